From an optimization exercise on the open Yosys and OpenROAD flow, aimed at small area and a short achievable clock period; shortcuts taken in it are not production practice.
Where RTL was checked, it was by simulation tests only, not by an equivalence proof against the original.
Order is by start time. A run may have started before the one above it ended, and the first run may already hold edits.
The series may have gaps, and a smaller design here may also do less where the tests do not look.
Only the layout flow was run in runs 15, 18 to 21, 26 and 29; the RTL was not checked for function there.
Power and IR drop assume default switching activity.

**flow/run.sh**
```bash
#!/bin/bash
# synth_recipe.tcl (not shown) runs the flow's synth.tcl, then flattens the netlist and writes it again
# the make line also repeats each setting of config.mk as NAME=value (left out here)
make -C /OpenROAD-flow-scripts/flow DESIGN_CONFIG=/design/flow/config.mk WORK_HOME=/design/flow/orfs CLKGATE_MAP_FILE= SYNTH_SCRIPT=/design/flow/synth_recipe.tcl finish
```
**flow/config.mk**
```make
export PLATFORM = sky130hd
export DESIGN_NAME = saw2sin
export DESIGN_NICKNAME = saw2sin
export VERILOG_FILES = /design/flow/design.v
export SDC_FILE = /design/flow/constraint.sdc
export NUM_CORES = 4
export LEC_CHECK = 0
export CAP_MARGIN = 20
export CORE_MARGIN = 2
export CORE_UTILIZATION = 40
export SLEW_MARGIN = 20
```
**flow/constraint.sdc**
```tcl
create_clock -name core_clock -period 70.0 [get_ports {i_clk}]
set_input_delay 14.0000 -clock core_clock [delete_from_list [all_inputs] [get_ports {i_clk}]]
set_output_delay 14.0000 -clock core_clock [all_outputs]
set_load 0.01 [all_outputs]
```
**flow/design.v**
```verilog
`default_nettype none
module cordic
( input  var [15:0] i_qph  
, output var [15:0] o_sin  
);
logic [15:0] i_x;
logic [15:0] i_y;
always_comb i_x = i_qph[15] ? 16'h0000 : 16'hDBD9;
always_comb i_y = i_qph[15] ? 16'hDBD9 : 16'h0000;
logic [22:0] cordic_angle [0:18];
always_comb cordic_angle[ 0] = 23'h25C80A;  
always_comb cordic_angle[ 1] = 23'h13F670;  
always_comb cordic_angle[ 2] = 23'h0A2223;  
always_comb cordic_angle[ 3] = 23'h05161A;  
always_comb cordic_angle[ 4] = 23'h028BAF;  
always_comb cordic_angle[ 5] = 23'h0145EC;  
always_comb cordic_angle[ 6] = 23'h00A2F8;  
always_comb cordic_angle[ 7] = 23'h00517C;  
always_comb cordic_angle[ 8] = 23'h0028BE;  
always_comb cordic_angle[ 9] = 23'h00145F;  
always_comb cordic_angle[10] = 23'h000A2F;  
always_comb cordic_angle[11] = 23'h000517;  
always_comb cordic_angle[12] = 23'h00028B;  
always_comb cordic_angle[13] = 23'h000145;  
always_comb cordic_angle[14] = 23'h0000A2;  
always_comb cordic_angle[15] = 23'h000051;  
always_comb cordic_angle[16] = 23'h000028;  
always_comb cordic_angle[17] = 23'h000014;  
always_comb cordic_angle[18] = 23'h00000A;  
/*verilator lint_off UNOPTFLAT*/
logic [18:0] x [0:19];
logic [18:0] y [0:19];
logic [22:0] p [0:19];
/*verilator lint_on UNOPTFLAT*/
always_comb x[0] = {1'b0, i_x, {2{1'b0}}};
always_comb y[0] = {1'b0, i_y, {2{1'b0}}};
always_comb p[0] = {i_qph, {7{1'b0}}};
/*verilator lint_off ALWCOMBORDER*/
for (genvar i = 0; i < 19; i = i + 1) begin: l_cordic_steps
  always_comb
    if (p[i][22]) begin
      x[i+1] = x[i] + (y[i] >>> (i+1));
      y[i+1] = y[i] - (x[i] >>> (i+1));
      p[i+1] = p[i] + cordic_angle[i];
    end else begin
      x[i+1] = x[i] - (y[i] >>> (i+1));
      y[i+1] = y[i] + (x[i] >>> (i+1));
      p[i+1] = p[i] - cordic_angle[i];
    end
end
/*verilator lint_on ALWCOMBORDER*/
always_comb
  if (i_qph > 16'd65508)   o_sin = 16'hFFFE;
  else if (i_qph < 16'd32) o_sin = i_qph + (i_qph >> 1);
  else                     o_sin = y[19][17:2];
endmodule
`default_nettype none
module saw2sin
( input  var        i_clk
, input  var [15:0] i_saw
, output var [15:0] o_sin
);
logic invert;
always_comb invert = i_saw[15];
logic reverse;
always_comb reverse = i_saw[14];
logic [15:0] qsaw;
always_comb qsaw = reverse
  ? {~i_saw[13:0], 2'b11}  
  : {i_saw[13:0], 2'b01};  
logic [15:0] qsin;
cordic cordic
( .i_qph (qsaw)
, .o_sin (qsin)
);
logic [16:0] sin;
always_ff @(posedge i_clk) sin <= reverse
  ? (invert ? ~{1'b1, qsin[15:0]}           
            : {1'b1, qsin[15:0]} + 17'd1)   
  : (invert ? ~{1'b1, qsin[15:0]} + 17'd2   
            : {1'b1, qsin[15:0]} + 17'd0);  
always_comb o_sin = sin[16:1];
endmodule
```
==> run summary, run 1 <==
post-synth top area share=between 20% and 30%; Max-Slew Margin vs Limit=between 30% and 40%; Slew Limit Fails=0; met3 Usage GRT=less than 1%; final-report setup violation count=0; initial DRC count=2139; met1 GRT Util=28.20%; fin util=roughly 45%; Seq cells post-synth=16; Hold WC Path Type=in -> reg; number of buffers created by CTS=3; most frequent cells in the layout=ha_1, xnor2_1, inv_1; syn_nets=slightly above 7000; slowest stage cell on the critical path=or4_1; post-detail-place hpwl=~110 mm; Final Cycle Share=a little over nine tenths; fmax=15.02 MHz; Post-Syn Area=~44000 um^2; Filler cells=between 10000 and 15000; most common cell after layout, fill and taps aside=ha_1; Clock Sinks=16; max_cap viols=0; grt ovf=0; ys async rst share=0%; DRC Markers=0; Top reg by flops=sin; max reg flops=16; sequential area share after synthesis=less than 1%; first-pass GRT wire length=199.8 mm; initial antenna violation count=0; Max H-tree Level=1; EDFF count, synth=0; antenna cell count=0; CTS Buffer Depth=2; Final min period=around 67 ns; largest net degree at the start of global routing=44; number of global-route vias before repair=a little under 40000; clock slew at reported path FFs=roughly 0.04 ns; met2 global-route usage=a little under two fifths; worst-path maximum fanout=23; row count=roughly 120; WHS=approximately 14 ns; Worst Max-Slew Pin Slew=~0.9 ns; Top-Level Pins=33; Initial Util=around two fifths; chip width=about 340 um; Core Box Area=roughly 110000 um^2; Final Wtd Congestion=between 0.9 and 1; nets=approximately 7200; largest registers=sin (16); Yosys warning total=6; top cells by area, synth=ha_1, xnor2_1, a21oi_1; Total Wirelength=125.1 mm; Hold Crit Depth=3; status=finished clean; Buffers on Ports=32; Distinct cells, synth=126; GR peak layer=met2; DR vias=42390; Die Area=about 110000 um^2; Routed WL per cell=about 16 um; clock root buffer master=clkbuf_16; Synth Area per Inst=about 7.3 um^2; cells after synthesis=roughly 6000; CTS tree=done; hold_buf cts=0; Area Overhead vs Synth=11.81%; Non-Filler Instances=7676; Pre-Repair DR Iteration Count=5; Synth Flop Type=dfxtp_1; share of cells above drive strength 1=between 10% and 20%; Die Y-Extent=about 340 um; All-Layer GR Usage=around a fifth; CP Launch Type=input pin; final setup margin=about 3.4 ns; CP arrival=66.77 ns; Synth area leader=ha_1; Critical Path RT=between 70 and 80 ns; routed vias/inst=between 5 and 6; Max stage delay on crit path=roughly 0.54 ns; Inst Count DP=around 7600; post-route ant nets=0; Final Hold Fails=0; WS Path Type=in -> reg; CP endpoint kind=register; pre-CTS setup slack=-2.119 ns
## final cells by class
| type | count | area [um^2] | area share [%] |
|---|---|---|---|
| multi-input cells | 5352 | 42830 | 86.79 |
| inverters | 589 | 2243 | 4.546 |
| repair buffers | 238 | 2024 | 4.102 |
| well taps | 1476 | 1847 | 3.742 |
| flip-flops and latches | 16 | 320.3 | 0.6491 |
| clock buffers | 3 | 75.07 | 0.1521 |
| repair inverters | 2 | 10.01 | 0.02028 |
## timing repair
item	in CTS	in global routing
cloned	0	3
pin swaps	5	72
endpoints found under the setup margin	16	16
resized for setup	38	442
setup buffers	6	82
endpoints found under the hold margin	0	0
## cell usage after synthesis, types with 8 or more instances
| master | instances |
|---|---|
| a211oi_1 | 29 |
| or2_2 | 20 |
| mux2i_1 | 25 |
| xor2_1 | 287 |
| buf_4 | 17 |
| o211a_1 | 11 |
| o211ai_1 | 24 |
| and3_1 | 22 |
| inv_1 | 577 |
| nor3_1 | 112 |
| ha_1 | 933 |
| a2111oi_0 | 11 |
| a21oi_1 | 639 |
| nor4_1 | 24 |
| nor3b_1 | 17 |
| o21ai_0 | 346 |
| nand3b_1 | 9 |
| o31a_1 | 8 |
| o22ai_1 | 11 |
| a211o_1 | 12 |
| a21boi_0 | 53 |
| o21a_1 | 61 |
| nand2b_1 | 110 |
| o21bai_1 | 281 |
| nor2b_1 | 90 |
| nand2_1 | 291 |
| or4_1 | 17 |
| and2_1 | 38 |
| fa_1 | 35 |
| nor2_1 | 473 |
| buf_6 | 8 |
| and4_1 | 8 |
| clkbuf_1 | 59 |
| a31o_2 | 18 |
| nand4_1 | 33 |
| a21o_1 | 262 |
| a31oi_1 | 69 |
| buf_1 | 11 |
| a41oi_1 | 8 |
| o41ai_1 | 8 |
| o31ai_1 | 38 |
| nand3_1 | 76 |
| dfxtp_1 | 16 |
| xnor2_1 | 624 |
| or3_1 | 36 |
## worst max-delay path: cells and delay by family
kind                       cells  cell delay, ns
xor gates and xnor gates      18            3.43
buffers and inverters         17            2.50
AOI/OAI and AO/OA            174           29.55
muxes                          1            0.16
and+or+nand+nor               57            9.32
adders and majority gates     26            7.78
## metrics by stage
stage / area, um^2 / TNS [ns]
floorplan: 44180 / 0
global placement: 46710 / -15.28
detailed placement: 46710 / -27.10
CTS: 47000 / 0
global route: 49350 / -3.777
finish: 49350 / 0
## layer usage
| metal | vias up | share of wire, % |
|---|---|---|
| li1 | 21880 | - |
| met5 | - | 0 |
| met3 | 124 | 2.2 |
| met4 | 0 | 2.0 |
| met2 | 614 | 48 |
| met1 | 19780 | 48 |
## kinds of logic (layout without fill, tap and decap cells)
logic type,count (synthesis),count (layout),share of synthesized area (%)
buffers and inverters,693,832,6.220
adder cells (fa/ha/maj),973,973,28.15
flip-flops,16,16,0.7257
AND/OR/NAND/NOR,1418,1418,15.79
multiplexers,32,32,0.7597
AO/OA/AOI/OAI,1995,1995,29.12
XOR/XNOR,934,934,19.23
## final timing paths
check,startpoint,to
worst max-delay path,i_saw[6],sin[15]$_DFF_P_
worst min-delay path,i_saw[14],sin[1]$_DFF_P_
Power of run 1 is not shown: default switching activity piles up to over one toggle a cycle in this logic, so the estimate is an artifact.
==> run 2: changes to the inputs <==
==> flow/design.v (replaced) <==
`default_nettype none
module sin_rom
( input  wire [5:0] m
, output logic [16:0] c0
, output logic [7:0] c1
);
always_comb
  case (m)
    6'd0: begin c0 = 17'd129946; c1 = 8'd201; end
    6'd1: begin c0 = 17'd2088; c1 = 8'd201; end
    6'd2: begin c0 = 17'd5301; c1 = 8'd201; end
    6'd3: begin c0 = 17'd8509; c1 = 8'd200; end
    6'd4: begin c0 = 17'd11710; c1 = 8'd200; end
    6'd5: begin c0 = 17'd14903; c1 = 8'd199; end
    6'd6: begin c0 = 17'd18086; c1 = 8'd199; end
    6'd7: begin c0 = 17'd21255; c1 = 8'd198; end
    6'd8: begin c0 = 17'd24410; c1 = 8'd197; end
    6'd9: begin c0 = 17'd27549; c1 = 8'd196; end
    6'd10: begin c0 = 17'd30670; c1 = 8'd194; end
    6'd11: begin c0 = 17'd33770; c1 = 8'd193; end
    6'd12: begin c0 = 17'd36848; c1 = 8'd192; end
    6'd13: begin c0 = 17'd39902; c1 = 8'd190; end
    6'd14: begin c0 = 17'd42931; c1 = 8'd188; end
    6'd15: begin c0 = 17'd45933; c1 = 8'd187; end
    6'd16: begin c0 = 17'd48905; c1 = 8'd185; end
    6'd17: begin c0 = 17'd51846; c1 = 8'd183; end
    6'd18: begin c0 = 17'd54754; c1 = 8'd181; end
    6'd19: begin c0 = 17'd57627; c1 = 8'd178; end
    6'd20: begin c0 = 17'd60464; c1 = 8'd176; end
    6'd21: begin c0 = 17'd63263; c1 = 8'd174; end
    6'd22: begin c0 = 17'd66022; c1 = 8'd171; end
    6'd23: begin c0 = 17'd68740; c1 = 8'd169; end
    6'd24: begin c0 = 17'd71415; c1 = 8'd166; end
    6'd25: begin c0 = 17'd74045; c1 = 8'd163; end
    6'd26: begin c0 = 17'd76629; c1 = 8'd160; end
    6'd27: begin c0 = 17'd79165; c1 = 8'd157; end
    6'd28: begin c0 = 17'd81652; c1 = 8'd154; end
    6'd29: begin c0 = 17'd84088; c1 = 8'd151; end
    6'd30: begin c0 = 17'd86471; c1 = 8'd147; end
    6'd31: begin c0 = 17'd88801; c1 = 8'd144; end
    6'd32: begin c0 = 17'd91076; c1 = 8'd140; end
    6'd33: begin c0 = 17'd93294; c1 = 8'd137; end
    6'd34: begin c0 = 17'd95454; c1 = 8'd133; end
    6'd35: begin c0 = 17'd97556; c1 = 8'd129; end
    6'd36: begin c0 = 17'd99596; c1 = 8'd126; end
    6'd37: begin c0 = 17'd101575; c1 = 8'd122; end
    6'd38: begin c0 = 17'd103492; c1 = 8'd118; end
    6'd39: begin c0 = 17'd105344; c1 = 8'd114; end
    6'd40: begin c0 = 17'd107131; c1 = 8'd110; end
    6'd41: begin c0 = 17'd108852; c1 = 8'd105; end
    6'd42: begin c0 = 17'd110506; c1 = 8'd101; end
    6'd43: begin c0 = 17'd112092; c1 = 8'd97; end
    6'd44: begin c0 = 17'd113608; c1 = 8'd93; end
    6'd45: begin c0 = 17'd115055; c1 = 8'd88; end
    6'd46: begin c0 = 17'd116430; c1 = 8'd84; end
    6'd47: begin c0 = 17'd117734; c1 = 8'd79; end
    6'd48: begin c0 = 17'd118964; c1 = 8'd75; end
    6'd49: begin c0 = 17'd120122; c1 = 8'd70; end
    6'd50: begin c0 = 17'd121206; c1 = 8'd65; end
    6'd51: begin c0 = 17'd122215; c1 = 8'd61; end
    6'd52: begin c0 = 17'd123149; c1 = 8'd56; end
    6'd53: begin c0 = 17'd124007; c1 = 8'd51; end
    6'd54: begin c0 = 17'd124788; c1 = 8'd46; end
    6'd55: begin c0 = 17'd125493; c1 = 8'd42; end
    6'd56: begin c0 = 17'd126121; c1 = 8'd37; end
    6'd57: begin c0 = 17'd126671; c1 = 8'd32; end
    6'd58: begin c0 = 17'd127143; c1 = 8'd27; end
    6'd59: begin c0 = 17'd127537; c1 = 8'd22; end
    6'd60: begin c0 = 17'd127852; c1 = 8'd17; end
    6'd61: begin c0 = 17'd128089; c1 = 8'd12; end
    6'd62: begin c0 = 17'd128246; c1 = 8'd7; end
    6'd63: begin c0 = 17'd128325; c1 = 8'd2; end
    default: begin c0 = 'x; c1 = 'x; end
  endcase
endmodule
module sin_qrom
( input  wire [2:0] mq
, input  wire [2:0] aq
, output logic [3:0] qn
);
always_comb
  case ({mq, aq})
    6'd0: qn = 4'd15;
    6'd1: qn = 4'd15;
    6'd2: qn = 4'd15;
    6'd3: qn = 4'd15;
    6'd4: qn = 4'd15;
    6'd5: qn = 4'd15;
    6'd6: qn = 4'd14;
    6'd7: qn = 4'd14;
    6'd8: qn = 4'd15;
    6'd9: qn = 4'd15;
    6'd10: qn = 4'd15;
    6'd11: qn = 4'd14;
    6'd12: qn = 4'd14;
    6'd13: qn = 4'd14;
    6'd14: qn = 4'd13;
    6'd15: qn = 4'd12;
    6'd16: qn = 4'd15;
    6'd17: qn = 4'd15;
    6'd18: qn = 4'd15;
    6'd19: qn = 4'd14;
    6'd20: qn = 4'd14;
    6'd21: qn = 4'd13;
    6'd22: qn = 4'd12;
    6'd23: qn = 4'd11;
    6'd24: qn = 4'd15;
    6'd25: qn = 4'd15;
    6'd26: qn = 4'd14;
    6'd27: qn = 4'd14;
    6'd28: qn = 4'd13;
    6'd29: qn = 4'd12;
    6'd30: qn = 4'd11;
    6'd31: qn = 4'd9;
    6'd32: qn = 4'd15;
    6'd33: qn = 4'd15;
    6'd34: qn = 4'd14;
    6'd35: qn = 4'd14;
    6'd36: qn = 4'd13;
    6'd37: qn = 4'd11;
    6'd38: qn = 4'd10;
    6'd39: qn = 4'd8;
    6'd40: qn = 4'd15;
    6'd41: qn = 4'd15;
    6'd42: qn = 4'd14;
    6'd43: qn = 4'd13;
    6'd44: qn = 4'd12;
    6'd45: qn = 4'd11;
    6'd46: qn = 4'd9;
    6'd47: qn = 4'd7;
    6'd48: qn = 4'd15;
    6'd49: qn = 4'd15;
    6'd50: qn = 4'd14;
    6'd51: qn = 4'd13;
    6'd52: qn = 4'd12;
    6'd53: qn = 4'd11;
    6'd54: qn = 4'd9;
    6'd55: qn = 4'd7;
    6'd56: qn = 4'd15;
    6'd57: qn = 4'd15;
    6'd58: qn = 4'd14;
    6'd59: qn = 4'd13;
    6'd60: qn = 4'd12;
    6'd61: qn = 4'd10;
    6'd62: qn = 4'd9;
    6'd63: qn = 4'd6;
    default: qn = 'x;
  endcase
endmodule
`default_nettype none
module saw2sin
( input  wire        i_clk
, input  wire [15:0] i_saw
, output logic [15:0] o_sin
);
wire inv = i_saw[15];
wire rev = i_saw[14];
wire [13:0] v = i_saw[13:0] ^ {14{rev}};
wire [5:0] m = v[13:8];
wire [7:0] tb = {~v[7], v[6:0]};
wire [6:0] a = tb[7] ? ~tb[6:0] : tb[6:0];
wire [16:0] c0;
wire [7:0] c1;
sin_rom rom (.m(m), .c0(c0), .c1(c1));
wire [3:0] qn;
sin_qrom qrom (.mq(m[5:3]), .aq(a[6:4]), .qn(qn));
wire [3:0] bneg, bone, btwo;
assign bneg[0] = tb[1];
assign bone[0] = tb[0] ^ rev;
assign btwo[0] = (tb[1] & ~tb[0] & ~rev) | (~tb[1] & tb[0] & rev);
assign bneg[1] = tb[3];
assign bone[1] = tb[2] ^ tb[1];
assign btwo[1] = (tb[3] & ~tb[2] & ~tb[1]) | (~tb[3] & tb[2] & tb[1]);
assign bneg[2] = tb[5];
assign bone[2] = tb[4] ^ tb[3];
assign btwo[2] = (tb[5] & ~tb[4] & ~tb[3]) | (~tb[5] & tb[4] & tb[3]);
assign bneg[3] = tb[7];
assign bone[3] = tb[6] ^ tb[5];
assign btwo[3] = (tb[7] & ~tb[6] & ~tb[5]) | (~tb[7] & tb[6] & tb[5]);
wire b_pp0_4 = (((bone[0] & c1[4]) | (btwo[0] & c1[3])) ^ bneg[0]);
wire b_pp0_5 = (((bone[0] & c1[5]) | (btwo[0] & c1[4])) ^ bneg[0]);
wire b_pp0_6 = (((bone[0] & c1[6]) | (btwo[0] & c1[5])) ^ bneg[0]);
wire b_pp0_7 = (((bone[0] & c1[7]) | (btwo[0] & c1[6])) ^ bneg[0]);
wire b_pp0_8 = ((btwo[0] & c1[7]) ^ bneg[0]);
wire b_nneg0 = ~bneg[0];
wire b_pp1_2 = (((bone[1] & c1[2]) | (btwo[1] & c1[1])) ^ bneg[1]);
wire b_pp1_3 = (((bone[1] & c1[3]) | (btwo[1] & c1[2])) ^ bneg[1]);
wire b_pp1_4 = (((bone[1] & c1[4]) | (btwo[1] & c1[3])) ^ bneg[1]);
wire b_pp1_5 = (((bone[1] & c1[5]) | (btwo[1] & c1[4])) ^ bneg[1]);
wire b_pp1_6 = (((bone[1] & c1[6]) | (btwo[1] & c1[5])) ^ bneg[1]);
wire b_pp1_7 = (((bone[1] & c1[7]) | (btwo[1] & c1[6])) ^ bneg[1]);
wire b_pp1_8 = ((btwo[1] & c1[7]) ^ bneg[1]);
wire b_nneg1 = ~bneg[1];
wire b_pp2_0 = ((bone[2] & c1[0]) ^ bneg[2]);
wire b_pp2_1 = (((bone[2] & c1[1]) | (btwo[2] & c1[0])) ^ bneg[2]);
wire b_pp2_2 = (((bone[2] & c1[2]) | (btwo[2] & c1[1])) ^ bneg[2]);
wire b_pp2_3 = (((bone[2] & c1[3]) | (btwo[2] & c1[2])) ^ bneg[2]);
wire b_pp2_4 = (((bone[2] & c1[4]) | (btwo[2] & c1[3])) ^ bneg[2]);
wire b_pp2_5 = (((bone[2] & c1[5]) | (btwo[2] & c1[4])) ^ bneg[2]);
wire b_pp2_6 = (((bone[2] & c1[6]) | (btwo[2] & c1[5])) ^ bneg[2]);
wire b_pp2_7 = (((bone[2] & c1[7]) | (btwo[2] & c1[6])) ^ bneg[2]);
wire b_pp2_8 = ((btwo[2] & c1[7]) ^ bneg[2]);
wire b_nneg2 = ~bneg[2];
wire b_neg2 = bneg[2];
wire b_pp3_0 = ((bone[3] & c1[0]) ^ bneg[3]);
wire b_pp3_1 = (((bone[3] & c1[1]) | (btwo[3] & c1[0])) ^ bneg[3]);
wire b_pp3_2 = (((bone[3] & c1[2]) | (btwo[3] & c1[1])) ^ bneg[3]);
wire b_pp3_3 = (((bone[3] & c1[3]) | (btwo[3] & c1[2])) ^ bneg[3]);
wire b_pp3_4 = (((bone[3] & c1[4]) | (btwo[3] & c1[3])) ^ bneg[3]);
wire b_pp3_5 = (((bone[3] & c1[5]) | (btwo[3] & c1[4])) ^ bneg[3]);
wire b_pp3_6 = (((bone[3] & c1[6]) | (btwo[3] & c1[5])) ^ bneg[3]);
wire b_pp3_7 = (((bone[3] & c1[7]) | (btwo[3] & c1[6])) ^ bneg[3]);
wire b_pp3_8 = ((btwo[3] & c1[7]) ^ bneg[3]);
wire b_nneg3 = ~bneg[3];
wire b_neg3 = bneg[3];
wire b_q0 = qn[0];
wire b_q1 = qn[1];
wire b_q2 = qn[2];
wire b_q3 = qn[3];
wire b_ninv = ~inv;
wire fs1 = b_pp0_6 ^ b_pp1_4 ^ b_pp2_2;
wire fc2 = (b_pp0_6 & b_pp1_4) | (b_pp0_6 & b_pp2_2) | (b_pp1_4 & b_pp2_2);
wire hs3 = b_pp0_7 ^ b_pp1_5;
wire hc4 = b_pp0_7 & b_pp1_5;
wire fs5 = b_pp0_4 ^ b_pp1_2 ^ b_pp2_0;
wire fc6 = (b_pp0_4 & b_pp1_2) | (b_pp0_4 & b_pp2_0) | (b_pp1_2 & b_pp2_0);
wire fs7 = b_pp0_5 ^ b_pp1_3 ^ b_pp2_1;
wire fc8 = (b_pp0_5 & b_pp1_3) | (b_pp0_5 & b_pp2_1) | (b_pp1_3 & b_pp2_1);
wire fs9 = fs1 ^ b_pp3_0 ^ b_neg3;
wire fc10 = (fs1 & b_pp3_0) | (fs1 & b_neg3) | (b_pp3_0 & b_neg3);
wire hs11 = b_q2 ^ b_ninv;
wire hc12 = b_q2 & b_ninv;
wire fs13 = hs3 ^ b_pp2_3 ^ b_pp3_1;
wire fc14 = (hs3 & b_pp2_3) | (hs3 & b_pp3_1) | (b_pp2_3 & b_pp3_1);
wire fs15 = b_q3 ^ c0[3] ^ fc2;
wire fc16 = (b_q3 & c0[3]) | (b_q3 & fc2) | (c0[3] & fc2);
wire fs17 = b_pp0_8 ^ b_pp1_6 ^ b_pp2_4;
wire fc18 = (b_pp0_8 & b_pp1_6) | (b_pp0_8 & b_pp2_4) | (b_pp1_6 & b_pp2_4);
wire fs19 = b_pp3_2 ^ c0[4] ^ hc4;
wire fc20 = (b_pp3_2 & c0[4]) | (b_pp3_2 & hc4) | (c0[4] & hc4);
wire fs21 = b_nneg0 ^ b_pp1_7 ^ b_pp2_5;
wire fc22 = (b_nneg0 & b_pp1_7) | (b_nneg0 & b_pp2_5) | (b_pp1_7 & b_pp2_5);
wire hs23 = b_pp3_3 ^ c0[5];
wire hc24 = b_pp3_3 & c0[5];
wire fs25 = b_pp1_8 ^ b_pp2_6 ^ b_pp3_4;
wire fc26 = (b_pp1_8 & b_pp2_6) | (b_pp1_8 & b_pp3_4) | (b_pp2_6 & b_pp3_4);
wire hs27 = b_nneg1 ^ b_pp2_7;
wire hc28 = b_nneg1 & b_pp2_7;
wire hs29 = fs5 ^ b_neg2;
wire hc30 = fs5 & b_neg2;
wire fs31 = fs7 ^ b_q1 ^ c0[1];
wire fc32 = (fs7 & b_q1) | (fs7 & c0[1]) | (b_q1 & c0[1]);
wire fs33 = fs9 ^ hs11 ^ c0[2];
wire fc34 = (fs9 & hs11) | (fs9 & c0[2]) | (hs11 & c0[2]);
wire fs35 = fs13 ^ fs15 ^ fc10;
wire fc36 = (fs13 & fs15) | (fs13 & fc10) | (fs15 & fc10);
wire fs37 = fs17 ^ fs19 ^ fc14;
wire fc38 = (fs17 & fs19) | (fs17 & fc14) | (fs19 & fc14);
wire fs39 = fs21 ^ hs23 ^ fc18;
wire fc40 = (fs21 & hs23) | (fs21 & fc18) | (hs23 & fc18);
wire fs41 = fs25 ^ c0[6] ^ fc22;
wire fc42 = (fs25 & c0[6]) | (fs25 & fc22) | (c0[6] & fc22);
wire fs43 = hs27 ^ b_pp3_5 ^ c0[7];
wire fc44 = (hs27 & b_pp3_5) | (hs27 & c0[7]) | (b_pp3_5 & c0[7]);
wire fs45 = b_pp2_8 ^ b_pp3_6 ^ c0[8];
wire fc46 = (b_pp2_8 & b_pp3_6) | (b_pp2_8 & c0[8]) | (b_pp3_6 & c0[8]);
wire hs47 = b_nneg2 ^ b_pp3_7;
wire hc48 = b_nneg2 & b_pp3_7;
wire hs49 = hs29 ^ b_q0;
wire hc50 = hs29 & b_q0;
wire fs51 = fs31 ^ fc6 ^ hc30;
wire fc52 = (fs31 & fc6) | (fs31 & hc30) | (fc6 & hc30);
wire fs53 = fs33 ^ fc8 ^ fc32;
wire fc54 = (fs33 & fc8) | (fs33 & fc32) | (fc8 & fc32);
wire fs55 = fs35 ^ hc12 ^ fc34;
wire fc56 = (fs35 & hc12) | (fs35 & fc34) | (hc12 & fc34);
wire fs57 = fs37 ^ fc16 ^ fc36;
wire fc58 = (fs37 & fc16) | (fs37 & fc36) | (fc16 & fc36);
wire fs59 = fs39 ^ fc20 ^ fc38;
wire fc60 = (fs39 & fc20) | (fs39 & fc38) | (fc20 & fc38);
wire fs61 = fs41 ^ hc24 ^ fc40;
wire fc62 = (fs41 & hc24) | (fs41 & fc40) | (hc24 & fc40);
wire fs63 = fs43 ^ fc26 ^ fc42;
wire fc64 = (fs43 & fc26) | (fs43 & fc42) | (fc26 & fc42);
wire fs65 = fs45 ^ hc28 ^ fc44;
wire fc66 = (fs45 & hc28) | (fs45 & fc44) | (hc28 & fc44);
wire fs67 = hs47 ^ c0[9] ^ fc46;
wire fc68 = (hs47 & c0[9]) | (hs47 & fc46) | (c0[9] & fc46);
wire fs69 = b_pp3_8 ^ c0[10] ^ hc48;
wire fc70 = (b_pp3_8 & c0[10]) | (b_pp3_8 & hc48) | (c0[10] & hc48);
wire hs71 = b_nneg3 ^ c0[11];
wire hc72 = b_nneg3 & c0[11];
wire [16:0] ra = {c0[16], c0[15], c0[14], c0[13], c0[12], hs71, fs69, fs67, fs65, fs63, fs61, fs59, fs57, fs55, fs53, fs51, hs49};
wire [16:0] rb = {1'b0, 1'b0, 1'b0, 1'b0, hc72, fc70, fc68, fc66, fc64, fc62, fc60, fc58, fc56, fc54, fc52, hc50, c0[0]};
wire [16:0] z = ra + rb;
wire [14:0] zi = z[16:2];
logic [15:0] sin_q;
always_ff @(posedge i_clk) sin_q <= {~inv, zi ^ {15{inv}}};
always_comb o_sin = sin_q;
endmodule
==> run 2 against run 1 <==
Net effect: final cell count decreased by 87%; sequential share of layout area up 4.6 points; first-iteration DRC count is 57% lower; maximum frequency rose to 3.0 times the previous value; wire length is 85% lower; critical path type unchanged.
==> run summary, run 2 <==
TNS Setup=0 ns; CP endpoint kind=register; post-synthesis mux area share=1.436%; Post-Syn Area=approximately 5700 um^2; setup bufs post-CTS=0; most frequent cells in the layout=nand2_1, a21oi_1, nor2_1; max_cap viols=0; Synth Area in XOR/XNOR=14.25%; Seq cells post-synth=16; ys async rst share=0%; share of cells above drive strength 1=5.769%; antenna cell count=0; grt ovf=0; Initial Util=about two fifths; Clock Sinks=16; PostCTS Resize Cnt=0; syn_nets=between 800 and 900; sequential area share after synthesis=about 5.6%; fmax=45.76 MHz; CP arrival=22.03 ns; DR vias=between 5000 and 6000; most common cell in the netlist=nand2_1; Top-Level Pins=33; number of global-route vias before repair=between 5000 and 6000; Routed WL per cell=around 20 um; top cells by area, synth=fa_1, xnor2_1, ha_1; post-route ant nets=0; Pre-Repair DR Iteration Count=7; EDFF count, synth=0; Total Wirelength=18.83 mm; Core Box Area=13930 um^2; Hold WC Path Type=in -> reg; initial antenna violation count=0; post-detail-place hpwl=approximately 14 mm; Area Overhead vs Synth=5.484%; clock slew at reported path FFs=about 0.05 ns; Synth Area in Simple Gates=19.89%; DRC Markers=0; CTS tree=done; RSZ-0062 raised after global routing=no; Final Cycle Share=31.22%; Die Area=15350 um^2; Post-synth top cells=nand2_1, a21oi_1, nor2_1, xnor2_1, o21ai_0; clock root buffer master=clkbuf_16; hold_buf cts=0; post-synthesis compound-gate area fraction=31.27%; Distinct cells, synth=85; Final Hold Fails=0; final-report setup violation count=0; Buffers on Ports=32; routed vias/inst=6.209; Final Wtd Congestion=~0.94; worst-path maximum fanout=51; Setup crit start=i_saw[11]; CP Launch Type=input pin; Filler cells=1428; WS Path Type=in -> reg; Worst Max-Slew Pin Slew=roughly 0.94 ns; cells after synthesis=~810; first-pass GRT wire length=29.76 mm; Top reg by flops=sin_q; main combinational cell family by area after synthesis=compound AO/OA/AOI/OAI gates; status=finished clean; Die Y-Extent=approximately 120 um; Final min period=~22 ns; initial DRC count=~920; row count=43; nets=around 860; post-synth top area share=a little under a tenth; Slew Limit Fails=0; CTS Buffer Depth=2; chip width=around 120 um; All-Layer GR Usage=24.68%; largest net degree at the start of global routing=60; Max-Slew Margin vs Limit=37.25%; Post-Synth Adder-Cell Area=between 10% and 20%; hold_sp=i_saw[15]; number of buffers created by CTS=3; Synth Area per Inst=about 7.1 um^2; Synth Flop Type=dfxtp_1; Critical Path RT=around 70 ns; most common cell after layout, fill and taps aside=nand2_1; largest registers=sin_q (16); Yosys warning total=3; Max H-tree Level=1; Synth area leader=fa_1; max reg flops=16
run 2: critical path, cell delays in order:
cell	delay [ns]
clkdlybuf4s50_1	1.02
xor2_4	0.17
buf_4	0.49
inv_2	0.48
nand2_1	0.24
and3_1	0.19
o31ai_2	0.08
a221oi_4	0.62
and3_1	0.25
a211oi_1	0.06
o22ai_1	0.24
xor2_1	0.14
fa_1	0.49
fa_1	0.52
fa_1	0.51
inv_1	0.05
fa_1	0.42
ha_1	0.36
a21o_1	0.22
a21oi_1	0.17
nor2b_1	0.08
or3_1	0.34
a21o_1	0.18
a21oi_1	0.22
o21bai_1	0.13
a21oi_1	0.18
xnor2_1	0.12
run 2: logic make-up after synthesis:
kind of cell	Yosys count
xor gates and xnor gates	82
buffers and inverters	122
muxes	8
and+or+nand+nor	247
adders and majority gates	67
AOI/OAI and AO/OA	270
DFF	16
run 2: layout make-up:
cell class | instances | area (um^2) | area share (%)
Sequential cell | 16 | 320.3 | 5.282
Timing Repair Buffer | 38 | 360.3 | 5.942
Tap cell | 180 | 225.2 | 3.714
Multi-Input combinational cell | 674 | 4890 | 80.63
Clock buffer | 4 | 88.84 | 1.465
Inverter | 48 | 180.2 | 2.971
run 2: metal layers:
metal	routed length (um)	share of wire [%]	vias to the layer above	global-route usage [%]
met4	827	4.4	0	11.24
met2	8011	43	338	36.68
met3	1586	8.4	47	1.923
li1	-	-	2817	-
met1	8400	45	2759	36.13
met5	0	0	-	0
run 2: final timing paths:
kind                to  depth (start not counted)
max   sin_q[8]$_DFF_P_                         27
min   sin_q[0]$_DFF_P_                          3
run 2: through the flow:
stage / setup slack, ns / cells / util (%) / hold WS, ns / area [um^2]
finish: 48.15 / 960 / 43.52 / 14.95 / 6065
global route: 47.67 / 960 / 43.52 / 15.01 / 6065
CTS: 48.19 / 960 / 43.52 / 14.95 / 6065
detailed placement: 47.96 / 956 / 42.88 / 14.73 / 5976
global placement: 48.13 / 956 / 42.88 / 14.74 / 5976
floorplan: 49.59 / 812 / - / 14.30 / 5749
Power of run 2 is not shown: the default activity estimate is doubtful for this run.
==> run 3: changes to the inputs <==
--- a/flow/config.mk
+++ b/flow/config.mk
@@ -6,4 +6,5 @@
 export NUM_CORES = 4
 export LEC_CHECK = 0
+export ABC_AREA = 1
 export CAP_MARGIN = 20
 export CORE_MARGIN = 2
==> run 3 against run 2 <==
Net effect: utilization grew 1.5 points; global-route usage grew 3.0 points; maximum frequency grew 8.7%; via count shrank 8.7%; area after synthesis shrank 13%; final cell count shrank 1.0%; wire length shrank 2.4%; die area shrank 12%.
==> run summary, run 3 <==
Max-Slew Margin vs Limit=between 40% and 50%; Initial Util=approximately 41%; Final min period=around 20 ns; antenna cell count=0; WS Path Type=in -> reg; Max H-tree Level=1; Routed WL per cell=roughly 19 um; Top reg by flops=sin_q; Filler cells=1353; Synth Flop Type=dfxtp_1; row count=40; PostCTS Resize Cnt=0; Final Cycle Share=28.71%; Final Hold Fails=0; Post-Syn Area=5011 um^2; ys async rst share=0%; Synth Area per Inst=~6.5 um^2; nets=~860; syn_nets=between 800 and 900; Top-Level Pins=33; top cells by area, synth=nand2_1, fa_1, ha_1; All-Layer GR Usage=between 20% and 30%; sequential area share after synthesis=between 6 and 7%; most frequent cells in the layout=nand2_1, inv_1, xor2_1, nand3_1, nor2_1; CP endpoint kind=register; Buffers on Ports=32; initial DRC count=544; fmax=~50 MHz; largest net degree at the start of global routing=52; Distinct cells, synth=56; DRC Markers=0; CTS Buffer Depth=2; status=finished clean; CP arrival=just over 20 ns; post-synth top area share=13.41%; number of buffers created by CTS=3; share of cells above drive strength 1=under 10%; post-detail-place hpwl=between 10 and 15 mm; initial antenna violation count=1; largest registers=sin_q (16); Pre-Repair DR Iteration Count=6; first-pass GRT wire length=about 29 mm; setup bufs post-CTS=0; EDFF count, synth=0; chip width=~120 um; Total Wirelength=between 15 and 20 mm; worst-path maximum fanout=20; final-report setup violation count=0; Worst Setup EP=sin_q[13]$_DFF_P_; clock slew at reported path FFs=roughly 0.040 ns; max_cap viols=0; CTS tree=done; Critical Path RT=~70 ns; Core Box Area=around 12000 um^2; Die Area=13440 um^2; hold_buf cts=0; number of global-route vias before repair=~5100; Final Cell Area=approximately 5400 um^2; Post-synth top cells=nand2_1, inv_1, nand3_1, xor2_1, nor2_1; Setup crit start=i_saw[10]; max reg flops=16; clock root buffer master=clkbuf_16; Final Wtd Congestion=just over 1; Synth area leader=nand2_1; CP Launch Type=input pin; TNS Setup=0 ns; grt ovf=0; Clock Sinks=16; Area Overhead vs Synth=8.714%; Seq cells post-synth=16; Yosys warning total=3; post-route ant nets=0; Worst Max-Slew Pin Slew=around 0.83 ns; Die Y-Extent=115.9 um; most common cell after layout, fill and taps aside=nand2_1; routed vias/inst=5.726; Hold WC Path Type=in -> reg; Area after DPL=between 5000 and 6000 um^2; cells after synthesis=between 700 and 800; DR vias=5440; most common cell in the netlist=nand2_1; Slew Limit Fails=0; RSZ-0062 raised after global routing=no
-- run 3: changes by cell type after synthesis, moves of 11 or more --
cell      previous run  this run
a21oi_1             74        34
a22oi_1             15         1
buf_2               21         7
clkbuf_1            31         7
inv_1               43       110
nand2_1             93       179
nand2_2              0        17
nand2b_1            11         0
nand3_1             15        51
nor2_1              70        48
o21ai_0             52        30
xnor2_1             53         7
xor2_1              23        51
-- run 3: cell type report --
| type | instances | area [um^2] | share of cell area, % |
|---|---|---|---|
| inverter | 124 | 470.5 | 8.636 |
| multi-input combinational | 605 | 4041 | 74.18 |
| tap | 168 | 210.2 | 3.859 |
| timing repair buffer | 34 | 330.3 | 6.063 |
| sequential | 16 | 320.3 | 5.880 |
| clock buffer | 3 | 75.07 | 1.378 |
-- run 3: critical path: stages --
cell             delay [ns]
clkdlybuf4s50_1        0.47
inv_1                  0.10
nand2_1                0.05
nand2_1                0.63
nand2_1                0.46
nand2_1                0.43
a21oi_1                0.15
a31oi_1                0.19
nand3_2                0.20
o21ai_1                0.20
xor2_1                 0.13
fa_1                   0.49
fa_1                   0.52
fa_1                   0.51
inv_1                  0.05
fa_1                   0.48
ha_1                   0.36
a21oi_1                0.22
o21a_1                 0.15
nand2_2                0.07
nand2_1                0.08
nand2_2                0.09
nand2_1                0.07
nand2_1                0.04
nand2_1                0.05
inv_1                  0.03
-- run 3: kinds of logic (layout without fill, tap and decap cells) --
kind of cell	after synthesis	count (layout)	synth area share, %
xor+xnor	61	61	11.56
simple gates	328	328	29.11
compound gates	153	153	20.20
flops	16	16	6.392
buf+inv	150	161	12.96
fa+ha+maj	63	63	19.78
-- run 3: how the worst min path moves through the flow --
| stage | from | end | slack, ns | cells past startpoint |
|---|---|---|---|---|
| detailed placement | sin_q[11]$_DFF_P_ | o_sin[11] | 14.74 | 1 |
| global route | sin_q[11]$_DFF_P_ | o_sin[11] | 15.00 | 1 |
| global placement | sin_q[11]$_DFF_P_ | o_sin[11] | 14.74 | 1 |
| CTS | i_saw[15] | sin_q[0]$_DFF_P_ | 14.97 | 3 |
| floorplan | sin_q[0]$_DFF_P_ | o_sin[0] | 14.30 | 0 |
| finish | i_saw[15] | sin_q[0]$_DFF_P_ | 14.96 | 3 |
-- run 3: metal layers --
layer | track usage [%] | vias up | part of all wire [%]
met5 | 0 | - | 0
met4 | 8.571 | 0 | 3.2
met3 | 5.492 | 43 | 11
met2 | 41.17 | 308 | 41
met1 | 40.24 | 2527 | 45
li1 | - | 2562 | -
-- run 3: metrics by stage --
step	setup slack, ns	hold WS (ns)	util [%]	instances
6_report	49.90	14.96	44.98	950
3_5_place_dp	49.01	14.74	44.40	947
4_1_cts	49.26	14.97	45.02	950
3_3_place_gp	48.97	14.74	44.40	947
2_1_floorplan	51.02	14.30	-	771
5_1_grt	49.57	15.00	44.98	950
Power of run 3 is not shown: the default activity estimate is doubtful for this run.
==> run 4: changes to the inputs <==
--- a/flow/config.mk
+++ b/flow/config.mk
@@ -9,4 +9,4 @@
 export CAP_MARGIN = 20
 export CORE_MARGIN = 2
-export CORE_UTILIZATION = 40
+export CORE_UTILIZATION = 65
 export SLEW_MARGIN = 20
==> run 4 against run 3 <==
Net effect: highest routed layer unchanged; wire length fell by 8.1%; worst hold slack got worse by 0.0098 ns; maximum frequency rose by 0.29%; sequential share of layout area increased by 0.13 points; area after synthesis is the same; cell area down 2.2%; worst setup slack gained 0.059 ns; critical path depth unchanged; non-clock buffer count is 2 lower; still clean; count of clock-buffer cells in the layout is 1 higher; synthesized cell count unchanged; global-route usage grew 11 points.
==> run summary, run 4 <==
most common cell after layout, fill and taps aside=nand2_1; most frequent cells in the layout=nand2_1, inv_1, xor2_1, nand3_1, nor2_1; routed vias/inst=around 6.6; Top-Level Pins=33; All-Layer GR Usage=~40%; top cells by area, synth=nand2_1, fa_1, ha_1; Final Cycle Share=between 20 and 30%; antenna cell count=0; cells after synthesis=just under 800; DRC Markers=0; post-synth top area share=a little over an eighth; Synth Flop Type=dfxtp_1; Hold Path Sink=sin_q[0]$_DFF_P_; fmax=49.91 MHz; CTS tree=done; chip width=roughly 92 um; initial antenna violation count=0; post-detail-place hpwl=between 10 and 15 mm; final-report setup violation count=0; Pre-Repair DR Iteration Count=19; Final Wtd Congestion=approximately 1.1; ys async rst share=0%; setup bufs post-CTS=0; Top reg by flops=sin_q; max reg flops=16; RSZ-0062 raised after global routing=no; Final Cell Area=~5300 um^2; EDFF count, synth=0; Post-synth top cells=nand2_1, inv_1, nand3_1, xor2_1, nor2_1; Setup crit start=i_saw[10]; Buffers on Ports=32; hold_buf cts=0; Max H-tree Level=1; clock root buffer master=clkbuf_8; WS Path Type=in -> reg; Core Box Area=7607 um^2; share of cells above drive strength 1=8.835%; max_cap viols=0; Area Overhead vs Synth=6.367%; largest registers=sin_q (16); Total Wirelength=16.89 mm; Die Area=8427 um^2; first-pass GRT wire length=about 26 mm; Die Y-Extent=91.80 um; status=finished clean; TNS Setup=0 ns; DR vias=between 5000 and 6000; Clock Sinks=16; post-route ant nets=0; Final min period=approximately 20 ns; nets=862; Final Hold Fails=0; CP endpoint kind=register; Routed WL per cell=19.12 um; number of global-route vias before repair=~5200; clock slew at reported path FFs=0.06 ns; sequential area share after synthesis=6.392%; grt ovf=0; CP Launch Type=input pin; Initial Util=about two thirds; Seq cells post-synth=16; Worst Max-Slew Pin Slew=approximately 0.95 ns; CP arrival=20.18 ns; Hold Crit Depth=3; initial DRC count=approximately 1100; syn_nets=between 800 and 900; Slew Limit Fails=0; Synth area leader=nand2_1; most common cell in the netlist=nand2_1; worst-path maximum fanout=20; Area after DPL=roughly 5300 um^2; Synth Area per Inst=6.499 um^2; number of buffers created by CTS=3; Post-Syn Area=5011 um^2; hold_sp=i_saw[15]; Hold WC Path Type=in -> reg; Distinct cells, synth=56; largest net degree at the start of global routing=52; PostCTS Resize Cnt=0; CTS Buffer Depth=2; row count=32; Max-Slew Margin vs Limit=between 30% and 40%; Yosys warning total=3; Critical Path RT=70.15 ns
run 4: cells by family after synthesis:
kind of cell	after synthesis	synth area share, %
flip-flops	16	6.392
XOR/XNOR	61	11.56
buffers and inverters	150	12.96
AO/OA/AOI/OAI	153	20.20
adder cells (fa/ha/maj)	63	19.78
AND/OR/NAND/NOR	328	29.11
run 4: final cells by class:
cell class | count | area [um^2]
fillers | 631 | 2277
repair buffers | 32 | 315.3
inverters | 124 | 470.5
multi-input cells | 605 | 4041
flip-flops and latches | 16 | 320.3
clock buffers | 4 | 55.05
well taps | 102 | 127.6
run 4: worst max-delay path by stage:
stage	endpoint	slack, ns
2_1_floorplan	sin_q[13]$_DFF_P_	51.02
3_3_place_gp	sin_q[13]$_DFF_P_	49.28
3_5_place_dp	sin_q[7]$_DFF_P_	49.12
4_1_cts	sin_q[7]$_DFF_P_	49.36
5_1_grt	sin_q[7]$_DFF_P_	49.69
6_report	sin_q[7]$_DFF_P_	49.96
run 4: routing by layer:
layer  global-route usage (%)  vias up  wire (um)
met3                    9.203      130       2506
li1                         -     2547          -
met1                    51.67     2535       6161
met2                    61.09      586       7129
met5                        0        -          0
met4                    17.41        0       1088
run 4: through the flow:
stage	setup slack (ns)	std cells	utilization, %	hold WS (ns)
after floorplan	51.02	771	-	14.30
after global placement	49.28	879	69.41	14.74
after detailed placement	49.12	879	69.41	14.73
after CTS	49.36	883	70.13	14.94
after global routing	49.69	883	70.07	15.02
final	49.96	883	70.07	14.95
run 4: worst max-delay path: stages:
cell and delay (ns):
clkdlybuf4s50_1 0.48, inv_1 0.10, nand2_1 0.05, nand2_1 0.59
nand2_1 0.41, nand2_1 0.29, a21oi_1 0.11, a31oi_1 0.20
nand3_2 0.24, o21ai_1 0.23, xor2_1 0.13, fa_1 0.48
fa_1 0.52, fa_1 0.51, inv_1 0.05, fa_1 0.46
ha_1 0.41, nand2_1 0.11, nor2_1 0.16, nand4_1 0.12
nand2_1 0.13, nand2_1 0.09, nand2_1 0.07, nand2_1 0.06
nand2_1 0.09, inv_1 0.05
Power of run 4 is not shown: the default activity estimate is doubtful for this run.
==> run 5: changes to the inputs <==
==> flow/design.v (replaced) <==
`default_nettype none
module sin_rom(m, c0, c1);
  input [5:0] m;
  wire [5:0] m;
  output [15:0] c0;
  wire [15:0] c0;
  output [7:0] c1;
  wire [7:0] c1;
  wire _000_;
  wire _001_;
  wire _002_;
  wire _003_;
  wire _004_;
  wire _005_;
  wire _006_;
  wire _007_;
  wire _008_;
  wire _009_;
  wire _010_;
  wire _011_;
  wire _012_;
  wire _013_;
  wire _014_;
  wire _015_;
  wire _016_;
  wire _017_;
  wire _018_;
  wire _019_;
  wire _020_;
  wire _021_;
  wire _022_;
  wire _023_;
  wire _024_;
  wire _025_;
  wire _026_;
  wire _027_;
  wire _028_;
  wire _029_;
  wire _030_;
  wire _031_;
  wire _032_;
  wire _033_;
  wire _034_;
  wire _035_;
  wire _036_;
  wire _037_;
  wire _038_;
  wire _039_;
  wire _040_;
  wire _041_;
  wire _042_;
  wire _043_;
  wire _044_;
  wire _045_;
  wire _046_;
  wire _047_;
  wire _048_;
  wire _049_;
  wire _050_;
  wire _051_;
  wire _052_;
  wire _053_;
  wire _054_;
  wire _055_;
  wire _056_;
  wire _057_;
  wire _058_;
  wire _059_;
  wire _060_;
  wire _061_;
  wire _062_;
  wire _063_;
  wire _064_;
  wire _065_;
  wire _066_;
  wire _067_;
  wire _068_;
  wire _069_;
  wire _070_;
  wire _071_;
  wire _072_;
  wire _073_;
  wire _074_;
  wire _075_;
  wire _076_;
  wire _077_;
  wire _078_;
  wire _079_;
  wire _080_;
  wire _081_;
  wire _082_;
  wire _083_;
  wire _084_;
  wire _085_;
  wire _086_;
  wire _087_;
  wire _088_;
  wire _089_;
  wire _090_;
  wire _091_;
  wire _092_;
  wire _093_;
  wire _094_;
  wire _095_;
  wire _096_;
  wire _097_;
  wire _098_;
  wire _099_;
  wire _100_;
  wire _101_;
  wire _102_;
  wire _103_;
  wire _104_;
  wire _105_;
  wire _106_;
  wire _107_;
  wire _108_;
  wire _109_;
  wire _110_;
  wire _111_;
  wire _112_;
  wire _113_;
  wire _114_;
  wire _115_;
  wire _116_;
  wire _117_;
  wire _118_;
  wire _119_;
  wire _120_;
  wire _121_;
  wire _122_;
  wire _123_;
  wire _124_;
  wire _125_;
  wire _126_;
  wire _127_;
  wire _128_;
  wire _129_;
  wire _130_;
  wire _131_;
  wire _132_;
  wire _133_;
  wire _134_;
  wire _135_;
  wire _136_;
  wire _137_;
  wire _138_;
  wire _139_;
  wire _140_;
  wire _141_;
  wire _142_;
  wire _143_;
  wire _144_;
  wire _145_;
  wire _146_;
  wire _147_;
  wire _148_;
  wire _149_;
  wire _150_;
  wire _151_;
  wire _152_;
  wire _153_;
  wire _154_;
  wire _155_;
  wire _156_;
  wire _157_;
  wire _158_;
  wire _159_;
  wire _160_;
  wire _161_;
  wire _162_;
  wire _163_;
  wire _164_;
  wire _165_;
  wire _166_;
  wire _167_;
  wire _168_;
  wire _169_;
  wire _170_;
  wire _171_;
  wire _172_;
  wire _173_;
  wire _174_;
  wire _175_;
  wire _176_;
  wire _177_;
  wire _178_;
  wire _179_;
  wire _180_;
  wire _181_;
  wire _182_;
  wire _183_;
  wire _184_;
  wire _185_;
  wire _186_;
  wire _187_;
  wire _188_;
  wire _189_;
  wire _190_;
  wire _191_;
  wire _192_;
  wire _193_;
  wire _194_;
  wire _195_;
  wire _196_;
  wire _197_;
  wire _198_;
  wire _199_;
  wire _200_;
  wire _201_;
  wire _202_;
  wire _203_;
  wire _204_;
  wire _205_;
  wire _206_;
  wire _207_;
  wire _208_;
  wire _209_;
  wire _210_;
  wire _211_;
  wire _212_;
  wire _213_;
  wire _214_;
  wire _215_;
  wire _216_;
  wire _217_;
  wire _218_;
  wire _219_;
  wire _220_;
  wire _221_;
  wire _222_;
  wire _223_;
  wire _224_;
  wire _225_;
  wire _226_;
  wire _227_;
  wire _228_;
  wire _229_;
  wire _230_;
  wire _231_;
  wire _232_;
  wire _233_;
  wire _234_;
  wire _235_;
  wire _236_;
  wire _237_;
  wire _238_;
  wire _239_;
  wire _240_;
  wire _241_;
  wire _242_;
  wire _243_;
  wire _244_;
  wire _245_;
  wire _246_;
  wire _247_;
  wire _248_;
  wire _249_;
  wire _250_;
  wire _251_;
  wire _252_;
  wire _253_;
  wire _254_;
  wire _255_;
  wire _256_;
  wire _257_;
  wire _258_;
  wire _259_;
  wire _260_;
  wire _261_;
  wire _262_;
  wire _263_;
  wire _264_;
  wire _265_;
  wire _266_;
  wire _267_;
  wire _268_;
  wire _269_;
  wire _270_;
  wire _271_;
  wire _272_;
  wire _273_;
  wire _274_;
  wire _275_;
  wire _276_;
  wire _277_;
  wire _278_;
  wire _279_;
  wire _280_;
  wire _281_;
  wire _282_;
  wire _283_;
  wire _284_;
  wire _285_;
  wire _286_;
  wire _287_;
  wire _288_;
  wire _289_;
  wire _290_;
  wire _291_;
  wire _292_;
  wire _293_;
  wire _294_;
  wire _295_;
  wire _296_;
  wire _297_;
  wire _298_;
  wire _299_;
  wire _300_;
  wire _301_;
  wire _302_;
  wire _303_;
  wire _304_;
  wire _305_;
  wire _306_;
  wire _307_;
  wire _308_;
  wire _309_;
  wire _310_;
  wire _311_;
  wire _312_;
  wire _313_;
  wire _314_;
  wire _315_;
  wire _316_;
  wire _317_;
  wire _318_;
  wire _319_;
  wire _320_;
  wire _321_;
  wire _322_;
  wire _323_;
  assign _195_ = ~m[5];
  assign _205_ = ~(m[4] | m[3]);
  assign _215_ = ~m[4];
  assign _225_ = ~(m[2] | m[3]);
  assign _236_ = _215_ & ~(_225_);
  assign _246_ = ~_236_;
  assign _256_ = ~(m[0] | m[1]);
  assign _265_ = m[2] & ~(_256_);
  assign _266_ = m[3] & ~(_265_);
  assign _267_ = ~m[3];
  assign _268_ = ~(m[1] & m[2]);
  assign _269_ = _267_ & ~(_268_);
  assign _270_ = ~m[0];
  assign _271_ = m[1] | m[2];
  assign _272_ = _270_ & ~(_271_);
  assign _273_ = _272_ | _269_;
  assign _274_ = _273_ | _266_;
  assign _275_ = m[2] & ~(m[0]);
  assign _276_ = _267_ & ~(_275_);
  assign _277_ = _276_ | _274_;
  assign _278_ = _277_ & ~(_246_);
  assign _279_ = _278_ | _205_;
  assign _280_ = _195_ & ~(_279_);
  assign _281_ = m[0] & m[1];
  assign _282_ = m[4] & ~(m[3]);
  assign _283_ = _282_ & ~(m[2]);
  assign _284_ = _283_ & ~(_281_);
  assign _285_ = _236_ | _195_;
  assign _286_ = _285_ | _284_;
  assign c1[6] = _286_ & ~(_280_);
  assign _287_ = m[3] | ~(m[2]);
  assign _288_ = m[3] & ~(m[2]);
  assign _289_ = _288_ | ~(_287_);
  assign _290_ = _215_ & ~(_289_);
  assign _291_ = m[5] & ~(_290_);
  assign _292_ = ~m[2];
  assign _293_ = _292_ & ~(_281_);
  assign _294_ = _267_ & ~(_293_);
  assign _295_ = m[3] & ~(_271_);
  assign _296_ = _295_ | _215_;
  assign _297_ = ~(_296_ | _294_);
  assign _298_ = _291_ & ~(_297_);
  assign _299_ = ~(m[0] | m[2]);
  assign _300_ = m[3] & ~(_299_);
  assign _301_ = _300_ & _271_;
  assign _302_ = _301_ & ~(_215_);
  assign _303_ = _280_ & ~(_302_);
  assign c1[5] = _303_ | _298_;
  assign _304_ = ~m[1];
  assign _305_ = m[0] | m[1];
  assign _306_ = _292_ ? _304_ : _305_;
  assign _307_ = _306_ & ~(_267_);
  assign _308_ = m[4] & ~(_269_);
  assign _309_ = _308_ & ~(_284_);
  assign _310_ = _309_ & ~(_307_);
  assign _311_ = ~(m[1] & m[3]);
  assign _312_ = ~(_311_ | _275_);
  assign _313_ = _312_ | m[4];
  assign _314_ = m[2] & ~(_313_);
  assign _315_ = _314_ | _310_;
  assign _316_ = m[0] & ~(m[1]);
  assign _317_ = m[0] | ~(m[1]);
  assign _318_ = _317_ & ~(_316_);
  assign _319_ = _288_ & ~(_318_);
  assign _320_ = ~(_319_ | _296_);
  assign _321_ = _265_ ? m[3] : _320_;
  assign c1[4] = m[5] ? _315_ : _321_;
  assign _322_ = m[0] & ~(m[2]);
  assign _323_ = ~_322_;
  assign _000_ = ~(_306_ & _267_);
  assign _001_ = _323_ & ~(_000_);
  assign _002_ = _300_ & ~(_306_);
  assign _003_ = _002_ | _215_;
  assign _004_ = _003_ | _001_;
  assign _005_ = _004_ & ~(_278_);
  assign _006_ = _005_ | m[5];
  assign _007_ = _292_ & ~(_318_);
  assign _008_ = _007_ | _316_;
  assign _009_ = _267_ & ~(_008_);
  assign _010_ = _322_ | _267_;
  assign _011_ = _268_ & ~(_010_);
  assign _012_ = _011_ & ~(_256_);
  assign _013_ = ~(_012_ | _009_);
  assign _014_ = _013_ | _215_;
  assign _015_ = m[1] & ~(m[3]);
  assign _016_ = m[0] & m[2];
  assign _017_ = ~(_311_ | _016_);
  assign _018_ = _017_ | m[4];
  assign _019_ = ~(_018_ | _015_);
  assign _020_ = _019_ | _195_;
  assign _021_ = _014_ & ~(_020_);
  assign c1[3] = _006_ & ~(_021_);
  assign _022_ = _292_ ? _267_ : _256_;
  assign _023_ = ~(_022_ | _312_);
  assign _024_ = _023_ & ~(m[4]);
  assign _025_ = _319_ | _215_;
  assign _026_ = _008_ | _288_;
  assign _027_ = _026_ & ~(_025_);
  assign _028_ = _027_ | _024_;
  assign _029_ = ~(_299_ | _016_);
  assign _030_ = _029_ | m[3];
  assign _031_ = m[3] & ~(_306_);
  assign _032_ = _031_ | _312_;
  assign _033_ = ~(_032_ & m[2]);
  assign _034_ = ~(_033_ & _030_);
  assign _035_ = _256_ & ~(_287_);
  assign _036_ = m[4] & ~(_035_);
  assign _037_ = _319_ | ~(_036_);
  assign _038_ = ~(_037_ | _034_);
  assign _039_ = m[0] & ~(m[3]);
  assign _040_ = _215_ & ~(_039_);
  assign _041_ = _268_ & ~(_270_);
  assign _042_ = _040_ & ~(_041_);
  assign _043_ = _042_ | _038_;
  assign c1[2] = _195_ ? _028_ : _043_;
  assign _044_ = _271_ & ~(_281_);
  assign _045_ = _307_ & ~(_044_);
  assign _046_ = _294_ | m[4];
  assign _047_ = _046_ | _045_;
  assign _048_ = ~(_311_ & m[4]);
  assign _049_ = _000_ & ~(_048_);
  assign _050_ = _047_ & ~(_049_);
  assign _051_ = m[3] & ~(_312_);
  assign _052_ = _270_ & ~(_268_);
  assign _053_ = ~(_052_ | _041_);
  assign _054_ = _267_ & ~(_053_);
  assign _055_ = _054_ | _215_;
  assign _056_ = _055_ | _051_;
  assign _057_ = _289_ & ~(_317_);
  assign _058_ = _215_ & ~(_057_);
  assign _059_ = _058_ & ~(_016_);
  assign _060_ = _056_ & ~(_059_);
  assign c1[1] = m[5] ? _050_ : _060_;
  assign _061_ = _267_ & ~(_318_);
  assign _062_ = _215_ & ~(_061_);
  assign _063_ = _062_ | m[5];
  assign _064_ = m[0] & ~(_311_);
  assign _065_ = _215_ & ~(_064_);
  assign _066_ = ~(_271_ & _268_);
  assign _067_ = m[0] | ~(m[3]);
  assign _068_ = _066_ & ~(_067_);
  assign _069_ = _068_ | _272_;
  assign _070_ = _065_ & ~(_069_);
  assign _071_ = _195_ & ~(_070_);
  assign _072_ = _071_ | ~(_063_);
  assign _073_ = _053_ | _267_;
  assign _074_ = _225_ | ~(_308_);
  assign _075_ = _073_ & ~(_074_);
  assign _076_ = _072_ & ~(_075_);
  assign _077_ = _246_ & ~(_062_);
  assign _078_ = _077_ | _032_;
  assign _079_ = ~(_268_ & _267_);
  assign _080_ = m[2] ? _256_ : _316_;
  assign _081_ = _080_ | _079_;
  assign _082_ = ~(_067_ & m[4]);
  assign _083_ = _081_ & ~(_082_);
  assign _084_ = _083_ | _195_;
  assign _085_ = _078_ & ~(_084_);
  assign c1[0] = _085_ | _076_;
  assign _086_ = _079_ & ~(_215_);
  assign _087_ = _195_ & ~(_086_);
  assign _088_ = _272_ & _205_;
  assign _089_ = ~_088_;
  assign c0[15] = ~(_089_ & _087_);
  assign _090_ = m[5] & ~(_225_);
  assign c1[7] = ~(_090_ | _291_);
  assign _091_ = _301_ | m[4];
  assign _092_ = _089_ & ~(_091_);
  assign _093_ = _092_ | ~(_087_);
  assign c0[14] = ~(_093_ & c1[7]);
  assign _094_ = ~(_090_ & _279_);
  assign _095_ = _091_ | ~(_274_);
  assign _096_ = m[4] & ~(_274_);
  assign _097_ = _096_ | m[5];
  assign _098_ = _095_ & ~(_097_);
  assign c0[13] = _094_ & ~(_098_);
  assign _099_ = ~(_031_ | _025_);
  assign _100_ = ~_318_;
  assign _101_ = m[2] ? m[1] : _100_;
  assign _102_ = _101_ & ~(_267_);
  assign _103_ = _215_ & ~(_102_);
  assign _104_ = _103_ | _099_;
  assign _105_ = _267_ & ~(_101_);
  assign _106_ = _104_ & ~(_105_);
  assign _107_ = _195_ & ~(_106_);
  assign _108_ = _266_ | _246_;
  assign _109_ = _283_ | _195_;
  assign _110_ = _108_ & ~(_109_);
  assign c0[12] = _110_ | _107_;
  assign _111_ = _015_ | m[4];
  assign _112_ = _111_ | _002_;
  assign _113_ = _289_ & ~(_048_);
  assign _114_ = _112_ & ~(_113_);
  assign _115_ = _114_ | _195_;
  assign _116_ = ~(m[4] & m[3]);
  assign _117_ = _116_ | _008_;
  assign _118_ = ~_029_;
  assign _119_ = _118_ & ~(_086_);
  assign _120_ = _119_ | m[5];
  assign _121_ = _117_ & ~(_120_);
  assign c0[11] = _115_ & ~(_121_);
  assign _122_ = ~(m[4] | m[1]);
  assign _123_ = ~_080_;
  assign _124_ = _323_ & ~(_044_);
  assign _125_ = _124_ | m[3];
  assign _126_ = _123_ & ~(_125_);
  assign _127_ = _322_ & ~(_311_);
  assign _128_ = _127_ | _052_;
  assign _129_ = ~(_128_ | _296_);
  assign _130_ = _129_ & ~(_126_);
  assign _131_ = _130_ | _122_;
  assign _132_ = _040_ & ~(_319_);
  assign _133_ = ~(_132_ & _033_);
  assign _134_ = _275_ | ~(_015_);
  assign _135_ = _134_ & ~(_296_);
  assign _136_ = _133_ & ~(_135_);
  assign c0[10] = _195_ ? _131_ : _136_;
  assign _137_ = _127_ | _256_;
  assign _138_ = _030_ & ~(_137_);
  assign _139_ = m[4] & ~(_138_);
  assign _140_ = ~(m[4] | m[0]);
  assign _141_ = _140_ & ~(_088_);
  assign _142_ = _141_ | _139_;
  assign _143_ = _055_ | _307_;
  assign _144_ = _125_ & ~(_018_);
  assign _145_ = _143_ & ~(_144_);
  assign c0[9] = _195_ ? _142_ : _145_;
  assign _146_ = _067_ & ~(m[4]);
  assign _147_ = _124_ | ~(_146_);
  assign _148_ = _300_ & ~(_265_);
  assign _149_ = _308_ & ~(_148_);
  assign _150_ = _149_ | _195_;
  assign _151_ = _147_ & ~(_150_);
  assign _152_ = _035_ | _015_;
  assign _153_ = _073_ & ~(_152_);
  assign _154_ = _153_ | _215_;
  assign _155_ = _016_ | m[3];
  assign _156_ = ~(_155_ | _272_);
  assign _157_ = _156_ & _058_;
  assign _158_ = _157_ | m[5];
  assign _159_ = _154_ & ~(_158_);
  assign c0[8] = _159_ | _151_;
  assign _160_ = _317_ & ~(_010_);
  assign _161_ = m[4] & ~(_160_);
  assign _162_ = _039_ & ~(_066_);
  assign _163_ = _267_ & ~(_162_);
  assign _164_ = ~(_155_ | _080_);
  assign _165_ = _163_ & ~(_164_);
  assign _166_ = _161_ & ~(_165_);
  assign _167_ = _166_ | _063_;
  assign _168_ = _033_ & ~(_156_);
  assign _169_ = _168_ | _215_;
  assign _170_ = _062_ & ~(_068_);
  assign _171_ = _170_ | _195_;
  assign _172_ = _169_ & ~(_171_);
  assign c0[7] = _167_ & ~(_172_);
  assign _173_ = _067_ & ~(_101_);
  assign _174_ = _173_ | _037_;
  assign _175_ = ~(_044_ | _010_);
  assign _176_ = _040_ & ~(_175_);
  assign _177_ = _174_ & ~(_176_);
  assign _178_ = _195_ & ~(_177_);
  assign _179_ = _034_ | _018_;
  assign _180_ = _320_ & ~(_069_);
  assign _181_ = _180_ | _195_;
  assign _182_ = _179_ & ~(_181_);
  assign c0[6] = _182_ | _178_;
  assign _183_ = ~(_032_ | _010_);
  assign _184_ = ~(_294_ | _275_);
  assign _185_ = _184_ & ~(_183_);
  assign _186_ = _185_ | _306_;
  assign _187_ = _011_ | ~(_186_);
  assign _188_ = _187_ | _313_;
  assign _189_ = _317_ & _282_;
  assign _190_ = _189_ | m[5];
  assign _191_ = _188_ & ~(_190_);
  assign _192_ = _292_ & ~(_316_);
  assign _193_ = m[3] & ~(_192_);
  assign _194_ = _193_ | _215_;
  assign _196_ = _194_ | _126_;
  assign _197_ = _271_ ? _300_ : _270_;
  assign _198_ = _062_ & ~(_197_);
  assign _199_ = _198_ | _195_;
  assign _200_ = _196_ & ~(_199_);
  assign c0[5] = _200_ | _191_;
  assign _201_ = ~(_044_ & _267_);
  assign _202_ = ~(_201_ & _161_);
  assign _203_ = _062_ & ~(_300_);
  assign _204_ = _202_ & ~(_203_);
  assign _206_ = ~(_082_ | _192_);
  assign _207_ = ~(_206_ & _000_);
  assign _208_ = _029_ | _267_;
  assign _209_ = _007_ | m[4];
  assign _210_ = _208_ & ~(_209_);
  assign _211_ = _207_ & ~(_210_);
  assign c0[4] = _195_ ? _204_ : _211_;
  assign _212_ = _163_ | ~(_073_);
  assign _213_ = _035_ | _322_;
  assign _214_ = _213_ | _183_;
  assign _216_ = m[4] ? _212_ : _214_;
  assign _217_ = _187_ | _215_;
  assign _218_ = ~(_079_ | _029_);
  assign _219_ = _146_ & ~(_218_);
  assign _220_ = _217_ & ~(_219_);
  assign c0[3] = m[5] ? _216_ : _220_;
  assign _221_ = _195_ & ~(_225_);
  assign _222_ = ~(_221_ & _317_);
  assign _223_ = _222_ | _183_;
  assign _224_ = _087_ & ~(_189_);
  assign _226_ = _223_ & ~(_224_);
  assign _227_ = m[3] & ~(_318_);
  assign _228_ = _227_ | m[4];
  assign _229_ = _186_ & ~(_228_);
  assign _230_ = _229_ | _226_;
  assign _231_ = _300_ & ~(_318_);
  assign _232_ = _231_ | _246_;
  assign _233_ = _232_ | _009_;
  assign _234_ = _300_ & ~(_044_);
  assign _235_ = _036_ & ~(_234_);
  assign _237_ = _235_ | _195_;
  assign _238_ = _233_ & ~(_237_);
  assign c0[2] = _230_ & ~(_238_);
  assign _239_ = _276_ & ~(_316_);
  assign _240_ = _239_ | _215_;
  assign _241_ = _033_ & ~(_240_);
  assign _242_ = _071_ & ~(_241_);
  assign _243_ = _215_ & ~(_164_);
  assign _244_ = _100_ & ~(_023_);
  assign _245_ = _277_ & ~(_244_);
  assign _247_ = _245_ | m[4];
  assign _248_ = _247_ & ~(_243_);
  assign _249_ = _248_ | _288_;
  assign _250_ = _316_ & _225_;
  assign _251_ = _250_ | _002_;
  assign _252_ = _161_ & ~(_251_);
  assign _253_ = _252_ | _195_;
  assign _254_ = _249_ & ~(_253_);
  assign c0[1] = _254_ | _242_;
  assign _255_ = _162_ | _025_;
  assign _257_ = _033_ & ~(_255_);
  assign _258_ = _247_ & ~(_257_);
  assign _259_ = _258_ | _195_;
  assign _260_ = _185_ | _215_;
  assign _261_ = _012_ | _288_;
  assign _262_ = _243_ & ~(_261_);
  assign _263_ = _262_ | m[5];
  assign _264_ = _260_ & ~(_263_);
  assign c0[0] = _259_ & ~(_264_);
endmodule
module sin_qrom(mq, aq, qn);
  input [1:0] mq;
  wire [1:0] mq;
  input [2:0] aq;
  wire [2:0] aq;
  output [2:0] qn;
  wire [2:0] qn;
  wire _00_;
  wire _01_;
  wire _02_;
  wire _03_;
  wire _04_;
  wire _05_;
  wire _06_;
  wire _07_;
  wire _08_;
  wire _09_;
  wire _10_;
  wire _11_;
  wire _12_;
  wire _13_;
  wire _14_;
  wire _15_;
  wire _16_;
  assign _16_ = ~aq[2];
  assign _00_ = ~(mq[0] | mq[1]);
  assign _01_ = _00_ & ~(aq[1]);
  assign _02_ = _01_ | _16_;
  assign _03_ = ~(aq[0] | mq[0]);
  assign _04_ = mq[1] & ~(_03_);
  assign _05_ = aq[1] & ~(_00_);
  assign _06_ = _05_ | _04_;
  assign _07_ = ~aq[0];
  assign _08_ = ~(aq[1] & mq[1]);
  assign _09_ = _08_ | _16_;
  assign qn[2] = _09_ | _07_;
  assign _10_ = ~(qn[2] & _06_);
  assign qn[1] = _10_ | _02_;
  assign _11_ = _06_ | _02_;
  assign _12_ = aq[2] | ~(aq[0]);
  assign _13_ = _05_ & ~(_12_);
  assign _14_ = _07_ & ~(_09_);
  assign _15_ = _14_ | _13_;
  assign qn[0] = _11_ & ~(_15_);
endmodule
`default_nettype none
module saw2sin
( input  wire        i_clk
, input  wire [15:0] i_saw
, output logic [15:0] o_sin
);
wire inv = i_saw[15];
wire rev = i_saw[14];
wire [13:0] v = i_saw[13:0] ^ {14{rev}};
wire [5:0] m = v[13:8];
wire [7:0] tb = {~v[7], v[6:0]};
wire [6:0] a = tb[7] ? ~tb[6:0] : tb[6:0];
wire [15:0] c0;
wire [7:0] c1;
sin_rom rom (.m(m), .c0(c0), .c1(c1));
wire [2:0] qn;
sin_qrom qrom (.mq(m[5:4]), .aq(a[6:4]), .qn(qn));
wire [3:0] bneg, bone, btwo;
assign bneg[0] = tb[1];
assign bone[0] = tb[0] ^ rev;
assign btwo[0] = (tb[1] & ~tb[0] & ~rev) | (~tb[1] & tb[0] & rev);
assign bneg[1] = tb[3];
assign bone[1] = tb[2] ^ tb[1];
assign btwo[1] = (tb[3] & ~tb[2] & ~tb[1]) | (~tb[3] & tb[2] & tb[1]);
assign bneg[2] = tb[5];
assign bone[2] = tb[4] ^ tb[3];
assign btwo[2] = (tb[5] & ~tb[4] & ~tb[3]) | (~tb[5] & tb[4] & tb[3]);
assign bneg[3] = tb[7];
assign bone[3] = tb[6] ^ tb[5];
assign btwo[3] = (tb[7] & ~tb[6] & ~tb[5]) | (~tb[7] & tb[6] & tb[5]);
wire b_pp0_5 = (((bone[0] & c1[5]) | (btwo[0] & c1[4])) ^ bneg[0]);
wire b_pp0_6 = (((bone[0] & c1[6]) | (btwo[0] & c1[5])) ^ bneg[0]);
wire b_pp0_7 = (((bone[0] & c1[7]) | (btwo[0] & c1[6])) ^ bneg[0]);
wire b_pp0_8 = ((btwo[0] & c1[7]) ^ bneg[0]);
wire b_nneg0 = ~bneg[0];
wire b_pp1_3 = (((bone[1] & c1[3]) | (btwo[1] & c1[2])) ^ bneg[1]);
wire b_pp1_4 = (((bone[1] & c1[4]) | (btwo[1] & c1[3])) ^ bneg[1]);
wire b_pp1_5 = (((bone[1] & c1[5]) | (btwo[1] & c1[4])) ^ bneg[1]);
wire b_pp1_6 = (((bone[1] & c1[6]) | (btwo[1] & c1[5])) ^ bneg[1]);
wire b_pp1_7 = (((bone[1] & c1[7]) | (btwo[1] & c1[6])) ^ bneg[1]);
wire b_pp1_8 = ((btwo[1] & c1[7]) ^ bneg[1]);
wire b_nneg1 = ~bneg[1];
wire b_pp2_1 = (((bone[2] & c1[1]) | (btwo[2] & c1[0])) ^ bneg[2]);
wire b_pp2_2 = (((bone[2] & c1[2]) | (btwo[2] & c1[1])) ^ bneg[2]);
wire b_pp2_3 = (((bone[2] & c1[3]) | (btwo[2] & c1[2])) ^ bneg[2]);
wire b_pp2_4 = (((bone[2] & c1[4]) | (btwo[2] & c1[3])) ^ bneg[2]);
wire b_pp2_5 = (((bone[2] & c1[5]) | (btwo[2] & c1[4])) ^ bneg[2]);
wire b_pp2_6 = (((bone[2] & c1[6]) | (btwo[2] & c1[5])) ^ bneg[2]);
wire b_pp2_7 = (((bone[2] & c1[7]) | (btwo[2] & c1[6])) ^ bneg[2]);
wire b_pp2_8 = ((btwo[2] & c1[7]) ^ bneg[2]);
wire b_nneg2 = ~bneg[2];
wire b_pp3_0 = ((bone[3] & c1[0]) ^ bneg[3]);
wire b_pp3_1 = (((bone[3] & c1[1]) | (btwo[3] & c1[0])) ^ bneg[3]);
wire b_pp3_2 = (((bone[3] & c1[2]) | (btwo[3] & c1[1])) ^ bneg[3]);
wire b_pp3_3 = (((bone[3] & c1[3]) | (btwo[3] & c1[2])) ^ bneg[3]);
wire b_pp3_4 = (((bone[3] & c1[4]) | (btwo[3] & c1[3])) ^ bneg[3]);
wire b_pp3_5 = (((bone[3] & c1[5]) | (btwo[3] & c1[4])) ^ bneg[3]);
wire b_pp3_6 = (((bone[3] & c1[6]) | (btwo[3] & c1[5])) ^ bneg[3]);
wire b_pp3_7 = (((bone[3] & c1[7]) | (btwo[3] & c1[6])) ^ bneg[3]);
wire b_pp3_8 = ((btwo[3] & c1[7]) ^ bneg[3]);
wire b_nneg3 = ~bneg[3];
wire b_neg3 = bneg[3];
wire b_q0 = qn[0];
wire b_q1 = qn[1];
wire b_q2 = qn[2];
wire b_ninv = ~inv;
wire fs1 = b_pp0_6 ^ b_pp1_4 ^ b_pp2_2;
wire fc2 = (b_pp0_6 & b_pp1_4) | (b_pp0_6 & b_pp2_2) | (b_pp1_4 & b_pp2_2);
wire hs3 = b_pp0_7 ^ b_pp1_5;
wire hc4 = b_pp0_7 & b_pp1_5;
wire hs5 = b_pp0_5 ^ b_pp1_3;
wire hc6 = b_pp0_5 & b_pp1_3;
wire fs7 = fs1 ^ b_pp3_0 ^ b_neg3;
wire fc8 = (fs1 & b_pp3_0) | (fs1 & b_neg3) | (b_pp3_0 & b_neg3);
wire hs9 = b_q1 ^ b_ninv;
wire hc10 = b_q1 & b_ninv;
wire fs11 = hs3 ^ b_pp2_3 ^ b_pp3_1;
wire fc12 = (hs3 & b_pp2_3) | (hs3 & b_pp3_1) | (b_pp2_3 & b_pp3_1);
wire fs13 = b_q2 ^ c0[2] ^ fc2;
wire fc14 = (b_q2 & c0[2]) | (b_q2 & fc2) | (c0[2] & fc2);
wire fs15 = b_pp0_8 ^ b_pp1_6 ^ b_pp2_4;
wire fc16 = (b_pp0_8 & b_pp1_6) | (b_pp0_8 & b_pp2_4) | (b_pp1_6 & b_pp2_4);
wire fs17 = b_pp3_2 ^ c0[3] ^ hc4;
wire fc18 = (b_pp3_2 & c0[3]) | (b_pp3_2 & hc4) | (c0[3] & hc4);
wire fs19 = b_nneg0 ^ b_pp1_7 ^ b_pp2_5;
wire fc20 = (b_nneg0 & b_pp1_7) | (b_nneg0 & b_pp2_5) | (b_pp1_7 & b_pp2_5);
wire hs21 = b_pp3_3 ^ c0[4];
wire hc22 = b_pp3_3 & c0[4];
wire fs23 = b_pp1_8 ^ b_pp2_6 ^ b_pp3_4;
wire fc24 = (b_pp1_8 & b_pp2_6) | (b_pp1_8 & b_pp3_4) | (b_pp2_6 & b_pp3_4);
wire hs25 = b_nneg1 ^ b_pp2_7;
wire hc26 = b_nneg1 & b_pp2_7;
wire hs27 = hs5 ^ b_pp2_1;
wire hc28 = hs5 & b_pp2_1;
wire fs29 = fs7 ^ hs9 ^ c0[1];
wire fc30 = (fs7 & hs9) | (fs7 & c0[1]) | (hs9 & c0[1]);
wire fs31 = fs11 ^ fs13 ^ fc8;
wire fc32 = (fs11 & fs13) | (fs11 & fc8) | (fs13 & fc8);
wire fs33 = fs15 ^ fs17 ^ fc12;
wire fc34 = (fs15 & fs17) | (fs15 & fc12) | (fs17 & fc12);
wire fs35 = fs19 ^ hs21 ^ fc16;
wire fc36 = (fs19 & hs21) | (fs19 & fc16) | (hs21 & fc16);
wire fs37 = fs23 ^ c0[5] ^ fc20;
wire fc38 = (fs23 & c0[5]) | (fs23 & fc20) | (c0[5] & fc20);
wire fs39 = hs25 ^ b_pp3_5 ^ c0[6];
wire fc40 = (hs25 & b_pp3_5) | (hs25 & c0[6]) | (b_pp3_5 & c0[6]);
wire fs41 = b_pp2_8 ^ b_pp3_6 ^ c0[7];
wire fc42 = (b_pp2_8 & b_pp3_6) | (b_pp2_8 & c0[7]) | (b_pp3_6 & c0[7]);
wire hs43 = b_nneg2 ^ b_pp3_7;
wire hc44 = b_nneg2 & b_pp3_7;
wire hs45 = hs27 ^ b_q0;
wire hc46 = hs27 & b_q0;
wire fs47 = fs29 ^ hc6 ^ hc28;
wire fc48 = (fs29 & hc6) | (fs29 & hc28) | (hc6 & hc28);
wire fs49 = fs31 ^ hc10 ^ fc30;
wire fc50 = (fs31 & hc10) | (fs31 & fc30) | (hc10 & fc30);
wire fs51 = fs33 ^ fc14 ^ fc32;
wire fc52 = (fs33 & fc14) | (fs33 & fc32) | (fc14 & fc32);
wire fs53 = fs35 ^ fc18 ^ fc34;
wire fc54 = (fs35 & fc18) | (fs35 & fc34) | (fc18 & fc34);
wire fs55 = fs37 ^ hc22 ^ fc36;
wire fc56 = (fs37 & hc22) | (fs37 & fc36) | (hc22 & fc36);
wire fs57 = fs39 ^ fc24 ^ fc38;
wire fc58 = (fs39 & fc24) | (fs39 & fc38) | (fc24 & fc38);
wire fs59 = fs41 ^ hc26 ^ fc40;
wire fc60 = (fs41 & hc26) | (fs41 & fc40) | (hc26 & fc40);
wire fs61 = hs43 ^ c0[8] ^ fc42;
wire fc62 = (hs43 & c0[8]) | (hs43 & fc42) | (c0[8] & fc42);
wire fs63 = b_pp3_8 ^ c0[9] ^ hc44;
wire fc64 = (b_pp3_8 & c0[9]) | (b_pp3_8 & hc44) | (c0[9] & hc44);
wire hs65 = b_nneg3 ^ c0[10];
wire hc66 = b_nneg3 & c0[10];
wire [15:0] ra = {c0[15], c0[14], c0[13], c0[12], c0[11], hs65, fs63, fs61, fs59, fs57, fs55, fs53, fs51, fs49, fs47, hs45};
wire [15:0] rb = {1'b0, 1'b0, 1'b0, 1'b0, hc66, fc64, fc62, fc60, fc58, fc56, fc54, fc52, fc50, fc48, hc46, c0[0]};
wire [15:0] z;
wire [15:0] pg_g0 = ra & rb;
wire [15:0] pg_p0 = ra ^ rb;
wire pfx_g1 = pg_g0[1] | (pg_p0[1] & pg_g0[0]);
wire pfx_p1 = pg_p0[1] & pg_p0[0];
wire pfx_g2 = pg_g0[3] | (pg_p0[3] & pg_g0[2]);
wire pfx_p2 = pg_p0[3] & pg_p0[2];
wire pfx_g3 = pg_g0[5] | (pg_p0[5] & pg_g0[4]);
wire pfx_p3 = pg_p0[5] & pg_p0[4];
wire pfx_g4 = pg_g0[7] | (pg_p0[7] & pg_g0[6]);
wire pfx_p4 = pg_p0[7] & pg_p0[6];
wire pfx_g5 = pg_g0[9] | (pg_p0[9] & pg_g0[8]);
wire pfx_p5 = pg_p0[9] & pg_p0[8];
wire pfx_g6 = pg_g0[11] | (pg_p0[11] & pg_g0[10]);
wire pfx_p6 = pg_p0[11] & pg_p0[10];
wire pfx_g7 = pg_g0[13] | (pg_p0[13] & pg_g0[12]);
wire pfx_p7 = pg_p0[13] & pg_p0[12];
wire pfx_g8 = pg_g0[15] | (pg_p0[15] & pg_g0[14]);
wire pfx_p8 = pg_p0[15] & pg_p0[14];
wire pfx_g9 = pfx_g2 | (pfx_p2 & pfx_g1);
wire pfx_p9 = pfx_p2 & pfx_p1;
wire pfx_g10 = pfx_g4 | (pfx_p4 & pfx_g3);
wire pfx_p10 = pfx_p4 & pfx_p3;
wire pfx_g11 = pfx_g6 | (pfx_p6 & pfx_g5);
wire pfx_p11 = pfx_p6 & pfx_p5;
wire pfx_g12 = pfx_g8 | (pfx_p8 & pfx_g7);
wire pfx_p12 = pfx_p8 & pfx_p7;
wire pfx_g13 = pfx_g10 | (pfx_p10 & pfx_g9);
wire pfx_p13 = pfx_p10 & pfx_p9;
wire pfx_g14 = pfx_g12 | (pfx_p12 & pfx_g11);
wire pfx_p14 = pfx_p12 & pfx_p11;
wire pfx_g15 = pfx_g14 | (pfx_p14 & pfx_g13);
wire pfx_p15 = pfx_p14 & pfx_p13;
wire pfx_g16 = pfx_g11 | (pfx_p11 & pfx_g13);
wire pfx_p16 = pfx_p11 & pfx_p13;
wire pfx_g17 = pfx_g3 | (pfx_p3 & pfx_g9);
wire pfx_p17 = pfx_p3 & pfx_p9;
wire pfx_g18 = pfx_g5 | (pfx_p5 & pfx_g13);
wire pfx_p18 = pfx_p5 & pfx_p13;
wire pfx_g19 = pfx_g7 | (pfx_p7 & pfx_g16);
wire pfx_p19 = pfx_p7 & pfx_p16;
wire pfx_g20 = pg_g0[2] | (pg_p0[2] & pfx_g1);
wire pfx_p20 = pg_p0[2] & pfx_p1;
wire pfx_g21 = pg_g0[4] | (pg_p0[4] & pfx_g9);
wire pfx_p21 = pg_p0[4] & pfx_p9;
wire pfx_g22 = pg_g0[6] | (pg_p0[6] & pfx_g17);
wire pfx_p22 = pg_p0[6] & pfx_p17;
wire pfx_g23 = pg_g0[8] | (pg_p0[8] & pfx_g13);
wire pfx_p23 = pg_p0[8] & pfx_p13;
wire pfx_g24 = pg_g0[10] | (pg_p0[10] & pfx_g18);
wire pfx_p24 = pg_p0[10] & pfx_p18;
wire pfx_g25 = pg_g0[12] | (pg_p0[12] & pfx_g16);
wire pfx_p25 = pg_p0[12] & pfx_p16;
wire pfx_g26 = pg_g0[14] | (pg_p0[14] & pfx_g19);
wire pfx_p26 = pg_p0[14] & pfx_p19;
assign z[0] = pg_p0[0];
assign z[1] = pg_p0[1] ^ pg_g0[0];
assign z[2] = pg_p0[2] ^ pfx_g1;
assign z[3] = pg_p0[3] ^ pfx_g20;
assign z[4] = pg_p0[4] ^ pfx_g9;
assign z[5] = pg_p0[5] ^ pfx_g21;
assign z[6] = pg_p0[6] ^ pfx_g17;
assign z[7] = pg_p0[7] ^ pfx_g22;
assign z[8] = pg_p0[8] ^ pfx_g13;
assign z[9] = pg_p0[9] ^ pfx_g23;
assign z[10] = pg_p0[10] ^ pfx_g18;
assign z[11] = pg_p0[11] ^ pfx_g24;
assign z[12] = pg_p0[12] ^ pfx_g16;
assign z[13] = pg_p0[13] ^ pfx_g25;
assign z[14] = pg_p0[14] ^ pfx_g19;
assign z[15] = pg_p0[15] ^ pfx_g26;
wire [14:0] zi = z[15:1];
logic [15:0] sin_q;
always_ff @(posedge i_clk) sin_q <= {~inv, zi ^ {15{inv}}};
always_comb o_sin = sin_q;
endmodule
--- a/flow/config.mk
+++ b/flow/config.mk
@@ -9,4 +9,4 @@
 export CAP_MARGIN = 20
 export CORE_MARGIN = 2
-export CORE_UTILIZATION = 65
+export CORE_UTILIZATION = 40
 export SLEW_MARGIN = 20
==> run 5 against run 4 <==
Net effect: flip-flop and latch count unchanged; worst hold slack worse by 0.11 ns; via count fell by 21%; utilization is 25 points lower; critical path type unchanged.
==> run summary, run 5 <==
Final min period=~21 ns; post-detail-place hpwl=between 10 and 15 mm; Final Cell Area=4823 um^2; CP arrival=roughly 21 ns; largest registers=sin_q (16); syn_nets=approximately 760; Non-Filler Instances=~840; Initial Util=roughly two fifths; most common cell after layout, fill and taps aside=nand2_1; Synth area leader=nand2_1; top cells by area, synth=nand2_1, fa_1, ha_1; Hold WC Path Type=in -> reg; Filler cells=about 1200; grt ovf=0; final-report setup violation count=0; status=finished clean; Seq cells post-synth=16; Die Area=around 12000 um^2; Final Cycle Share=roughly 30%; Area Overhead vs Synth=9.145%; number of global-route vias before repair=between 4000 and 5000; DRC Markers=0; Post-Synth Adder-Cell Area=between 20% and 30%; Max H-tree Level=1; worst-path maximum fanout=24; nets=780; CTS Buffer Depth=2; Worst Max-Slew Pin Slew=approximately 0.78 ns; All-Layer GR Usage=between 20% and 30%; pwr dens=44.13 nW/um^2; Synth Flop Type=dfxtp_1; Core Box Area=~11000 um^2; Top reg by flops=sin_q; Leak Pwr=about 2.5 nW; Area after DPL=around 4800 um^2; Max VDD drop=48.76 uV; Top-Level Pins=33; DR vias=4583; chip width=around 110 um; Max-Slew Margin vs Limit=between 40% and 50%; number of buffers created by CTS=3; Synth Area per Inst=roughly 6.5 um^2; total power=0.2128 mW; Routed WL per cell=17.60 um; Distinct cells, synth=49; Slew Limit Fails=0; WHS=between 10 and 15 ns; Post-Syn Area=between 4000 and 5000 um^2; Die Y-Extent=roughly 110 um; hold_sp=i_saw[15]; Clock Sinks=16; max_cap viols=0; clock slew at reported path FFs=around 0.060 ns; Setup crit start=i_saw[14]; main combinational cell family by area after synthesis=simple AND/OR/NAND/NOR gates; Total Wirelength=around 15 mm; most common cell in the netlist=nand2_1; ys async rst share=0%; Final Wtd Congestion=between 1 and 1.5; TNS Setup=0 ns; max reg flops=16; row count=38; WS Path Type=in -> reg; largest net degree at the start of global routing=31; hold_buf cts=0; post-synth top area share=between 15 and 20%; first-pass GRT wire length=between 20 and 25 mm; Synth Area in XOR/XNOR=under 10%; antenna cell count=0; Buffers on Ports=32; RSZ-0062 raised after global routing=no; CTS tree=done; most frequent cells in the layout=nand2_1, nand3_1, inv_1; CP Launch Type=input pin; initial antenna violation count=0; routed vias/inst=~5.5; CP endpoint kind=register; Pre-Repair DR Iteration Count=6; clock root buffer master=clkbuf_8; Critical Path RT=approximately 70 ns; post-synthesis mux area share=0.2265%; Synth Area in Simple Gates=just under 40%; cells after synthesis=just under 700; EDFF count, synth=0; post-synthesis compound-gate area fraction=slightly above 10%; share of cells above drive strength 1=under 10%; Yosys warning total=1; Post-synth top cells=nand2_1, nand3_1, inv_1, ha_1, nor2_1; Final Hold Fails=0; fmax=roughly 48 MHz; Inst Count DP=approximately 840; setup bufs post-CTS=0; sequential area share after synthesis=around 7.2%; initial DRC count=~540; post-route ant nets=0; PostCTS Resize Cnt=0
==> run 5: path summary, 6_finish.rpt <==
check | end | slack [ns] | depth (start not counted)
setup / recovery | sin_q[10]$_DFF_P_ | 49.18 | 26
hold / removal | sin_q[0]$_DFF_P_ | 14.84 | 2
==> run 5: where the power goes <==
group	switching (mW)	internal, mW	total (mW)
clock network	0.00297	0.00499	0.00796
logic	0.103	0.0840	0.187
registers	0.00103	0.0168	0.0179
==> run 5: worst max-delay path: stages <==
cell             delay, ns
clkdlybuf4s50_1       0.39
buf_4                 0.26
or2_2                 0.34
nand2_2               0.41
inv_1                 0.52
o21ai_0               0.20
inv_1                 0.08
nor2_2                0.43
nand2_1               0.14
nand3_1               0.12
nand2_1               0.06
ha_1                  0.32
fa_1                  0.54
inv_1                 0.05
fa_1                  0.52
inv_1                 0.05
fa_1                  0.50
ha_1                  0.30
nand2_1               0.04
nor2_1                0.09
a211oi_1              0.08
o31ai_1               0.48
a31oi_1               0.21
fa_1                  0.47
xnor2_1               0.15
xor2_1                0.17
==> run 5: metal layers <==
layer  GRT usage [%]  vias up  part of all wire, %  wire (um)
li1                -     2215                    -          -
met1           36.75     2113                   45       6692
met2           38.73      220                   44       6478
met3           2.331       35                  7.4       1093
met4           9.158        0                  3.4        505
met5               0        -                    0          0
==> run 5: through the flow <==
step,setup slack (ns),util (%)
finish,49.18,44.69
global route,48.68,44.69
CTS,49.18,44.69
detailed placement,48.92,44.18
global placement,49.04,44.18
floorplan,50.39,-
==> run 5: kinds of logic (layout without fill, tap and decap cells) <==
kind of cell,count (synthesis),after routing
muxes,1,1
and+or+nand+nor,376,376
adders and majority gates,63,63
AOI/OAI and AO/OA,77,77
DFF,16,16
xor gates and xnor gates,36,36
buffers and inverters,112,130
==> run 5: cell type report <==
type	instances	area [um^2]	share of cell area, %
multi-input combinational	553	3583	74.29
inverter	91	346.6	7.185
timing repair buffer	35	342.8	7.108
sequential	16	320.3	6.641
tap	140	175.2	3.632
clock buffer	4	55.05	1.141
==> run 6: changes to the inputs <==
==> flow/flow/run.sh (new file) <==
#!/bin/bash
# Own flow: the standard layout, with one change to synthesis: ABC maps the
# combinational logic with flow/abc_area.script (area-first mapping, then
# sizing) instead of ORFS's abc_area.script.  Everything else, including
# synth_recipe.tcl (-nofsm -noshare, flatten, rename), is the standard flow.
set -euo pipefail
rm -rf scripts_abc
cp -r "$FLOW_HOME/scripts" scripts_abc
cp flow/abc_area.script scripts_abc/abc_area.script
bash standard.sh SCRIPTS_DIR="$PWD/scripts_abc" synth > synth.log 2>&1
bash standard.sh finish > layout.log 2>&1
==> flow/flow/abc_area.script (new file) <==
strash
dch
map -a
topo
dnsize -c
==> flow/standard.sh (new file) <==
#!/bin/bash
# synth_recipe.tcl (not shown) runs the flow's synth.tcl, then flattens the netlist and writes it again
# the make line also repeats each setting of config.mk as NAME=value (left out here)
make -C /OpenROAD-flow-scripts/flow DESIGN_CONFIG=/design/flow/config.mk WORK_HOME=/design/flow/orfs CLKGATE_MAP_FILE= SYNTH_SCRIPT=/design/flow/synth_recipe.tcl "${@:-finish}"
removed: flow/run.sh
==> run 6 against run 5 <==
Net effect: synthesized cell count decreased by 23%; first-iteration DRC count decreased by 18%; final cell count decreased by 19%; count of clock-buffer cells in the layout unchanged; flip-flop and latch count unchanged; worst setup slack got worse by 2.2 ns; critical path depth increased by 10; still clean on timing, DRC and antenna; sequential share of layout area increased by 0.92 points; die area decreased by 17%; maximum frequency decreased by 9.5%; worst hold slack improved by 0.044 ns; via count decreased by 15%; critical endpoint is now sin_q[14]$_DFF_P_.
==> run summary, run 6 <==
EDFF count, synth=0; Area after DPL=4183 um^2; Post-Syn Area=3645 um^2; Final Hold Fails=0; syn_nets=between 600 and 700; RSZ-0062 raised after global routing=no; fmax=around 43 MHz; Distinct cells, synth=33; Pre-Repair DR Iteration Count=5; antenna cell count=0; share of cells above drive strength 1=about 3.2%; chip width=99.46 um; clock slew at reported path FFs=about 0.06 ns; Inst Count DP=about 670; number of global-route vias before repair=around 3600; largest registers=sin_q (16); top cells by area, synth=fa_1, ha_1, clkinv_1; CP Launch Type=input pin; Synth Area per Inst=around 7.0 um^2; slowest stage cell on the critical path=xnor2_1; Initial Util=between 40% and 50%; TNS Setup=0 ns; largest net degree at the start of global routing=28; row count=34; PostCTS Resize Cnt=0; Seq cells post-synth=16; CTS tree=done; WS Path Type=in -> reg; most frequent cells in the layout=clkinv_1, nor2_1, nand2_1; Clock Sinks=16; Non-Filler Instances=between 600 and 700; Final min period=23.02 ns; sequential area share after synthesis=under 10%; setup bufs post-CTS=0; Filler cells=roughly 890; Slew Limit Fails=0; final-report setup violation count=0; Core Box Area=slightly below 9000 um^2; Die Y-Extent=99.46 um; CTS Buffer Depth=2; Hold WC Path Type=in -> reg; Total Wirelength=about 12 mm; post-route ant nets=0; max_cap viols=0; initial antenna violation count=0; Buffers on Ports=32; Max stage delay on crit path=between 0.8 and 0.9 ns; Max-Slew Margin vs Limit=between 30% and 40%; number of buffers created by CTS=3; Final Wtd Congestion=1.024; nets=~650; Max H-tree Level=1; Yosys warning total=1; Die Area=9891 um^2; Hold Path Sink=sin_q[7]$_DFF_P_; status=finished clean; Synth Flop Type=dfxtp_1; ys async rst share=0%; Post-synth top cells=clkinv_1, nor2_1, nand2_1, a21oi_1; max reg flops=16; most common cell in the netlist=clkinv_1; WP buf/inv=8; grt ovf=0; worst-path maximum fanout=13; Hold Crit Depth=2; WHS=~15 ns; most common cell after layout, fill and taps aside=clkinv_1; Final Cell Area=between 4000 and 5000 um^2; Critical Path RT=70.13 ns; All-Layer GR Usage=23.64%; Worst Max-Slew Pin Slew=a little under 1 ns; DRC Markers=0; Top delay family on crit path=adder cells; Top-Level Pins=33; post-synth top area share=15.93%; routed vias/inst=between 5 and 6; Top reg by flops=sin_q; clock root buffer master=clkbuf_8; Synth area leader=fa_1; hold_buf cts=0; cells after synthesis=about 520; Routed WL per cell=around 17 um; initial DRC count=442; post-detail-place hpwl=slightly below 10 mm; CP endpoint kind=register; first-pass GRT wire length=~18 mm; DR vias=3898; Area Overhead vs Synth=16.27%; hold_sp=i_saw[15]; Worst path most repeated cell=clkinv_1; Final Cycle Share=roughly 33%; CP arrival=~23 ns
[run 6: cell types whose count changed after synthesis, sizes merged, moves of 11 or more]
cell	delta
nor3	+11
nand2	-187
o22ai	+19
xor2	+15
clkinv	+103
inv	-90
nand3	-82
nor2	+41
buf	-19
a21oi	+12
[run 6: worst max-delay path by stage]
stage | slack, ns | endpoint | startpoint | cells after the start
finish | 46.98 | sin_q[14]$_DFF_P_ | i_saw[14] | 36
global route | 46.22 | sin_q[14]$_DFF_P_ | i_saw[14] | 36
CTS | 47.06 | sin_q[14]$_DFF_P_ | i_saw[14] | 36
detailed placement | 46.83 | sin_q[14]$_DFF_P_ | i_saw[14] | 36
global placement | 47.12 | sin_q[14]$_DFF_P_ | i_saw[14] | 36
floorplan | 48.43 | sin_q[14]$_DFF_P_ | i_saw[14] | 33
[run 6: layer usage]
metal	vias to the layer above	part of all wire, %	global-route usage (%)
met5	-	0	0
met4	0	3.5	9.062
met3	32	10	3.092
met2	237	42	35.71
met1	1788	44	34.31
li1	1841	-	-
[run 6: kinds of logic (layout without fill, tap and decap cells)]
group	Yosys count	after routing	share of synthesized area, %
AND/OR/NAND/NOR	152	152	16.79
AO/OA/AOI/OAI	129	129	21.70
buffers and inverters	104	150	10.71
adder cells (fa/ha/maj)	63	63	27.60
XOR/XNOR	60	60	14.42
flip-flops	16	16	8.788
[run 6: cell type report]
cell class                 instances  area (um^2)  area share, %
multi-input combinational        404         2942          69.41
timing repair buffer              42        395.4          9.330
inverter                         104        390.4          9.212
sequential                        16        320.3          7.558
tap                              108        135.1          3.189
clock buffer                       4        55.05          1.299
[run 6: through the flow]
step	util, %	worst slack [ns]
after floorplan	-	48.43
after global placement	47.73	47.12
after detailed placement	47.73	46.83
after CTS	48.36	47.06
after global routing	48.36	46.22
final	48.36	46.98
Power of run 6 is not shown: the default activity estimate is doubtful for this run.
==> run 7: changes to the inputs <==
==> flow/flow/abc_area.script (replaced) <==
strash
dch
map -a
topo
stime -c
buffer -c
upsize -c
dnsize -c
==> run 7 against run 6 <==
Net effect: still clean on timing, DRC and antenna; maximum frequency up 6.6%; sequential share of layout area decreased by 0.35 points; global-route usage up 0.71 points; worst setup slack better by 1.4 ns; first-iteration DRC count decreased by 14%; critical path depth shrank 4; cell area grew 4.8%; via count fell by 1.7%; worst hold slack worse by 0.033 ns; critical path type unchanged; critical endpoint unchanged.
==> run summary, run 7 <==
Post-Syn Area=between 3000 and 4000 um^2; fmax=46.33 MHz; most common cell in the netlist=inv_1; first-pass GRT wire length=between 15 and 20 mm; Yosys warning total=1; Die Y-Extent=103.5 um; row count=36; CP arrival=about 22 ns; CTS tree=done; ys async rst share=0%; DR vias=approximately 3800; EDFF count, synth=0; Max stage delay on crit path=around 0.55 ns; chip width=slightly above 100 um; final-report setup violation count=0; Final Hold Fails=0; most frequent cells in the layout=inv_1, nor2_1, nand2_1; TNS Setup=0 ns; sequential area share after synthesis=approximately 8.1%; WS Path Type=in -> reg; top cells by area, synth=fa_1, ha_1, inv_1; slowest stage cell on the critical path=fa_1; max reg flops=16; Hold WC Path Type=in -> reg; PostCTS Resize Cnt=0; Routed WL per cell=~18 um; Synth Flop Type=dfxtp_1; Worst Max-Slew Pin Slew=0.7498 ns; Max H-tree Level=1; initial antenna violation count=0; Final Wtd Congestion=about 1.0; most common cell after layout, fill and taps aside=inv_1; post-synth top area share=between 10% and 20%; antenna cell count=0; number of global-route vias before repair=3770; largest registers=sin_q (16); WP buf/inv=7; Seq cells post-synth=16; hold_buf cts=0; worst-path maximum fanout=13; cells after synthesis=between 500 and 600; initial DRC count=between 300 and 400; CP endpoint kind=register; nets=between 600 and 700; All-Layer GR Usage=24.35%; Total Wirelength=approximately 12 mm; clock slew at reported path FFs=about 0.060 ns; Area after DPL=4385 um^2; Buffers on Ports=32; Distinct cells, synth=55; largest net degree at the start of global routing=28; Final Cycle Share=roughly 31%; Post-synth top cells=inv_1, nor2_1, nand2_1, a21oi_1; Pre-Repair DR Iteration Count=7; CTS Buffer Depth=2; Top-Level Pins=33; Synth Area per Inst=7.340 um^2; post-detail-place hpwl=~10 mm; DRC Markers=0; Top delay family on crit path=adder cells; post-route ant nets=0; Final Cell Area=around 4400 um^2; RSZ-0062 raised after global routing=no; setup bufs post-CTS=0; number of buffers created by CTS=3; clock root buffer master=clkbuf_8; Area Overhead vs Synth=12.24%; share of cells above drive strength 1=under 10%; Max-Slew Margin vs Limit=approximately half; CP Launch Type=input pin; Initial Util=just over 40%; Slew Limit Fails=0; Core Box Area=approximately 9700 um^2; Clock Sinks=16; WHS=approximately 15 ns; Final min period=~22 ns; Critical Path RT=~70 ns; Top reg by flops=sin_q; routed vias/inst=about 5.5; Die Area=between 10000 and 15000 um^2; max_cap viols=0; Synth area leader=fa_1; status=finished clean; syn_nets=619; grt ovf=0
## run 7: final timing paths
check,slack [ns],from,cells past startpoint,end
worst max-delay path,48.42,i_saw[14],32,sin_q[14]$_DFF_P_
worst min-delay path,14.85,i_saw[15],2,sin_q[7]$_DFF_P_
## run 7: kinds of logic (layout without fill, tap and decap cells)
| kind of cell | Yosys count | in the layout | synth area share [%] |
|---|---|---|---|
| buffers and inverters | 119 | 144 | 12.40 |
| XOR/XNOR | 60 | 60 | 15.65 |
| adder cells (fa/ha/maj) | 63 | 63 | 25.43 |
| AO/OA/AOI/OAI | 129 | 129 | 20.56 |
| flip-flops | 16 | 16 | 8.096 |
| AND/OR/NAND/NOR | 152 | 152 | 17.87 |
## run 7: stage by stage
step / worst slack, ns / utilization (%) / cells
floorplan: 49.51 / - / 539
CTS: 48.43 / 45.85 / 697
global route: 47.83 / 45.85 / 697
finish: 48.42 / 45.85 / 697
detailed placement: 48.16 / 45.28 / 693
global placement: 48.27 / 45.28 / 693
## run 7: cell type report
type | count | area, um^2
Inverter | 104 | 402.9
Multi-Input combinational cell | 404 | 3146
Timing Repair Buffer | 36 | 350.3
Fill cell | 1004 | 5244
Tap cell | 133 | 166.4
Clock buffer | 4 | 55.05
Sequential cell | 16 | 320.3
## run 7: per-layer routing
metal,vias up,global-route usage (%),part of all wire [%]
met2,192,38.11,44
met4,0,8.198,3.0
li1,1820,-,-
met1,1790,33.99,44
met3,28,4.099,8.2
met5,-,0,0
Power of run 7 is not shown: the default activity estimate is doubtful for this run.
==> run 8: changes to the inputs <==
--- a/flow/flow/run.sh
+++ b/flow/flow/run.sh
@@ -9,3 +9,3 @@
 cp flow/abc_area.script scripts_abc/abc_area.script
 bash standard.sh SCRIPTS_DIR="$PWD/scripts_abc" synth > synth.log 2>&1
-bash standard.sh finish > layout.log 2>&1
+bash standard.sh "BUFFER_PORTS_ARGS=-buffer_cell sky130_fd_sc_hd__buf_2" finish > layout.log 2>&1
==> run 8 against run 7 <==
Net effect: highest routed layer unchanged; via count is essentially flat; wire length grew 1.6%; worst setup slack gained 0.22 ns; still clean; critical path type unchanged.
==> run summary, run 8 <==
Buffers on Ports=32; All-Layer GR Usage=24.19%; Final Hold Fails=0; CP endpoint kind=register; Distinct cells, synth=55; post-detail-place hpwl=10.37 mm; max reg flops=16; nets=approximately 640; Hold WC Path Type=in -> reg; initial DRC count=~270; CTS Buffer Depth=2; CTS tree=done; TNS Setup=0 ns; Worst path most repeated cell=inv_1; fmax=between 40 and 50 MHz; antenna cell count=0; first-pass GRT wire length=between 15 and 20 mm; Clock Sinks=16; hold_buf cts=0; ys async rst share=0%; post-synth top area share=between 10% and 20%; Die Area=about 11000 um^2; CP Launch Type=input pin; most common cell in the netlist=inv_1; WS Path Type=in -> reg; WL met3=roughly 1.0 mm; chip width=a little over 100 um; Synth Flop Type=dfxtp_1; Final Wtd Congestion=approximately 0.98; largest net degree at the start of global routing=28; clock root buffer master=clkbuf_8; Worst Setup EP=sin_q[14]$_DFF_P_; Area Overhead vs Synth=7.812%; Non-Filler Instances=about 700; worst-path maximum fanout=25; final-report setup violation count=0; clock slew at reported path FFs=0.06 ns; PostCTS Resize Cnt=0; Max H-tree Level=1; setup bufs post-CTS=0; Top-Level Pins=33; sequential area share after synthesis=8.096%; cells after synthesis=539; Synth area leader=fa_1; DR vias=between 3000 and 4000; Routed WL per cell=18.12 um; Met1 Wirelength=approximately 5.7 mm; number of buffers created by CTS=3; Post-synth top cells=inv_1, nor2_1, nand2_1, a21oi_1; CP arrival=21.50 ns; Slew Limit Fails=0; slowest stage cell on the critical path=fa_1; Die Y-Extent=103.5 um; post-route ant nets=0; DRC Markers=0; Critical Path RT=between 70 and 80 ns; Initial Util=roughly two fifths; status=finished clean; share of cells above drive strength 1=between 10 and 15%; number of global-route vias before repair=between 3000 and 4000; max_cap viols=0; row count=36; Hold Crit Depth=2; grt ovf=0; Final Cycle Share=a little under a third; RSZ-0062 raised after global routing=no; Max-Slew Margin vs Limit=42.76%; Pre-Repair DR Iteration Count=5; initial antenna violation count=0; Yosys warning total=1; top cells by area, synth=fa_1, ha_1, inv_1; largest registers=sin_q (16); most common cell after layout, fill and taps aside=inv_1; Worst Max-Slew Pin Slew=0.8586 ns; pre-CTS setup slack=between 40 and 50 ns; Core Box Area=just under 10000 um^2; Inst Count DP=between 600 and 700; Setup crit start=i_saw[14]; Seq cells post-synth=16; Top reg by flops=sin_q; Final min period=21.37 ns; Total Wirelength=~13 mm; Max stage delay on crit path=between 0.5 and 0.6 ns; Post-Syn Area=just under 4000 um^2; met2 WL=approximately 5.4 mm; EDFF count, synth=0; syn_nets=just over 600; routed vias/inst=roughly 5.5; Synth Area per Inst=7.340 um^2; final setup margin=about 50 ns; max layer used=met4; most frequent cells in the layout=inv_1, nor2_1, nand2_1
run 8: worst min-delay path by stage:
stage | from | to | slack (ns)
floorplan | sin_q[0]$_DFF_P_ | o_sin[0] | 14.30
global placement | sin_q[3]$_DFF_P_ | o_sin[3] | 14.40
detailed placement | sin_q[13]$_DFF_P_ | o_sin[13] | 14.39
CTS | i_saw[15] | sin_q[1]$_DFF_P_ | 14.20
global route | i_saw[15] | sin_q[9]$_DFF_P_ | 14.21
finish | i_saw[15] | sin_q[0]$_DFF_P_ | 14.20
run 8: kinds of logic (layout without fill, tap and decap cells):
family / count (synthesis) / count (layout) / share of synthesized area [%]
and+or+nand+nor: 152 / 152 / 17.87
buffers and inverters: 119 / 142 / 12.40
xor gates and xnor gates: 60 / 60 / 15.65
DFF: 16 / 16 / 8.096
adders and majority gates: 63 / 63 / 25.43
AOI/OAI and AO/OA: 129 / 129 / 20.56
run 8: per-layer routing:
metal | global-route usage (%) | up-vias
met2 | 36.43 | 203
met5 | 0 | -
met4 | 8.603 | 0
li1 | - | 1819
met1 | 35.59 | 1784
met3 | 2.688 | 26
run 8: layout make-up:
cell class	count	area [um^2]
clock buffers	4	55.05
fillers	1037	5419
inverters	104	402.9
multi-input cells	404	3146
flip-flops and latches	16	320.3
well taps	133	166.4
repair buffers	34	175.2
run 8: through the flow:
step / hold slack (ns) / instance area [um^2] / util [%]
floorplan: 14.30 / 3956 / -
detailed placement: 14.39 / 4210 / 43.48
global placement: 14.40 / 4210 / 43.48
global route: 14.21 / 4265 / 44.04
finish: 14.20 / 4265 / 44.04
CTS: 14.20 / 4265 / 44.04
run 8: critical path: cells and delay by family:
kind / cells / cell delay (ns)
fa+ha+maj: 6 / 2.21
compound gates: 8 / 1.69
simple gates: 9 / 1.56
buf+inv: 9 / 1.40
xor+xnor: 3 / 0.57
Power of run 8 is not shown: the default activity estimate is doubtful for this run.
==> run 9: changes to the inputs <==
--- a/flow/flow/run.sh
+++ b/flow/flow/run.sh
@@ -9,3 +9,3 @@
 cp flow/abc_area.script scripts_abc/abc_area.script
 bash standard.sh SCRIPTS_DIR="$PWD/scripts_abc" synth > synth.log 2>&1
-bash standard.sh "BUFFER_PORTS_ARGS=-buffer_cell sky130_fd_sc_hd__buf_2" finish > layout.log 2>&1
+bash standard.sh finish > layout.log 2>&1
--- a/flow/config.mk
+++ b/flow/config.mk
@@ -10,3 +10,4 @@
 export CORE_MARGIN = 2
 export CORE_UTILIZATION = 40
+export GPL_TIMING_DRIVEN = 1
 export SLEW_MARGIN = 20
==> run 9 against run 8 <==
Net effect: flip-flop and latch count is the same; global-route usage up 0.16 points; first-iteration DRC count grew 42%; via count hardly changed; cell area is 4.1% higher; wire length is 1.6% lower.
==> run summary, run 9 <==
Final min period=roughly 22 ns; final-report setup violation count=0; Max-Slew Margin vs Limit=about half; initial DRC count=approximately 380; post-detail-place hpwl=10.32 mm; Die Area=about 11000 um^2; CP arrival=between 20 and 25 ns; Synth area leader=fa_1; Distinct cells, synth=55; fmax=approximately 46 MHz; post-synth top area share=between 10% and 20%; routed vias/inst=5.495; Synth Area per Inst=approximately 7.3 um^2; CTS Buffer Depth=2; Non-Filler Instances=around 700; max layer used=met4; most common cell after layout, fill and taps aside=inv_1; Total Wirelength=roughly 12 mm; most frequent cells in the layout=inv_1, nor2_1, nand2_1; clock root buffer master=clkbuf_8; max reg flops=16; hold_buf cts=0; cells after synthesis=about 540; Area after DPL=~4400 um^2; status=finished clean; register area=320.3 um^2; largest registers=sin_q (16); number of global-route vias before repair=~3800; first-pass GRT wire length=19.78 mm; max_cap viols=0; hold_sp=i_saw[15]; Routed WL per cell=17.78 um; CTS tree=done; Multi-input gate area=3146 um^2; WS Path Type=in -> reg; TNS Setup=0 ns; initial antenna violation count=0; EDFF count, synth=0; Hold Path Sink=sin_q[7]$_DFF_P_; clock slew at reported path FFs=approximately 0.060 ns; met2 WL=~5.5 mm; Inst Count DP=693; Hold WC Path Type=in -> reg; worst-path maximum fanout=13; Clock Sinks=16; Final Cell Area=4441 um^2; sequential area share after synthesis=8.096%; Final Hold Fails=0; Yosys warning total=1; Max stage delay on crit path=0.55 ns; RSZ-0062 raised after global routing=no; setup bufs post-CTS=0; Worst Max-Slew Pin Slew=~0.75 ns; DRC Markers=0; Buffers on Ports=32; most common cell in the netlist=inv_1; chip width=slightly above 100 um; Max H-tree Level=1; Top reg by flops=sin_q; pre-CTS setup slack=just under 50 ns; post-synthesis compound-gate area fraction=20.56%; share of cells above drive strength 1=9.397%; Post-synth top cells=inv_1, nor2_1, nand2_1, a21oi_1; Met1 Wirelength=about 5.5 mm; Core Box Area=9684 um^2; Final Wtd Congestion=around 1.0; DR vias=around 3800; row count=36; PostCTS Resize Cnt=0; main combinational cell family by area after synthesis=adder cells; Top-Level Pins=33; Synth Flop Type=dfxtp_1; final setup margin=~48 ns; post-route ant nets=0; Slew Limit Fails=0; CP endpoint kind=register; post-synthesis mux area share=0%; nets=around 650; Filler cells=1004; antenna cell count=0; Post-Syn Area=approximately 4000 um^2; Seq cells post-synth=16; Hold Crit Depth=2; syn_nets=619; Post-Synth Adder-Cell Area=between 20 and 30%; Critical Path RT=70.13 ns; largest net degree at the start of global routing=28; top cells by area, synth=fa_1, ha_1, inv_1; All-Layer GR Usage=approximately a quarter; CP Launch Type=input pin; Final Cycle Share=a little under a third; grt ovf=0; number of buffers created by CTS=3; WL met3=~1.0 mm; Pre-Repair DR Iteration Count=7; Synth Area in XOR/XNOR=15.65%; Synth Area in Simple Gates=~18%; Area Overhead vs Synth=12.24%; slowest stage cell on the critical path=fa_1; Die Y-Extent=~100 um; Initial Util=about two fifths; ys async rst share=0%
==> run 9: cell count changes in the layout (fill, tap and decap cells not counted), sizes merged <==
| cell | delta |
|---|---|
| clkdlybuf4s50 | +32 |
| buf | -30 |
==> run 9: cells by family (layout without fill, tap and decap cells) <==
logic type                 after synthesis  after routing
AOI/OAI and AO/OA                      129            129
xor gates and xnor gates                60             60
adders and majority gates               63             63
buffers and inverters                  119            144
DFF                                     16             16
and+or+nand+nor                        152            152
==> run 9: routing by layer <==
metal | up-vias | track usage (%)
met3 | 28 | 4.099
met5 | - | 0
met4 | 0 | 8.198
met1 | 1790 | 33.99
li1 | 1820 | -
met2 | 192 | 38.11
==> run 9: critical path, delay by kind of cell <==
family / cells / cell delay (ns)
AO/OA/AOI/OAI: 7 / 1.54
AND/OR/NAND/NOR: 7 / 1.12
buffers and inverters: 7 / 1.31
XOR/XNOR: 4 / 0.98
adder cells (fa/ha/maj): 7 / 2.75
==> run 9: worst max-delay path by stage <==
stage                          from                 to  cells past startpoint
after floorplan           i_saw[14]  sin_q[14]$_DFF_P_                     36
after global placement    i_saw[14]  sin_q[14]$_DFF_P_                     36
after detailed placement  i_saw[14]  sin_q[14]$_DFF_P_                     35
after CTS                 i_saw[14]  sin_q[14]$_DFF_P_                     36
after global routing      i_saw[14]  sin_q[14]$_DFF_P_                     34
final                     i_saw[14]  sin_q[14]$_DFF_P_                     32
==> run 9: cell type report <==
cell class,count,share of cell area [%]
Timing Repair Buffer,36,7.890
Multi-Input combinational cell,404,70.84
Clock buffer,4,1.240
Inverter,104,9.073
Sequential cell,16,7.213
Tap cell,133,3.748
==> run 9: metrics by stage <==
step	hold slack [ns]	util [%]
after floorplan	14.30	-
final	14.85	45.85
after global placement	14.74	45.28
after detailed placement	14.73	45.28
after global routing	14.92	45.85
after CTS	14.87	45.85
Power of run 9 is not shown: the default activity estimate is doubtful for this run.
==> run 10: changes to the inputs <==
--- a/flow/flow/run.sh
+++ b/flow/flow/run.sh
@@ -9,3 +9,3 @@
 cp flow/abc_area.script scripts_abc/abc_area.script
 bash standard.sh SCRIPTS_DIR="$PWD/scripts_abc" synth > synth.log 2>&1
-bash standard.sh finish > layout.log 2>&1
+bash standard.sh "BUFFER_PORTS_ARGS=-buffer_cell sky130_fd_sc_hd__buf_1" finish > layout.log 2>&1
--- a/flow/config.mk
+++ b/flow/config.mk
@@ -10,4 +10,3 @@
 export CORE_MARGIN = 2
 export CORE_UTILIZATION = 40
-export GPL_TIMING_DRIVEN = 1
 export SLEW_MARGIN = 20
==> run 10 against run 9 <==
Net effect: final cell count fell by 0.29%; count of clock-buffer cells in the layout fell by 1; worst hold slack lost 0.43 ns; area after synthesis unchanged; die area unchanged; sequential share of layout area grew 0.38 points; maximum frequency increased by 0.92%; first-iteration DRC count is 11% lower; via count increased by 0.63%; synthesized cell count unchanged.
==> run summary, run 10 <==
status=finished clean; DRC Markers=0; CTS Buffer Depth=2; Top reg by flops=sin_q; Distinct cells, synth=55; hold_buf cts=0; nets=644; share of cells above drive strength 1=a little under a tenth; most common cell after layout, fill and taps aside=inv_1; top cells by area, synth=fa_1, ha_1, inv_1; number of buffers created by CTS=3; Slew Limit Fails=0; WHS=between 10 and 15 ns; Final Cycle Share=between 30% and 40%; post-route ant nets=0; PostCTS Resize Cnt=0; Critical Path RT=around 70 ns; slowest stage cell on the critical path=fa_1; grt ovf=0; CTS tree=done; Final Hold Fails=0; number of global-route vias before repair=approximately 3600; antenna cell count=0; WP buf/inv=8; initial antenna violation count=0; Post-synth top cells=inv_1, nor2_1, nand2_1, a21oi_1; clock root buffer master=clkbuf_8; EDFF count, synth=0; Die Area=between 10000 and 15000 um^2; Clock Sinks=16; Die Y-Extent=around 100 um; CP arrival=~22 ns; hold_sp=i_saw[15]; cells after synthesis=about 540; largest registers=sin_q (16); sequential area share after synthesis=about 8.1%; Yosys warning total=1; CP endpoint kind=register; initial DRC count=338; DR vias=slightly below 4000; Top delay family on crit path=adder cells; post-synth top area share=roughly 15%; CP Launch Type=input pin; max_cap viols=0; Final Wtd Congestion=~1.1; Top-Level Pins=33; Synth Area per Inst=around 7.3 um^2; row count=36; Hold WC Path Type=in -> reg; syn_nets=approximately 620; Hold Path Sink=sin_q[7]$_DFF_P_; chip width=approximately 100 um; ys async rst share=0%; RSZ-0062 raised after global routing=no; Core Box Area=just under 10000 um^2; Seq cells post-synth=16; Pre-Repair DR Iteration Count=5; Worst Max-Slew Pin Slew=~0.94 ns; clock slew at reported path FFs=around 0.050 ns; Synth Flop Type=dfxtp_1; most common cell in the netlist=inv_1; Hold Crit Depth=2; Routed WL per cell=around 17 um; Post-Syn Area=~4000 um^2; Max H-tree Level=1; setup bufs post-CTS=0; final-report setup violation count=0; All-Layer GR Usage=22.67%; WS Path Type=in -> reg; Total Wirelength=11.88 mm; Max-Slew Margin vs Limit=37.01%; max reg flops=16; fmax=46.75 MHz; TNS Setup=0 ns; most frequent cells in the layout=inv_1, nor2_1, nand2_1; Area Overhead vs Synth=6.641%; Final min period=about 21 ns; Initial Util=between 40% and 50%; Buffers on Ports=32; fin util=between 40% and 50%; worst-path maximum fanout=13; post-detail-place hpwl=9.919 mm; Max stage delay on crit path=0.53 ns; routed vias/inst=roughly 5.5; largest net degree at the start of global routing=28; Synth area leader=fa_1; first-pass GRT wire length=approximately 19 mm
## run 10: worst max-delay path by stage
stage          cells after the start                end      start  slack (ns)
2_1_floorplan                     36  sin_q[14]$_DFF_P_  i_saw[14]       49.51
3_3_place_gp                      38  sin_q[14]$_DFF_P_  i_saw[14]       48.44
3_5_place_dp                      38  sin_q[14]$_DFF_P_  i_saw[14]       48.38
4_1_cts                           35  sin_q[14]$_DFF_P_  i_saw[14]       48.63
5_1_grt                           35  sin_q[14]$_DFF_P_  i_saw[14]       48.09
6_report                          36  sin_q[14]$_DFF_P_  i_saw[14]       48.61
## run 10: per-stage QoR
stage / instances / instance area, um^2 / worst slack (ns)
finish: 695 / 4219 / 48.61
global route: 695 / 4219 / 48.09
CTS: 695 / 4219 / 48.63
detailed placement: 692 / 4178 / 48.38
global placement: 692 / 4178 / 48.44
floorplan: 539 / 3956 / 49.51
## run 10: cell type report
cell class,instances,area (um^2)
fillers,1033,5465
flip-flops and latches,16,320.3
well taps,133,166.4
repair buffers,35,142.6
inverters,104,402.9
clock buffers,3,41.29
multi-input cells,404,3146
## run 10: logic make-up (layout without fill, tap and decap cells)
group	Yosys count	after routing	synth area share, %
fa+ha+maj	63	63	25.43
xor+xnor	60	60	15.65
simple gates	152	152	17.87
compound gates	129	129	20.56
buf+inv	119	142	12.40
flops	16	16	8.096
## run 10: metal layers
layer  vias to the layer above  part of all wire [%]  global-route usage, %
li1                       1820                     -                      -
met2                       201                    42                  34.89
met3                        34                   7.6                  1.008
met5                         -                     0                      0
met4                         0                   4.7                  10.02
met1                      1799                    45                  32.87
Power of run 10 is not shown: the default activity estimate is doubtful for this run.
==> run 11: changes to the inputs <==
--- a/flow/design.v
+++ b/flow/design.v
@@ -725,4 +725,23 @@
   assign qn[0] = _11_ & ~(_15_);
 endmodule
+module sin_fa
+( input  wire a
+, input  wire b
+, input  wire c
+, output wire s
+, output wire co
+);
+assign s = a ^ b ^ c;
+assign co = (a & b) | (a & c) | (b & c);
+endmodule
+module sin_ha
+( input  wire a
+, input  wire b
+, output wire s
+, output wire co
+);
+assign s = a ^ b;
+assign co = a & b;
+endmodule
 `default_nettype none
 module saw2sin
@@ -791,70 +810,70 @@
 wire b_q2 = qn[2];
 wire b_ninv = ~inv;
-wire fs1 = b_pp0_6 ^ b_pp1_4 ^ b_pp2_2;
-wire fc2 = (b_pp0_6 & b_pp1_4) | (b_pp0_6 & b_pp2_2) | (b_pp1_4 & b_pp2_2);
-wire hs3 = b_pp0_7 ^ b_pp1_5;
-wire hc4 = b_pp0_7 & b_pp1_5;
-wire hs5 = b_pp0_5 ^ b_pp1_3;
-wire hc6 = b_pp0_5 & b_pp1_3;
-wire fs7 = fs1 ^ b_pp3_0 ^ b_neg3;
-wire fc8 = (fs1 & b_pp3_0) | (fs1 & b_neg3) | (b_pp3_0 & b_neg3);
-wire hs9 = b_q1 ^ b_ninv;
-wire hc10 = b_q1 & b_ninv;
-wire fs11 = hs3 ^ b_pp2_3 ^ b_pp3_1;
-wire fc12 = (hs3 & b_pp2_3) | (hs3 & b_pp3_1) | (b_pp2_3 & b_pp3_1);
-wire fs13 = b_q2 ^ c0[2] ^ fc2;
-wire fc14 = (b_q2 & c0[2]) | (b_q2 & fc2) | (c0[2] & fc2);
-wire fs15 = b_pp0_8 ^ b_pp1_6 ^ b_pp2_4;
-wire fc16 = (b_pp0_8 & b_pp1_6) | (b_pp0_8 & b_pp2_4) | (b_pp1_6 & b_pp2_4);
-wire fs17 = b_pp3_2 ^ c0[3] ^ hc4;
-wire fc18 = (b_pp3_2 & c0[3]) | (b_pp3_2 & hc4) | (c0[3] & hc4);
-wire fs19 = b_nneg0 ^ b_pp1_7 ^ b_pp2_5;
-wire fc20 = (b_nneg0 & b_pp1_7) | (b_nneg0 & b_pp2_5) | (b_pp1_7 & b_pp2_5);
-wire hs21 = b_pp3_3 ^ c0[4];
-wire hc22 = b_pp3_3 & c0[4];
-wire fs23 = b_pp1_8 ^ b_pp2_6 ^ b_pp3_4;
-wire fc24 = (b_pp1_8 & b_pp2_6) | (b_pp1_8 & b_pp3_4) | (b_pp2_6 & b_pp3_4);
-wire hs25 = b_nneg1 ^ b_pp2_7;
-wire hc26 = b_nneg1 & b_pp2_7;
-wire hs27 = hs5 ^ b_pp2_1;
-wire hc28 = hs5 & b_pp2_1;
-wire fs29 = fs7 ^ hs9 ^ c0[1];
-wire fc30 = (fs7 & hs9) | (fs7 & c0[1]) | (hs9 & c0[1]);
-wire fs31 = fs11 ^ fs13 ^ fc8;
-wire fc32 = (fs11 & fs13) | (fs11 & fc8) | (fs13 & fc8);
-wire fs33 = fs15 ^ fs17 ^ fc12;
-wire fc34 = (fs15 & fs17) | (fs15 & fc12) | (fs17 & fc12);
-wire fs35 = fs19 ^ hs21 ^ fc16;
-wire fc36 = (fs19 & hs21) | (fs19 & fc16) | (hs21 & fc16);
-wire fs37 = fs23 ^ c0[5] ^ fc20;
-wire fc38 = (fs23 & c0[5]) | (fs23 & fc20) | (c0[5] & fc20);
-wire fs39 = hs25 ^ b_pp3_5 ^ c0[6];
-wire fc40 = (hs25 & b_pp3_5) | (hs25 & c0[6]) | (b_pp3_5 & c0[6]);
-wire fs41 = b_pp2_8 ^ b_pp3_6 ^ c0[7];
-wire fc42 = (b_pp2_8 & b_pp3_6) | (b_pp2_8 & c0[7]) | (b_pp3_6 & c0[7]);
-wire hs43 = b_nneg2 ^ b_pp3_7;
-wire hc44 = b_nneg2 & b_pp3_7;
-wire hs45 = hs27 ^ b_q0;
-wire hc46 = hs27 & b_q0;
-wire fs47 = fs29 ^ hc6 ^ hc28;
-wire fc48 = (fs29 & hc6) | (fs29 & hc28) | (hc6 & hc28);
-wire fs49 = fs31 ^ hc10 ^ fc30;
-wire fc50 = (fs31 & hc10) | (fs31 & fc30) | (hc10 & fc30);
-wire fs51 = fs33 ^ fc14 ^ fc32;
-wire fc52 = (fs33 & fc14) | (fs33 & fc32) | (fc14 & fc32);
-wire fs53 = fs35 ^ fc18 ^ fc34;
-wire fc54 = (fs35 & fc18) | (fs35 & fc34) | (fc18 & fc34);
-wire fs55 = fs37 ^ hc22 ^ fc36;
-wire fc56 = (fs37 & hc22) | (fs37 & fc36) | (hc22 & fc36);
-wire fs57 = fs39 ^ fc24 ^ fc38;
-wire fc58 = (fs39 & fc24) | (fs39 & fc38) | (fc24 & fc38);
-wire fs59 = fs41 ^ hc26 ^ fc40;
-wire fc60 = (fs41 & hc26) | (fs41 & fc40) | (hc26 & fc40);
-wire fs61 = hs43 ^ c0[8] ^ fc42;
-wire fc62 = (hs43 & c0[8]) | (hs43 & fc42) | (c0[8] & fc42);
-wire fs63 = b_pp3_8 ^ c0[9] ^ hc44;
-wire fc64 = (b_pp3_8 & c0[9]) | (b_pp3_8 & hc44) | (c0[9] & hc44);
-wire hs65 = b_nneg3 ^ c0[10];
-wire hc66 = b_nneg3 & c0[10];
+wire fs1, fc2;
+sin_fa u_fs1 (.a(b_pp0_6), .b(b_pp1_4), .c(b_pp2_2), .s(fs1), .co(fc2));
+wire hs3, hc4;
+sin_ha u_hs3 (.a(b_pp0_7), .b(b_pp1_5), .s(hs3), .co(hc4));
+wire hs5, hc6;
+sin_ha u_hs5 (.a(b_pp0_5), .b(b_pp1_3), .s(hs5), .co(hc6));
+wire fs7, fc8;
+sin_fa u_fs7 (.a(fs1), .b(b_pp3_0), .c(b_neg3), .s(fs7), .co(fc8));
+wire hs9, hc10;
+sin_ha u_hs9 (.a(b_q1), .b(b_ninv), .s(hs9), .co(hc10));
+wire fs11, fc12;
+sin_fa u_fs11 (.a(hs3), .b(b_pp2_3), .c(b_pp3_1), .s(fs11), .co(fc12));
+wire fs13, fc14;
+sin_fa u_fs13 (.a(b_q2), .b(c0[2]), .c(fc2), .s(fs13), .co(fc14));
+wire fs15, fc16;
+sin_fa u_fs15 (.a(b_pp0_8), .b(b_pp1_6), .c(b_pp2_4), .s(fs15), .co(fc16));
+wire fs17, fc18;
+sin_fa u_fs17 (.a(b_pp3_2), .b(c0[3]), .c(hc4), .s(fs17), .co(fc18));
+wire fs19, fc20;
+sin_fa u_fs19 (.a(b_nneg0), .b(b_pp1_7), .c(b_pp2_5), .s(fs19), .co(fc20));
+wire hs21, hc22;
+sin_ha u_hs21 (.a(b_pp3_3), .b(c0[4]), .s(hs21), .co(hc22));
+wire fs23, fc24;
+sin_fa u_fs23 (.a(b_pp1_8), .b(b_pp2_6), .c(b_pp3_4), .s(fs23), .co(fc24));
+wire hs25, hc26;
+sin_ha u_hs25 (.a(b_nneg1), .b(b_pp2_7), .s(hs25), .co(hc26));
+wire hs27, hc28;
+sin_ha u_hs27 (.a(hs5), .b(b_pp2_1), .s(hs27), .co(hc28));
+wire fs29, fc30;
+sin_fa u_fs29 (.a(fs7), .b(hs9), .c(c0[1]), .s(fs29), .co(fc30));
+wire fs31, fc32;
+sin_fa u_fs31 (.a(fs11), .b(fs13), .c(fc8), .s(fs31), .co(fc32));
+wire fs33, fc34;
+sin_fa u_fs33 (.a(fs15), .b(fs17), .c(fc12), .s(fs33), .co(fc34));
+wire fs35, fc36;
+sin_fa u_fs35 (.a(fs19), .b(hs21), .c(fc16), .s(fs35), .co(fc36));
+wire fs37, fc38;
+sin_fa u_fs37 (.a(fs23), .b(c0[5]), .c(fc20), .s(fs37), .co(fc38));
+wire fs39, fc40;
+sin_fa u_fs39 (.a(hs25), .b(b_pp3_5), .c(c0[6]), .s(fs39), .co(fc40));
+wire fs41, fc42;
+sin_fa u_fs41 (.a(b_pp2_8), .b(b_pp3_6), .c(c0[7]), .s(fs41), .co(fc42));
+wire hs43, hc44;
+sin_ha u_hs43 (.a(b_nneg2), .b(b_pp3_7), .s(hs43), .co(hc44));
+wire hs45, hc46;
+sin_ha u_hs45 (.a(hs27), .b(b_q0), .s(hs45), .co(hc46));
+wire fs47, fc48;
+sin_fa u_fs47 (.a(fs29), .b(hc6), .c(hc28), .s(fs47), .co(fc48));
+wire fs49, fc50;
+sin_fa u_fs49 (.a(fs31), .b(hc10), .c(fc30), .s(fs49), .co(fc50));
+wire fs51, fc52;
+sin_fa u_fs51 (.a(fs33), .b(fc14), .c(fc32), .s(fs51), .co(fc52));
+wire fs53, fc54;
+sin_fa u_fs53 (.a(fs35), .b(fc18), .c(fc34), .s(fs53), .co(fc54));
+wire fs55, fc56;
+sin_fa u_fs55 (.a(fs37), .b(hc22), .c(fc36), .s(fs55), .co(fc56));
+wire fs57, fc58;
+sin_fa u_fs57 (.a(fs39), .b(fc24), .c(fc38), .s(fs57), .co(fc58));
+wire fs59, fc60;
+sin_fa u_fs59 (.a(fs41), .b(hc26), .c(fc40), .s(fs59), .co(fc60));
+wire fs61, fc62;
+sin_fa u_fs61 (.a(hs43), .b(c0[8]), .c(fc42), .s(fs61), .co(fc62));
+wire fs63, fc64;
+sin_fa u_fs63 (.a(b_pp3_8), .b(c0[9]), .c(hc44), .s(fs63), .co(fc64));
+wire hs65, hc66;
+sin_ha u_hs65 (.a(b_nneg3), .b(c0[10]), .s(hs65), .co(hc66));
 wire [15:0] ra = {c0[15], c0[14], c0[13], c0[12], c0[11], hs65, fs63, fs61, fs59, fs57, fs55, fs53, fs51, fs49, fs47, hs45};
 wire [15:0] rb = {1'b0, 1'b0, 1'b0, 1'b0, hc66, fc64, fc62, fc60, fc58, fc56, fc54, fc52, fc50, fc48, hc46, c0[0]};
--- a/flow/flow/run.sh
+++ b/flow/flow/run.sh
@@ -9,3 +9,3 @@
 cp flow/abc_area.script scripts_abc/abc_area.script
 bash standard.sh SCRIPTS_DIR="$PWD/scripts_abc" synth > synth.log 2>&1
-bash standard.sh "BUFFER_PORTS_ARGS=-buffer_cell sky130_fd_sc_hd__buf_1" finish > layout.log 2>&1
+bash standard.sh "BUFFER_PORTS_ARGS=-buffer_cell sky130_fd_sc_hd__buf_2" finish > layout.log 2>&1
--- a/flow/config.mk
+++ b/flow/config.mk
@@ -11,2 +11,3 @@
 export CORE_UTILIZATION = 40
 export SLEW_MARGIN = 20
+export SYNTH_HIERARCHICAL = 1
==> run 11 against run 10 <==
Net effect: still clean on timing, DRC and antenna; area after synthesis fell by 2.8%; critical path depth shrank 5; flip-flop and latch count stayed put; via count decreased by 2.6%; cell area fell by 0.92%; wire length decreased by 3.7%; final cell count fell by 4.2%; highest routed layer unchanged; maximum frequency increased by 0.73%; worst hold slack worse by 0.24 ns; utilization increased by 1.5 points; global-route usage down 0.091 points; count of clock-buffer cells in the layout is 1 higher.
==> run summary, run 11 <==
status=finished clean; CTS tree=done; Clock Sinks=16; fmax=47.10 MHz; Routed WL per cell=about 17 um; share of cells above drive strength 1=around 15%; met3 Usage GRT=~2.5%; Final Cell Area=approximately 4200 um^2; hold_sp=i_saw[15]; Inst Count DP=662; Non-Filler Instances=between 600 and 700; most common cell in the netlist=inv_1; grt ovf=0; DR vias=3752; number of global-route vias before repair=3544; Post-synth top cells=inv_1, nor2_1, nand2_1, xor2_1, ha_1; Final min period=around 21 ns; number of buffers created by CTS=3; final-report setup violation count=0; Die Y-Extent=~100 um; Pre-Repair DR Iteration Count=7; TNS Setup=0 ns; initial antenna violation count=0; ys async rst share=0%; Setup crit start=i_saw[14]; sequential area share after synthesis=8.328%; DRC Markers=0; CP endpoint kind=register; PostCTS Resize Cnt=0; Hold Crit Depth=2; All-Layer GR Usage=between 20% and 30%; Core Box Area=9284 um^2; Hold WC Path Type=in -> reg; top cells by area, synth=fa_1, ha_1, xor2_1; antenna cell count=0; Synth Area per Inst=approximately 7.5 um^2; Worst Max-Slew Pin Slew=roughly 0.75 ns; Die Area=approximately 10000 um^2; Seq cells post-synth=16; routed vias/inst=5.634; CP arrival=~21 ns; most common cell after layout, fill and taps aside=inv_1; Slew Limit Fails=0; Total Wirelength=roughly 11 mm; initial DRC count=~460; Synth Flop Type=dfxtp_1; Max H-tree Level=1; Final Hold Fails=0; Buffers on Ports=32; Max stage delay on crit path=0.58 ns; met1 GRT Util=between 30% and 40%; Distinct cells, synth=52; Top reg by flops=sin_q; slowest stage cell on the critical path=xor2_1; Max-Slew Margin vs Limit=~50%; most frequent cells in the layout=inv_1, nor2_1, nand2_1; Area after DPL=4125 um^2; Initial Util=41.43%; CTS Buffer Depth=2; clock root buffer master=clkbuf_8; clock slew at reported path FFs=0.06 ns; chip width=between 100 and 150 um; RSZ-0062 raised after global routing=no; worst-path maximum fanout=14; post-detail-place hpwl=~9.3 mm; Critical Path RT=about 70 ns; Yosys warning total=7; Final Wtd Congestion=1.066; cells after synthesis=between 500 and 600; largest net degree at the start of global routing=32; EDFF count, synth=0; Final Cycle Share=~30%; Post-Syn Area=3846 um^2; max_cap viols=0; first-pass GRT wire length=about 18 mm; Synth area leader=fa_1; row count=35; GR peak layer=met2; syn_nets=599; setup bufs post-CTS=0; met2 global-route usage=33.81%; Area Overhead vs Synth=8.686%; Top-Level Pins=33; post-synth top area share=15.61%; hold_buf cts=0; largest registers=sin_q (16); post-route ant nets=0; max reg flops=16; CP Launch Type=input pin; Hold Path Sink=sin_q[7]$_DFF_P_; WS Path Type=in -> reg; nets=a little over 600
## run 11: cell types whose count changed after synthesis, sizes merged, moves of 3 or more
cell,delta
ha,+4
nor2,-15
o22ai,+9
xor2,+10
clkbuf,+3
inv,-27
a21oi,-5
xnor2,-10
## run 11: worst max-delay path: cells and delay by family
kind / cells / cell delay (ns)
simple gates: 8 / 0.94
buf+inv: 6 / 0.99
fa+ha+maj: 7 / 3.07
compound gates: 7 / 1.36
xor+xnor: 3 / 0.98
## run 11: layout make-up
class / instances / area, um^2
Fill cell: 980 / 5104
Timing Repair Buffer: 38 / 205.2
Tap cell: 129 / 161.4
Inverter: 76 / 285.3
Clock buffer: 4 / 55.05
Sequential cell: 16 / 320.3
Multi-Input combinational cell: 403 / 3153
## run 11: per-stage QoR
step                      worst slack (ns)  utilization, %  hold slack [ns]
after global routing                 48.07           45.03            14.20
after detailed placement             48.54           44.43            14.39
after global placement               48.73           44.43            14.39
after CTS                            48.78           45.03            14.19
final                                48.77           45.03            14.19
after floorplan                      49.61               -            14.30
## run 11: how the worst max path moves through the flow
| stage | to | slack (ns) | cells after the start |
|---|---|---|---|
| after floorplan | sin_q[13]$_DFF_P_ | 49.61 | 31 |
| after global placement | sin_q[14]$_DFF_P_ | 48.73 | 32 |
| after detailed placement | sin_q[13]$_DFF_P_ | 48.54 | 31 |
| after CTS | sin_q[14]$_DFF_P_ | 48.78 | 32 |
| after global routing | sin_q[14]$_DFF_P_ | 48.07 | 32 |
| final | sin_q[13]$_DFF_P_ | 48.77 | 31 |
## run 11: logic make-up (layout without fill, tap and decap cells)
logic type | count (synthesis) | in the layout | share of synthesized area (%)
AND/OR/NAND/NOR | 141 | 141 | 16.79
AO/OA/AOI/OAI | 133 | 133 | 22.19
buffers and inverters | 95 | 118 | 10.08
adder cells (fa/ha/maj) | 68 | 68 | 27.98
XOR/XNOR | 60 | 60 | 14.05
flip-flops | 16 | 16 | 8.328
multiplexers | 1 | 1 | 0.5855
## run 11: per-module statistics from Yosys (local to each module, per instance)
module / flip-flops and latches / area, um^2 / times used / cells
sin_qrom: 0 / 62.56 / 1 / 12
saw2sin: 16 / 1774 / 1 / 212
sin_ha: 0 / 12.51 / 9 / 1
sin_fa: 0 / 20.02 / 24 / 1
sin_rom: 0 / 1416 / 1 / 257
## run 11: per-layer routing
layer  wire [um]  up-vias
met4         449        0
li1            -     1782
met3        1026       38
met5           0        -
met1        5147     1708
met2        4821      224
Power of run 11 is not shown: the default activity estimate is doubtful for this run.
==> run 12: changes to the inputs <==
--- a/flow/flow/run.sh
+++ b/flow/flow/run.sh
@@ -9,3 +9,3 @@
 cp flow/abc_area.script scripts_abc/abc_area.script
 bash standard.sh SCRIPTS_DIR="$PWD/scripts_abc" synth > synth.log 2>&1
-bash standard.sh "BUFFER_PORTS_ARGS=-buffer_cell sky130_fd_sc_hd__buf_2" finish > layout.log 2>&1
+bash standard.sh "BUFFER_PORTS_ARGS=-buffer_cell sky130_fd_sc_hd__buf_1" finish > layout.log 2>&1
==> run 12 against run 11 <==
Net effect: worst setup slack got worse by 0.46 ns; flip-flop and latch count unchanged; still clean on timing, DRC and antenna; maximum frequency decreased by 2.1%; worst hold slack improved by 0.21 ns; area after synthesis unchanged; sequential share of layout area increased by 0.11 points; wire length increased by 4.4%; utilization decreased by 0.66 points; count of clock-buffer cells in the layout decreased by 1.
==> run summary, run 12 <==
clock root buffer master=clkbuf_8; routed vias/inst=5.709; EDFF count, synth=0; Final Cell Area=~4000 um^2; Yosys warning total=7; Max-Slew Margin vs Limit=a little over a third; WS Path Type=in -> reg; Synth area leader=fa_1; chip width=just over 100 um; worst-path maximum fanout=14; Top reg by flops=sin_q; Final Cycle Share=between 30% and 40%; CTS Buffer Depth=2; Die Y-Extent=around 100 um; number of buffers created by CTS=3; syn_nets=approximately 600; largest registers=sin_q (16); post-synth top area share=approximately 16%; post-route ant nets=0; final-report setup violation count=0; Area Overhead vs Synth=7.092%; clock slew at reported path FFs=~0.05 ns; WP buf/inv=6; Critical Path RT=approximately 70 ns; Die Area=roughly 10000 um^2; Top delay family on crit path=adder cells; largest net degree at the start of global routing=32; initial DRC count=roughly 360; DR vias=about 3800; CP arrival=roughly 22 ns; DRC Markers=0; Distinct cells, synth=52; Pre-Repair DR Iteration Count=5; Total Wirelength=roughly 12 mm; slowest stage cell on the critical path=buf_1; max reg flops=16; status=finished clean; All-Layer GR Usage=approximately a quarter; Clock Sinks=16; hold_buf cts=0; post-synthesis compound-gate area fraction=~22%; Max stage delay on crit path=between 0.6 and 0.7 ns; Filler cells=1004; Worst Max-Slew Pin Slew=around 0.97 ns; Non-Filler Instances=approximately 660; Slew Limit Fails=0; setup bufs post-CTS=0; antenna cell count=0; fmax=approximately 46 MHz; Top-Level Pins=33; Initial Util=roughly 41%; cells after synthesis=around 510; Synth Flop Type=dfxtp_1; Core Box Area=between 9000 and 10000 um^2; top cells by area, synth=fa_1, ha_1, xor2_1; post-synthesis mux area share=less than 1%; fin util=between 40% and 50%; Final min period=approximately 22 ns; CP endpoint kind=register; Area after DPL=about 4100 um^2; Synth Area per Inst=about 7.5 um^2; CTS tree=done; Max H-tree Level=1; Inst Count DP=661; row count=35; Synth Area in Simple Gates=between 10% and 20%; ys async rst share=0%; first-pass GRT wire length=18.72 mm; post-detail-place hpwl=just under 10 mm; main combinational cell family by area after synthesis=adder cells; sequential area share after synthesis=8.328%; most common cell after layout, fill and taps aside=inv_1; TNS Setup=0 ns; number of global-route vias before repair=roughly 3500; most common cell in the netlist=inv_1; Synth Area in XOR/XNOR=between 10% and 20%; Post-synth top cells=inv_1, nor2_1, nand2_1, xor2_1, ha_1; initial antenna violation count=0; max_cap viols=0; nets=around 620; RSZ-0062 raised after global routing=no; Post-Synth Adder-Cell Area=approximately 28%; grt ovf=0; Final Hold Fails=0; Hold WC Path Type=in -> reg; Routed WL per cell=approximately 18 um; PostCTS Resize Cnt=0; CP Launch Type=input pin; Seq cells post-synth=16; share of cells above drive strength 1=between 8 and 9%; Post-Syn Area=slightly below 4000 um^2; most frequent cells in the layout=inv_1, nor2_1, nand2_1; Final Wtd Congestion=roughly 1.0; Buffers on Ports=32
## run 12: changes by cell type in the layout (fill, tap and decap cells not counted)
cell | before | now
buf_2 | 32 | 0
buf_1 | 0 | 32
clkbuf_8 | 4 | 3
buf_4 | 6 | 5
## run 12: cell families (layout without fill, tap and decap cells)
| kind of cell | after synthesis | after routing |
|---|---|---|
| DFF | 16 | 16 |
| muxes | 1 | 1 |
| AOI/OAI and AO/OA | 133 | 133 |
| and+or+nand+nor | 141 | 141 |
| adders and majority gates | 68 | 68 |
| xor gates and xnor gates | 60 | 60 |
| buffers and inverters | 95 | 116 |
## run 12: cell type report
cell class                      instances  area [um^2]  area share, %
Clock buffer                            3        41.29          1.002
Timing Repair Buffer                   37        157.7          3.827
Tap cell                              129        161.4          3.919
Sequential cell                        16        320.3          7.776
Multi-Input combinational cell        403         3153          76.55
Inverter                               76        285.3          6.926
## run 12: modules after synthesis (local to each module, per instance)
module / copies in the design / area, um^2 / cells / flops+latches
saw2sin: 1 / 1774 / 212 / 16
sin_fa: 24 / 20.02 / 1 / 0
sin_ha: 9 / 12.51 / 1 / 0
sin_qrom: 1 / 62.56 / 12 / 0
sin_rom: 1 / 1416 / 257 / 0
## run 12: path summary, 6_finish.rpt
path	startpoint	to	slack, ns	cells past startpoint
max	i_saw[14]	sin_q[13]$_DFF_P_	48.31	31
min	i_saw[15]	sin_q[9]$_DFF_P_	14.40	2
## run 12: per-layer routing
layer  part of all wire (%)  track usage [%]
met5                      0                0
met2                     45            36.29
met1                     46            35.06
met4                    2.3            5.744
met3                    7.0            1.573
## run 12: through the flow
| step | worst slack, ns | hold WS (ns) |
|---|---|---|
| floorplan | 49.61 | 14.30 |
| global placement | 48.34 | 14.39 |
| detailed placement | 48.06 | 14.39 |
| CTS | 48.30 | 14.41 |
| global route | 47.69 | 14.46 |
| finish | 48.31 | 14.40 |
Power of run 12 is not shown: the default activity estimate is doubtful for this run.
==> run 13: changes to the inputs <==
--- a/flow/flow/run.sh
+++ b/flow/flow/run.sh
@@ -9,3 +9,3 @@
 cp flow/abc_area.script scripts_abc/abc_area.script
 bash standard.sh SCRIPTS_DIR="$PWD/scripts_abc" synth > synth.log 2>&1
-bash standard.sh "BUFFER_PORTS_ARGS=-buffer_cell sky130_fd_sc_hd__buf_1" finish > layout.log 2>&1
+bash standard.sh SETUP_SLACK_MARGIN=53 "BUFFER_PORTS_ARGS=-buffer_cell sky130_fd_sc_hd__buf_1" finish > layout.log 2>&1
==> run 13 against run 12 <==
Net effect: non-clock buffer count grew 80; sequential share of layout area shrank 1.7 points; area after synthesis is the same; utilization grew 12 points; first-iteration DRC count grew 55%; final cell count grew 12%; wire length grew 16%; cell area grew 28%; highest routed layer unchanged; count of clock-buffer cells in the layout is the same; critical path depth grew 15.
==> run summary, run 13 <==
sequential area share after synthesis=under 10%; largest net degree at the start of global routing=32; clock slew at reported path FFs=0.05 ns; DRC Markers=0; Inst Count DP=roughly 660; Hold WC Path Type=in -> reg; syn_nets=599; status=finished clean; Max stage delay on crit path=0.24 ns; largest registers=sin_q (16); share of cells above drive strength 1=between 30% and 40%; Die Area=10420 um^2; Final Hold Fails=0; post-synth top area share=about 16%; Worst Max-Slew Pin Slew=around 0.9 ns; ys async rst share=0%; initial DRC count=554; Critical Path RT=approximately 70 ns; Seq cells post-synth=16; Yosys warning total=7; grt ovf=0; Area Overhead vs Synth=36.99%; Die Y-Extent=102.1 um; row count=35; Top reg by flops=sin_q; WS Path Type=in -> reg; DR vias=about 4200; Max H-tree Level=1; Final Wtd Congestion=approximately 1.0; max_cap viols=0; antenna cell count=0; Post-Syn Area=just under 4000 um^2; pre-CTS setup slack=roughly 49 ns; Core Box Area=roughly 9300 um^2; Synth area leader=fa_1; Distinct cells, synth=52; RSZ-0062 raised after global routing=yes; top cells by area, synth=fa_1, ha_1, xor2_1; CTS tree=done; Final Cycle Share=between 20% and 30%; post-detail-place hpwl=around 9.8 mm; Clock Sinks=16; Routed WL per cell=~19 um; nets=702; slowest stage cell on the critical path=a211oi_2; most common cell in the netlist=inv_1; Total Wirelength=between 10 and 15 mm; Non-Filler Instances=approximately 740; Synth Area per Inst=approximately 7.5 um^2; routed vias/inst=between 5 and 6; first-pass GRT wire length=about 22 mm; CP Launch Type=input pin; Initial Util=41.43%; post-route ant nets=0; All-Layer GR Usage=roughly 27%; max reg flops=16; final setup margin=around 50 ns; CTS Buffer Depth=2; Synth Flop Type=dfxtp_1; number of global-route vias before repair=approximately 4100; worst-path maximum fanout=7; cells after synthesis=just over 500; Worst path most repeated cell=buf_4; CP endpoint kind=register; Pre-Repair DR Iteration Count=6; TNS Setup=0 ns; most common cell after layout, fill and taps aside=buf_4; CP arrival=approximately 20 ns; Max-Slew Margin vs Limit=around two fifths; clock root buffer master=clkbuf_8; EDFF count, synth=0; Top-Level Pins=33; Slew Limit Fails=0; initial antenna violation count=0; chip width=102.1 um; Final min period=around 20 ns; Post-synth top cells=inv_1, nor2_1, nand2_1, xor2_1, ha_1; number of buffers created by CTS=3; Buffers on Ports=32; fmax=just over 50 MHz; most frequent cells in the layout=buf_4, inv_1, nand2_1; final-report setup violation count=0
==> run 13: cell counts after synthesis <==
No cell type changed its count.
==> run 13: timing repair <==
item                       in CTS  in global routing
setup buffers                  68                 10
hold buffers                    0                  0
gates resized for setup        59                 32
gates cloned                    1                  0
pin swaps                      25                 24
setup endpoints to repair      15                 15
==> run 13: path summary, 6_finish.rpt <==
path              startpoint                 to  slack, ns  cells after the start
hold / removal     i_saw[15]   sin_q[7]$_DFF_P_      14.41                      2
setup / recovery   i_saw[14]  sin_q[13]$_DFF_P_      50.11                     46
==> run 13: worst max-delay path, delay by kind of cell <==
family                   cells  cell delay (ns)
adder cells (fa/ha/maj)      1             0.21
XOR/XNOR                     2             0.37
buffers and inverters       35             4.22
AND/OR/NAND/NOR              5             0.68
AO/OA/AOI/OAI                3             0.49
==> run 13: per-module statistics from Yosys (local to each module, per instance) <==
| module | times used | flip-flops and latches |
|---|---|---|
| saw2sin | 1 | 16 |
| sin_rom | 1 | 0 |
| sin_qrom | 1 | 0 |
| sin_fa | 24 | 0 |
| sin_ha | 9 | 0 |
==> run 13: cells by family after synthesis <==
logic type | after synthesis | share of synthesized area [%]
AND/OR/NAND/NOR | 141 | 16.79
AO/OA/AOI/OAI | 133 | 22.19
buffers and inverters | 95 | 10.08
adder cells (fa/ha/maj) | 68 | 27.98
XOR/XNOR | 60 | 14.05
flip-flops | 16 | 8.328
multiplexers | 1 | 0.5855
==> run 13: routing by layer <==
metal  global-route usage [%]  part of all wire [%]  wire [um]
met1                    37.62                    41       5686
met2                    41.60                    43       5988
met3                    3.830                   9.4       1306
met4                    13.54                   6.4        881
met5                        0                     0          0
==> run 13: area by class of cell <==
type                       instances  area (um^2)
fill                             880         4015
tap                              129        161.4
inverter                          76        319.1
sequential                        16        320.3
multi-input combinational        403         3553
clock buffer                       3        41.29
timing repair buffer             117        873.3
==> run 13: stage by stage <==
step	instance area, um^2	hold slack [ns]	util (%)
2_1_floorplan	3976	14.30	-
3_3_place_gp	4199	14.39	45.23
3_5_place_dp	4199	14.39	45.23
4_1_cts	5036	14.39	54.25
5_1_grt	5269	14.45	56.75
6_report	5269	14.41	56.75
Power of run 13 is not shown: the default activity estimate is doubtful for this run.
==> run 14: changes to the inputs <==
--- a/flow/flow/run.sh
+++ b/flow/flow/run.sh
@@ -9,3 +9,3 @@
 cp flow/abc_area.script scripts_abc/abc_area.script
 bash standard.sh SCRIPTS_DIR="$PWD/scripts_abc" synth > synth.log 2>&1
-bash standard.sh SETUP_SLACK_MARGIN=53 "BUFFER_PORTS_ARGS=-buffer_cell sky130_fd_sc_hd__buf_1" finish > layout.log 2>&1
+bash standard.sh SETUP_SLACK_MARGIN=50 "BUFFER_PORTS_ARGS=-buffer_cell sky130_fd_sc_hd__buf_1" finish > layout.log 2>&1
==> run 14 against run 13 <==
Net effect: die area is the same; final cell count fell by 5.8%; still clean; via count is 4.5% lower; first-iteration DRC count is 10% lower; synthesized cell count stayed put; worst hold slack got worse by 0.21 ns.
==> run summary, run 14 <==
status=finished clean; initial antenna violation count=0; syn_nets=around 600; largest net degree at the start of global routing=32; most common cell after layout, fill and taps aside=inv_1; Post-Syn Area=3846 um^2; row count=35; Pre-Repair DR Iteration Count=5; Max stage delay on crit path=between 0.5 and 0.6 ns; most common cell in the netlist=inv_1; Max H-tree Level=1; final-report setup violation count=0; Slew Limit Fails=0; Synth Flop Type=dfxtp_1; Synth Area per Inst=~7.5 um^2; All-Layer GR Usage=about a quarter; number of global-route vias before repair=3699; Buffers on Ports=32; clock root buffer master=clkbuf_8; grt ovf=0; nets=between 600 and 700; WP buf/inv=8; routed vias/inst=between 5 and 6; Max-Slew Margin vs Limit=just under 60%; antenna cell count=0; Initial Util=between 40% and 50%; Top-Level Pins=33; slowest stage cell on the critical path=fa_1; TNS Setup=0 ns; cells after synthesis=approximately 510; most frequent cells in the layout=inv_1, nand2_1, nor2_1; max reg flops=16; Setup crit start=i_saw[14]; CP arrival=between 15 and 20 ns; EDFF count, synth=0; Area Overhead vs Synth=23.78%; worst-path maximum fanout=7; Hold WC Path Type=in -> reg; fin util=between 50 and 60%; Worst Setup EP=sin_q[10]$_DFF_P_; Final Hold Fails=0; Final Cell Area=about 4800 um^2; Distinct cells, synth=52; Final Wtd Congestion=1.023; top cells by area, synth=fa_1, ha_1, xor2_1; CP Launch Type=input pin; fmax=approximately 50 MHz; DR vias=just over 4000; ys async rst share=0%; Total Wirelength=approximately 13 mm; number of buffers created by CTS=3; share of cells above drive strength 1=a little under a quarter; Routed WL per cell=roughly 18 um; Die Area=10420 um^2; post-detail-place hpwl=approximately 9.7 mm; Final Cycle Share=between 20 and 30%; Worst path most repeated cell=fa_1; initial DRC count=approximately 500; hold_buf cts=0; Top reg by flops=sin_q; DRC Markers=0; Critical Path RT=about 70 ns; sequential area share after synthesis=8.328%; Top delay family on crit path=adder cells; Synth area leader=fa_1; RSZ-0062 raised after global routing=no; largest registers=sin_q (16); Die Y-Extent=roughly 100 um; post-synth top area share=between 10% and 20%; CTS tree=done; first-pass GRT wire length=approximately 19 mm; clock slew at reported path FFs=around 0.060 ns; Area after DPL=4161 um^2; Worst Max-Slew Pin Slew=roughly 0.61 ns; Clock Sinks=16; Core Box Area=9284 um^2; WS Path Type=in -> reg; Levels on crit path=28; Yosys warning total=7; post-route ant nets=0; max_cap viols=0; CP endpoint kind=register; chip width=approximately 100 um; Post-synth top cells=inv_1, nor2_1, nand2_1, xor2_1, ha_1; CTS Buffer Depth=2; Seq cells post-synth=16; Final min period=19.77 ns
-- run 14: per-layer routing --
| metal | global-route usage, % | wire (um) |
|---|---|---|
| met4 | 10.67 | 782 |
| met3 | 3.283 | 1140 |
| met2 | 36.18 | 5399 |
| met5 | 0 | 0 |
| met1 | 33.56 | 5313 |
-- run 14: worst min-delay path by stage --
stage	endpoint	start	depth (start not counted)	slack, ns
final	sin_q[10]$_DFF_P_	i_saw[15]	3	14.19
after global routing	sin_q[10]$_DFF_P_	i_saw[15]	3	14.21
after CTS	sin_q[10]$_DFF_P_	i_saw[15]	3	14.19
after global placement	o_sin[11]	sin_q[11]$_DFF_P_	1	14.39
after detailed placement	o_sin[11]	sin_q[11]$_DFF_P_	1	14.39
after floorplan	o_sin[0]	sin_q[0]$_DFF_P_	0	14.30
-- run 14: per-module statistics from Yosys (local to each module, per instance) --
module / area, um^2 / copies in the design / flops+latches
saw2sin: 1774 / 1 / 16
sin_rom: 1416 / 1 / 0
sin_qrom: 62.56 / 1 / 0
sin_fa: 20.02 / 24 / 0
sin_ha: 12.51 / 9 / 0
-- run 14: cell type report --
class,count,area (um^2)
multi-input cells,403,3416
flip-flops and latches,16,320.3
well taps,129,161.4
repair buffers,73,489.2
clock buffers,4,55.05
fillers,911,4523
inverters,76,319.1
-- run 14: worst min-delay path, delay by kind of cell --
kind                      cells  cell delay (ns)
buffers and inverters         2             0.30
xor gates and xnor gates      1             0.09
-- run 14: through the flow --
step	setup WS [ns]	std cells	hold slack, ns
after CTS	50.00	676	14.19
final	50.23	701	14.19
after global placement	48.86	663	14.39
after detailed placement	48.92	663	14.39
after floorplan	50.01	514	14.30
after global routing	49.97	701	14.21
-- run 14: timing repair --
action | in CTS | in global routing
cloned | 0 | 1
resized for setup | 41 | 39
setup buffers | 9 | 24
pin swaps | 6 | 22
setup endpoints to repair | 12 | 9
-- run 14: kinds of logic (layout without fill, tap and decap cells) --
| family | after synthesis | count (layout) | share of synthesized area, % |
|---|---|---|---|
| compound gates | 133 | 133 | 22.19 |
| xor+xnor | 60 | 60 | 14.05 |
| fa+ha+maj | 68 | 68 | 27.98 |
| buf+inv | 95 | 153 | 10.08 |
| flops | 16 | 16 | 8.328 |
| mux | 1 | 1 | 0.5855 |
| simple gates | 141 | 141 | 16.79 |
Power of run 14 is not shown: the default activity estimate is doubtful for this run.
==> run 15: changes to the inputs <==
==> flow/design.v (replaced) <==
`default_nettype none
module sin_rom(m, c0, c1);
  input [5:0] m;
  wire [5:0] m;
  output [15:0] c0;
  wire [15:0] c0;
  output [7:0] c1;
  wire [7:0] c1;
  wire _000_;
  wire _001_;
  wire _002_;
  wire _003_;
  wire _004_;
  wire _005_;
  wire _006_;
  wire _007_;
  wire _008_;
  wire _009_;
  wire _010_;
  wire _011_;
  wire _012_;
  wire _013_;
  wire _014_;
  wire _015_;
  wire _016_;
  wire _017_;
  wire _018_;
  wire _019_;
  wire _020_;
  wire _021_;
  wire _022_;
  wire _023_;
  wire _024_;
  wire _025_;
  wire _026_;
  wire _027_;
  wire _028_;
  wire _029_;
  wire _030_;
  wire _031_;
  wire _032_;
  wire _033_;
  wire _034_;
  wire _035_;
  wire _036_;
  wire _037_;
  wire _038_;
  wire _039_;
  wire _040_;
  wire _041_;
  wire _042_;
  wire _043_;
  wire _044_;
  wire _045_;
  wire _046_;
  wire _047_;
  wire _048_;
  wire _049_;
  wire _050_;
  wire _051_;
  wire _052_;
  wire _053_;
  wire _054_;
  wire _055_;
  wire _056_;
  wire _057_;
  wire _058_;
  wire _059_;
  wire _060_;
  wire _061_;
  wire _062_;
  wire _063_;
  wire _064_;
  wire _065_;
  wire _066_;
  wire _067_;
  wire _068_;
  wire _069_;
  wire _070_;
  wire _071_;
  wire _072_;
  wire _073_;
  wire _074_;
  wire _075_;
  wire _076_;
  wire _077_;
  wire _078_;
  wire _079_;
  wire _080_;
  wire _081_;
  wire _082_;
  wire _083_;
  wire _084_;
  wire _085_;
  wire _086_;
  wire _087_;
  wire _088_;
  wire _089_;
  wire _090_;
  wire _091_;
  wire _092_;
  wire _093_;
  wire _094_;
  wire _095_;
  wire _096_;
  wire _097_;
  wire _098_;
  wire _099_;
  wire _100_;
  wire _101_;
  wire _102_;
  wire _103_;
  wire _104_;
  wire _105_;
  wire _106_;
  wire _107_;
  wire _108_;
  wire _109_;
  wire _110_;
  wire _111_;
  wire _112_;
  wire _113_;
  wire _114_;
  wire _115_;
  wire _116_;
  wire _117_;
  wire _118_;
  wire _119_;
  wire _120_;
  wire _121_;
  wire _122_;
  wire _123_;
  wire _124_;
  wire _125_;
  wire _126_;
  wire _127_;
  wire _128_;
  wire _129_;
  wire _130_;
  wire _131_;
  wire _132_;
  wire _133_;
  wire _134_;
  wire _135_;
  wire _136_;
  wire _137_;
  wire _138_;
  wire _139_;
  wire _140_;
  wire _141_;
  wire _142_;
  wire _143_;
  wire _144_;
  wire _145_;
  wire _146_;
  wire _147_;
  wire _148_;
  wire _149_;
  wire _150_;
  wire _151_;
  wire _152_;
  wire _153_;
  wire _154_;
  wire _155_;
  wire _156_;
  wire _157_;
  wire _158_;
  wire _159_;
  wire _160_;
  wire _161_;
  wire _162_;
  wire _163_;
  wire _164_;
  wire _165_;
  wire _166_;
  wire _167_;
  wire _168_;
  wire _169_;
  wire _170_;
  wire _171_;
  wire _172_;
  wire _173_;
  wire _174_;
  wire _175_;
  wire _176_;
  wire _177_;
  wire _178_;
  wire _179_;
  wire _180_;
  wire _181_;
  wire _182_;
  wire _183_;
  wire _184_;
  wire _185_;
  wire _186_;
  wire _187_;
  wire _188_;
  wire _189_;
  wire _190_;
  wire _191_;
  wire _192_;
  wire _193_;
  wire _194_;
  wire _195_;
  wire _196_;
  wire _197_;
  wire _198_;
  wire _199_;
  wire _200_;
  wire _201_;
  wire _202_;
  wire _203_;
  wire _204_;
  wire _205_;
  wire _206_;
  wire _207_;
  wire _208_;
  wire _209_;
  wire _210_;
  wire _211_;
  wire _212_;
  wire _213_;
  wire _214_;
  wire _215_;
  wire _216_;
  wire _217_;
  wire _218_;
  wire _219_;
  wire _220_;
  wire _221_;
  wire _222_;
  wire _223_;
  wire _224_;
  wire _225_;
  wire _226_;
  wire _227_;
  wire _228_;
  wire _229_;
  wire _230_;
  wire _231_;
  wire _232_;
  wire _233_;
  wire _234_;
  wire _235_;
  wire _236_;
  wire _237_;
  wire _238_;
  wire _239_;
  wire _240_;
  wire _241_;
  wire _242_;
  wire _243_;
  wire _244_;
  wire _245_;
  wire _246_;
  wire _247_;
  wire _248_;
  wire _249_;
  wire _250_;
  wire _251_;
  wire _252_;
  wire _253_;
  wire _254_;
  wire _255_;
  wire _256_;
  wire _257_;
  wire _258_;
  wire _259_;
  wire _260_;
  wire _261_;
  wire _262_;
  wire _263_;
  wire _264_;
  wire _265_;
  wire _266_;
  wire _267_;
  wire _268_;
  wire _269_;
  wire _270_;
  wire _271_;
  wire _272_;
  wire _273_;
  wire _274_;
  wire _275_;
  wire _276_;
  wire _277_;
  wire _278_;
  wire _279_;
  wire _280_;
  wire _281_;
  wire _282_;
  wire _283_;
  wire _284_;
  wire _285_;
  wire _286_;
  wire _287_;
  wire _288_;
  wire _289_;
  wire _290_;
  wire _291_;
  wire _292_;
  wire _293_;
  wire _294_;
  wire _295_;
  wire _296_;
  wire _297_;
  wire _298_;
  wire _299_;
  wire _300_;
  wire _301_;
  assign _194_ = ~m[5];
  assign _204_ = ~m[4];
  assign _215_ = ~(m[0] | m[1]);
  assign _225_ = ~(m[2] & m[3]);
  assign _235_ = ~(_225_ | _215_);
  assign _241_ = _204_ & ~(_235_);
  assign _242_ = _194_ & ~(_241_);
  assign _243_ = ~(m[2] | m[3]);
  assign _244_ = ~(_243_ & m[4]);
  assign _245_ = m[1] ? m[0] : m[2];
  assign _246_ = _245_ | _244_;
  assign _247_ = _243_ | m[4];
  assign _248_ = ~(_247_ & m[5]);
  assign _249_ = _248_ | ~(_246_);
  assign c1[6] = _249_ & ~(_242_);
  assign _250_ = m[2] & ~(m[3]);
  assign _251_ = m[3] & ~(m[2]);
  assign _252_ = _204_ & ~(_251_);
  assign _253_ = _252_ & ~(_250_);
  assign _254_ = m[5] & ~(_253_);
  assign _255_ = ~(m[0] & m[1]);
  assign _256_ = _255_ | m[3];
  assign _257_ = ~_250_;
  assign _258_ = ~m[2];
  assign _259_ = m[3] & ~(m[1]);
  assign _260_ = ~(_259_ & _258_);
  assign _261_ = ~(_260_ & m[4]);
  assign _262_ = _257_ & ~(_261_);
  assign _263_ = _262_ & _256_;
  assign _264_ = _254_ & ~(_263_);
  assign _265_ = ~(m[1] | m[2]);
  assign _266_ = ~_265_;
  assign _267_ = m[0] & m[3];
  assign _268_ = _267_ | ~(_225_);
  assign _269_ = ~(_268_ & _266_);
  assign _270_ = _269_ | _204_;
  assign _271_ = _270_ & _242_;
  assign c1[5] = _271_ | _264_;
  assign _272_ = ~m[3];
  assign _273_ = m[2] & ~(_215_);
  assign _274_ = _272_ & ~(_273_);
  assign _275_ = _269_ & ~(_274_);
  assign _276_ = _242_ & ~(_275_);
  assign _277_ = _255_ | _272_;
  assign _278_ = m[2] & ~(m[4]);
  assign _279_ = ~(_278_ & _277_);
  assign _280_ = ~(m[0] ^ m[1]);
  assign _281_ = ~(m[0] ^ m[2]);
  assign _282_ = ~(_281_ & m[3]);
  assign _283_ = ~(_282_ | _280_);
  assign _284_ = ~(_283_ | _245_);
  assign _285_ = m[4] & ~(_284_);
  assign _286_ = m[1] & m[2];
  assign _287_ = _286_ | _235_;
  assign _288_ = _285_ & ~(_287_);
  assign _289_ = _279_ & ~(_288_);
  assign _290_ = m[5] & ~(_289_);
  assign c1[4] = _290_ | _276_;
  assign _291_ = _273_ | ~(_268_);
  assign _292_ = _266_ & ~(_291_);
  assign _293_ = _292_ | _204_;
  assign _294_ = _245_ & ~(_281_);
  assign _295_ = _258_ & ~(_280_);
  assign _296_ = ~(_295_ | _294_);
  assign _297_ = _296_ & ~(m[3]);
  assign _298_ = _297_ | _293_;
  assign _299_ = _241_ & ~(_274_);
  assign _300_ = _299_ | m[5];
  assign _301_ = _298_ & ~(_300_);
  assign _000_ = m[2] & ~(m[0]);
  assign _001_ = ~(_000_ | _280_);
  assign _002_ = _272_ & ~(_001_);
  assign _003_ = _283_ | _204_;
  assign _004_ = _003_ | _002_;
  assign _005_ = _280_ & ~(_282_);
  assign _006_ = m[1] & ~(m[4]);
  assign _007_ = _006_ & ~(_005_);
  assign _008_ = _007_ | _194_;
  assign _009_ = _004_ & ~(_008_);
  assign c1[3] = _009_ | _301_;
  assign _010_ = _280_ & ~(_258_);
  assign _011_ = _010_ | _295_;
  assign _012_ = _011_ | _272_;
  assign _013_ = ~_215_;
  assign _014_ = _281_ | m[3];
  assign _015_ = _013_ & ~(_014_);
  assign _016_ = _015_ | _204_;
  assign _017_ = _016_ | ~(_012_);
  assign _018_ = m[0] & ~(_286_);
  assign _019_ = _018_ | _250_;
  assign _020_ = m[4] | ~(m[0]);
  assign _021_ = _019_ & ~(_020_);
  assign _022_ = _017_ & ~(_021_);
  assign _023_ = _022_ | _194_;
  assign _024_ = _286_ | _204_;
  assign _025_ = _272_ ? _280_ : _011_;
  assign _026_ = _025_ | _024_;
  assign _027_ = _274_ | m[4];
  assign _028_ = _265_ | _272_;
  assign _029_ = ~(_028_ | _273_);
  assign _030_ = _277_ & ~(_029_);
  assign _031_ = _030_ & ~(_027_);
  assign _032_ = _031_ | m[5];
  assign _033_ = _026_ & ~(_032_);
  assign c1[2] = _023_ & ~(_033_);
  assign _034_ = m[2] & ~(m[1]);
  assign _035_ = m[3] | ~(m[0]);
  assign _036_ = _034_ & ~(_035_);
  assign _037_ = ~(_036_ | _015_);
  assign _038_ = _259_ | _204_;
  assign _039_ = _268_ & ~(_280_);
  assign _040_ = ~(_039_ | _038_);
  assign _041_ = ~(_040_ & _037_);
  assign _042_ = _286_ & ~(m[3]);
  assign _043_ = m[0] & m[2];
  assign _044_ = _204_ & ~(_043_);
  assign _045_ = _044_ & ~(_042_);
  assign _046_ = _045_ & ~(_283_);
  assign _047_ = _041_ & ~(_046_);
  assign _048_ = _243_ & _215_;
  assign _049_ = _048_ | m[4];
  assign _050_ = _280_ & ~(_294_);
  assign _051_ = _050_ | _028_;
  assign _052_ = _243_ & ~(_280_);
  assign _053_ = _051_ & ~(_052_);
  assign _054_ = _053_ & ~(_049_);
  assign _055_ = ~(_274_ & _266_);
  assign _056_ = _055_ & ~(_038_);
  assign _057_ = _056_ | _054_;
  assign c1[1] = _194_ ? _047_ : _057_;
  assign _058_ = _010_ | ~(_268_);
  assign _059_ = _034_ | m[3];
  assign _060_ = ~(_059_ & _058_);
  assign _061_ = m[3] & ~(_280_);
  assign _062_ = ~m[0];
  assign _063_ = ~(_034_ & _062_);
  assign _064_ = _061_ | ~(_063_);
  assign _065_ = _256_ & ~(_064_);
  assign _066_ = m[4] ? _060_ : _065_;
  assign _067_ = _030_ & ~(_052_);
  assign _068_ = _204_ & ~(_067_);
  assign _069_ = _014_ | m[1];
  assign _070_ = _042_ | _204_;
  assign _071_ = _070_ | _267_;
  assign _072_ = _069_ & ~(_071_);
  assign _073_ = _072_ | _068_;
  assign c1[0] = _194_ ? _066_ : _073_;
  assign _074_ = _272_ & ~(_286_);
  assign _075_ = m[4] & ~(_074_);
  assign _076_ = _194_ & ~(_075_);
  assign _077_ = ~(_048_ & _204_);
  assign c0[15] = ~(_077_ & _076_);
  assign _078_ = m[5] & ~(_243_);
  assign _079_ = _078_ | _254_;
  assign _080_ = _049_ | ~(_269_);
  assign _081_ = _080_ & _076_;
  assign c0[14] = _081_ | _079_;
  assign _082_ = ~(_078_ & _241_);
  assign _083_ = _272_ & ~(_215_);
  assign _084_ = _083_ | _245_;
  assign _085_ = _084_ | m[2];
  assign _086_ = _085_ & ~(_042_);
  assign _087_ = _086_ ^ _293_;
  assign _088_ = _194_ & ~(_087_);
  assign c0[13] = _082_ & ~(_088_);
  assign _089_ = _278_ & ~(_029_);
  assign _090_ = _244_ & ~(_089_);
  assign _091_ = _090_ | _194_;
  assign _092_ = m[1] & ~(m[2]);
  assign _093_ = _268_ & ~(_092_);
  assign _094_ = _093_ | _061_;
  assign _095_ = _270_ & ~(_094_);
  assign _096_ = _278_ | _273_;
  assign _097_ = _096_ & ~(_006_);
  assign _098_ = _097_ | _095_;
  assign _099_ = _074_ & ~(_295_);
  assign _100_ = _099_ | m[5];
  assign _101_ = _098_ & ~(_100_);
  assign c0[12] = _091_ & ~(_101_);
  assign _102_ = _281_ & ~(_075_);
  assign _103_ = m[4] & m[3];
  assign _104_ = _103_ & ~(_001_);
  assign _105_ = _104_ | _102_;
  assign _106_ = m[1] & ~(m[3]);
  assign _107_ = ~(_292_ | _106_);
  assign _108_ = _204_ & ~(_107_);
  assign _109_ = _108_ | _262_;
  assign c0[11] = _194_ ? _105_ : _109_;
  assign _110_ = _106_ & ~(_000_);
  assign _111_ = _110_ | _261_;
  assign _112_ = ~(_010_ | _295_);
  assign _113_ = _112_ | _272_;
  assign _114_ = ~(_035_ & _204_);
  assign _115_ = _113_ & ~(_114_);
  assign _116_ = _111_ & ~(_115_);
  assign _117_ = ~(m[4] | m[1]);
  assign _118_ = _281_ ? m[3] : _245_;
  assign _119_ = _272_ & ~(_112_);
  assign _120_ = _119_ | _118_;
  assign _121_ = _120_ & ~(_092_);
  assign _122_ = _083_ & ~(_121_);
  assign _123_ = ~(_012_ | _034_);
  assign _124_ = ~(_123_ | _261_);
  assign _125_ = _124_ & ~(_122_);
  assign _126_ = _125_ | _117_;
  assign c0[10] = m[5] ? _116_ : _126_;
  assign _127_ = _050_ | _259_;
  assign _128_ = ~(_127_ & _204_);
  assign _129_ = _261_ | _235_;
  assign _130_ = _037_ & ~(_129_);
  assign _131_ = _128_ & ~(_130_);
  assign _132_ = _131_ | _194_;
  assign _133_ = _061_ | _235_;
  assign _134_ = _133_ | _016_;
  assign _135_ = _247_ & ~(_006_);
  assign _136_ = _062_ & ~(_135_);
  assign _137_ = _136_ | m[5];
  assign _138_ = _134_ & ~(_137_);
  assign c0[9] = _132_ & ~(_138_);
  assign _139_ = m[3] & ~(m[0]);
  assign _140_ = _139_ | m[4];
  assign _141_ = _140_ | _050_;
  assign _142_ = _291_ & ~(_070_);
  assign _143_ = _141_ & ~(_142_);
  assign _144_ = _250_ & _215_;
  assign _145_ = _144_ | _106_;
  assign _146_ = _058_ & ~(_145_);
  assign _147_ = _146_ | _204_;
  assign _148_ = _274_ & ~(_049_);
  assign _149_ = _147_ & ~(_148_);
  assign c0[8] = m[5] ? _143_ : _149_;
  assign _150_ = _272_ & ~(_280_);
  assign _151_ = _204_ & ~(_150_);
  assign _152_ = ~(_139_ & _112_);
  assign _153_ = m[5] & ~(_152_);
  assign _154_ = _151_ & ~(_153_);
  assign _155_ = m[1] & ~(m[0]);
  assign _156_ = _272_ ? _155_ : _280_;
  assign _157_ = _296_ & ~(_156_);
  assign _158_ = _157_ | _251_;
  assign _159_ = _194_ ? _121_ : _158_;
  assign _160_ = m[4] & ~(_159_);
  assign c0[7] = _160_ | _154_;
  assign _161_ = _005_ | ~(_035_);
  assign _162_ = ~(_161_ & _204_);
  assign _163_ = _215_ & ~(_272_);
  assign _164_ = _163_ | _024_;
  assign _165_ = ~(_164_ | _052_);
  assign _166_ = _162_ & ~(_165_);
  assign _167_ = ~_084_;
  assign _168_ = _259_ & ~(_000_);
  assign _169_ = _014_ & ~(_168_);
  assign _170_ = m[4] ? _167_ : _169_;
  assign c0[6] = _194_ ? _166_ : _170_;
  assign _171_ = _118_ | m[4];
  assign _172_ = ~(_038_ | _155_);
  assign _173_ = _172_ & ~(_093_);
  assign _174_ = _171_ & ~(_173_);
  assign _175_ = _093_ | _204_;
  assign _176_ = _175_ | _122_;
  assign _177_ = _025_ & ~(_080_);
  assign _178_ = _176_ & ~(_177_);
  assign c0[5] = _194_ ? _174_ : _178_;
  assign _179_ = _268_ | ~(_151_);
  assign _180_ = m[4] & ~(_034_);
  assign _181_ = _180_ & ~(_156_);
  assign _182_ = _179_ & ~(_181_);
  assign _183_ = ~(_144_ | _267_);
  assign _184_ = _183_ | _293_;
  assign _185_ = _282_ & ~(m[4]);
  assign _186_ = _185_ & ~(_295_);
  assign _187_ = _184_ & ~(_186_);
  assign c0[4] = _194_ ? _182_ : _187_;
  assign _188_ = _019_ & ~(_036_);
  assign _189_ = _204_ & ~(_188_);
  assign _190_ = _118_ & ~(_024_);
  assign _191_ = _190_ | m[5];
  assign _192_ = _191_ | _189_;
  assign _193_ = _036_ | m[3];
  assign _195_ = _193_ | ~(_255_);
  assign _196_ = _195_ & ~(_070_);
  assign _197_ = _027_ & ~(_189_);
  assign _198_ = _260_ & ~(_197_);
  assign _199_ = _198_ | _196_;
  assign _200_ = ~(_058_ & m[5]);
  assign _201_ = _199_ & ~(_200_);
  assign c0[3] = _192_ & ~(_201_);
  assign _202_ = _048_ | _017_;
  assign _203_ = _014_ & ~(_094_);
  assign _205_ = _151_ & ~(_203_);
  assign _206_ = _202_ & ~(_205_);
  assign _207_ = _206_ | m[5];
  assign _208_ = _053_ & ~(_161_);
  assign _209_ = ~(_277_ & m[4]);
  assign _210_ = _209_ | _208_;
  assign _211_ = _039_ | m[4];
  assign _212_ = _193_ & ~(_211_);
  assign _213_ = _212_ | _194_;
  assign _214_ = _210_ & ~(_213_);
  assign c0[2] = _207_ & ~(_214_);
  assign _216_ = _158_ & ~(_215_);
  assign _217_ = _055_ & ~(_216_);
  assign _218_ = _217_ | _204_;
  assign _219_ = _112_ & ~(_059_);
  assign _220_ = _252_ & ~(_219_);
  assign _221_ = _220_ | _194_;
  assign _222_ = _218_ & ~(_221_);
  assign _223_ = _135_ | _123_;
  assign _224_ = _048_ | _204_;
  assign _226_ = _224_ | _110_;
  assign _227_ = ~(_226_ | _029_);
  assign _228_ = _227_ | m[5];
  assign _229_ = _223_ & ~(_228_);
  assign c0[1] = _229_ | _222_;
  assign _230_ = _011_ & ~(_127_);
  assign _231_ = _241_ & ~(_230_);
  assign _232_ = _119_ | _204_;
  assign _233_ = _152_ & ~(_232_);
  assign _234_ = _233_ | _231_;
  assign _236_ = m[2] | ~(m[0]);
  assign _237_ = _156_ | ~(_252_);
  assign _238_ = _237_ & ~(_117_);
  assign _239_ = _236_ & ~(_238_);
  assign _240_ = _239_ | _285_;
  assign c0[0] = m[5] ? _234_ : _240_;
  assign c1[7] = ~_079_;
endmodule
module sin_qrom(mq, aq, qn);
  input [0:0] mq;
  wire [0:0] mq;
  input [2:0] aq;
  wire [2:0] aq;
  output [2:0] qn;
  wire [2:0] qn;
  wire _00_;
  wire _01_;
  wire _02_;
  wire _03_;
  wire _04_;
  wire _05_;
  assign _04_ = ~(aq[1] | mq);
  assign _05_ = aq[0] & ~(_04_);
  assign _00_ = ~(aq[1] & mq);
  assign _01_ = _00_ | ~(aq[0]);
  assign qn[0] = aq[2] ? _05_ : _01_;
  assign qn[2] = _01_ | ~(aq[2]);
  assign _02_ = _00_ & ~(_05_);
  assign _03_ = ~(_01_ & aq[2]);
  assign qn[1] = _03_ | _02_;
endmodule
module sin_fa
( input  wire a
, input  wire b
, input  wire c
, output wire s
, output wire co
);
assign s = a ^ b ^ c;
assign co = (a & b) | (a & c) | (b & c);
endmodule
module sin_ha
( input  wire a
, input  wire b
, output wire s
, output wire co
);
assign s = a ^ b;
assign co = a & b;
endmodule
`default_nettype none
module saw2sin
( input  wire        i_clk
, input  wire [15:0] i_saw
, output logic [15:0] o_sin
);
wire inv = i_saw[15];
wire rev = i_saw[14];
wire [13:0] v = i_saw[13:0] ^ {14{rev}};
wire [5:0] m = v[13:8];
wire [7:0] x = {~i_saw[7], i_saw[6:0]};
wire [6:0] a = x[7] ? ~x[6:0] : x[6:0];
wire [15:0] c0;
wire [7:0] c1;
sin_rom rom (.m(m), .c0(c0), .c1(c1));
wire [2:0] qn;
sin_qrom qrom (.mq(m[5:5]), .aq(a[6:4]), .qn(qn));
wire [3:0] bneg, bone, btwo;
assign bneg[0] = x[1] ^ rev;
assign bone[0] = x[0] ^ 1'b0;
assign btwo[0] = (x[1] & ~x[0] & ~1'b0) | (~x[1] & x[0] & 1'b0);
assign bneg[1] = x[3] ^ rev;
assign bone[1] = x[2] ^ x[1];
assign btwo[1] = (x[3] & ~x[2] & ~x[1]) | (~x[3] & x[2] & x[1]);
assign bneg[2] = x[5] ^ rev;
assign bone[2] = x[4] ^ x[3];
assign btwo[2] = (x[5] & ~x[4] & ~x[3]) | (~x[5] & x[4] & x[3]);
assign bneg[3] = x[7] ^ rev;
assign bone[3] = x[6] ^ x[5];
assign btwo[3] = (x[7] & ~x[6] & ~x[5]) | (~x[7] & x[6] & x[5]);
wire b_pp0_5 = (((bone[0] & c1[5]) | (btwo[0] & c1[4])) ^ bneg[0]);
wire b_pp0_6 = (((bone[0] & c1[6]) | (btwo[0] & c1[5])) ^ bneg[0]);
wire b_pp0_7 = (((bone[0] & c1[7]) | (btwo[0] & c1[6])) ^ bneg[0]);
wire b_pp0_8 = ((btwo[0] & c1[7]) ^ bneg[0]);
wire b_nneg0 = ~bneg[0];
wire b_pp1_3 = (((bone[1] & c1[3]) | (btwo[1] & c1[2])) ^ bneg[1]);
wire b_pp1_4 = (((bone[1] & c1[4]) | (btwo[1] & c1[3])) ^ bneg[1]);
wire b_pp1_5 = (((bone[1] & c1[5]) | (btwo[1] & c1[4])) ^ bneg[1]);
wire b_pp1_6 = (((bone[1] & c1[6]) | (btwo[1] & c1[5])) ^ bneg[1]);
wire b_pp1_7 = (((bone[1] & c1[7]) | (btwo[1] & c1[6])) ^ bneg[1]);
wire b_pp1_8 = ((btwo[1] & c1[7]) ^ bneg[1]);
wire b_nneg1 = ~bneg[1];
wire b_pp2_1 = (((bone[2] & c1[1]) | (btwo[2] & c1[0])) ^ bneg[2]);
wire b_pp2_2 = (((bone[2] & c1[2]) | (btwo[2] & c1[1])) ^ bneg[2]);
wire b_pp2_3 = (((bone[2] & c1[3]) | (btwo[2] & c1[2])) ^ bneg[2]);
wire b_pp2_4 = (((bone[2] & c1[4]) | (btwo[2] & c1[3])) ^ bneg[2]);
wire b_pp2_5 = (((bone[2] & c1[5]) | (btwo[2] & c1[4])) ^ bneg[2]);
wire b_pp2_6 = (((bone[2] & c1[6]) | (btwo[2] & c1[5])) ^ bneg[2]);
wire b_pp2_7 = (((bone[2] & c1[7]) | (btwo[2] & c1[6])) ^ bneg[2]);
wire b_pp2_8 = ((btwo[2] & c1[7]) ^ bneg[2]);
wire b_nneg2 = ~bneg[2];
wire b_pp3_0 = ((bone[3] & c1[0]) ^ bneg[3]);
wire b_pp3_1 = (((bone[3] & c1[1]) | (btwo[3] & c1[0])) ^ bneg[3]);
wire b_pp3_2 = (((bone[3] & c1[2]) | (btwo[3] & c1[1])) ^ bneg[3]);
wire b_pp3_3 = (((bone[3] & c1[3]) | (btwo[3] & c1[2])) ^ bneg[3]);
wire b_pp3_4 = (((bone[3] & c1[4]) | (btwo[3] & c1[3])) ^ bneg[3]);
wire b_pp3_5 = (((bone[3] & c1[5]) | (btwo[3] & c1[4])) ^ bneg[3]);
wire b_pp3_6 = (((bone[3] & c1[6]) | (btwo[3] & c1[5])) ^ bneg[3]);
wire b_pp3_7 = (((bone[3] & c1[7]) | (btwo[3] & c1[6])) ^ bneg[3]);
wire b_pp3_8 = ((btwo[3] & c1[7]) ^ bneg[3]);
wire b_nneg3 = ~bneg[3];
wire b_neg3 = bneg[3];
wire b_q0 = qn[0];
wire b_q1 = qn[1];
wire b_q2 = qn[2];
wire b_ninv = ~inv;
wire fs1, fc2;
sin_fa u_fs1 (.a(b_pp0_6), .b(b_pp1_4), .c(b_pp2_2), .s(fs1), .co(fc2));
wire hs3, hc4;
sin_ha u_hs3 (.a(b_pp0_7), .b(b_pp1_5), .s(hs3), .co(hc4));
wire hs5, hc6;
sin_ha u_hs5 (.a(b_pp0_5), .b(b_pp1_3), .s(hs5), .co(hc6));
wire fs7, fc8;
sin_fa u_fs7 (.a(fs1), .b(b_pp3_0), .c(b_neg3), .s(fs7), .co(fc8));
wire hs9, hc10;
sin_ha u_hs9 (.a(b_q1), .b(b_ninv), .s(hs9), .co(hc10));
wire fs11, fc12;
sin_fa u_fs11 (.a(hs3), .b(b_pp2_3), .c(b_pp3_1), .s(fs11), .co(fc12));
wire fs13, fc14;
sin_fa u_fs13 (.a(b_q2), .b(c0[2]), .c(fc2), .s(fs13), .co(fc14));
wire fs15, fc16;
sin_fa u_fs15 (.a(b_pp0_8), .b(b_pp1_6), .c(b_pp2_4), .s(fs15), .co(fc16));
wire fs17, fc18;
sin_fa u_fs17 (.a(b_pp3_2), .b(c0[3]), .c(hc4), .s(fs17), .co(fc18));
wire fs19, fc20;
sin_fa u_fs19 (.a(b_nneg0), .b(b_pp1_7), .c(b_pp2_5), .s(fs19), .co(fc20));
wire hs21, hc22;
sin_ha u_hs21 (.a(b_pp3_3), .b(c0[4]), .s(hs21), .co(hc22));
wire fs23, fc24;
sin_fa u_fs23 (.a(b_pp1_8), .b(b_pp2_6), .c(b_pp3_4), .s(fs23), .co(fc24));
wire hs25, hc26;
sin_ha u_hs25 (.a(b_nneg1), .b(b_pp2_7), .s(hs25), .co(hc26));
wire hs27, hc28;
sin_ha u_hs27 (.a(hs5), .b(b_pp2_1), .s(hs27), .co(hc28));
wire fs29, fc30;
sin_fa u_fs29 (.a(fs7), .b(hs9), .c(c0[1]), .s(fs29), .co(fc30));
wire fs31, fc32;
sin_fa u_fs31 (.a(fs11), .b(fs13), .c(fc8), .s(fs31), .co(fc32));
wire fs33, fc34;
sin_fa u_fs33 (.a(fs15), .b(fs17), .c(fc12), .s(fs33), .co(fc34));
wire fs35, fc36;
sin_fa u_fs35 (.a(fs19), .b(hs21), .c(fc16), .s(fs35), .co(fc36));
wire fs37, fc38;
sin_fa u_fs37 (.a(fs23), .b(c0[5]), .c(fc20), .s(fs37), .co(fc38));
wire fs39, fc40;
sin_fa u_fs39 (.a(hs25), .b(b_pp3_5), .c(c0[6]), .s(fs39), .co(fc40));
wire fs41, fc42;
sin_fa u_fs41 (.a(b_pp2_8), .b(b_pp3_6), .c(c0[7]), .s(fs41), .co(fc42));
wire hs43, hc44;
sin_ha u_hs43 (.a(b_nneg2), .b(b_pp3_7), .s(hs43), .co(hc44));
wire hs45, hc46;
sin_ha u_hs45 (.a(hs27), .b(b_q0), .s(hs45), .co(hc46));
wire fs47, fc48;
sin_fa u_fs47 (.a(fs29), .b(hc6), .c(hc28), .s(fs47), .co(fc48));
wire fs49, fc50;
sin_fa u_fs49 (.a(fs31), .b(hc10), .c(fc30), .s(fs49), .co(fc50));
wire fs51, fc52;
sin_fa u_fs51 (.a(fs33), .b(fc14), .c(fc32), .s(fs51), .co(fc52));
wire fs53, fc54;
sin_fa u_fs53 (.a(fs35), .b(fc18), .c(fc34), .s(fs53), .co(fc54));
wire fs55, fc56;
sin_fa u_fs55 (.a(fs37), .b(hc22), .c(fc36), .s(fs55), .co(fc56));
wire fs57, fc58;
sin_fa u_fs57 (.a(fs39), .b(fc24), .c(fc38), .s(fs57), .co(fc58));
wire fs59, fc60;
sin_fa u_fs59 (.a(fs41), .b(hc26), .c(fc40), .s(fs59), .co(fc60));
wire fs61, fc62;
sin_fa u_fs61 (.a(hs43), .b(c0[8]), .c(fc42), .s(fs61), .co(fc62));
wire fs63, fc64;
sin_fa u_fs63 (.a(b_pp3_8), .b(c0[9]), .c(hc44), .s(fs63), .co(fc64));
wire hs65, hc66;
sin_ha u_hs65 (.a(b_nneg3), .b(c0[10]), .s(hs65), .co(hc66));
wire [15:0] ra = {c0[15], c0[14], c0[13], c0[12], c0[11], hs65, fs63, fs61, fs59, fs57, fs55, fs53, fs51, fs49, fs47, hs45};
wire [15:0] rb = {1'b0, 1'b0, 1'b0, 1'b0, hc66, fc64, fc62, fc60, fc58, fc56, fc54, fc52, fc50, fc48, hc46, c0[0]};
wire [15:0] z;
wire [15:0] pg_g0 = ra & rb;
wire [15:0] pg_p0 = ra ^ rb;
wire pfx_g1 = pg_g0[1] | (pg_p0[1] & pg_g0[0]);
wire pfx_p1 = pg_p0[1] & pg_p0[0];
wire pfx_g2 = pg_g0[3] | (pg_p0[3] & pg_g0[2]);
wire pfx_p2 = pg_p0[3] & pg_p0[2];
wire pfx_g3 = pg_g0[5] | (pg_p0[5] & pg_g0[4]);
wire pfx_p3 = pg_p0[5] & pg_p0[4];
wire pfx_g4 = pg_g0[7] | (pg_p0[7] & pg_g0[6]);
wire pfx_p4 = pg_p0[7] & pg_p0[6];
wire pfx_g5 = pg_g0[9] | (pg_p0[9] & pg_g0[8]);
wire pfx_p5 = pg_p0[9] & pg_p0[8];
wire pfx_g6 = pg_g0[11] | (pg_p0[11] & pg_g0[10]);
wire pfx_p6 = pg_p0[11] & pg_p0[10];
wire pfx_g7 = pg_g0[13] | (pg_p0[13] & pg_g0[12]);
wire pfx_p7 = pg_p0[13] & pg_p0[12];
wire pfx_g8 = pg_g0[15] | (pg_p0[15] & pg_g0[14]);
wire pfx_p8 = pg_p0[15] & pg_p0[14];
wire pfx_g9 = pfx_g2 | (pfx_p2 & pfx_g1);
wire pfx_p9 = pfx_p2 & pfx_p1;
wire pfx_g10 = pfx_g4 | (pfx_p4 & pfx_g3);
wire pfx_p10 = pfx_p4 & pfx_p3;
wire pfx_g11 = pfx_g6 | (pfx_p6 & pfx_g5);
wire pfx_p11 = pfx_p6 & pfx_p5;
wire pfx_g12 = pfx_g8 | (pfx_p8 & pfx_g7);
wire pfx_p12 = pfx_p8 & pfx_p7;
wire pfx_g13 = pfx_g10 | (pfx_p10 & pfx_g9);
wire pfx_p13 = pfx_p10 & pfx_p9;
wire pfx_g14 = pfx_g12 | (pfx_p12 & pfx_g11);
wire pfx_p14 = pfx_p12 & pfx_p11;
wire pfx_g15 = pfx_g14 | (pfx_p14 & pfx_g13);
wire pfx_p15 = pfx_p14 & pfx_p13;
wire pfx_g16 = pfx_g11 | (pfx_p11 & pfx_g13);
wire pfx_p16 = pfx_p11 & pfx_p13;
wire pfx_g17 = pfx_g3 | (pfx_p3 & pfx_g9);
wire pfx_p17 = pfx_p3 & pfx_p9;
wire pfx_g18 = pfx_g5 | (pfx_p5 & pfx_g13);
wire pfx_p18 = pfx_p5 & pfx_p13;
wire pfx_g19 = pfx_g7 | (pfx_p7 & pfx_g16);
wire pfx_p19 = pfx_p7 & pfx_p16;
wire pfx_g20 = pg_g0[2] | (pg_p0[2] & pfx_g1);
wire pfx_p20 = pg_p0[2] & pfx_p1;
wire pfx_g21 = pg_g0[4] | (pg_p0[4] & pfx_g9);
wire pfx_p21 = pg_p0[4] & pfx_p9;
wire pfx_g22 = pg_g0[6] | (pg_p0[6] & pfx_g17);
wire pfx_p22 = pg_p0[6] & pfx_p17;
wire pfx_g23 = pg_g0[8] | (pg_p0[8] & pfx_g13);
wire pfx_p23 = pg_p0[8] & pfx_p13;
wire pfx_g24 = pg_g0[10] | (pg_p0[10] & pfx_g18);
wire pfx_p24 = pg_p0[10] & pfx_p18;
wire pfx_g25 = pg_g0[12] | (pg_p0[12] & pfx_g16);
wire pfx_p25 = pg_p0[12] & pfx_p16;
wire pfx_g26 = pg_g0[14] | (pg_p0[14] & pfx_g19);
wire pfx_p26 = pg_p0[14] & pfx_p19;
wire [15:0] pg_pi = pg_p0 ^ {16{inv}};
assign z[0] = pg_pi[0];
assign z[1] = pg_pi[1] ^ pg_g0[0];
assign z[2] = pg_pi[2] ^ pfx_g1;
assign z[3] = pg_pi[3] ^ pfx_g20;
assign z[4] = pg_pi[4] ^ pfx_g9;
assign z[5] = pg_pi[5] ^ pfx_g21;
assign z[6] = pg_pi[6] ^ pfx_g17;
assign z[7] = pg_pi[7] ^ pfx_g22;
assign z[8] = pg_pi[8] ^ pfx_g13;
assign z[9] = pg_pi[9] ^ pfx_g23;
assign z[10] = pg_pi[10] ^ pfx_g18;
assign z[11] = pg_pi[11] ^ pfx_g24;
assign z[12] = pg_pi[12] ^ pfx_g16;
assign z[13] = pg_pi[13] ^ pfx_g25;
assign z[14] = pg_pi[14] ^ pfx_g19;
assign z[15] = pg_pi[15] ^ pfx_g26;
wire [14:0] zi = z[15:1];
logic [15:0] sin_q;
always_ff @(posedge i_clk) sin_q <= {~inv, zi};
always_comb o_sin = sin_q;
endmodule
--- a/flow/flow/run.sh
+++ b/flow/flow/run.sh
@@ -9,3 +9,3 @@
 cp flow/abc_area.script scripts_abc/abc_area.script
 bash standard.sh SCRIPTS_DIR="$PWD/scripts_abc" synth > synth.log 2>&1
-bash standard.sh SETUP_SLACK_MARGIN=50 "BUFFER_PORTS_ARGS=-buffer_cell sky130_fd_sc_hd__buf_1" finish > layout.log 2>&1
+bash standard.sh "BUFFER_PORTS_ARGS=-buffer_cell sky130_fd_sc_hd__buf_1" finish > layout.log 2>&1
==> run 15 against run 14 <==
Net effect: die area down 6.0%; maximum frequency down 6.5%; via count down 7.2%; sequential share of layout area up 1.5 points; utilization down 6.9 points; global-route usage down 2.7 points; area after synthesis down 6.2%; first-iteration DRC count up 23%; count of clock-buffer cells in the layout unchanged; critical path depth up 3.
==> run summary, run 15 <==
Synth area leader=fa_1; Yosys warning total=7; Final Wtd Congestion=roughly 1.1; largest net degree at the start of global routing=35; setup bufs post-CTS=0; Max H-tree Level=1; Post-Synth Adder-Cell Area=between 20% and 30%; syn_nets=574; Die Y-Extent=a little under 100 um; EDFF count, synth=0; Routed WL per cell=between 15 and 20 um; largest registers=sin_q (16); Setup crit start=i_saw[14]; Seq cells post-synth=16; Synth Area per Inst=~7.2 um^2; max_cap viols=0; most common cell after layout, fill and taps aside=nor2_1; Post-Syn Area=3606 um^2; Slew Limit Fails=0; Worst path most repeated cell=fa_1; Die Area=~9800 um^2; number of buffers created by CTS=3; fmax=47.28 MHz; antenna cell count=0; clock root buffer master=clkbuf_8; Clock Sinks=16; RSZ-0062 raised after global routing=no; Filler cells=between 800 and 900; ys async rst share=0%; Distinct cells, synth=39; initial antenna violation count=0; Pre-Repair DR Iteration Count=6; max reg flops=16; Core Box Area=8721 um^2; sequential area share after synthesis=about 9%; Area Overhead vs Synth=7.356%; final-report setup violation count=0; Total Wirelength=~10 mm; share of cells above drive strength 1=under 10%; DRC Markers=0; cells after synthesis=around 500; Final min period=about 21 ns; Synth Area in Simple Gates=18.22%; clock slew at reported path FFs=roughly 0.06 ns; post-synth top area share=13.32%; hold_buf cts=0; Final Cycle Share=between 30% and 40%; initial DRC count=611; Post-synth top cells=nor2_1, inv_1, nand2_1, xor2_1; Top reg by flops=sin_q; Synth Flop Type=dfxtp_1; routed vias/inst=between 5 and 6; CP endpoint kind=register; row count=34; number of global-route vias before repair=roughly 3400; Worst Max-Slew Pin Slew=about 1.0 ns; Buffers on Ports=32; post-synthesis compound-gate area fraction=a little under a quarter; PostCTS Resize Cnt=0; CTS tree=done; TNS Setup=0 ns; nets=~600; status=finished clean; Final Hold Fails=0; Top-Level Pins=33; CP arrival=~21 ns; chip width=98.95 um; grt ovf=0; post-detail-place hpwl=around 8.6 mm; top cells by area, synth=fa_1, xor2_1, ha_1; Synth Area in XOR/XNOR=between 10% and 20%; first-pass GRT wire length=~17 mm; most frequent cells in the layout=nor2_1, inv_1, nand2_1; Critical Path RT=between 70 and 80 ns; post-synthesis mux area share=0%; Worst Setup EP=sin_q[14]$_DFF_P_; Hold WC Path Type=in -> reg; main combinational cell family by area after synthesis=adder cells; Max stage delay on crit path=0.76 ns; DR vias=3752; worst-path maximum fanout=10; WS Path Type=in -> reg; CP Launch Type=input pin; post-route ant nets=0; slowest stage cell on the critical path=xor2_1; All-Layer GR Usage=a little over a fifth; CTS Buffer Depth=2; Initial Util=around two fifths; Max-Slew Margin vs Limit=31.04%; most common cell in the netlist=nor2_1
-- run 15: changes by cell type in the layout (fill, tap and decap cells not counted), sizes merged, moves of 6 or more --
cell   previous run  this run
buf              71        35
nor2             61        70
xnor2            16        25
ha               38        30
inv              71        64
fa               30        24
-- run 15: metrics by stage --
| stage | instances | util [%] | area (um^2) | worst slack (ns) | hold WS [ns] |
|---|---|---|---|---|---|
| floorplan | 503 | - | 3606 | 49.86 | 14.30 |
| global placement | 629 | 43.76 | 3816 | 48.76 | 14.39 |
| detailed placement | 629 | 43.76 | 3816 | 48.67 | 14.38 |
| global route | 633 | 44.39 | 3871 | 48.42 | 14.55 |
| CTS | 633 | 44.39 | 3871 | 48.92 | 14.49 |
| finish | 633 | 44.39 | 3871 | 48.85 | 14.48 |
-- run 15: kinds of logic (layout without fill, tap and decap cells) --
kind of cell	count (synthesis)	count (layout)
buffers and inverters	83	105
AO/OA/AOI/OAI	129	129
adder cells (fa/ha/maj)	54	54
flip-flops	16	16
XOR/XNOR	71	71
AND/OR/NAND/NOR	150	150
-- run 15: Yosys stat by module (local to each module, per instance) --
| module | times used | cells | cell area (um^2) |
|---|---|---|---|
| saw2sin | 1 | 205 | 1647 |
| sin_fa | 24 | 1 | 20.02 |
| sin_ha | 9 | 1 | 12.51 |
| sin_qrom | 1 | 10 | 51.30 |
| sin_rom | 1 | 255 | 1315 |
-- run 15: final cells by class --
type	count	area (um^2)	share of cell area, %
Sequential cell	16	320.3	8.274
Multi-Input combinational cell	404	2970	76.73
Inverter	66	247.7	6.399
Clock buffer	4	55.05	1.422
Timing Repair Buffer	35	142.6	3.685
Tap cell	108	135.1	3.491
-- run 15: worst min path at each step --
stage,startpoint,endpoint,slack (ns),cells past startpoint
after global placement,sin_q[5]$_DFF_P_,o_sin[5],14.39,1
after CTS,i_saw[15],sin_q[15]$_DFF_P_,14.49,2
after global routing,i_saw[15],sin_q[15]$_DFF_P_,14.55,2
final,i_saw[15],sin_q[15]$_DFF_P_,14.48,2
after floorplan,sin_q[0]$_DFF_P_,o_sin[0],14.30,0
after detailed placement,sin_q[10]$_DFF_P_,o_sin[10],14.38,1
-- run 15: critical path, delay by kind of cell --
| family | cells | cell delay, ns |
|---|---|---|
| xor+xnor | 3 | 1.14 |
| simple gates | 9 | 1.02 |
| buf+inv | 6 | 1.16 |
| compound gates | 6 | 0.70 |
| fa+ha+maj | 7 | 3.23 |
-- run 15: routing by layer --
metal	share of wire [%]	global-route usage (%)
met1	41	29.01
met2	43	32.38
met3	10	3.688
met4	5.0	9.589
met5	0	0
Power of run 15 is not shown: the default activity estimate is doubtful for this run.
==> run 16: changes to the inputs <==
--- a/flow/design.v
+++ b/flow/design.v
@@ -636,11 +636,13 @@
   assign c1[7] = ~_079_;
 endmodule
-module sin_qrom(mq, aq, qn);
+module sin_qrom(mq, aq, ex, qn);
   input [0:0] mq;
   wire [0:0] mq;
   input [2:0] aq;
   wire [2:0] aq;
-  output [2:0] qn;
-  wire [2:0] qn;
+  input [1:0] ex;
+  wire [1:0] ex;
+  output [3:0] qn;
+  wire [3:0] qn;
   wire _00_;
   wire _01_;
@@ -649,13 +651,28 @@
   wire _04_;
   wire _05_;
-  assign _04_ = ~(aq[1] | mq);
-  assign _05_ = aq[0] & ~(_04_);
-  assign _00_ = ~(aq[1] & mq);
-  assign _01_ = _00_ | ~(aq[0]);
-  assign qn[0] = aq[2] ? _05_ : _01_;
-  assign qn[2] = _01_ | ~(aq[2]);
-  assign _02_ = _00_ & ~(_05_);
-  assign _03_ = ~(_01_ & aq[2]);
-  assign qn[1] = _03_ | _02_;
+  wire _06_;
+  wire _07_;
+  wire _08_;
+  wire _09_;
+  wire _10_;
+  wire _11_;
+  wire _12_;
+  assign _00_ = ex[1] & ~(ex[0]);
+  assign _01_ = ~(mq | aq[1]);
+  assign _02_ = ~(aq[0] & aq[2]);
+  assign _03_ = ~(_02_ | _01_);
+  assign _04_ = ~(mq & aq[1]);
+  assign _05_ = aq[2] & ~(_04_);
+  assign _06_ = _05_ | _03_;
+  assign _07_ = aq[0] & ~(_04_);
+  assign _08_ = _07_ | ~(_06_);
+  assign _09_ = ~(ex[0] ^ ex[1]);
+  assign _10_ = ~(_09_ | _08_);
+  assign _11_ = _06_ & ~(_10_);
+  assign qn[2] = _11_ ^ _00_;
+  assign qn[1] = _09_ ^ _08_;
+  assign _12_ = _07_ | aq[2];
+  assign qn[0] = _03_ | ~(_12_);
+  assign qn[3] = ~(_11_ | _00_);
 endmodule
 module sin_fa
@@ -693,6 +710,6 @@
 wire [7:0] c1;
 sin_rom rom (.m(m), .c0(c0), .c1(c1));
-wire [2:0] qn;
-sin_qrom qrom (.mq(m[5:5]), .aq(a[6:4]), .qn(qn));
+wire [3:0] qn;
+sin_qrom qrom (.mq(m[5:5]), .aq(a[6:4]), .ex({inv, bneg[3]}), .qn(qn));
 wire [3:0] bneg, bone, btwo;
 assign bneg[0] = x[1] ^ rev;
@@ -739,77 +756,72 @@
 wire b_pp3_8 = ((btwo[3] & c1[7]) ^ bneg[3]);
 wire b_nneg3 = ~bneg[3];
-wire b_neg3 = bneg[3];
 wire b_q0 = qn[0];
 wire b_q1 = qn[1];
 wire b_q2 = qn[2];
-wire b_ninv = ~inv;
-wire fs1, fc2;
-sin_fa u_fs1 (.a(b_pp0_6), .b(b_pp1_4), .c(b_pp2_2), .s(fs1), .co(fc2));
-wire hs3, hc4;
-sin_ha u_hs3 (.a(b_pp0_7), .b(b_pp1_5), .s(hs3), .co(hc4));
+wire b_q3 = qn[3];
+wire hs1, hc2;
+sin_ha u_hs1 (.a(b_pp0_5), .b(b_pp1_3), .s(hs1), .co(hc2));
+wire fs3, fc4;
+sin_fa u_fs3 (.a(b_pp0_6), .b(b_pp1_4), .c(b_pp2_2), .s(fs3), .co(fc4));
 wire hs5, hc6;
-sin_ha u_hs5 (.a(b_pp0_5), .b(b_pp1_3), .s(hs5), .co(hc6));
+sin_ha u_hs5 (.a(b_pp3_0), .b(b_q1), .s(hs5), .co(hc6));
 wire fs7, fc8;
-sin_fa u_fs7 (.a(fs1), .b(b_pp3_0), .c(b_neg3), .s(fs7), .co(fc8));
-wire hs9, hc10;
-sin_ha u_hs9 (.a(b_q1), .b(b_ninv), .s(hs9), .co(hc10));
+sin_fa u_fs7 (.a(b_pp0_7), .b(b_pp1_5), .c(b_pp2_3), .s(fs7), .co(fc8));
+wire fs9, fc10;
+sin_fa u_fs9 (.a(b_pp3_1), .b(b_q2), .c(c0[2]), .s(fs9), .co(fc10));
 wire fs11, fc12;
-sin_fa u_fs11 (.a(hs3), .b(b_pp2_3), .c(b_pp3_1), .s(fs11), .co(fc12));
+sin_fa u_fs11 (.a(b_pp0_8), .b(b_pp1_6), .c(b_pp2_4), .s(fs11), .co(fc12));
 wire fs13, fc14;
-sin_fa u_fs13 (.a(b_q2), .b(c0[2]), .c(fc2), .s(fs13), .co(fc14));
+sin_fa u_fs13 (.a(b_pp3_2), .b(b_q3), .c(c0[3]), .s(fs13), .co(fc14));
 wire fs15, fc16;
-sin_fa u_fs15 (.a(b_pp0_8), .b(b_pp1_6), .c(b_pp2_4), .s(fs15), .co(fc16));
-wire fs17, fc18;
-sin_fa u_fs17 (.a(b_pp3_2), .b(c0[3]), .c(hc4), .s(fs17), .co(fc18));
+sin_fa u_fs15 (.a(b_nneg0), .b(b_pp1_7), .c(b_pp2_5), .s(fs15), .co(fc16));
+wire hs17, hc18;
+sin_ha u_hs17 (.a(b_pp3_3), .b(c0[4]), .s(hs17), .co(hc18));
 wire fs19, fc20;
-sin_fa u_fs19 (.a(b_nneg0), .b(b_pp1_7), .c(b_pp2_5), .s(fs19), .co(fc20));
+sin_fa u_fs19 (.a(b_pp1_8), .b(b_pp2_6), .c(b_pp3_4), .s(fs19), .co(fc20));
 wire hs21, hc22;
-sin_ha u_hs21 (.a(b_pp3_3), .b(c0[4]), .s(hs21), .co(hc22));
-wire fs23, fc24;
-sin_fa u_fs23 (.a(b_pp1_8), .b(b_pp2_6), .c(b_pp3_4), .s(fs23), .co(fc24));
-wire hs25, hc26;
-sin_ha u_hs25 (.a(b_nneg1), .b(b_pp2_7), .s(hs25), .co(hc26));
-wire hs27, hc28;
-sin_ha u_hs27 (.a(hs5), .b(b_pp2_1), .s(hs27), .co(hc28));
+sin_ha u_hs21 (.a(b_nneg1), .b(b_pp2_7), .s(hs21), .co(hc22));
+wire hs23, hc24;
+sin_ha u_hs23 (.a(hs1), .b(b_pp2_1), .s(hs23), .co(hc24));
+wire fs25, fc26;
+sin_fa u_fs25 (.a(fs3), .b(hs5), .c(c0[1]), .s(fs25), .co(fc26));
+wire fs27, fc28;
+sin_fa u_fs27 (.a(fs7), .b(fs9), .c(fc4), .s(fs27), .co(fc28));
 wire fs29, fc30;
-sin_fa u_fs29 (.a(fs7), .b(hs9), .c(c0[1]), .s(fs29), .co(fc30));
+sin_fa u_fs29 (.a(fs11), .b(fs13), .c(fc8), .s(fs29), .co(fc30));
 wire fs31, fc32;
-sin_fa u_fs31 (.a(fs11), .b(fs13), .c(fc8), .s(fs31), .co(fc32));
+sin_fa u_fs31 (.a(fs15), .b(hs17), .c(fc12), .s(fs31), .co(fc32));
 wire fs33, fc34;
-sin_fa u_fs33 (.a(fs15), .b(fs17), .c(fc12), .s(fs33), .co(fc34));
+sin_fa u_fs33 (.a(fs19), .b(c0[5]), .c(fc16), .s(fs33), .co(fc34));
 wire fs35, fc36;
-sin_fa u_fs35 (.a(fs19), .b(hs21), .c(fc16), .s(fs35), .co(fc36));
+sin_fa u_fs35 (.a(hs21), .b(b_pp3_5), .c(c0[6]), .s(fs35), .co(fc36));
 wire fs37, fc38;
-sin_fa u_fs37 (.a(fs23), .b(c0[5]), .c(fc20), .s(fs37), .co(fc38));
-wire fs39, fc40;
-sin_fa u_fs39 (.a(hs25), .b(b_pp3_5), .c(c0[6]), .s(fs39), .co(fc40));
-wire fs41, fc42;
-sin_fa u_fs41 (.a(b_pp2_8), .b(b_pp3_6), .c(c0[7]), .s(fs41), .co(fc42));
-wire hs43, hc44;
-sin_ha u_hs43 (.a(b_nneg2), .b(b_pp3_7), .s(hs43), .co(hc44));
-wire hs45, hc46;
-sin_ha u_hs45 (.a(hs27), .b(b_q0), .s(hs45), .co(hc46));
+sin_fa u_fs37 (.a(b_pp2_8), .b(b_pp3_6), .c(c0[7]), .s(fs37), .co(fc38));
+wire hs39, hc40;
+sin_ha u_hs39 (.a(b_nneg2), .b(b_pp3_7), .s(hs39), .co(hc40));
+wire hs41, hc42;
+sin_ha u_hs41 (.a(hs23), .b(b_q0), .s(hs41), .co(hc42));
+wire fs43, fc44;
+sin_fa u_fs43 (.a(fs25), .b(hc2), .c(hc24), .s(fs43), .co(fc44));
+wire fs45, fc46;
+sin_fa u_fs45 (.a(fs27), .b(hc6), .c(fc26), .s(fs45), .co(fc46));
 wire fs47, fc48;
-sin_fa u_fs47 (.a(fs29), .b(hc6), .c(hc28), .s(fs47), .co(fc48));
+sin_fa u_fs47 (.a(fs29), .b(fc10), .c(fc28), .s(fs47), .co(fc48));
 wire fs49, fc50;
-sin_fa u_fs49 (.a(fs31), .b(hc10), .c(fc30), .s(fs49), .co(fc50));
+sin_fa u_fs49 (.a(fs31), .b(fc14), .c(fc30), .s(fs49), .co(fc50));
 wire fs51, fc52;
-sin_fa u_fs51 (.a(fs33), .b(fc14), .c(fc32), .s(fs51), .co(fc52));
+sin_fa u_fs51 (.a(fs33), .b(hc18), .c(fc32), .s(fs51), .co(fc52));
 wire fs53, fc54;
-sin_fa u_fs53 (.a(fs35), .b(fc18), .c(fc34), .s(fs53), .co(fc54));
+sin_fa u_fs53 (.a(fs35), .b(fc20), .c(fc34), .s(fs53), .co(fc54));
 wire fs55, fc56;
 sin_fa u_fs55 (.a(fs37), .b(hc22), .c(fc36), .s(fs55), .co(fc56));
 wire fs57, fc58;
-sin_fa u_fs57 (.a(fs39), .b(fc24), .c(fc38), .s(fs57), .co(fc58));
+sin_fa u_fs57 (.a(hs39), .b(c0[8]), .c(fc38), .s(fs57), .co(fc58));
 wire fs59, fc60;
-sin_fa u_fs59 (.a(fs41), .b(hc26), .c(fc40), .s(fs59), .co(fc60));
-wire fs61, fc62;
-sin_fa u_fs61 (.a(hs43), .b(c0[8]), .c(fc42), .s(fs61), .co(fc62));
-wire fs63, fc64;
-sin_fa u_fs63 (.a(b_pp3_8), .b(c0[9]), .c(hc44), .s(fs63), .co(fc64));
-wire hs65, hc66;
-sin_ha u_hs65 (.a(b_nneg3), .b(c0[10]), .s(hs65), .co(hc66));
-wire [15:0] ra = {c0[15], c0[14], c0[13], c0[12], c0[11], hs65, fs63, fs61, fs59, fs57, fs55, fs53, fs51, fs49, fs47, hs45};
-wire [15:0] rb = {1'b0, 1'b0, 1'b0, 1'b0, hc66, fc64, fc62, fc60, fc58, fc56, fc54, fc52, fc50, fc48, hc46, c0[0]};
+sin_fa u_fs59 (.a(b_pp3_8), .b(c0[9]), .c(hc40), .s(fs59), .co(fc60));
+wire hs61, hc62;
+sin_ha u_hs61 (.a(b_nneg3), .b(c0[10]), .s(hs61), .co(hc62));
+wire [15:0] ra = {c0[15], c0[14], c0[13], c0[12], c0[11], hs61, fs59, fs57, fs55, fs53, fs51, fs49, fs47, fs45, fs43, hs41};
+wire [15:0] rb = {1'b0, 1'b0, 1'b0, 1'b0, hc62, fc60, fc58, fc56, fc54, fc52, fc50, fc48, fc46, fc44, hc42, c0[0]};
 wire [15:0] z;
 wire [15:0] pg_g0 = ra & rb;
==> run 16 against run 15 <==
Net effect: still clean on timing, DRC and antenna; worst setup slack better by 0.55 ns; first-iteration DRC count is 7.0% higher; sequential share of layout area is 0.082 points lower; via count is 0.29% higher; die area is 0.44% higher; worst hold slack worse by 0.35 ns; wire length is 3.1% higher; utilization is 0.23 points higher; critical path depth is 1 lower; largest cell class unchanged; highest routed layer unchanged.
==> run summary, run 16 <==
Die Y-Extent=just under 100 um; PostCTS Resize Cnt=0; Area Overhead vs Synth=7.945%; number of buffers created by CTS=3; Synth Flop Type=dfxtp_1; final setup margin=about 49 ns; pre-CTS setup slack=between 40 and 50 ns; initial antenna violation count=0; most common cell after layout, fill and taps aside=nor2_1; Die Area=slightly below 10000 um^2; clock root buffer master=clkbuf_8; Pre-Repair DR Iteration Count=8; ys async rst share=0%; post-detail-place hpwl=between 8 and 9 mm; syn_nets=approximately 580; EDFF count, synth=0; Initial Util=just over 40%; Post-Syn Area=about 3600 um^2; RSZ-0062 raised after global routing=no; Post-synth top cells=nor2_1, inv_1, nand2_1, xor2_1, ha_1; Max stage delay on crit path=0.66 ns; TNS Setup=0 ns; routed vias/inst=approximately 6; first-pass GRT wire length=17.26 mm; Seq cells post-synth=16; Filler cells=~890; Non-Filler Instances=approximately 640; initial DRC count=roughly 650; Clock Sinks=16; DR vias=between 3000 and 4000; Final min period=between 20 and 25 ns; Yosys warning total=7; worst-path maximum fanout=10; top cells by area, synth=fa_1, ha_1, xor2_1; max_cap viols=0; CTS Buffer Depth=2; Routed WL per cell=about 17 um; share of cells above drive strength 1=a little under 9%; slowest stage cell on the critical path=xor2_1; final-report setup violation count=0; Inst Count DP=roughly 630; hold_sp=i_saw[15]; Total Wirelength=about 11 mm; most common cell in the netlist=nor2_1; Top reg by flops=sin_q; chip width=roughly 100 um; All-Layer GR Usage=between 20% and 30%; WHS=roughly 14 ns; clock slew at reported path FFs=~0.06 ns; Core Box Area=just under 9000 um^2; CP endpoint kind=register; most frequent cells in the layout=nor2_1, inv_1, nand2_1; Buffers on Ports=32; fmax=approximately 49 MHz; sequential area share after synthesis=under 10%; CTS tree=done; CP arrival=a little over 20 ns; Synth Area per Inst=between 7 and 8 um^2; Max-Slew Margin vs Limit=38.81%; nets=603; hold_buf cts=0; largest registers=sin_q (16); Critical Path RT=around 70 ns; Max H-tree Level=1; Synth area leader=fa_1; max reg flops=16; Distinct cells, synth=41; post-synth top area share=roughly an eighth; Slew Limit Fails=0; DRC Markers=0; cells after synthesis=506; Final Cycle Share=between 20 and 30%; Final Wtd Congestion=approximately 1.1; Hold WC Path Type=in -> reg; grt ovf=0; Worst Max-Slew Pin Slew=just over 0.9 ns; setup bufs post-CTS=0; status=finished clean; antenna cell count=0; largest net degree at the start of global routing=36; row count=34; WS Path Type=in -> reg; Setup crit start=i_saw[14]; number of global-route vias before repair=about 3400; CP Launch Type=input pin; post-route ant nets=0; Final Hold Fails=0; Top-Level Pins=33
==> run 16: cell count changes after synthesis, sizes merged <==
cell,previous run,this run
inv,64,67
nor2,70,69
a31oi,11,12
ha,30,32
fa,24,23
or2,0,1
o21ai,35,33
and3,0,1
nand3,12,10
o21bai,3,4
==> run 16: logic make-up after synthesis <==
kind of cell	Yosys count	synth area share (%)
buf+inv	86	9.430
flops	16	8.843
fa+ha+maj	55	23.76
compound gates	129	22.66
simple gates	149	17.93
xor+xnor	71	17.37
==> run 16: metal layers <==
metal	up-vias	share of wire, %	GRT usage [%]
met5	-	0	0
met2	287	41	32.69
met3	60	11	4.146
met4	0	5.6	11.49
li1	1744	-	-
met1	1672	42	30.15
==> run 16: Yosys stat by module (local to each module, per instance) <==
module | copies in the design | cell area (um^2)
saw2sin | 1 | 1647
sin_qrom | 1 | 100.1
sin_ha | 8 | 12.51
sin_fa | 23 | 20.02
sin_rom | 1 | 1315
==> run 16: area by class of cell <==
type	count	area [um^2]	area share, %
Clock buffer	4	55.05	1.408
Inverter	69	259.0	6.624
Multi-Input combinational cell	404	2983	76.29
Sequential cell	16	320.3	8.192
Tap cell	108	135.1	3.456
Timing Repair Buffer	37	157.7	4.032
==> run 16: worst paths after layout <==
kind | to | slack, ns | depth (start not counted)
worst min-delay path | sin_q[15]$_DFF_P_ | 14.14 | 3
worst max-delay path | sin_q[14]$_DFF_P_ | 49.40 | 30
==> run 16: metrics by stage <==
| step | area [um^2] | utilization [%] |
|---|---|---|
| 2_1_floorplan | 3622 | - |
| 3_3_place_gp | 3855 | 43.99 |
| 3_5_place_dp | 3855 | 43.99 |
| 4_1_cts | 3910 | 44.62 |
| 5_1_grt | 3910 | 44.62 |
| 6_report | 3910 | 44.62 |
==> run 16: worst max-delay path, delay by kind of cell <==
family                   cells  cell delay, ns
adder cells (fa/ha/maj)      6            2.80
AO/OA/AOI/OAI                6            0.69
buffers and inverters        6            1.23
AND/OR/NAND/NOR              9            0.99
XOR/XNOR                     3            1.02
Power of run 16 is not shown: the default activity estimate is doubtful for this run.
==> run 17: changes to the inputs <==
==> flow/flow/run.sh (replaced) <==
#!/bin/bash
# Own flow: the standard layout (standard.sh) with two changes.
#  1. Synthesis: ABC maps the combinational logic with flow/abc_area.script
#     (area-first mapping, then buffering and sizing) instead of ORFS's
#     abc_area.script.  It runs from a private copy of the ORFS scripts in
#     which only that file differs; synth_recipe.tcl (-nofsm -noshare,
#     flatten, rename) and everything else is the standard synthesis.
#  2. Layout: the port buffers that global placement inserts on every input
#     and output are sky130_fd_sc_hd__buf_1 cells.
# Each tool's full output goes to synth.log / layout.log here (and ORFS's own
# per-step logs under orfs/logs/).
set -euo pipefail
rm -rf scripts_abc
cp -r "$FLOW_HOME/scripts" scripts_abc
cp flow/abc_area.script scripts_abc/abc_area.script
bash standard.sh SCRIPTS_DIR="$PWD/scripts_abc" synth > synth.log 2>&1
bash standard.sh "BUFFER_PORTS_ARGS=-buffer_cell sky130_fd_sc_hd__buf_1" finish > layout.log 2>&1
==> run 17 against run 16 <==
Net effect: still clean; global-route usage unchanged; flip-flop and latch count unchanged; first-iteration DRC count unchanged; worst setup slack unchanged; sequential share of layout area unchanged; area after synthesis unchanged; die area unchanged; non-clock buffer count unchanged.
==> run summary, run 17 <==
status=finished clean; Final Hold Fails=0; met3 Usage GRT=4.146%; Final Cycle Share=about 30%; DR vias=between 3000 and 4000; Post-synth top cells=nor2_1, inv_1, nand2_1, xor2_1, ha_1; post-synth top area share=around an eighth; Die Area=around 9800 um^2; CP arrival=around 21 ns; Filler cells=893; most common cell in the netlist=nor2_1; Area Overhead vs Synth=7.945%; Multi-input gate area=2983 um^2; Top reg by flops=sin_q; post-detail-place hpwl=around 9 mm; Core Box Area=~9000 um^2; met1 GRT Util=~30%; final-report setup violation count=0; register area=approximately 320 um^2; TNS Setup=0 ns; pre-CTS setup slack=~50 ns; Routed WL per cell=16.94 um; final setup margin=approximately 49 ns; Max stage delay on crit path=~0.66 ns; met2 global-route usage=roughly 33%; Yosys warning total=7; Post-Syn Area=approximately 3600 um^2; DRC Markers=0; Slew Limit Fails=0; clock slew at reported path FFs=around 0.06 ns; Hold Crit Depth=3; WS Path Type=in -> reg; max_cap viols=0; nets=603; CP Launch Type=input pin; slowest stage cell on the critical path=xor2_1; Max-Slew Margin vs Limit=38.81%; most common cell after layout, fill and taps aside=nor2_1; largest registers=sin_q (16); Area after DPL=between 3000 and 4000 um^2; clock root buffer master=clkbuf_8; top cells by area, synth=fa_1, ha_1, xor2_1; cells after synthesis=approximately 510; Hold WC Path Type=in -> reg; Critical Path RT=70.12 ns; number of global-route vias before repair=3441; fmax=approximately 49 MHz; PostCTS Resize Cnt=0; share of cells above drive strength 1=under 10%; Final min period=20.60 ns; Initial Util=between 40% and 50%; hold_buf cts=0; Hold Path Sink=sin_q[15]$_DFF_P_; CTS tree=done; ys async rst share=0%; grt ovf=0; Die Y-Extent=between 90 and 100 um; Worst Max-Slew Pin Slew=just over 0.9 ns; Synth Area per Inst=just over 7 um^2; Distinct cells, synth=41; Total Wirelength=10.81 mm; CP endpoint kind=register; Synth area leader=fa_1; Synth Flop Type=dfxtp_1; most frequent cells in the layout=nor2_1, inv_1, nand2_1; antenna cell count=0; hold_sp=i_saw[15]; sequential area share after synthesis=under 10%; GR peak layer=met2; syn_nets=between 500 and 600; row count=34; All-Layer GR Usage=between 20% and 30%; Pre-Repair DR Iteration Count=8; worst-path maximum fanout=10; chip width=~100 um; max reg flops=16; Buffers on Ports=32; Max H-tree Level=1; routed vias/inst=between 5 and 6; first-pass GRT wire length=approximately 17 mm; EDFF count, synth=0; Final Cell Area=roughly 3900 um^2; initial antenna violation count=0; initial DRC count=about 650; Final Wtd Congestion=roughly 1.1; RSZ-0062 raised after global routing=no; setup bufs post-CTS=0; largest net degree at the start of global routing=36; CTS Buffer Depth=2; Seq cells post-synth=16; post-route ant nets=0; number of buffers created by CTS=3; fin util=about 45%; Clock Sinks=16; Top-Level Pins=33
## run 17: cell counts after synthesis
Identical to the previous run, type by type.
## run 17: area by class of cell
cell class,count,share of cell area [%]
tap,108,3.456
inverter,69,6.624
timing repair buffer,37,4.032
multi-input combinational,404,76.29
clock buffer,4,1.408
sequential,16,8.192
## run 17: worst max-delay path by stage
stage	start	endpoint	slack, ns	cells past startpoint
final	i_saw[14]	sin_q[14]$_DFF_P_	49.40	30
after global routing	i_saw[14]	sin_q[14]$_DFF_P_	48.96	30
after CTS	i_saw[14]	sin_q[14]$_DFF_P_	49.45	30
after detailed placement	i_saw[14]	sin_q[14]$_DFF_P_	49.20	30
after global placement	i_saw[14]	sin_q[14]$_DFF_P_	49.25	30
after floorplan	i_saw[14]	sin_q[14]$_DFF_P_	50.38	30
## run 17: logic make-up (layout without fill, tap and decap cells)
logic type / after synthesis / count (layout) / synth area share [%]
AND/OR/NAND/NOR: 149 / 149 / 17.93
AO/OA/AOI/OAI: 129 / 129 / 22.66
buffers and inverters: 86 / 110 / 9.430
XOR/XNOR: 71 / 71 / 17.37
adder cells (fa/ha/maj): 55 / 55 / 23.76
flip-flops: 16 / 16 / 8.843
## run 17: per-module statistics from Yosys (local to each module, per instance)
module / cell area, um^2 / flip-flops and latches
sin_fa: 20.02 / 0
sin_rom: 1315 / 0
sin_ha: 12.51 / 0
sin_qrom: 100.1 / 0
saw2sin: 1647 / 16
## run 17: critical path: cells and delay by family
family                   cells  cell delay (ns)
AND/OR/NAND/NOR              9             0.99
XOR/XNOR                     3             1.02
buffers and inverters        6             1.23
AO/OA/AOI/OAI                6             0.69
adder cells (fa/ha/maj)      6             2.80
## run 17: layer usage
layer	routed length, um	vias up
li1	-	1744
met1	4502	1672
met2	4468	287
met3	1227	60
met4	610	0
met5	0	-
## run 17: stage by stage
| stage | hold WS (ns) | std cells |
|---|---|---|
| 4_1_cts | 14.13 | 638 |
| 3_5_place_dp | 14.38 | 634 |
| 2_1_floorplan | 14.30 | 506 |
| 3_3_place_gp | 14.39 | 634 |
| 6_report | 14.14 | 638 |
| 5_1_grt | 14.16 | 638 |
Power of run 17 is not shown: the default activity estimate is doubtful for this run.
==> run 18: changes to the inputs <==
--- a/flow/design.v
+++ b/flow/design.v
@@ -760,68 +760,64 @@
 wire b_q2 = qn[2];
 wire b_q3 = qn[3];
-wire hs1, hc2;
-sin_ha u_hs1 (.a(b_pp0_5), .b(b_pp1_3), .s(hs1), .co(hc2));
-wire fs3, fc4;
-sin_fa u_fs3 (.a(b_pp0_6), .b(b_pp1_4), .c(b_pp2_2), .s(fs3), .co(fc4));
-wire hs5, hc6;
-sin_ha u_hs5 (.a(b_pp3_0), .b(b_q1), .s(hs5), .co(hc6));
-wire fs7, fc8;
-sin_fa u_fs7 (.a(b_pp0_7), .b(b_pp1_5), .c(b_pp2_3), .s(fs7), .co(fc8));
-wire fs9, fc10;
-sin_fa u_fs9 (.a(b_pp3_1), .b(b_q2), .c(c0[2]), .s(fs9), .co(fc10));
-wire fs11, fc12;
-sin_fa u_fs11 (.a(b_pp0_8), .b(b_pp1_6), .c(b_pp2_4), .s(fs11), .co(fc12));
-wire fs13, fc14;
-sin_fa u_fs13 (.a(b_pp3_2), .b(b_q3), .c(c0[3]), .s(fs13), .co(fc14));
-wire fs15, fc16;
-sin_fa u_fs15 (.a(b_nneg0), .b(b_pp1_7), .c(b_pp2_5), .s(fs15), .co(fc16));
-wire hs17, hc18;
-sin_ha u_hs17 (.a(b_pp3_3), .b(c0[4]), .s(hs17), .co(hc18));
-wire fs19, fc20;
-sin_fa u_fs19 (.a(b_pp1_8), .b(b_pp2_6), .c(b_pp3_4), .s(fs19), .co(fc20));
-wire hs21, hc22;
-sin_ha u_hs21 (.a(b_nneg1), .b(b_pp2_7), .s(hs21), .co(hc22));
-wire hs23, hc24;
-sin_ha u_hs23 (.a(hs1), .b(b_pp2_1), .s(hs23), .co(hc24));
-wire fs25, fc26;
-sin_fa u_fs25 (.a(fs3), .b(hs5), .c(c0[1]), .s(fs25), .co(fc26));
-wire fs27, fc28;
-sin_fa u_fs27 (.a(fs7), .b(fs9), .c(fc4), .s(fs27), .co(fc28));
-wire fs29, fc30;
-sin_fa u_fs29 (.a(fs11), .b(fs13), .c(fc8), .s(fs29), .co(fc30));
-wire fs31, fc32;
-sin_fa u_fs31 (.a(fs15), .b(hs17), .c(fc12), .s(fs31), .co(fc32));
-wire fs33, fc34;
-sin_fa u_fs33 (.a(fs19), .b(c0[5]), .c(fc16), .s(fs33), .co(fc34));
-wire fs35, fc36;
-sin_fa u_fs35 (.a(hs21), .b(b_pp3_5), .c(c0[6]), .s(fs35), .co(fc36));
-wire fs37, fc38;
-sin_fa u_fs37 (.a(b_pp2_8), .b(b_pp3_6), .c(c0[7]), .s(fs37), .co(fc38));
-wire hs39, hc40;
-sin_ha u_hs39 (.a(b_nneg2), .b(b_pp3_7), .s(hs39), .co(hc40));
-wire hs41, hc42;
-sin_ha u_hs41 (.a(hs23), .b(b_q0), .s(hs41), .co(hc42));
-wire fs43, fc44;
-sin_fa u_fs43 (.a(fs25), .b(hc2), .c(hc24), .s(fs43), .co(fc44));
-wire fs45, fc46;
-sin_fa u_fs45 (.a(fs27), .b(hc6), .c(fc26), .s(fs45), .co(fc46));
-wire fs47, fc48;
-sin_fa u_fs47 (.a(fs29), .b(fc10), .c(fc28), .s(fs47), .co(fc48));
-wire fs49, fc50;
-sin_fa u_fs49 (.a(fs31), .b(fc14), .c(fc30), .s(fs49), .co(fc50));
-wire fs51, fc52;
-sin_fa u_fs51 (.a(fs33), .b(hc18), .c(fc32), .s(fs51), .co(fc52));
-wire fs53, fc54;
-sin_fa u_fs53 (.a(fs35), .b(fc20), .c(fc34), .s(fs53), .co(fc54));
-wire fs55, fc56;
-sin_fa u_fs55 (.a(fs37), .b(hc22), .c(fc36), .s(fs55), .co(fc56));
-wire fs57, fc58;
-sin_fa u_fs57 (.a(hs39), .b(c0[8]), .c(fc38), .s(fs57), .co(fc58));
-wire fs59, fc60;
-sin_fa u_fs59 (.a(b_pp3_8), .b(c0[9]), .c(hc40), .s(fs59), .co(fc60));
-wire hs61, hc62;
-sin_ha u_hs61 (.a(b_nneg3), .b(c0[10]), .s(hs61), .co(hc62));
-wire [15:0] ra = {c0[15], c0[14], c0[13], c0[12], c0[11], hs61, fs59, fs57, fs55, fs53, fs51, fs49, fs47, fs45, fs43, hs41};
-wire [15:0] rb = {1'b0, 1'b0, 1'b0, 1'b0, hc62, fc60, fc58, fc56, fc54, fc52, fc50, fc48, fc46, fc44, hc42, c0[0]};
+wire ws1, wc1;
+sin_fa u_ws1 (.a(b_pp0_5), .b(b_pp1_3), .c(b_pp2_1), .s(ws1), .co(wc1));
+wire ws2, wc2;
+sin_ha u_ws2 (.a(b_q0), .b(c0[0]), .s(ws2), .co(wc2));
+wire ws3, wc3;
+sin_fa u_ws3 (.a(b_pp0_6), .b(b_pp1_4), .c(b_pp2_2), .s(ws3), .co(wc3));
+wire ws4, wc4;
+sin_fa u_ws4 (.a(b_pp3_0), .b(b_q1), .c(c0[1]), .s(ws4), .co(wc4));
+wire ws5, wc5;
+sin_fa u_ws5 (.a(b_pp0_7), .b(b_pp1_5), .c(b_pp2_3), .s(ws5), .co(wc5));
+wire ws6, wc6;
+sin_fa u_ws6 (.a(b_pp3_1), .b(b_q2), .c(c0[2]), .s(ws6), .co(wc6));
+wire ws7, wc7;
+sin_fa u_ws7 (.a(b_pp0_8), .b(b_pp1_6), .c(b_pp2_4), .s(ws7), .co(wc7));
+wire ws8, wc8;
+sin_fa u_ws8 (.a(b_pp3_2), .b(b_q3), .c(c0[3]), .s(ws8), .co(wc8));
+wire ws9, wc9;
+sin_fa u_ws9 (.a(b_nneg0), .b(b_pp1_7), .c(b_pp2_5), .s(ws9), .co(wc9));
+wire ws10, wc10;
+sin_ha u_ws10 (.a(b_pp3_3), .b(c0[4]), .s(ws10), .co(wc10));
+wire ws11, wc11;
+sin_fa u_ws11 (.a(b_pp1_8), .b(b_pp2_6), .c(b_pp3_4), .s(ws11), .co(wc11));
+wire ws12, wc12;
+sin_fa u_ws12 (.a(b_nneg1), .b(b_pp2_7), .c(b_pp3_5), .s(ws12), .co(wc12));
+wire ws13, wc13;
+sin_fa u_ws13 (.a(b_pp2_8), .b(b_pp3_6), .c(c0[7]), .s(ws13), .co(wc13));
+wire ws14, wc14;
+sin_fa u_ws14 (.a(b_nneg2), .b(b_pp3_7), .c(c0[8]), .s(ws14), .co(wc14));
+wire ws15, wc15;
+sin_fa u_ws15 (.a(wc1), .b(wc2), .c(ws3), .s(ws15), .co(wc15));
+wire ws16, wc16;
+sin_fa u_ws16 (.a(wc3), .b(wc4), .c(ws5), .s(ws16), .co(wc16));
+wire ws17, wc17;
+sin_fa u_ws17 (.a(wc5), .b(wc6), .c(ws7), .s(ws17), .co(wc17));
+wire ws18, wc18;
+sin_fa u_ws18 (.a(wc7), .b(wc8), .c(ws9), .s(ws18), .co(wc18));
+wire ws19, wc19;
+sin_fa u_ws19 (.a(wc9), .b(wc10), .c(ws11), .s(ws19), .co(wc19));
+wire ws20, wc20;
+sin_fa u_ws20 (.a(wc11), .b(ws12), .c(c0[6]), .s(ws20), .co(wc20));
+wire ws21, wc21;
+sin_fa u_ws21 (.a(wc14), .b(b_pp3_8), .c(c0[9]), .s(ws21), .co(wc21));
+wire ws22, wc22;
+sin_fa u_ws22 (.a(wc15), .b(ws16), .c(ws6), .s(ws22), .co(wc22));
+wire ws23, wc23;
+sin_fa u_ws23 (.a(wc16), .b(ws17), .c(ws8), .s(ws23), .co(wc23));
+wire ws24, wc24;
+sin_fa u_ws24 (.a(wc17), .b(ws18), .c(ws10), .s(ws24), .co(wc24));
+wire ws25, wc25;
+sin_fa u_ws25 (.a(wc18), .b(ws19), .c(c0[5]), .s(ws25), .co(wc25));
+wire ws26, wc26;
+sin_fa u_ws26 (.a(wc20), .b(wc12), .c(ws13), .s(ws26), .co(wc26));
+wire ws27, wc27;
+sin_fa u_ws27 (.a(wc21), .b(b_nneg3), .c(c0[10]), .s(ws27), .co(wc27));
+wire ws28, wc28;
+sin_fa u_ws28 (.a(wc25), .b(wc19), .c(ws20), .s(ws28), .co(wc28));
+wire ws29, wc29;
+sin_fa u_ws29 (.a(wc26), .b(wc13), .c(ws14), .s(ws29), .co(wc29));
+wire [15:0] ra = {c0[15], c0[14], c0[13], c0[12], wc27, ws27, wc29, ws29, wc28, ws28, wc24, wc23, wc22, ws22, ws15, ws1};
+wire [15:0] rb = {1'b0, 1'b0, 1'b0, 1'b0, c0[11], 1'b0, ws21, 1'b0, ws26, 1'b0, ws25, ws24, ws23, 1'b0, ws4, ws2};
 wire [15:0] z;
 wire [15:0] pg_g0 = ra & rb;
==> run 18 against run 17 <==
Net effect: still clean; count of clock-buffer cells in the layout is 1 lower; non-clock buffer count fell by 1; wire length increased by 3.0%; worst hold slack gained 0.093 ns; maximum frequency decreased by 0.48%; global-route usage increased by 1.2 points; worst setup slack worse by 0.099 ns; die area down 2.3%; critical path depth down 3; sequential share of layout area increased by 0.23 points; via count down 4.9%; critical endpoint unchanged; cell area decreased by 2.8%.
==> run summary, run 18 <==
CTS Buffer Depth=2; row count=34; Max H-tree Level=1; antenna cell count=0; Max-Slew Margin vs Limit=between 30% and 40%; Final Cell Area=around 3800 um^2; EDFF count, synth=0; hold_buf cts=0; slowest stage cell on the critical path=xor2_1; Distinct cells, synth=41; max_cap viols=0; TNS Setup=0 ns; Worst Max-Slew Pin Slew=slightly above 0.9 ns; PostCTS Resize Cnt=0; fmax=approximately 48 MHz; register area=about 320 um^2; Post-synth top cells=nor2_1, nand2_1, inv_1, xor2_1; RSZ-0062 raised after global routing=no; hold_sp=i_saw[15]; Top delay family on crit path=adder cells; Core Box Area=between 8000 and 9000 um^2; Seq cells post-synth=16; Final min period=just over 20 ns; post-synth top area share=about 15%; final-report setup violation count=0; DR vias=approximately 3600; Initial Util=about two fifths; grt ovf=0; share of cells above drive strength 1=about 8.8%; Filler cells=between 800 and 900; Buffers on Ports=32; largest registers=sin_q (16); Yosys warning total=7; WP buf/inv=5; CTS tree=done; Final Cycle Share=between 20% and 30%; cells after synthesis=488; Routed WL per cell=between 15 and 20 um; Multi-input gate area=between 2000 and 3000 um^2; chip width=98.01 um; initial DRC count=between 400 and 500; Area Overhead vs Synth=7.575%; post-route ant nets=0; worst-path maximum fanout=10; initial antenna violation count=0; Die Y-Extent=between 90 and 100 um; Total Wirelength=between 10 and 15 mm; most common cell after layout, fill and taps aside=nor2_1; largest net degree at the start of global routing=36; Slew Limit Fails=0; Hold Path Sink=sin_q[15]$_DFF_P_; syn_nets=around 550; first-pass GRT wire length=about 18 mm; sequential area share after synthesis=a little under a tenth; Pre-Repair DR Iteration Count=5; top cells by area, synth=fa_1, xor2_1, dfxtp_1; Top reg by flops=sin_q; most frequent cells in the layout=nor2_1, nand2_1, inv_1; CP arrival=about 21 ns; Critical Path RT=around 70 ns; setup bufs post-CTS=0; routed vias/inst=between 5 and 6; number of buffers created by CTS=3; Final Wtd Congestion=slightly above 1; nets=roughly 580; Max stage delay on crit path=0.65 ns; CP Launch Type=input pin; number of global-route vias before repair=~3400; clock slew at reported path FFs=roughly 0.05 ns; CP endpoint kind=register; Clock Sinks=16; Die Area=9605 um^2; Hold WC Path Type=in -> reg; post-detail-place hpwl=around 9.3 mm; Area after DPL=between 3000 and 4000 um^2; Top-Level Pins=33; All-Layer GR Usage=23.13%; DRC Markers=0; most common cell in the netlist=nor2_1; Synth Flop Type=dfxtp_1; Synth area leader=fa_1; status=finished clean; max reg flops=16; Synth Area per Inst=7.243 um^2; Post-Syn Area=3535 um^2; WS Path Type=in -> reg; Final Hold Fails=0; ys async rst share=0%; Hold Crit Depth=2; clock root buffer master=clkbuf_8
[run 18: changes by cell type after synthesis, sizes merged]
| cell | change |
|---|---|
| ha | -10 |
| inv | -6 |
| nor2 | -5 |
| fa | +4 |
| nand2 | +2 |
| o21bai | -2 |
| a211oi | -1 |
| a21o | +1 |
| a221oi | -1 |
| a311oi | +1 |
| nor3 | -1 |
| o21ai | -1 |
| xor2 | +1 |
[run 18: area by class of cell]
class	instances	share of cell area [%]
Multi-Input combinational cell	392	76.74
Sequential cell	16	8.424
Clock buffer	3	1.086
Tap cell	108	3.554
Inverter	63	6.219
Timing Repair Buffer	36	3.982
[run 18: worst max-delay path by stage]
stage	startpoint	end	slack (ns)	depth (start not counted)
final	i_saw[14]	sin_q[14]$_DFF_P_	49.30	27
after global routing	i_saw[14]	sin_q[14]$_DFF_P_	48.79	28
after CTS	i_saw[14]	sin_q[14]$_DFF_P_	49.27	27
after detailed placement	i_saw[14]	sin_q[14]$_DFF_P_	49.04	27
after global placement	i_saw[14]	sin_q[14]$_DFF_P_	49.11	27
after floorplan	i_saw[14]	sin_q[14]$_DFF_P_	50.32	27
[run 18: cell families after synthesis]
kind of cell	share of synthesized area, %
AO/OA/AOI/OAI	22.90
AND/OR/NAND/NOR	17.88
XOR/XNOR	18.05
flip-flops	9.062
adder cells (fa/ha/maj)	23.08
buffers and inverters	9.027
[run 18: metrics by stage]
| step | cells | setup slack (ns) | hold slack [ns] | util [%] |
|---|---|---|---|---|
| finish | 618 | 49.30 | 14.23 | 44.03 |
| global route | 618 | 48.79 | 14.28 | 44.03 |
| CTS | 618 | 49.27 | 14.39 | 44.02 |
| detailed placement | 615 | 49.04 | 14.38 | 43.54 |
| global placement | 615 | 49.11 | 14.39 | 43.54 |
| floorplan | 488 | 50.32 | 14.30 | - |
[run 18: routing by layer]
metal / global-route usage (%) / vias to the layer above / share of wire (%)
met4: 9.081 / 0 / 4.2
met2: 35.77 / 228 / 44
li1: - / 1678 / -
met5: 0 / - / 0
met3: 1.790 / 35 / 9.2
met1: 33.56 / 1637 / 43
[run 18: modules after synthesis (local to each module, per instance)]
module    cell area (um^2)  times used  flip-flops and latches  cells
saw2sin               1554           1                      16    189
sin_fa               20.02          27                       0      1
sin_ha               12.51           2                       0      1
sin_qrom             100.1           1                       0     15
sin_rom               1315           1                       0    255
Power of run 18 is not shown: the default activity estimate is doubtful for this run.
==> run 19: changes to the inputs <==
--- a/flow/design.v
+++ b/flow/design.v
@@ -760,64 +760,68 @@
 wire b_q2 = qn[2];
 wire b_q3 = qn[3];
-wire ws1, wc1;
-sin_fa u_ws1 (.a(b_pp0_5), .b(b_pp1_3), .c(b_pp2_1), .s(ws1), .co(wc1));
-wire ws2, wc2;
-sin_ha u_ws2 (.a(b_q0), .b(c0[0]), .s(ws2), .co(wc2));
-wire ws3, wc3;
-sin_fa u_ws3 (.a(b_pp0_6), .b(b_pp1_4), .c(b_pp2_2), .s(ws3), .co(wc3));
-wire ws4, wc4;
-sin_fa u_ws4 (.a(b_pp3_0), .b(b_q1), .c(c0[1]), .s(ws4), .co(wc4));
-wire ws5, wc5;
-sin_fa u_ws5 (.a(b_pp0_7), .b(b_pp1_5), .c(b_pp2_3), .s(ws5), .co(wc5));
-wire ws6, wc6;
-sin_fa u_ws6 (.a(b_pp3_1), .b(b_q2), .c(c0[2]), .s(ws6), .co(wc6));
-wire ws7, wc7;
-sin_fa u_ws7 (.a(b_pp0_8), .b(b_pp1_6), .c(b_pp2_4), .s(ws7), .co(wc7));
-wire ws8, wc8;
-sin_fa u_ws8 (.a(b_pp3_2), .b(b_q3), .c(c0[3]), .s(ws8), .co(wc8));
-wire ws9, wc9;
-sin_fa u_ws9 (.a(b_nneg0), .b(b_pp1_7), .c(b_pp2_5), .s(ws9), .co(wc9));
-wire ws10, wc10;
-sin_ha u_ws10 (.a(b_pp3_3), .b(c0[4]), .s(ws10), .co(wc10));
-wire ws11, wc11;
-sin_fa u_ws11 (.a(b_pp1_8), .b(b_pp2_6), .c(b_pp3_4), .s(ws11), .co(wc11));
-wire ws12, wc12;
-sin_fa u_ws12 (.a(b_nneg1), .b(b_pp2_7), .c(b_pp3_5), .s(ws12), .co(wc12));
-wire ws13, wc13;
-sin_fa u_ws13 (.a(b_pp2_8), .b(b_pp3_6), .c(c0[7]), .s(ws13), .co(wc13));
-wire ws14, wc14;
-sin_fa u_ws14 (.a(b_nneg2), .b(b_pp3_7), .c(c0[8]), .s(ws14), .co(wc14));
-wire ws15, wc15;
-sin_fa u_ws15 (.a(wc1), .b(wc2), .c(ws3), .s(ws15), .co(wc15));
-wire ws16, wc16;
-sin_fa u_ws16 (.a(wc3), .b(wc4), .c(ws5), .s(ws16), .co(wc16));
-wire ws17, wc17;
-sin_fa u_ws17 (.a(wc5), .b(wc6), .c(ws7), .s(ws17), .co(wc17));
-wire ws18, wc18;
-sin_fa u_ws18 (.a(wc7), .b(wc8), .c(ws9), .s(ws18), .co(wc18));
-wire ws19, wc19;
-sin_fa u_ws19 (.a(wc9), .b(wc10), .c(ws11), .s(ws19), .co(wc19));
-wire ws20, wc20;
-sin_fa u_ws20 (.a(wc11), .b(ws12), .c(c0[6]), .s(ws20), .co(wc20));
-wire ws21, wc21;
-sin_fa u_ws21 (.a(wc14), .b(b_pp3_8), .c(c0[9]), .s(ws21), .co(wc21));
-wire ws22, wc22;
-sin_fa u_ws22 (.a(wc15), .b(ws16), .c(ws6), .s(ws22), .co(wc22));
-wire ws23, wc23;
-sin_fa u_ws23 (.a(wc16), .b(ws17), .c(ws8), .s(ws23), .co(wc23));
-wire ws24, wc24;
-sin_fa u_ws24 (.a(wc17), .b(ws18), .c(ws10), .s(ws24), .co(wc24));
-wire ws25, wc25;
-sin_fa u_ws25 (.a(wc18), .b(ws19), .c(c0[5]), .s(ws25), .co(wc25));
-wire ws26, wc26;
-sin_fa u_ws26 (.a(wc20), .b(wc12), .c(ws13), .s(ws26), .co(wc26));
-wire ws27, wc27;
-sin_fa u_ws27 (.a(wc21), .b(b_nneg3), .c(c0[10]), .s(ws27), .co(wc27));
-wire ws28, wc28;
-sin_fa u_ws28 (.a(wc25), .b(wc19), .c(ws20), .s(ws28), .co(wc28));
-wire ws29, wc29;
-sin_fa u_ws29 (.a(wc26), .b(wc13), .c(ws14), .s(ws29), .co(wc29));
-wire [15:0] ra = {c0[15], c0[14], c0[13], c0[12], wc27, ws27, wc29, ws29, wc28, ws28, wc24, wc23, wc22, ws22, ws15, ws1};
-wire [15:0] rb = {1'b0, 1'b0, 1'b0, 1'b0, c0[11], 1'b0, ws21, 1'b0, ws26, 1'b0, ws25, ws24, ws23, 1'b0, ws4, ws2};
+wire hs1, hc2;
+sin_ha u_hs1 (.a(b_pp0_5), .b(b_pp1_3), .s(hs1), .co(hc2));
+wire fs3, fc4;
+sin_fa u_fs3 (.a(b_pp0_6), .b(b_pp1_4), .c(b_pp2_2), .s(fs3), .co(fc4));
+wire hs5, hc6;
+sin_ha u_hs5 (.a(b_pp3_0), .b(b_q1), .s(hs5), .co(hc6));
+wire fs7, fc8;
+sin_fa u_fs7 (.a(b_pp0_7), .b(b_pp1_5), .c(b_pp2_3), .s(fs7), .co(fc8));
+wire fs9, fc10;
+sin_fa u_fs9 (.a(b_pp3_1), .b(b_q2), .c(c0[2]), .s(fs9), .co(fc10));
+wire fs11, fc12;
+sin_fa u_fs11 (.a(b_pp0_8), .b(b_pp1_6), .c(b_pp2_4), .s(fs11), .co(fc12));
+wire fs13, fc14;
+sin_fa u_fs13 (.a(b_pp3_2), .b(b_q3), .c(c0[3]), .s(fs13), .co(fc14));
+wire fs15, fc16;
+sin_fa u_fs15 (.a(b_nneg0), .b(b_pp1_7), .c(b_pp2_5), .s(fs15), .co(fc16));
+wire hs17, hc18;
+sin_ha u_hs17 (.a(b_pp3_3), .b(c0[4]), .s(hs17), .co(hc18));
+wire fs19, fc20;
+sin_fa u_fs19 (.a(b_pp1_8), .b(b_pp2_6), .c(b_pp3_4), .s(fs19), .co(fc20));
+wire hs21, hc22;
+sin_ha u_hs21 (.a(b_nneg1), .b(b_pp2_7), .s(hs21), .co(hc22));
+wire hs23, hc24;
+sin_ha u_hs23 (.a(hs1), .b(b_pp2_1), .s(hs23), .co(hc24));
+wire fs25, fc26;
+sin_fa u_fs25 (.a(fs3), .b(hs5), .c(c0[1]), .s(fs25), .co(fc26));
+wire fs27, fc28;
+sin_fa u_fs27 (.a(fs7), .b(fs9), .c(fc4), .s(fs27), .co(fc28));
+wire fs29, fc30;
+sin_fa u_fs29 (.a(fs11), .b(fs13), .c(fc8), .s(fs29), .co(fc30));
+wire fs31, fc32;
+sin_fa u_fs31 (.a(fs15), .b(hs17), .c(fc12), .s(fs31), .co(fc32));
+wire fs33, fc34;
+sin_fa u_fs33 (.a(fs19), .b(c0[5]), .c(fc16), .s(fs33), .co(fc34));
+wire fs35, fc36;
+sin_fa u_fs35 (.a(hs21), .b(b_pp3_5), .c(c0[6]), .s(fs35), .co(fc36));
+wire fs37, fc38;
+sin_fa u_fs37 (.a(b_pp2_8), .b(b_pp3_6), .c(c0[7]), .s(fs37), .co(fc38));
+wire hs39, hc40;
+sin_ha u_hs39 (.a(b_nneg2), .b(b_pp3_7), .s(hs39), .co(hc40));
+wire hs41, hc42;
+sin_ha u_hs41 (.a(hs23), .b(b_q0), .s(hs41), .co(hc42));
+wire fs43, fc44;
+sin_fa u_fs43 (.a(fs25), .b(hc2), .c(hc24), .s(fs43), .co(fc44));
+wire fs45, fc46;
+sin_fa u_fs45 (.a(fs27), .b(hc6), .c(fc26), .s(fs45), .co(fc46));
+wire fs47, fc48;
+sin_fa u_fs47 (.a(fs29), .b(fc10), .c(fc28), .s(fs47), .co(fc48));
+wire fs49, fc50;
+sin_fa u_fs49 (.a(fs31), .b(fc14), .c(fc30), .s(fs49), .co(fc50));
+wire fs51, fc52;
+sin_fa u_fs51 (.a(fs33), .b(hc18), .c(fc32), .s(fs51), .co(fc52));
+wire fs53, fc54;
+sin_fa u_fs53 (.a(fs35), .b(fc20), .c(fc34), .s(fs53), .co(fc54));
+wire fs55, fc56;
+sin_fa u_fs55 (.a(fs37), .b(hc22), .c(fc36), .s(fs55), .co(fc56));
+wire fs57, fc58;
+sin_fa u_fs57 (.a(hs39), .b(c0[8]), .c(fc38), .s(fs57), .co(fc58));
+wire fs59, fc60;
+sin_fa u_fs59 (.a(b_pp3_8), .b(c0[9]), .c(hc40), .s(fs59), .co(fc60));
+wire hs61, hc62;
+sin_ha u_hs61 (.a(b_nneg3), .b(c0[10]), .s(hs61), .co(hc62));
+wire [15:0] ra = {c0[15], c0[14], c0[13], c0[12], c0[11], hs61, fs59, fs57, fs55, fs53, fs51, fs49, fs47, fs45, fs43, hs41};
+wire [15:0] rb = {1'b0, 1'b0, 1'b0, 1'b0, hc62, fc60, fc58, fc56, fc54, fc52, fc50, fc48, fc46, fc44, hc42, c0[0]};
 wire [15:0] z;
 wire [15:0] pg_g0 = ra & rb;
@@ -839,57 +843,69 @@
 wire pfx_g8 = pg_g0[15] | (pg_p0[15] & pg_g0[14]);
 wire pfx_p8 = pg_p0[15] & pg_p0[14];
-wire pfx_g9 = pfx_g2 | (pfx_p2 & pfx_g1);
-wire pfx_p9 = pfx_p2 & pfx_p1;
-wire pfx_g10 = pfx_g4 | (pfx_p4 & pfx_g3);
-wire pfx_p10 = pfx_p4 & pfx_p3;
-wire pfx_g11 = pfx_g6 | (pfx_p6 & pfx_g5);
-wire pfx_p11 = pfx_p6 & pfx_p5;
-wire pfx_g12 = pfx_g8 | (pfx_p8 & pfx_g7);
-wire pfx_p12 = pfx_p8 & pfx_p7;
-wire pfx_g13 = pfx_g10 | (pfx_p10 & pfx_g9);
-wire pfx_p13 = pfx_p10 & pfx_p9;
-wire pfx_g14 = pfx_g12 | (pfx_p12 & pfx_g11);
-wire pfx_p14 = pfx_p12 & pfx_p11;
-wire pfx_g15 = pfx_g14 | (pfx_p14 & pfx_g13);
-wire pfx_p15 = pfx_p14 & pfx_p13;
-wire pfx_g16 = pfx_g11 | (pfx_p11 & pfx_g13);
-wire pfx_p16 = pfx_p11 & pfx_p13;
-wire pfx_g17 = pfx_g3 | (pfx_p3 & pfx_g9);
-wire pfx_p17 = pfx_p3 & pfx_p9;
-wire pfx_g18 = pfx_g5 | (pfx_p5 & pfx_g13);
-wire pfx_p18 = pfx_p5 & pfx_p13;
-wire pfx_g19 = pfx_g7 | (pfx_p7 & pfx_g16);
-wire pfx_p19 = pfx_p7 & pfx_p16;
-wire pfx_g20 = pg_g0[2] | (pg_p0[2] & pfx_g1);
-wire pfx_p20 = pg_p0[2] & pfx_p1;
-wire pfx_g21 = pg_g0[4] | (pg_p0[4] & pfx_g9);
-wire pfx_p21 = pg_p0[4] & pfx_p9;
-wire pfx_g22 = pg_g0[6] | (pg_p0[6] & pfx_g17);
-wire pfx_p22 = pg_p0[6] & pfx_p17;
-wire pfx_g23 = pg_g0[8] | (pg_p0[8] & pfx_g13);
-wire pfx_p23 = pg_p0[8] & pfx_p13;
-wire pfx_g24 = pg_g0[10] | (pg_p0[10] & pfx_g18);
-wire pfx_p24 = pg_p0[10] & pfx_p18;
-wire pfx_g25 = pg_g0[12] | (pg_p0[12] & pfx_g16);
-wire pfx_p25 = pg_p0[12] & pfx_p16;
-wire pfx_g26 = pg_g0[14] | (pg_p0[14] & pfx_g19);
-wire pfx_p26 = pg_p0[14] & pfx_p19;
+wire pfx_g9 = pg_g0[2] | (pg_p0[2] & pfx_g1);
+wire pfx_p9 = pg_p0[2] & pfx_p1;
+wire pfx_g10 = pfx_g2 | (pfx_p2 & pfx_g1);
+wire pfx_p10 = pfx_p2 & pfx_p1;
+wire pfx_g11 = pg_g0[6] | (pg_p0[6] & pfx_g3);
+wire pfx_p11 = pg_p0[6] & pfx_p3;
+wire pfx_g12 = pfx_g4 | (pfx_p4 & pfx_g3);
+wire pfx_p12 = pfx_p4 & pfx_p3;
+wire pfx_g13 = pg_g0[10] | (pg_p0[10] & pfx_g5);
+wire pfx_p13 = pg_p0[10] & pfx_p5;
+wire pfx_g14 = pfx_g6 | (pfx_p6 & pfx_g5);
+wire pfx_p14 = pfx_p6 & pfx_p5;
+wire pfx_g15 = pg_g0[14] | (pg_p0[14] & pfx_g7);
+wire pfx_p15 = pg_p0[14] & pfx_p7;
+wire pfx_g16 = pfx_g8 | (pfx_p8 & pfx_g7);
+wire pfx_p16 = pfx_p8 & pfx_p7;
+wire pfx_g17 = pg_g0[4] | (pg_p0[4] & pfx_g10);
+wire pfx_p17 = pg_p0[4] & pfx_p10;
+wire pfx_g18 = pfx_g3 | (pfx_p3 & pfx_g10);
+wire pfx_p18 = pfx_p3 & pfx_p10;
+wire pfx_g19 = pfx_g11 | (pfx_p11 & pfx_g10);
+wire pfx_p19 = pfx_p11 & pfx_p10;
+wire pfx_g20 = pfx_g12 | (pfx_p12 & pfx_g10);
+wire pfx_p20 = pfx_p12 & pfx_p10;
+wire pfx_g21 = pg_g0[12] | (pg_p0[12] & pfx_g14);
+wire pfx_p21 = pg_p0[12] & pfx_p14;
+wire pfx_g22 = pfx_g7 | (pfx_p7 & pfx_g14);
+wire pfx_p22 = pfx_p7 & pfx_p14;
+wire pfx_g23 = pfx_g15 | (pfx_p15 & pfx_g14);
+wire pfx_p23 = pfx_p15 & pfx_p14;
+wire pfx_g24 = pfx_g16 | (pfx_p16 & pfx_g14);
+wire pfx_p24 = pfx_p16 & pfx_p14;
+wire pfx_g25 = pg_g0[8] | (pg_p0[8] & pfx_g20);
+wire pfx_p25 = pg_p0[8] & pfx_p20;
+wire pfx_g26 = pfx_g5 | (pfx_p5 & pfx_g20);
+wire pfx_p26 = pfx_p5 & pfx_p20;
+wire pfx_g27 = pfx_g13 | (pfx_p13 & pfx_g20);
+wire pfx_p27 = pfx_p13 & pfx_p20;
+wire pfx_g28 = pfx_g14 | (pfx_p14 & pfx_g20);
+wire pfx_p28 = pfx_p14 & pfx_p20;
+wire pfx_g29 = pfx_g21 | (pfx_p21 & pfx_g20);
+wire pfx_p29 = pfx_p21 & pfx_p20;
+wire pfx_g30 = pfx_g22 | (pfx_p22 & pfx_g20);
+wire pfx_p30 = pfx_p22 & pfx_p20;
+wire pfx_g31 = pfx_g23 | (pfx_p23 & pfx_g20);
+wire pfx_p31 = pfx_p23 & pfx_p20;
+wire pfx_g32 = pfx_g24 | (pfx_p24 & pfx_g20);
+wire pfx_p32 = pfx_p24 & pfx_p20;
 wire [15:0] pg_pi = pg_p0 ^ {16{inv}};
 assign z[0] = pg_pi[0];
 assign z[1] = pg_pi[1] ^ pg_g0[0];
 assign z[2] = pg_pi[2] ^ pfx_g1;
-assign z[3] = pg_pi[3] ^ pfx_g20;
-assign z[4] = pg_pi[4] ^ pfx_g9;
-assign z[5] = pg_pi[5] ^ pfx_g21;
-assign z[6] = pg_pi[6] ^ pfx_g17;
-assign z[7] = pg_pi[7] ^ pfx_g22;
-assign z[8] = pg_pi[8] ^ pfx_g13;
-assign z[9] = pg_pi[9] ^ pfx_g23;
-assign z[10] = pg_pi[10] ^ pfx_g18;
-assign z[11] = pg_pi[11] ^ pfx_g24;
-assign z[12] = pg_pi[12] ^ pfx_g16;
-assign z[13] = pg_pi[13] ^ pfx_g25;
-assign z[14] = pg_pi[14] ^ pfx_g19;
-assign z[15] = pg_pi[15] ^ pfx_g26;
+assign z[3] = pg_pi[3] ^ pfx_g9;
+assign z[4] = pg_pi[4] ^ pfx_g10;
+assign z[5] = pg_pi[5] ^ pfx_g17;
+assign z[6] = pg_pi[6] ^ pfx_g18;
+assign z[7] = pg_pi[7] ^ pfx_g19;
+assign z[8] = pg_pi[8] ^ pfx_g20;
+assign z[9] = pg_pi[9] ^ pfx_g25;
+assign z[10] = pg_pi[10] ^ pfx_g26;
+assign z[11] = pg_pi[11] ^ pfx_g27;
+assign z[12] = pg_pi[12] ^ pfx_g28;
+assign z[13] = pg_pi[13] ^ pfx_g29;
+assign z[14] = pg_pi[14] ^ pfx_g30;
+assign z[15] = pg_pi[15] ^ pfx_g31;
 wire [14:0] zi = z[15:1];
 logic [15:0] sin_q;
==> run 19 against run 18 <==
Net effect: still clean on timing, DRC and antenna; critical path depth down 3; cell area increased by 3.0%; flip-flop and latch count unchanged; non-clock buffer count rose by 1; critical path type unchanged; critical endpoint is now sin_q[6]$_DFF_P_.
==> run summary, run 19 <==
status=finished clean; slowest stage cell on the critical path=xor2_1; Final min period=about 20 ns; clock root buffer master=clkbuf_8; Core Box Area=approximately 9000 um^2; CP arrival=between 20 and 25 ns; Clock Sinks=16; setup bufs post-CTS=0; RSZ-0062 raised after global routing=no; post-detail-place hpwl=9.168 mm; WS Path Type=in -> reg; worst-path maximum fanout=10; CP Launch Type=input pin; number of buffers created by CTS=3; post-synth top area share=approximately 13%; Worst Max-Slew Pin Slew=0.9161 ns; Top-Level Pins=33; first-pass GRT wire length=roughly 18 mm; clock slew at reported path FFs=roughly 0.050 ns; WP buf/inv=4; Final Cycle Share=about 29%; hold_sp=i_saw[15]; All-Layer GR Usage=between 20% and 30%; most common cell after layout, fill and taps aside=nor2_1; Post-synth top cells=nor2_1, nand2_1, inv_1, xor2_1; CP endpoint kind=register; Max-Slew Margin vs Limit=around two fifths; Hold Crit Depth=2; chip width=99.54 um; most common cell in the netlist=nor2_1; CTS Buffer Depth=2; routed vias/inst=roughly 5.8; Seq cells post-synth=16; Area Overhead vs Synth=7.231%; cells after synthesis=slightly above 500; Distinct cells, synth=42; Max H-tree Level=1; CP cell instances=buf_1 > xor2_1 > inv_2 > ha_1 > ha_1 > inv_1 > nand2_1 > o21ai_0 > nor3_1 > a31oi_1 > o22ai_1 > inv_1 > o22ai_1 > xor2_1 > fa_1 > fa_1 > fa_1 > ha_1 > a31oi_4 > nor3_2 > nor2_2 > o21ai_0 > a21oi_1 > xor2_1; ys async rst share=0%; Buffers on Ports=32; Die Area=around 10000 um^2; Routed WL per cell=~17 um; largest net degree at the start of global routing=36; max_cap viols=0; Initial Util=around two fifths; initial antenna violation count=0; Top delay family on crit path=adder cells; Synth Flop Type=dfxtp_1; final-report setup violation count=0; CTS tree=done; max reg flops=16; fmax=49.06 MHz; Max stage delay on crit path=roughly 0.79 ns; Yosys warning total=7; hold_buf cts=0; number of global-route vias before repair=approximately 3500; TNS Setup=0 ns; post-route ant nets=0; Critical Path RT=approximately 70 ns; share of cells above drive strength 1=9.398%; Synth area leader=fa_1; largest registers=sin_q (16); antenna cell count=0; syn_nets=around 580; Final Wtd Congestion=1.001; DR vias=3707; Slew Limit Fails=0; Post-Syn Area=roughly 3700 um^2; most frequent cells in the layout=nor2_1, nand2_1, inv_1; Die Y-Extent=99.54 um; PostCTS Resize Cnt=0; DRC Markers=0; Synth Area per Inst=~7.2 um^2; EDFF count, synth=0; top cells by area, synth=fa_1, xor2_1, ha_1; grt ovf=0; Final Hold Fails=0; nets=606; Hold WC Path Type=in -> reg; sequential area share after synthesis=a little under 9%; row count=34; Pre-Repair DR Iteration Count=6; initial DRC count=about 400; Top reg by flops=sin_q; Total Wirelength=around 11 mm; Hold Path Sink=sin_q[15]$_DFF_P_
run 19: cell count changes after synthesis, moves of 3 or more:
cell / change
inv_2: +3
fa_1: -4
xor2_1: +4
ha_1: +10
xnor2_1: -3
a21oi_1: +4
nand3_1: +4
run 19: how the worst max path moves through the flow:
stage | depth (start not counted) | slack, ns | startpoint | to
floorplan | 27 | 50.77 | i_saw[14] | sin_q[12]$_DFF_P_
global placement | 27 | 49.52 | i_saw[14] | sin_q[12]$_DFF_P_
detailed placement | 24 | 49.43 | i_saw[14] | sin_q[6]$_DFF_P_
CTS | 24 | 49.68 | i_saw[14] | sin_q[6]$_DFF_P_
global route | 25 | 49.18 | i_saw[14] | sin_q[6]$_DFF_P_
finish | 24 | 49.62 | i_saw[14] | sin_q[6]$_DFF_P_
run 19: Yosys stat by module, one instance, submodules excluded:
module,flops+latches,times used,cell area [um^2]
saw2sin,16,1,1675
sin_fa,0,23,20.02
sin_ha,0,8,12.51
sin_qrom,0,1,100.1
sin_rom,0,1,1315
run 19: cell type report:
class / instances / area [um^2]
fillers: 921 / 4891
multi-input cells: 410 / 3012
flip-flops and latches: 16 / 320.3
inverters: 66 / 247.7
repair buffers: 37 / 158.9
well taps: 108 / 135.1
clock buffers: 3 / 41.29
run 19: logic make-up (layout without fill, tap and decap cells):
logic type                 count (synthesis)  in the layout  synth area share [%]
adders and majority gates                 55             55                 23.58
DFF                                       16             16                 8.773
buffers and inverters                     83            106                 9.356
xor gates and xnor gates                  72             72                 17.27
and+or+nand+nor                          149            149                 17.79
AOI/OAI and AO/OA                        134            134                 23.23
run 19: stage by stage:
step	util [%]	setup slack [ns]	instances	hold WS [ns]	cell area, um^2
global placement	43.98	49.52	637	14.39	3872
CTS	44.44	49.68	640	14.40	3914
finish	44.46	49.62	640	14.25	3915
detailed placement	43.98	49.43	637	14.39	3872
floorplan	-	50.77	509	14.30	3651
global route	44.46	49.18	640	14.31	3915
run 19: per-layer routing:
layer | global-route usage (%) | share of wire, % | wire length [um] | up-vias
met1 | 31.09 | 43 | 4794 | 1660
met2 | 34.62 | 43 | 4722 | 245
met4 | 11.49 | 5.2 | 574 | 0
met5 | 0 | 0 | 0 | -
met3 | 2.741 | 8.7 | 963 | 44
li1 | - | - | - | 1758
Power of run 19 is not shown: the default activity estimate is doubtful for this run.
==> run 20: changes to the inputs <==
==> flow/design.v: back to that of run 18 <==
--- a/flow/flow/run.sh
+++ b/flow/flow/run.sh
@@ -15,3 +15,3 @@
 cp flow/abc_area.script scripts_abc/abc_area.script
 bash standard.sh SCRIPTS_DIR="$PWD/scripts_abc" synth > synth.log 2>&1
-bash standard.sh "BUFFER_PORTS_ARGS=-buffer_cell sky130_fd_sc_hd__buf_1" finish > layout.log 2>&1
+bash standard.sh SETUP_SLACK_MARGIN=50.2 "BUFFER_PORTS_ARGS=-buffer_cell sky130_fd_sc_hd__buf_1" finish > layout.log 2>&1
==> run 20 against run 19 <==
Net effect: global-route usage is 0.70 points higher; synthesized cell count down 4.1%; die area down 3.1%; flip-flop and latch count unchanged; worst hold slack lost 0.018 ns; cell area grew 2.5%; still clean; maximum frequency rose by 4.5%; count of clock-buffer cells in the layout stayed put; non-clock buffer count up 15; utilization grew 2.0 points; final cell count down 0.94%; critical path depth is 3 higher.
==> run summary, run 20 <==
Die Area=9605 um^2; worst-path maximum fanout=10; number of buffers created by CTS=3; Post-Syn Area=around 3500 um^2; sequential area share after synthesis=9.062%; post-detail-place hpwl=around 9.3 mm; Slew Limit Fails=0; slowest stage cell on the critical path=fa_1; top cells by area, synth=fa_1, xor2_1, dfxtp_1; Synth Area per Inst=between 7 and 8 um^2; initial antenna violation count=0; Top reg by flops=sin_q; max_cap viols=0; Final min period=around 19 ns; Post-synth top cells=nor2_1, nand2_1, inv_1, xor2_1; Final Cycle Share=roughly 28%; Synth Flop Type=dfxtp_1; largest registers=sin_q (16); Max stage delay on crit path=0.46 ns; status=finished clean; CTS tree=done; Inst Count DP=615; Non-Filler Instances=roughly 630; Yosys warning total=7; Final Cell Area=4014 um^2; Worst Max-Slew Pin Slew=0.8070 ns; DRC Markers=0; TNS Setup=0 ns; Area after DPL=roughly 3800 um^2; nets=around 590; row count=34; Die Y-Extent=98.01 um; routed vias/inst=between 5 and 6; hold_buf cts=0; Hold WC Path Type=in -> reg; CP endpoint kind=register; grt ovf=0; Top-Level Pins=33; CTS Buffer Depth=2; largest net degree at the start of global routing=36; clock root buffer master=clkbuf_8; most common cell after layout, fill and taps aside=nor2_1; share of cells above drive strength 1=a little over an eighth; Critical Path RT=roughly 70 ns; Final Hold Fails=0; met2 global-route usage=between 30% and 40%; GR peak layer=met2; DR vias=approximately 3700; post-synth top area share=roughly 15%; Routed WL per cell=approximately 18 um; CP Launch Type=input pin; met1 GRT Util=approximately a third; met3 Usage GRT=around 2.6%; most common cell in the netlist=nor2_1; Core Box Area=8636 um^2; Setup crit start=i_saw[14]; Final Wtd Congestion=approximately 1; post-route ant nets=0; number of global-route vias before repair=between 3000 and 4000; cells after synthesis=around 490; initial DRC count=about 470; chip width=slightly below 100 um; final-report setup violation count=0; All-Layer GR Usage=a little under a quarter; CP arrival=19.61 ns; RSZ-0062 raised after global routing=no; fmax=around 50 MHz; max reg flops=16; Max H-tree Level=1; pre-CTS setup slack=49.04 ns; Synth area leader=fa_1; Buffers on Ports=32; first-pass GRT wire length=about 18 mm; syn_nets=554; Max-Slew Margin vs Limit=a little under half; Worst path most repeated cell=fa_1; Area Overhead vs Synth=13.56%; Worst Setup EP=sin_q[14]$_DFF_P_; Clock Sinks=16; Distinct cells, synth=41; clock slew at reported path FFs=around 0.05 ns; Pre-Repair DR Iteration Count=5; antenna cell count=0; WS Path Type=in -> reg; Total Wirelength=11.32 mm; final setup margin=50.51 ns; ys async rst share=0%; Seq cells post-synth=16; Initial Util=between 40% and 50%; EDFF count, synth=0; most frequent cells in the layout=nor2_1, nand2_1, inv_1
run 20: changes by cell type after synthesis, sizes merged, moves of 4 or more:
cell and change:
o21ai -5, nand3 -4, fa +4, a21oi -4
ha -10
run 20: how the worst min path moves through the flow:
stage | from | endpoint | depth (start not counted) | slack (ns)
after floorplan | sin_q[0]$_DFF_P_ | o_sin[0] | 0 | 14.30
after global placement | sin_q[3]$_DFF_P_ | o_sin[3] | 1 | 14.39
after detailed placement | sin_q[15]$_DFF_P_ | o_sin[15] | 1 | 14.38
after CTS | i_saw[15] | sin_q[15]$_DFF_P_ | 2 | 14.39
after global routing | i_saw[15] | sin_q[15]$_DFF_P_ | 2 | 14.28
final | i_saw[15] | sin_q[15]$_DFF_P_ | 2 | 14.23
run 20: final cells by class:
cell class              instances  area [um^2]
multi-input cells             392         2982
well taps                     108        135.1
inverters                      63        244.0
clock buffers                   3        41.29
flip-flops and latches         16        320.3
fillers                       883         4622
repair buffers                 52        291.5
run 20: logic make-up after synthesis:
| kind of cell | after synthesis | synth area share [%] |
|---|---|---|
| compound gates | 126 | 22.90 |
| xor+xnor | 72 | 18.05 |
| fa+ha+maj | 49 | 23.08 |
| buf+inv | 80 | 9.027 |
| flops | 16 | 9.062 |
| simple gates | 145 | 17.88 |
run 20: metrics by stage:
step	hold WS [ns]	utilization, %
3_3_place_gp	14.39	43.54
3_5_place_dp	14.38	43.54
4_1_cts	14.39	44.52
2_1_floorplan	14.30	-
6_report	14.23	46.48
5_1_grt	14.28	46.48
run 20: timing repair:
| action | 4_1_cts | 5_1_grt |
|---|---|---|
| setup buffers | 0 | 16 |
| pin swaps | 1 | 3 |
| resized for setup | 10 | 9 |
| setup endpoints to repair | 11 | 8 |
run 20: worst max-delay path, delay by kind of cell:
family | cells | cell delay, ns
AO/OA/AOI/OAI | 6 | 0.85
AND/OR/NAND/NOR | 6 | 0.83
XOR/XNOR | 3 | 0.55
buffers and inverters | 5 | 0.62
adder cells (fa/ha/maj) | 7 | 2.76
run 20: per-layer routing:
layer,share of wire [%],vias to the layer above,wire length (um)
met1,43,1682,4823
met2,44,226,4990
met3,9.4,38,1062
met4,3.9,0,443
met5,0,-,0
li1,-,1705,-
run 20: Yosys stat by module, one instance, submodules excluded:
module,area [um^2],copies in the design
sin_ha,12.51,2
sin_qrom,100.1,1
saw2sin,1554,1
sin_rom,1315,1
sin_fa,20.02,27
Power of run 20 is not shown: the default activity estimate is doubtful for this run.
==> run 21: changes to the inputs <==
--- a/flow/flow/run.sh
+++ b/flow/flow/run.sh
@@ -15,3 +15,3 @@
 cp flow/abc_area.script scripts_abc/abc_area.script
 bash standard.sh SCRIPTS_DIR="$PWD/scripts_abc" synth > synth.log 2>&1
-bash standard.sh SETUP_SLACK_MARGIN=50.2 "BUFFER_PORTS_ARGS=-buffer_cell sky130_fd_sc_hd__buf_1" finish > layout.log 2>&1
+bash standard.sh SETUP_SLACK_MARGIN=49.7 "BUFFER_PORTS_ARGS=-buffer_cell sky130_fd_sc_hd__buf_1" finish > layout.log 2>&1
==> run 21 against run 20 <==
Net effect: flip-flop and latch count unchanged; critical path type unchanged; first-iteration DRC count down 3.0%; via count down 1.4%; area after synthesis unchanged; worst hold slack unchanged; final cell count down 2.5%; global-route usage down 0.090 points; utilization down 1.8 points; still clean on timing, DRC and antenna; die area unchanged; count of clock-buffer cells in the layout unchanged.
==> run summary, run 21 <==
worst-path maximum fanout=10; slowest stage cell on the critical path=ha_1; Buffers on Ports=32; clock slew at reported path FFs=around 0.05 ns; DR vias=3601; fmax=between 50 and 60 MHz; Die Y-Extent=between 90 and 100 um; Distinct cells, synth=between 40 and 50; cells after synthesis=around 490; Area after DPL=3760 um^2; TNS Setup=0 ns; Synth Flop Type=dfxtp_1; Slew Limit Fails=0; initial DRC count=451; top cells by area, synth=fa_1, xor2_1, dfxtp_1; Hold Crit Depth=2; CP endpoint kind=register; CTS tree=done; Yosys warning total=7; number of buffers created by CTS=3; Area Overhead vs Synth=9.062%; Max H-tree Level=1; RSZ-0062 raised after global routing=no; setup bufs post-CTS=0; All-Layer GR Usage=a little under a quarter; first-pass GRT wire length=17.87 mm; Max stage delay on crit path=between 0.4 and 0.5 ns; number of global-route vias before repair=between 3000 and 4000; Inst Count DP=around 600; Die Area=~9600 um^2; Final Wtd Congestion=between 1 and 1.5; Synth Area per Inst=slightly above 7 um^2; Max-Slew Margin vs Limit=~46%; DRC Markers=0; CTS Buffer Depth=2; Core Box Area=between 8000 and 9000 um^2; final-report setup violation count=0; largest net degree at the start of global routing=36; WS Path Type=in -> reg; Total Wirelength=around 11 mm; Initial Util=about two fifths; Top-Level Pins=33; status=finished clean; routed vias/inst=around 5.8; share of cells above drive strength 1=under 10%; max reg flops=16; chip width=approximately 98 um; Post-synth top cells=nor2_1, nand2_1, inv_1, xor2_1; EDFF count, synth=0; most common cell in the netlist=nor2_1; sequential area share after synthesis=9.062%; Routed WL per cell=18.03 um; most frequent cells in the layout=nor2_1, nand2_1, inv_1; largest registers=sin_q (16); Pre-Repair DR Iteration Count=6; most common cell after layout, fill and taps aside=nor2_1; Final Hold Fails=0; hold_buf cts=0; CP arrival=between 20 and 25 ns; post-detail-place hpwl=around 9 mm; syn_nets=about 550; antenna cell count=0; row count=34; Clock Sinks=16; Final Cell Area=about 3900 um^2; post-route ant nets=0; nets=~580; grt ovf=0; hold_sp=i_saw[15]; Non-Filler Instances=between 600 and 700; Final min period=approximately 20 ns; post-synth top area share=between 10% and 20%; initial antenna violation count=0; Worst Max-Slew Pin Slew=between 0.8 and 0.9 ns; PostCTS Resize Cnt=6; Post-Syn Area=3535 um^2; ys async rst share=0%; Critical Path RT=approximately 70 ns; CP Launch Type=input pin; Top reg by flops=sin_q; Synth area leader=fa_1; Filler cells=895; Hold Path Sink=sin_q[15]$_DFF_P_; max_cap viols=0; clock root buffer master=clkbuf_8; Hold WC Path Type=in -> reg; Seq cells post-synth=16; Final Cycle Share=28.48%
## run 21: area by class of cell
cell class	count	area [um^2]	share of cell area, %
clock buffer	3	41.29	1.071
timing repair buffer	36	155.1	4.025
sequential	16	320.3	8.309
inverter	63	236.5	6.134
multi-input combinational	392	2967	76.96
tap	108	135.1	3.505
## run 21: kinds of logic (layout without fill, tap and decap cells)
group	after synthesis	after routing	synth area share, %
AND/OR/NAND/NOR	145	145	17.88
XOR/XNOR	72	72	18.05
flip-flops	16	16	9.062
AO/OA/AOI/OAI	126	126	22.90
adder cells (fa/ha/maj)	49	49	23.08
buffers and inverters	80	102	9.027
## run 21: stage by stage
step / hold slack (ns) / util, % / worst slack, ns
3_3_place_gp: 14.39 / 43.54 / 49.11
4_1_cts: 14.39 / 44.54 / 49.82
3_5_place_dp: 14.38 / 43.54 / 49.04
6_report: 14.23 / 44.64 / 50.06
5_1_grt: 14.28 / 44.64 / 49.71
2_1_floorplan: 14.30 / - / 50.32
## run 21: how the worst max path moves through the flow
stage / start / to / slack [ns] / cells after the start
after floorplan: i_saw[14] / sin_q[14]$_DFF_P_ / 50.32 / 27
after global placement: i_saw[14] / sin_q[14]$_DFF_P_ / 49.11 / 27
after detailed placement: i_saw[14] / sin_q[14]$_DFF_P_ / 49.04 / 27
after CTS: i_saw[14] / sin_q[14]$_DFF_P_ / 49.82 / 27
after global routing: i_saw[14] / sin_q[14]$_DFF_P_ / 49.71 / 28
final: i_saw[14] / sin_q[14]$_DFF_P_ / 50.06 / 27
## run 21: modules after synthesis, one instance, submodules excluded
module / cells inside / cell area [um^2] / copies in the design
sin_fa: 1 / 20.02 / 27
saw2sin: 189 / 1554 / 1
sin_ha: 1 / 12.51 / 2
sin_qrom: 15 / 100.1 / 1
sin_rom: 255 / 1315 / 1
## run 21: worst max-delay path, delay by kind of cell
kind | cells | cell delay (ns)
AO/OA/AOI/OAI | 6 | 0.86
buffers and inverters | 5 | 0.79
XOR/XNOR | 3 | 0.58
AND/OR/NAND/NOR | 6 | 0.85
adder cells (fa/ha/maj) | 7 | 2.96
## run 21: metal layers
metal	GRT usage, %	share of wire (%)	wire length [um]
met5	0	0	0
met4	9.081	4.3	483
met3	1.790	8.9	992
met2	35.88	44	4848
met1	33.54	43	4816
Power of run 21 is not shown: the default activity estimate is doubtful for this run.
==> run 22: changes to the inputs <==
--- a/flow/design.v
+++ b/flow/design.v
@@ -308,106 +308,105 @@
   wire _299_;
   wire _300_;
-  wire _301_;
-  assign _194_ = ~m[5];
-  assign _204_ = ~m[4];
-  assign _215_ = ~(m[0] | m[1]);
-  assign _225_ = ~(m[2] & m[3]);
-  assign _235_ = ~(_225_ | _215_);
-  assign _241_ = _204_ & ~(_235_);
-  assign _242_ = _194_ & ~(_241_);
-  assign _243_ = ~(m[2] | m[3]);
-  assign _244_ = ~(_243_ & m[4]);
-  assign _245_ = m[1] ? m[0] : m[2];
-  assign _246_ = _245_ | _244_;
-  assign _247_ = _243_ | m[4];
-  assign _248_ = ~(_247_ & m[5]);
-  assign _249_ = _248_ | ~(_246_);
-  assign c1[6] = _249_ & ~(_242_);
-  assign _250_ = m[2] & ~(m[3]);
-  assign _251_ = m[3] & ~(m[2]);
-  assign _252_ = _204_ & ~(_251_);
-  assign _253_ = _252_ & ~(_250_);
-  assign _254_ = m[5] & ~(_253_);
-  assign _255_ = ~(m[0] & m[1]);
-  assign _256_ = _255_ | m[3];
-  assign _257_ = ~_250_;
-  assign _258_ = ~m[2];
-  assign _259_ = m[3] & ~(m[1]);
-  assign _260_ = ~(_259_ & _258_);
-  assign _261_ = ~(_260_ & m[4]);
-  assign _262_ = _257_ & ~(_261_);
-  assign _263_ = _262_ & _256_;
-  assign _264_ = _254_ & ~(_263_);
-  assign _265_ = ~(m[1] | m[2]);
-  assign _266_ = ~_265_;
-  assign _267_ = m[0] & m[3];
-  assign _268_ = _267_ | ~(_225_);
-  assign _269_ = ~(_268_ & _266_);
-  assign _270_ = _269_ | _204_;
-  assign _271_ = _270_ & _242_;
-  assign c1[5] = _271_ | _264_;
-  assign _272_ = ~m[3];
-  assign _273_ = m[2] & ~(_215_);
-  assign _274_ = _272_ & ~(_273_);
-  assign _275_ = _269_ & ~(_274_);
-  assign _276_ = _242_ & ~(_275_);
-  assign _277_ = _255_ | _272_;
-  assign _278_ = m[2] & ~(m[4]);
-  assign _279_ = ~(_278_ & _277_);
-  assign _280_ = ~(m[0] ^ m[1]);
-  assign _281_ = ~(m[0] ^ m[2]);
-  assign _282_ = ~(_281_ & m[3]);
-  assign _283_ = ~(_282_ | _280_);
-  assign _284_ = ~(_283_ | _245_);
-  assign _285_ = m[4] & ~(_284_);
-  assign _286_ = m[1] & m[2];
-  assign _287_ = _286_ | _235_;
-  assign _288_ = _285_ & ~(_287_);
-  assign _289_ = _279_ & ~(_288_);
-  assign _290_ = m[5] & ~(_289_);
-  assign c1[4] = _290_ | _276_;
-  assign _291_ = _273_ | ~(_268_);
-  assign _292_ = _266_ & ~(_291_);
-  assign _293_ = _292_ | _204_;
-  assign _294_ = _245_ & ~(_281_);
-  assign _295_ = _258_ & ~(_280_);
-  assign _296_ = ~(_295_ | _294_);
-  assign _297_ = _296_ & ~(m[3]);
-  assign _298_ = _297_ | _293_;
-  assign _299_ = _241_ & ~(_274_);
-  assign _300_ = _299_ | m[5];
-  assign _301_ = _298_ & ~(_300_);
-  assign _000_ = m[2] & ~(m[0]);
-  assign _001_ = ~(_000_ | _280_);
-  assign _002_ = _272_ & ~(_001_);
-  assign _003_ = _283_ | _204_;
-  assign _004_ = _003_ | _002_;
-  assign _005_ = _280_ & ~(_282_);
-  assign _006_ = m[1] & ~(m[4]);
-  assign _007_ = _006_ & ~(_005_);
-  assign _008_ = _007_ | _194_;
-  assign _009_ = _004_ & ~(_008_);
-  assign c1[3] = _009_ | _301_;
-  assign _010_ = _280_ & ~(_258_);
-  assign _011_ = _010_ | _295_;
-  assign _012_ = _011_ | _272_;
-  assign _013_ = ~_215_;
-  assign _014_ = _281_ | m[3];
-  assign _015_ = _013_ & ~(_014_);
-  assign _016_ = _015_ | _204_;
-  assign _017_ = _016_ | ~(_012_);
-  assign _018_ = m[0] & ~(_286_);
-  assign _019_ = _018_ | _250_;
+  assign _193_ = ~m[5];
+  assign _203_ = ~m[4];
+  assign _214_ = ~(m[0] | m[1]);
+  assign _224_ = ~(m[2] & m[3]);
+  assign _234_ = ~(_224_ | _214_);
+  assign _240_ = _203_ & ~(_234_);
+  assign _241_ = _193_ & ~(_240_);
+  assign _242_ = ~(m[2] | m[3]);
+  assign _243_ = ~(_242_ & m[4]);
+  assign _244_ = m[1] ? m[0] : m[2];
+  assign _245_ = _244_ | _243_;
+  assign _246_ = _242_ | m[4];
+  assign _247_ = ~(_246_ & m[5]);
+  assign _248_ = _247_ | ~(_245_);
+  assign c1[6] = _248_ & ~(_241_);
+  assign _249_ = m[2] & ~(m[3]);
+  assign _250_ = m[3] & ~(m[2]);
+  assign _251_ = _203_ & ~(_250_);
+  assign _252_ = _251_ & ~(_249_);
+  assign _253_ = m[5] & ~(_252_);
+  assign _254_ = ~m[3];
+  assign _255_ = m[0] & m[1];
+  assign _256_ = ~(_255_ & _254_);
+  assign _257_ = ~m[2];
+  assign _258_ = m[1] | ~(m[3]);
+  assign _259_ = _257_ & ~(_258_);
+  assign _260_ = _259_ | _203_;
+  assign _261_ = _260_ | _249_;
+  assign _262_ = _256_ & ~(_261_);
+  assign _263_ = _253_ & ~(_262_);
+  assign _264_ = ~(m[1] | m[2]);
+  assign _265_ = ~_264_;
+  assign _266_ = m[0] & m[3];
+  assign _267_ = _266_ | ~(_224_);
+  assign _268_ = ~(_267_ & _265_);
+  assign _269_ = _268_ | _203_;
+  assign _270_ = _269_ & _241_;
+  assign c1[5] = _270_ | _263_;
+  assign _271_ = m[2] & ~(_214_);
+  assign _272_ = _254_ & ~(_271_);
+  assign _273_ = _268_ & ~(_272_);
+  assign _274_ = _241_ & ~(_273_);
+  assign _275_ = ~(_255_ & m[3]);
+  assign _276_ = m[2] & ~(m[4]);
+  assign _277_ = ~(_276_ & _275_);
+  assign _278_ = ~_244_;
+  assign _279_ = _255_ | _214_;
+  assign _280_ = m[2] & ~(m[0]);
+  assign _281_ = m[0] & ~(m[2]);
+  assign _282_ = ~(_281_ | _280_);
+  assign _283_ = ~(_282_ & m[3]);
+  assign _284_ = ~(_283_ | _279_);
+  assign _285_ = _278_ & ~(_284_);
+  assign _286_ = m[4] & ~(_285_);
+  assign _287_ = m[1] & m[2];
+  assign _288_ = _287_ | _234_;
+  assign _289_ = _286_ & ~(_288_);
+  assign _290_ = _277_ & ~(_289_);
+  assign _291_ = m[5] & ~(_290_);
+  assign c1[4] = _291_ | _274_;
+  assign _292_ = _271_ | ~(_267_);
+  assign _293_ = _265_ & ~(_292_);
+  assign _294_ = _293_ | _203_;
+  assign _295_ = _244_ & ~(_282_);
+  assign _296_ = _257_ & ~(_279_);
+  assign _297_ = ~(_296_ | _295_);
+  assign _298_ = _297_ & ~(m[3]);
+  assign _299_ = _298_ | _294_;
+  assign _300_ = _240_ & ~(_272_);
+  assign _000_ = _300_ | m[5];
+  assign _001_ = _299_ & ~(_000_);
+  assign _002_ = ~(_280_ | _279_);
+  assign _003_ = _254_ & ~(_002_);
+  assign _004_ = _284_ | _203_;
+  assign _005_ = _004_ | _003_;
+  assign _006_ = _279_ & ~(_283_);
+  assign _007_ = m[1] & ~(m[4]);
+  assign _008_ = _007_ & ~(_006_);
+  assign _009_ = _008_ | _193_;
+  assign _010_ = _005_ & ~(_009_);
+  assign c1[3] = _010_ | _001_;
+  assign _011_ = _279_ & ~(_257_);
+  assign _012_ = _011_ | _296_;
+  assign _013_ = _012_ | _254_;
+  assign _014_ = _254_ & ~(_214_);
+  assign _015_ = _014_ & ~(_282_);
+  assign _016_ = _015_ | _203_;
+  assign _017_ = _016_ | ~(_013_);
+  assign _018_ = m[0] & ~(_287_);
+  assign _019_ = _018_ | _249_;
   assign _020_ = m[4] | ~(m[0]);
   assign _021_ = _019_ & ~(_020_);
   assign _022_ = _017_ & ~(_021_);
-  assign _023_ = _022_ | _194_;
-  assign _024_ = _286_ | _204_;
-  assign _025_ = _272_ ? _280_ : _011_;
-  assign _026_ = _025_ | _024_;
-  assign _027_ = _274_ | m[4];
-  assign _028_ = _265_ | _272_;
-  assign _029_ = ~(_028_ | _273_);
-  assign _030_ = _277_ & ~(_029_);
+  assign _023_ = _022_ | _193_;
+  assign _024_ = m[4] & ~(_287_);
+  assign _025_ = _254_ ? _279_ : _012_;
+  assign _026_ = _025_ | ~(_024_);
+  assign _027_ = _272_ | m[4];
+  assign _028_ = _264_ | _254_;
+  assign _029_ = ~(_028_ | _271_);
+  assign _030_ = _275_ & ~(_029_);
   assign _031_ = _030_ & ~(_027_);
   assign _032_ = _031_ | m[5];
@@ -418,221 +417,220 @@
   assign _036_ = _034_ & ~(_035_);
   assign _037_ = ~(_036_ | _015_);
-  assign _038_ = _259_ | _204_;
-  assign _039_ = _268_ & ~(_280_);
-  assign _040_ = ~(_039_ | _038_);
+  assign _038_ = _258_ & ~(_203_);
+  assign _039_ = _267_ & ~(_279_);
+  assign _040_ = _038_ & ~(_039_);
   assign _041_ = ~(_040_ & _037_);
-  assign _042_ = _286_ & ~(m[3]);
+  assign _042_ = _287_ & ~(m[3]);
   assign _043_ = m[0] & m[2];
-  assign _044_ = _204_ & ~(_043_);
-  assign _045_ = _044_ & ~(_042_);
-  assign _046_ = _045_ & ~(_283_);
+  assign _044_ = _043_ | m[4];
+  assign _045_ = ~(_044_ | _042_);
+  assign _046_ = _045_ & ~(_284_);
   assign _047_ = _041_ & ~(_046_);
-  assign _048_ = _243_ & _215_;
+  assign _048_ = _242_ & _214_;
   assign _049_ = _048_ | m[4];
-  assign _050_ = _280_ & ~(_294_);
+  assign _050_ = _279_ & ~(_295_);
   assign _051_ = _050_ | _028_;
-  assign _052_ = _243_ & ~(_280_);
+  assign _052_ = _242_ & ~(_279_);
   assign _053_ = _051_ & ~(_052_);
   assign _054_ = _053_ & ~(_049_);
-  assign _055_ = ~(_274_ & _266_);
-  assign _056_ = _055_ & ~(_038_);
+  assign _055_ = ~(_272_ & _265_);
+  assign _056_ = _055_ & _038_;
   assign _057_ = _056_ | _054_;
-  assign c1[1] = _194_ ? _047_ : _057_;
-  assign _058_ = _010_ | ~(_268_);
-  assign _059_ = _034_ | m[3];
-  assign _060_ = ~(_059_ & _058_);
-  assign _061_ = m[3] & ~(_280_);
-  assign _062_ = ~m[0];
-  assign _063_ = ~(_034_ & _062_);
-  assign _064_ = _061_ | ~(_063_);
+  assign c1[1] = _193_ ? _047_ : _057_;
+  assign _058_ = ~_267_;
+  assign _059_ = _011_ | _058_;
+  assign _060_ = _034_ | m[3];
+  assign _061_ = ~(_060_ & _059_);
+  assign _062_ = m[3] & ~(_279_);
+  assign _063_ = _034_ & ~(m[0]);
+  assign _064_ = _063_ | _062_;
   assign _065_ = _256_ & ~(_064_);
-  assign _066_ = m[4] ? _060_ : _065_;
+  assign _066_ = m[4] ? _061_ : _065_;
   assign _067_ = _030_ & ~(_052_);
-  assign _068_ = _204_ & ~(_067_);
-  assign _069_ = _014_ | m[1];
-  assign _070_ = _042_ | _204_;
-  assign _071_ = _070_ | _267_;
-  assign _072_ = _069_ & ~(_071_);
-  assign _073_ = _072_ | _068_;
-  assign c1[0] = _194_ ? _066_ : _073_;
-  assign _074_ = _272_ & ~(_286_);
-  assign _075_ = m[4] & ~(_074_);
-  assign _076_ = _194_ & ~(_075_);
-  assign _077_ = ~(_048_ & _204_);
-  assign c0[15] = ~(_077_ & _076_);
-  assign _078_ = m[5] & ~(_243_);
-  assign _079_ = _078_ | _254_;
-  assign _080_ = _049_ | ~(_269_);
-  assign _081_ = _080_ & _076_;
-  assign c0[14] = _081_ | _079_;
-  assign _082_ = ~(_078_ & _241_);
-  assign _083_ = _272_ & ~(_215_);
-  assign _084_ = _083_ | _245_;
-  assign _085_ = _084_ | m[2];
-  assign _086_ = _085_ & ~(_042_);
-  assign _087_ = _086_ ^ _293_;
-  assign _088_ = _194_ & ~(_087_);
-  assign c0[13] = _082_ & ~(_088_);
-  assign _089_ = _278_ & ~(_029_);
-  assign _090_ = _244_ & ~(_089_);
-  assign _091_ = _090_ | _194_;
-  assign _092_ = m[1] & ~(m[2]);
-  assign _093_ = _268_ & ~(_092_);
-  assign _094_ = _093_ | _061_;
-  assign _095_ = _270_ & ~(_094_);
-  assign _096_ = _278_ | _273_;
-  assign _097_ = _096_ & ~(_006_);
-  assign _098_ = _097_ | _095_;
-  assign _099_ = _074_ & ~(_295_);
-  assign _100_ = _099_ | m[5];
-  assign _101_ = _098_ & ~(_100_);
-  assign c0[12] = _091_ & ~(_101_);
-  assign _102_ = _281_ & ~(_075_);
-  assign _103_ = m[4] & m[3];
-  assign _104_ = _103_ & ~(_001_);
-  assign _105_ = _104_ | _102_;
-  assign _106_ = m[1] & ~(m[3]);
-  assign _107_ = ~(_292_ | _106_);
-  assign _108_ = _204_ & ~(_107_);
-  assign _109_ = _108_ | _262_;
-  assign c0[11] = _194_ ? _105_ : _109_;
-  assign _110_ = _106_ & ~(_000_);
-  assign _111_ = _110_ | _261_;
-  assign _112_ = ~(_010_ | _295_);
-  assign _113_ = _112_ | _272_;
-  assign _114_ = ~(_035_ & _204_);
+  assign _068_ = _203_ & ~(_067_);
+  assign _069_ = _282_ | m[3];
+  assign _070_ = _069_ | m[1];
+  assign _071_ = _042_ | _203_;
+  assign _072_ = _071_ | _266_;
+  assign _073_ = _070_ & ~(_072_);
+  assign _074_ = _073_ | _068_;
+  assign c1[0] = _193_ ? _066_ : _074_;
+  assign _075_ = _254_ & ~(_287_);
+  assign _076_ = m[4] & ~(_075_);
+  assign _077_ = _193_ & ~(_076_);
+  assign _078_ = ~(_048_ & _203_);
+  assign c0[15] = ~(_078_ & _077_);
+  assign _079_ = m[5] & ~(_242_);
+  assign c1[7] = ~(_079_ | _253_);
+  assign _080_ = _049_ | ~(_268_);
+  assign _081_ = ~(_080_ & _077_);
+  assign c0[14] = ~(_081_ & c1[7]);
+  assign _082_ = ~(_079_ & _240_);
+  assign _083_ = _014_ | _244_;
+  assign _084_ = _257_ & ~(_083_);
+  assign _085_ = ~(_084_ | _042_);
+  assign _086_ = _294_ | ~(_085_);
+  assign _087_ = _294_ & ~(_085_);
+  assign _088_ = _087_ | m[5];
+  assign _089_ = _086_ & ~(_088_);
+  assign c0[13] = _082_ & ~(_089_);
+  assign _090_ = _276_ & ~(_029_);
+  assign _091_ = _243_ & ~(_090_);
+  assign _092_ = _091_ | _193_;
+  assign _093_ = m[1] & ~(m[2]);
+  assign _094_ = _267_ & ~(_093_);
+  assign _095_ = _094_ | _062_;
+  assign _096_ = _269_ & ~(_095_);
+  assign _097_ = _276_ | _271_;
+  assign _098_ = _097_ & ~(_007_);
+  assign _099_ = _098_ | _096_;
+  assign _100_ = _075_ & ~(_296_);
+  assign _101_ = _100_ | m[5];
+  assign _102_ = _099_ & ~(_101_);
+  assign c0[12] = _092_ & ~(_102_);
+  assign _103_ = _282_ & ~(_076_);
+  assign _104_ = m[4] & m[3];
+  assign _105_ = _104_ & ~(_002_);
+  assign _106_ = _105_ | _103_;
+  assign _107_ = m[1] & ~(m[3]);
+  assign _108_ = ~(_293_ | _107_);
+  assign _109_ = _108_ | m[4];
+  assign _110_ = ~(_109_ & _261_);
+  assign c0[11] = _193_ ? _106_ : _110_;
+  assign _111_ = _107_ & ~(_280_);
+  assign _112_ = _111_ | _260_;
+  assign _113_ = ~(_012_ & m[3]);
+  assign _114_ = ~(_035_ & _203_);
   assign _115_ = _113_ & ~(_114_);
-  assign _116_ = _111_ & ~(_115_);
+  assign _116_ = _112_ & ~(_115_);
   assign _117_ = ~(m[4] | m[1]);
-  assign _118_ = _281_ ? m[3] : _245_;
-  assign _119_ = _272_ & ~(_112_);
-  assign _120_ = _119_ | _118_;
-  assign _121_ = _120_ & ~(_092_);
-  assign _122_ = _083_ & ~(_121_);
-  assign _123_ = ~(_012_ | _034_);
-  assign _124_ = ~(_123_ | _261_);
+  assign _118_ = _282_ ? _254_ : _278_;
+  assign _119_ = _012_ & ~(m[3]);
+  assign _120_ = _119_ | ~(_118_);
+  assign _121_ = _120_ & ~(_093_);
+  assign _122_ = _014_ & ~(_121_);
+  assign _123_ = ~(_013_ | _034_);
+  assign _124_ = ~(_123_ | _260_);
   assign _125_ = _124_ & ~(_122_);
   assign _126_ = _125_ | _117_;
   assign c0[10] = m[5] ? _116_ : _126_;
-  assign _127_ = _050_ | _259_;
-  assign _128_ = ~(_127_ & _204_);
-  assign _129_ = _261_ | _235_;
-  assign _130_ = _037_ & ~(_129_);
+  assign _127_ = _062_ | _234_;
+  assign _128_ = _127_ | _016_;
+  assign _129_ = _246_ & ~(_007_);
+  assign _130_ = ~(_129_ | m[0]);
   assign _131_ = _128_ & ~(_130_);
-  assign _132_ = _131_ | _194_;
-  assign _133_ = _061_ | _235_;
-  assign _134_ = _133_ | _016_;
-  assign _135_ = _247_ & ~(_006_);
-  assign _136_ = _062_ & ~(_135_);
-  assign _137_ = _136_ | m[5];
+  assign _132_ = _193_ & ~(_131_);
+  assign _133_ = _050_ | ~(_258_);
+  assign _134_ = ~(_133_ & _203_);
+  assign _135_ = _260_ | _234_;
+  assign _136_ = _037_ & ~(_135_);
+  assign _137_ = _136_ | _193_;
   assign _138_ = _134_ & ~(_137_);
-  assign c0[9] = _132_ & ~(_138_);
+  assign c0[9] = _138_ | _132_;
   assign _139_ = m[3] & ~(m[0]);
   assign _140_ = _139_ | m[4];
   assign _141_ = _140_ | _050_;
-  assign _142_ = _291_ & ~(_070_);
+  assign _142_ = _292_ & ~(_071_);
   assign _143_ = _141_ & ~(_142_);
-  assign _144_ = _250_ & _215_;
-  assign _145_ = _144_ | _106_;
-  assign _146_ = _058_ & ~(_145_);
-  assign _147_ = _146_ | _204_;
-  assign _148_ = _274_ & ~(_049_);
+  assign _144_ = _249_ & _214_;
+  assign _145_ = _144_ | _107_;
+  assign _146_ = _059_ & ~(_145_);
+  assign _147_ = _146_ | _203_;
+  assign _148_ = _272_ & ~(_049_);
   assign _149_ = _147_ & ~(_148_);
   assign c0[8] = m[5] ? _143_ : _149_;
-  assign _150_ = _272_ & ~(_280_);
-  assign _151_ = _204_ & ~(_150_);
-  assign _152_ = ~(_139_ & _112_);
+  assign _150_ = _254_ & ~(_279_);
+  assign _151_ = _203_ & ~(_150_);
+  assign _152_ = _012_ | ~(_139_);
   assign _153_ = m[5] & ~(_152_);
   assign _154_ = _151_ & ~(_153_);
   assign _155_ = m[1] & ~(m[0]);
-  assign _156_ = _272_ ? _155_ : _280_;
-  assign _157_ = _296_ & ~(_156_);
-  assign _158_ = _157_ | _251_;
-  assign _159_ = _194_ ? _121_ : _158_;
+  assign _156_ = _254_ ? _155_ : _279_;
+  assign _157_ = _297_ & ~(_156_);
+  assign _158_ = _157_ | _250_;
+  assign _159_ = _193_ ? _121_ : _158_;
   assign _160_ = m[4] & ~(_159_);
   assign c0[7] = _160_ | _154_;
-  assign _161_ = _005_ | ~(_035_);
-  assign _162_ = ~(_161_ & _204_);
-  assign _163_ = _215_ & ~(_272_);
-  assign _164_ = _163_ | _024_;
+  assign _161_ = _006_ | ~(_035_);
+  assign _162_ = ~(_161_ & _203_);
+  assign _163_ = _258_ | m[0];
+  assign _164_ = ~(_163_ & _024_);
   assign _165_ = ~(_164_ | _052_);
   assign _166_ = _162_ & ~(_165_);
-  assign _167_ = ~_084_;
-  assign _168_ = _259_ & ~(_000_);
-  assign _169_ = _014_ & ~(_168_);
+  assign _167_ = ~_083_;
+  assign _168_ = ~(_280_ | _258_);
+  assign _169_ = _069_ & ~(_168_);
   assign _170_ = m[4] ? _167_ : _169_;
-  assign c0[6] = _194_ ? _166_ : _170_;
-  assign _171_ = _118_ | m[4];
-  assign _172_ = ~(_038_ | _155_);
-  assign _173_ = _172_ & ~(_093_);
+  assign c0[6] = _193_ ? _166_ : _170_;
+  assign _171_ = ~(_118_ & _203_);
+  assign _172_ = _038_ & ~(_155_);
+  assign _173_ = _172_ & ~(_094_);
   assign _174_ = _171_ & ~(_173_);
-  assign _175_ = _093_ | _204_;
+  assign _175_ = _094_ | _203_;
   assign _176_ = _175_ | _122_;
   assign _177_ = _025_ & ~(_080_);
   assign _178_ = _176_ & ~(_177_);
-  assign c0[5] = _194_ ? _174_ : _178_;
-  assign _179_ = _268_ | ~(_151_);
+  assign c0[5] = _193_ ? _174_ : _178_;
+  assign _179_ = ~(_151_ & _058_);
   assign _180_ = m[4] & ~(_034_);
   assign _181_ = _180_ & ~(_156_);
   assign _182_ = _179_ & ~(_181_);
-  assign _183_ = ~(_144_ | _267_);
-  assign _184_ = _183_ | _293_;
-  assign _185_ = _282_ & ~(m[4]);
-  assign _186_ = _185_ & ~(_295_);
+  assign _183_ = ~(_144_ | _266_);
+  assign _184_ = _183_ | _294_;
+  assign _185_ = _283_ & ~(m[4]);
+  assign _186_ = _185_ & ~(_296_);
   assign _187_ = _184_ & ~(_186_);
-  assign c0[4] = _194_ ? _182_ : _187_;
+  assign c0[4] = _193_ ? _182_ : _187_;
   assign _188_ = _019_ & ~(_036_);
-  assign _189_ = _204_ & ~(_188_);
-  assign _190_ = _118_ & ~(_024_);
+  assign _189_ = _203_ & ~(_188_);
+  assign _190_ = _024_ & ~(_118_);
   assign _191_ = _190_ | m[5];
   assign _192_ = _191_ | _189_;
-  assign _193_ = _036_ | m[3];
-  assign _195_ = _193_ | ~(_255_);
-  assign _196_ = _195_ & ~(_070_);
-  assign _197_ = _027_ & ~(_189_);
-  assign _198_ = _260_ & ~(_197_);
+  assign _194_ = _036_ | m[3];
+  assign _195_ = _194_ | _255_;
+  assign _196_ = _195_ & ~(_071_);
+  assign _197_ = _189_ | ~(_027_);
+  assign _198_ = _197_ & ~(_259_);
   assign _199_ = _198_ | _196_;
-  assign _200_ = ~(_058_ & m[5]);
+  assign _200_ = ~(_059_ & m[5]);
   assign _201_ = _199_ & ~(_200_);
   assign c0[3] = _192_ & ~(_201_);
   assign _202_ = _048_ | _017_;
-  assign _203_ = _014_ & ~(_094_);
-  assign _205_ = _151_ & ~(_203_);
+  assign _204_ = _069_ & ~(_095_);
+  assign _205_ = _151_ & ~(_204_);
   assign _206_ = _202_ & ~(_205_);
   assign _207_ = _206_ | m[5];
   assign _208_ = _053_ & ~(_161_);
-  assign _209_ = ~(_277_ & m[4]);
+  assign _209_ = ~(_275_ & m[4]);
   assign _210_ = _209_ | _208_;
   assign _211_ = _039_ | m[4];
-  assign _212_ = _193_ & ~(_211_);
-  assign _213_ = _212_ | _194_;
-  assign _214_ = _210_ & ~(_213_);
-  assign c0[2] = _207_ & ~(_214_);
-  assign _216_ = _158_ & ~(_215_);
+  assign _212_ = _194_ & ~(_211_);
+  assign _213_ = _212_ | _193_;
+  assign _215_ = _210_ & ~(_213_);
+  assign c0[2] = _207_ & ~(_215_);
+  assign _216_ = _158_ & ~(_214_);
   assign _217_ = _055_ & ~(_216_);
-  assign _218_ = _217_ | _204_;
-  assign _219_ = _112_ & ~(_059_);
-  assign _220_ = _252_ & ~(_219_);
-  assign _221_ = _220_ | _194_;
+  assign _218_ = _217_ | _203_;
+  assign _219_ = ~(_060_ | _012_);
+  assign _220_ = _251_ & ~(_219_);
+  assign _221_ = _220_ | _193_;
   assign _222_ = _218_ & ~(_221_);
-  assign _223_ = _135_ | _123_;
-  assign _224_ = _048_ | _204_;
-  assign _226_ = _224_ | _110_;
+  assign _223_ = _129_ | _123_;
+  assign _225_ = _048_ | _203_;
+  assign _226_ = _225_ | _111_;
   assign _227_ = ~(_226_ | _029_);
   assign _228_ = _227_ | m[5];
   assign _229_ = _223_ & ~(_228_);
   assign c0[1] = _229_ | _222_;
-  assign _230_ = _011_ & ~(_127_);
-  assign _231_ = _241_ & ~(_230_);
-  assign _232_ = _119_ | _204_;
+  assign _230_ = _012_ & ~(_133_);
+  assign _231_ = _240_ & ~(_230_);
+  assign _232_ = _119_ | _203_;
   assign _233_ = _152_ & ~(_232_);
-  assign _234_ = _233_ | _231_;
-  assign _236_ = m[2] | ~(m[0]);
-  assign _237_ = _156_ | ~(_252_);
-  assign _238_ = _237_ & ~(_117_);
-  assign _239_ = _236_ & ~(_238_);
-  assign _240_ = _239_ | _285_;
-  assign c0[0] = m[5] ? _234_ : _240_;
-  assign c1[7] = ~_079_;
+  assign _235_ = _233_ | _231_;
+  assign _236_ = _251_ & ~(_156_);
+  assign _237_ = _236_ | _117_;
+  assign _238_ = _237_ & ~(_281_);
+  assign _239_ = _238_ | _286_;
+  assign c0[0] = m[5] ? _235_ : _239_;
 endmodule
 module sin_qrom(mq, aq, ex, qn);
@@ -658,21 +656,27 @@
   wire _11_;
   wire _12_;
+  wire _13_;
+  wire _14_;
+  wire _15_;
   assign _00_ = ex[1] & ~(ex[0]);
   assign _01_ = ~(mq | aq[1]);
   assign _02_ = ~(aq[0] & aq[2]);
-  assign _03_ = ~(_02_ | _01_);
+  assign _03_ = _02_ | _01_;
   assign _04_ = ~(mq & aq[1]);
   assign _05_ = aq[2] & ~(_04_);
-  assign _06_ = _05_ | _03_;
+  assign _06_ = _03_ & ~(_05_);
   assign _07_ = aq[0] & ~(_04_);
-  assign _08_ = _07_ | ~(_06_);
-  assign _09_ = ~(ex[0] ^ ex[1]);
-  assign _10_ = ~(_09_ | _08_);
-  assign _11_ = _06_ & ~(_10_);
-  assign qn[2] = _11_ ^ _00_;
-  assign qn[1] = _09_ ^ _08_;
-  assign _12_ = _07_ | aq[2];
-  assign qn[0] = _03_ | ~(_12_);
-  assign qn[3] = ~(_11_ | _00_);
+  assign _08_ = _07_ | _06_;
+  assign _09_ = ex[0] & ~(ex[1]);
+  assign _10_ = ~(_09_ | _00_);
+  assign _11_ = ~(_10_ | _08_);
+  assign _12_ = ~(_11_ | _06_);
+  assign qn[3] = ~(_12_ | _00_);
+  assign _13_ = ~(_12_ & _00_);
+  assign qn[2] = _13_ & ~(qn[3]);
+  assign _14_ = _10_ & _08_;
+  assign qn[1] = ~(_14_ | _11_);
+  assign _15_ = _07_ | aq[2];
+  assign qn[0] = ~(_15_ & _03_);
 endmodule
 module sin_fa
==> run 22 against run 21 <==
Net effect: critical endpoint unchanged; count of clock-buffer cells in the layout did not move; cell area fell by 1.3%; flip-flop and latch count did not move; synthesized cell count rose by 0.20%; critical path depth did not move; utilization fell by 0.56 points; maximum frequency rose by 0.21%; largest cell class unchanged.
==> run summary, run 22 <==
met1 GRT Util=about 31%; Max H-tree Level=1; Pre-Repair DR Iteration Count=5; initial DRC count=approximately 490; Total Wirelength=roughly 10 mm; Hold WC Path Type=in -> reg; syn_nets=555; antenna cell count=0; post-detail-place hpwl=8.467 mm; Filler cells=880; Top-Level Pins=33; CP arrival=approximately 20 ns; EDFF count, synth=0; Synth Area per Inst=slightly above 7 um^2; nets=around 580; All-Layer GR Usage=about 22%; largest net degree at the start of global routing=36; Final Cycle Share=28.43%; Synth Flop Type=dfxtp_1; Final Hold Fails=0; top cells by area, synth=fa_1, xor2_1, dfxtp_1; largest registers=sin_q (16); Routed WL per cell=around 17 um; Buffers on Ports=32; initial antenna violation count=0; DR vias=3587; CTS Buffer Depth=2; Slew Limit Fails=0; clock slew at reported path FFs=0.05 ns; Area Overhead vs Synth=8.372%; row count=34; clock root buffer master=clkbuf_8; number of buffers created by CTS=3; routed vias/inst=~5.8; max reg flops=16; status=finished clean; setup bufs post-CTS=0; RSZ-0062 raised after global routing=no; Post-Syn Area=around 3500 um^2; Max-Slew Margin vs Limit=approximately 29%; met2 global-route usage=between 30% and 40%; Critical Path RT=roughly 70 ns; final-report setup violation count=0; max_cap viols=0; number of global-route vias before repair=3496; Final min period=a little under 20 ns; Die Y-Extent=approximately 98 um; sequential area share after synthesis=a little under a tenth; DRC Markers=0; Hold Path Sink=sin_q[15]$_DFF_P_; grt ovf=0; cells after synthesis=~490; Post-synth top cells=nor2_1, inv_1, nand2_1, xor2_1, a21oi_1; Die Area=between 9000 and 10000 um^2; CP Launch Type=input pin; Yosys warning total=7; Final Wtd Congestion=roughly 1.1; CTS tree=done; post-synth top area share=15.39%; most frequent cells in the layout=nor2_1, inv_1, nand2_1; Inst Count DP=~600; Distinct cells, synth=40; Synth area leader=fa_1; most common cell in the netlist=nor2_1; share of cells above drive strength 1=approximately 7.5%; Top reg by flops=sin_q; fmax=between 50 and 60 MHz; hold_sp=i_saw[15]; hold_buf cts=0; worst-path maximum fanout=10; Clock Sinks=16; ys async rst share=0%; Hold Crit Depth=2; Setup crit start=i_saw[14]; GR peak layer=met2; chip width=a little under 100 um; Seq cells post-synth=16; first-pass GRT wire length=17.42 mm; Worst Max-Slew Pin Slew=between 1 and 1.5 ns; WS Path Type=in -> reg; Non-Filler Instances=618; TNS Setup=0 ns; post-route ant nets=0; met3 Usage GRT=between 3 and 4%; Core Box Area=8636 um^2; Initial Util=between 40% and 50%; most common cell after layout, fill and taps aside=nor2_1; CP endpoint kind=register
run 22: cell types whose count changed in the layout (fill, tap and decap cells not counted), sizes merged:
| cell | delta |
|---|---|
| nand2 | -5 |
| a32oi | -2 |
| o21ai | -2 |
| buf | +1 |
| nor2 | +4 |
| o31ai | +1 |
| a21oi | +1 |
| clkinv | -1 |
| inv | +2 |
| a22oi | +2 |
| clkbuf | -1 |
| xnor2 | +1 |
| nor3 | -1 |
run 22: repair_timing:
item                       CTS  global route
cloned                       0             0
setup endpoints to repair    7             6
pin swaps                    0             2
gates resized for setup      6             4
run 22: metal layers:
metal | vias to the layer above | wire length (um)
met5 | - | 0
met4 | 0 | 587
met3 | 51 | 1052
met2 | 251 | 4386
met1 | 1608 | 4468
li1 | 1677 | -
run 22: stage by stage:
step / worst slack, ns / instance area, um^2 / hold WS (ns) / utilization, %
after global routing: 49.80 / 3806 / 14.42 / 44.07
after detailed placement: 49.07 / 3721 / 14.38 / 43.09
after CTS: 49.85 / 3807 / 14.38 / 44.09
final: 50.10 / 3806 / 14.37 / 44.07
after global placement: 48.96 / 3721 / 14.39 / 43.09
after floorplan: 50.33 / 3512 / 14.30 / -
run 22: how the worst max path moves through the flow:
stage | end | depth (start not counted)
2_1_floorplan | sin_q[14]$_DFF_P_ | 27
6_report | sin_q[14]$_DFF_P_ | 27
4_1_cts | sin_q[14]$_DFF_P_ | 27
3_5_place_dp | sin_q[14]$_DFF_P_ | 27
5_1_grt | sin_q[14]$_DFF_P_ | 27
3_3_place_gp | sin_q[14]$_DFF_P_ | 27
run 22: Yosys stat by module (local to each module, per instance):
module    times used  cell area, um^2
sin_qrom           1            100.1
sin_ha             2            12.51
sin_rom            1             1292
sin_fa            27            20.02
saw2sin            1             1554
run 22: layout make-up:
type	instances	area (um^2)	share of cell area, %
sequential	16	320.3	8.416
tap	108	135.1	3.550
clock buffer	3	41.29	1.085
timing repair buffer	36	153.9	4.043
inverter	64	240.2	6.312
multi-input combinational	391	2915	76.59
run 22: cells by family (layout without fill, tap and decap cells):
| group | after synthesis | after routing | synth area share, % |
|---|---|---|---|
| buffers and inverters | 82 | 103 | 9.227 |
| XOR/XNOR | 73 | 73 | 18.42 |
| AND/OR/NAND/NOR | 143 | 143 | 17.39 |
| adder cells (fa/ha/maj) | 49 | 49 | 23.23 |
| AO/OA/AOI/OAI | 126 | 126 | 22.62 |
| flip-flops | 16 | 16 | 9.120 |
run 22: worst max-delay path: stages:
cell	delay [ns]
clkbuf_4	0.28
xor2_4	0.30
inv_1	0.22
ha_2	0.40
ha_1	0.42
inv_1	0.13
nand2_1	0.09
o21ai_0	0.18
nor3_1	0.19
a31oi_1	0.07
o22ai_1	0.14
inv_1	0.12
o22ai_1	0.24
xor2_1	0.13
fa_1	0.45
fa_1	0.44
fa_1	0.47
fa_1	0.43
ha_1	0.32
inv_1	0.04
nor2_1	0.16
nand4_2	0.14
a21oi_2	0.19
a311oi_4	0.06
nor2_2	0.15
nand2_2	0.08
xor2_2	0.14
Power of run 22 is not shown: the default activity estimate is doubtful for this run.
==> run 23: changes to the inputs <==
--- a/flow/flow/run.sh
+++ b/flow/flow/run.sh
@@ -15,3 +15,3 @@
 cp flow/abc_area.script scripts_abc/abc_area.script
 bash standard.sh SCRIPTS_DIR="$PWD/scripts_abc" synth > synth.log 2>&1
-bash standard.sh SETUP_SLACK_MARGIN=49.7 "BUFFER_PORTS_ARGS=-buffer_cell sky130_fd_sc_hd__buf_1" finish > layout.log 2>&1
+bash standard.sh SETUP_SLACK_MARGIN=49.95 "BUFFER_PORTS_ARGS=-buffer_cell sky130_fd_sc_hd__buf_1" finish > layout.log 2>&1
==> run 23 against run 22 <==
Net effect: first-iteration DRC count is 16% lower; worst setup slack better by 0.17 ns; area after synthesis stayed put; global-route usage is 0.12 points lower; critical path depth stayed put; final cell count is 0.81% higher; utilization is 0.51 points higher; non-clock buffer count is 5 higher; sequential share of layout area is 0.096 points lower; die area stayed put; via count is 0.17% higher; synthesized cell count stayed put; highest routed layer unchanged.
==> run summary, run 23 <==
max layer used=met4; Inst Count DP=between 600 and 700; Non-Filler Instances=slightly above 600; met2 WL=between 4 and 5 mm; Yosys warning total=7; largest registers=sin_q (16); Core Box Area=about 8600 um^2; final-report setup violation count=0; top cells by area, synth=fa_1, xor2_1, dfxtp_1; Multi-input gate area=around 3000 um^2; Worst Setup EP=sin_q[14]$_DFF_P_; Seq cells post-synth=16; chip width=a little under 100 um; routed vias/inst=5.767; worst-path maximum fanout=10; DRC Markers=0; Synth area leader=fa_1; Slew Limit Fails=0; TNS Setup=0 ns; Max H-tree Level=1; most frequent cells in the layout=nor2_1, inv_1, nand2_1; initial DRC count=414; Die Y-Extent=just under 100 um; cells after synthesis=roughly 500; Synth Flop Type=dfxtp_1; row count=34; Critical Path RT=~70 ns; Setup crit start=i_saw[14]; post-detail-place hpwl=between 8 and 9 mm; clock slew at reported path FFs=0.05 ns; WL met3=just over 1 mm; CP endpoint kind=register; grt ovf=0; Area Overhead vs Synth=9.619%; CTS Buffer Depth=2; initial antenna violation count=0; share of cells above drive strength 1=between 9 and 10%; ys async rst share=0%; CP Launch Type=input pin; fmax=~50 MHz; CTS tree=done; Final Hold Fails=0; number of buffers created by CTS=3; Initial Util=between 40% and 50%; most common cell in the netlist=nor2_1; first-pass GRT wire length=roughly 17 mm; clock root buffer master=clkbuf_8; Worst Max-Slew Pin Slew=about 1.1 ns; Final Wtd Congestion=between 1 and 1.5; CP arrival=between 15 and 20 ns; Pre-Repair DR Iteration Count=5; Routed WL per cell=approximately 17 um; status=finished clean; most common cell after layout, fill and taps aside=nor2_1; Distinct cells, synth=40; Synth Area per Inst=7.182 um^2; max reg flops=16; post-synth top area share=between 10% and 20%; Top reg by flops=sin_q; WS Path Type=in -> reg; number of global-route vias before repair=approximately 3500; Met1 Wirelength=~4.6 mm; syn_nets=555; Hold WC Path Type=in -> reg; RSZ-0062 raised after global routing=no; Post-synth top cells=nor2_1, inv_1, nand2_1, xor2_1, a21oi_1; Clock Sinks=16; All-Layer GR Usage=~22%; post-route ant nets=0; Post-Syn Area=3512 um^2; DR vias=3593; max_cap viols=0; register area=320.3 um^2; Filler cells=876; sequential area share after synthesis=a little under a tenth; antenna cell count=0; Buffers on Ports=32; Final min period=approximately 20 ns; Total Wirelength=between 10 and 15 mm; largest net degree at the start of global routing=36; nets=583; Die Area=9546 um^2; EDFF count, synth=0; Top-Level Pins=33; Max-Slew Margin vs Limit=28.96%; Final Cycle Share=between 20% and 30%
run 23: cell types whose count changed in the layout (fill, tap and decap cells not counted), sizes merged:
cell	previous run	this run
buf	35	40
clkinv	1	0
clkinvlp	0	1
run 23: critical path, cell delays in order:
cell and delay [ns]:
clkbuf_4 0.28, xor2_4 0.26, inv_2 0.13, ha_2 0.37, ha_1 0.42, inv_1 0.12, nand2_1 0.09, o21ai_0 0.19
nor3_1 0.20, a31oi_1 0.07, o22ai_1 0.13, inv_1 0.12, o22ai_1 0.25, xor2_1 0.13, fa_1 0.45, fa_1 0.44
fa_1 0.47, fa_1 0.43, ha_1 0.31, inv_1 0.04, nor2_1 0.16, nand4_2 0.14, a21oi_2 0.19, a311oi_4 0.06
nor2_2 0.15, nand2_2 0.08, xor2_2 0.14
run 23: modules after synthesis (local to each module, per instance):
module	cells inside	times used	flip-flops and latches
saw2sin	189	1	16
sin_rom	256	1	0
sin_qrom	15	1	0
sin_fa	1	27	0
sin_ha	1	2	0
run 23: metrics by stage:
stage	util, %	area (um^2)	hold WS, ns	setup slack, ns
global placement	43.09	3721	14.39	48.96
floorplan	-	3512	14.30	50.33
detailed placement	43.09	3721	14.38	49.07
finish	44.58	3850	14.37	50.28
CTS	44.02	3801	14.38	50.01
global route	44.58	3850	14.42	49.95
run 23: repair_timing:
action	CTS	global route
gates resized for setup	8	6
setup buffers	0	5
pin swaps	2	2
setup endpoints to repair	9	8
hold buffers	0	0
cloned	0	0
run 23: final cells by class:
type | count | area share (%)
multi-input combinational | 391 | 75.79
sequential | 16 | 8.320
inverter | 64 | 6.337
timing repair buffer | 41 | 4.972
tap | 108 | 3.510
clock buffer | 3 | 1.072
run 23: logic make-up (layout without fill, tap and decap cells):
| logic type | after synthesis | after routing | share of synthesized area [%] |
|---|---|---|---|
| and+or+nand+nor | 143 | 143 | 17.39 |
| AOI/OAI and AO/OA | 126 | 126 | 22.62 |
| buffers and inverters | 82 | 108 | 9.227 |
| xor gates and xnor gates | 73 | 73 | 18.42 |
| adders and majority gates | 49 | 49 | 23.23 |
| DFF | 16 | 16 | 9.120 |
run 23: how the worst min path moves through the flow:
stage                     cells past startpoint             start                 to  slack, ns
after CTS                                     2         i_saw[15]  sin_q[15]$_DFF_P_      14.38
after floorplan                               0  sin_q[0]$_DFF_P_           o_sin[0]      14.30
after detailed placement                      1  sin_q[3]$_DFF_P_           o_sin[3]      14.38
after global routing                          2         i_saw[15]  sin_q[15]$_DFF_P_      14.42
after global placement                        1  sin_q[5]$_DFF_P_           o_sin[5]      14.39
final                                         2         i_saw[15]  sin_q[15]$_DFF_P_      14.37
run 23: layer usage:
layer	up-vias	global-route usage, %
met3	54	4.029
met2	240	32.47
met5	-	0
li1	1690	-
met1	1609	30.98
met4	0	12.39
Power of run 23 is not shown: the default activity estimate is doubtful for this run.
==> run 24: changes to the inputs <==
--- a/flow/flow/run.sh
+++ b/flow/flow/run.sh
@@ -7,5 +7,8 @@
 #     flatten, rename) and everything else is the standard synthesis.
 #  2. Layout: the port buffers that global placement inserts on every input
-#     and output are sky130_fd_sc_hd__buf_1 cells.
+#     and output are sky130_fd_sc_hd__buf_1 cells, and ORFS's repair_timing
+#     steps aim for 49.7 ns of setup slack (SETUP_SLACK_MARGIN) instead of 0,
+#     so they size up the few gates on the slowest paths.  The clock period
+#     and the SDC constraints are the design's, unchanged.
 # Each tool's full output goes to synth.log / layout.log here (and ORFS's own
 # per-step logs under orfs/logs/).
@@ -15,3 +18,3 @@
 cp flow/abc_area.script scripts_abc/abc_area.script
 bash standard.sh SCRIPTS_DIR="$PWD/scripts_abc" synth > synth.log 2>&1
-bash standard.sh SETUP_SLACK_MARGIN=49.95 "BUFFER_PORTS_ARGS=-buffer_cell sky130_fd_sc_hd__buf_1" finish > layout.log 2>&1
+bash standard.sh SETUP_SLACK_MARGIN=49.7 "BUFFER_PORTS_ARGS=-buffer_cell sky130_fd_sc_hd__buf_1" finish > layout.log 2>&1
==> run 24 against run 23 <==
Net effect: critical endpoint unchanged; worst setup slack got worse by 0.17 ns; sequential share of layout area rose by 0.096 points; worst hold slack improved by 0.0014 ns; count of clock-buffer cells in the layout did not move; still clean; non-clock buffer count fell by 5; die area did not move; via count fell by 0.17%; critical path depth did not move.
==> run summary, run 24 <==
worst-path maximum fanout=10; CP endpoint kind=register; antenna cell count=0; chip width=~100 um; Initial Util=~40%; CP Launch Type=input pin; Post-synth top cells=nor2_1, inv_1, nand2_1, xor2_1, a21oi_1; row count=34; post-detail-place hpwl=between 8 and 9 mm; pre-CTS setup slack=roughly 49 ns; ys async rst share=0%; nets=approximately 580; met1 GRT Util=a little under a third; Final Cycle Share=around 28%; clock slew at reported path FFs=roughly 0.05 ns; All-Layer GR Usage=between 20% and 30%; Synth area leader=fa_1; max reg flops=16; CTS tree=done; Post-Syn Area=3512 um^2; grt ovf=0; Max H-tree Level=1; max_cap viols=0; Distinct cells, synth=40; RSZ-0062 raised after global routing=no; Max stage delay on crit path=between 0.4 and 0.5 ns; Synth Flop Type=dfxtp_1; syn_nets=~560; Total Wirelength=~10 mm; hold_buf cts=0; Buffers on Ports=32; Filler cells=880; routed vias/inst=a little under 6; Critical Path RT=around 70 ns; most common cell in the netlist=nor2_1; Core Box Area=around 8600 um^2; setup bufs post-CTS=0; post-route ant nets=0; CP arrival=20.02 ns; DR vias=3587; DRC Markers=0; Area after DPL=3721 um^2; WP buf/inv=5; clock root buffer master=clkbuf_8; Max-Slew Margin vs Limit=28.82%; number of global-route vias before repair=3496; fmax=just over 50 MHz; top cells by area, synth=fa_1, xor2_1, dfxtp_1; largest net degree at the start of global routing=36; Clock Sinks=16; Die Y-Extent=about 100 um; Pre-Repair DR Iteration Count=5; met2 global-route usage=about a third; Synth Area per Inst=7.182 um^2; status=finished clean; EDFF count, synth=0; share of cells above drive strength 1=under 10%; final setup margin=~50 ns; initial antenna violation count=0; Final Wtd Congestion=between 1 and 1.5; Final Cell Area=3806 um^2; Slew Limit Fails=0; first-pass GRT wire length=17.42 mm; Top reg by flops=sin_q; Worst Max-Slew Pin Slew=1.068 ns; GR peak layer=met2; slowest stage cell on the critical path=fa_1; post-synth top area share=15.39%; sequential area share after synthesis=between 9 and 10%; initial DRC count=491; Yosys warning total=7; Routed WL per cell=about 17 um; Seq cells post-synth=16; met3 Usage GRT=3.597%; Hold WC Path Type=in -> reg; WS Path Type=in -> reg; number of buffers created by CTS=3; Final Hold Fails=0; CTS Buffer Depth=2; Final min period=roughly 20 ns; most frequent cells in the layout=nor2_1, inv_1, nand2_1; Top-Level Pins=33; cells after synthesis=about 500; Top delay family on crit path=adder cells; Die Area=approximately 9500 um^2; TNS Setup=0 ns; Area Overhead vs Synth=8.372%; final-report setup violation count=0; largest registers=sin_q (16); most common cell after layout, fill and taps aside=nor2_1
[run 24: logic make-up (layout without fill, tap and decap cells)]
| family | count (synthesis) | in the layout | share of synthesized area, % |
|---|---|---|---|
| flip-flops | 16 | 16 | 9.120 |
| AND/OR/NAND/NOR | 143 | 143 | 17.39 |
| adder cells (fa/ha/maj) | 49 | 49 | 23.23 |
| AO/OA/AOI/OAI | 126 | 126 | 22.62 |
| XOR/XNOR | 73 | 73 | 18.42 |
| buffers and inverters | 82 | 103 | 9.227 |
[run 24: final cells by class]
cell class / count / area, um^2 / area share (%)
Multi-Input combinational cell: 391 / 2915 / 76.59
Sequential cell: 16 / 320.3 / 8.416
Clock buffer: 3 / 41.29 / 1.085
Inverter: 64 / 240.2 / 6.312
Timing Repair Buffer: 36 / 153.9 / 4.043
Tap cell: 108 / 135.1 / 3.550
[run 24: metal layers]
metal / up-vias / wire length (um) / part of all wire, %
met5: - / 0 / 0
met4: 0 / 587 / 5.6
met3: 51 / 1052 / 10
met2: 251 / 4386 / 42
met1: 1608 / 4468 / 43
li1: 1677 / - / -
[run 24: per-stage QoR]
step           hold WS, ns  std cells  utilization, %
3_3_place_gp         14.39        615           43.09
5_1_grt              14.42        618           44.07
2_1_floorplan        14.30        489               -
6_report             14.37        618           44.07
3_5_place_dp         14.38        615           43.09
4_1_cts              14.38        618           44.09
[run 24: per-module statistics from Yosys, one instance, submodules excluded]
module    copies in the design  cells  flops+latches
saw2sin                      1    189             16
sin_fa                      27      1              0
sin_ha                       2      1              0
sin_qrom                     1     15              0
sin_rom                      1    256              0
[run 24: what timing repair did]
action | in CTS | in global routing
resized for setup | 6 | 4
hold endpoints to repair | 0 | 0
setup endpoints to repair | 7 | 6
pin swaps | 0 | 2
[run 24: final timing paths]
path,to,cells after the start,start,slack (ns)
max,sin_q[14]$_DFF_P_,27,i_saw[14],50.10
min,sin_q[15]$_DFF_P_,2,i_saw[15],14.37
Power of run 24 is not shown: the default activity estimate is doubtful for this run.
==> run 25: changes to the inputs <==
--- a/flow/config.mk
+++ b/flow/config.mk
@@ -9,5 +9,5 @@
 export CAP_MARGIN = 20
 export CORE_MARGIN = 2
-export CORE_UTILIZATION = 40
+export CORE_UTILIZATION = 60
 export SLEW_MARGIN = 20
 export SYNTH_HIERARCHICAL = 1
==> run 25 against run 24 <==
Net effect: maximum frequency is 0.58% lower; highest routed layer unchanged; critical endpoint unchanged; critical path depth stayed put; wire length is 7.3% higher; still clean on timing, DRC and antenna.
==> run summary, run 25 <==
share of cells above drive strength 1=between 7 and 8%; Synth Area per Inst=between 7 and 8 um^2; Clock Sinks=16; RSZ-0062 raised after global routing=no; Die Area=about 6500 um^2; main combinational cell family by area after synthesis=adder cells; All-Layer GR Usage=between 30% and 40%; Hold WC Path Type=in -> reg; post-synthesis mux area share=0%; Synth Area in XOR/XNOR=between 10% and 20%; final-report setup violation count=0; Max H-tree Level=1; Distinct cells, synth=40; ys async rst share=0%; clock slew at reported path FFs=around 0.070 ns; chip width=around 81 um; largest registers=sin_q (16); grt ovf=0; post-detail-place hpwl=9.067 mm; Buffers on Ports=32; most frequent cells in the layout=nor2_1, inv_1, nand2_1; DRC Markers=0; CTS Buffer Depth=2; Routed WL per cell=slightly below 20 um; Critical Path RT=70.13 ns; most common cell after layout, fill and taps aside=nor2_1; Area Overhead vs Synth=7.695%; Pre-Repair DR Iteration Count=6; number of global-route vias before repair=approximately 3600; Slew Limit Fails=0; Synth Area in Simple Gates=17.39%; Initial Util=63.01%; Worst Max-Slew Pin Slew=0.7531 ns; Post-synth top cells=nor2_1, inv_1, nand2_1, xor2_1, a21oi_1; CP Launch Type=input pin; status=finished clean; Inst Count DP=slightly below 600; Die Y-Extent=approximately 81 um; worst-path maximum fanout=10; TNS Setup=0 ns; Non-Filler Instances=approximately 580; hold_sp=i_saw[15]; post-synth top area share=15.39%; cells after synthesis=around 500; Final Cycle Share=~29%; fmax=about 50 MHz; Post-Synth Adder-Cell Area=23.23%; first-pass GRT wire length=17.83 mm; Core Box Area=approximately 5600 um^2; routed vias/inst=between 6 and 7; post-synthesis compound-gate area fraction=22.62%; row count=27; DR vias=3784; Top reg by flops=sin_q; Final min period=about 20 ns; initial antenna violation count=0; Seq cells post-synth=16; post-route ant nets=0; WS Path Type=in -> reg; top cells by area, synth=fa_1, xor2_1, dfxtp_1; antenna cell count=0; CTS tree=done; most common cell in the netlist=nor2_1; clock root buffer master=clkbuf_8; Hold Crit Depth=3; CP endpoint kind=register; EDFF count, synth=0; Max-Slew Margin vs Limit=49.46%; Top-Level Pins=33; CP arrival=around 20 ns; Post-Syn Area=around 3500 um^2; Synth Flop Type=dfxtp_1; Synth area leader=fa_1; Total Wirelength=about 11 mm; syn_nets=roughly 560; largest net degree at the start of global routing=35; Final Wtd Congestion=about 1; Yosys warning total=7; initial DRC count=540; Final Hold Fails=0; fin util=between 60 and 70%; sequential area share after synthesis=9.120%; max_cap viols=0; max reg flops=16; nets=slightly below 600; Hold Path Sink=sin_q[15]$_DFF_P_; number of buffers created by CTS=3
==> run 25: cell counts after synthesis <==
Identical to the previous run, type by type.
==> run 25: metrics by stage <==
step | worst slack (ns) | instance area [um^2] | hold WS (ns)
2_1_floorplan | 50.33 | 3512 | 14.30
3_3_place_gp | 49.22 | 3684 | 14.38
3_5_place_dp | 49.07 | 3684 | 14.39
4_1_cts | 49.87 | 3755 | 14.15
5_1_grt | 49.74 | 3782 | 14.16
6_report | 49.99 | 3782 | 14.15
==> run 25: worst max-delay path by stage <==
stage / end / startpoint / slack, ns
floorplan: sin_q[14]$_DFF_P_ / i_saw[14] / 50.33
global placement: sin_q[14]$_DFF_P_ / i_saw[14] / 49.22
detailed placement: sin_q[14]$_DFF_P_ / i_saw[14] / 49.07
CTS: sin_q[14]$_DFF_P_ / i_saw[14] / 49.87
global route: sin_q[14]$_DFF_P_ / i_saw[14] / 49.74
finish: sin_q[14]$_DFF_P_ / i_saw[14] / 49.99
==> run 25: critical path, cell delays in order <==
cell,delay [ns]
clkbuf_4,0.27
xor2_4,0.31
inv_1,0.22
ha_2,0.41
ha_1,0.42
inv_1,0.11
nand2_1,0.09
o21ai_0,0.18
nor3_1,0.18
a31oi_1,0.06
o22ai_1,0.16
inv_1,0.13
o22ai_1,0.24
xor2_1,0.13
fa_1,0.47
fa_1,0.45
fa_1,0.48
fa_1,0.45
ha_1,0.34
inv_1,0.05
nor2_1,0.18
nand4_2,0.14
a21oi_2,0.21
a311oi_4,0.07
nor2_2,0.16
nand2_2,0.08
xor2_2,0.15
==> run 25: Yosys stat by module (local to each module, per instance) <==
module	copies in the design	flops+latches	area, um^2
sin_fa	27	0	20.02
sin_rom	1	0	1292
saw2sin	1	16	1554
sin_ha	2	0	12.51
sin_qrom	1	0	100.1
==> run 25: cell families after synthesis <==
family          after synthesis
buf+inv                      82
simple gates                143
compound gates              126
xor+xnor                     73
fa+ha+maj                    49
flops                        16
==> run 25: what timing repair did <==
item | 4_1_cts | 5_1_grt
gates resized for setup | 3 | 4
endpoints found under the setup margin | 7 | 6
hold buffers | 0 | 0
pin swaps | 0 | 1
buffers inserted | 0 | 0
==> run 25: final cells by class <==
type	count	area [um^2]
Tap cell	72	90.09
Timing Repair Buffer	37	161.4
Multi-Input combinational cell	391	2915
Inverter	64	240.2
Clock buffer	4	55.05
Fill cell	482	1792
Sequential cell	16	320.3
==> run 25: routing by layer <==
metal	global-route usage [%]	share of wire (%)	vias to the layer above
li1	-	-	1680
met3	8.652	14	60
met4	18.64	5.5	0
met5	3.636	0	-
met2	58.33	44	321
met1	44.01	37	1723
Power of run 25 is not shown: the default activity estimate is doubtful for this run.
==> run 26: changes to the inputs <==
--- a/flow/design.v
+++ b/flow/design.v
@@ -764,64 +764,68 @@
 wire b_q2 = qn[2];
 wire b_q3 = qn[3];
-wire ws1, wc1;
-sin_fa u_ws1 (.a(b_pp0_5), .b(b_pp1_3), .c(b_pp2_1), .s(ws1), .co(wc1));
-wire ws2, wc2;
-sin_ha u_ws2 (.a(b_q0), .b(c0[0]), .s(ws2), .co(wc2));
-wire ws3, wc3;
-sin_fa u_ws3 (.a(b_pp0_6), .b(b_pp1_4), .c(b_pp2_2), .s(ws3), .co(wc3));
-wire ws4, wc4;
-sin_fa u_ws4 (.a(b_pp3_0), .b(b_q1), .c(c0[1]), .s(ws4), .co(wc4));
-wire ws5, wc5;
-sin_fa u_ws5 (.a(b_pp0_7), .b(b_pp1_5), .c(b_pp2_3), .s(ws5), .co(wc5));
-wire ws6, wc6;
-sin_fa u_ws6 (.a(b_pp3_1), .b(b_q2), .c(c0[2]), .s(ws6), .co(wc6));
-wire ws7, wc7;
-sin_fa u_ws7 (.a(b_pp0_8), .b(b_pp1_6), .c(b_pp2_4), .s(ws7), .co(wc7));
-wire ws8, wc8;
-sin_fa u_ws8 (.a(b_pp3_2), .b(b_q3), .c(c0[3]), .s(ws8), .co(wc8));
-wire ws9, wc9;
-sin_fa u_ws9 (.a(b_nneg0), .b(b_pp1_7), .c(b_pp2_5), .s(ws9), .co(wc9));
-wire ws10, wc10;
-sin_ha u_ws10 (.a(b_pp3_3), .b(c0[4]), .s(ws10), .co(wc10));
-wire ws11, wc11;
-sin_fa u_ws11 (.a(b_pp1_8), .b(b_pp2_6), .c(b_pp3_4), .s(ws11), .co(wc11));
-wire ws12, wc12;
-sin_fa u_ws12 (.a(b_nneg1), .b(b_pp2_7), .c(b_pp3_5), .s(ws12), .co(wc12));
-wire ws13, wc13;
-sin_fa u_ws13 (.a(b_pp2_8), .b(b_pp3_6), .c(c0[7]), .s(ws13), .co(wc13));
-wire ws14, wc14;
-sin_fa u_ws14 (.a(b_nneg2), .b(b_pp3_7), .c(c0[8]), .s(ws14), .co(wc14));
-wire ws15, wc15;
-sin_fa u_ws15 (.a(wc1), .b(wc2), .c(ws3), .s(ws15), .co(wc15));
-wire ws16, wc16;
-sin_fa u_ws16 (.a(wc3), .b(wc4), .c(ws5), .s(ws16), .co(wc16));
-wire ws17, wc17;
-sin_fa u_ws17 (.a(wc5), .b(wc6), .c(ws7), .s(ws17), .co(wc17));
-wire ws18, wc18;
-sin_fa u_ws18 (.a(wc7), .b(wc8), .c(ws9), .s(ws18), .co(wc18));
-wire ws19, wc19;
-sin_fa u_ws19 (.a(wc9), .b(wc10), .c(ws11), .s(ws19), .co(wc19));
-wire ws20, wc20;
-sin_fa u_ws20 (.a(wc11), .b(ws12), .c(c0[6]), .s(ws20), .co(wc20));
-wire ws21, wc21;
-sin_fa u_ws21 (.a(wc14), .b(b_pp3_8), .c(c0[9]), .s(ws21), .co(wc21));
-wire ws22, wc22;
-sin_fa u_ws22 (.a(wc15), .b(ws16), .c(ws6), .s(ws22), .co(wc22));
-wire ws23, wc23;
-sin_fa u_ws23 (.a(wc16), .b(ws17), .c(ws8), .s(ws23), .co(wc23));
-wire ws24, wc24;
-sin_fa u_ws24 (.a(wc17), .b(ws18), .c(ws10), .s(ws24), .co(wc24));
-wire ws25, wc25;
-sin_fa u_ws25 (.a(wc18), .b(ws19), .c(c0[5]), .s(ws25), .co(wc25));
-wire ws26, wc26;
-sin_fa u_ws26 (.a(wc20), .b(wc12), .c(ws13), .s(ws26), .co(wc26));
-wire ws27, wc27;
-sin_fa u_ws27 (.a(wc21), .b(b_nneg3), .c(c0[10]), .s(ws27), .co(wc27));
-wire ws28, wc28;
-sin_fa u_ws28 (.a(wc25), .b(wc19), .c(ws20), .s(ws28), .co(wc28));
-wire ws29, wc29;
-sin_fa u_ws29 (.a(wc26), .b(wc13), .c(ws14), .s(ws29), .co(wc29));
-wire [15:0] ra = {c0[15], c0[14], c0[13], c0[12], wc27, ws27, wc29, ws29, wc28, ws28, wc24, wc23, wc22, ws22, ws15, ws1};
-wire [15:0] rb = {1'b0, 1'b0, 1'b0, 1'b0, c0[11], 1'b0, ws21, 1'b0, ws26, 1'b0, ws25, ws24, ws23, 1'b0, ws4, ws2};
+wire hs1, hc2;
+sin_ha u_hs1 (.a(b_pp0_5), .b(b_pp1_3), .s(hs1), .co(hc2));
+wire fs3, fc4;
+sin_fa u_fs3 (.a(b_pp0_6), .b(b_pp1_4), .c(b_pp2_2), .s(fs3), .co(fc4));
+wire hs5, hc6;
+sin_ha u_hs5 (.a(b_pp3_0), .b(b_q1), .s(hs5), .co(hc6));
+wire fs7, fc8;
+sin_fa u_fs7 (.a(b_pp0_7), .b(b_pp1_5), .c(b_pp2_3), .s(fs7), .co(fc8));
+wire fs9, fc10;
+sin_fa u_fs9 (.a(b_pp3_1), .b(b_q2), .c(c0[2]), .s(fs9), .co(fc10));
+wire fs11, fc12;
+sin_fa u_fs11 (.a(b_pp0_8), .b(b_pp1_6), .c(b_pp2_4), .s(fs11), .co(fc12));
+wire fs13, fc14;
+sin_fa u_fs13 (.a(b_pp3_2), .b(b_q3), .c(c0[3]), .s(fs13), .co(fc14));
+wire fs15, fc16;
+sin_fa u_fs15 (.a(b_nneg0), .b(b_pp1_7), .c(b_pp2_5), .s(fs15), .co(fc16));
+wire hs17, hc18;
+sin_ha u_hs17 (.a(b_pp3_3), .b(c0[4]), .s(hs17), .co(hc18));
+wire fs19, fc20;
+sin_fa u_fs19 (.a(b_pp1_8), .b(b_pp2_6), .c(b_pp3_4), .s(fs19), .co(fc20));
+wire hs21, hc22;
+sin_ha u_hs21 (.a(b_nneg1), .b(b_pp2_7), .s(hs21), .co(hc22));
+wire hs23, hc24;
+sin_ha u_hs23 (.a(hs1), .b(b_pp2_1), .s(hs23), .co(hc24));
+wire fs25, fc26;
+sin_fa u_fs25 (.a(fs3), .b(hs5), .c(c0[1]), .s(fs25), .co(fc26));
+wire fs27, fc28;
+sin_fa u_fs27 (.a(fs7), .b(fs9), .c(fc4), .s(fs27), .co(fc28));
+wire fs29, fc30;
+sin_fa u_fs29 (.a(fs11), .b(fs13), .c(fc8), .s(fs29), .co(fc30));
+wire fs31, fc32;
+sin_fa u_fs31 (.a(fs15), .b(hs17), .c(fc12), .s(fs31), .co(fc32));
+wire fs33, fc34;
+sin_fa u_fs33 (.a(fs19), .b(c0[5]), .c(fc16), .s(fs33), .co(fc34));
+wire fs35, fc36;
+sin_fa u_fs35 (.a(hs21), .b(b_pp3_5), .c(c0[6]), .s(fs35), .co(fc36));
+wire fs37, fc38;
+sin_fa u_fs37 (.a(b_pp2_8), .b(b_pp3_6), .c(c0[7]), .s(fs37), .co(fc38));
+wire hs39, hc40;
+sin_ha u_hs39 (.a(b_nneg2), .b(b_pp3_7), .s(hs39), .co(hc40));
+wire hs41, hc42;
+sin_ha u_hs41 (.a(hs23), .b(b_q0), .s(hs41), .co(hc42));
+wire fs43, fc44;
+sin_fa u_fs43 (.a(fs25), .b(hc2), .c(hc24), .s(fs43), .co(fc44));
+wire fs45, fc46;
+sin_fa u_fs45 (.a(fs27), .b(hc6), .c(fc26), .s(fs45), .co(fc46));
+wire fs47, fc48;
+sin_fa u_fs47 (.a(fs29), .b(fc10), .c(fc28), .s(fs47), .co(fc48));
+wire fs49, fc50;
+sin_fa u_fs49 (.a(fs31), .b(fc14), .c(fc30), .s(fs49), .co(fc50));
+wire fs51, fc52;
+sin_fa u_fs51 (.a(fs33), .b(hc18), .c(fc32), .s(fs51), .co(fc52));
+wire fs53, fc54;
+sin_fa u_fs53 (.a(fs35), .b(fc20), .c(fc34), .s(fs53), .co(fc54));
+wire fs55, fc56;
+sin_fa u_fs55 (.a(fs37), .b(hc22), .c(fc36), .s(fs55), .co(fc56));
+wire fs57, fc58;
+sin_fa u_fs57 (.a(hs39), .b(c0[8]), .c(fc38), .s(fs57), .co(fc58));
+wire fs59, fc60;
+sin_fa u_fs59 (.a(b_pp3_8), .b(c0[9]), .c(hc40), .s(fs59), .co(fc60));
+wire hs61, hc62;
+sin_ha u_hs61 (.a(b_nneg3), .b(c0[10]), .s(hs61), .co(hc62));
+wire [15:0] ra = {c0[15], c0[14], c0[13], c0[12], c0[11], hs61, fs59, fs57, fs55, fs53, fs51, fs49, fs47, fs45, fs43, hs41};
+wire [15:0] rb = {1'b0, 1'b0, 1'b0, 1'b0, hc62, fc60, fc58, fc56, fc54, fc52, fc50, fc48, fc46, fc44, hc42, c0[0]};
 wire [15:0] z;
 wire [15:0] pg_g0 = ra & rb;
@@ -843,57 +847,69 @@
 wire pfx_g8 = pg_g0[15] | (pg_p0[15] & pg_g0[14]);
 wire pfx_p8 = pg_p0[15] & pg_p0[14];
-wire pfx_g9 = pfx_g2 | (pfx_p2 & pfx_g1);
-wire pfx_p9 = pfx_p2 & pfx_p1;
-wire pfx_g10 = pfx_g4 | (pfx_p4 & pfx_g3);
-wire pfx_p10 = pfx_p4 & pfx_p3;
-wire pfx_g11 = pfx_g6 | (pfx_p6 & pfx_g5);
-wire pfx_p11 = pfx_p6 & pfx_p5;
-wire pfx_g12 = pfx_g8 | (pfx_p8 & pfx_g7);
-wire pfx_p12 = pfx_p8 & pfx_p7;
-wire pfx_g13 = pfx_g10 | (pfx_p10 & pfx_g9);
-wire pfx_p13 = pfx_p10 & pfx_p9;
-wire pfx_g14 = pfx_g12 | (pfx_p12 & pfx_g11);
-wire pfx_p14 = pfx_p12 & pfx_p11;
-wire pfx_g15 = pfx_g14 | (pfx_p14 & pfx_g13);
-wire pfx_p15 = pfx_p14 & pfx_p13;
-wire pfx_g16 = pfx_g11 | (pfx_p11 & pfx_g13);
-wire pfx_p16 = pfx_p11 & pfx_p13;
-wire pfx_g17 = pfx_g3 | (pfx_p3 & pfx_g9);
-wire pfx_p17 = pfx_p3 & pfx_p9;
-wire pfx_g18 = pfx_g5 | (pfx_p5 & pfx_g13);
-wire pfx_p18 = pfx_p5 & pfx_p13;
-wire pfx_g19 = pfx_g7 | (pfx_p7 & pfx_g16);
-wire pfx_p19 = pfx_p7 & pfx_p16;
-wire pfx_g20 = pg_g0[2] | (pg_p0[2] & pfx_g1);
-wire pfx_p20 = pg_p0[2] & pfx_p1;
-wire pfx_g21 = pg_g0[4] | (pg_p0[4] & pfx_g9);
-wire pfx_p21 = pg_p0[4] & pfx_p9;
-wire pfx_g22 = pg_g0[6] | (pg_p0[6] & pfx_g17);
-wire pfx_p22 = pg_p0[6] & pfx_p17;
-wire pfx_g23 = pg_g0[8] | (pg_p0[8] & pfx_g13);
-wire pfx_p23 = pg_p0[8] & pfx_p13;
-wire pfx_g24 = pg_g0[10] | (pg_p0[10] & pfx_g18);
-wire pfx_p24 = pg_p0[10] & pfx_p18;
-wire pfx_g25 = pg_g0[12] | (pg_p0[12] & pfx_g16);
-wire pfx_p25 = pg_p0[12] & pfx_p16;
-wire pfx_g26 = pg_g0[14] | (pg_p0[14] & pfx_g19);
-wire pfx_p26 = pg_p0[14] & pfx_p19;
+wire pfx_g9 = pg_g0[2] | (pg_p0[2] & pfx_g1);
+wire pfx_p9 = pg_p0[2] & pfx_p1;
+wire pfx_g10 = pfx_g2 | (pfx_p2 & pfx_g1);
+wire pfx_p10 = pfx_p2 & pfx_p1;
+wire pfx_g11 = pg_g0[6] | (pg_p0[6] & pfx_g3);
+wire pfx_p11 = pg_p0[6] & pfx_p3;
+wire pfx_g12 = pfx_g4 | (pfx_p4 & pfx_g3);
+wire pfx_p12 = pfx_p4 & pfx_p3;
+wire pfx_g13 = pg_g0[10] | (pg_p0[10] & pfx_g5);
+wire pfx_p13 = pg_p0[10] & pfx_p5;
+wire pfx_g14 = pfx_g6 | (pfx_p6 & pfx_g5);
+wire pfx_p14 = pfx_p6 & pfx_p5;
+wire pfx_g15 = pg_g0[14] | (pg_p0[14] & pfx_g7);
+wire pfx_p15 = pg_p0[14] & pfx_p7;
+wire pfx_g16 = pfx_g8 | (pfx_p8 & pfx_g7);
+wire pfx_p16 = pfx_p8 & pfx_p7;
+wire pfx_g17 = pg_g0[4] | (pg_p0[4] & pfx_g10);
+wire pfx_p17 = pg_p0[4] & pfx_p10;
+wire pfx_g18 = pfx_g3 | (pfx_p3 & pfx_g10);
+wire pfx_p18 = pfx_p3 & pfx_p10;
+wire pfx_g19 = pfx_g11 | (pfx_p11 & pfx_g10);
+wire pfx_p19 = pfx_p11 & pfx_p10;
+wire pfx_g20 = pfx_g12 | (pfx_p12 & pfx_g10);
+wire pfx_p20 = pfx_p12 & pfx_p10;
+wire pfx_g21 = pg_g0[12] | (pg_p0[12] & pfx_g14);
+wire pfx_p21 = pg_p0[12] & pfx_p14;
+wire pfx_g22 = pfx_g7 | (pfx_p7 & pfx_g14);
+wire pfx_p22 = pfx_p7 & pfx_p14;
+wire pfx_g23 = pfx_g15 | (pfx_p15 & pfx_g14);
+wire pfx_p23 = pfx_p15 & pfx_p14;
+wire pfx_g24 = pfx_g16 | (pfx_p16 & pfx_g14);
+wire pfx_p24 = pfx_p16 & pfx_p14;
+wire pfx_g25 = pg_g0[8] | (pg_p0[8] & pfx_g20);
+wire pfx_p25 = pg_p0[8] & pfx_p20;
+wire pfx_g26 = pfx_g5 | (pfx_p5 & pfx_g20);
+wire pfx_p26 = pfx_p5 & pfx_p20;
+wire pfx_g27 = pfx_g13 | (pfx_p13 & pfx_g20);
+wire pfx_p27 = pfx_p13 & pfx_p20;
+wire pfx_g28 = pfx_g14 | (pfx_p14 & pfx_g20);
+wire pfx_p28 = pfx_p14 & pfx_p20;
+wire pfx_g29 = pfx_g21 | (pfx_p21 & pfx_g20);
+wire pfx_p29 = pfx_p21 & pfx_p20;
+wire pfx_g30 = pfx_g22 | (pfx_p22 & pfx_g20);
+wire pfx_p30 = pfx_p22 & pfx_p20;
+wire pfx_g31 = pfx_g23 | (pfx_p23 & pfx_g20);
+wire pfx_p31 = pfx_p23 & pfx_p20;
+wire pfx_g32 = pfx_g24 | (pfx_p24 & pfx_g20);
+wire pfx_p32 = pfx_p24 & pfx_p20;
 wire [15:0] pg_pi = pg_p0 ^ {16{inv}};
 assign z[0] = pg_pi[0];
 assign z[1] = pg_pi[1] ^ pg_g0[0];
 assign z[2] = pg_pi[2] ^ pfx_g1;
-assign z[3] = pg_pi[3] ^ pfx_g20;
-assign z[4] = pg_pi[4] ^ pfx_g9;
-assign z[5] = pg_pi[5] ^ pfx_g21;
-assign z[6] = pg_pi[6] ^ pfx_g17;
-assign z[7] = pg_pi[7] ^ pfx_g22;
-assign z[8] = pg_pi[8] ^ pfx_g13;
-assign z[9] = pg_pi[9] ^ pfx_g23;
-assign z[10] = pg_pi[10] ^ pfx_g18;
-assign z[11] = pg_pi[11] ^ pfx_g24;
-assign z[12] = pg_pi[12] ^ pfx_g16;
-assign z[13] = pg_pi[13] ^ pfx_g25;
-assign z[14] = pg_pi[14] ^ pfx_g19;
-assign z[15] = pg_pi[15] ^ pfx_g26;
+assign z[3] = pg_pi[3] ^ pfx_g9;
+assign z[4] = pg_pi[4] ^ pfx_g10;
+assign z[5] = pg_pi[5] ^ pfx_g17;
+assign z[6] = pg_pi[6] ^ pfx_g18;
+assign z[7] = pg_pi[7] ^ pfx_g19;
+assign z[8] = pg_pi[8] ^ pfx_g20;
+assign z[9] = pg_pi[9] ^ pfx_g25;
+assign z[10] = pg_pi[10] ^ pfx_g26;
+assign z[11] = pg_pi[11] ^ pfx_g27;
+assign z[12] = pg_pi[12] ^ pfx_g28;
+assign z[13] = pg_pi[13] ^ pfx_g29;
+assign z[14] = pg_pi[14] ^ pfx_g30;
+assign z[15] = pg_pi[15] ^ pfx_g31;
 wire [14:0] zi = z[15:1];
 logic [15:0] sin_q;
--- a/flow/config.mk
+++ b/flow/config.mk
@@ -9,5 +9,5 @@
 export CAP_MARGIN = 20
 export CORE_MARGIN = 2
-export CORE_UTILIZATION = 60
+export CORE_UTILIZATION = 40
 export SLEW_MARGIN = 20
 export SYNTH_HIERARCHICAL = 1
==> run 26 against run 25 <==
Net effect: critical endpoint is now sin_q[8]$_DFF_P_; worst setup slack better by 0.095 ns; count of clock-buffer cells in the layout down 1; worst hold slack better by 0.093 ns; die area grew 52%; utilization shrank 23 points; area after synthesis rose by 3.3%; maximum frequency increased by 0.48%; sequential share of layout area is 0.29 points lower; wire length decreased by 1.4%; still clean.
==> run summary, run 26 <==
antenna cell count=0; setup bufs post-CTS=0; post-synth top area share=12.69%; Final Cycle Share=28.46%; DRC Markers=0; Area Overhead vs Synth=7.896%; register area=320.3 um^2; routed vias/inst=between 5 and 6; number of buffers created by CTS=3; Yosys warning total=7; Top-Level Pins=33; max_cap viols=0; cells after synthesis=510; syn_nets=about 580; DR vias=3717; main combinational cell family by area after synthesis=adder cells; Synth Area in XOR/XNOR=about 18%; Final Hold Fails=0; Multi-input gate area=about 3000 um^2; Routed WL per cell=17.34 um; most frequent cells in the layout=nor2_1, inv_1, nand2_1; Critical Path RT=around 70 ns; max reg flops=16; Max H-tree Level=1; Hold Crit Depth=2; sequential area share after synthesis=roughly 9%; top cells by area, synth=fa_1, xor2_1, ha_1; Pre-Repair DR Iteration Count=5; post-synthesis compound-gate area fraction=a little under a quarter; Final Wtd Congestion=around 1.1; EDFF count, synth=0; number of global-route vias before repair=3508; Filler cells=941; WS Path Type=in -> reg; Post-Synth Adder-Cell Area=between 20% and 30%; RSZ-0062 raised after global routing=no; Buffers on Ports=32; Post-Syn Area=approximately 3600 um^2; Top reg by flops=sin_q; nets=606; hold_sp=i_saw[15]; most common cell in the netlist=nor2_1; post-route ant nets=0; Slew Limit Fails=0; first-pass GRT wire length=approximately 18 mm; final-report setup violation count=0; Clock Sinks=16; fmax=50.20 MHz; ys async rst share=0%; status=finished clean; All-Layer GR Usage=about 23%; Synth Flop Type=dfxtp_1; initial antenna violation count=0; Post-synth top cells=nor2_1, inv_1, nand2_1, xor2_1, a21oi_1; CTS tree=done; grt ovf=0; post-detail-place hpwl=9.053 mm; Core Box Area=about 9000 um^2; Distinct cells, synth=42; clock slew at reported path FFs=around 0.050 ns; Final min period=19.92 ns; clock root buffer master=clkbuf_8; Max-Slew Margin vs Limit=between 40% and 50%; Hold WC Path Type=in -> reg; CP Launch Type=input pin; post-synthesis mux area share=0%; Die Area=9849 um^2; chip width=~99 um; share of cells above drive strength 1=approximately 8.1%; Total Wirelength=~11 mm; CP endpoint kind=register; Worst Max-Slew Pin Slew=roughly 0.75 ns; Synth Area in Simple Gates=roughly 17%; CTS Buffer Depth=2; Die Y-Extent=~99 um; initial DRC count=~540; row count=34; CP arrival=20.07 ns; most common cell after layout, fill and taps aside=nor2_1; Seq cells post-synth=16; Initial Util=41.40%; Synth area leader=fa_1; largest net degree at the start of global routing=36; Synth Area per Inst=about 7.1 um^2; worst-path maximum fanout=10; largest registers=sin_q (16); TNS Setup=0 ns; Hold Path Sink=sin_q[15]$_DFF_P_
[run 26: cell count changes after synthesis, sizes merged, moves of 3 or more]
cell | previous run | this run
a21oi | 34 | 38
nand3 | 10 | 14
xnor2 | 26 | 23
inv | 63 | 66
xor2 | 47 | 50
o21ai | 30 | 35
fa | 27 | 23
ha | 22 | 32
[run 26: logic make-up (layout without fill, tap and decap cells)]
family	Yosys count	in the layout
adder cells (fa/ha/maj)	55	55
XOR/XNOR	73	73
flip-flops	16	16
buffers and inverters	85	107
AND/OR/NAND/NOR	147	147
AO/OA/AOI/OAI	134	134
[run 26: area by class of cell]
| cell class | instances | area share, % |
|---|---|---|
| flip-flops and latches | 16 | 8.182 |
| repair buffers | 37 | 4.091 |
| clock buffers | 3 | 1.055 |
| well taps | 108 | 3.452 |
| multi-input cells | 409 | 76.80 |
| inverters | 67 | 6.424 |
[run 26: worst max-delay path by stage]
stage / start / end / cells after the start
CTS: i_saw[14] / sin_q[8]$_DFF_P_ / 26
floorplan: i_saw[14] / sin_q[12]$_DFF_P_ / 27
detailed placement: i_saw[14] / sin_q[8]$_DFF_P_ / 26
global placement: i_saw[14] / sin_q[12]$_DFF_P_ / 27
global route: i_saw[14] / sin_q[8]$_DFF_P_ / 26
finish: i_saw[14] / sin_q[8]$_DFF_P_ / 26
[run 26: worst max-delay path: stages]
cell and delay (ns):
clkbuf_2 0.38, xor2_4 0.33, inv_1 0.22, ha_1 0.48
ha_1 0.52, inv_1 0.10, nand2_1 0.09, o21ai_0 0.14
nor3_1 0.18, a31oi_1 0.06, o22ai_1 0.17, inv_1 0.14
o22ai_1 0.20, xor2_1 0.22, fa_1 0.47, fa_1 0.53
fa_1 0.50, ha_1 0.35, a31oi_4 0.19, nor3_2 0.06
nor2_2 0.15, inv_2 0.06, nand2_2 0.07, nand2_4 0.08
a21oi_1 0.17, xor2_1 0.19
[run 26: per-module statistics from Yosys (local to each module, per instance)]
module,area (um^2),cells inside
sin_rom,1292,256
sin_qrom,100.1,15
saw2sin,1675,208
sin_ha,12.51,1
sin_fa,20.02,1
[run 26: per-stage QoR]
stage	cell area, um^2	util (%)	setup slack (ns)	cells	hold slack, ns
after global routing	3915	44.67	49.69	640	14.31
after CTS	3890	44.39	49.77	640	14.39
after global placement	3834	43.75	49.32	637	14.39
after floorplan	3628	-	50.77	510	14.30
final	3915	44.67	50.08	640	14.24
after detailed placement	3834	43.75	49.29	637	14.38
[run 26: repair_timing]
item,in CTS,in global routing
pin swaps,0,0
hold buffers,0,0
setup endpoints to repair,9,12
resized for setup,2,4
[run 26: routing by layer]
layer | up-vias | share of wire [%] | GRT usage, %
li1 | 1759 | - | -
met1 | 1705 | 44 | 32.01
met2 | 216 | 44 | 35.24
met3 | 37 | 8.4 | 2.881
met4 | 0 | 4.0 | 7.587
met5 | - | 0 | 0
Power of run 26 is not shown: the default activity estimate is doubtful for this run.
==> run 27: changes to the inputs <==
==> flow/design.v: back to that of run 22 <==
--- a/flow/flow/run.sh
+++ b/flow/flow/run.sh
@@ -8,5 +8,5 @@
 #  2. Layout: the port buffers that global placement inserts on every input
 #     and output are sky130_fd_sc_hd__buf_1 cells, and ORFS's repair_timing
-#     steps aim for 49.7 ns of setup slack (SETUP_SLACK_MARGIN) instead of 0,
+#     steps aim for 49.5 ns of setup slack (SETUP_SLACK_MARGIN) instead of 0,
 #     so they size up the few gates on the slowest paths.  The clock period
 #     and the SDC constraints are the design's, unchanged.
@@ -18,3 +18,3 @@
 cp flow/abc_area.script scripts_abc/abc_area.script
 bash standard.sh SCRIPTS_DIR="$PWD/scripts_abc" synth > synth.log 2>&1
-bash standard.sh SETUP_SLACK_MARGIN=49.7 "BUFFER_PORTS_ARGS=-buffer_cell sky130_fd_sc_hd__buf_1" finish > layout.log 2>&1
+bash standard.sh SETUP_SLACK_MARGIN=49.5 "BUFFER_PORTS_ARGS=-buffer_cell sky130_fd_sc_hd__buf_1" finish > layout.log 2>&1
==> run 27 against run 26 <==
Net effect: still clean; largest cell class unchanged; cell area is 2.9% lower; count of clock-buffer cells in the layout stayed put; final cell count shrank 3.4%; synthesized cell count decreased by 4.1%; worst hold slack better by 0.13 ns; global-route usage fell by 0.33 points.
==> run summary, run 27 <==
status=finished clean; nets=578; final-report setup violation count=0; Max-Slew Margin vs Limit=between 20% and 30%; ys async rst share=0%; Final Wtd Congestion=1.090; post-route ant nets=0; Hold WC Path Type=in -> reg; Critical Path RT=about 70 ns; Hold Crit Depth=2; grt ovf=0; final setup margin=~50 ns; Buffers on Ports=32; hold_sp=i_saw[15]; antenna cell count=0; fin util=roughly 44%; hold_buf cts=0; CTS tree=done; Synth Area per Inst=7.182 um^2; routed vias/inst=around 5.8; Hold Path Sink=sin_q[15]$_DFF_P_; Clock Sinks=16; Final min period=~20 ns; sequential area share after synthesis=around 9.1%; Distinct cells, synth=40; Initial Util=slightly above 40%; Max H-tree Level=1; CP arrival=20.20 ns; Slew Limit Fails=0; clock slew at reported path FFs=approximately 0.05 ns; Final Cycle Share=~29%; Top-Level Pins=33; post-synth top area share=15.39%; worst-path maximum fanout=10; Top reg by flops=sin_q; Synth Flop Type=dfxtp_1; fmax=~50 MHz; EDFF count, synth=0; clock root buffer master=clkbuf_8; TNS Setup=0 ns; Worst Max-Slew Pin Slew=1.068 ns; Final Hold Fails=0; pre-CTS setup slack=roughly 50 ns; most common cell in the netlist=nor2_1; max reg flops=16; Seq cells post-synth=16; syn_nets=about 560; DRC Markers=0; CP endpoint kind=register; share of cells above drive strength 1=7.255%; Die Y-Extent=97.71 um; Yosys warning total=7; CTS Buffer Depth=2; max_cap viols=0; DR vias=~3600; Post-Syn Area=around 3500 um^2; Core Box Area=between 8000 and 9000 um^2; All-Layer GR Usage=about 22%; WS Path Type=in -> reg; row count=34; first-pass GRT wire length=17.25 mm; Total Wirelength=between 10 and 15 mm; Post-synth top cells=nor2_1, inv_1, nand2_1, xor2_1, a21oi_1; cells after synthesis=approximately 500; post-detail-place hpwl=~8.5 mm; Die Area=approximately 9500 um^2; Synth area leader=fa_1; initial DRC count=between 400 and 500; Routed WL per cell=around 17 um; RSZ-0062 raised after global routing=no; largest net degree at the start of global routing=36; number of global-route vias before repair=between 3000 and 4000; number of buffers created by CTS=3; top cells by area, synth=fa_1, xor2_1, dfxtp_1; Area Overhead vs Synth=8.230%; initial antenna violation count=0; most common cell after layout, fill and taps aside=nor2_1; CP Launch Type=input pin; chip width=approximately 98 um; largest registers=sin_q (16); Pre-Repair DR Iteration Count=7; most frequent cells in the layout=nor2_1, inv_1, nand2_1
-- run 27: critical path, cell delays in order --
cell and delay [ns]:
clkbuf_2 0.39, xor2_4 0.35, inv_1 0.20, ha_1 0.45, ha_1 0.44, inv_1 0.12
nand2_1 0.09, o21ai_0 0.18, nor3_1 0.20, a31oi_1 0.07, o22ai_1 0.13, inv_1 0.12
o22ai_1 0.24, xor2_1 0.13, fa_1 0.45, fa_1 0.44, fa_1 0.47, fa_1 0.43
ha_1 0.31, inv_1 0.04, nor2_1 0.16, nand4_2 0.14, a21oi_2 0.19, a311oi_4 0.06
nor2_2 0.15, nand2_2 0.08, xor2_2 0.14
-- run 27: cells by family after synthesis --
family                     after synthesis  synth area share (%)
AOI/OAI and AO/OA                      126                 22.62
buffers and inverters                   82                 9.227
and+or+nand+nor                        143                 17.39
adders and majority gates               49                 23.23
DFF                                     16                 9.120
xor gates and xnor gates                73                 18.42
-- run 27: worst max path at each step --
stage | start | end | slack (ns)
after floorplan | i_saw[14] | sin_q[14]$_DFF_P_ | 50.33
after global placement | i_saw[14] | sin_q[14]$_DFF_P_ | 48.96
after detailed placement | i_saw[14] | sin_q[14]$_DFF_P_ | 49.07
after CTS | i_saw[14] | sin_q[14]$_DFF_P_ | 49.54
after global routing | i_saw[14] | sin_q[14]$_DFF_P_ | 49.53
final | i_saw[14] | sin_q[14]$_DFF_P_ | 49.92
-- run 27: modules after synthesis (local to each module, per instance) --
module,copies in the design,flops+latches
saw2sin,1,16
sin_fa,27,0
sin_ha,2,0
sin_qrom,1,0
sin_rom,1,0
-- run 27: cell type report --
| cell class | instances | area, um^2 |
|---|---|---|
| fill | 872 | 4835 |
| tap | 108 | 135.1 |
| inverter | 64 | 240.2 |
| timing repair buffer | 36 | 151.4 |
| clock buffer | 3 | 41.29 |
| sequential | 16 | 320.3 |
| multi-input combinational | 391 | 2913 |
-- run 27: per-stage QoR --
stage	instances	instance area, um^2	hold WS, ns
after floorplan	489	3512	14.30
after global placement	615	3721	14.39
after detailed placement	615	3721	14.38
after CTS	618	3777	14.38
after global routing	618	3801	14.42
final	618	3801	14.37
-- run 27: layer usage --
metal	wire, um	global-route usage (%)
met1	4401	31.01
met2	4369	32.94
met3	1155	3.309
met4	586	11.97
met5	0	0
-- run 27: timing repair --
item	CTS	global route
gates resized for setup	2	4
setup buffers	0	0
hold endpoints to repair	0	0
endpoints found under the setup margin	5	8
Power of run 27 is not shown: the default activity estimate is doubtful for this run.
==> run 28: changes to the inputs <==
--- a/flow/flow/run.sh
+++ b/flow/flow/run.sh
@@ -8,5 +8,5 @@
 #  2. Layout: the port buffers that global placement inserts on every input
 #     and output are sky130_fd_sc_hd__buf_1 cells, and ORFS's repair_timing
-#     steps aim for 49.5 ns of setup slack (SETUP_SLACK_MARGIN) instead of 0,
+#     steps aim for 49.85 ns of setup slack (SETUP_SLACK_MARGIN) instead of 0,
 #     so they size up the few gates on the slowest paths.  The clock period
 #     and the SDC constraints are the design's, unchanged.
@@ -18,3 +18,3 @@
 cp flow/abc_area.script scripts_abc/abc_area.script
 bash standard.sh SCRIPTS_DIR="$PWD/scripts_abc" synth > synth.log 2>&1
-bash standard.sh SETUP_SLACK_MARGIN=49.5 "BUFFER_PORTS_ARGS=-buffer_cell sky130_fd_sc_hd__buf_1" finish > layout.log 2>&1
+bash standard.sh SETUP_SLACK_MARGIN=49.85 "BUFFER_PORTS_ARGS=-buffer_cell sky130_fd_sc_hd__buf_1" finish > layout.log 2>&1
==> run 28 against run 27 <==
Net effect: still clean; worst hold slack about the same; die area unchanged; count of clock-buffer cells in the layout unchanged; first-iteration DRC count down 5.8%; synthesized cell count unchanged; via count up 0.87%.
==> run summary, run 28 <==
DR vias=about 3600; initial antenna violation count=0; Area Overhead vs Synth=9.084%; CTS tree=done; Top reg by flops=sin_q; Worst Max-Slew Pin Slew=roughly 1.1 ns; Slew Limit Fails=0; Pre-Repair DR Iteration Count=6; max_cap viols=0; hold_buf cts=0; Clock Sinks=16; most common cell after layout, fill and taps aside=nor2_1; Critical Path RT=between 70 and 80 ns; Die Area=around 9500 um^2; Post-synth top cells=nor2_1, inv_1, nand2_1, xor2_1, a21oi_1; Die Y-Extent=between 90 and 100 um; Max H-tree Level=1; ys async rst share=0%; CTS Buffer Depth=2; fmax=~50 MHz; Filler cells=880; clock slew at reported path FFs=0.05 ns; post-route ant nets=0; syn_nets=555; Final min period=19.81 ns; hold_sp=i_saw[15]; TNS Setup=0 ns; Core Box Area=roughly 8600 um^2; Yosys warning total=7; final-report setup violation count=0; Buffers on Ports=32; first-pass GRT wire length=17.42 mm; largest registers=sin_q (16); nets=~580; DRC Markers=0; routed vias/inst=5.787; cells after synthesis=489; Total Wirelength=approximately 11 mm; sequential area share after synthesis=a little under a tenth; Top-Level Pins=33; Max-Slew Margin vs Limit=between 20% and 30%; share of cells above drive strength 1=8.382%; All-Layer GR Usage=~22%; Hold WC Path Type=in -> reg; number of global-route vias before repair=between 3000 and 4000; Routed WL per cell=16.97 um; post-synth top area share=roughly 15%; Distinct cells, synth=40; Initial Util=40.67%; chip width=97.71 um; Final Cycle Share=between 20% and 30%; WS Path Type=in -> reg; largest net degree at the start of global routing=36; worst-path maximum fanout=35; Final Wtd Congestion=around 1.1; status=finished clean; top cells by area, synth=fa_1, xor2_1, dfxtp_1; CP Launch Type=input pin; antenna cell count=0; grt ovf=0; most frequent cells in the layout=nor2_1, inv_1, nand2_1; Setup crit start=i_saw[14]; clock root buffer master=clkbuf_8; EDFF count, synth=0; initial DRC count=439; RSZ-0062 raised after global routing=no; most common cell in the netlist=nor2_1; Final Hold Fails=0; Seq cells post-synth=16; max reg flops=16; Synth Flop Type=dfxtp_1; number of buffers created by CTS=3; Post-Syn Area=about 3500 um^2; post-detail-place hpwl=~8.5 mm; CP arrival=roughly 20 ns; Synth Area per Inst=~7 um^2; CP endpoint kind=register; row count=34; Synth area leader=fa_1
run 28: cell counts after synthesis:
No cell type changed its count.
run 28: cells by family (layout without fill, tap and decap cells):
group / after synthesis / in the layout / synth area share [%]
AND/OR/NAND/NOR: 143 / 143 / 17.39
AO/OA/AOI/OAI: 126 / 126 / 22.62
buffers and inverters: 82 / 106 / 9.227
XOR/XNOR: 73 / 73 / 18.42
adder cells (fa/ha/maj): 49 / 49 / 23.23
flip-flops: 16 / 16 / 9.120
run 28: layout make-up:
class	instances	area, um^2	share of cell area [%]
Timing Repair Buffer	39	176.4	4.605
Multi-Input combinational cell	391	2918	76.16
Tap cell	108	135.1	3.527
Inverter	64	240.2	6.270
Sequential cell	16	320.3	8.361
Clock buffer	3	41.29	1.078
run 28: worst paths after layout:
path                           endpoint  slack [ns]  cells past startpoint
worst max-delay path  sin_q[14]$_DFF_P_       50.19                     25
worst min-delay path  sin_q[15]$_DFF_P_       14.37                      2
run 28: modules after synthesis (local to each module, per instance):
| module | flops+latches | area [um^2] | copies in the design | cells inside |
|---|---|---|---|---|
| sin_rom | 0 | 1292 | 1 | 256 |
| saw2sin | 16 | 1554 | 1 | 189 |
| sin_qrom | 0 | 100.1 | 1 | 15 |
| sin_fa | 0 | 20.02 | 27 | 1 |
| sin_ha | 0 | 12.51 | 2 | 1 |
run 28: routing by layer:
metal | GRT usage (%) | wire (um)
met1 | 31.29 | 4416
met2 | 32.94 | 4412
met3 | 3.597 | 1139
met4 | 12.18 | 567
met5 | 0 | 0
run 28: critical path, stage by stage:
cell and delay [ns]:
clkbuf_4 0.27, xor2_2 0.15, buf_4 0.35, clkinv_1 0.61, nor2_1 0.44, nand2_1 0.11
nor2_1 0.10, a21oi_1 0.05, o21ai_0 0.15, inv_1 0.15, o22ai_1 0.21, xor2_1 0.20
fa_1 0.46, fa_1 0.47, fa_1 0.44, fa_1 0.43, ha_1 0.31, inv_1 0.04
nor2_1 0.16, nand4_2 0.14, a21oi_2 0.19, a311oi_4 0.06, nor2_2 0.15, nand2_2 0.08
xor2_2 0.14
run 28: through the flow:
stage,utilization [%],instance area [um^2],cells,hold WS [ns],setup WS [ns]
after floorplan,-,3512,489,14.30,50.33
after global placement,43.09,3721,615,14.39,48.96
after detailed placement,43.09,3721,615,14.38,49.07
after CTS,44.09,3807,618,14.38,49.85
after global routing,44.36,3831,621,14.42,49.87
final,44.36,3831,621,14.37,50.19
run 28: timing repair:
item / CTS / global route
endpoints found under the setup margin: 8 / 8
gates cloned: 0 / 0
hold endpoints to repair: 0 / 0
pin swaps: 0 / 2
resized for setup: 6 / 6
setup buffers: 0 / 3
Power of run 28 is not shown: the default activity estimate is doubtful for this run.
==> run 29: changes to the inputs <==
--- a/flow/design.v
+++ b/flow/design.v
@@ -764,64 +764,68 @@
 wire b_q2 = qn[2];
 wire b_q3 = qn[3];
-wire ws1, wc1;
-sin_fa u_ws1 (.a(b_pp0_5), .b(b_pp1_3), .c(b_pp2_1), .s(ws1), .co(wc1));
-wire ws2, wc2;
-sin_ha u_ws2 (.a(b_q0), .b(c0[0]), .s(ws2), .co(wc2));
-wire ws3, wc3;
-sin_fa u_ws3 (.a(b_pp0_6), .b(b_pp1_4), .c(b_pp2_2), .s(ws3), .co(wc3));
-wire ws4, wc4;
-sin_fa u_ws4 (.a(b_pp3_0), .b(b_q1), .c(c0[1]), .s(ws4), .co(wc4));
-wire ws5, wc5;
-sin_fa u_ws5 (.a(b_pp0_7), .b(b_pp1_5), .c(b_pp2_3), .s(ws5), .co(wc5));
-wire ws6, wc6;
-sin_fa u_ws6 (.a(b_pp3_1), .b(b_q2), .c(c0[2]), .s(ws6), .co(wc6));
-wire ws7, wc7;
-sin_fa u_ws7 (.a(b_pp0_8), .b(b_pp1_6), .c(b_pp2_4), .s(ws7), .co(wc7));
-wire ws8, wc8;
-sin_fa u_ws8 (.a(b_pp3_2), .b(b_q3), .c(c0[3]), .s(ws8), .co(wc8));
-wire ws9, wc9;
-sin_fa u_ws9 (.a(b_nneg0), .b(b_pp1_7), .c(b_pp2_5), .s(ws9), .co(wc9));
-wire ws10, wc10;
-sin_ha u_ws10 (.a(b_pp3_3), .b(c0[4]), .s(ws10), .co(wc10));
-wire ws11, wc11;
-sin_fa u_ws11 (.a(b_pp1_8), .b(b_pp2_6), .c(b_pp3_4), .s(ws11), .co(wc11));
-wire ws12, wc12;
-sin_fa u_ws12 (.a(b_nneg1), .b(b_pp2_7), .c(b_pp3_5), .s(ws12), .co(wc12));
-wire ws13, wc13;
-sin_fa u_ws13 (.a(b_pp2_8), .b(b_pp3_6), .c(c0[7]), .s(ws13), .co(wc13));
-wire ws14, wc14;
-sin_fa u_ws14 (.a(b_nneg2), .b(b_pp3_7), .c(c0[8]), .s(ws14), .co(wc14));
-wire ws15, wc15;
-sin_fa u_ws15 (.a(wc1), .b(wc2), .c(ws3), .s(ws15), .co(wc15));
-wire ws16, wc16;
-sin_fa u_ws16 (.a(wc3), .b(wc4), .c(ws5), .s(ws16), .co(wc16));
-wire ws17, wc17;
-sin_fa u_ws17 (.a(wc5), .b(wc6), .c(ws7), .s(ws17), .co(wc17));
-wire ws18, wc18;
-sin_fa u_ws18 (.a(wc7), .b(wc8), .c(ws9), .s(ws18), .co(wc18));
-wire ws19, wc19;
-sin_fa u_ws19 (.a(wc9), .b(wc10), .c(ws11), .s(ws19), .co(wc19));
-wire ws20, wc20;
-sin_fa u_ws20 (.a(wc11), .b(ws12), .c(c0[6]), .s(ws20), .co(wc20));
-wire ws21, wc21;
-sin_fa u_ws21 (.a(wc14), .b(b_pp3_8), .c(c0[9]), .s(ws21), .co(wc21));
-wire ws22, wc22;
-sin_fa u_ws22 (.a(wc15), .b(ws16), .c(ws6), .s(ws22), .co(wc22));
-wire ws23, wc23;
-sin_fa u_ws23 (.a(wc16), .b(ws17), .c(ws8), .s(ws23), .co(wc23));
-wire ws24, wc24;
-sin_fa u_ws24 (.a(wc17), .b(ws18), .c(ws10), .s(ws24), .co(wc24));
-wire ws25, wc25;
-sin_fa u_ws25 (.a(wc18), .b(ws19), .c(c0[5]), .s(ws25), .co(wc25));
-wire ws26, wc26;
-sin_fa u_ws26 (.a(wc20), .b(wc12), .c(ws13), .s(ws26), .co(wc26));
-wire ws27, wc27;
-sin_fa u_ws27 (.a(wc21), .b(b_nneg3), .c(c0[10]), .s(ws27), .co(wc27));
-wire ws28, wc28;
-sin_fa u_ws28 (.a(wc25), .b(wc19), .c(ws20), .s(ws28), .co(wc28));
-wire ws29, wc29;
-sin_fa u_ws29 (.a(wc26), .b(wc13), .c(ws14), .s(ws29), .co(wc29));
-wire [15:0] ra = {c0[15], c0[14], c0[13], c0[12], wc27, ws27, wc29, ws29, wc28, ws28, wc24, wc23, wc22, ws22, ws15, ws1};
-wire [15:0] rb = {1'b0, 1'b0, 1'b0, 1'b0, c0[11], 1'b0, ws21, 1'b0, ws26, 1'b0, ws25, ws24, ws23, 1'b0, ws4, ws2};
+wire hs1, hc2;
+sin_ha u_hs1 (.a(b_pp0_5), .b(b_pp1_3), .s(hs1), .co(hc2));
+wire fs3, fc4;
+sin_fa u_fs3 (.a(b_pp0_6), .b(b_pp1_4), .c(b_pp2_2), .s(fs3), .co(fc4));
+wire hs5, hc6;
+sin_ha u_hs5 (.a(b_pp3_0), .b(b_q1), .s(hs5), .co(hc6));
+wire fs7, fc8;
+sin_fa u_fs7 (.a(b_pp0_7), .b(b_pp1_5), .c(b_pp2_3), .s(fs7), .co(fc8));
+wire fs9, fc10;
+sin_fa u_fs9 (.a(b_pp3_1), .b(b_q2), .c(c0[2]), .s(fs9), .co(fc10));
+wire fs11, fc12;
+sin_fa u_fs11 (.a(b_pp0_8), .b(b_pp1_6), .c(b_pp2_4), .s(fs11), .co(fc12));
+wire fs13, fc14;
+sin_fa u_fs13 (.a(b_pp3_2), .b(b_q3), .c(c0[3]), .s(fs13), .co(fc14));
+wire fs15, fc16;
+sin_fa u_fs15 (.a(b_nneg0), .b(b_pp1_7), .c(b_pp2_5), .s(fs15), .co(fc16));
+wire hs17, hc18;
+sin_ha u_hs17 (.a(b_pp3_3), .b(c0[4]), .s(hs17), .co(hc18));
+wire fs19, fc20;
+sin_fa u_fs19 (.a(b_pp1_8), .b(b_pp2_6), .c(b_pp3_4), .s(fs19), .co(fc20));
+wire hs21, hc22;
+sin_ha u_hs21 (.a(b_nneg1), .b(b_pp2_7), .s(hs21), .co(hc22));
+wire hs23, hc24;
+sin_ha u_hs23 (.a(hs1), .b(b_pp2_1), .s(hs23), .co(hc24));
+wire fs25, fc26;
+sin_fa u_fs25 (.a(fs3), .b(hs5), .c(c0[1]), .s(fs25), .co(fc26));
+wire fs27, fc28;
+sin_fa u_fs27 (.a(fs7), .b(fs9), .c(fc4), .s(fs27), .co(fc28));
+wire fs29, fc30;
+sin_fa u_fs29 (.a(fs11), .b(fs13), .c(fc8), .s(fs29), .co(fc30));
+wire fs31, fc32;
+sin_fa u_fs31 (.a(fs15), .b(hs17), .c(fc12), .s(fs31), .co(fc32));
+wire fs33, fc34;
+sin_fa u_fs33 (.a(fs19), .b(c0[5]), .c(fc16), .s(fs33), .co(fc34));
+wire fs35, fc36;
+sin_fa u_fs35 (.a(hs21), .b(b_pp3_5), .c(c0[6]), .s(fs35), .co(fc36));
+wire fs37, fc38;
+sin_fa u_fs37 (.a(b_pp2_8), .b(b_pp3_6), .c(c0[7]), .s(fs37), .co(fc38));
+wire hs39, hc40;
+sin_ha u_hs39 (.a(b_nneg2), .b(b_pp3_7), .s(hs39), .co(hc40));
+wire hs41, hc42;
+sin_ha u_hs41 (.a(hs23), .b(b_q0), .s(hs41), .co(hc42));
+wire fs43, fc44;
+sin_fa u_fs43 (.a(fs25), .b(hc2), .c(hc24), .s(fs43), .co(fc44));
+wire fs45, fc46;
+sin_fa u_fs45 (.a(fs27), .b(hc6), .c(fc26), .s(fs45), .co(fc46));
+wire fs47, fc48;
+sin_fa u_fs47 (.a(fs29), .b(fc10), .c(fc28), .s(fs47), .co(fc48));
+wire fs49, fc50;
+sin_fa u_fs49 (.a(fs31), .b(fc14), .c(fc30), .s(fs49), .co(fc50));
+wire fs51, fc52;
+sin_fa u_fs51 (.a(fs33), .b(hc18), .c(fc32), .s(fs51), .co(fc52));
+wire fs53, fc54;
+sin_fa u_fs53 (.a(fs35), .b(fc20), .c(fc34), .s(fs53), .co(fc54));
+wire fs55, fc56;
+sin_fa u_fs55 (.a(fs37), .b(hc22), .c(fc36), .s(fs55), .co(fc56));
+wire fs57, fc58;
+sin_fa u_fs57 (.a(hs39), .b(c0[8]), .c(fc38), .s(fs57), .co(fc58));
+wire fs59, fc60;
+sin_fa u_fs59 (.a(b_pp3_8), .b(c0[9]), .c(hc40), .s(fs59), .co(fc60));
+wire hs61, hc62;
+sin_ha u_hs61 (.a(b_nneg3), .b(c0[10]), .s(hs61), .co(hc62));
+wire [15:0] ra = {c0[15], c0[14], c0[13], c0[12], c0[11], hs61, fs59, fs57, fs55, fs53, fs51, fs49, fs47, fs45, fs43, hs41};
+wire [15:0] rb = {1'b0, 1'b0, 1'b0, 1'b0, hc62, fc60, fc58, fc56, fc54, fc52, fc50, fc48, fc46, fc44, hc42, c0[0]};
 wire [15:0] z;
 wire [15:0] pg_g0 = ra & rb;
--- a/flow/flow/run.sh
+++ b/flow/flow/run.sh
@@ -8,5 +8,5 @@
 #  2. Layout: the port buffers that global placement inserts on every input
 #     and output are sky130_fd_sc_hd__buf_1 cells, and ORFS's repair_timing
-#     steps aim for 49.85 ns of setup slack (SETUP_SLACK_MARGIN) instead of 0,
+#     steps aim for 49.7 ns of setup slack (SETUP_SLACK_MARGIN) instead of 0,
 #     so they size up the few gates on the slowest paths.  The clock period
 #     and the SDC constraints are the design's, unchanged.
@@ -18,3 +18,3 @@
 cp flow/abc_area.script scripts_abc/abc_area.script
 bash standard.sh SCRIPTS_DIR="$PWD/scripts_abc" synth > synth.log 2>&1
-bash standard.sh SETUP_SLACK_MARGIN=49.85 "BUFFER_PORTS_ARGS=-buffer_cell sky130_fd_sc_hd__buf_1" finish > layout.log 2>&1
+bash standard.sh SETUP_SLACK_MARGIN=49.7 "BUFFER_PORTS_ARGS=-buffer_cell sky130_fd_sc_hd__buf_1" finish > layout.log 2>&1
--- a/flow/config.mk
+++ b/flow/config.mk
@@ -10,4 +10,7 @@
 export CORE_MARGIN = 2
 export CORE_UTILIZATION = 40
+export CTS_BUF_LIST = sky130_fd_sc_hd__clkbuf_4
+export CTS_CLUSTER_DIAMETER = 300
+export CTS_CLUSTER_SIZE = 50
 export SLEW_MARGIN = 20
 export SYNTH_HIERARCHICAL = 1
==> run 29 against run 28 <==
Net effect: area after synthesis rose by 2.5%; worst setup slack worse by 0.16 ns; highest routed layer unchanged; via count is 2.4% higher; still clean on timing, DRC and antenna; first-iteration DRC count is 23% lower; maximum frequency is 0.80% lower; cell area up 1.2%; critical path depth increased by 5; synthesized cell count up 3.7%; largest cell class unchanged; global-route usage rose by 1.6 points.
==> run summary, run 29 <==
cells after synthesis=507; main combinational cell family by area after synthesis=adder cells; Final Hold Fails=0; status=finished clean; Hold WC Path Type=in -> reg; DRC Markers=0; most common cell after layout, fill and taps aside=nor2_1; Routed WL per cell=roughly 19 um; DR vias=between 3000 and 4000; WS Path Type=in -> reg; Total Wirelength=11.79 mm; CP Launch Type=input pin; Top reg by flops=sin_q; antenna cell count=0; Synth Area per Inst=about 7 um^2; post-synth top area share=about an eighth; chip width=around 100 um; slowest stage cell on the critical path=fa_1; clock root buffer master=clkbuf_4; ys async rst share=0%; CTS Buffer Depth=2; Buffers on Ports=32; Yosys warning total=7; syn_nets=a little under 600; Initial Util=41.28%; Core Box Area=between 8000 and 9000 um^2; Slew Limit Fails=0; number of buffers created by CTS=3; initial DRC count=approximately 340; Clock Sinks=16; nets=between 600 and 700; Post-synth top cells=nor2_1, inv_1, nand2_1, xor2_1, ha_1; post-synthesis mux area share=0%; Distinct cells, synth=40; sequential area share after synthesis=approximately 9%; Final min period=19.97 ns; row count=34; most common cell in the netlist=nor2_1; Die Area=~9800 um^2; Synth area leader=fa_1; post-synthesis compound-gate area fraction=22.38%; max_cap viols=0; top cells by area, synth=fa_1, ha_1, xor2_1; routed vias/inst=about 5.8; final setup margin=approximately 50 ns; RSZ-0062 raised after global routing=no; Filler cells=900; max reg flops=16; Area Overhead vs Synth=7.716%; clock slew at reported path FFs=~0.090 ns; share of cells above drive strength 1=between 7 and 8%; initial antenna violation count=0; Max H-tree Level=1; Final Cycle Share=approximately 29%; Die Y-Extent=slightly below 100 um; grt ovf=0; worst-path maximum fanout=10; Max-Slew Margin vs Limit=around half; Final Wtd Congestion=about 1.1; Synth Area in XOR/XNOR=17.73%; Synth Flop Type=dfxtp_1; Max stage delay on crit path=around 0.52 ns; largest registers=sin_q (16); Synth Area in Simple Gates=~17%; All-Layer GR Usage=between 20% and 30%; Seq cells post-synth=16; setup bufs post-CTS=0; Top-Level Pins=33; Critical Path RT=roughly 70 ns; Post-Syn Area=3600 um^2; CP arrival=20.13 ns; Pre-Repair DR Iteration Count=7; CP endpoint kind=register; final-report setup violation count=0; post-detail-place hpwl=a little under 10 mm; Worst Max-Slew Pin Slew=about 0.77 ns; CTS tree=done; WHS=about 14 ns; first-pass GRT wire length=around 18 mm; fmax=about 50 MHz; most frequent cells in the layout=nor2_1, inv_1, nand2_1; EDFF count, synth=0; pre-CTS setup slack=approximately 50 ns; Post-Synth Adder-Cell Area=23.91%; number of global-route vias before repair=3511; post-route ant nets=0; largest net degree at the start of global routing=35; TNS Setup=0 ns
-- run 29: changes by cell type in the layout (fill, tap and decap cells not counted), moves of 2 or more --
cell	before	now
fa_1	27	23
o21bai_1	2	4
inv_1	54	60
clkbuf_4	1	4
ha_1	21	32
nor2_1	59	65
buf_4	7	4
nand2_1	49	46
clkbuf_8	3	0
-- run 29: cell type report --
type / count / area [um^2] / share of cell area, %
inverters: 70 / 262.8 / 6.776
flip-flops and latches: 16 / 320.3 / 8.261
repair buffers: 36 / 155.1 / 4.001
clock inverters: 1 / 3.754 / 0.09681
clock buffers: 3 / 22.52 / 0.5808
well taps: 108 / 135.1 / 3.485
multi-input cells: 403 / 2978 / 76.80
-- run 29: cell families (layout without fill, tap and decap cells) --
logic type	count (synthesis)	in the layout
XOR/XNOR	72	72
AND/OR/NAND/NOR	147	147
AO/OA/AOI/OAI	129	129
adder cells (fa/ha/maj)	55	55
flip-flops	16	16
buffers and inverters	88	110
-- run 29: final timing paths --
path / from / end / slack (ns) / depth (start not counted)
max: i_saw[14] / sin_q[14]$_DFF_P_ / 50.03 / 30
min: i_saw[15] / sin_q[15]$_DFF_P_ / 14.22 / 2
-- run 29: stage by stage --
stage	utilization [%]	std cells	area, um^2
6_report	44.46	637	3877
5_1_grt	44.46	637	3877
4_1_cts	44.49	637	3880
3_5_place_dp	43.67	633	3809
3_3_place_gp	43.67	633	3809
2_1_floorplan	-	507	3600
-- run 29: metal layers --
layer | vias up | GRT usage [%] | part of all wire, %
met4 | 0 | 11.17 | 4.1
li1 | 1739 | - | -
met1 | 1695 | 34.02 | 45
met3 | 34 | 2.695 | 7.9
met2 | 213 | 36.33 | 43
met5 | - | 0 | 0
-- run 29: repair_timing --
item	4_1_cts	5_1_grt
endpoints found under the setup margin	9	6
pin swaps	0	1
resized for setup	6	3
hold buffers	0	0
-- run 29: modules after synthesis, one instance, submodules excluded --
module / flops+latches / cells / times used / area [um^2]
sin_qrom: 0 / 15 / 1 / 100.1
sin_fa: 0 / 1 / 23 / 20.02
sin_ha: 0 / 1 / 8 / 12.51
saw2sin: 16 / 205 / 1 / 1647
sin_rom: 0 / 256 / 1 / 1292
-- run 29: critical path: cells and delay by family --
kind	cells	cell delay [ns]
buf+inv	6	0.84
xor+xnor	3	0.73
fa+ha+maj	6	2.75
compound gates	6	0.74
simple gates	9	1.05
Power of run 29 is not shown: the default activity estimate is doubtful for this run.
==> run 30: changes to the inputs <==
==> flow/design.v: back to that of run 22 <==
==> run 30 against run 29 <==
Net effect: still clean; global-route usage is 1.6 points lower; sequential share of layout area is 0.20 points higher; flip-flop and latch count did not move; maximum frequency about the same; synthesized cell count shrank 3.6%; non-clock buffer count unchanged; first-iteration DRC count is 51% higher; worst hold slack better by 0.12 ns; utilization decreased by 0.63 points; count of clock-buffer cells in the layout is the same; critical path type unchanged.
==> run summary, run 30 <==
top cells by area, synth=fa_1, xor2_1, dfxtp_1; Clock Sinks=16; Worst Max-Slew Pin Slew=1.081 ns; most frequent cells in the layout=nor2_1, inv_1, nand2_1; cells after synthesis=roughly 500; WS Path Type=in -> reg; first-pass GRT wire length=between 15 and 20 mm; CTS Buffer Depth=2; Die Area=between 9000 and 10000 um^2; post-route ant nets=0; EDFF count, synth=0; TNS Setup=0 ns; Die Y-Extent=just under 100 um; Final Hold Fails=0; initial antenna violation count=0; post-detail-place hpwl=approximately 8.5 mm; final-report setup violation count=0; DRC Markers=0; Total Wirelength=between 10 and 15 mm; clock slew at reported path FFs=around 0.080 ns; Seq cells post-synth=16; Max-Slew Margin vs Limit=27.91%; routed vias/inst=between 5 and 6; CP endpoint kind=register; Distinct cells, synth=40; share of cells above drive strength 1=under 10%; Critical Path RT=around 70 ns; Core Box Area=between 8000 and 9000 um^2; Filler cells=just under 900; status=finished clean; max_cap viols=0; All-Layer GR Usage=~22%; row count=34; Initial Util=about two fifths; CP Launch Type=input pin; slowest stage cell on the critical path=fa_1; sequential area share after synthesis=9.120%; ys async rst share=0%; Routed WL per cell=approximately 17 um; number of global-route vias before repair=around 3500; CP arrival=between 20 and 25 ns; Final min period=roughly 20 ns; RSZ-0062 raised after global routing=no; largest registers=sin_q (16); post-synth top area share=roughly 15%; setup bufs post-CTS=0; Pre-Repair DR Iteration Count=5; Max H-tree Level=1; antenna cell count=0; Final Wtd Congestion=1.090; Buffers on Ports=32; Final Cell Area=around 3800 um^2; Synth Area per Inst=7.182 um^2; Hold WC Path Type=in -> reg; clock root buffer master=clkbuf_4; syn_nets=about 560; Slew Limit Fails=0; grt ovf=0; Synth Flop Type=dfxtp_1; Synth area leader=fa_1; Post-Syn Area=~3500 um^2; Post-synth top cells=nor2_1, inv_1, nand2_1, xor2_1, a21oi_1; number of buffers created by CTS=3; Top-Level Pins=33; Non-Filler Instances=a little over 600; Final Cycle Share=between 20% and 30%; Hold Crit Depth=2; Area Overhead vs Synth=7.766%; nets=slightly below 600; most common cell in the netlist=nor2_1; Inst Count DP=approximately 620; worst-path maximum fanout=10; Top reg by flops=sin_q; largest net degree at the start of global routing=36; Yosys warning total=7; Max stage delay on crit path=0.47 ns; most common cell after layout, fill and taps aside=nor2_1; DR vias=about 3500; initial DRC count=roughly 510; chip width=slightly below 100 um; Area after DPL=3721 um^2; CTS tree=done; max reg flops=16; fmax=roughly 50 MHz
[run 30: timing repair]
item / in CTS / in global routing
gates resized for setup: 6 / 3
pin swaps: 0 / 2
hold buffers: 0 / 0
setup endpoints to repair: 7 / 6
[run 30: worst paths after layout]
check	slack, ns	end	startpoint
setup / recovery	50.05	sin_q[14]$_DFF_P_	i_saw[14]
hold / removal	14.34	sin_q[15]$_DFF_P_	i_saw[15]
[run 30: layout make-up]
type                            count  area [um^2]  area share (%)
Clock buffer                        3        22.52          0.5950
Timing Repair Buffer               36        153.9           4.066
Inverter                           64        240.2           6.347
Tap cell                          108        135.1           3.570
Sequential cell                    16        320.3           8.463
Multi-Input combinational cell    391         2913           76.96
[run 30: per-module statistics from Yosys, one instance, submodules excluded]
module,cells,flip-flops and latches
saw2sin,189,16
sin_ha,1,0
sin_qrom,15,0
sin_fa,1,0
sin_rom,256,0
[run 30: cells by family after synthesis]
| group | Yosys count | synth area share, % |
|---|---|---|
| buffers and inverters | 82 | 9.227 |
| and+or+nand+nor | 143 | 17.39 |
| DFF | 16 | 9.120 |
| adders and majority gates | 49 | 23.23 |
| AOI/OAI and AO/OA | 126 | 22.62 |
| xor gates and xnor gates | 73 | 18.42 |
[run 30: layer usage]
| metal | share of wire (%) | vias to the layer above | track usage, % | routed length, um |
|---|---|---|---|---|
| met3 | 8.7 | 59 | 3.597 | 908 |
| met1 | 44 | 1576 | 31.38 | 4607 |
| met5 | 0 | - | 0 | 0 |
| met4 | 6.0 | 0 | 12.18 | 631 |
| li1 | - | 1676 | - | - |
| met2 | 41 | 235 | 32.89 | 4347 |
[run 30: stage by stage]
stage / setup slack, ns / hold WS [ns] / util [%]
floorplan: 50.33 / 14.30 / -
global placement: 48.96 / 14.39 / 43.09
detailed placement: 49.07 / 14.38 / 43.09
CTS: 49.90 / 14.34 / 43.87
global route: 49.74 / 14.37 / 43.83
finish: 50.05 / 14.34 / 43.83
[run 30: worst max-delay path: cells and delay by family]
| kind | cells | cell delay [ns] |
|---|---|---|
| simple gates | 6 | 0.81 |
| fa+ha+maj | 7 | 2.99 |
| compound gates | 6 | 0.88 |
| buf+inv | 5 | 0.77 |
| xor+xnor | 3 | 0.62 |
Power of run 30 is not shown: the default activity estimate is doubtful for this run.
==> run 31: changes to the inputs <==
--- a/flow/config.mk
+++ b/flow/config.mk
@@ -13,4 +13,5 @@
 export CTS_CLUSTER_DIAMETER = 300
 export CTS_CLUSTER_SIZE = 50
+export PLACE_DENSITY = 0.75
 export SLEW_MARGIN = 20
 export SYNTH_HIERARCHICAL = 1
==> run 31 against run 30 <==
Net effect: critical endpoint unchanged; highest routed layer unchanged; non-clock buffer count rose by 4; via count rose by 2.8%; count of clock-buffer cells in the layout did not move; worst hold slack got worse by 0.0078 ns; flip-flop and latch count did not move; worst setup slack got worse by 0.076 ns; critical path type unchanged; die area did not move; global-route usage barely moved.
==> run summary, run 31 <==
most frequent cells in the layout=nor2_1, inv_1, nand2_1; number of global-route vias before repair=3477; CP Launch Type=input pin; DRC Markers=0; Synth Area in XOR/XNOR=a little under a fifth; nets=roughly 580; main combinational cell family by area after synthesis=adder cells; Post-Synth Adder-Cell Area=23.23%; post-synthesis mux area share=0%; Core Box Area=~8600 um^2; Synth Area in Simple Gates=17.39%; All-Layer GR Usage=roughly 22%; sequential area share after synthesis=9.120%; Routed WL per cell=17.48 um; share of cells above drive strength 1=under 10%; largest net degree at the start of global routing=35; clock root buffer master=clkbuf_4; DR vias=between 3000 and 4000; hold_buf cts=0; most common cell in the netlist=nor2_1; WP buf/inv=5; ys async rst share=0%; final-report setup violation count=0; Top-Level Pins=33; Max stage delay on crit path=0.48 ns; WS Path Type=in -> reg; Synth Area per Inst=about 7.2 um^2; CTS tree=done; Seq cells post-synth=16; slowest stage cell on the critical path=fa_1; Final min period=approximately 20 ns; Post-Syn Area=around 3500 um^2; CP arrival=20.19 ns; post-synth top area share=about 15%; Buffers on Ports=32; number of buffers created by CTS=3; Distinct cells, synth=40; Top reg by flops=sin_q; RSZ-0062 raised after global routing=no; Slew Limit Fails=0; cells after synthesis=489; post-route ant nets=0; register area=approximately 320 um^2; syn_nets=between 500 and 600; Max-Slew Margin vs Limit=between 20% and 30%; largest registers=sin_q (16); routed vias/inst=between 5 and 6; Final Wtd Congestion=about 1.1; Final Hold Fails=0; most common cell after layout, fill and taps aside=nor2_1; Post-synth top cells=nor2_1, inv_1, nand2_1, xor2_1, a21oi_1; Yosys warning total=7; Synth area leader=fa_1; Multi-input gate area=a little under 3000 um^2; post-detail-place hpwl=between 8 and 9 mm; Die Y-Extent=97.71 um; Synth Flop Type=dfxtp_1; fmax=between 40 and 50 MHz; post-synthesis compound-gate area fraction=a little under a quarter; Hold WC Path Type=in -> reg; Filler cells=around 910; top cells by area, synth=fa_1, xor2_1, dfxtp_1; Final Cycle Share=28.61%; Top delay family on crit path=adder cells; Clock Sinks=16; status=finished clean; CTS Buffer Depth=2; grt ovf=0; chip width=~98 um; Worst Max-Slew Pin Slew=roughly 1.1 ns; Max H-tree Level=1; Area Overhead vs Synth=8.799%; Initial Util=between 40% and 50%; CP endpoint kind=register; initial antenna violation count=0; max_cap viols=0; first-pass GRT wire length=~17 mm; antenna cell count=0; Pre-Repair DR Iteration Count=5; Total Wirelength=about 11 mm; Critical Path RT=70.16 ns; worst-path maximum fanout=10; Die Area=~9500 um^2; row count=34; clock slew at reported path FFs=0.08 ns; EDFF count, synth=0; TNS Setup=0 ns; max reg flops=16; initial DRC count=between 600 and 700
run 31: cells by family after synthesis:
group / Yosys count
DFF: 16
buffers and inverters: 82
adders and majority gates: 49
xor gates and xnor gates: 73
and+or+nand+nor: 143
AOI/OAI and AO/OA: 126
run 31: per-layer routing:
layer,share of wire [%],GRT usage (%),up-vias
li1,-,-,1691
met1,40,30.35,1662
met2,45,35.97,248
met3,9.6,2.446,44
met4,5.6,10.04,0
met5,0,0,-
run 31: per-module statistics from Yosys (local to each module, per instance):
module / times used / cells inside / flip-flops and latches
saw2sin: 1 / 189 / 16
sin_fa: 27 / 1 / 0
sin_qrom: 1 / 15 / 0
sin_rom: 1 / 256 / 0
sin_ha: 2 / 1 / 0
run 31: cell type report:
class | instances | area share, %
multi-input combinational | 391 | 76.29
inverter | 64 | 6.287
sequential | 16 | 8.382
timing repair buffer | 40 | 4.813
tap | 108 | 3.536
clock inverter | 1 | 0.09823
clock buffer | 3 | 0.5894
run 31: repair_timing:
action / in CTS / in global routing
resized for setup: 3 / 4
pin swaps: 0 / 2
buffers inserted: 0 / 3
setup endpoints to repair: 8 / 6
run 31: worst paths after layout:
kind | start | end | slack (ns) | cells after the start
hold / removal | i_saw[15] | sin_q[15]$_DFF_P_ | 14.33 | 2
setup / recovery | i_saw[14] | sin_q[14]$_DFF_P_ | 49.97 | 27
run 31: through the flow:
| step | area, um^2 | util [%] | setup slack [ns] | std cells | hold WS, ns |
|---|---|---|---|---|---|
| finish | 3821 | 44.25 | 49.97 | 623 | 14.33 |
| global route | 3821 | 44.25 | 49.70 | 623 | 14.36 |
| CTS | 3771 | 43.67 | 49.82 | 620 | 14.32 |
| detailed placement | 3729 | 43.18 | 48.95 | 616 | 14.39 |
| global placement | 3729 | 43.18 | 49.00 | 616 | 14.39 |
| floorplan | 3512 | - | 50.33 | 489 | 14.30 |
Power of run 31 is not shown: the default activity estimate is doubtful for this run.
==> run 32: changes to the inputs <==
--- a/flow/config.mk
+++ b/flow/config.mk
@@ -9,9 +9,8 @@
 export CAP_MARGIN = 20
 export CORE_MARGIN = 2
-export CORE_UTILIZATION = 40
+export CORE_UTILIZATION = 50
 export CTS_BUF_LIST = sky130_fd_sc_hd__clkbuf_4
 export CTS_CLUSTER_DIAMETER = 300
 export CTS_CLUSTER_SIZE = 50
-export PLACE_DENSITY = 0.75
 export SLEW_MARGIN = 20
 export SYNTH_HIERARCHICAL = 1
==> run 32 against run 31 <==
Net effect: worst hold slack worse by 0.23 ns; global-route usage rose by 6.3 points; wire length down 2.2%; cell area fell by 1.0%; critical path depth did not move; maximum frequency up 0.97%; sequential share of layout area grew 0.089 points; final cell count decreased by 2.6%.
==> run summary, run 32 <==
max_cap viols=0; routed vias/inst=about 6; max reg flops=16; most frequent cells in the layout=nor2_1, inv_1, nand2_1; Distinct cells, synth=40; Top reg by flops=sin_q; Synth Area per Inst=slightly above 7 um^2; Filler cells=approximately 630; grt ovf=0; Hold Path Sink=sin_q[15]$_DFF_P_; hold_sp=i_saw[15]; Worst Max-Slew Pin Slew=0.7594 ns; Max H-tree Level=1; Final Wtd Congestion=between 1 and 1.5; syn_nets=between 500 and 600; Final min period=around 20 ns; DR vias=3580; Post-Syn Area=3512 um^2; sequential area share after synthesis=9.120%; clock slew at reported path FFs=around 0.08 ns; Die Y-Extent=between 80 and 90 um; Clock Sinks=16; worst-path maximum fanout=10; Core Box Area=~6800 um^2; Hold Crit Depth=3; Area Overhead vs Synth=7.660%; Non-Filler Instances=just over 600; EDFF count, synth=0; CTS tree=done; antenna cell count=0; first-pass GRT wire length=between 15 and 20 mm; Hold WC Path Type=in -> reg; Pre-Repair DR Iteration Count=5; Top-Level Pins=33; setup bufs post-CTS=0; RSZ-0062 raised after global routing=no; CTS Buffer Depth=2; row count=30; Die Area=slightly below 8000 um^2; Routed WL per cell=17.54 um; Post-synth top cells=nor2_1, inv_1, nand2_1, xor2_1, a21oi_1; Max-Slew Margin vs Limit=49.01%; clock root buffer master=clkbuf_4; chip width=approximately 88 um; Final Hold Fails=0; Initial Util=51.69%; CP arrival=between 20 and 25 ns; WS Path Type=in -> reg; hold_buf cts=0; number of global-route vias before repair=between 3000 and 4000; post-detail-place hpwl=around 8.7 mm; WHS=around 14 ns; post-synth top area share=15.39%; pre-CTS setup slack=between 40 and 50 ns; status=finished clean; Slew Limit Fails=0; Total Wirelength=between 10 and 15 mm; Buffers on Ports=32; fmax=about 50 MHz; TNS Setup=0 ns; ys async rst share=0%; top cells by area, synth=fa_1, xor2_1, dfxtp_1; most common cell after layout, fill and taps aside=nor2_1; All-Layer GR Usage=28.68%; share of cells above drive strength 1=approximately 7.4%; Synth Flop Type=dfxtp_1; cells after synthesis=slightly below 500; CP endpoint kind=register; final setup margin=approximately 50 ns; Yosys warning total=7; Inst Count DP=around 600; most common cell in the netlist=nor2_1; Final Cycle Share=between 20% and 30%; CP Launch Type=input pin; DRC Markers=0; nets=approximately 580; initial DRC count=577; Synth area leader=fa_1; Critical Path RT=70.18 ns; Seq cells post-synth=16; post-route ant nets=0; initial antenna violation count=0; number of buffers created by CTS=3; largest registers=sin_q (16); largest net degree at the start of global routing=36; final-report setup violation count=0
==> run 32: per-stage QoR <==
step / area, um^2 / utilization (%)
after floorplan: 3512 / -
after CTS: 3785 / 55.71
after global placement: 3706 / 54.55
final: 3781 / 55.65
after detailed placement: 3706 / 54.55
after global routing: 3781 / 55.65
==> run 32: routing by layer <==
layer / part of all wire (%) / GRT usage, %
met4: 5.1 / 13.01
met5: 0 / 0
met2: 42 / 43.53
met1: 41 / 39.39
met3: 11 / 5.655
==> run 32: worst max path at each step <==
stage               startpoint                 to  slack, ns  cells past startpoint
floorplan            i_saw[14]  sin_q[14]$_DFF_P_      50.33                     27
global placement     i_saw[14]  sin_q[14]$_DFF_P_      49.15                     27
detailed placement   i_saw[14]  sin_q[14]$_DFF_P_      49.14                     27
CTS                  i_saw[14]  sin_q[14]$_DFF_P_      49.94                     27
global route         i_saw[14]  sin_q[14]$_DFF_P_      49.76                     27
finish               i_saw[14]  sin_q[14]$_DFF_P_      50.16                     27
==> run 32: final cells by class <==
class	instances	area, um^2	share of cell area [%]
timing repair buffer	36	153.9	4.070
inverter	64	240.2	6.353
clock buffer	3	22.52	0.5956
tap	96	120.1	3.177
clock inverter	1	3.754	0.09927
multi-input combinational	391	2920	77.23
sequential	16	320.3	8.471
==> run 32: repair_timing <==
action | 4_1_cts | 5_1_grt
gates resized for setup | 7 | 3
pin swaps | 0 | 1
gates cloned | 0 | 0
endpoints found under the setup margin | 6 | 6
==> run 32: per-module statistics from Yosys, one instance, submodules excluded <==
module    flops+latches  cells
sin_qrom              0     15
saw2sin              16    189
sin_fa                0      1
sin_ha                0      1
sin_rom               0    256
==> run 32: critical path, cell delays in order <==
cell and delay (ns):
clkbuf_4 0.28, xor2_4 0.31, inv_1 0.21, ha_1 0.45
ha_1 0.45, inv_1 0.08, nand2_1 0.08, o21ai_0 0.19
nor3_1 0.18, a31oi_1 0.06, o22ai_1 0.14, inv_1 0.13
o22ai_1 0.23, xor2_1 0.13, fa_1 0.47, fa_1 0.43
fa_1 0.47, fa_1 0.43, ha_1 0.32, inv_1 0.04
nor2_1 0.15, nand4_2 0.14, a21oi_2 0.19, a311oi_4 0.06
nor2_2 0.15, nand2_2 0.08, xor2_2 0.14
==> run 32: kinds of logic (layout without fill, tap and decap cells) <==
kind of cell | count (synthesis) | count (layout) | synth area share (%)
xor gates and xnor gates | 73 | 73 | 18.42
adders and majority gates | 49 | 49 | 23.23
and+or+nand+nor | 143 | 143 | 17.39
AOI/OAI and AO/OA | 126 | 126 | 22.62
DFF | 16 | 16 | 9.120
buffers and inverters | 82 | 104 | 9.227
Power of run 32 is not shown: the default activity estimate is doubtful for this run.

==> afterwards: timing with drivers on the ports <==
No port has a modelled driver above. Below, the same layouts with a new extraction and two added sets of constraints. Step 1 sets driving cells, clkbuf_16 on the clock port and buf_2 on the other inputs (assumed; they add their load-dependent delay and slew). Step 2 times the ports against the registers' clock, not the clock port: input delays grow and output delays shrink by t, the midpoint of the rising clock arrivals with the driver on. Three values: ideal ports, drivers, drivers and shift; two values: the first two.
run | t (ns) | slack for setup (ns) | worst data-port slew with drivers (ns)
run 1 | 0.262 | 3.403 / 3.409 / 3.147 | 0.05
run 2 | 0.273 | 48.148 / 48.153 / 47.880 | 0.04
run 3 | 0.266 | 49.904 / 49.912 / 49.646 | 0.05
run 4 | 0.275 | 49.963 / 49.967 / 49.692 | 0.03
run 5 | 0.269 | 49.178 / 49.180 / 48.911 | 0.03
run 6 | 0.263 | 46.984 / 46.981 / 46.718 | 0.03
run 7 | 0.267 | 48.415 / 48.416 / 48.149 | 0.03
run 8 | 0.269 | 48.632 / 48.635 / 48.366 | 0.03
run 9 | 0.267 | 48.415 / 48.416 / 48.149 | 0.03
run 10 | 0.259 | 48.612 / 48.615 / 48.357 | 0.03
run 11 | 0.266 | 48.767 / 48.769 / 48.503 | 0.03
run 12 | 0.261 | 48.310 / 48.307 / 48.046 | 0.04
run 13 | 0.261 | 50.111 / 50.106 / 49.845 | 0.04
run 14 | 0.263 | 50.232 / 50.217 / 49.954 | 0.04
run 15 | 0.265 | 48.848 / 48.849 / 48.584 | 0.03
run 16 | 0.263 | 49.397 / 49.394 / 49.132 | 0.04
run 17 | 0.263 | 49.397 / 49.394 / 49.132 | 0.04
run 18 | 0.257 | 49.297 / 49.299 / 49.042 | 0.03
run 19 | 0.260 | 49.619 / 49.618 / 49.358 | 0.03
run 20 | 0.257 | 50.505 / 50.494 / 50.237 | 0.04
run 21 | 0.257 | 50.061 / 50.062 / 49.805 | 0.03
run 22 | 0.260 | 50.102 / 50.102 / 49.843 | 0.03
run 23 | 0.260 | 50.276 / 50.274 / 50.015 | 0.03
run 24 | 0.260 | 50.102 / 50.102 / 49.843 | 0.03
run 25 | 0.274 | 49.986 / 49.990 / 49.717 | 0.03
run 26 | 0.257 | 50.081 / 50.085 / 49.829 | 0.03
run 27 | 0.260 | 49.923 / 49.924 / 49.664 | 0.03
run 28 | 0.260 | 50.189 / 50.189 / 49.930 | 0.03
run 29 | 0.294 | 50.029 / 50.027 / 49.733 | 0.03
run 30 | 0.290 | 50.046 / 50.044 / 49.754 | 0.03
run 31 | 0.292 | 49.970 / 49.971 / 49.679 | 0.03
run 32 | 0.310 | 50.163 / 50.164 / 49.854 | 0.03
After both steps every run listed still meets setup and hold. The setup slack of run 32, which loses most, moves by +0.001 ns with the drivers and by -0.309 ns with both steps.
